Background: an optimization exercise with open tools, aiming at small area and a short achievable clock period. Do not read the settings as production practice. Where RTL was checked, it was by simulation tests only, not by an equivalence proof against the original. Order is by start time. A run may have started before the one above it ended, and the first run may already hold edits. The series may have gaps, and a smaller design here may also do less where the tests do not look. No functional check of the RTL was part of runs 2 to 5, 7, 15, 18, 21, 22, 24 and 28.

$ cat design/flow/design.v
module FA(inputA, inputB, outputY, Cin, Cout);
 input inputA;
 input inputB;
 input Cin;
 output Cout;
 output outputY;
 wire c1, c2, c3, a1;
 xor g1(a1, inputA, inputB);
 xor g2(outputY, Cin, a1);
 and g3(c1, inputA,inputB);
 and g4(c2, inputA, Cin);
 and g5(c3, inputB, Cin);
 or  g6(Cout, c1, c2, c3);
endmodule  
module FA8(inputA,inputB,outputY,Cin,Co);
 input [7:0]inputA;
 input [7:0]inputB;
 input Cin;
 output Co;
 output [7:0]outputY;
 wire [6:0]Cout;
FA i1(inputA[0], inputB[0], outputY[0], Cin, Cout[0]);
FA i2(inputA[1], inputB[1], outputY[1], Cout[0], Cout[1]);
FA i3(inputA[2], inputB[2], outputY[2], Cout[1], Cout[2]);
FA i4(inputA[3], inputB[3], outputY[3], Cout[2], Cout[3]);
FA i5(inputA[4], inputB[4], outputY[4], Cout[3], Cout[4]);
FA i6(inputA[5], inputB[5], outputY[5], Cout[4], Cout[5]);
FA i7(inputA[6], inputB[6], outputY[6], Cout[5], Cout[6]);
FA i8(inputA[7], inputB[7], outputY[7], Cout[6], Co);
endmodule
module mult8 (out, a, b);
	output [7:0] out;
	input  [7:0] a;
	input  [7:0] b;
        wire  [15:0] out1;
	assign out1 = a * b;
        assign out=out1[11:4];
endmodule
module SigmoidROM(out, add, CS, read);
output[7:0] out;
input[7:0] add;
input CS,read;
reg [7:0] out;
reg [7:0] rom;
always @(*)
begin
case(add)
8'd0: rom = 8'd255;
8'd1: rom = 8'd254;
8'd2: rom = 8'd253;
8'd3: rom = 8'd252;
8'd4: rom = 8'd251;
8'd5: rom = 8'd250;
8'd6: rom = 8'd249;
8'd7: rom = 8'd248;
8'd8: rom = 8'd247;
8'd9: rom = 8'd246;
8'd10: rom = 8'd245;
8'd11: rom = 8'd244;
8'd12: rom = 8'd243;
8'd13: rom = 8'd242;
8'd14: rom = 8'd241;
8'd15: rom = 8'd240;
8'd16: rom = 8'd239;
8'd17: rom = 8'd238;
8'd18: rom = 8'd237;
8'd19: rom = 8'd236;
8'd20: rom = 8'd235;
8'd21: rom = 8'd234;
8'd22: rom = 8'd233;
8'd23: rom = 8'd232;
8'd24: rom = 8'd231;
8'd25: rom = 8'd230;
8'd26: rom = 8'd229;
8'd27: rom = 8'd228;
8'd28: rom = 8'd227;
8'd29: rom = 8'd226;
8'd30: rom = 8'd225;
8'd31: rom = 8'd224;
8'd32: rom = 8'd223;
8'd33: rom = 8'd222;
8'd34: rom = 8'd221;
8'd35: rom = 8'd220;
8'd36: rom = 8'd219;
8'd37: rom = 8'd218;
8'd38: rom = 8'd217;
8'd39: rom = 8'd216;
8'd40: rom = 8'd215;
8'd41: rom = 8'd214;
8'd42: rom = 8'd213;
8'd43: rom = 8'd212;
8'd44: rom = 8'd211;
8'd45: rom = 8'd210;
8'd46: rom = 8'd209;
8'd47: rom = 8'd208;
8'd48: rom = 8'd207;
8'd49: rom = 8'd206;
8'd50: rom = 8'd205;
8'd51: rom = 8'd204;
8'd52: rom = 8'd203;
8'd53: rom = 8'd202;
8'd54: rom = 8'd201;
8'd55: rom = 8'd200;
8'd56: rom = 8'd199;
8'd57: rom = 8'd198;
8'd58: rom = 8'd197;
8'd59: rom = 8'd196;
8'd60: rom = 8'd195;
8'd61: rom = 8'd194;
8'd62: rom = 8'd193;
8'd63: rom = 8'd192;
8'd64: rom = 8'd191;
8'd65: rom = 8'd190;
8'd66: rom = 8'd189;
8'd67: rom = 8'd188;
8'd68: rom = 8'd187;
8'd69: rom = 8'd186;
8'd70: rom = 8'd185;
8'd71: rom = 8'd184;
8'd72: rom = 8'd183;
8'd73: rom = 8'd182;
8'd74: rom = 8'd181;
8'd75: rom = 8'd180;
8'd76: rom = 8'd179;
8'd77: rom = 8'd178;
8'd78: rom = 8'd177;
8'd79: rom = 8'd176;
8'd80: rom = 8'd175;
8'd81: rom = 8'd174;
8'd82: rom = 8'd173;
8'd83: rom = 8'd172;
8'd84: rom = 8'd171;
8'd85: rom = 8'd170;
8'd86: rom = 8'd169;
8'd87: rom = 8'd168;
8'd88: rom = 8'd167;
8'd89: rom = 8'd166;
8'd90: rom = 8'd165;
8'd91: rom = 8'd164;
8'd92: rom = 8'd163;
8'd93: rom = 8'd162;
8'd94: rom = 8'd161;
8'd95: rom = 8'd160;
8'd96: rom = 8'd159;
8'd97: rom = 8'd158;
8'd98: rom = 8'd157;
8'd99: rom = 8'd156;
8'd100: rom = 8'd155;
8'd101: rom = 8'd154;
8'd102: rom = 8'd153;
8'd103: rom = 8'd152;
8'd104: rom = 8'd151;
8'd105: rom = 8'd150;
8'd106: rom = 8'd149;
8'd107: rom = 8'd148;
8'd108: rom = 8'd147;
8'd109: rom = 8'd146;
8'd110: rom = 8'd145;
8'd111: rom = 8'd144;
8'd112: rom = 8'd143;
8'd113: rom = 8'd142;
8'd114: rom = 8'd141;
8'd115: rom = 8'd140;
8'd116: rom = 8'd139;
8'd117: rom = 8'd138;
8'd118: rom = 8'd137;
8'd119: rom = 8'd136;
8'd120: rom = 8'd135;
8'd121: rom = 8'd134;
8'd122: rom = 8'd133;
8'd123: rom = 8'd132;
8'd124: rom = 8'd131;
8'd125: rom = 8'd130;
8'd126: rom = 8'd129;
8'd127: rom = 8'd128;
8'd128: rom = 8'd127;
8'd129: rom = 8'd126;
8'd130: rom = 8'd125;
8'd131: rom = 8'd124;
8'd132: rom = 8'd123;
8'd133: rom = 8'd122;
8'd134: rom = 8'd121;
8'd135: rom = 8'd120;
8'd136: rom = 8'd119;
8'd137: rom = 8'd118;
8'd138: rom = 8'd117;
8'd139: rom = 8'd116;
8'd140: rom = 8'd115;
8'd141: rom = 8'd114;
8'd142: rom = 8'd113;
8'd143: rom = 8'd112;
8'd144: rom = 8'd111;
8'd145: rom = 8'd110;
8'd146: rom = 8'd109;
8'd147: rom = 8'd108;
8'd148: rom = 8'd107;
8'd149: rom = 8'd106;
8'd150: rom = 8'd105;
8'd151: rom = 8'd104;
8'd152: rom = 8'd103;
8'd153: rom = 8'd102;
8'd154: rom = 8'd101;
8'd155: rom = 8'd100;
8'd156: rom = 8'd99;
8'd157: rom = 8'd98;
8'd158: rom = 8'd97;
8'd159: rom = 8'd96;
8'd160: rom = 8'd95;
8'd161: rom = 8'd94;
8'd162: rom = 8'd93;
8'd163: rom = 8'd92;
8'd164: rom = 8'd91;
8'd165: rom = 8'd90;
8'd166: rom = 8'd89;
8'd167: rom = 8'd88;
8'd168: rom = 8'd87;
8'd169: rom = 8'd86;
8'd170: rom = 8'd85;
8'd171: rom = 8'd84;
8'd172: rom = 8'd83;
8'd173: rom = 8'd82;
8'd174: rom = 8'd81;
8'd175: rom = 8'd80;
8'd176: rom = 8'd79;
8'd177: rom = 8'd78;
8'd178: rom = 8'd77;
8'd179: rom = 8'd76;
8'd180: rom = 8'd75;
8'd181: rom = 8'd74;
8'd182: rom = 8'd73;
8'd183: rom = 8'd72;
8'd184: rom = 8'd71;
8'd185: rom = 8'd70;
8'd186: rom = 8'd69;
8'd187: rom = 8'd68;
8'd188: rom = 8'd67;
8'd189: rom = 8'd66;
8'd190: rom = 8'd65;
8'd191: rom = 8'd64;
8'd192: rom = 8'd63;
8'd193: rom = 8'd62;
8'd194: rom = 8'd61;
8'd195: rom = 8'd60;
8'd196: rom = 8'd59;
8'd197: rom = 8'd58;
8'd198: rom = 8'd57;
8'd199: rom = 8'd56;
8'd200: rom = 8'd55;
8'd201: rom = 8'd54;
8'd202: rom = 8'd53;
8'd203: rom = 8'd52;
8'd204: rom = 8'd51;
8'd205: rom = 8'd50;
8'd206: rom = 8'd49;
8'd207: rom = 8'd48;
8'd208: rom = 8'd47;
8'd209: rom = 8'd46;
8'd210: rom = 8'd45;
8'd211: rom = 8'd44;
8'd212: rom = 8'd43;
8'd213: rom = 8'd42;
8'd214: rom = 8'd41;
8'd215: rom = 8'd40;
8'd216: rom = 8'd39;
8'd217: rom = 8'd38;
8'd218: rom = 8'd37;
8'd219: rom = 8'd36;
8'd220: rom = 8'd35;
8'd221: rom = 8'd34;
8'd222: rom = 8'd33;
8'd223: rom = 8'd32;
8'd224: rom = 8'd31;
8'd225: rom = 8'd30;
8'd226: rom = 8'd29;
8'd227: rom = 8'd28;
8'd228: rom = 8'd27;
8'd229: rom = 8'd26;
8'd230: rom = 8'd25;
8'd231: rom = 8'd24;
8'd232: rom = 8'd23;
8'd233: rom = 8'd22;
8'd234: rom = 8'd21;
8'd235: rom = 8'd20;
8'd236: rom = 8'd19;
8'd237: rom = 8'd18;
8'd238: rom = 8'd17;
8'd239: rom = 8'd16;
8'd240: rom = 8'd15;
8'd241: rom = 8'd14;
8'd242: rom = 8'd13;
8'd243: rom = 8'd12;
8'd244: rom = 8'd11;
8'd245: rom = 8'd10;
8'd246: rom = 8'd9;
8'd247: rom = 8'd8;
8'd248: rom = 8'd7;
8'd249: rom = 8'd6;
8'd250: rom = 8'd5;
8'd251: rom = 8'd4;
8'd252: rom = 8'd3;
8'd253: rom = 8'd2;
8'd254: rom = 8'd1;
8'd255: rom = 8'd0;
default: rom = 8'd0;
endcase
end
always @(posedge CS)
begin
if(read==1)
out<=rom;
else
out<=0;
end
endmodule
module LSTM(clk, Of, En, Ci, Cip, In, Ui, Uf, Uk, Uo, Wi, Wk, Wf, Wo, Vo, Bi, Bo, Bf, Bk, PrevH, Cout, Hout);
 input clk, En, Cip; 
 input [7:0] In, Ci, Ui, Uf, Uk;
 input [7:0] Uo, Wi, Wk, Wf, Wo;
 input [7:0] Vo, Bi, Bo, Bf, Bk;
 input [7:0]           PrevH;
 output [7:0] Cout, Hout;
 output Of;
 wire [7:0] m1, m2, m3, m4;
 wire [7:0] m5, m7, m8;
 wire [7:0] m9, m10, m11, m12;
 wire [7:0] m13, m14, m15, m16;
 wire [7:0] i1, f1, k1, o1;
 wire [7:0] It, Ft, Kt, t1;
 wire [10:0] Cin;
 mult8 ins1(m1, In, Wi); 
 mult8 ins2(m2, PrevH, Ui);
 FA8   ins3(m1, m2, m3, Cip, Cin[0]);
 FA8   ins4(m3, Bi, i1,Cin[0], Cin[1]);
 SigmoidROM sg1(It, i1, clk, En);
 mult8 ins5(m4, In, Wf); 
 mult8 ins6(t1, In, Wf);
 FA8   ins7(t1, m4, m5, Cin[1], Cin[2]);
 FA8   ins8(t1, Bi, f1, Cin[2], Cin[3]);
 SigmoidROM sg2(Ft, f1, clk, En);
 mult8 ins9(m7, In, Wk); 
 mult8 ins10(m8, PrevH, Uk);
 FA8   ins11(m7, m8, m9, Cin[3], Cin[4]);
 FA8   ins12(m9, Bk, k1, Cin[4], Cin[5]);
 SigmoidROM sg3(Kt, k1, clk, En);
 FA8   ins13(It, Kt, m10,Cin[5], Cin[6]);
 FA8   ins14(Ft, Ci, m11, Cin[6], Cin[7]);
 FA8   ins15(m10, m11, Cout, Cin[7], Cin[8]);
 mult8 ins16(m12, In, Wo); 
 mult8 ins17(m13, PrevH, Uo);
 mult8 ins18(m14, Ci, Vo);
 FA8   ins19(m12, m13, m15, Cin[8], Cin[9]);
 FA8   ins21(m14, Bo, m16, Cin[9], Cin[10]);
 FA8   ins22(m16, m15, o1, Cin[10], Of);
 SigmoidROM sg4(Hout, o1, clk, En);
 endmodule
$ cat design/flow/run.sh
#!/bin/bash
# synth_recipe.tcl (not shown) runs the flow's synth.tcl, then flattens the netlist and writes it again
# the make line also repeats each setting of config.mk as NAME=value (left out here)
make -C /OpenROAD-flow-scripts/flow DESIGN_CONFIG=/design/flow/config.mk WORK_HOME=/design/flow/orfs CLKGATE_MAP_FILE= SYNTH_SCRIPT=/design/flow/synth_recipe.tcl finish
$ cat design/flow/config.mk
export PLATFORM = sky130hd
export DESIGN_NAME = LSTM
export DESIGN_NICKNAME = LSTM
export VERILOG_FILES = /design/flow/design.v
export SDC_FILE = /design/flow/constraint.sdc
export NUM_CORES = 4
export LEC_CHECK = 0
export CAP_MARGIN = 20
export CORE_MARGIN = 2
export CORE_UTILIZATION = 40
export SLEW_MARGIN = 20
$ cat design/flow/constraint.sdc
create_clock -name core_clock -period 45.0 [get_ports {clk}]
set_input_delay 9.0000 -clock core_clock [delete_from_list [all_inputs] [get_ports {clk}]]
set_output_delay 9.0000 -clock core_clock [all_outputs]
set_load 0.01 [all_outputs]
==> key figures, run 1 <==
Placed design
  • Port Buf Inserts: ~130
  • GP Congestion: approximately 0.84
  • Place WS: -1.949 ns
  • Final HPWL DP: 31,170 µm

Synthesis
  • Mean Syn Cell Area: 8.942 µm²
  • Yosys top cell by area: fa_1
  • Cell count after synthesis: about 1,800
  • Post-synth top area share: 0.4273
  • Top cells by area, synth: fa_1, ha_1, and2_1, inv_1, nand2_1
  • Seq/Total Area, Yosys: 0.04082
  • Post-synth EDFFs: 0
  • Primary FF master, synth: dfxtp_1
  • Seq cells post-synth: 32
  • Ys Warns: 1
  • Netlist Area Pre-Place: about 16,000 µm²
  • Syn_nets: 2,381
  • Synth async-reset ratio: 0
  • Synth cell types: 40

Timing
  • Skew final: 0.004654 ns
  • Fmax: 0.02275 GHz
  • Final period util: 0.9767
  • Slew @ Worst Pin: around 0.84 ns
  • Fin crit period: roughly 44 ns
  • RSZ-0062 raised after global routing: no
  • Final hold vios: 0
  • Final setup margin: 1.048 ns
  • Final hold slack: 1.572 ns
  • Final Max Slew Viols: 0
  • Final setup TNS: 0 ns
  • Slew headroom: 0.4396
  • Final setup vio count: 0

Drt
  • Vias: about 12,000
  • Routed vias/inst: 4.821
  • Routed WL: 36,440 µm
  • Routed len/inst: 15.06 µm
  • Detail Route Antenna Nets: 0
  • DR pass1 iterations: 4
  • 1st-iter DRT viols: 415
  • Number of remaining DRC errors: 0

Clock network
  • Clock insertion delay at the later pin of the skew report: 0.27 ns
  • Root Driver: clkbuf_16
  • Num CTS Buffers: 5
  • CTS tree: yes
  • Clk buf depth: 2
  • Clk pin slew, worst setup/hold paths: about 0.050 ns
  • Clock sink total: 32
  • Depth of the CTS H-tree: 2

Critical path
  • Critical Path End Type: output pin
  • Crit-path max FO: 7
  • Startpoint types: primary input
  • CP arrival: 34.95 ns
  • CP required: 36.00 ns
  • Most used cell along the critical path: fa_2
  • Crit-path slowest cell: fa_1
  • Kind of critical path: in -> out
  • Largest stage delay, worst path: 0.55 ns

Floorplanning
  • Placement row count: 72
  • Initial Util: 0.4061
  • Core ar.: 38,650 µm²
  • Die ar.: roughly 41,000 µm²
  • # IOs: 148
  • Die Wd: 202.1 µm
  • Die Y-Extent: 202.1 µm

Flow run
  • Total of max-cap violations: 0

Global routing
  • Largest net degree at the start of global routing: 33
  • Number of global-route vias before repair: 13,030
  • Total GRT Usage: 0.1909
  • Total gr overflow: 0
  • Initial antenna violation count: 3
  • Global-route wire length before repair: between 60,000 and 70,000 µm

Worst hold path
  • Worst min path class: reg -> reg

Cells and area
  • Layout cells sized above 1: 0.07676
  • N_diodes: 0
  • Filler cells: 3,708
  • Final nets: between 2,000 and 3,000
  • Area growth from synthesis to final layout: 16.10%

Status
  • Status: finished clean
synth_stat cells, types with 4 or more instances:
cell and instances:
inv_1 397, fa_1 335, and2_1 252, nand2_1 207
ha_1 160, xnor2_1 79, clkbuf_1 40, xor2_1 34
dfxtp_1 32, nor2_1 32, nor2b_1 26, a21oi_1 24
o21ai_0 24, a21o_1 17, nand4_1 10, a211oi_1 9
nor3_1 9, buf_4 8, a311oi_1 7, o21ai_1 7
a31oi_1 6, o2111a_1 6, o41ai_1 6, and2_2 5
nand4b_1 5, nand2b_1 4
layout make-up:
cell class / count / area [µm²] / area share
inverter: 397 / 1490 / 0.08179
tap: 518 / 648.1 / 0.03557
multi-input combinational: 1277 / 13550 / 0.7439
clock buffer: 8 / 146.4 / 0.008035
timing repair buffer: 188 / 1742 / 0.09559
sequential: 32 / 640.6 / 0.03516
sequential cells by signal (all words and copies together) (netlist names):
| register | flops |
|---|---|
| sg2.out | 8 |
| sg4.out | 8 |
| sg1.out | 8 |
| sg3.out | 8 |
timing repair:
item | in CTS | in global routing
endpoints found under the setup margin | 1 | 1
hold buffers | 0 | 0
resized for setup | 71 | 18
pin swaps | 9 | 40
hold endpoints to repair | 0 | 0
setup buffers | 1 | 2
layer usage:
metal  up-vias  GRT usage  routed length [µm]
met4         6    0.02705                 466
met2       186     0.3454               18300
met1      5932     0.2488               15990
met3        28    0.02483                1640
li1       5516          -                   -
met5         -          0                  36
cell families (layout without fill, tap and decap cells):
| family | count (synthesis) | in the layout | share of synthesized area |
|---|---|---|---|
| flip-flops | 32 | 32 | 0.04082 |
| XOR/XNOR | 113 | 113 | 0.06306 |
| AO/OA/AOI/OAI | 115 | 115 | 0.04871 |
| buffers and inverters | 446 | 593 | 0.1087 |
| AND/OR/NAND/NOR | 554 | 554 | 0.1838 |
| adder cells (fa/ha/maj) | 495 | 495 | 0.5549 |
layout by cell type (no fill, tap or decap), drive strengths merged, types with 18 or more instances in the layout:
cell	instances
a21oi	24
nor2	32
nor2b	26
nand2	207
xnor2	79
o21ai	32
clkdlybuf4s50	122
buf	57
fa	335
xor2	34
dfxtp	32
and2	257
inv	397
ha	160
a21o	18
worst max-delay path: cells and delay by family:
kind / cells / cell delay (ns)
simple gates: 2 / 0.21
compound gates: 2 / 0.29
xor+xnor: 1 / 0.23
buf+inv: 16 / 1.66
fa+ha+maj: 77 / 23.50
through the flow:
stage	util	instances	instance area (µm²)
floorplan	-	1755	15690
global placement	0.4617	2409	17840
detailed placement	0.4617	2409	17840
CTS	0.4700	2418	18160
global route	0.4714	2420	18220
finish	0.4714	2420	18220
worst paths after layout:
path	start	end	cells after the start	slack [ns]
setup / recovery	In[2]	Of	98	1.05
hold / removal	sg2.out[7]	sg4.out[0]	7	1.57
setup reg to reg	sg1.out[0]	sg4.out[7]	56	28.84
hold reg to reg	sg2.out[7]	sg4.out[0]	7	1.57
Power of run 1 is not shown: the default activity estimate is doubtful for this run.
==> run 2, diff against run 1 <==
==> design/flow/design.v (replaced) <==
module LSTM(clk, Of, En, Ci, Cip, In, Ui, Uf, Uk, Uo, Wi, Wk, Wf, Wo, Vo, Bi, Bo, Bf, Bk, PrevH, Cout, Hout);
  input clk, En, Cip;
  input [7:0] In, Ci, Ui, Uf, Uk;
  input [7:0] Uo, Wi, Wk, Wf, Wo;
  input [7:0] Vo, Bi, Bo, Bf, Bk;
  input [7:0] PrevH;
  output [7:0] Cout, Hout;
  output Of;
  reg [8:0] u_r;    
  reg [7:0] ft_r;   
  reg [7:0] h_r;    
  wire w1 = ~Bi[0];
  wire w2 = ~Bi[1];
  wire w3 = ~Bi[2];
  wire w4 = ~Bi[3];
  wire w5 = ~Bi[4];
  wire w6 = ~Bi[5];
  wire w7 = ~Bi[6];
  wire w8 = ~Bi[7];
  wire w9 = ~Bk[0];
  wire w10 = ~Bk[1];
  wire w11 = ~Bk[2];
  wire w12 = ~Bk[3];
  wire w13 = ~Bk[4];
  wire w14 = ~Bk[5];
  wire w15 = ~Bk[6];
  wire w16 = ~Bk[7];
  wire w17 = ~Bo[0];
  wire w18 = ~Bo[1];
  wire w19 = ~Bo[2];
  wire w20 = ~Bo[3];
  wire w21 = ~Bo[4];
  wire w22 = ~Bo[5];
  wire w23 = ~Bo[6];
  wire w24 = ~Bo[7];
  wire pp25 = ~(In[0] & Wi[0]);
  wire pp26 = ~(In[0] & Wi[1]);
  wire pp27 = ~(In[0] & Wi[2]);
  wire pp28 = ~(In[0] & Wi[3]);
  wire pp29 = ~(In[0] & Wi[4]);
  wire pp30 = ~(In[0] & Wi[5]);
  wire pp31 = ~(In[0] & Wi[6]);
  wire pp32 = ~(In[0] & Wi[7]);
  wire pp33 = ~(In[1] & Wi[0]);
  wire pp34 = ~(In[1] & Wi[1]);
  wire pp35 = ~(In[1] & Wi[2]);
  wire pp36 = ~(In[1] & Wi[3]);
  wire pp37 = ~(In[1] & Wi[4]);
  wire pp38 = ~(In[1] & Wi[5]);
  wire pp39 = ~(In[1] & Wi[6]);
  wire pp40 = ~(In[1] & Wi[7]);
  wire pp41 = ~(In[2] & Wi[0]);
  wire pp42 = ~(In[2] & Wi[1]);
  wire pp43 = ~(In[2] & Wi[2]);
  wire pp44 = ~(In[2] & Wi[3]);
  wire pp45 = ~(In[2] & Wi[4]);
  wire pp46 = ~(In[2] & Wi[5]);
  wire pp47 = ~(In[2] & Wi[6]);
  wire pp48 = ~(In[2] & Wi[7]);
  wire pp49 = ~(In[3] & Wi[0]);
  wire pp50 = ~(In[3] & Wi[1]);
  wire pp51 = ~(In[3] & Wi[2]);
  wire pp52 = ~(In[3] & Wi[3]);
  wire pp53 = ~(In[3] & Wi[4]);
  wire pp54 = ~(In[3] & Wi[5]);
  wire pp55 = ~(In[3] & Wi[6]);
  wire pp56 = ~(In[3] & Wi[7]);
  wire pp57 = ~(In[4] & Wi[0]);
  wire pp58 = ~(In[4] & Wi[1]);
  wire pp59 = ~(In[4] & Wi[2]);
  wire pp60 = ~(In[4] & Wi[3]);
  wire pp61 = ~(In[4] & Wi[4]);
  wire pp62 = ~(In[4] & Wi[5]);
  wire pp63 = ~(In[4] & Wi[6]);
  wire pp64 = ~(In[4] & Wi[7]);
  wire pp65 = ~(In[5] & Wi[0]);
  wire pp66 = ~(In[5] & Wi[1]);
  wire pp67 = ~(In[5] & Wi[2]);
  wire pp68 = ~(In[5] & Wi[3]);
  wire pp69 = ~(In[5] & Wi[4]);
  wire pp70 = ~(In[5] & Wi[5]);
  wire pp71 = ~(In[5] & Wi[6]);
  wire pp72 = ~(In[6] & Wi[0]);
  wire pp73 = ~(In[6] & Wi[1]);
  wire pp74 = ~(In[6] & Wi[2]);
  wire pp75 = ~(In[6] & Wi[3]);
  wire pp76 = ~(In[6] & Wi[4]);
  wire pp77 = ~(In[6] & Wi[5]);
  wire pp78 = ~(In[7] & Wi[0]);
  wire pp79 = ~(In[7] & Wi[1]);
  wire pp80 = ~(In[7] & Wi[2]);
  wire pp81 = ~(In[7] & Wi[3]);
  wire pp82 = ~(In[7] & Wi[4]);
  wire s83 = ~(pp31 ^ pp38);
  wire c84 = pp31 | pp38;
  wire s85 = pp32 ^ pp39 ^ pp46;
  wire c86 = (pp32 & pp39) | (pp32 & pp46) | (pp39 & pp46);
  wire s87 = ~(pp53 ^ pp60);
  wire c88 = pp53 | pp60;
  wire s89 = pp40 ^ pp47 ^ pp54;
  wire c90 = (pp40 & pp47) | (pp40 & pp54) | (pp47 & pp54);
  wire s91 = ~(pp61 ^ pp68);
  wire c92 = pp61 | pp68;
  wire s93 = pp48 ^ pp55 ^ pp62;
  wire c94 = (pp48 & pp55) | (pp48 & pp62) | (pp55 & pp62);
  wire s95 = ~(pp29 ^ pp36);
  wire c96 = pp29 | pp36;
  wire s97 = pp30 ^ pp37 ^ pp44;
  wire c98 = (pp30 & pp37) | (pp30 & pp44) | (pp37 & pp44);
  wire s99 = ~(pp51 ^ pp58);
  wire c100 = pp51 | pp58;
  wire s101 = pp45 ^ pp52 ^ pp59;
  wire c102 = (pp45 & pp52) | (pp45 & pp59) | (pp52 & pp59);
  wire s103 = pp66 ^ pp72 ^ s83;
  wire c104 = (pp66 & pp72) | (pp66 & s83) | (pp72 & s83);
  wire s105 = pp67 ^ pp73 ^ pp78;
  wire c106 = (pp67 & pp73) | (pp67 & pp78) | (pp73 & pp78);
  wire s107 = c84 ^ s87 ^ s85;
  wire c108 = (c84 & s87) | (c84 & s85) | (s87 & s85);
  wire s109 = pp74 ^ pp79 ^ c88;
  wire c110 = (pp74 & pp79) | (pp74 & c88) | (pp79 & c88);
  wire s111 = s91 ^ c86 ^ s89;
  wire c112 = (s91 & c86) | (s91 & s89) | (c86 & s89);
  wire s113 = pp69 ^ pp75 ^ pp80;
  wire c114 = (pp69 & pp75) | (pp69 & pp80) | (pp75 & pp80);
  wire s115 = c92 ^ c90 ^ s93;
  wire c116 = (c92 & c90) | (c92 & s93) | (c90 & s93);
  wire s117 = pp56 ^ pp63 ^ pp70;
  wire c118 = (pp56 & pp63) | (pp56 & pp70) | (pp63 & pp70);
  wire s119 = pp76 ^ pp81 ^ c94;
  wire c120 = (pp76 & pp81) | (pp76 & c94) | (pp81 & c94);
  wire s121 = pp64 ^ pp71 ^ pp77;
  wire s122 = ~(pp28 ^ pp35);
  wire c123 = pp28 | pp35;
  wire s124 = pp43 ^ pp50 ^ pp57;
  wire c125 = (pp43 & pp50) | (pp43 & pp57) | (pp50 & pp57);
  wire s126 = pp65 ^ c96 ^ s99;
  wire c127 = (pp65 & c96) | (pp65 & s99) | (c96 & s99);
  wire s128 = c100 ^ c98 ^ s101;
  wire c129 = (c100 & c98) | (c100 & s101) | (c98 & s101);
  wire s130 = c102 ^ s105 ^ c104;
  wire c131 = (c102 & s105) | (c102 & c104) | (s105 & c104);
  wire s132 = c106 ^ s109 ^ c108;
  wire c133 = (c106 & s109) | (c106 & c108) | (s109 & c108);
  wire s134 = s113 ^ c110 ^ c112;
  wire c135 = (s113 & c110) | (s113 & c112) | (c110 & c112);
  wire s136 = c114 ^ s117 ^ c116;
  wire c137 = (c114 & s117) | (c114 & c116) | (s117 & c116);
  wire s138 = pp82 ^ c118 ^ s121;
  wire s139 = ~(pp27 ^ pp34);
  wire c140 = pp27 | pp34;
  wire s141 = pp42 ^ pp49 ^ s122;
  wire c142 = (pp42 & pp49) | (pp42 & s122) | (pp49 & s122);
  wire s143 = c123 ^ s95 ^ s124;
  wire c144 = (c123 & s95) | (c123 & s124) | (s95 & s124);
  wire s145 = c125 ^ s97 ^ s126;
  wire c146 = (c125 & s97) | (c125 & s126) | (s97 & s126);
  wire s147 = c127 ^ s103 ^ s128;
  wire c148 = (c127 & s103) | (c127 & s128) | (s103 & s128);
  wire s149 = c129 ^ s107 ^ s130;
  wire c150 = (c129 & s107) | (c129 & s130) | (s107 & s130);
  wire s151 = s111 ^ c131 ^ s132;
  wire c152 = (s111 & c131) | (s111 & s132) | (c131 & s132);
  wire s153 = s115 ^ c133 ^ s134;
  wire c154 = (s115 & c133) | (s115 & s134) | (c133 & s134);
  wire s155 = s119 ^ c135 ^ s136;
  wire c156 = (s119 & c135) | (s119 & s136) | (c135 & s136);
  wire s157 = c120 ^ s138 ^ c137;
  wire c158 = pp26 | pp33;
  wire c159 = (s139 & pp41) | (s139 & c158) | (pp41 & c158);
  wire c160 = (c140 & s141) | (c140 & c159) | (s141 & c159);
  wire s161 = c142 ^ s143 ^ c160;
  wire c162 = (c142 & s143) | (c142 & c160) | (s143 & c160);
  wire s163 = c144 ^ s145 ^ c162;
  wire c164 = (c144 & s145) | (c144 & c162) | (s145 & c162);
  wire s165 = c146 ^ s147 ^ c164;
  wire c166 = (c146 & s147) | (c146 & c164) | (s147 & c164);
  wire s167 = c148 ^ s149 ^ c166;
  wire c168 = (c148 & s149) | (c148 & c166) | (s149 & c166);
  wire s169 = c150 ^ s151 ^ c168;
  wire c170 = (c150 & s151) | (c150 & c168) | (s151 & c168);
  wire s171 = c152 ^ s153 ^ c170;
  wire c172 = (c152 & s153) | (c152 & c170) | (s153 & c170);
  wire s173 = c154 ^ s155 ^ c172;
  wire c174 = (c154 & s155) | (c154 & c172) | (s155 & c172);
  wire s175 = c156 ^ s157 ^ c174;
  wire pp176 = ~(PrevH[0] & Ui[0]);
  wire pp177 = ~(PrevH[0] & Ui[1]);
  wire pp178 = ~(PrevH[0] & Ui[2]);
  wire pp179 = ~(PrevH[0] & Ui[3]);
  wire pp180 = ~(PrevH[0] & Ui[4]);
  wire pp181 = ~(PrevH[0] & Ui[5]);
  wire pp182 = ~(PrevH[0] & Ui[6]);
  wire pp183 = ~(PrevH[0] & Ui[7]);
  wire pp184 = ~(PrevH[1] & Ui[0]);
  wire pp185 = ~(PrevH[1] & Ui[1]);
  wire pp186 = ~(PrevH[1] & Ui[2]);
  wire pp187 = ~(PrevH[1] & Ui[3]);
  wire pp188 = ~(PrevH[1] & Ui[4]);
  wire pp189 = ~(PrevH[1] & Ui[5]);
  wire pp190 = ~(PrevH[1] & Ui[6]);
  wire pp191 = ~(PrevH[1] & Ui[7]);
  wire pp192 = ~(PrevH[2] & Ui[0]);
  wire pp193 = ~(PrevH[2] & Ui[1]);
  wire pp194 = ~(PrevH[2] & Ui[2]);
  wire pp195 = ~(PrevH[2] & Ui[3]);
  wire pp196 = ~(PrevH[2] & Ui[4]);
  wire pp197 = ~(PrevH[2] & Ui[5]);
  wire pp198 = ~(PrevH[2] & Ui[6]);
  wire pp199 = ~(PrevH[2] & Ui[7]);
  wire pp200 = ~(PrevH[3] & Ui[0]);
  wire pp201 = ~(PrevH[3] & Ui[1]);
  wire pp202 = ~(PrevH[3] & Ui[2]);
  wire pp203 = ~(PrevH[3] & Ui[3]);
  wire pp204 = ~(PrevH[3] & Ui[4]);
  wire pp205 = ~(PrevH[3] & Ui[5]);
  wire pp206 = ~(PrevH[3] & Ui[6]);
  wire pp207 = ~(PrevH[3] & Ui[7]);
  wire pp208 = ~(PrevH[4] & Ui[0]);
  wire pp209 = ~(PrevH[4] & Ui[1]);
  wire pp210 = ~(PrevH[4] & Ui[2]);
  wire pp211 = ~(PrevH[4] & Ui[3]);
  wire pp212 = ~(PrevH[4] & Ui[4]);
  wire pp213 = ~(PrevH[4] & Ui[5]);
  wire pp214 = ~(PrevH[4] & Ui[6]);
  wire pp215 = ~(PrevH[4] & Ui[7]);
  wire pp216 = ~(PrevH[5] & Ui[0]);
  wire pp217 = ~(PrevH[5] & Ui[1]);
  wire pp218 = ~(PrevH[5] & Ui[2]);
  wire pp219 = ~(PrevH[5] & Ui[3]);
  wire pp220 = ~(PrevH[5] & Ui[4]);
  wire pp221 = ~(PrevH[5] & Ui[5]);
  wire pp222 = ~(PrevH[5] & Ui[6]);
  wire pp223 = ~(PrevH[6] & Ui[0]);
  wire pp224 = ~(PrevH[6] & Ui[1]);
  wire pp225 = ~(PrevH[6] & Ui[2]);
  wire pp226 = ~(PrevH[6] & Ui[3]);
  wire pp227 = ~(PrevH[6] & Ui[4]);
  wire pp228 = ~(PrevH[6] & Ui[5]);
  wire pp229 = ~(PrevH[7] & Ui[0]);
  wire pp230 = ~(PrevH[7] & Ui[1]);
  wire pp231 = ~(PrevH[7] & Ui[2]);
  wire pp232 = ~(PrevH[7] & Ui[3]);
  wire pp233 = ~(PrevH[7] & Ui[4]);
  wire s234 = ~(pp182 ^ pp189);
  wire c235 = pp182 | pp189;
  wire s236 = pp183 ^ pp190 ^ pp197;
  wire c237 = (pp183 & pp190) | (pp183 & pp197) | (pp190 & pp197);
  wire s238 = ~(pp204 ^ pp211);
  wire c239 = pp204 | pp211;
  wire s240 = pp191 ^ pp198 ^ pp205;
  wire c241 = (pp191 & pp198) | (pp191 & pp205) | (pp198 & pp205);
  wire s242 = ~(pp212 ^ pp219);
  wire c243 = pp212 | pp219;
  wire s244 = pp199 ^ pp206 ^ pp213;
  wire c245 = (pp199 & pp206) | (pp199 & pp213) | (pp206 & pp213);
  wire s246 = ~(pp180 ^ pp187);
  wire c247 = pp180 | pp187;
  wire s248 = pp181 ^ pp188 ^ pp195;
  wire c249 = (pp181 & pp188) | (pp181 & pp195) | (pp188 & pp195);
  wire s250 = ~(pp202 ^ pp209);
  wire c251 = pp202 | pp209;
  wire s252 = pp196 ^ pp203 ^ pp210;
  wire c253 = (pp196 & pp203) | (pp196 & pp210) | (pp203 & pp210);
  wire s254 = pp217 ^ pp223 ^ s234;
  wire c255 = (pp217 & pp223) | (pp217 & s234) | (pp223 & s234);
  wire s256 = pp218 ^ pp224 ^ pp229;
  wire c257 = (pp218 & pp224) | (pp218 & pp229) | (pp224 & pp229);
  wire s258 = c235 ^ s238 ^ s236;
  wire c259 = (c235 & s238) | (c235 & s236) | (s238 & s236);
  wire s260 = pp225 ^ pp230 ^ c239;
  wire c261 = (pp225 & pp230) | (pp225 & c239) | (pp230 & c239);
  wire s262 = s242 ^ c237 ^ s240;
  wire c263 = (s242 & c237) | (s242 & s240) | (c237 & s240);
  wire s264 = pp220 ^ pp226 ^ pp231;
  wire c265 = (pp220 & pp226) | (pp220 & pp231) | (pp226 & pp231);
  wire s266 = c243 ^ c241 ^ s244;
  wire c267 = (c243 & c241) | (c243 & s244) | (c241 & s244);
  wire s268 = pp207 ^ pp214 ^ pp221;
  wire c269 = (pp207 & pp214) | (pp207 & pp221) | (pp214 & pp221);
  wire s270 = pp227 ^ pp232 ^ c245;
  wire c271 = (pp227 & pp232) | (pp227 & c245) | (pp232 & c245);
  wire s272 = pp215 ^ pp222 ^ pp228;
  wire s273 = ~(pp179 ^ pp186);
  wire c274 = pp179 | pp186;
  wire s275 = pp194 ^ pp201 ^ pp208;
  wire c276 = (pp194 & pp201) | (pp194 & pp208) | (pp201 & pp208);
  wire s277 = pp216 ^ c247 ^ s250;
  wire c278 = (pp216 & c247) | (pp216 & s250) | (c247 & s250);
  wire s279 = c251 ^ c249 ^ s252;
  wire c280 = (c251 & c249) | (c251 & s252) | (c249 & s252);
  wire s281 = c253 ^ s256 ^ c255;
  wire c282 = (c253 & s256) | (c253 & c255) | (s256 & c255);
  wire s283 = c257 ^ s260 ^ c259;
  wire c284 = (c257 & s260) | (c257 & c259) | (s260 & c259);
  wire s285 = s264 ^ c261 ^ c263;
  wire c286 = (s264 & c261) | (s264 & c263) | (c261 & c263);
  wire s287 = c265 ^ s268 ^ c267;
  wire c288 = (c265 & s268) | (c265 & c267) | (s268 & c267);
  wire s289 = pp233 ^ c269 ^ s272;
  wire s290 = ~(pp178 ^ pp185);
  wire c291 = pp178 | pp185;
  wire s292 = pp193 ^ pp200 ^ s273;
  wire c293 = (pp193 & pp200) | (pp193 & s273) | (pp200 & s273);
  wire s294 = c274 ^ s246 ^ s275;
  wire c295 = (c274 & s246) | (c274 & s275) | (s246 & s275);
  wire s296 = c276 ^ s248 ^ s277;
  wire c297 = (c276 & s248) | (c276 & s277) | (s248 & s277);
  wire s298 = c278 ^ s254 ^ s279;
  wire c299 = (c278 & s254) | (c278 & s279) | (s254 & s279);
  wire s300 = c280 ^ s258 ^ s281;
  wire c301 = (c280 & s258) | (c280 & s281) | (s258 & s281);
  wire s302 = s262 ^ c282 ^ s283;
  wire c303 = (s262 & c282) | (s262 & s283) | (c282 & s283);
  wire s304 = s266 ^ c284 ^ s285;
  wire c305 = (s266 & c284) | (s266 & s285) | (c284 & s285);
  wire s306 = s270 ^ c286 ^ s287;
  wire c307 = (s270 & c286) | (s270 & s287) | (c286 & s287);
  wire s308 = c271 ^ s289 ^ c288;
  wire c309 = pp177 | pp184;
  wire c310 = (s290 & pp192) | (s290 & c309) | (pp192 & c309);
  wire c311 = (c291 & s292) | (c291 & c310) | (s292 & c310);
  wire s312 = c293 ^ s294 ^ c311;
  wire c313 = (c293 & s294) | (c293 & c311) | (s294 & c311);
  wire s314 = c295 ^ s296 ^ c313;
  wire c315 = (c295 & s296) | (c295 & c313) | (s296 & c313);
  wire s316 = c297 ^ s298 ^ c315;
  wire c317 = (c297 & s298) | (c297 & c315) | (s298 & c315);
  wire s318 = c299 ^ s300 ^ c317;
  wire c319 = (c299 & s300) | (c299 & c317) | (s300 & c317);
  wire s320 = c301 ^ s302 ^ c319;
  wire c321 = (c301 & s302) | (c301 & c319) | (s302 & c319);
  wire s322 = c303 ^ s304 ^ c321;
  wire c323 = (c303 & s304) | (c303 & c321) | (s304 & c321);
  wire s324 = c305 ^ s306 ^ c323;
  wire c325 = (c305 & s306) | (c305 & c323) | (s306 & c323);
  wire s326 = c307 ^ s308 ^ c325;
  wire pp327 = ~(In[0] & Wf[0]);
  wire pp328 = ~(In[0] & Wf[1]);
  wire pp329 = ~(In[0] & Wf[2]);
  wire pp330 = ~(In[0] & Wf[3]);
  wire pp331 = ~(In[0] & Wf[4]);
  wire pp332 = ~(In[0] & Wf[5]);
  wire pp333 = ~(In[0] & Wf[6]);
  wire pp334 = ~(In[0] & Wf[7]);
  wire pp335 = ~(In[1] & Wf[0]);
  wire pp336 = ~(In[1] & Wf[1]);
  wire pp337 = ~(In[1] & Wf[2]);
  wire pp338 = ~(In[1] & Wf[3]);
  wire pp339 = ~(In[1] & Wf[4]);
  wire pp340 = ~(In[1] & Wf[5]);
  wire pp341 = ~(In[1] & Wf[6]);
  wire pp342 = ~(In[1] & Wf[7]);
  wire pp343 = ~(In[2] & Wf[0]);
  wire pp344 = ~(In[2] & Wf[1]);
  wire pp345 = ~(In[2] & Wf[2]);
  wire pp346 = ~(In[2] & Wf[3]);
  wire pp347 = ~(In[2] & Wf[4]);
  wire pp348 = ~(In[2] & Wf[5]);
  wire pp349 = ~(In[2] & Wf[6]);
  wire pp350 = ~(In[2] & Wf[7]);
  wire pp351 = ~(In[3] & Wf[0]);
  wire pp352 = ~(In[3] & Wf[1]);
  wire pp353 = ~(In[3] & Wf[2]);
  wire pp354 = ~(In[3] & Wf[3]);
  wire pp355 = ~(In[3] & Wf[4]);
  wire pp356 = ~(In[3] & Wf[5]);
  wire pp357 = ~(In[3] & Wf[6]);
  wire pp358 = ~(In[3] & Wf[7]);
  wire pp359 = ~(In[4] & Wf[0]);
  wire pp360 = ~(In[4] & Wf[1]);
  wire pp361 = ~(In[4] & Wf[2]);
  wire pp362 = ~(In[4] & Wf[3]);
  wire pp363 = ~(In[4] & Wf[4]);
  wire pp364 = ~(In[4] & Wf[5]);
  wire pp365 = ~(In[4] & Wf[6]);
  wire pp366 = ~(In[4] & Wf[7]);
  wire pp367 = ~(In[5] & Wf[0]);
  wire pp368 = ~(In[5] & Wf[1]);
  wire pp369 = ~(In[5] & Wf[2]);
  wire pp370 = ~(In[5] & Wf[3]);
  wire pp371 = ~(In[5] & Wf[4]);
  wire pp372 = ~(In[5] & Wf[5]);
  wire pp373 = ~(In[5] & Wf[6]);
  wire pp374 = ~(In[6] & Wf[0]);
  wire pp375 = ~(In[6] & Wf[1]);
  wire pp376 = ~(In[6] & Wf[2]);
  wire pp377 = ~(In[6] & Wf[3]);
  wire pp378 = ~(In[6] & Wf[4]);
  wire pp379 = ~(In[6] & Wf[5]);
  wire pp380 = ~(In[7] & Wf[0]);
  wire pp381 = ~(In[7] & Wf[1]);
  wire pp382 = ~(In[7] & Wf[2]);
  wire pp383 = ~(In[7] & Wf[3]);
  wire pp384 = ~(In[7] & Wf[4]);
  wire s385 = ~(pp333 ^ pp340);
  wire c386 = pp333 | pp340;
  wire s387 = pp334 ^ pp341 ^ pp348;
  wire c388 = (pp334 & pp341) | (pp334 & pp348) | (pp341 & pp348);
  wire s389 = ~(pp355 ^ pp362);
  wire c390 = pp355 | pp362;
  wire s391 = pp342 ^ pp349 ^ pp356;
  wire c392 = (pp342 & pp349) | (pp342 & pp356) | (pp349 & pp356);
  wire s393 = ~(pp363 ^ pp370);
  wire c394 = pp363 | pp370;
  wire s395 = pp350 ^ pp357 ^ pp364;
  wire c396 = (pp350 & pp357) | (pp350 & pp364) | (pp357 & pp364);
  wire s397 = ~(pp331 ^ pp338);
  wire c398 = pp331 | pp338;
  wire s399 = pp332 ^ pp339 ^ pp346;
  wire c400 = (pp332 & pp339) | (pp332 & pp346) | (pp339 & pp346);
  wire s401 = ~(pp353 ^ pp360);
  wire c402 = pp353 | pp360;
  wire s403 = pp347 ^ pp354 ^ pp361;
  wire c404 = (pp347 & pp354) | (pp347 & pp361) | (pp354 & pp361);
  wire s405 = pp368 ^ pp374 ^ s385;
  wire c406 = (pp368 & pp374) | (pp368 & s385) | (pp374 & s385);
  wire s407 = pp369 ^ pp375 ^ pp380;
  wire c408 = (pp369 & pp375) | (pp369 & pp380) | (pp375 & pp380);
  wire s409 = c386 ^ s389 ^ s387;
  wire c410 = (c386 & s389) | (c386 & s387) | (s389 & s387);
  wire s411 = pp376 ^ pp381 ^ c390;
  wire c412 = (pp376 & pp381) | (pp376 & c390) | (pp381 & c390);
  wire s413 = s393 ^ c388 ^ s391;
  wire c414 = (s393 & c388) | (s393 & s391) | (c388 & s391);
  wire s415 = pp371 ^ pp377 ^ pp382;
  wire c416 = (pp371 & pp377) | (pp371 & pp382) | (pp377 & pp382);
  wire s417 = c394 ^ c392 ^ s395;
  wire c418 = (c394 & c392) | (c394 & s395) | (c392 & s395);
  wire s419 = pp358 ^ pp365 ^ pp372;
  wire c420 = (pp358 & pp365) | (pp358 & pp372) | (pp365 & pp372);
  wire s421 = pp378 ^ pp383 ^ c396;
  wire c422 = (pp378 & pp383) | (pp378 & c396) | (pp383 & c396);
  wire s423 = pp366 ^ pp373 ^ pp379;
  wire s424 = ~(pp330 ^ pp337);
  wire c425 = pp330 | pp337;
  wire s426 = pp345 ^ pp352 ^ pp359;
  wire c427 = (pp345 & pp352) | (pp345 & pp359) | (pp352 & pp359);
  wire s428 = pp367 ^ c398 ^ s401;
  wire c429 = (pp367 & c398) | (pp367 & s401) | (c398 & s401);
  wire s430 = c402 ^ c400 ^ s403;
  wire c431 = (c402 & c400) | (c402 & s403) | (c400 & s403);
  wire s432 = c404 ^ s407 ^ c406;
  wire c433 = (c404 & s407) | (c404 & c406) | (s407 & c406);
  wire s434 = c408 ^ s411 ^ c410;
  wire c435 = (c408 & s411) | (c408 & c410) | (s411 & c410);
  wire s436 = s415 ^ c412 ^ c414;
  wire c437 = (s415 & c412) | (s415 & c414) | (c412 & c414);
  wire s438 = c416 ^ s419 ^ c418;
  wire c439 = (c416 & s419) | (c416 & c418) | (s419 & c418);
  wire s440 = pp384 ^ c420 ^ s423;
  wire s441 = ~(pp329 ^ pp336);
  wire c442 = pp329 | pp336;
  wire s443 = pp344 ^ pp351 ^ s424;
  wire c444 = (pp344 & pp351) | (pp344 & s424) | (pp351 & s424);
  wire s445 = c425 ^ s397 ^ s426;
  wire c446 = (c425 & s397) | (c425 & s426) | (s397 & s426);
  wire s447 = c427 ^ s399 ^ s428;
  wire c448 = (c427 & s399) | (c427 & s428) | (s399 & s428);
  wire s449 = c429 ^ s405 ^ s430;
  wire c450 = (c429 & s405) | (c429 & s430) | (s405 & s430);
  wire s451 = c431 ^ s409 ^ s432;
  wire c452 = (c431 & s409) | (c431 & s432) | (s409 & s432);
  wire s453 = s413 ^ c433 ^ s434;
  wire c454 = (s413 & c433) | (s413 & s434) | (c433 & s434);
  wire s455 = s417 ^ c435 ^ s436;
  wire c456 = (s417 & c435) | (s417 & s436) | (c435 & s436);
  wire s457 = s421 ^ c437 ^ s438;
  wire c458 = (s421 & c437) | (s421 & s438) | (c437 & s438);
  wire s459 = c422 ^ s440 ^ c439;
  wire c460 = pp328 | pp335;
  wire c461 = (s441 & pp343) | (s441 & c460) | (pp343 & c460);
  wire c462 = (c442 & s443) | (c442 & c461) | (s443 & c461);
  wire s463 = c444 ^ s445 ^ c462;
  wire c464 = (c444 & s445) | (c444 & c462) | (s445 & c462);
  wire s465 = c446 ^ s447 ^ c464;
  wire c466 = (c446 & s447) | (c446 & c464) | (s447 & c464);
  wire s467 = c448 ^ s449 ^ c466;
  wire c468 = (c448 & s449) | (c448 & c466) | (s449 & c466);
  wire s469 = c450 ^ s451 ^ c468;
  wire c470 = (c450 & s451) | (c450 & c468) | (s451 & c468);
  wire s471 = c452 ^ s453 ^ c470;
  wire c472 = (c452 & s453) | (c452 & c470) | (s453 & c470);
  wire s473 = c454 ^ s455 ^ c472;
  wire c474 = (c454 & s455) | (c454 & c472) | (s455 & c472);
  wire s475 = c456 ^ s457 ^ c474;
  wire c476 = (c456 & s457) | (c456 & c474) | (s457 & c474);
  wire s477 = c458 ^ s459 ^ c476;
  wire pp478 = ~(In[0] & Wk[0]);
  wire pp479 = ~(In[0] & Wk[1]);
  wire pp480 = ~(In[0] & Wk[2]);
  wire pp481 = ~(In[0] & Wk[3]);
  wire pp482 = ~(In[0] & Wk[4]);
  wire pp483 = ~(In[0] & Wk[5]);
  wire pp484 = ~(In[0] & Wk[6]);
  wire pp485 = ~(In[0] & Wk[7]);
  wire pp486 = ~(In[1] & Wk[0]);
  wire pp487 = ~(In[1] & Wk[1]);
  wire pp488 = ~(In[1] & Wk[2]);
  wire pp489 = ~(In[1] & Wk[3]);
  wire pp490 = ~(In[1] & Wk[4]);
  wire pp491 = ~(In[1] & Wk[5]);
  wire pp492 = ~(In[1] & Wk[6]);
  wire pp493 = ~(In[1] & Wk[7]);
  wire pp494 = ~(In[2] & Wk[0]);
  wire pp495 = ~(In[2] & Wk[1]);
  wire pp496 = ~(In[2] & Wk[2]);
  wire pp497 = ~(In[2] & Wk[3]);
  wire pp498 = ~(In[2] & Wk[4]);
  wire pp499 = ~(In[2] & Wk[5]);
  wire pp500 = ~(In[2] & Wk[6]);
  wire pp501 = ~(In[2] & Wk[7]);
  wire pp502 = ~(In[3] & Wk[0]);
  wire pp503 = ~(In[3] & Wk[1]);
  wire pp504 = ~(In[3] & Wk[2]);
  wire pp505 = ~(In[3] & Wk[3]);
  wire pp506 = ~(In[3] & Wk[4]);
  wire pp507 = ~(In[3] & Wk[5]);
  wire pp508 = ~(In[3] & Wk[6]);
  wire pp509 = ~(In[3] & Wk[7]);
  wire pp510 = ~(In[4] & Wk[0]);
  wire pp511 = ~(In[4] & Wk[1]);
  wire pp512 = ~(In[4] & Wk[2]);
  wire pp513 = ~(In[4] & Wk[3]);
  wire pp514 = ~(In[4] & Wk[4]);
  wire pp515 = ~(In[4] & Wk[5]);
  wire pp516 = ~(In[4] & Wk[6]);
  wire pp517 = ~(In[4] & Wk[7]);
  wire pp518 = ~(In[5] & Wk[0]);
  wire pp519 = ~(In[5] & Wk[1]);
  wire pp520 = ~(In[5] & Wk[2]);
  wire pp521 = ~(In[5] & Wk[3]);
  wire pp522 = ~(In[5] & Wk[4]);
  wire pp523 = ~(In[5] & Wk[5]);
  wire pp524 = ~(In[5] & Wk[6]);
  wire pp525 = ~(In[6] & Wk[0]);
  wire pp526 = ~(In[6] & Wk[1]);
  wire pp527 = ~(In[6] & Wk[2]);
  wire pp528 = ~(In[6] & Wk[3]);
  wire pp529 = ~(In[6] & Wk[4]);
  wire pp530 = ~(In[6] & Wk[5]);
  wire pp531 = ~(In[7] & Wk[0]);
  wire pp532 = ~(In[7] & Wk[1]);
  wire pp533 = ~(In[7] & Wk[2]);
  wire pp534 = ~(In[7] & Wk[3]);
  wire pp535 = ~(In[7] & Wk[4]);
  wire s536 = ~(pp484 ^ pp491);
  wire c537 = pp484 | pp491;
  wire s538 = pp485 ^ pp492 ^ pp499;
  wire c539 = (pp485 & pp492) | (pp485 & pp499) | (pp492 & pp499);
  wire s540 = ~(pp506 ^ pp513);
  wire c541 = pp506 | pp513;
  wire s542 = pp493 ^ pp500 ^ pp507;
  wire c543 = (pp493 & pp500) | (pp493 & pp507) | (pp500 & pp507);
  wire s544 = ~(pp514 ^ pp521);
  wire c545 = pp514 | pp521;
  wire s546 = pp501 ^ pp508 ^ pp515;
  wire c547 = (pp501 & pp508) | (pp501 & pp515) | (pp508 & pp515);
  wire s548 = ~(pp482 ^ pp489);
  wire c549 = pp482 | pp489;
  wire s550 = pp483 ^ pp490 ^ pp497;
  wire c551 = (pp483 & pp490) | (pp483 & pp497) | (pp490 & pp497);
  wire s552 = ~(pp504 ^ pp511);
  wire c553 = pp504 | pp511;
  wire s554 = pp498 ^ pp505 ^ pp512;
  wire c555 = (pp498 & pp505) | (pp498 & pp512) | (pp505 & pp512);
  wire s556 = pp519 ^ pp525 ^ s536;
  wire c557 = (pp519 & pp525) | (pp519 & s536) | (pp525 & s536);
  wire s558 = pp520 ^ pp526 ^ pp531;
  wire c559 = (pp520 & pp526) | (pp520 & pp531) | (pp526 & pp531);
  wire s560 = c537 ^ s540 ^ s538;
  wire c561 = (c537 & s540) | (c537 & s538) | (s540 & s538);
  wire s562 = pp527 ^ pp532 ^ c541;
  wire c563 = (pp527 & pp532) | (pp527 & c541) | (pp532 & c541);
  wire s564 = s544 ^ c539 ^ s542;
  wire c565 = (s544 & c539) | (s544 & s542) | (c539 & s542);
  wire s566 = pp522 ^ pp528 ^ pp533;
  wire c567 = (pp522 & pp528) | (pp522 & pp533) | (pp528 & pp533);
  wire s568 = c545 ^ c543 ^ s546;
  wire c569 = (c545 & c543) | (c545 & s546) | (c543 & s546);
  wire s570 = pp509 ^ pp516 ^ pp523;
  wire c571 = (pp509 & pp516) | (pp509 & pp523) | (pp516 & pp523);
  wire s572 = pp529 ^ pp534 ^ c547;
  wire c573 = (pp529 & pp534) | (pp529 & c547) | (pp534 & c547);
  wire s574 = pp517 ^ pp524 ^ pp530;
  wire s575 = ~(pp481 ^ pp488);
  wire c576 = pp481 | pp488;
  wire s577 = pp496 ^ pp503 ^ pp510;
  wire c578 = (pp496 & pp503) | (pp496 & pp510) | (pp503 & pp510);
  wire s579 = pp518 ^ c549 ^ s552;
  wire c580 = (pp518 & c549) | (pp518 & s552) | (c549 & s552);
  wire s581 = c553 ^ c551 ^ s554;
  wire c582 = (c553 & c551) | (c553 & s554) | (c551 & s554);
  wire s583 = c555 ^ s558 ^ c557;
  wire c584 = (c555 & s558) | (c555 & c557) | (s558 & c557);
  wire s585 = c559 ^ s562 ^ c561;
  wire c586 = (c559 & s562) | (c559 & c561) | (s562 & c561);
  wire s587 = s566 ^ c563 ^ c565;
  wire c588 = (s566 & c563) | (s566 & c565) | (c563 & c565);
  wire s589 = c567 ^ s570 ^ c569;
  wire c590 = (c567 & s570) | (c567 & c569) | (s570 & c569);
  wire s591 = pp535 ^ c571 ^ s574;
  wire s592 = ~(pp480 ^ pp487);
  wire c593 = pp480 | pp487;
  wire s594 = pp495 ^ pp502 ^ s575;
  wire c595 = (pp495 & pp502) | (pp495 & s575) | (pp502 & s575);
  wire s596 = c576 ^ s548 ^ s577;
  wire c597 = (c576 & s548) | (c576 & s577) | (s548 & s577);
  wire s598 = c578 ^ s550 ^ s579;
  wire c599 = (c578 & s550) | (c578 & s579) | (s550 & s579);
  wire s600 = c580 ^ s556 ^ s581;
  wire c601 = (c580 & s556) | (c580 & s581) | (s556 & s581);
  wire s602 = c582 ^ s560 ^ s583;
  wire c603 = (c582 & s560) | (c582 & s583) | (s560 & s583);
  wire s604 = s564 ^ c584 ^ s585;
  wire c605 = (s564 & c584) | (s564 & s585) | (c584 & s585);
  wire s606 = s568 ^ c586 ^ s587;
  wire c607 = (s568 & c586) | (s568 & s587) | (c586 & s587);
  wire s608 = s572 ^ c588 ^ s589;
  wire c609 = (s572 & c588) | (s572 & s589) | (c588 & s589);
  wire s610 = c573 ^ s591 ^ c590;
  wire c611 = pp479 | pp486;
  wire c612 = (s592 & pp494) | (s592 & c611) | (pp494 & c611);
  wire c613 = (c593 & s594) | (c593 & c612) | (s594 & c612);
  wire s614 = c595 ^ s596 ^ c613;
  wire c615 = (c595 & s596) | (c595 & c613) | (s596 & c613);
  wire s616 = c597 ^ s598 ^ c615;
  wire c617 = (c597 & s598) | (c597 & c615) | (s598 & c615);
  wire s618 = c599 ^ s600 ^ c617;
  wire c619 = (c599 & s600) | (c599 & c617) | (s600 & c617);
  wire s620 = c601 ^ s602 ^ c619;
  wire c621 = (c601 & s602) | (c601 & c619) | (s602 & c619);
  wire s622 = c603 ^ s604 ^ c621;
  wire c623 = (c603 & s604) | (c603 & c621) | (s604 & c621);
  wire s624 = c605 ^ s606 ^ c623;
  wire c625 = (c605 & s606) | (c605 & c623) | (s606 & c623);
  wire s626 = c607 ^ s608 ^ c625;
  wire c627 = (c607 & s608) | (c607 & c625) | (s608 & c625);
  wire s628 = c609 ^ s610 ^ c627;
  wire pp629 = ~(PrevH[0] & Uk[0]);
  wire pp630 = ~(PrevH[0] & Uk[1]);
  wire pp631 = ~(PrevH[0] & Uk[2]);
  wire pp632 = ~(PrevH[0] & Uk[3]);
  wire pp633 = ~(PrevH[0] & Uk[4]);
  wire pp634 = ~(PrevH[0] & Uk[5]);
  wire pp635 = ~(PrevH[0] & Uk[6]);
  wire pp636 = ~(PrevH[0] & Uk[7]);
  wire pp637 = ~(PrevH[1] & Uk[0]);
  wire pp638 = ~(PrevH[1] & Uk[1]);
  wire pp639 = ~(PrevH[1] & Uk[2]);
  wire pp640 = ~(PrevH[1] & Uk[3]);
  wire pp641 = ~(PrevH[1] & Uk[4]);
  wire pp642 = ~(PrevH[1] & Uk[5]);
  wire pp643 = ~(PrevH[1] & Uk[6]);
  wire pp644 = ~(PrevH[1] & Uk[7]);
  wire pp645 = ~(PrevH[2] & Uk[0]);
  wire pp646 = ~(PrevH[2] & Uk[1]);
  wire pp647 = ~(PrevH[2] & Uk[2]);
  wire pp648 = ~(PrevH[2] & Uk[3]);
  wire pp649 = ~(PrevH[2] & Uk[4]);
  wire pp650 = ~(PrevH[2] & Uk[5]);
  wire pp651 = ~(PrevH[2] & Uk[6]);
  wire pp652 = ~(PrevH[2] & Uk[7]);
  wire pp653 = ~(PrevH[3] & Uk[0]);
  wire pp654 = ~(PrevH[3] & Uk[1]);
  wire pp655 = ~(PrevH[3] & Uk[2]);
  wire pp656 = ~(PrevH[3] & Uk[3]);
  wire pp657 = ~(PrevH[3] & Uk[4]);
  wire pp658 = ~(PrevH[3] & Uk[5]);
  wire pp659 = ~(PrevH[3] & Uk[6]);
  wire pp660 = ~(PrevH[3] & Uk[7]);
  wire pp661 = ~(PrevH[4] & Uk[0]);
  wire pp662 = ~(PrevH[4] & Uk[1]);
  wire pp663 = ~(PrevH[4] & Uk[2]);
  wire pp664 = ~(PrevH[4] & Uk[3]);
  wire pp665 = ~(PrevH[4] & Uk[4]);
  wire pp666 = ~(PrevH[4] & Uk[5]);
  wire pp667 = ~(PrevH[4] & Uk[6]);
  wire pp668 = ~(PrevH[4] & Uk[7]);
  wire pp669 = ~(PrevH[5] & Uk[0]);
  wire pp670 = ~(PrevH[5] & Uk[1]);
  wire pp671 = ~(PrevH[5] & Uk[2]);
  wire pp672 = ~(PrevH[5] & Uk[3]);
  wire pp673 = ~(PrevH[5] & Uk[4]);
  wire pp674 = ~(PrevH[5] & Uk[5]);
  wire pp675 = ~(PrevH[5] & Uk[6]);
  wire pp676 = ~(PrevH[6] & Uk[0]);
  wire pp677 = ~(PrevH[6] & Uk[1]);
  wire pp678 = ~(PrevH[6] & Uk[2]);
  wire pp679 = ~(PrevH[6] & Uk[3]);
  wire pp680 = ~(PrevH[6] & Uk[4]);
  wire pp681 = ~(PrevH[6] & Uk[5]);
  wire pp682 = ~(PrevH[7] & Uk[0]);
  wire pp683 = ~(PrevH[7] & Uk[1]);
  wire pp684 = ~(PrevH[7] & Uk[2]);
  wire pp685 = ~(PrevH[7] & Uk[3]);
  wire pp686 = ~(PrevH[7] & Uk[4]);
  wire s687 = ~(pp635 ^ pp642);
  wire c688 = pp635 | pp642;
  wire s689 = pp636 ^ pp643 ^ pp650;
  wire c690 = (pp636 & pp643) | (pp636 & pp650) | (pp643 & pp650);
  wire s691 = ~(pp657 ^ pp664);
  wire c692 = pp657 | pp664;
  wire s693 = pp644 ^ pp651 ^ pp658;
  wire c694 = (pp644 & pp651) | (pp644 & pp658) | (pp651 & pp658);
  wire s695 = ~(pp665 ^ pp672);
  wire c696 = pp665 | pp672;
  wire s697 = pp652 ^ pp659 ^ pp666;
  wire c698 = (pp652 & pp659) | (pp652 & pp666) | (pp659 & pp666);
  wire s699 = ~(pp633 ^ pp640);
  wire c700 = pp633 | pp640;
  wire s701 = pp634 ^ pp641 ^ pp648;
  wire c702 = (pp634 & pp641) | (pp634 & pp648) | (pp641 & pp648);
  wire s703 = ~(pp655 ^ pp662);
  wire c704 = pp655 | pp662;
  wire s705 = pp649 ^ pp656 ^ pp663;
  wire c706 = (pp649 & pp656) | (pp649 & pp663) | (pp656 & pp663);
  wire s707 = pp670 ^ pp676 ^ s687;
  wire c708 = (pp670 & pp676) | (pp670 & s687) | (pp676 & s687);
  wire s709 = pp671 ^ pp677 ^ pp682;
  wire c710 = (pp671 & pp677) | (pp671 & pp682) | (pp677 & pp682);
  wire s711 = c688 ^ s691 ^ s689;
  wire c712 = (c688 & s691) | (c688 & s689) | (s691 & s689);
  wire s713 = pp678 ^ pp683 ^ c692;
  wire c714 = (pp678 & pp683) | (pp678 & c692) | (pp683 & c692);
  wire s715 = s695 ^ c690 ^ s693;
  wire c716 = (s695 & c690) | (s695 & s693) | (c690 & s693);
  wire s717 = pp673 ^ pp679 ^ pp684;
  wire c718 = (pp673 & pp679) | (pp673 & pp684) | (pp679 & pp684);
  wire s719 = c696 ^ c694 ^ s697;
  wire c720 = (c696 & c694) | (c696 & s697) | (c694 & s697);
  wire s721 = pp660 ^ pp667 ^ pp674;
  wire c722 = (pp660 & pp667) | (pp660 & pp674) | (pp667 & pp674);
  wire s723 = pp680 ^ pp685 ^ c698;
  wire c724 = (pp680 & pp685) | (pp680 & c698) | (pp685 & c698);
  wire s725 = pp668 ^ pp675 ^ pp681;
  wire s726 = ~(pp632 ^ pp639);
  wire c727 = pp632 | pp639;
  wire s728 = pp647 ^ pp654 ^ pp661;
  wire c729 = (pp647 & pp654) | (pp647 & pp661) | (pp654 & pp661);
  wire s730 = pp669 ^ c700 ^ s703;
  wire c731 = (pp669 & c700) | (pp669 & s703) | (c700 & s703);
  wire s732 = c704 ^ c702 ^ s705;
  wire c733 = (c704 & c702) | (c704 & s705) | (c702 & s705);
  wire s734 = c706 ^ s709 ^ c708;
  wire c735 = (c706 & s709) | (c706 & c708) | (s709 & c708);
  wire s736 = c710 ^ s713 ^ c712;
  wire c737 = (c710 & s713) | (c710 & c712) | (s713 & c712);
  wire s738 = s717 ^ c714 ^ c716;
  wire c739 = (s717 & c714) | (s717 & c716) | (c714 & c716);
  wire s740 = c718 ^ s721 ^ c720;
  wire c741 = (c718 & s721) | (c718 & c720) | (s721 & c720);
  wire s742 = pp686 ^ c722 ^ s725;
  wire s743 = ~(pp631 ^ pp638);
  wire c744 = pp631 | pp638;
  wire s745 = pp646 ^ pp653 ^ s726;
  wire c746 = (pp646 & pp653) | (pp646 & s726) | (pp653 & s726);
  wire s747 = c727 ^ s699 ^ s728;
  wire c748 = (c727 & s699) | (c727 & s728) | (s699 & s728);
  wire s749 = c729 ^ s701 ^ s730;
  wire c750 = (c729 & s701) | (c729 & s730) | (s701 & s730);
  wire s751 = c731 ^ s707 ^ s732;
  wire c752 = (c731 & s707) | (c731 & s732) | (s707 & s732);
  wire s753 = c733 ^ s711 ^ s734;
  wire c754 = (c733 & s711) | (c733 & s734) | (s711 & s734);
  wire s755 = s715 ^ c735 ^ s736;
  wire c756 = (s715 & c735) | (s715 & s736) | (c735 & s736);
  wire s757 = s719 ^ c737 ^ s738;
  wire c758 = (s719 & c737) | (s719 & s738) | (c737 & s738);
  wire s759 = s723 ^ c739 ^ s740;
  wire c760 = (s723 & c739) | (s723 & s740) | (c739 & s740);
  wire s761 = c724 ^ s742 ^ c741;
  wire c762 = pp630 | pp637;
  wire c763 = (s743 & pp645) | (s743 & c762) | (pp645 & c762);
  wire c764 = (c744 & s745) | (c744 & c763) | (s745 & c763);
  wire s765 = c746 ^ s747 ^ c764;
  wire c766 = (c746 & s747) | (c746 & c764) | (s747 & c764);
  wire s767 = c748 ^ s749 ^ c766;
  wire c768 = (c748 & s749) | (c748 & c766) | (s749 & c766);
  wire s769 = c750 ^ s751 ^ c768;
  wire c770 = (c750 & s751) | (c750 & c768) | (s751 & c768);
  wire s771 = c752 ^ s753 ^ c770;
  wire c772 = (c752 & s753) | (c752 & c770) | (s753 & c770);
  wire s773 = c754 ^ s755 ^ c772;
  wire c774 = (c754 & s755) | (c754 & c772) | (s755 & c772);
  wire s775 = c756 ^ s757 ^ c774;
  wire c776 = (c756 & s757) | (c756 & c774) | (s757 & c774);
  wire s777 = c758 ^ s759 ^ c776;
  wire c778 = (c758 & s759) | (c758 & c776) | (s759 & c776);
  wire s779 = c760 ^ s761 ^ c778;
  wire pp780 = ~(In[0] & Wo[0]);
  wire pp781 = ~(In[0] & Wo[1]);
  wire pp782 = ~(In[0] & Wo[2]);
  wire pp783 = ~(In[0] & Wo[3]);
  wire pp784 = ~(In[0] & Wo[4]);
  wire pp785 = ~(In[0] & Wo[5]);
  wire pp786 = ~(In[0] & Wo[6]);
  wire pp787 = ~(In[0] & Wo[7]);
  wire pp788 = ~(In[1] & Wo[0]);
  wire pp789 = ~(In[1] & Wo[1]);
  wire pp790 = ~(In[1] & Wo[2]);
  wire pp791 = ~(In[1] & Wo[3]);
  wire pp792 = ~(In[1] & Wo[4]);
  wire pp793 = ~(In[1] & Wo[5]);
  wire pp794 = ~(In[1] & Wo[6]);
  wire pp795 = ~(In[1] & Wo[7]);
  wire pp796 = ~(In[2] & Wo[0]);
  wire pp797 = ~(In[2] & Wo[1]);
  wire pp798 = ~(In[2] & Wo[2]);
  wire pp799 = ~(In[2] & Wo[3]);
  wire pp800 = ~(In[2] & Wo[4]);
  wire pp801 = ~(In[2] & Wo[5]);
  wire pp802 = ~(In[2] & Wo[6]);
  wire pp803 = ~(In[2] & Wo[7]);
  wire pp804 = ~(In[3] & Wo[0]);
  wire pp805 = ~(In[3] & Wo[1]);
  wire pp806 = ~(In[3] & Wo[2]);
  wire pp807 = ~(In[3] & Wo[3]);
  wire pp808 = ~(In[3] & Wo[4]);
  wire pp809 = ~(In[3] & Wo[5]);
  wire pp810 = ~(In[3] & Wo[6]);
  wire pp811 = ~(In[3] & Wo[7]);
  wire pp812 = ~(In[4] & Wo[0]);
  wire pp813 = ~(In[4] & Wo[1]);
  wire pp814 = ~(In[4] & Wo[2]);
  wire pp815 = ~(In[4] & Wo[3]);
  wire pp816 = ~(In[4] & Wo[4]);
  wire pp817 = ~(In[4] & Wo[5]);
  wire pp818 = ~(In[4] & Wo[6]);
  wire pp819 = ~(In[4] & Wo[7]);
  wire pp820 = ~(In[5] & Wo[0]);
  wire pp821 = ~(In[5] & Wo[1]);
  wire pp822 = ~(In[5] & Wo[2]);
  wire pp823 = ~(In[5] & Wo[3]);
  wire pp824 = ~(In[5] & Wo[4]);
  wire pp825 = ~(In[5] & Wo[5]);
  wire pp826 = ~(In[5] & Wo[6]);
  wire pp827 = ~(In[6] & Wo[0]);
  wire pp828 = ~(In[6] & Wo[1]);
  wire pp829 = ~(In[6] & Wo[2]);
  wire pp830 = ~(In[6] & Wo[3]);
  wire pp831 = ~(In[6] & Wo[4]);
  wire pp832 = ~(In[6] & Wo[5]);
  wire pp833 = ~(In[7] & Wo[0]);
  wire pp834 = ~(In[7] & Wo[1]);
  wire pp835 = ~(In[7] & Wo[2]);
  wire pp836 = ~(In[7] & Wo[3]);
  wire pp837 = ~(In[7] & Wo[4]);
  wire s838 = ~(pp786 ^ pp793);
  wire c839 = pp786 | pp793;
  wire s840 = pp787 ^ pp794 ^ pp801;
  wire c841 = (pp787 & pp794) | (pp787 & pp801) | (pp794 & pp801);
  wire s842 = ~(pp808 ^ pp815);
  wire c843 = pp808 | pp815;
  wire s844 = pp795 ^ pp802 ^ pp809;
  wire c845 = (pp795 & pp802) | (pp795 & pp809) | (pp802 & pp809);
  wire s846 = ~(pp816 ^ pp823);
  wire c847 = pp816 | pp823;
  wire s848 = pp803 ^ pp810 ^ pp817;
  wire c849 = (pp803 & pp810) | (pp803 & pp817) | (pp810 & pp817);
  wire s850 = ~(pp784 ^ pp791);
  wire c851 = pp784 | pp791;
  wire s852 = pp785 ^ pp792 ^ pp799;
  wire c853 = (pp785 & pp792) | (pp785 & pp799) | (pp792 & pp799);
  wire s854 = ~(pp806 ^ pp813);
  wire c855 = pp806 | pp813;
  wire s856 = pp800 ^ pp807 ^ pp814;
  wire c857 = (pp800 & pp807) | (pp800 & pp814) | (pp807 & pp814);
  wire s858 = pp821 ^ pp827 ^ s838;
  wire c859 = (pp821 & pp827) | (pp821 & s838) | (pp827 & s838);
  wire s860 = pp822 ^ pp828 ^ pp833;
  wire c861 = (pp822 & pp828) | (pp822 & pp833) | (pp828 & pp833);
  wire s862 = c839 ^ s842 ^ s840;
  wire c863 = (c839 & s842) | (c839 & s840) | (s842 & s840);
  wire s864 = pp829 ^ pp834 ^ c843;
  wire c865 = (pp829 & pp834) | (pp829 & c843) | (pp834 & c843);
  wire s866 = s846 ^ c841 ^ s844;
  wire c867 = (s846 & c841) | (s846 & s844) | (c841 & s844);
  wire s868 = pp824 ^ pp830 ^ pp835;
  wire c869 = (pp824 & pp830) | (pp824 & pp835) | (pp830 & pp835);
  wire s870 = c847 ^ c845 ^ s848;
  wire c871 = (c847 & c845) | (c847 & s848) | (c845 & s848);
  wire s872 = pp811 ^ pp818 ^ pp825;
  wire c873 = (pp811 & pp818) | (pp811 & pp825) | (pp818 & pp825);
  wire s874 = pp831 ^ pp836 ^ c849;
  wire c875 = (pp831 & pp836) | (pp831 & c849) | (pp836 & c849);
  wire s876 = pp819 ^ pp826 ^ pp832;
  wire s877 = ~(pp783 ^ pp790);
  wire c878 = pp783 | pp790;
  wire s879 = pp798 ^ pp805 ^ pp812;
  wire c880 = (pp798 & pp805) | (pp798 & pp812) | (pp805 & pp812);
  wire s881 = pp820 ^ c851 ^ s854;
  wire c882 = (pp820 & c851) | (pp820 & s854) | (c851 & s854);
  wire s883 = c855 ^ c853 ^ s856;
  wire c884 = (c855 & c853) | (c855 & s856) | (c853 & s856);
  wire s885 = c857 ^ s860 ^ c859;
  wire c886 = (c857 & s860) | (c857 & c859) | (s860 & c859);
  wire s887 = c861 ^ s864 ^ c863;
  wire c888 = (c861 & s864) | (c861 & c863) | (s864 & c863);
  wire s889 = s868 ^ c865 ^ c867;
  wire c890 = (s868 & c865) | (s868 & c867) | (c865 & c867);
  wire s891 = c869 ^ s872 ^ c871;
  wire c892 = (c869 & s872) | (c869 & c871) | (s872 & c871);
  wire s893 = pp837 ^ c873 ^ s876;
  wire s894 = ~(pp782 ^ pp789);
  wire c895 = pp782 | pp789;
  wire s896 = pp797 ^ pp804 ^ s877;
  wire c897 = (pp797 & pp804) | (pp797 & s877) | (pp804 & s877);
  wire s898 = c878 ^ s850 ^ s879;
  wire c899 = (c878 & s850) | (c878 & s879) | (s850 & s879);
  wire s900 = c880 ^ s852 ^ s881;
  wire c901 = (c880 & s852) | (c880 & s881) | (s852 & s881);
  wire s902 = c882 ^ s858 ^ s883;
  wire c903 = (c882 & s858) | (c882 & s883) | (s858 & s883);
  wire s904 = c884 ^ s862 ^ s885;
  wire c905 = (c884 & s862) | (c884 & s885) | (s862 & s885);
  wire s906 = s866 ^ c886 ^ s887;
  wire c907 = (s866 & c886) | (s866 & s887) | (c886 & s887);
  wire s908 = s870 ^ c888 ^ s889;
  wire c909 = (s870 & c888) | (s870 & s889) | (c888 & s889);
  wire s910 = s874 ^ c890 ^ s891;
  wire c911 = (s874 & c890) | (s874 & s891) | (c890 & s891);
  wire s912 = c875 ^ s893 ^ c892;
  wire c913 = pp781 | pp788;
  wire c914 = (s894 & pp796) | (s894 & c913) | (pp796 & c913);
  wire c915 = (c895 & s896) | (c895 & c914) | (s896 & c914);
  wire s916 = c897 ^ s898 ^ c915;
  wire c917 = (c897 & s898) | (c897 & c915) | (s898 & c915);
  wire s918 = c899 ^ s900 ^ c917;
  wire c919 = (c899 & s900) | (c899 & c917) | (s900 & c917);
  wire s920 = c901 ^ s902 ^ c919;
  wire c921 = (c901 & s902) | (c901 & c919) | (s902 & c919);
  wire s922 = c903 ^ s904 ^ c921;
  wire c923 = (c903 & s904) | (c903 & c921) | (s904 & c921);
  wire s924 = c905 ^ s906 ^ c923;
  wire c925 = (c905 & s906) | (c905 & c923) | (s906 & c923);
  wire s926 = c907 ^ s908 ^ c925;
  wire c927 = (c907 & s908) | (c907 & c925) | (s908 & c925);
  wire s928 = c909 ^ s910 ^ c927;
  wire c929 = (c909 & s910) | (c909 & c927) | (s910 & c927);
  wire s930 = c911 ^ s912 ^ c929;
  wire pp931 = ~(PrevH[0] & Uo[0]);
  wire pp932 = ~(PrevH[0] & Uo[1]);
  wire pp933 = ~(PrevH[0] & Uo[2]);
  wire pp934 = ~(PrevH[0] & Uo[3]);
  wire pp935 = ~(PrevH[0] & Uo[4]);
  wire pp936 = ~(PrevH[0] & Uo[5]);
  wire pp937 = ~(PrevH[0] & Uo[6]);
  wire pp938 = ~(PrevH[0] & Uo[7]);
  wire pp939 = ~(PrevH[1] & Uo[0]);
  wire pp940 = ~(PrevH[1] & Uo[1]);
  wire pp941 = ~(PrevH[1] & Uo[2]);
  wire pp942 = ~(PrevH[1] & Uo[3]);
  wire pp943 = ~(PrevH[1] & Uo[4]);
  wire pp944 = ~(PrevH[1] & Uo[5]);
  wire pp945 = ~(PrevH[1] & Uo[6]);
  wire pp946 = ~(PrevH[1] & Uo[7]);
  wire pp947 = ~(PrevH[2] & Uo[0]);
  wire pp948 = ~(PrevH[2] & Uo[1]);
  wire pp949 = ~(PrevH[2] & Uo[2]);
  wire pp950 = ~(PrevH[2] & Uo[3]);
  wire pp951 = ~(PrevH[2] & Uo[4]);
  wire pp952 = ~(PrevH[2] & Uo[5]);
  wire pp953 = ~(PrevH[2] & Uo[6]);
  wire pp954 = ~(PrevH[2] & Uo[7]);
  wire pp955 = ~(PrevH[3] & Uo[0]);
  wire pp956 = ~(PrevH[3] & Uo[1]);
  wire pp957 = ~(PrevH[3] & Uo[2]);
  wire pp958 = ~(PrevH[3] & Uo[3]);
  wire pp959 = ~(PrevH[3] & Uo[4]);
  wire pp960 = ~(PrevH[3] & Uo[5]);
  wire pp961 = ~(PrevH[3] & Uo[6]);
  wire pp962 = ~(PrevH[3] & Uo[7]);
  wire pp963 = ~(PrevH[4] & Uo[0]);
  wire pp964 = ~(PrevH[4] & Uo[1]);
  wire pp965 = ~(PrevH[4] & Uo[2]);
  wire pp966 = ~(PrevH[4] & Uo[3]);
  wire pp967 = ~(PrevH[4] & Uo[4]);
  wire pp968 = ~(PrevH[4] & Uo[5]);
  wire pp969 = ~(PrevH[4] & Uo[6]);
  wire pp970 = ~(PrevH[4] & Uo[7]);
  wire pp971 = ~(PrevH[5] & Uo[0]);
  wire pp972 = ~(PrevH[5] & Uo[1]);
  wire pp973 = ~(PrevH[5] & Uo[2]);
  wire pp974 = ~(PrevH[5] & Uo[3]);
  wire pp975 = ~(PrevH[5] & Uo[4]);
  wire pp976 = ~(PrevH[5] & Uo[5]);
  wire pp977 = ~(PrevH[5] & Uo[6]);
  wire pp978 = ~(PrevH[6] & Uo[0]);
  wire pp979 = ~(PrevH[6] & Uo[1]);
  wire pp980 = ~(PrevH[6] & Uo[2]);
  wire pp981 = ~(PrevH[6] & Uo[3]);
  wire pp982 = ~(PrevH[6] & Uo[4]);
  wire pp983 = ~(PrevH[6] & Uo[5]);
  wire pp984 = ~(PrevH[7] & Uo[0]);
  wire pp985 = ~(PrevH[7] & Uo[1]);
  wire pp986 = ~(PrevH[7] & Uo[2]);
  wire pp987 = ~(PrevH[7] & Uo[3]);
  wire pp988 = ~(PrevH[7] & Uo[4]);
  wire s989 = ~(pp937 ^ pp944);
  wire c990 = pp937 | pp944;
  wire s991 = pp938 ^ pp945 ^ pp952;
  wire c992 = (pp938 & pp945) | (pp938 & pp952) | (pp945 & pp952);
  wire s993 = ~(pp959 ^ pp966);
  wire c994 = pp959 | pp966;
  wire s995 = pp946 ^ pp953 ^ pp960;
  wire c996 = (pp946 & pp953) | (pp946 & pp960) | (pp953 & pp960);
  wire s997 = ~(pp967 ^ pp974);
  wire c998 = pp967 | pp974;
  wire s999 = pp954 ^ pp961 ^ pp968;
  wire c1000 = (pp954 & pp961) | (pp954 & pp968) | (pp961 & pp968);
  wire s1001 = ~(pp935 ^ pp942);
  wire c1002 = pp935 | pp942;
  wire s1003 = pp936 ^ pp943 ^ pp950;
  wire c1004 = (pp936 & pp943) | (pp936 & pp950) | (pp943 & pp950);
  wire s1005 = ~(pp957 ^ pp964);
  wire c1006 = pp957 | pp964;
  wire s1007 = pp951 ^ pp958 ^ pp965;
  wire c1008 = (pp951 & pp958) | (pp951 & pp965) | (pp958 & pp965);
  wire s1009 = pp972 ^ pp978 ^ s989;
  wire c1010 = (pp972 & pp978) | (pp972 & s989) | (pp978 & s989);
  wire s1011 = pp973 ^ pp979 ^ pp984;
  wire c1012 = (pp973 & pp979) | (pp973 & pp984) | (pp979 & pp984);
  wire s1013 = c990 ^ s993 ^ s991;
  wire c1014 = (c990 & s993) | (c990 & s991) | (s993 & s991);
  wire s1015 = pp980 ^ pp985 ^ c994;
  wire c1016 = (pp980 & pp985) | (pp980 & c994) | (pp985 & c994);
  wire s1017 = s997 ^ c992 ^ s995;
  wire c1018 = (s997 & c992) | (s997 & s995) | (c992 & s995);
  wire s1019 = pp975 ^ pp981 ^ pp986;
  wire c1020 = (pp975 & pp981) | (pp975 & pp986) | (pp981 & pp986);
  wire s1021 = c998 ^ c996 ^ s999;
  wire c1022 = (c998 & c996) | (c998 & s999) | (c996 & s999);
  wire s1023 = pp962 ^ pp969 ^ pp976;
  wire c1024 = (pp962 & pp969) | (pp962 & pp976) | (pp969 & pp976);
  wire s1025 = pp982 ^ pp987 ^ c1000;
  wire c1026 = (pp982 & pp987) | (pp982 & c1000) | (pp987 & c1000);
  wire s1027 = pp970 ^ pp977 ^ pp983;
  wire s1028 = ~(pp934 ^ pp941);
  wire c1029 = pp934 | pp941;
  wire s1030 = pp949 ^ pp956 ^ pp963;
  wire c1031 = (pp949 & pp956) | (pp949 & pp963) | (pp956 & pp963);
  wire s1032 = pp971 ^ c1002 ^ s1005;
  wire c1033 = (pp971 & c1002) | (pp971 & s1005) | (c1002 & s1005);
  wire s1034 = c1006 ^ c1004 ^ s1007;
  wire c1035 = (c1006 & c1004) | (c1006 & s1007) | (c1004 & s1007);
  wire s1036 = c1008 ^ s1011 ^ c1010;
  wire c1037 = (c1008 & s1011) | (c1008 & c1010) | (s1011 & c1010);
  wire s1038 = c1012 ^ s1015 ^ c1014;
  wire c1039 = (c1012 & s1015) | (c1012 & c1014) | (s1015 & c1014);
  wire s1040 = s1019 ^ c1016 ^ c1018;
  wire c1041 = (s1019 & c1016) | (s1019 & c1018) | (c1016 & c1018);
  wire s1042 = c1020 ^ s1023 ^ c1022;
  wire c1043 = (c1020 & s1023) | (c1020 & c1022) | (s1023 & c1022);
  wire s1044 = pp988 ^ c1024 ^ s1027;
  wire s1045 = ~(pp933 ^ pp940);
  wire c1046 = pp933 | pp940;
  wire s1047 = pp948 ^ pp955 ^ s1028;
  wire c1048 = (pp948 & pp955) | (pp948 & s1028) | (pp955 & s1028);
  wire s1049 = c1029 ^ s1001 ^ s1030;
  wire c1050 = (c1029 & s1001) | (c1029 & s1030) | (s1001 & s1030);
  wire s1051 = c1031 ^ s1003 ^ s1032;
  wire c1052 = (c1031 & s1003) | (c1031 & s1032) | (s1003 & s1032);
  wire s1053 = c1033 ^ s1009 ^ s1034;
  wire c1054 = (c1033 & s1009) | (c1033 & s1034) | (s1009 & s1034);
  wire s1055 = c1035 ^ s1013 ^ s1036;
  wire c1056 = (c1035 & s1013) | (c1035 & s1036) | (s1013 & s1036);
  wire s1057 = s1017 ^ c1037 ^ s1038;
  wire c1058 = (s1017 & c1037) | (s1017 & s1038) | (c1037 & s1038);
  wire s1059 = s1021 ^ c1039 ^ s1040;
  wire c1060 = (s1021 & c1039) | (s1021 & s1040) | (c1039 & s1040);
  wire s1061 = s1025 ^ c1041 ^ s1042;
  wire c1062 = (s1025 & c1041) | (s1025 & s1042) | (c1041 & s1042);
  wire s1063 = c1026 ^ s1044 ^ c1043;
  wire c1064 = pp932 | pp939;
  wire c1065 = (s1045 & pp947) | (s1045 & c1064) | (pp947 & c1064);
  wire c1066 = (c1046 & s1047) | (c1046 & c1065) | (s1047 & c1065);
  wire s1067 = c1048 ^ s1049 ^ c1066;
  wire c1068 = (c1048 & s1049) | (c1048 & c1066) | (s1049 & c1066);
  wire s1069 = c1050 ^ s1051 ^ c1068;
  wire c1070 = (c1050 & s1051) | (c1050 & c1068) | (s1051 & c1068);
  wire s1071 = c1052 ^ s1053 ^ c1070;
  wire c1072 = (c1052 & s1053) | (c1052 & c1070) | (s1053 & c1070);
  wire s1073 = c1054 ^ s1055 ^ c1072;
  wire c1074 = (c1054 & s1055) | (c1054 & c1072) | (s1055 & c1072);
  wire s1075 = c1056 ^ s1057 ^ c1074;
  wire c1076 = (c1056 & s1057) | (c1056 & c1074) | (s1057 & c1074);
  wire s1077 = c1058 ^ s1059 ^ c1076;
  wire c1078 = (c1058 & s1059) | (c1058 & c1076) | (s1059 & c1076);
  wire s1079 = c1060 ^ s1061 ^ c1078;
  wire c1080 = (c1060 & s1061) | (c1060 & c1078) | (s1061 & c1078);
  wire s1081 = c1062 ^ s1063 ^ c1080;
  wire pp1082 = ~(Ci[0] & Vo[0]);
  wire pp1083 = ~(Ci[0] & Vo[1]);
  wire pp1084 = ~(Ci[0] & Vo[2]);
  wire pp1085 = ~(Ci[0] & Vo[3]);
  wire pp1086 = ~(Ci[0] & Vo[4]);
  wire pp1087 = ~(Ci[0] & Vo[5]);
  wire pp1088 = ~(Ci[0] & Vo[6]);
  wire pp1089 = ~(Ci[0] & Vo[7]);
  wire pp1090 = ~(Ci[1] & Vo[0]);
  wire pp1091 = ~(Ci[1] & Vo[1]);
  wire pp1092 = ~(Ci[1] & Vo[2]);
  wire pp1093 = ~(Ci[1] & Vo[3]);
  wire pp1094 = ~(Ci[1] & Vo[4]);
  wire pp1095 = ~(Ci[1] & Vo[5]);
  wire pp1096 = ~(Ci[1] & Vo[6]);
  wire pp1097 = ~(Ci[1] & Vo[7]);
  wire pp1098 = ~(Ci[2] & Vo[0]);
  wire pp1099 = ~(Ci[2] & Vo[1]);
  wire pp1100 = ~(Ci[2] & Vo[2]);
  wire pp1101 = ~(Ci[2] & Vo[3]);
  wire pp1102 = ~(Ci[2] & Vo[4]);
  wire pp1103 = ~(Ci[2] & Vo[5]);
  wire pp1104 = ~(Ci[2] & Vo[6]);
  wire pp1105 = ~(Ci[2] & Vo[7]);
  wire pp1106 = ~(Ci[3] & Vo[0]);
  wire pp1107 = ~(Ci[3] & Vo[1]);
  wire pp1108 = ~(Ci[3] & Vo[2]);
  wire pp1109 = ~(Ci[3] & Vo[3]);
  wire pp1110 = ~(Ci[3] & Vo[4]);
  wire pp1111 = ~(Ci[3] & Vo[5]);
  wire pp1112 = ~(Ci[3] & Vo[6]);
  wire pp1113 = ~(Ci[3] & Vo[7]);
  wire pp1114 = ~(Ci[4] & Vo[0]);
  wire pp1115 = ~(Ci[4] & Vo[1]);
  wire pp1116 = ~(Ci[4] & Vo[2]);
  wire pp1117 = ~(Ci[4] & Vo[3]);
  wire pp1118 = ~(Ci[4] & Vo[4]);
  wire pp1119 = ~(Ci[4] & Vo[5]);
  wire pp1120 = ~(Ci[4] & Vo[6]);
  wire pp1121 = ~(Ci[4] & Vo[7]);
  wire pp1122 = ~(Ci[5] & Vo[0]);
  wire pp1123 = ~(Ci[5] & Vo[1]);
  wire pp1124 = ~(Ci[5] & Vo[2]);
  wire pp1125 = ~(Ci[5] & Vo[3]);
  wire pp1126 = ~(Ci[5] & Vo[4]);
  wire pp1127 = ~(Ci[5] & Vo[5]);
  wire pp1128 = ~(Ci[5] & Vo[6]);
  wire pp1129 = ~(Ci[6] & Vo[0]);
  wire pp1130 = ~(Ci[6] & Vo[1]);
  wire pp1131 = ~(Ci[6] & Vo[2]);
  wire pp1132 = ~(Ci[6] & Vo[3]);
  wire pp1133 = ~(Ci[6] & Vo[4]);
  wire pp1134 = ~(Ci[6] & Vo[5]);
  wire pp1135 = ~(Ci[7] & Vo[0]);
  wire pp1136 = ~(Ci[7] & Vo[1]);
  wire pp1137 = ~(Ci[7] & Vo[2]);
  wire pp1138 = ~(Ci[7] & Vo[3]);
  wire pp1139 = ~(Ci[7] & Vo[4]);
  wire s1140 = ~(pp1088 ^ pp1095);
  wire c1141 = pp1088 | pp1095;
  wire s1142 = pp1089 ^ pp1096 ^ pp1103;
  wire c1143 = (pp1089 & pp1096) | (pp1089 & pp1103) | (pp1096 & pp1103);
  wire s1144 = ~(pp1110 ^ pp1117);
  wire c1145 = pp1110 | pp1117;
  wire s1146 = pp1097 ^ pp1104 ^ pp1111;
  wire c1147 = (pp1097 & pp1104) | (pp1097 & pp1111) | (pp1104 & pp1111);
  wire s1148 = ~(pp1118 ^ pp1125);
  wire c1149 = pp1118 | pp1125;
  wire s1150 = pp1105 ^ pp1112 ^ pp1119;
  wire c1151 = (pp1105 & pp1112) | (pp1105 & pp1119) | (pp1112 & pp1119);
  wire s1152 = ~(pp1086 ^ pp1093);
  wire c1153 = pp1086 | pp1093;
  wire s1154 = pp1087 ^ pp1094 ^ pp1101;
  wire c1155 = (pp1087 & pp1094) | (pp1087 & pp1101) | (pp1094 & pp1101);
  wire s1156 = ~(pp1108 ^ pp1115);
  wire c1157 = pp1108 | pp1115;
  wire s1158 = pp1102 ^ pp1109 ^ pp1116;
  wire c1159 = (pp1102 & pp1109) | (pp1102 & pp1116) | (pp1109 & pp1116);
  wire s1160 = pp1123 ^ pp1129 ^ s1140;
  wire c1161 = (pp1123 & pp1129) | (pp1123 & s1140) | (pp1129 & s1140);
  wire s1162 = pp1124 ^ pp1130 ^ pp1135;
  wire c1163 = (pp1124 & pp1130) | (pp1124 & pp1135) | (pp1130 & pp1135);
  wire s1164 = c1141 ^ s1144 ^ s1142;
  wire c1165 = (c1141 & s1144) | (c1141 & s1142) | (s1144 & s1142);
  wire s1166 = pp1131 ^ pp1136 ^ c1145;
  wire c1167 = (pp1131 & pp1136) | (pp1131 & c1145) | (pp1136 & c1145);
  wire s1168 = s1148 ^ c1143 ^ s1146;
  wire c1169 = (s1148 & c1143) | (s1148 & s1146) | (c1143 & s1146);
  wire s1170 = pp1126 ^ pp1132 ^ pp1137;
  wire c1171 = (pp1126 & pp1132) | (pp1126 & pp1137) | (pp1132 & pp1137);
  wire s1172 = c1149 ^ c1147 ^ s1150;
  wire c1173 = (c1149 & c1147) | (c1149 & s1150) | (c1147 & s1150);
  wire s1174 = pp1113 ^ pp1120 ^ pp1127;
  wire c1175 = (pp1113 & pp1120) | (pp1113 & pp1127) | (pp1120 & pp1127);
  wire s1176 = pp1133 ^ pp1138 ^ c1151;
  wire c1177 = (pp1133 & pp1138) | (pp1133 & c1151) | (pp1138 & c1151);
  wire s1178 = pp1121 ^ pp1128 ^ pp1134;
  wire s1179 = ~(pp1085 ^ pp1092);
  wire c1180 = pp1085 | pp1092;
  wire s1181 = pp1100 ^ pp1107 ^ pp1114;
  wire c1182 = (pp1100 & pp1107) | (pp1100 & pp1114) | (pp1107 & pp1114);
  wire s1183 = pp1122 ^ c1153 ^ s1156;
  wire c1184 = (pp1122 & c1153) | (pp1122 & s1156) | (c1153 & s1156);
  wire s1185 = c1157 ^ c1155 ^ s1158;
  wire c1186 = (c1157 & c1155) | (c1157 & s1158) | (c1155 & s1158);
  wire s1187 = c1159 ^ s1162 ^ c1161;
  wire c1188 = (c1159 & s1162) | (c1159 & c1161) | (s1162 & c1161);
  wire s1189 = c1163 ^ s1166 ^ c1165;
  wire c1190 = (c1163 & s1166) | (c1163 & c1165) | (s1166 & c1165);
  wire s1191 = s1170 ^ c1167 ^ c1169;
  wire c1192 = (s1170 & c1167) | (s1170 & c1169) | (c1167 & c1169);
  wire s1193 = c1171 ^ s1174 ^ c1173;
  wire c1194 = (c1171 & s1174) | (c1171 & c1173) | (s1174 & c1173);
  wire s1195 = pp1139 ^ c1175 ^ s1178;
  wire s1196 = ~(pp1084 ^ pp1091);
  wire c1197 = pp1084 | pp1091;
  wire s1198 = pp1099 ^ pp1106 ^ s1179;
  wire c1199 = (pp1099 & pp1106) | (pp1099 & s1179) | (pp1106 & s1179);
  wire s1200 = c1180 ^ s1152 ^ s1181;
  wire c1201 = (c1180 & s1152) | (c1180 & s1181) | (s1152 & s1181);
  wire s1202 = c1182 ^ s1154 ^ s1183;
  wire c1203 = (c1182 & s1154) | (c1182 & s1183) | (s1154 & s1183);
  wire s1204 = c1184 ^ s1160 ^ s1185;
  wire c1205 = (c1184 & s1160) | (c1184 & s1185) | (s1160 & s1185);
  wire s1206 = c1186 ^ s1164 ^ s1187;
  wire c1207 = (c1186 & s1164) | (c1186 & s1187) | (s1164 & s1187);
  wire s1208 = s1168 ^ c1188 ^ s1189;
  wire c1209 = (s1168 & c1188) | (s1168 & s1189) | (c1188 & s1189);
  wire s1210 = s1172 ^ c1190 ^ s1191;
  wire c1211 = (s1172 & c1190) | (s1172 & s1191) | (c1190 & s1191);
  wire s1212 = s1176 ^ c1192 ^ s1193;
  wire c1213 = (s1176 & c1192) | (s1176 & s1193) | (c1192 & s1193);
  wire s1214 = c1177 ^ s1195 ^ c1194;
  wire c1215 = pp1083 | pp1090;
  wire c1216 = (s1196 & pp1098) | (s1196 & c1215) | (pp1098 & c1215);
  wire c1217 = (c1197 & s1198) | (c1197 & c1216) | (s1198 & c1216);
  wire s1218 = c1199 ^ s1200 ^ c1217;
  wire c1219 = (c1199 & s1200) | (c1199 & c1217) | (s1200 & c1217);
  wire s1220 = c1201 ^ s1202 ^ c1219;
  wire c1221 = (c1201 & s1202) | (c1201 & c1219) | (s1202 & c1219);
  wire s1222 = c1203 ^ s1204 ^ c1221;
  wire c1223 = (c1203 & s1204) | (c1203 & c1221) | (s1204 & c1221);
  wire s1224 = c1205 ^ s1206 ^ c1223;
  wire c1225 = (c1205 & s1206) | (c1205 & c1223) | (s1206 & c1223);
  wire s1226 = c1207 ^ s1208 ^ c1225;
  wire c1227 = (c1207 & s1208) | (c1207 & c1225) | (s1208 & c1225);
  wire s1228 = c1209 ^ s1210 ^ c1227;
  wire c1229 = (c1209 & s1210) | (c1209 & c1227) | (s1210 & c1227);
  wire s1230 = c1211 ^ s1212 ^ c1229;
  wire c1231 = (c1211 & s1212) | (c1211 & c1229) | (s1212 & c1229);
  wire s1232 = c1213 ^ s1214 ^ c1231;
  wire s1233 = s161 ^ s312 ^ ~Cip;
  wire c1234 = (s161 & s312) | (s161 & ~Cip) | (s312 & ~Cip);
  wire s1235 = s163 ^ s314 ^ c1234;
  wire c1236 = (s163 & s314) | (s163 & c1234) | (s314 & c1234);
  wire s1237 = s165 ^ s316 ^ c1236;
  wire c1238 = (s165 & s316) | (s165 & c1236) | (s316 & c1236);
  wire s1239 = s167 ^ s318 ^ c1238;
  wire c1240 = (s167 & s318) | (s167 & c1238) | (s318 & c1238);
  wire s1241 = s169 ^ s320 ^ c1240;
  wire c1242 = (s169 & s320) | (s169 & c1240) | (s320 & c1240);
  wire s1243 = s171 ^ s322 ^ c1242;
  wire c1244 = (s171 & s322) | (s171 & c1242) | (s322 & c1242);
  wire s1245 = s173 ^ s324 ^ c1244;
  wire c1246 = (s173 & s324) | (s173 & c1244) | (s324 & c1244);
  wire s1247 = s175 ^ s326 ^ c1246;
  wire c1248 = (s175 & s326) | (s175 & c1246) | (s326 & c1246);
  wire s1249 = s1233 ^ w1 ^ c1248;
  wire c1250 = (s1233 & w1) | (s1233 & c1248) | (w1 & c1248);
  wire s1251 = s1235 ^ w2 ^ c1250;
  wire c1252 = (s1235 & w2) | (s1235 & c1250) | (w2 & c1250);
  wire s1253 = s1237 ^ w3 ^ c1252;
  wire c1254 = (s1237 & w3) | (s1237 & c1252) | (w3 & c1252);
  wire s1255 = s1239 ^ w4 ^ c1254;
  wire c1256 = (s1239 & w4) | (s1239 & c1254) | (w4 & c1254);
  wire s1257 = s1241 ^ w5 ^ c1256;
  wire c1258 = (s1241 & w5) | (s1241 & c1256) | (w5 & c1256);
  wire s1259 = s1243 ^ w6 ^ c1258;
  wire c1260 = (s1243 & w6) | (s1243 & c1258) | (w6 & c1258);
  wire s1261 = s1245 ^ w7 ^ c1260;
  wire c1262 = (s1245 & w7) | (s1245 & c1260) | (w7 & c1260);
  wire s1263 = s1247 ^ w8 ^ c1262;
  wire s1264 = ~(s463 ^ w1);
  wire c1265 = s463 | w1;
  wire s1266 = s465 ^ w2 ^ c1265;
  wire c1267 = (s465 & w2) | (s465 & c1265) | (w2 & c1265);
  wire s1268 = s467 ^ w3 ^ c1267;
  wire c1269 = (s467 & w3) | (s467 & c1267) | (w3 & c1267);
  wire s1270 = s469 ^ w4 ^ c1269;
  wire c1271 = (s469 & w4) | (s469 & c1269) | (w4 & c1269);
  wire s1272 = s471 ^ w5 ^ c1271;
  wire c1273 = (s471 & w5) | (s471 & c1271) | (w5 & c1271);
  wire s1274 = s473 ^ w6 ^ c1273;
  wire c1275 = (s473 & w6) | (s473 & c1273) | (w6 & c1273);
  wire s1276 = s475 ^ w7 ^ c1275;
  wire c1277 = (s475 & w7) | (s475 & c1275) | (w7 & c1275);
  wire s1278 = s477 ^ w8 ^ c1277;
  wire c1279 = (s477 & w8) | (s477 & c1277) | (w8 & c1277);
  wire w1280 = &{~s1264, ~s1266, ~s1268, ~s1270, ~s1272, ~s1274, ~s1276, ~s1278};
  wire w1281 = ~c1279 | (~s477 & w1280);
  wire s1282 = ~(s1264 ^ s477);
  wire c1283 = s1264 | s477;
  wire s1284 = ~(s1266 ^ c1283);
  wire c1285 = s1266 | c1283;
  wire s1286 = ~(s1268 ^ c1285);
  wire c1287 = s1268 | c1285;
  wire s1288 = ~(s1270 ^ c1287);
  wire c1289 = s1270 | c1287;
  wire s1290 = ~(s1272 ^ c1289);
  wire c1291 = s1272 | c1289;
  wire s1292 = ~(s1274 ^ c1291);
  wire c1293 = s1274 | c1291;
  wire s1294 = ~(s1276 ^ c1293);
  wire c1295 = s1276 | c1293;
  wire s1296 = ~(s1278 ^ c1295);
  wire s1297 = ~(s614 ^ s765);
  wire c1298 = s614 | s765;
  wire s1299 = s616 ^ s767 ^ c1298;
  wire c1300 = (s616 & s767) | (s616 & c1298) | (s767 & c1298);
  wire s1301 = s618 ^ s769 ^ c1300;
  wire c1302 = (s618 & s769) | (s618 & c1300) | (s769 & c1300);
  wire s1303 = s620 ^ s771 ^ c1302;
  wire c1304 = (s620 & s771) | (s620 & c1302) | (s771 & c1302);
  wire s1305 = s622 ^ s773 ^ c1304;
  wire c1306 = (s622 & s773) | (s622 & c1304) | (s773 & c1304);
  wire s1307 = s624 ^ s775 ^ c1306;
  wire c1308 = (s624 & s775) | (s624 & c1306) | (s775 & c1306);
  wire s1309 = s626 ^ s777 ^ c1308;
  wire c1310 = (s626 & s777) | (s626 & c1308) | (s777 & c1308);
  wire s1311 = s628 ^ s779 ^ c1310;
  wire c1312 = (s628 & s779) | (s628 & c1310) | (s779 & c1310);
  wire s1313 = ~(s1297 ^ w9);
  wire c1314 = s1297 | w9;
  wire s1315 = s1299 ^ w10 ^ c1314;
  wire c1316 = (s1299 & w10) | (s1299 & c1314) | (w10 & c1314);
  wire s1317 = s1301 ^ w11 ^ c1316;
  wire c1318 = (s1301 & w11) | (s1301 & c1316) | (w11 & c1316);
  wire s1319 = s1303 ^ w12 ^ c1318;
  wire c1320 = (s1303 & w12) | (s1303 & c1318) | (w12 & c1318);
  wire s1321 = s1305 ^ w13 ^ c1320;
  wire c1322 = (s1305 & w13) | (s1305 & c1320) | (w13 & c1320);
  wire s1323 = s1307 ^ w14 ^ c1322;
  wire c1324 = (s1307 & w14) | (s1307 & c1322) | (w14 & c1322);
  wire s1325 = s1309 ^ w15 ^ c1324;
  wire c1326 = (s1309 & w15) | (s1309 & c1324) | (w15 & c1324);
  wire s1327 = s1311 ^ w16 ^ c1326;
  wire c1328 = (s1311 & w16) | (s1311 & c1326) | (w16 & c1326);
  wire w1329 = &{~s1297, ~s1299, ~s1301, ~s1303, ~s1305, ~s1307, ~s1309, ~s1311};
  wire w1330 = &{~s1313, ~s1315, ~s1317, ~s1319, ~s1321, ~s1323, ~s1325, ~s1327};
  wire w1331 = (&{~s1315, ~s1317, ~s1319, ~s1321, ~s1323, ~s1325, ~s1327}) & ~(~s1313);
  wire w1332 = &Bk;
  wire w1333 = ~c1312 | (w1281 & w1329);
  wire w1334 = ~c1328 | (~c1312 & w1330);
  wire w1335 = w1329 ? w1332 : (~c1328 | w1330 | (~c1312 & w1331));
  wire w1336 = w1281 ? w1335 : w1334;
  wire w1337 = w1281 ^ w1333;
  wire w1338 = w1281 & w1333;
  wire s1339 = ~(s1313 ^ ~w1337);
  wire c1340 = s1313 | ~w1337;
  wire s1341 = s1315 ^ ~w1338 ^ c1340;
  wire c1342 = (s1315 & ~w1338) | (s1315 & c1340) | (~w1338 & c1340);
  wire s1343 = ~(s1317 ^ c1342);
  wire c1344 = s1317 | c1342;
  wire s1345 = ~(s1319 ^ c1344);
  wire c1346 = s1319 | c1344;
  wire s1347 = ~(s1321 ^ c1346);
  wire c1348 = s1321 | c1346;
  wire s1349 = ~(s1323 ^ c1348);
  wire c1350 = s1323 | c1348;
  wire s1351 = ~(s1325 ^ c1350);
  wire c1352 = s1325 | c1350;
  wire s1353 = ~(s1327 ^ c1352);
  wire s1354 = s1249 ^ s1339;
  wire c1355 = s1249 & s1339;
  wire s1356 = s1251 ^ s1341 ^ c1355;
  wire c1357 = (s1251 & s1341) | (s1251 & c1355) | (s1341 & c1355);
  wire s1358 = s1253 ^ s1343 ^ c1357;
  wire c1359 = (s1253 & s1343) | (s1253 & c1357) | (s1343 & c1357);
  wire s1360 = s1255 ^ s1345 ^ c1359;
  wire c1361 = (s1255 & s1345) | (s1255 & c1359) | (s1345 & c1359);
  wire s1362 = s1257 ^ s1347 ^ c1361;
  wire c1363 = (s1257 & s1347) | (s1257 & c1361) | (s1347 & c1361);
  wire s1364 = s1259 ^ s1349 ^ c1363;
  wire c1365 = (s1259 & s1349) | (s1259 & c1363) | (s1349 & c1363);
  wire s1366 = s1261 ^ s1351 ^ c1365;
  wire c1367 = (s1261 & s1351) | (s1261 & c1365) | (s1351 & c1365);
  wire s1368 = s1263 ^ s1353 ^ c1367;
  wire c1369 = (s1263 & s1353) | (s1263 & c1367) | (s1353 & c1367);
  wire [8:0] u_d = {c1369, s1368, s1366, s1364, s1362, s1360, s1358, s1356, s1354};
  wire [7:0] ft_d = {s1296, s1294, s1292, s1290, s1288, s1286, s1284, s1282};
  wire s1370 = ft_r[0] ^ Ci[0];
  wire c1371 = ft_r[0] & Ci[0];
  wire s1372 = ft_r[1] ^ Ci[1] ^ c1371;
  wire c1373 = (ft_r[1] & Ci[1]) | (ft_r[1] & c1371) | (Ci[1] & c1371);
  wire s1374 = ft_r[2] ^ Ci[2] ^ c1373;
  wire c1375 = (ft_r[2] & Ci[2]) | (ft_r[2] & c1373) | (Ci[2] & c1373);
  wire s1376 = ft_r[3] ^ Ci[3] ^ c1375;
  wire c1377 = (ft_r[3] & Ci[3]) | (ft_r[3] & c1375) | (Ci[3] & c1375);
  wire s1378 = ft_r[4] ^ Ci[4] ^ c1377;
  wire c1379 = (ft_r[4] & Ci[4]) | (ft_r[4] & c1377) | (Ci[4] & c1377);
  wire s1380 = ft_r[5] ^ Ci[5] ^ c1379;
  wire c1381 = (ft_r[5] & Ci[5]) | (ft_r[5] & c1379) | (Ci[5] & c1379);
  wire s1382 = ft_r[6] ^ Ci[6] ^ c1381;
  wire c1383 = (ft_r[6] & Ci[6]) | (ft_r[6] & c1381) | (Ci[6] & c1381);
  wire s1384 = ft_r[7] ^ Ci[7] ^ c1383;
  wire c1385 = (ft_r[7] & Ci[7]) | (ft_r[7] & c1383) | (Ci[7] & c1383);
  wire s1386 = u_r[0] ^ s1370;
  wire c1387 = u_r[0] & s1370;
  wire s1388 = u_r[1] ^ s1372 ^ c1387;
  wire c1389 = (u_r[1] & s1372) | (u_r[1] & c1387) | (s1372 & c1387);
  wire s1390 = u_r[2] ^ s1374 ^ c1389;
  wire c1391 = (u_r[2] & s1374) | (u_r[2] & c1389) | (s1374 & c1389);
  wire s1392 = u_r[3] ^ s1376 ^ c1391;
  wire c1393 = (u_r[3] & s1376) | (u_r[3] & c1391) | (s1376 & c1391);
  wire s1394 = u_r[4] ^ s1378 ^ c1393;
  wire c1395 = (u_r[4] & s1378) | (u_r[4] & c1393) | (s1378 & c1393);
  wire s1396 = u_r[5] ^ s1380 ^ c1395;
  wire c1397 = (u_r[5] & s1380) | (u_r[5] & c1395) | (s1380 & c1395);
  wire s1398 = u_r[6] ^ s1382 ^ c1397;
  wire c1399 = (u_r[6] & s1382) | (u_r[6] & c1397) | (s1382 & c1397);
  wire s1400 = u_r[7] ^ s1384 ^ c1399;
  wire c1401 = (u_r[7] & s1384) | (u_r[7] & c1399) | (s1384 & c1399);
  wire s1402 = u_r[8] ^ c1385 ^ c1401;
  wire c1403 = (u_r[8] & c1385) | (u_r[8] & c1401) | (c1385 & c1401);
  wire [9:0] P1403 = {c1403, s1402, s1400, s1398, s1396, s1394, s1392, s1390, s1388, s1386};
  wire w1404 = &{u_r[0], u_r[1], u_r[2], u_r[3], u_r[4], u_r[5], u_r[6], u_r[7]};
  wire w1405 = &{s1370, s1372, s1374, s1376, s1378, s1380, s1382, s1384};
  wire w1406 = u_r[8] | (0 & w1404);
  wire w1407 = c1385 | (w1406 & w1405);
  wire w1408 = ((w1406 & w1407) ? ({1'b0, P1403} + 11'd0 >= 11'd766) : ((w1406 | w1407) ? ({1'b0, P1403} + 11'd0 >= 11'd511) : ({1'b0, P1403} + 11'd0 >= 11'd256)));
  wire w1409 = 0 ^ w1406 ^ w1407;
  wire w1410 = (0 & w1406) | (0 & w1407) | (w1406 & w1407);
  wire w1411 = u_r[8] | (1 & w1404);
  wire w1412 = c1385 | (w1411 & w1405);
  wire w1413 = ((w1411 & w1412) ? ({1'b0, P1403} + 11'd1 >= 11'd766) : ((w1411 | w1412) ? ({1'b0, P1403} + 11'd1 >= 11'd511) : ({1'b0, P1403} + 11'd1 >= 11'd256)));
  wire w1414 = 1 ^ w1411 ^ w1412;
  wire w1415 = (1 & w1411) | (1 & w1412) | (w1411 & w1412);
  wire w1416 = w1336 ? w1414 : w1409;
  wire w1417 = w1336 ? w1415 : w1410;
  wire w1418 = w1336 ? w1413 : w1408;
  wire w1419 = s1386 & w1416;
  wire w1420 = (s1388 & w1417) | ((s1388 ^ w1417) & w1419);
  wire w1421 = s1386 ^ w1416;
  wire w1422 = s1388 ^ w1417 ^ w1419;
  wire w1423 = s1390 ^ (w1420 & 1'b1);
  wire w1424 = &{s1390};
  wire w1425 = s1392 ^ (w1420 & w1424);
  wire w1426 = &{s1390, s1392};
  wire w1427 = s1394 ^ (w1420 & w1426);
  wire w1428 = &{s1390, s1392, s1394};
  wire w1429 = s1396 ^ (w1420 & w1428);
  wire w1430 = &{s1390, s1392, s1394, s1396};
  wire w1431 = s1398 ^ (w1420 & w1430);
  wire w1432 = &{s1390, s1392, s1394, s1396, s1398};
  wire w1433 = s1400 ^ (w1420 & w1432);
  wire [7:0] cout_w = {w1433, w1431, w1429, w1427, w1425, w1423, w1422, w1421};
  wire s1434 = ~(s916 ^ s1067);
  wire c1435 = s916 | s1067;
  wire s1436 = s918 ^ s1069 ^ c1435;
  wire c1437 = (s918 & s1069) | (s918 & c1435) | (s1069 & c1435);
  wire s1438 = s920 ^ s1071 ^ c1437;
  wire c1439 = (s920 & s1071) | (s920 & c1437) | (s1071 & c1437);
  wire s1440 = s922 ^ s1073 ^ c1439;
  wire c1441 = (s922 & s1073) | (s922 & c1439) | (s1073 & c1439);
  wire s1442 = s924 ^ s1075 ^ c1441;
  wire c1443 = (s924 & s1075) | (s924 & c1441) | (s1075 & c1441);
  wire s1444 = s926 ^ s1077 ^ c1443;
  wire c1445 = (s926 & s1077) | (s926 & c1443) | (s1077 & c1443);
  wire s1446 = s928 ^ s1079 ^ c1445;
  wire c1447 = (s928 & s1079) | (s928 & c1445) | (s1079 & c1445);
  wire s1448 = s930 ^ s1081 ^ c1447;
  wire c1449 = (s930 & s1081) | (s930 & c1447) | (s1081 & c1447);
  wire s1450 = ~(s1218 ^ w17);
  wire c1451 = s1218 | w17;
  wire s1452 = s1220 ^ w18 ^ c1451;
  wire c1453 = (s1220 & w18) | (s1220 & c1451) | (w18 & c1451);
  wire s1454 = s1222 ^ w19 ^ c1453;
  wire c1455 = (s1222 & w19) | (s1222 & c1453) | (w19 & c1453);
  wire s1456 = s1224 ^ w20 ^ c1455;
  wire c1457 = (s1224 & w20) | (s1224 & c1455) | (w20 & c1455);
  wire s1458 = s1226 ^ w21 ^ c1457;
  wire c1459 = (s1226 & w21) | (s1226 & c1457) | (w21 & c1457);
  wire s1460 = s1228 ^ w22 ^ c1459;
  wire c1461 = (s1228 & w22) | (s1228 & c1459) | (w22 & c1459);
  wire s1462 = s1230 ^ w23 ^ c1461;
  wire c1463 = (s1230 & w23) | (s1230 & c1461) | (w23 & c1461);
  wire s1464 = s1232 ^ w24 ^ c1463;
  wire c1465 = (s1232 & w24) | (s1232 & c1463) | (w24 & c1463);
  wire s1466 = ~(s1434 ^ s1450);
  wire c1467 = s1434 | s1450;
  wire s1468 = s1436 ^ s1452 ^ c1467;
  wire c1469 = (s1436 & s1452) | (s1436 & c1467) | (s1452 & c1467);
  wire s1470 = s1438 ^ s1454 ^ c1469;
  wire c1471 = (s1438 & s1454) | (s1438 & c1469) | (s1454 & c1469);
  wire s1472 = s1440 ^ s1456 ^ c1471;
  wire c1473 = (s1440 & s1456) | (s1440 & c1471) | (s1456 & c1471);
  wire s1474 = s1442 ^ s1458 ^ c1473;
  wire c1475 = (s1442 & s1458) | (s1442 & c1473) | (s1458 & c1473);
  wire s1476 = s1444 ^ s1460 ^ c1475;
  wire c1477 = (s1444 & s1460) | (s1444 & c1475) | (s1460 & c1475);
  wire s1478 = s1446 ^ s1462 ^ c1477;
  wire c1479 = (s1446 & s1462) | (s1446 & c1477) | (s1462 & c1477);
  wire s1480 = s1448 ^ s1464 ^ c1479;
  wire c1481 = (s1448 & s1464) | (s1448 & c1479) | (s1464 & c1479);
  wire s1482 = c1449 ^ c1465 ^ c1481;
  wire c1483 = (c1449 & c1465) | (c1449 & c1481) | (c1465 & c1481);
  wire [9:0] P1483 = {~c1483, ~s1482, ~s1480, ~s1478, ~s1476, ~s1474, ~s1472, ~s1470, ~s1468, ~s1466};
  wire w1484 = &{~s1434, ~s1436, ~s1438, ~s1440, ~s1442, ~s1444, ~s1446, ~s1448};
  wire w1485 = &{~s1450, ~s1452, ~s1454, ~s1456, ~s1458, ~s1460, ~s1462, ~s1464};
  wire w1486 = ~c1449 | (0 & w1484);
  wire w1487 = ~c1465 | (w1486 & w1485);
  wire w1488 = ((w1486 & w1487) ? ({1'b0, P1483} + 11'd0 >= 11'd766) : ((w1486 | w1487) ? ({1'b0, P1483} + 11'd0 >= 11'd511) : ({1'b0, P1483} + 11'd0 >= 11'd256)));
  wire w1489 = 0 ^ w1486 ^ w1487;
  wire w1490 = (0 & w1486) | (0 & w1487) | (w1486 & w1487);
  wire w1491 = ~c1449 | (1 & w1484);
  wire w1492 = ~c1465 | (w1491 & w1485);
  wire w1493 = ((w1491 & w1492) ? ({1'b0, P1483} + 11'd1 >= 11'd766) : ((w1491 | w1492) ? ({1'b0, P1483} + 11'd1 >= 11'd511) : ({1'b0, P1483} + 11'd1 >= 11'd256)));
  wire w1494 = 1 ^ w1491 ^ w1492;
  wire w1495 = (1 & w1491) | (1 & w1492) | (w1491 & w1492);
  wire w1496 = w1418 ? w1493 : w1488;
  wire w1497 = w1418 ? w1494 : w1489;
  wire w1498 = w1418 ? w1495 : w1490;
  wire s1499 = ~(s1466 ^ ~w1497);
  wire c1500 = s1466 | ~w1497;
  wire s1501 = s1468 ^ ~w1498 ^ c1500;
  wire c1502 = (s1468 & ~w1498) | (s1468 & c1500) | (~w1498 & c1500);
  wire s1503 = ~(s1470 ^ c1502);
  wire c1504 = s1470 | c1502;
  wire s1505 = ~(s1472 ^ c1504);
  wire c1506 = s1472 | c1504;
  wire s1507 = ~(s1474 ^ c1506);
  wire c1508 = s1474 | c1506;
  wire s1509 = ~(s1476 ^ c1508);
  wire c1510 = s1476 | c1508;
  wire s1511 = ~(s1478 ^ c1510);
  wire c1512 = s1478 | c1510;
  wire s1513 = ~(s1480 ^ c1512);
  wire [7:0] h_d = {s1513, s1511, s1509, s1507, s1505, s1503, s1501, s1499};
  always @(posedge clk) begin
    u_r  <= En ? u_d  : 9'd0;
    ft_r <= En ? ft_d : 8'd0;
    h_r  <= En ? h_d  : 8'd0;
  end
  assign Hout = h_r;
  assign Cout = cout_w;
  assign Of = w1496;
endmodule
==> run 2 against run 1 <==
Compared with the run above:
- still clean on timing, DRC and antenna
- sequential share of layout area down 0.60 points
- routed wire length down 5.5%
- critical path depth down 68
- register-to-register slack better by 8.8 ns
- area after synthesis down 3.0%
- die area down 2.9%
- synthesized cell count down 5.2%
- largest cell class unchanged
==> key figures, run 2 <==
Placed design
  • Place WS: 17.47 ns (+19.42 ns)
  • GP Congestion: 0.8582 (+2.2%)
  • Port Buf Inserts: 131 (unchanged)
  • Final HPWL DP: 29,150 µm (-6.5%)
  • Placed cell area: 17,060 µm² (-4.4%)

Floorplanning
  • Die Y-Extent: 199.1 µm (-1.5%)
  • Die ar.: 39,650 µm² (-2.9%)
  • # IOs: 148 (unchanged)
  • Placement row count: 71 (-1.4%)
  • Core ar.: 37,580 µm² (-2.8%)
  • Die Wd: 199.1 µm (-1.5%)
  • Initial Util: 0.4053 (-0.0007925)

Cells and area
  • Layout cells sized above 1: 0.01246 (-0.06430)
  • Largest register by flop count: u_r
  • Area growth from synthesis to final layout: 12.55%
  • Most frequent cells in the layout: inv_1, fa_1, and2_1, nand2_1, clkdlybuf4s50_1
  • Biggest regs: u_r x9, ft_r x8, h_r x8
  • N_diodes: 0 (unchanged)
  • Final nets: 2,369 (-6.3%)
  • Leading cell type in the layout, fill and taps excluded: inv_1
  • Filler cells: 3,739 (+0.84%)
  • Multi-input gate area: 12,890 µm² (-4.9%)
  • Design area: 17,140 µm² (-5.9%)
  • Register area: 500.5 µm² (-22%)
  • Max reg flops: 9
  • Final core occ: 0.4561 (-0.01531)

Global routing
  • Initial antenna violation count: 1 (-2)
  • Largest net degree at the start of global routing: 34 (+3.0%)
  • Number of global-route vias before repair: 11,780 (-9.6%)
  • Total GRT Usage: 0.1869 (-0.004062)
  • Global-route wire length before repair: 59,060 µm (-7.0%)
  • Total gr overflow: 0 (unchanged)

Drt
  • Number of remaining DRC errors: 0 (unchanged)
  • Routed vias/inst: 4.682 (-2.9%)
  • Detail Route Antenna Nets: 0 (unchanged)
  • DR pass1 iterations: 4 (unchanged)
  • Routed WL: 34,420 µm (-5.5%)
  • Vias: 10,660 (-8.7%)
  • 1st-iter DRT viols: 364 (-12%)
  • Routed len/inst: 15.12 µm (+0.44%)

Worst hold path
  • Worst min path class: reg -> reg
  • Worst Hold Path EP: h_r[0]
  • Hold_sp: u_r[8]
  • Hold path cells: 7 (unchanged)

Timing
  • Slew headroom: 0.4131 (-0.02648)
  • Fin crit period: 27.51 ns (-16.44 ns)
  • Final period util: 0.6114 (-0.3653)
  • Final hold vios: 0 (unchanged)
  • Final Max Slew Viols: 0 (unchanged)
  • RSZ-0062 raised after global routing: no
  • Slew @ Worst Pin: 0.8776 ns (+0.03959 ns)
  • Final setup vio count: 0 (unchanged)
  • Fmax: 0.03635 GHz (+60%)
  • Final setup TNS: 0 ns (unchanged)
  • Skew final: 0.003886 ns (-0.0007685 ns)
  • Final setup margin: 17.49 ns (+16.44 ns)

Critical path
  • CP arrival: 18.51 ns (-16.44 ns)
  • R2R Setup Slk: 37.64 ns (+8.80 ns)
  • Worst Setup SP: PrevH[1]
  • Reg-to-Reg End: h_r[7]
  • R2R cell count: 30 (-46%)
  • Most used cell along the critical path: fa_1
  • Largest stage delay, worst path: 0.88 ns (+0.33 ns)
  • Startpoint types: primary input
  • Crit-path max FO: 24 (+17)
  • Crit-path slowest cell: clkdlybuf4s50_1
  • Kind of critical path: in -> out
  • Critical Path End Type: output pin
  • CP required: 36.00 ns (about the same)
  • Worst r2r src: ft_r[0]

Clock network
  • Clk buf depth: 2 (unchanged)
  • Clk pin slew, worst setup/hold paths: 0.06 ns (about the same)
  • Hold_buf cts: 0 (unchanged)
  • CTS tree: yes
  • PostCTS Resize Cnt: 0 (-100%)
  • Depth of the CTS H-tree: 1 (-1)
  • Num CTS Buffers: 3 (-2)
  • Root Driver: clkbuf_16
  • Setup Buffers After CTS: 0 (-1)
  • Clock sink total: 25 (-22%)
  • Clock insertion delay at the later pin of the skew report: 0.26 ns (about the same)

Synthesis
  • Top post-synthesis cells by count: inv_1, fa_1, and2_1
  • Synth async-reset ratio: 0 (unchanged)
  • Synth cell types: 47 (+18%)
  • Primary FF master, synth: dfxtp_1
  • Most frequent cell after synthesis: inv_1
  • Seq cells post-synth: 25 (-22%)
  • Syn_nets: 2,267 (-4.8%)
  • Post-synth EDFFs: 0 (unchanged)
  • Ys Warns: 1 (unchanged)
  • Seq/Total Area, Yosys: 0.03286 (-0.007957)
  • Yosys top cell by area: fa_1
  • Top cells by area, synth: fa_1, and2_1, inv_1, ha_1, nand2_1
  • Netlist Area Pre-Place: 15,230 µm² (-3.0%)
  • Mean Syn Cell Area: 9.152 µm² (+2.3%)
  • Cell count after synthesis: 1,664 (-5.2%)
  • Post-synth top area share: 0.4877 (+0.06035)

Flow run
  • Total of max-cap violations: 0 (unchanged)

Status
  • Status: finished clean
[run 2: layout make-up]
cell class                      count  area share
Clock buffer                        3    0.004380
Clock inverter                      1   0.0002920
Timing Repair Buffer              143     0.08176
Multi-Input combinational cell   1158      0.7518
Sequential cell                    25     0.02920
Inverter                          435     0.09526
Tap cell                          511     0.03730
[run 2: worst max-delay path, delay by kind of cell]
family	cells	cell delay, ns
adders and majority gates	14	5.77
buffers and inverters	5	1.61
xor gates and xnor gates	1	0.16
muxes	1	0.34
and+or+nand+nor	5	0.87
AOI/OAI and AO/OA	4	0.74
[run 2: how the worst max path moves through the flow]
stage,slack [ns],to,cells after the start
6_report,17.49,Cout[7],30
4_1_cts,17.45,Cout[7],30
3_5_place_dp,17.47,Cout[7],30
3_3_place_gp,17.61,Cout[7],33
2_1_floorplan,19.33,Cout[7],31
5_1_grt,16.99,Cout[7],30
[run 2: kinds of logic (layout without fill, tap and decap cells)]
group | count (synthesis) | in the layout | synth area share
AND/OR/NAND/NOR | 550 | 550 | 0.1998
buffers and inverters | 481 | 582 | 0.1210
adder cells (fa/ha/maj) | 478 | 478 | 0.5746
XOR/XNOR | 77 | 77 | 0.04617
AO/OA/AOI/OAI | 46 | 46 | 0.01972
flip-flops | 25 | 25 | 0.03286
multiplexers | 7 | 7 | 0.005833
[run 2: through the flow]
stage / cells / hold WS [ns]
4_1_cts: 2276 / 1.414
2_1_floorplan: 1664 / 1.174
3_5_place_dp: 2272 / 1.386
6_report: 2276 / 1.406
5_1_grt: 2276 / 1.538
3_3_place_gp: 2272 / 1.414
[run 2: metal layers]
layer / part of all wire / GRT usage / vias up
li1: - / - / 4965
met1: 0.44 / 0.2451 / 5492
met2: 0.50 / 0.3382 / 169
met3: 0.049 / 0.02667 / 28
met4: 0.0097 / 0.01852 / 2
met5: 0.00029 / 0 / -
Power of run 2 is left out: the tool's default activity adds up to more than one toggle a clock period on the data nets, which glitch-free logic cannot reach.
==> run 3: too many edits to list; what changed since run 2 <==
design/flow/design.v: 1539 -> 1734 lines; modules unchanged: 0
  FA: new, 6 lines
  HA: new, 6 lines
  XN2: new, 5 lines
  OR2: new, 5 lines
  LSTM: edited, 1539 -> 1712 lines, not shown
==> module FA as of run 3 <==
module FA(a, b, ci, s, co);
  input a, b, ci;
  output s, co;
  assign s = a ^ b ^ ci;
  assign co = (a & b) | (a & ci) | (b & ci);
endmodule
==> module HA as of run 3 <==
module HA(a, b, s, co);
  input a, b;
  output s, co;
  assign s = a ^ b;
  assign co = a & b;
endmodule
==> module XN2 as of run 3 <==
module XN2(a, b, y);
  input a, b;
  output y;
  assign y = ~(a ^ b);
endmodule
==> module OR2 as of run 3 <==
module OR2(a, b, y);
  input a, b;
  output y;
  assign y = a | b;
endmodule
--- a/design/flow/config.mk
+++ b/design/flow/config.mk
@@ -9,3 +9,4 @@
 export CORE_MARGIN = 2
 export CORE_UTILIZATION = 40
 export SLEW_MARGIN = 20
+export SYNTH_HIERARCHICAL = 1
==> run 3 against run 2 <==
Compared with the run above:
- maximum frequency decreased by 0.86%
- via count fell by 10%
- design area down 12%
- critical endpoint unchanged
- global-route usage up 0.28 points
- largest cell class unchanged
- routed wire length decreased by 9.7%
- first-iteration DRC count increased by 35%
- hold slack better by 0.00099 ns
- register-to-register slack got worse by 0.56 ns
- critical path type unchanged
- final cell count decreased by 16%
==> key figures, run 3 <==
Status
  • Status: finished clean

Placed design
  • Final HPWL DP: 26,260 µm (-9.9%)
  • Port Buf Inserts: 131 (unchanged)
  • GP Congestion: 0.8614 (+0.37%)

Timing
  • Final hold vios: 0 (unchanged)
  • Skew final: 0.003648 ns (-0.0002377 ns)
  • Final period util: 0.6167 (+0.005309)
  • Final setup TNS: 0 ns (unchanged)
  • Slew @ Worst Pin: 0.9742 ns (+0.09659 ns)
  • RSZ-0062 raised after global routing: no
  • Fin crit period: 27.75 ns (+0.2389 ns)
  • Slew headroom: 0.3485 (-0.06460)
  • Final Max Slew Viols: 0 (unchanged)
  • Final setup vio count: 0 (unchanged)
  • Fmax: 0.03603 GHz (-0.86%)

Critical path
  • Kind of critical path: in -> out
  • Worst Setup SP: PrevH[1]
  • Largest stage delay, worst path: 1.11 ns (+0.23 ns)
  • CP arrival: 18.75 ns (+0.24 ns)
  • Most used cell along the critical path: fa_1
  • Critical Path End Type: output pin
  • R2R Setup Slk: 37.08 ns (-0.56 ns)
  • Worst r2r src: ft_r[0]
  • Crit path to: Cout[7]
  • Crit-path slowest cell: clkdlybuf4s50_1
  • Crit-path max FO: 24 (unchanged)
  • Startpoint types: primary input
  • CP required: 36.00 ns (about the same)
  • Reg-to-Reg End: h_r[7]
  • R2R cell count: 26 (-13%)

Cells and area
  • Register area: 500.5 µm² (unchanged)
  • Biggest regs: u_r x9, ft_r x8, h_r x8
  • Multi-input gate area: 12,310 µm² (-4.5%)
  • Most frequent cells in the layout: nand2_1, fa_1, xnor2_1, clkdlybuf4s50_1, or2_1
  • Leading cell type in the layout, fill and taps excluded: nand2_1
  • Largest register by flop count: u_r
  • Max reg flops: 9 (unchanged)
  • Layout cells sized above 1: 0.01647 (+0.004008)
  • Filler cells: 3,138 (-16%)
  • Final nets: 1,977 (-17%)
  • Area growth from synthesis to final layout: 12.71%

Clock network
  • Root Driver: clkbuf_16
  • Clk buf depth: 2 (unchanged)
  • Clk pin slew, worst setup/hold paths: 0.07 ns (about the same)
  • Clock insertion delay at the later pin of the skew report: 0.27 ns (about the same)
  • CTS tree: yes
  • Num CTS Buffers: 3 (unchanged)
  • Setup Buffers After CTS: 0 (unchanged)
  • PostCTS Resize Cnt: 0 (unchanged)
  • Clock sink total: 25 (unchanged)
  • Hold_buf cts: 0 (unchanged)
  • Depth of the CTS H-tree: 1 (unchanged)

Global routing
  • Number of global-route vias before repair: 10,880 (-7.6%)
  • Largest net degree at the start of global routing: 33 (-2.9%)
  • Initial antenna violation count: 3 (+2)
  • Total gr overflow: 0 (unchanged)
  • Total GRT Usage: 0.1897 (+0.002825)
  • Global-route wire length before repair: 53,550 µm (-9.3%)

Synthesis
  • Primary FF master, synth: dfxtp_1
  • Top post-synthesis cells by count: nand2_1, fa_1, xnor2_1
  • Yosys top cell by area: fa_1
  • Synth async-reset ratio: 0 (unchanged)
  • Seq cells post-synth: 25 (unchanged)
  • Synth cell types: 49 (+4.3%)
  • Post-synth top area share: 0.5572 (+0.06954)
  • Seq/Total Area, Yosys: 0.03755 (+0.004686)
  • Mean Syn Cell Area: 9.569 µm² (+4.5%)
  • Cell count after synthesis: 1,393 (-16%)
  • Ys Warns: 7 (+6)
  • Most frequent cell after synthesis: nand2_1
  • Syn_nets: 1,912 (-16%)
  • Post-synth EDFFs: 0 (unchanged)
  • Top cells by area, synth: fa_1, nand2_1, xnor2_1, or2_1, dfxtp_1
  • Netlist Area Pre-Place: 13,330 µm² (-12%)

Drt
  • 1st-iter DRT viols: 493 (+35%)
  • Number of remaining DRC errors: 0 (unchanged)
  • Routed WL: 31,080 µm (-9.7%)
  • DR pass1 iterations: 4 (unchanged)
  • Routed vias/inst: 5.018 (+7.2%)
  • Detail Route Antenna Nets: 0 (unchanged)
  • Vias: 9,540 (-10%)
  • Routed len/inst: 16.35 µm (+8.1%)

Floorplanning
  • Die ar.: 34,800 µm² (-12%)
  • Initial Util: 0.4076 (+0.002311)
  • Die Wd: 186.5 µm (-6.3%)
  • Placement row count: 66 (-7.0%)
  • Core ar.: 32,700 µm² (-13%)
  • # IOs: 148 (unchanged)
  • Die Y-Extent: 186.5 µm (-6.3%)

Worst hold path
  • Worst min path class: reg -> reg

Flow run
  • Total of max-cap violations: 0 (unchanged)
[run 3: cell types whose count changed after synthesis, moves of 27 or more]
cell      delta
or2_1       +88
xnor2_1     +79
inv_1      -388
clkbuf_1    +27
and2_1     -295
nand2_1    +331
ha_1        -84
[run 3: cells by family after synthesis]
group,after synthesis,share of synthesized area
compound gates,36,0.01915
xor+xnor,156,0.1051
mux,8,0.007040
flops,25,0.03755
buf+inv,129,0.03914
simple gates,635,0.2068
fa+ha+maj,404,0.5852
[run 3: critical path, delay by kind of cell]
family / cells / cell delay [ns]
adders and majority gates: 13 / 5.20
buffers and inverters: 3 / 1.72
and+or+nand+nor: 6 / 1.03
xor gates and xnor gates: 5 / 0.99
AOI/OAI and AO/OA: 2 / 0.43
muxes: 1 / 0.37
[run 3: worst min-delay path by stage]
stage | from | to | slack [ns] | depth (start not counted)
finish | u_r[8] | h_r[0] | 1.41 | 6
detailed placement | u_r[8] | h_r[0] | 1.40 | 6
floorplan | u_r[8] | h_r[0] | 1.18 | 6
global placement | u_r[8] | h_r[0] | 1.40 | 6
global route | u_r[8] | h_r[0] | 1.51 | 6
CTS | u_r[8] | h_r[0] | 1.42 | 6
[run 3: cell type report]
type / instances / share of cell area
Antenna cell: 2 / 0.0003331
Clock buffer: 3 / 0.004997
Clock inverter: 1 / 0.0005830
Inverter: 46 / 0.01149
Multi-Input combinational cell: 1239 / 0.8192
Sequential cell: 25 / 0.03331
Tap cell: 442 / 0.03681
Timing Repair Buffer: 143 / 0.09328
[run 3: metrics by stage]
step	instance area, µm²	cells	utilization	setup WS, ns	hold WS (ns)
CTS	15020	1899	0.4593	17.16	1.421
global placement	14930	1895	0.4567	17.29	1.396
detailed placement	14930	1895	0.4567	17.16	1.400
finish	15020	1901	0.4594	17.25	1.407
global route	15020	1901	0.4594	16.62	1.510
floorplan	13330	1393	-	18.99	1.176
[run 3: per-layer routing]
| layer | routed length [µm] | GRT usage | up-vias |
|---|---|---|---|
| met1 | 13440 | 0.2497 | 4943 |
| met5 | 0 | 0 | - |
| li1 | - | - | 4353 |
| met3 | 1258 | 0.01429 | 33 |
| met4 | 591 | 0.05128 | 0 |
| met2 | 15790 | 0.3387 | 211 |
[run 3: per-module statistics from Yosys, one instance, submodules excluded]
module / cells / flops+latches / area (µm²)
OR2: 1 / 0 / 6.256
FA: 1 / 0 / 20.02
LSTM: 847 / 25 / 4592
HA: 1 / 0 / 12.51
XN2: 1 / 0 / 8.758
Power of run 3 is left out for the same reason.
==> run 4, diff against run 3 <==
==> design/flow/flow/run.sh (new file) <==
#!/bin/bash
set -euo pipefail
export BUFFER_PORTS_ARGS="-buffer_cell sky130_fd_sc_hd__buf_2"
bash standard.sh > standard_flow.log 2>&1
==> design/flow/standard.sh (new file) <==
#!/bin/bash
# synth_recipe.tcl (not shown) runs the flow's synth.tcl, then flattens the netlist and writes it again
# the make line also repeats each setting of config.mk as NAME=value (left out here)
make -C /OpenROAD-flow-scripts/flow DESIGN_CONFIG=/design/flow/config.mk WORK_HOME=/design/flow/orfs CLKGATE_MAP_FILE= SYNTH_SCRIPT=/design/flow/synth_recipe.tcl "${@:-finish}"
removed: design/flow/run.sh
==> run 4 against run 3 <==
Compared with the run above:
- final cell count down 0.47%
- area after synthesis stayed put
- critical endpoint unchanged
- flip-flop and latch count stayed put
- critical path type unchanged
- non-clock buffer count is 10 lower
==> key figures, run 4 <==
Cells and area
  • Largest register by flop count: u_r
  • Most frequent cells in the layout: nand2_1, fa_1, xnor2_1, buf_2, or2_1
  • Biggest regs: u_r x9, ft_r x8, h_r x8
  • Max reg flops: 9 (unchanged)
  • Layout cells sized above 1: 0.1002 (+0.08374)
  • Area growth from synthesis to final layout: 7.247%
  • Filler cells: 3,210 (+2.3%)
  • Leading cell type in the layout, fill and taps excluded: nand2_1
  • Final nets: 1,967 (-0.51%)

Clock network
  • Hold_buf cts: 0 (unchanged)
  • CTS tree: yes
  • Depth of the CTS H-tree: 1 (unchanged)
  • Clock insertion delay at the later pin of the skew report: 0.27 ns (about the same)
  • Clock sink total: 25 (unchanged)
  • Root Driver: clkbuf_16
  • Clk buf depth: 2 (unchanged)
  • Num CTS Buffers: 3 (unchanged)
  • Setup Buffers After CTS: 0 (unchanged)
  • Clk pin slew, worst setup/hold paths: 0.07 ns (about the same)
  • PostCTS Resize Cnt: 0 (unchanged)

Drt
  • Met2 wire length: 15,840 µm (+0.28%)
  • Routed vias/inst: 5.100 (+1.6%)
  • Number of remaining DRC errors: 0 (unchanged)
  • WL met1: 13,760 µm (+2.4%)
  • Routed len/inst: 16.49 µm (+0.88%)
  • Top routing layer in use: met5
  • DR pass1 iterations: 6 (+2)
  • Detail Route Antenna Nets: 0 (unchanged)
  • 1st-iter DRT viols: 471 (-4.5%)
  • Routed WL: 31,200 µm (+0.41%)
  • Vias: 9,650 (+1.2%)
  • DR WL met3: 1287 µm (+2.3%)

Critical path
  • CP required: 36.00 ns (about the same)
  • Most used cell along the critical path: fa_1
  • Startpoint types: primary input
  • Crit-path leading delay family: adder cells
  • CP arrival: 17.78 ns (-0.97 ns)
  • Largest stage delay, worst path: 0.60 ns (-0.51 ns)
  • Crit-path max FO: 32 (+33%)
  • Critical Path End Type: output pin
  • R2R Setup Slk: 37.10 ns (+0.02 ns)
  • R2R cell count: 26 (unchanged)
  • Crit-path slowest cell: fa_1
  • Kind of critical path: in -> out
  • Buf/Inv on CP: 3 (unchanged)
  • Crit path depth: 29 (-3.3%)

Timing
  • Final setup vio count: 0 (unchanged)
  • Final setup TNS: 0 ns (unchanged)
  • Fin crit period: 26.78 ns (-0.9691 ns)
  • Final period util: 0.5952 (-0.02154)
  • Slew headroom: 0.5078 (+0.1593)
  • Skew final: 0.003040 ns (-0.0006083 ns)
  • Fmax: 0.03734 GHz (+3.6%)
  • RSZ-0062 raised after global routing: no
  • Slew @ Worst Pin: 0.7383 ns (-0.2358 ns)
  • Final Max Slew Viols: 0 (unchanged)
  • Final hold vios: 0 (unchanged)

Synthesis
  • Yosys top cell by area: fa_1
  • Post-synth top area share: 0.5572 (unchanged)
  • Cell count after synthesis: 1,393 (unchanged)
  • Synth async-reset ratio: 0 (unchanged)
  • Syn_nets: 1,912 (unchanged)
  • Top post-synthesis cells by count: nand2_1, fa_1, xnor2_1
  • Netlist Area Pre-Place: 13,330 µm² (unchanged)
  • Ys Warns: 7 (unchanged)
  • Seq/Total Area, Yosys: 0.03755 (unchanged)
  • Synth cell types: 49 (unchanged)
  • Seq cells post-synth: 25 (unchanged)
  • Post-synth EDFFs: 0 (unchanged)
  • Top cells by area, synth: fa_1, nand2_1, xnor2_1, or2_1, dfxtp_1
  • Most frequent cell after synthesis: nand2_1
  • Mean Syn Cell Area: 9.569 µm² (unchanged)
  • Primary FF master, synth: dfxtp_1

Floorplanning
  • Die ar.: 34,800 µm² (unchanged)
  • Placement row count: 66 (unchanged)
  • Die Wd: 186.5 µm (unchanged)
  • Core ar.: 32,700 µm² (unchanged)
  • Die Y-Extent: 186.5 µm (unchanged)
  • # IOs: 148 (unchanged)
  • Initial Util: 0.4076 (unchanged)

Global routing
  • Largest net degree at the start of global routing: 33 (unchanged)
  • Initial antenna violation count: 6 (+3)
  • Total gr overflow: 0 (unchanged)
  • Global-route wire length before repair: 53,880 µm (+0.62%)
  • Number of global-route vias before repair: 10,790 (-0.81%)
  • Total GRT Usage: 0.1891 (-0.0005497)

Status
  • Status: finished clean

Placed design
  • GP Congestion: 0.8377 (-2.8%)
  • Port Buf Inserts: 131 (unchanged)
  • Final HPWL DP: 26,170 µm (-0.36%)

Worst hold path
  • Hold path cells: 6 (unchanged)
  • Worst min path class: reg -> reg

Flow run
  • Total of max-cap violations: 0 (unchanged)
## run 4: cell counts after synthesis
No cell type changed its count.
## run 4: final cells by class
cell class	count	area (µm²)	share of cell area
Multi-Input combinational cell	1239	12310	0.8609
Timing Repair Buffer	133	670.6	0.04691
Inverter	46	172.7	0.01208
Clock inverter	1	8.758	0.0006127
Sequential cell	25	500.5	0.03501
Tap cell	442	553.0	0.03869
Antenna cell	3	7.507	0.0005252
Clock buffer	3	75.07	0.005252
## run 4: final timing paths
kind / start / to
min reg2reg: u_r[8] / h_r[0]
min: u_r[8] / h_r[0]
max: In[2] / Cout[7]
max reg2reg: ft_r[0] / h_r[7]
## run 4: routing by layer
metal	vias up	GRT usage
li1	4332	-
met1	5067	0.2569
met2	217	0.3360
met3	28	0.01561
met4	6	0.03327
met5	-	0
## run 4: per-module statistics from Yosys (local to each module, per instance)
module  flops+latches  times used
FA                  0         370
HA                  0           3
LSTM               25           1
OR2                 0          89
XN2                 0          84
## run 4: kinds of logic (layout without fill, tap and decap cells)
kind of cell,Yosys count,count (layout),share of synthesized area
xor+xnor,156,156,0.1051
other cells,0,3,0
flops,25,25,0.03755
mux,8,8,0.007040
compound gates,36,36,0.01915
fa+ha+maj,404,404,0.5852
simple gates,635,635,0.2068
buf+inv,129,183,0.03914
## run 4: stage by stage
stage | area (µm²) | cells | hold WS, ns | utilization | setup WS, ns
2_1_floorplan | 13330 | 1393 | 1.176 | - | 18.99
3_3_place_gp | 14200 | 1885 | 1.388 | 0.4343 | 18.25
3_5_place_dp | 14200 | 1885 | 1.394 | 0.4343 | 18.18
4_1_cts | 14290 | 1889 | 1.408 | 0.4369 | 18.17
5_1_grt | 14290 | 1891 | 1.536 | 0.4371 | 17.80
6_report | 14300 | 1892 | 1.407 | 0.4371 | 18.22
## run 4: tightest hold or removal path: stages (launching register included)
cell and delay (ns):
dfxtp_1 0.47, o22ai_1 0.12, a31oi_1 0.16, mux2_4 0.21, mux2i_1 0.13, xnor2_1 0.15
and2_1 0.12
Power of run 4 is left out for the same reason.
==> run 5, diff against run 4 <==
--- a/design/flow/design.v
+++ b/design/flow/design.v
@@ -1603,126 +1603,149 @@
   wire w991 = ((w989 & w990) ? ({1'b0, P981} + 11'd1 >= 11'd766) : ((w989 | w990) ? ({1'b0, P981} + 11'd1 >= 11'd511) : ({1'b0, P981} + 11'd1 >= 11'd256)));
   wire w992 = 1 ^ w989 ^ w990;
   wire w993 = (1 & w989) | (1 & w990) | (w989 & w990);
-  wire w994 = w946 ? w992 : w987;
-  wire w995 = w946 ? w993 : w988;
-  wire w996 = w946 ? w991 : w986;
-  wire w997 = s973 & w994;
-  wire w998 = (s974 & w995) | ((s974 ^ w995) & w997);
-  wire w999 = s973 ^ w994;
-  wire w1000 = s974 ^ w995 ^ w997;
-  wire w1001 = s975 ^ (w998 & 1'b1);
-  wire w1002 = &{s975};
-  wire w1003 = s976 ^ (w998 & w1002);
-  wire w1004 = &{s975, s976};
-  wire w1005 = s977 ^ (w998 & w1004);
-  wire w1006 = &{s975, s976, s977};
-  wire w1007 = s978 ^ (w998 & w1006);
-  wire w1008 = &{s975, s976, s977, s978};
-  wire w1009 = s979 ^ (w998 & w1008);
-  wire w1010 = &{s975, s976, s977, s978, s979};
-  wire w1011 = s980 ^ (w998 & w1010);
-  wire [7:0] cout_w = {w1011, w1009, w1007, w1005, w1003, w1001, w1000, w999};
-  wire s1012;
-  XN2 xn1012(.a(s665), .b(s773), .y(s1012));
-  wire c1012;
-  OR2 or1012(.a(s665), .b(s773), .y(c1012));
-  wire s1013, c1013;
-  FA fa1013(.a(s666), .b(s774), .ci(c1012), .s(s1013), .co(c1013));
-  wire s1014, c1014;
-  FA fa1014(.a(s667), .b(s775), .ci(c1013), .s(s1014), .co(c1014));
-  wire s1015, c1015;
-  FA fa1015(.a(s668), .b(s776), .ci(c1014), .s(s1015), .co(c1015));
-  wire s1016, c1016;
-  FA fa1016(.a(s669), .b(s777), .ci(c1015), .s(s1016), .co(c1016));
-  wire s1017, c1017;
-  FA fa1017(.a(s670), .b(s778), .ci(c1016), .s(s1017), .co(c1017));
-  wire s1018, c1018;
-  FA fa1018(.a(s671), .b(s779), .ci(c1017), .s(s1018), .co(c1018));
-  wire s1019, c1019;
-  FA fa1019(.a(s672), .b(s780), .ci(c1018), .s(s1019), .co(c1019));
-  wire s1020;
-  XN2 xn1020(.a(s881), .b(w17), .y(s1020));
-  wire c1020;
-  OR2 or1020(.a(s881), .b(w17), .y(c1020));
+  wire w994 = w946 ? w991 : w986;
+  wire s995, c995;
+  HA ha995(.a(s973), .b(w987), .s(s995), .co(c995));
+  wire s996, c996;
+  FA fa996(.a(s974), .b(w988), .ci(c995), .s(s996), .co(c996));
+  wire s997, c997;
+  HA ha997(.a(s975), .b(c996), .s(s997), .co(c997));
+  wire s998, c998;
+  HA ha998(.a(s976), .b(c997), .s(s998), .co(c998));
+  wire s999, c999;
+  HA ha999(.a(s977), .b(c998), .s(s999), .co(c999));
+  wire s1000, c1000;
+  HA ha1000(.a(s978), .b(c999), .s(s1000), .co(c1000));
+  wire s1001, c1001;
+  HA ha1001(.a(s979), .b(c1000), .s(s1001), .co(c1001));
+  wire s1002 = s980 ^ c1001;
+  wire s1003, c1003;
+  HA ha1003(.a(s973), .b(w992), .s(s1003), .co(c1003));
+  wire s1004, c1004;
+  FA fa1004(.a(s974), .b(w993), .ci(c1003), .s(s1004), .co(c1004));
+  wire s1005, c1005;
+  HA ha1005(.a(s975), .b(c1004), .s(s1005), .co(c1005));
+  wire s1006, c1006;
+  HA ha1006(.a(s976), .b(c1005), .s(s1006), .co(c1006));
+  wire s1007, c1007;
+  HA ha1007(.a(s977), .b(c1006), .s(s1007), .co(c1007));
+  wire s1008, c1008;
+  HA ha1008(.a(s978), .b(c1007), .s(s1008), .co(c1008));
+  wire s1009, c1009;
+  HA ha1009(.a(s979), .b(c1008), .s(s1009), .co(c1009));
+  wire s1010 = s980 ^ c1009;
+  wire w1011 = w946 ? s1003 : s995;
+  wire w1012 = w946 ? s1004 : s996;
+  wire w1013 = w946 ? s1005 : s997;
+  wire w1014 = w946 ? s1006 : s998;
+  wire w1015 = w946 ? s1007 : s999;
+  wire w1016 = w946 ? s1008 : s1000;
+  wire w1017 = w946 ? s1009 : s1001;
+  wire w1018 = w946 ? s1010 : s1002;
+  wire [7:0] cout_w = {w1018, w1017, w1016, w1015, w1014, w1013, w1012, w1011};
+  wire s1019;
+  XN2 xn1019(.a(s665), .b(s773), .y(s1019));
+  wire c1019;
+  OR2 or1019(.a(s665), .b(s773), .y(c1019));
+  wire s1020, c1020;
+  FA fa1020(.a(s666), .b(s774), .ci(c1019), .s(s1020), .co(c1020));
   wire s1021, c1021;
-  FA fa1021(.a(s882), .b(w18), .ci(c1020), .s(s1021), .co(c1021));
+  FA fa1021(.a(s667), .b(s775), .ci(c1020), .s(s1021), .co(c1021));
   wire s1022, c1022;
-  FA fa1022(.a(s883), .b(w19), .ci(c1021), .s(s1022), .co(c1022));
+  FA fa1022(.a(s668), .b(s776), .ci(c1021), .s(s1022), .co(c1022));
   wire s1023, c1023;
-  FA fa1023(.a(s884), .b(w20), .ci(c1022), .s(s1023), .co(c1023));
+  FA fa1023(.a(s669), .b(s777), .ci(c1022), .s(s1023), .co(c1023));
   wire s1024, c1024;
-  FA fa1024(.a(s885), .b(w21), .ci(c1023), .s(s1024), .co(c1024));
+  FA fa1024(.a(s670), .b(s778), .ci(c1023), .s(s1024), .co(c1024));
   wire s1025, c1025;
-  FA fa1025(.a(s886), .b(w22), .ci(c1024), .s(s1025), .co(c1025));
+  FA fa1025(.a(s671), .b(s779), .ci(c1024), .s(s1025), .co(c1025));
   wire s1026, c1026;
-  FA fa1026(.a(s887), .b(w23), .ci(c1025), .s(s1026), .co(c1026));
-  wire s1027, c1027;
-  FA fa1027(.a(s888), .b(w24), .ci(c1026), .s(s1027), .co(c1027));
-  wire s1028;
-  XN2 xn1028(.a(s1012), .b(s1020), .y(s1028));
-  wire c1028;
-  OR2 or1028(.a(s1012), .b(s1020), .y(c1028));
+  FA fa1026(.a(s672), .b(s780), .ci(c1025), .s(s1026), .co(c1026));
+  wire s1027;
+  XN2 xn1027(.a(s881), .b(w17), .y(s1027));
+  wire c1027;
+  OR2 or1027(.a(s881), .b(w17), .y(c1027));
+  wire s1028, c1028;
+  FA fa1028(.a(s882), .b(w18), .ci(c1027), .s(s1028), .co(c1028));
   wire s1029, c1029;
-  FA fa1029(.a(s1013), .b(s1021), .ci(c1028), .s(s1029), .co(c1029));
+  FA fa1029(.a(s883), .b(w19), .ci(c1028), .s(s1029), .co(c1029));
   wire s1030, c1030;
-  FA fa1030(.a(s1014), .b(s1022), .ci(c1029), .s(s1030), .co(c1030));
+  FA fa1030(.a(s884), .b(w20), .ci(c1029), .s(s1030), .co(c1030));
   wire s1031, c1031;
-  FA fa1031(.a(s1015), .b(s1023), .ci(c1030), .s(s1031), .co(c1031));
+  FA fa1031(.a(s885), .b(w21), .ci(c1030), .s(s1031), .co(c1031));
   wire s1032, c1032;
-  FA fa1032(.a(s1016), .b(s1024), .ci(c1031), .s(s1032), .co(c1032));
+  FA fa1032(.a(s886), .b(w22), .ci(c1031), .s(s1032), .co(c1032));
   wire s1033, c1033;
-  FA fa1033(.a(s1017), .b(s1025), .ci(c1032), .s(s1033), .co(c1033));
+  FA fa1033(.a(s887), .b(w23), .ci(c1032), .s(s1033), .co(c1033));
   wire s1034, c1034;
-  FA fa1034(.a(s1018), .b(s1026), .ci(c1033), .s(s1034), .co(c1034));
-  wire s1035, c1035;
-  FA fa1035(.a(s1019), .b(s1027), .ci(c1034), .s(s1035), .co(c1035));
+  FA fa1034(.a(s888), .b(w24), .ci(c1033), .s(s1034), .co(c1034));
+  wire s1035;
+  XN2 xn1035(.a(s1019), .b(s1027), .y(s1035));
+  wire c1035;
+  OR2 or1035(.a(s1019), .b(s1027), .y(c1035));
   wire s1036, c1036;
-  FA fa1036(.a(c1019), .b(c1027), .ci(c1035), .s(s1036), .co(c1036));
-  wire [9:0] P1036 = {~c1036, ~s1036, ~s1035, ~s1034, ~s1033, ~s1032, ~s1031, ~s1030, ~s1029, ~s1028};
-  wire w1037 = &{~s1012, ~s1013, ~s1014, ~s1015, ~s1016, ~s1017, ~s1018, ~s1019};
-  wire w1038 = &{~s1020, ~s1021, ~s1022, ~s1023, ~s1024, ~s1025, ~s1026, ~s1027};
-  wire w1039 = ~c1019 | (0 & w1037);
-  wire w1040 = ~c1027 | (w1039 & w1038);
-  wire w1041 = ((w1039 & w1040) ? ({1'b0, P1036} + 11'd0 >= 11'd766) : ((w1039 | w1040) ? ({1'b0, P1036} + 11'd0 >= 11'd511) : ({1'b0, P1036} + 11'd0 >= 11'd256)));
-  wire w1042 = 0 ^ w1039 ^ w1040;
-  wire w1043 = (0 & w1039) | (0 & w1040) | (w1039 & w1040);
-  wire w1044 = ~c1019 | (1 & w1037);
-  wire w1045 = ~c1027 | (w1044 & w1038);
-  wire w1046 = ((w1044 & w1045) ? ({1'b0, P1036} + 11'd1 >= 11'd766) : ((w1044 | w1045) ? ({1'b0, P1036} + 11'd1 >= 11'd511) : ({1'b0, P1036} + 11'd1 >= 11'd256)));
-  wire w1047 = 1 ^ w1044 ^ w1045;
-  wire w1048 = (1 & w1044) | (1 & w1045) | (w1044 & w1045);
-  wire w1049 = w996 ? w1046 : w1041;
-  wire w1050 = w996 ? w1047 : w1042;
-  wire w1051 = w996 ? w1048 : w1043;
-  wire s1052;
-  XN2 xn1052(.a(s1028), .b(~w1050), .y(s1052));
-  wire c1052;
-  OR2 or1052(.a(s1028), .b(~w1050), .y(c1052));
-  wire s1053, c1053;
-  FA fa1053(.a(s1029), .b(~w1051), .ci(c1052), .s(s1053), .co(c1053));
-  wire s1054;
-  XN2 xn1054(.a(s1030), .b(c1053), .y(s1054));
-  wire c1054;
-  OR2 or1054(.a(s1030), .b(c1053), .y(c1054));
-  wire s1055;
-  XN2 xn1055(.a(s1031), .b(c1054), .y(s1055));
-  wire c1055;
-  OR2 or1055(.a(s1031), .b(c1054), .y(c1055));
-  wire s1056;
-  XN2 xn1056(.a(s1032), .b(c1055), .y(s1056));
-  wire c1056;
-  OR2 or1056(.a(s1032), .b(c1055), .y(c1056));
-  wire s1057;
-  XN2 xn1057(.a(s1033), .b(c1056), .y(s1057));
-  wire c1057;
-  OR2 or1057(.a(s1033), .b(c1056), .y(c1057));
-  wire s1058;
-  XN2 xn1058(.a(s1034), .b(c1057), .y(s1058));
-  wire c1058;
-  OR2 or1058(.a(s1034), .b(c1057), .y(c1058));
-  wire s1059;
-  XN2 xn1059(.a(s1035), .b(c1058), .y(s1059));
-  wire [7:0] h_d = {s1059, s1058, s1057, s1056, s1055, s1054, s1053, s1052};
+  FA fa1036(.a(s1020), .b(s1028), .ci(c1035), .s(s1036), .co(c1036));
+  wire s1037, c1037;
+  FA fa1037(.a(s1021), .b(s1029), .ci(c1036), .s(s1037), .co(c1037));
+  wire s1038, c1038;
+  FA fa1038(.a(s1022), .b(s1030), .ci(c1037), .s(s1038), .co(c1038));
+  wire s1039, c1039;
+  FA fa1039(.a(s1023), .b(s1031), .ci(c1038), .s(s1039), .co(c1039));
+  wire s1040, c1040;
+  FA fa1040(.a(s1024), .b(s1032), .ci(c1039), .s(s1040), .co(c1040));
+  wire s1041, c1041;
+  FA fa1041(.a(s1025), .b(s1033), .ci(c1040), .s(s1041), .co(c1041));
+  wire s1042, c1042;
+  FA fa1042(.a(s1026), .b(s1034), .ci(c1041), .s(s1042), .co(c1042));
+  wire s1043, c1043;
+  FA fa1043(.a(c1026), .b(c1034), .ci(c1042), .s(s1043), .co(c1043));
+  wire [9:0] P1043 = {~c1043, ~s1043, ~s1042, ~s1041, ~s1040, ~s1039, ~s1038, ~s1037, ~s1036, ~s1035};
+  wire w1044 = &{~s1019, ~s1020, ~s1021, ~s1022, ~s1023, ~s1024, ~s1025, ~s1026};
+  wire w1045 = &{~s1027, ~s1028, ~s1029, ~s1030, ~s1031, ~s1032, ~s1033, ~s1034};
+  wire w1046 = ~c1026 | (0 & w1044);
+  wire w1047 = ~c1034 | (w1046 & w1045);
+  wire w1048 = ((w1046 & w1047) ? ({1'b0, P1043} + 11'd0 >= 11'd766) : ((w1046 | w1047) ? ({1'b0, P1043} + 11'd0 >= 11'd511) : ({1'b0, P1043} + 11'd0 >= 11'd256)));
+  wire w1049 = 0 ^ w1046 ^ w1047;
+  wire w1050 = (0 & w1046) | (0 & w1047) | (w1046 & w1047);
+  wire w1051 = ~c1026 | (1 & w1044);
+  wire w1052 = ~c1034 | (w1051 & w1045);
+  wire w1053 = ((w1051 & w1052) ? ({1'b0, P1043} + 11'd1 >= 11'd766) : ((w1051 | w1052) ? ({1'b0, P1043} + 11'd1 >= 11'd511) : ({1'b0, P1043} + 11'd1 >= 11'd256)));
+  wire w1054 = 1 ^ w1051 ^ w1052;
+  wire w1055 = (1 & w1051) | (1 & w1052) | (w1051 & w1052);
+  wire w1056 = w986 ? w1053 : w1048;
+  wire w1057 = w991 ? w1053 : w1048;
+  wire w1058 = w946 ? w1057 : w1056;
+  wire w1059 = w994 ? w1054 : w1049;
+  wire w1060 = w994 ? w1055 : w1050;
+  wire s1061;
+  XN2 xn1061(.a(s1035), .b(~w1059), .y(s1061));
+  wire c1061;
+  OR2 or1061(.a(s1035), .b(~w1059), .y(c1061));
+  wire s1062, c1062;
+  FA fa1062(.a(s1036), .b(~w1060), .ci(c1061), .s(s1062), .co(c1062));
+  wire s1063;
+  XN2 xn1063(.a(s1037), .b(c1062), .y(s1063));
+  wire c1063;
+  OR2 or1063(.a(s1037), .b(c1062), .y(c1063));
+  wire s1064;
+  XN2 xn1064(.a(s1038), .b(c1063), .y(s1064));
+  wire c1064;
+  OR2 or1064(.a(s1038), .b(c1063), .y(c1064));
+  wire s1065;
+  XN2 xn1065(.a(s1039), .b(c1064), .y(s1065));
+  wire c1065;
+  OR2 or1065(.a(s1039), .b(c1064), .y(c1065));
+  wire s1066;
+  XN2 xn1066(.a(s1040), .b(c1065), .y(s1066));
+  wire c1066;
+  OR2 or1066(.a(s1040), .b(c1065), .y(c1066));
+  wire s1067;
+  XN2 xn1067(.a(s1041), .b(c1066), .y(s1067));
+  wire c1067;
+  OR2 or1067(.a(s1041), .b(c1066), .y(c1067));
+  wire s1068;
+  XN2 xn1068(.a(s1042), .b(c1067), .y(s1068));
+  wire [7:0] h_d = {s1068, s1067, s1066, s1065, s1064, s1063, s1062, s1061};
   always @(posedge clk) begin
     u_r  <= En ? u_d  : 9'd0;
     ft_r <= En ? ft_d : 8'd0;
@@ -1730,5 +1753,5 @@
   end
   assign Hout = h_r;
   assign Cout = cout_w;
-  assign Of = w1049;
+  assign Of = w1058;
 endmodule
==> run 5 against run 4 <==
Compared with the run above:
- first-iteration DRC count grew 11%
- hold slack gained 0.16 ns
- routed wire length up 2.6%
- still clean
- final cell count up 1.8%
- clock skew is 0.00067 ns higher
- core utilization is 0.12 points lower
- largest cell class unchanged
==> key figures, run 5 <==
Status
  • Status: finished clean

Worst hold path
  • Hold path cells: 8 (+2)
  • Worst min path class: reg -> reg

Critical path
  • Startpoint types: primary input
  • CP required: 36.00 ns (about the same)
  • Buf/Inv on CP: 2 (-1)
  • Crit-path slowest cell: fa_1
  • Crit-path max FO: 32 (unchanged)
  • Largest stage delay, worst path: 0.55 ns (-0.05 ns)
  • Cells along the critical path: buf_2, nand2_1, xnor2_1, fa_1, maj3_1, fa_1, fa_1, fa_1, fa_1, fa_1, fa_1, fa_1, fa_1, fa_1, fa_1, or3_1, a211o_1, a31oi_1, nor2_1, a221oi_4, mux2i_1, buf_2
  • CP arrival: 17.17 ns (-0.61 ns)
  • Critical Path End Type: output pin
  • Crit path depth: 22 (-24%)
  • Kind of critical path: in -> out
  • Crit-path leading delay family: adder cells
  • R2R cell count: 25 (-3.8%)
  • Most used cell along the critical path: fa_1

Synthesis
  • Primary FF master, synth: dfxtp_1
  • Seq cells post-synth: 25 (unchanged)
  • Cell count after synthesis: 1,422 (+2.1%)
  • Top cells by area, synth: fa_1, nand2_1, xnor2_1, or2_1, dfxtp_1
  • Post-synth EDFFs: 0 (unchanged)
  • Netlist Area Pre-Place: 13,730 µm² (+3.0%)
  • Seq/Total Area, Yosys: 0.03645 (-0.001098)
  • Mean Syn Cell Area: 9.656 µm² (+0.91%)
  • Syn_nets: 1,953 (+2.1%)
  • Yosys top cell by area: fa_1
  • Synth async-reset ratio: 0 (unchanged)
  • Post-synth top area share: 0.5424 (-0.01484)
  • Most frequent cell after synthesis: nand2_1
  • Ys Warns: 7 (unchanged)
  • Top post-synthesis cells by count: nand2_1, fa_1, xnor2_1
  • Synth cell types: 70 (+43%)

Global routing
  • Total GRT Usage: 0.1893 (+0.0001904)
  • Number of global-route vias before repair: 10,880 (+0.82%)
  • Total gr overflow: 0 (unchanged)
  • Global-route wire length before repair: 54,560 µm (+1.3%)
  • Largest net degree at the start of global routing: 33 (unchanged)
  • Initial antenna violation count: 8 (+2)

Placed design
  • Port Buf Inserts: 131 (unchanged)
  • Place WS: 18.76 ns (+0.5821 ns)
  • GP Congestion: 0.8752 (+4.5%)
  • Final HPWL DP: 27,310 µm (+4.4%)

Timing
  • Final setup margin: 18.83 ns (+0.6168 ns)
  • Final hold vios: 0 (unchanged)
  • Slew headroom: 0.5200 (+0.01221)
  • Fmax: 0.03822 GHz (+2.4%)
  • Skew final: 0.003707 ns (+0.0006674 ns)
  • Fin crit period: 26.17 ns (-0.6168 ns)
  • Slew @ Worst Pin: 0.7200 ns (-0.01832 ns)
  • Final setup vio count: 0 (unchanged)
  • Final period util: 0.5815 (-0.01371)
  • Final setup TNS: 0 ns (unchanged)
  • RSZ-0062 raised after global routing: no
  • Final Max Slew Viols: 0 (unchanged)

Drt
  • WL met1: 13,610 µm (-1.1%)
  • 1st-iter DRT viols: 521 (+11%)
  • Routed WL: 32,000 µm (+2.6%)
  • Routed len/inst: 16.61 µm (+0.74%)
  • Met2 wire length: 16,340 µm (+3.2%)
  • Top routing layer in use: met5
  • Detail Route Antenna Nets: 0 (unchanged)
  • DR WL met3: 1706 µm (+33%)
  • Number of remaining DRC errors: 0 (unchanged)
  • Routed vias/inst: 5.129 (+0.57%)
  • Vias: 9,879 (+2.4%)
  • DR pass1 iterations: 4 (-2)

Flow run
  • Total of max-cap violations: 0 (unchanged)

Floorplanning
  • Die Y-Extent: 189.3 µm (+1.5%)
  • # IOs: 148 (unchanged)
  • Placement row count: 67 (+1.5%)
  • Core ar.: 33,700 µm² (+3.1%)
  • Die Wd: 189.3 µm (+1.5%)
  • Die ar.: 35,830 µm² (+2.9%)
  • Initial Util: 0.4074 (about the same)

Cells and area
  • Biggest regs: u_r x9, ft_r x8, h_r x8
  • Filler cells: 3,290 (+2.5%)
  • Area growth from synthesis to final layout: 6.989%
  • Largest register by flop count: u_r
  • Max reg flops: 9 (unchanged)
  • Final nets: 2,006 (+2.0%)
  • Layout cells sized above 1: 0.1038 (+0.003592)
  • Most frequent cells in the layout: nand2_1, fa_1, xnor2_1, buf_2, or2_1
  • Leading cell type in the layout, fill and taps excluded: nand2_1

Clock network
  • Depth of the CTS H-tree: 1 (unchanged)
  • Clock insertion delay at the later pin of the skew report: 0.26 ns (about the same)
  • Root Driver: clkbuf_16
  • Num CTS Buffers: 3 (unchanged)
  • PostCTS Resize Cnt: 0 (unchanged)
  • Clk buf depth: 2 (unchanged)
  • Clock sink total: 25 (unchanged)
  • CTS tree: yes
  • Clk pin slew, worst setup/hold paths: 0.07 ns (about the same)
  • Hold_buf cts: 0 (unchanged)
  • Setup Buffers After CTS: 0 (unchanged)
run 5: metrics by stage:
stage                     hold slack [ns]  utilization  std cells  area [µm²]
after floorplan                     1.365            -       1422       13730
after global placement              1.533       0.4331       1918       14600
after detailed placement            1.540       0.4331       1918       14600
after CTS                           1.558       0.4356       1922       14680
after global routing                1.761       0.4358       1925       14690
final                               1.567       0.4359       1926       14690
run 5: path summary, 6_finish.rpt:
check / startpoint / end / slack (ns)
setup reg to reg: ft_r[0] / h_r[7] / 36.79
hold / removal: u_r[8] / h_r[0] / 1.57
setup / recovery: In[1] / Of / 18.83
hold reg to reg: u_r[8] / h_r[0] / 1.57
run 5: per-module statistics from Yosys, one instance, submodules excluded:
module,flops+latches,cells inside,copies in the design,cell area (µm²)
LSTM,25,862,1,4803
FA,0,1,372,20.02
HA,0,1,15,12.51
XN2,0,1,84,8.758
OR2,0,1,89,6.256
run 5: logic make-up after synthesis:
kind of cell | synth area share
AND/OR/NAND/NOR | 0.2051
adder cells (fa/ha/maj) | 0.5796
XOR/XNOR | 0.09960
AO/OA/AOI/OAI | 0.02980
multiplexers | 0.01057
buffers and inverters | 0.03891
flip-flops | 0.03645
run 5: final cells by class:
| type | count | area, µm² | area share |
|---|---|---|---|
| diodes | 4 | 10.01 | 0.0006814 |
| inverters | 45 | 168.9 | 0.01150 |
| clock inverters | 1 | 8.758 | 0.0005962 |
| well taps | 448 | 560.5 | 0.03816 |
| multi-input cells | 1267 | 12700 | 0.8642 |
| clock buffers | 3 | 75.07 | 0.005110 |
| repair buffers | 133 | 670.6 | 0.04565 |
| flip-flops and latches | 25 | 500.5 | 0.03407 |
run 5: tightest hold or removal path, delay by kind of cell (launching register included):
kind,cells,cell delay [ns]
DFF,1,0.45
xor gates and xnor gates,1,0.15
muxes,1,0.17
AOI/OAI and AO/OA,3,0.40
and+or+nand+nor,3,0.38
run 5: per-layer routing:
layer,up-vias,global-route usage
li1,4466,-
met1,5148,0.2534
met2,231,0.3425
met3,26,0.01854
met4,8,0.02296
met5,-,0
Power of run 5 is left out for the same reason.
## Run 6: large edit since run 5, in outline
design/flow/design.v: 1757 -> 1741 lines; modules unchanged: 4
  LSTM: edited, 1735 -> 1719 lines, shown in part
==> module LSTM, changes in run 6, first 50 of 1520 lines <==
@@ -91,114 +91,112 @@
   wire pp80 = ~(In[7] & Wi[2]);
   wire pp81 = ~(In[7] & Wi[3]);
   wire pp82 = ~(In[7] & Wi[4]);
-  wire s83;
-  XN2 xn83(.a(pp31), .b(pp38), .y(s83));
-  wire c83;
-  OR2 or83(.a(pp31), .b(pp38), .y(c83));
+  wire s83, c83;
+  FA fa83(.a(pp27), .b(pp34), .ci(pp41), .s(s83), .co(c83));
   wire s84, c84;
-  FA fa84(.a(pp32), .b(pp39), .ci(pp46), .s(s84), .co(c84));
-  wire s85;
-  XN2 xn85(.a(pp53), .b(pp60), .y(s85));
-  wire c85;
-  OR2 or85(.a(pp53), .b(pp60), .y(c85));
+  FA fa84(.a(pp28), .b(pp35), .ci(pp42), .s(s84), .co(c84));
+  wire s85, c85;
+  FA fa85(.a(pp49), .b(c83), .ci(s84), .s(s85), .co(c85));
   wire s86, c86;
-  FA fa86(.a(pp40), .b(pp47), .ci(pp54), .s(s86), .co(c86));
-  wire s87;
-  XN2 xn87(.a(pp61), .b(pp68), .y(s87));
-  wire c87;
-  OR2 or87(.a(pp61), .b(pp68), .y(c87));
+  FA fa86(.a(pp29), .b(pp36), .ci(pp43), .s(s86), .co(c86));
+  wire s87, c87;
+  FA fa87(.a(pp50), .b(pp57), .ci(c84), .s(s87), .co(c87));
   wire s88, c88;
-  FA fa88(.a(pp48), .b(pp55), .ci(pp62), .s(s88), .co(c88));
-  wire s89;
-  XN2 xn89(.a(pp29), .b(pp36), .y(s89));
-  wire c89;
-  OR2 or89(.a(pp29), .b(pp36), .y(c89));
+  FA fa88(.a(s86), .b(c85), .ci(s87), .s(s88), .co(c88));
+  wire s89, c89;
+  FA fa89(.a(pp30), .b(pp37), .ci(pp44), .s(s89), .co(c89));
   wire s90, c90;
-  FA fa90(.a(pp30), .b(pp37), .ci(pp44), .s(s90), .co(c90));
-  wire s91;
-  XN2 xn91(.a(pp51), .b(pp58), .y(s91));
-  wire c91;
-  OR2 or91(.a(pp51), .b(pp58), .y(c91));
+  FA fa90(.a(pp51), .b(pp58), .ci(pp65), .s(s90), .co(c90));
+  wire s91, c91;
+  FA fa91(.a(c86), .b(s89), .ci(s90), .s(s91), .co(c91));
   wire s92, c92;
-  FA fa92(.a(pp45), .b(pp52), .ci(pp59), .s(s92), .co(c92));
+  FA fa92(.a(c87), .b(s91), .ci(c88), .s(s92), .co(c92));
   wire s93, c93;
==> run 6 against run 5 <==
Compared with the run above:
- still clean on timing, DRC and antenna
- via count shrank 3.7%
- count of clock-buffer cells in the layout did not move
- first-iteration DRC count decreased by 11%
- clock skew is 0.00087 ns higher
- non-clock buffer count down 1
- core utilization shrank 0.21 points
- die area fell by 1.6%
- global-route usage decreased by 0.58 points
- sequential share of layout area up 0.051 points
- synthesized cell count shrank 3.0%
- area after synthesis decreased by 1.7%
- routed wire length fell by 4.7%
- highest routed layer unchanged
==> key figures, run 6 <==
Status
  • Status: finished clean

Clock network
  • Clock insertion delay at the later pin of the skew report: 0.27 ns (about the same)
  • PostCTS Resize Cnt: 0 (unchanged)
  • Setup Buffers After CTS: 0 (unchanged)
  • Num CTS Buffers: 3 (unchanged)
  • CTS tree: yes
  • Clk buf depth: 2 (unchanged)
  • Clk pin slew, worst setup/hold paths: 0.07 ns (about the same)
  • Clock sink total: 25 (unchanged)
  • Depth of the CTS H-tree: 1 (unchanged)
  • Root Driver: clkbuf_16
  • Hold_buf cts: 0 (unchanged)

Critical path
  • Startpoint types: primary input
  • Critical Path End Type: output pin
  • Crit-path max FO: 32 (unchanged)
  • CP arrival: 17.38 ns (+0.21 ns)
  • Kind of critical path: in -> out
  • CP required: 36.00 ns (about the same)

Worst hold path
  • Worst min path class: reg -> reg

Floorplanning
  • Die Y-Extent: 187.7 µm (-0.82%)
  • Core ar.: 33,360 µm² (-0.99%)
  • Placement row count: 67 (unchanged)
  • Die Wd: 187.7 µm (-0.82%)
  • Die ar.: 35,240 µm² (-1.6%)
  • # IOs: 148 (unchanged)
  • Initial Util: 0.4047 (-0.002768)

Synthesis
  • Top cells by area, synth: fa_1, nand2_1, xnor2_1, or2_1, dfxtp_1
  • Seq cells post-synth: 25 (unchanged)
  • Post-synth EDFFs: 0 (unchanged)
  • Mean Syn Cell Area: 9.784 µm² (+1.3%)
  • Seq/Total Area, Yosys: 0.03707 (+0.0006181)
  • Post-synth top area share: 0.5753 (+0.03292)
  • Cell count after synthesis: 1,380 (-3.0%)
  • Top post-synthesis cells by count: nand2_1, fa_1, xnor2_1
  • Most frequent cell after synthesis: nand2_1
  • Syn_nets: 1,927 (-1.3%)
  • Synth async-reset ratio: 0 (unchanged)
  • Synth cell types: 50 (-29%)
  • Ys Warns: 7 (unchanged)
  • Yosys top cell by area: fa_1
  • Netlist Area Pre-Place: 13,500 µm² (-1.7%)
  • Primary FF master, synth: dfxtp_1

Cells and area
  • Leading cell type in the layout, fill and taps excluded: nand2_1
  • Design area: 14,470 µm² (-1.5%)
  • Most frequent cells in the layout: nand2_1, fa_1, buf_2, xnor2_1, or2_1
  • Final nets: 1,981 (-1.2%)
  • Filler cells: 3,312 (+0.67%)
  • Max reg flops: 9 (unchanged)
  • Layout cells sized above 1: 0.1068 (+0.002970)
  • Biggest regs: u_r x9, ft_r x8, h_r x8
  • Area growth from synthesis to final layout: 7.191%
  • Largest register by flop count: u_r

Drt
  • DR pass1 iterations: 5 (+1)
  • Routed WL: 30,500 µm (-4.7%)
  • 1st-iter DRT viols: 465 (-11%)
  • Detail Route Antenna Nets: 0 (unchanged)
  • Routed len/inst: 16.18 µm (-2.6%)
  • Routed vias/inst: 5.046 (-1.6%)
  • Number of remaining DRC errors: 0 (unchanged)
  • Vias: 9,511 (-3.7%)

Global routing
  • Global-route wire length before repair: 52,300 µm (-4.1%)
  • Largest net degree at the start of global routing: 33 (unchanged)
  • Initial antenna violation count: 6 (-2)
  • Total gr overflow: 0 (unchanged)
  • Number of global-route vias before repair: 10,480 (-3.6%)
  • Total GRT Usage: 0.1835 (-0.005782)

Timing
  • Final hold slack: 1.504 ns (-0.06279 ns)
  • Slew headroom: 0.4912 (-0.02882)
  • Slew @ Worst Pin: 0.7563 ns (+0.03626 ns)
  • Fin crit period: 26.38 ns (+0.2142 ns)
  • Final setup TNS: 0 ns (unchanged)
  • RSZ-0062 raised after global routing: no
  • Final setup vio count: 0 (unchanged)
  • Fmax: 0.03791 GHz (-0.81%)
  • Final hold vios: 0 (unchanged)
  • Final Max Slew Viols: 0 (unchanged)
  • Final period util: 0.5862 (+0.004760)
  • Skew final: 0.004576 ns (+0.0008691 ns)

Placed design
  • Final HPWL DP: 25,900 µm (-5.1%)
  • GP Congestion: 0.8417 (-3.8%)
  • Placed cell area: 14,380 µm² (-1.5%)
  • Port Buf Inserts: 131 (unchanged)

Flow run
  • Total of max-cap violations: 0 (unchanged)
run 6: final timing paths:
path / start / endpoint / slack [ns] / cells after the start
worst max-delay path: In[1] / Of / 18.62 / 22
worst max register to register: ft_r[0] / h_r[7] / 37.05 / 26
worst min-delay path: u_r[8] / h_r[0] / 1.50 / 7
worst min register to register: u_r[8] / h_r[0] / 1.50 / 7
run 6: modules after synthesis (local to each module, per instance):
module  cell area (µm²)  copies in the design  cells inside
LSTM               4394                     1           820
HA                12.51                    15             1
XN2               8.758                    68             1
FA                20.02                   388             1
OR2               6.256                    89             1
run 6: through the flow:
stage | setup WS (ns) | instances | util
6_report | 18.62 | 1885 | 0.4338
5_1_grt | 18.25 | 1883 | 0.4336
4_1_cts | 18.59 | 1881 | 0.4335
3_5_place_dp | 18.58 | 1877 | 0.4310
3_3_place_gp | 18.63 | 1877 | 0.4310
2_1_floorplan | 19.37 | 1380 | -
run 6: routing by layer:
layer / up-vias / track usage / part of all wire
met5: - / 0 / 0.00079
met4: 4 / 0.03059 / 0.013
met3: 27 / 0.01422 / 0.040
met2: 221 / 0.3282 / 0.51
met1: 4984 / 0.2485 / 0.43
li1: 4275 / - / -
run 6: cells by family (layout without fill, tap and decap cells):
kind of cell    Yosys count  after routing  synth area share
other cells               0              4                 0
fa+ha+maj               416            416            0.6012
simple gates            624            624            0.2017
mux                      14             14           0.01260
compound gates           36             36           0.01798
buf+inv                 129            182           0.03846
flops                    25             25           0.03707
xor+xnor                136            136           0.09091
run 6: final cells by class:
type	instances	area [µm²]	area share
multi-input combinational	1226	12480	0.8625
timing repair buffer	132	663.1	0.04582
clock inverter	1	8.758	0.0006052
inverter	46	172.7	0.01193
antenna	4	10.01	0.0006916
tap	448	560.5	0.03873
sequential	25	500.5	0.03458
clock buffer	3	75.07	0.005187
run 6: worst max-delay path, stage by stage:
cell	delay, ns
buf_2	0.52
nand2_1	0.16
fa_1	0.50
fa_1	0.41
fa_1	0.42
fa_1	0.39
fa_1	0.38
fa_1	0.38
fa_1	0.47
or2_1	0.24
fa_1	0.38
fa_1	0.49
fa_1	0.60
fa_1	0.47
fa_1	0.48
nor3_1	0.26
nand2_1	0.09
o31a_1	0.28
mux2i_4	0.42
mux2i_2	0.53
mux2_4	0.34
buf_2	0.14
Power of run 6 is left out for the same reason.
==> run 7, diff against run 6 <==
--- a/design/flow/design.v
+++ b/design/flow/design.v
@@ -20,6 +20,11 @@
   output y;
   assign y = a | b;
 endmodule
+module MX(s, a, b, y);
+  input s, a, b;
+  output y;
+  assign y = s ? a : b;
+endmodule
 module LSTM(clk, Of, En, Ci, Cip, In, Ui, Uf, Uk, Uo, Wi, Wk, Wf, Wo, Vo, Bi, Bo, Bf, Bk, PrevH, Cout, Hout);
   input clk, En, Cip;
   input [7:0] In, Ci, Ui, Uf, Uk;
@@ -1491,7 +1496,8 @@
   wire w943 = ~c930 | (w914 & w939);
   wire w944 = ~c938 | (~c930 & w940);
   wire w945 = w939 ? w942 : (~c938 | w940 | (~c930 & w941));
-  wire w946 = w914 ? w945 : w944;
+  wire m946;
+  MX mx946(.s(w914), .a(w945), .b(w944), .y(m946));
   wire w947 = w914 ^ w943;
   wire w948 = w914 & w943;
   wire s949;
@@ -1587,7 +1593,7 @@
   wire w991 = ((w989 & w990) ? ({1'b0, P981} + 11'd1 >= 11'd766) : ((w989 | w990) ? ({1'b0, P981} + 11'd1 >= 11'd511) : ({1'b0, P981} + 11'd1 >= 11'd256)));
   wire w992 = 1 ^ w989 ^ w990;
   wire w993 = (1 & w989) | (1 & w990) | (w989 & w990);
-  wire w994 = w946 ? w991 : w986;
+  wire w994 = m946 ? w991 : w986;
   wire s995, c995;
   HA ha995(.a(s973), .b(w987), .s(s995), .co(c995));
   wire s996, c996;
@@ -1618,15 +1624,23 @@
   wire s1009, c1009;
   HA ha1009(.a(s979), .b(c1008), .s(s1009), .co(c1009));
   wire s1010 = s980 ^ c1009;
-  wire w1011 = w946 ? s1003 : s995;
-  wire w1012 = w946 ? s1004 : s996;
-  wire w1013 = w946 ? s1005 : s997;
-  wire w1014 = w946 ? s1006 : s998;
-  wire w1015 = w946 ? s1007 : s999;
-  wire w1016 = w946 ? s1008 : s1000;
-  wire w1017 = w946 ? s1009 : s1001;
-  wire w1018 = w946 ? s1010 : s1002;
-  wire [7:0] cout_w = {w1018, w1017, w1016, w1015, w1014, w1013, w1012, w1011};
+  wire m1011;
+  MX mx1011(.s(m946), .a(s1003), .b(s995), .y(m1011));
+  wire m1012;
+  MX mx1012(.s(m946), .a(s1004), .b(s996), .y(m1012));
+  wire m1013;
+  MX mx1013(.s(m946), .a(s1005), .b(s997), .y(m1013));
+  wire m1014;
+  MX mx1014(.s(m946), .a(s1006), .b(s998), .y(m1014));
+  wire m1015;
+  MX mx1015(.s(m946), .a(s1007), .b(s999), .y(m1015));
+  wire m1016;
+  MX mx1016(.s(m946), .a(s1008), .b(s1000), .y(m1016));
+  wire m1017;
+  MX mx1017(.s(m946), .a(s1009), .b(s1001), .y(m1017));
+  wire m1018;
+  MX mx1018(.s(m946), .a(s1010), .b(s1002), .y(m1018));
+  wire [7:0] cout_w = {m1018, m1017, m1016, m1015, m1014, m1013, m1012, m1011};
   wire s1019;
   XN2 xn1019(.a(s665), .b(s773), .y(s1019));
   wire c1019;
@@ -1696,9 +1710,12 @@
   wire w1053 = ((w1051 & w1052) ? ({1'b0, P1043} + 11'd1 >= 11'd766) : ((w1051 | w1052) ? ({1'b0, P1043} + 11'd1 >= 11'd511) : ({1'b0, P1043} + 11'd1 >= 11'd256)));
   wire w1054 = 1 ^ w1051 ^ w1052;
   wire w1055 = (1 & w1051) | (1 & w1052) | (w1051 & w1052);
-  wire w1056 = w986 ? w1053 : w1048;
-  wire w1057 = w991 ? w1053 : w1048;
-  wire w1058 = w946 ? w1057 : w1056;
+  wire m1056;
+  MX mx1056(.s(w986), .a(w1053), .b(w1048), .y(m1056));
+  wire m1057;
+  MX mx1057(.s(w991), .a(w1053), .b(w1048), .y(m1057));
+  wire m1058;
+  MX mx1058(.s(m946), .a(m1057), .b(m1056), .y(m1058));
   wire w1059 = w994 ? w1054 : w1049;
   wire w1060 = w994 ? w1055 : w1050;
   wire s1061;
@@ -1737,5 +1754,5 @@
   end
   assign Hout = h_r;
   assign Cout = cout_w;
-  assign Of = w1058;
+  assign Of = m1058;
 endmodule
==> run 7 against run 6 <==
Compared with the run above:
- still clean on timing, DRC and antenna
- routed wire length rose by 5.1%
- sequential share of layout area barely moved
- critical path depth rose by 3
- die area rose by 0.53%
- largest cell class unchanged
==> key figures, run 7 <==
Synthesis
  • Mean Syn Cell Area: 9.774 µm² (-0.10%)
  • Synth cell types: 46 (-8.0%)
  • Primary FF master, synth: dfxtp_1
  • Top post-synthesis cells by count: nand2_1, fa_1, xnor2_1
  • Top cells by area, synth: fa_1, nand2_1, xnor2_1, or2_1, dfxtp_1
  • Netlist Area Pre-Place: 13,580 µm² (+0.55%)
  • Yosys top cell by area: fa_1
  • Post-synth top area share: 0.5722 (-0.003128)
  • Ys Warns: 7 (unchanged)
  • Syn_nets: 1,936 (+0.47%)
  • Synth async-reset ratio: 0 (unchanged)
  • Seq cells post-synth: 25 (unchanged)
  • Cell count after synthesis: 1,389 (+0.65%)
  • Seq/Total Area, Yosys: 0.03687 (-0.0002016)
  • Most frequent cell after synthesis: nand2_1
  • Post-synth EDFFs: 0 (unchanged)

Floorplanning
  • Die Wd: 188.2 µm (+0.27%)
  • Initial Util: 0.4059 (+0.001193)
  • Core ar.: 33,450 µm² (+0.25%)
  • Placement row count: 67 (unchanged)
  • # IOs: 148 (unchanged)
  • Die Y-Extent: 188.2 µm (+0.27%)
  • Die ar.: 35,430 µm² (+0.53%)

Global routing
  • Global-route wire length before repair: 54,170 µm (+3.6%)
  • Met3 Usage GRT: 0.01769 (+0.003470)
  • Met2 global-route usage: 0.3385 (+0.01028)
  • Initial antenna violation count: 10 (+4)
  • Gr busiest metal: met2
  • Total gr overflow: 0 (unchanged)
  • Largest net degree at the start of global routing: 33 (unchanged)
  • Met1 usage: 0.2591 (+0.01062)
  • Number of global-route vias before repair: 10,580 (+0.96%)
  • Total GRT Usage: 0.1908 (+0.007234)

Drt
  • Routed vias/inst: 5.109 (+1.3%)
  • Number of remaining DRC errors: 0 (unchanged)
  • 1st-iter DRT viols: 534 (+15%)
  • Routed len/inst: 16.91 µm (+4.5%)
  • Routed WL: 32,050 µm (+5.1%)
  • DR pass1 iterations: 5 (unchanged)
  • Vias: 9,681 (+1.8%)
  • Detail Route Antenna Nets: 0 (unchanged)

Clock network
  • Clock sink total: 25 (unchanged)
  • CTS tree: yes
  • Setup Buffers After CTS: 0 (unchanged)
  • Depth of the CTS H-tree: 1 (unchanged)
  • Clock insertion delay at the later pin of the skew report: 0.27 ns (about the same)
  • Root Driver: clkbuf_16
  • Clk pin slew, worst setup/hold paths: 0.07 ns (about the same)
  • PostCTS Resize Cnt: 0 (unchanged)
  • Num CTS Buffers: 3 (unchanged)
  • Hold_buf cts: 0 (unchanged)
  • Clk buf depth: 2 (unchanged)

Timing
  • Final Max Slew Viols: 0 (unchanged)
  • Fin crit period: 26.86 ns (+0.4817 ns)
  • RSZ-0062 raised after global routing: no
  • Final period util: 0.5969 (+0.01070)
  • Final setup vio count: 0 (unchanged)
  • Slew headroom: 0.5135 (+0.02229)
  • Final setup margin: 18.14 ns (-0.4817 ns)
  • Slew @ Worst Pin: 0.7298 ns (-0.02646 ns)
  • Fmax: 0.03723 GHz (-1.8%)
  • Final hold vios: 0 (unchanged)
  • Skew final: 0.009099 ns (+0.004522 ns)
  • Final setup TNS: 0 ns (unchanged)

Critical path
  • Most used cell along the critical path: fa_1
  • Crit-path slowest cell: or4_4
  • Worst r2r src: ft_r[0]
  • CP required: 36.00 ns (about the same)
  • CP arrival: 17.86 ns (+0.48 ns)
  • Crit-path max FO: 32 (unchanged)
  • Crit-path leading delay family: adder cells
  • Largest stage delay, worst path: 0.58 ns (-0.02 ns)
  • Worst Setup SP: In[1]
  • Critical Path End Type: output pin
  • Kind of critical path: in -> out
  • Startpoint types: primary input
  • Buf/Inv on CP: 2 (unchanged)

Cells and area
  • Area growth from synthesis to final layout: 7.208% (about the same)
  • Multi-input gate area: 12,560 µm² (+0.59%)
  • Biggest regs: u_r x9, ft_r x8, h_r x8
  • Most frequent cells in the layout: nand2_1, fa_1, buf_2, xnor2_1, or2_1
  • Layout cells sized above 1: 0.1083 (+0.001564)
  • Final nets: 1,988 (+0.35%)
  • Register area: 500.5 µm² (unchanged)
  • Filler cells: 3,252 (-1.8%)
  • Max reg flops: 9 (unchanged)
  • Largest register by flop count: u_r
  • Leading cell type in the layout, fill and taps excluded: nand2_1

Status
  • Status: finished clean

Worst hold path
  • Worst min path class: reg -> reg
  • Hold_sp: u_r[8]

Placed design
  • Final HPWL DP: 27,090 µm (+4.6%)
  • Place WS: 18.11 ns (-0.4671 ns)
  • GP Congestion: 0.9128 (+8.4%)
  • Port Buf Inserts: 131 (unchanged)

Flow run
  • Total of max-cap violations: 0 (unchanged)
run 7: cells by family (layout without fill, tap and decap cells):
kind of cell	after synthesis	after routing	synth area share
buffers and inverters	130	181	0.03825
AO/OA/AOI/OAI	40	40	0.01926
XOR/XNOR	138	138	0.08903
adder cells (fa/ha/maj)	416	416	0.5980
multiplexers	15	15	0.01558
flip-flops	25	25	0.03687
other	0	7	0
AND/OR/NAND/NOR	625	625	0.2030
run 7: final timing paths:
path	endpoint	slack (ns)	cells after the start
setup / recovery	Of	18.14	25
hold / removal	h_r[0]	1.50	7
setup reg to reg	h_r[7]	37.12	25
hold reg to reg	h_r[0]	1.50	7
run 7: cell type report:
class	instances	share of cell area
Multi-Input combinational cell	1234	0.8627
Clock buffer	3	0.005158
Tap cell	448	0.03851
Antenna cell	7	0.001204
Timing Repair Buffer	133	0.04608
Inverter	44	0.01135
Clock inverter	1	0.0006018
Sequential cell	25	0.03439
run 7: routing by layer:
layer,share of wire,up-vias,wire length (µm)
met5,0.0013,-,41
met4,0.012,6,400
met3,0.056,32,1804
met2,0.51,292,16360
met1,0.42,5035,13450
li1,-,4316,-
run 7: per-module statistics from Yosys (local to each module, per instance):
module,cell area [µm²],cells inside
XN2,8.758,1
MX,15.01,1
HA,12.51,1
LSTM,4288,817
OR2,6.256,1
FA,20.02,1
run 7: worst min-delay path: stages, from the launching register on:
cell     delay (ns)
dfxtp_1        0.37
nor3_1         0.18
o21ai_0        0.10
nand3_1        0.15
mux2_2         0.22
mux2i_1        0.11
xnor2_1        0.14
and2_1         0.18
run 7: per-stage QoR:
step           area [µm²]  hold WS [ns]  std cells    util
6_report            14550         1.500       1895  0.4351
4_1_cts             14540         1.516       1888  0.4346
5_1_grt             14540         1.656       1891  0.4348
2_1_floorplan       13580         1.234       1389       -
3_5_place_dp        14450         1.513       1884  0.4321
3_3_place_gp        14450         1.502       1884  0.4321
Power of run 7 is left out for the same reason.
## Run 8: large edit since run 7, in outline
design/flow/design.v: 1758 -> 1811 lines; modules unchanged: 5
  X2: new, 5 lines
  LSTM: edited, 1731 -> 1779 lines, shown in part
==> module X2 as of run 8 <==
module X2(a, b, y);
  input a, b;
  output y;
  assign y = a ^ b;
endmodule
==> module LSTM as of run 8, first 64 of 1779 lines <==
module LSTM(clk, Of, En, Ci, Cip, In, Ui, Uf, Uk, Uo, Wi, Wk, Wf, Wo, Vo, Bi, Bo, Bf, Bk, PrevH, Cout, Hout);
  input clk, En, Cip;
  input [7:0] In, Ci, Ui, Uf, Uk;
  input [7:0] Uo, Wi, Wk, Wf, Wo;
  input [7:0] Vo, Bi, Bo, Bf, Bk;
  input [7:0] PrevH;
  output [7:0] Cout, Hout;
  output Of;
  reg [8:0] u_r;    
  reg [7:0] ft_r;   
  reg [7:0] h_r;    
  wire w1 = ~Bi[0];
  wire w2 = ~Bi[1];
  wire w3 = ~Bi[2];
  wire w4 = ~Bi[3];
  wire w5 = ~Bi[4];
  wire w6 = ~Bi[5];
  wire w7 = ~Bi[6];
  wire w8 = ~Bi[7];
  wire w9 = ~Bk[0];
  wire w10 = ~Bk[1];
  wire w11 = ~Bk[2];
  wire w12 = ~Bk[3];
  wire w13 = ~Bk[4];
  wire w14 = ~Bk[5];
  wire w15 = ~Bk[6];
  wire w16 = ~Bk[7];
  wire w17 = ~Bo[0];
  wire w18 = ~Bo[1];
  wire w19 = ~Bo[2];
  wire w20 = ~Bo[3];
  wire w21 = ~Bo[4];
  wire w22 = ~Bo[5];
  wire w23 = ~Bo[6];
  wire w24 = ~Bo[7];
  wire pp25 = ~(In[0] & Wi[0]);
  wire pp26 = ~(In[0] & Wi[1]);
  wire pp27 = ~(In[0] & Wi[2]);
  wire pp28 = ~(In[0] & Wi[3]);
  wire pp29 = ~(In[0] & Wi[4]);
  wire pp30 = ~(In[0] & Wi[5]);
  wire pp31 = ~(In[0] & Wi[6]);
  wire pp32 = ~(In[0] & Wi[7]);
  wire pp33 = ~(In[1] & Wi[0]);
  wire pp34 = ~(In[1] & Wi[1]);
  wire pp35 = ~(In[1] & Wi[2]);
  wire pp36 = ~(In[1] & Wi[3]);
  wire pp37 = ~(In[1] & Wi[4]);
  wire pp38 = ~(In[1] & Wi[5]);
  wire pp39 = ~(In[1] & Wi[6]);
  wire pp40 = ~(In[1] & Wi[7]);
  wire pp41 = ~(In[2] & Wi[0]);
  wire pp42 = ~(In[2] & Wi[1]);
  wire pp43 = ~(In[2] & Wi[2]);
  wire pp44 = ~(In[2] & Wi[3]);
  wire pp45 = ~(In[2] & Wi[4]);
  wire pp46 = ~(In[2] & Wi[5]);
  wire pp47 = ~(In[2] & Wi[6]);
  wire pp48 = ~(In[2] & Wi[7]);
  wire pp49 = ~(In[3] & Wi[0]);
  wire pp50 = ~(In[3] & Wi[1]);
  wire pp51 = ~(In[3] & Wi[2]);
  wire pp52 = ~(In[3] & Wi[3]);
  wire pp53 = ~(In[3] & Wi[4]);
==> run 8 against run 7 <==
Compared with the run above:
- non-clock buffer count is 1 lower
- largest cell class unchanged
- count of clock-buffer cells in the layout stayed put
- flip-flop and latch count stayed put
- design area is 0.33% higher
==> key figures, run 8 <==
Cells and area
  • Max reg flops: 9 (unchanged)
  • Biggest regs: u_r x9, ft_r x8, h_r x8
  • Most frequent cells in the layout: nand2_1, fa_1, buf_2, xnor2_1, or2_1
  • N_diodes: 0 (-7)
  • Leading cell type in the layout, fill and taps excluded: nand2_1
  • Final nets: 2,002 (+0.70%)
  • Area growth from synthesis to final layout: 7.054%
  • Largest register by flop count: u_r
  • Layout cells sized above 1: 0.1091 (+0.0007950)

Timing
  • Slew @ Worst Pin: 0.9844 ns (+0.2546 ns)
  • Final hold vios: 0 (unchanged)
  • Fin crit period: 26.13 ns (-0.7324 ns)
  • Final Max Slew Viols: 0 (unchanged)
  • Final period util: 0.5807 (-0.01628)
  • Skew final: 0.004273 ns (-0.004826 ns)
  • Fmax: 0.03827 GHz (+2.8%)
  • Final setup vio count: 0 (unchanged)
  • Final setup TNS: 0 ns (unchanged)
  • Slew headroom: 0.3352 (-0.1783)
  • RSZ-0062 raised after global routing: no

Critical path
  • Startpoint types: primary input
  • CP required: 36.00 ns (about the same)
  • CP arrival: 17.13 ns (-0.73 ns)
  • Crit-path max FO: 32 (unchanged)
  • Kind of critical path: in -> out
  • Critical Path End Type: output pin

Synthesis
  • Synth async-reset ratio: 0 (unchanged)
  • Seq/Total Area, Yosys: 0.03669 (-0.0001725)
  • Ys Warns: 7 (unchanged)
  • Yosys top cell by area: fa_1
  • Seq cells post-synth: 25 (unchanged)
  • Top post-synthesis cells by count: nand2_1, fa_1, xnor2_1
  • Top cells by area, synth: fa_1, nand2_1, xnor2_1, or2_1, dfxtp_1
  • Mean Syn Cell Area: 9.708 µm² (-0.67%)
  • Post-synth top area share: 0.5695 (-0.002677)
  • Primary FF master, synth: dfxtp_1
  • Syn_nets: 1,949 (+0.67%)
  • Cell count after synthesis: 1,405 (+1.2%)
  • Netlist Area Pre-Place: 13,640 µm² (+0.47%)
  • Post-synth EDFFs: 0 (unchanged)
  • Most frequent cell after synthesis: nand2_1
  • Synth cell types: 46 (unchanged)

Placed design
  • GP Congestion: 0.8303 (-9.0%)
  • Port Buf Inserts: 131 (unchanged)
  • Final HPWL DP: 26,570 µm (-1.9%)

Global routing
  • Met2 global-route usage: 0.3170 (-0.02147)
  • Total gr overflow: 0 (unchanged)
  • Initial antenna violation count: 1 (-9)
  • Met3 Usage GRT: 0.01676 (-0.0009313)
  • Gr busiest metal: met2
  • Met1 usage: 0.2563 (-0.002792)
  • Number of global-route vias before repair: 10,360 (-2.1%)
  • Global-route wire length before repair: 52,710 µm (-2.7%)
  • Total GRT Usage: 0.1835 (-0.007260)
  • Largest net degree at the start of global routing: 33 (unchanged)

Drt
  • Routed len/inst: 16.23 µm (-4.0%)
  • Routed vias/inst: 5.014 (-1.9%)
  • 1st-iter DRT viols: 513 (-3.9%)
  • Vias: 9,552 (-1.3%)
  • Number of remaining DRC errors: 0 (unchanged)
  • DR pass1 iterations: 4 (-1)
  • Detail Route Antenna Nets: 0 (unchanged)
  • Routed WL: 30,920 µm (-3.5%)

Clock network
  • PostCTS Resize Cnt: 0 (unchanged)
  • Setup Buffers After CTS: 0 (unchanged)
  • Root Driver: clkbuf_16
  • CTS tree: yes
  • Clk buf depth: 2 (unchanged)
  • Clk pin slew, worst setup/hold paths: 0.06 ns (about the same)
  • Clock insertion delay at the later pin of the skew report: 0.26 ns (about the same)
  • Depth of the CTS H-tree: 1 (unchanged)
  • Hold_buf cts: 0 (unchanged)
  • Clock sink total: 25 (unchanged)
  • Num CTS Buffers: 3 (unchanged)

Status
  • Status: finished clean

Flow run
  • Total of max-cap violations: 0 (unchanged)

Floorplanning
  • Die Y-Extent: 188.7 µm (+0.23%)
  • Die ar.: 35,590 µm² (+0.46%)
  • Die Wd: 188.7 µm (+0.23%)
  • # IOs: 148 (unchanged)
  • Core ar.: 33,530 µm² (+0.25%)
  • Initial Util: 0.4068 (+0.0008883)
  • Placement row count: 67 (unchanged)

Worst hold path
  • Worst min path class: reg -> reg
==> run 8: Yosys stat by module, one instance, submodules excluded <==
| module | cell area [µm²] | times used |
|---|---|---|
| LSTM | 4209 | 1 |
| XN2 | 8.758 | 68 |
| MX | 15.01 | 16 |
| HA | 12.51 | 15 |
| X2 | 8.758 | 8 |
| FA | 20.02 | 388 |
| OR2 | 6.256 | 91 |
==> run 8: cell families (layout without fill, tap and decap cells) <==
family                   Yosys count  after routing  share of synthesized area
AND/OR/NAND/NOR                  639            639                     0.2059
adder cells (fa/ha/maj)          413            413                     0.5924
buffers and inverters            141            193                    0.04101
XOR/XNOR                         140            140                    0.08990
AO/OA/AOI/OAI                     28             28                    0.01468
flip-flops                        25             25                    0.03669
multiplexers                      18             18                    0.01908
other                              1              1                  0.0002749
==> run 8: per-stage QoR <==
step / util / cells / instance area (µm²) / setup WS, ns / hold WS, ns
6_report: 0.4354 / 1905 / 14600 / 18.87 / 1.390
5_1_grt: 0.4354 / 1905 / 14600 / 18.57 / 1.568
4_1_cts: 0.4354 / 1905 / 14600 / 18.85 / 1.399
3_5_place_dp: 0.4329 / 1901 / 14520 / 18.87 / 1.371
3_3_place_gp: 0.4329 / 1901 / 14520 / 18.92 / 1.360
2_1_floorplan: - / 1405 / 13640 / 19.42 / 1.238
==> run 8: worst paths after layout <==
check / startpoint / endpoint / slack [ns] / cells after the start
hold reg to reg: u_r[8] / h_r[0] / 1.39 / 8
setup reg to reg: ft_r[0] / h_r[7] / 36.95 / 25
hold / removal: u_r[8] / h_r[0] / 1.39 / 8
setup / recovery: In[1] / Of / 18.87 / 25
==> run 8: area by class of cell <==
| class | instances | area [µm²] |
|---|---|---|
| clock buffer | 3 | 75.07 |
| sequential | 25 | 500.5 |
| clock inverter | 1 | 8.758 |
| fill | 3293 | 18930 |
| timing repair buffer | 132 | 663.1 |
| tap | 448 | 560.5 |
| inverter | 57 | 214.0 |
| multi-input combinational | 1239 | 12580 |
==> run 8: worst max-delay path: stages <==
cell and delay (ns):
buf_2 0.52, nand2_1 0.16, fa_1 0.52, fa_1 0.40, fa_1 0.42, fa_1 0.38
fa_1 0.39, fa_1 0.39, fa_1 0.48, or2_1 0.25, fa_1 0.49, fa_1 0.45
fa_1 0.55, fa_1 0.47, fa_1 0.56, nor2_1 0.06, nand2_1 0.07, or2_2 0.14
nor2_1 0.05, and2_1 0.17, mux2_4 0.26, mux2_4 0.27, mux2_4 0.26, mux2_4 0.27
buf_2 0.15
==> run 8: per-layer routing <==
metal  vias to the layer above  routed length [µm]  share of wire
met5                         -                  13        0.00042
met4                         2                 497          0.016
met3                        31                1635          0.053
met2                       271               15200           0.49
met1                      4925               13580           0.44
li1                       4323                   -              -
Power of run 8 is left out for the same reason.
==> run 9, diff against run 8 <==
==> design/flow/flow/run.sh (replaced) <==
#!/bin/bash
set -euo pipefail
export BUFFER_PORTS_ARGS="-buffer_cell sky130_fd_sc_hd__buf_2"
export SETUP_SLACK_MARGIN=20
bash standard.sh > standard_flow.log 2>&1
==> run 9 against run 8 <==
Compared with the run above:
- critical path depth unchanged
- highest routed layer is now met4
- synthesized cell count stayed put
- flip-flop and latch count unchanged
- hold slack better by 0.045 ns
- global-route usage increased by 0.69 points
- clock skew shrank 0.0010 ns
- final cell count increased by 1.6%
- largest cell class unchanged
- design area increased by 6.9%
==> key figures, run 9 <==
Critical path
  • Crit-path slowest cell: fa_2
  • Crit path depth: 25 (unchanged)
  • Crit path to: Of
  • R2R Setup Slk: 36.90 ns (-0.05 ns)
  • Crit-path leading delay family: adder cells
  • CP required: 36.00 ns (about the same)
  • Crit-path max FO: 8 (-75%)
  • Largest stage delay, worst path: 0.56 ns (about the same)
  • Critical Path End Type: output pin
  • Reg-to-Reg End: h_r[7]
  • Worst Setup SP: Vo[3]
  • Startpoint types: primary input
  • Buf/Inv on CP: 2 (unchanged)
  • R2R cell count: 25 (unchanged)
  • Worst r2r src: ft_r[0]
  • Kind of critical path: in -> out
  • CP arrival: 16.29 ns (-0.84 ns)

Placed design
  • Port Buf Inserts: 131 (unchanged)
  • Final HPWL DP: 26,240 µm (-1.2%)
  • GP Congestion: 0.8430 (+1.5%)

Clock network
  • Clock insertion delay at the later pin of the skew report: 0.26 ns (about the same)
  • Clk buf depth: 2 (unchanged)
  • Hold_buf cts: 0 (unchanged)
  • Root Driver: clkbuf_16
  • Depth of the CTS H-tree: 1 (unchanged)
  • Clk pin slew, worst setup/hold paths: 0.06 ns (about the same)
  • Clock sink total: 25 (unchanged)
  • CTS tree: yes
  • Num CTS Buffers: 3 (unchanged)

Drt
  • Number of remaining DRC errors: 0 (unchanged)
  • Detail Route Antenna Nets: 0 (unchanged)
  • Routed len/inst: 16.66 µm (+2.6%)
  • Routed vias/inst: 5.064 (+0.99%)
  • 1st-iter DRT viols: 392 (-24%)
  • DR pass1 iterations: 7 (+3)
  • Vias: 9,804 (+2.6%)
  • Routed WL: 32,250 µm (+4.3%)

Cells and area
  • Final nets: 2,030 (+1.4%)
  • Max reg flops: 9 (unchanged)
  • Biggest regs: u_r x9, ft_r x8, h_r x8
  • Area growth from synthesis to final layout: 14.41%
  • Largest register by flop count: u_r
  • Filler cells: 3,165 (-3.9%)
  • Most frequent cells in the layout: nand2_1, fa_1, xnor2_1, or2_1, buf_2
  • Layout cells sized above 1: 0.1899 (+0.08077)
  • Leading cell type in the layout, fill and taps excluded: nand2_1

Timing
  • Final setup TNS: 0 ns (unchanged)
  • Final Max Slew Viols: 0 (unchanged)
  • Final hold vios: 0 (unchanged)
  • Fin crit period: 25.29 ns (-0.8357 ns)
  • Final setup vio count: 0 (unchanged)
  • Slew headroom: 0.6464 (+0.3112)
  • RSZ-0062 raised after global routing: yes
  • Final period util: 0.5621 (-0.01857)
  • Slew @ Worst Pin: 0.5304 ns (-0.4540 ns)
  • Fmax: 0.03953 GHz (+3.3%)
  • Skew final: 0.003264 ns (-0.001009 ns)

Worst hold path
  • Worst min path class: reg -> reg

Synthesis
  • Cell count after synthesis: 1,405 (unchanged)
  • Top cells by area, synth: fa_1, nand2_1, xnor2_1, or2_1, dfxtp_1
  • Synth cell types: 46 (unchanged)
  • Top post-synthesis cells by count: nand2_1, fa_1, xnor2_1
  • Mean Syn Cell Area: 9.708 µm² (unchanged)
  • Most frequent cell after synthesis: nand2_1
  • Primary FF master, synth: dfxtp_1
  • Syn_nets: 1,949 (unchanged)
  • Seq cells post-synth: 25 (unchanged)
  • Post-synth EDFFs: 0 (unchanged)
  • Synth async-reset ratio: 0 (unchanged)
  • Seq/Total Area, Yosys: 0.03669 (unchanged)
  • Ys Warns: 7 (unchanged)
  • Netlist Area Pre-Place: 13,640 µm² (unchanged)
  • Yosys top cell by area: fa_1
  • Post-synth top area share: 0.5695 (unchanged)

Floorplanning
  • Die Wd: 188.7 µm (unchanged)
  • Initial Util: 0.4068 (unchanged)
  • # IOs: 148 (unchanged)
  • Core ar.: 33,530 µm² (unchanged)
  • Placement row count: 67 (unchanged)
  • Die ar.: 35,590 µm² (unchanged)
  • Die Y-Extent: 188.7 µm (unchanged)

Global routing
  • Total GRT Usage: 0.1904 (+0.006858)
  • Number of global-route vias before repair: 10,490 (+1.3%)
  • Global-route wire length before repair: 53,990 µm (+2.4%)
  • Total gr overflow: 0 (unchanged)
  • Largest net degree at the start of global routing: 33 (unchanged)
  • Initial antenna violation count: 0 (-1)

Flow run
  • Total of max-cap violations: 0 (unchanged)

Status
  • Status: finished clean
==> run 9: cell counts after synthesis <==
No cell type changed its count.
==> run 9: Yosys stat by module (local to each module, per instance) <==
module | cells inside | flip-flops and latches
XN2 | 1 | 0
X2 | 1 | 0
LSTM | 819 | 25
OR2 | 1 | 0
FA | 1 | 0
HA | 1 | 0
MX | 1 | 0
==> run 9: layer usage <==
metal  GRT usage  wire, µm  share of wire  up-vias
met5           0         0              0        -
met4     0.04447       779          0.024        0
met3     0.01416      1714          0.053       45
met2      0.3266     16010           0.50      322
met1      0.2647     13750           0.43     5026
li1            -         -              -     4411
==> run 9: cell families after synthesis <==
| kind of cell | after synthesis | share of synthesized area |
|---|---|---|
| buf+inv | 141 | 0.04101 |
| mux | 18 | 0.01908 |
| compound gates | 28 | 0.01468 |
| fa+ha+maj | 413 | 0.5924 |
| other cells | 1 | 0.0002749 |
| xor+xnor | 140 | 0.08990 |
| flops | 25 | 0.03669 |
| simple gates | 639 | 0.2059 |
==> run 9: stage by stage <==
step | cell area, µm² | util | worst slack [ns] | hold WS [ns] | std cells
6_report | 15610 | 0.4654 | 19.71 | 1.435 | 1936
5_1_grt | 15600 | 0.4651 | 19.50 | 1.523 | 1933
4_1_cts | 15350 | 0.4576 | 19.65 | 1.424 | 1921
2_1_floorplan | 13750 | - | 19.95 | 1.238 | 1405
3_3_place_gp | 14590 | 0.4350 | 19.09 | 1.352 | 1900
3_5_place_dp | 14590 | 0.4350 | 19.04 | 1.396 | 1900
==> run 9: worst min-delay path, delay by kind of cell (launching register included) <==
kind / cells / cell delay [ns]
AO/OA/AOI/OAI: 3 / 0.34
XOR/XNOR: 1 / 0.11
flip-flops: 1 / 0.37
AND/OR/NAND/NOR: 4 / 0.59
==> run 9: area by class of cell <==
type	instances	area, µm²	area share
Antenna cell	3	7.507	0.0004811
Sequential cell	25	500.5	0.03207
Clock buffer	3	75.07	0.004811
Multi-Input combinational cell	1240	12890	0.8262
Timing Repair Buffer	159	1346	0.08627
Clock inverter	1	8.758	0.0005613
Inverter	57	214.0	0.01371
Tap cell	448	560.5	0.03592
==> run 9: what timing repair did <==
action                     CTS  global route
cloned                       7             0
resized for setup          117            40
setup endpoints to repair    9             9
buffers inserted            10            12
pin swaps                   39            38
==> run 9: how the worst min path moves through the flow <==
stage                 from  endpoint  cells past startpoint
global placement    u_r[8]    h_r[0]                      8
CTS                 u_r[8]    h_r[0]                      8
finish              u_r[8]    h_r[0]                      8
detailed placement  u_r[8]    h_r[0]                      8
floorplan           u_r[8]    h_r[0]                      8
global route        u_r[8]    h_r[0]                      8
Power of run 9 is left out for the same reason.
==> run 10, diff against run 9 <==
==> design/flow/flow/run.sh (replaced) <==
#!/bin/bash
set -euo pipefail
export BUFFER_PORTS_ARGS="-buffer_cell sky130_fd_sc_hd__buf_2"
export SETUP_SLACK_MARGIN=22
bash standard.sh > standard_flow.log 2>&1
==> run 10 against run 9 <==
Compared with the run above:
- global-route usage increased by 0.44 points
- core utilization rose by 0.37 points
- non-clock buffer count up 5
- register-to-register slack about the same
- hold slack worse by 0.028 ns
- final cell count increased by 0.26%
- sequential share of layout area hardly changed
- critical path depth increased by 2
- die area did not move
- design area grew 0.80%
- routed wire length increased by 3.2%
==> key figures, run 10 <==
Status
  • Status: finished clean

Timing
  • Final setup vio count: 0 (unchanged)
  • Skew final: 0.002179 ns (-0.001085 ns)
  • Final hold vios: 0 (unchanged)
  • Final period util: 0.5602 (-0.001900)
  • Fin crit period: 25.21 ns (-0.08550 ns)
  • RSZ-0062 raised after global routing: yes
  • Fmax: 0.03967 GHz (+0.34%)
  • Slew headroom: 0.6245 (-0.02190)
  • Slew @ Worst Pin: 0.5632 ns (+0.03284 ns)
  • Final Max Slew Viols: 0 (unchanged)
  • Final setup TNS: 0 ns (unchanged)

Critical path
  • CP arrival: 16.21 ns (-0.08 ns)
  • Worst Setup SP: In[3]
  • Kind of critical path: in -> out
  • CP required: 36.00 ns (about the same)
  • Largest stage delay, worst path: 0.57 ns (about the same)
  • Most used cell along the critical path: fa_2
  • R2R cell count: 25 (unchanged)
  • Buf/Inv on CP: 5 (+3)
  • R2R Setup Slk: 36.90 ns (about the same)
  • Crit-path leading delay family: adder cells
  • Crit path to: Of
  • Crit-path max FO: 16 (+8)
  • Worst r2r src: ft_r[0]
  • Reg-to-Reg End: h_r[7]
  • Critical Path End Type: output pin
  • Crit-path slowest cell: fa_2
  • Startpoint types: primary input
  • Crit path depth: 27 (+8.0%)

Cells and area
  • Largest register by flop count: u_r
  • Area growth from synthesis to final layout: 15.33%
  • Most frequent cells in the layout: nand2_1, fa_1, xnor2_1, buf_2, or2_1
  • Layout cells sized above 1: 0.2020 (+0.01211)
  • Leading cell type in the layout, fill and taps excluded: nand2_1
  • Multi-input gate area: 12,950 µm² (+0.48%)
  • Final nets: 2,035 (+0.25%)
  • Biggest regs: u_r x9, ft_r x8, h_r x8
  • Filler cells: 3,188 (+0.73%)
  • Register area: 500.5 µm² (unchanged)
  • Design area: 15,730 µm² (+0.80%)
  • Max reg flops: 9 (unchanged)
  • Non-filler cells, final: 1,941 (+0.26%)

Synthesis
  • Most frequent cell after synthesis: nand2_1
  • Post-synth top area share: 0.5695 (unchanged)
  • Seq cells post-synth: 25 (unchanged)
  • Primary FF master, synth: dfxtp_1
  • Top cells by area, synth: fa_1, nand2_1, xnor2_1, or2_1, dfxtp_1
  • Syn_nets: 1,949 (unchanged)
  • Synth cell types: 46 (unchanged)
  • Mean Syn Cell Area: 9.708 µm² (unchanged)
  • Seq/Total Area, Yosys: 0.03669 (unchanged)
  • Synth async-reset ratio: 0 (unchanged)
  • Ys Warns: 7 (unchanged)
  • Top post-synthesis cells by count: nand2_1, fa_1, xnor2_1
  • Post-synth EDFFs: 0 (unchanged)
  • Cell count after synthesis: 1,405 (unchanged)
  • Netlist Area Pre-Place: 13,640 µm² (unchanged)
  • Yosys top cell by area: fa_1

Floorplanning
  • Die Wd: 188.7 µm (unchanged)
  • Die Y-Extent: 188.7 µm (unchanged)
  • Initial Util: 0.4068 (unchanged)
  • Placement row count: 67 (unchanged)
  • # IOs: 148 (unchanged)
  • Die ar.: 35,590 µm² (unchanged)
  • Core ar.: 33,530 µm² (unchanged)

Drt
  • Vias: 9,939 (+1.4%)
  • Number of remaining DRC errors: 0 (unchanged)
  • Routed len/inst: 17.15 µm (+2.9%)
  • Routed vias/inst: 5.121 (+1.1%)
  • 1st-iter DRT viols: 511 (+30%)
  • Detail Route Antenna Nets: 0 (unchanged)
  • Routed WL: 33,280 µm (+3.2%)
  • DR pass1 iterations: 5 (-2)

Global routing
  • Largest net degree at the start of global routing: 33 (unchanged)
  • Global-route wire length before repair: 55,170 µm (+2.2%)
  • Total GRT Usage: 0.1948 (+0.004431)
  • Total gr overflow: 0 (unchanged)
  • Number of global-route vias before repair: 10,850 (+3.4%)
  • Initial antenna violation count: 5 (+5)

Worst hold path
  • Worst min path class: reg -> reg
  • Hold path cells: 8 (unchanged)

Clock network
  • Depth of the CTS H-tree: 1 (unchanged)
  • Hold_buf cts: 0 (unchanged)
  • Clk buf depth: 2 (unchanged)
  • CTS tree: yes
  • Clock sink total: 25 (unchanged)
  • Root Driver: clkbuf_16
  • Clock insertion delay at the later pin of the skew report: 0.26 ns (about the same)
  • Clk pin slew, worst setup/hold paths: 0.06 ns (about the same)
  • Num CTS Buffers: 3 (unchanged)

Placed design
  • GP Congestion: 0.8153 (-3.3%)
  • Cell total after placement: 1,902 (+0.11%)
  • Port Buf Inserts: 131 (unchanged)
  • Final HPWL DP: 26,500 µm (+0.99%)
  • Placed cell area: 14,680 µm² (+0.63%)

Flow run
  • Total of max-cap violations: 0 (unchanged)
## run 10: cell counts after synthesis
No cell type changed its count.
## run 10: layout make-up
cell class,instances,share of cell area
multi-input cells,1240,0.8236
repair buffers,164,0.08956
well taps,448,0.03563
flip-flops and latches,25,0.03182
inverters,57,0.01360
clock buffers,3,0.004773
clock inverters,1,0.0005568
diodes,3,0.0004773
## run 10: routing by layer
metal  global-route usage  vias to the layer above  routed length [µm]
met5                    0                        -                   7
met1               0.2620                     5155               13560
met3              0.02030                       37                2151
li1                     -                     4409                   -
met2               0.3421                      336               17090
met4              0.04087                        2                 479
## run 10: per-module statistics from Yosys, one instance, submodules excluded
module / cell area, µm² / times used / cells / flops+latches
X2: 8.758 / 8 / 1 / 0
LSTM: 4209 / 1 / 819 / 25
OR2: 6.256 / 91 / 1 / 0
HA: 12.51 / 15 / 1 / 0
XN2: 8.758 / 68 / 1 / 0
MX: 15.01 / 16 / 1 / 0
FA: 20.02 / 388 / 1 / 0
## run 10: how the worst min path moves through the flow
stage,from,to
5_1_grt,u_r[8],h_r[0]
6_report,u_r[8],h_r[0]
3_3_place_gp,u_r[8],h_r[0]
3_5_place_dp,u_r[8],h_r[0]
4_1_cts,u_r[8],h_r[0]
2_1_floorplan,u_r[8],h_r[0]
## run 10: repair_timing
action,CTS,global route
resized for setup,111,37
setup endpoints to repair,9,9
endpoints found under the hold margin,0,0
setup buffers,22,2
gates cloned,6,2
pin swaps,27,20
## run 10: cell families (layout without fill, tap and decap cells)
group | count (synthesis) | after routing | share of synthesized area
simple gates | 639 | 639 | 0.2059
fa+ha+maj | 413 | 413 | 0.5924
buf+inv | 141 | 225 | 0.04101
xor+xnor | 140 | 140 | 0.08990
compound gates | 28 | 28 | 0.01468
flops | 25 | 25 | 0.03669
mux | 18 | 19 | 0.01908
other cells | 1 | 4 | 0.0002749
## run 10: stage by stage
| stage | worst slack [ns] | hold slack [ns] | utilization |
|---|---|---|---|
| global placement | 19.16 | 1.353 | 0.4378 |
| finish | 19.79 | 1.406 | 0.4691 |
| detailed placement | 19.09 | 1.362 | 0.4378 |
| CTS | 19.67 | 1.378 | 0.4628 |
| floorplan | 19.97 | 1.238 | - |
| global route | 19.56 | 1.487 | 0.4691 |
## run 10: worst reg2reg max path, cell delays in order, from the launching register on
cell and delay [ns]:
dfxtp_1 0.31, ha_1 0.20, fa_1 0.38, fa_1 0.39, fa_1 0.50, fa_1 0.43, fa_1 0.40, fa_1 0.39
fa_1 0.39, fa_1 0.39, fa_1 0.63, inv_1 0.10, nor4_1 0.34, xnor2_1 0.12, o311a_1 0.15, or3_4 0.39
a211o_1 0.29, or2_1 0.25, fa_1 0.39, or2_1 0.27, or2_1 0.25, or2_1 0.25, or2_1 0.25, or2_1 0.24
xnor2_1 0.14, and2_1 0.16
Power of run 10 is left out for the same reason.
==> run 11, diff against run 10 <==
==> design/flow/flow/run.sh (replaced) <==
#!/bin/bash
set -euo pipefail
export BUFFER_PORTS_ARGS="-buffer_cell sky130_fd_sc_hd__buf_1"
bash standard.sh > standard_flow.log 2>&1
==> run 11 against run 10 <==
Compared with the run above:
- first-iteration DRC count down 17%
- routed wire length down 7.3%
- synthesized cell count did not move
- area after synthesis stayed put
- critical path type unchanged
==> key figures, run 11 <==
Synthesis
  • Netlist Area Pre-Place: 13,640 µm² (unchanged)
  • Most frequent cell after synthesis: nand2_1
  • Compound-cell area share of the yosys netlist: 0.01468 (unchanged)
  • Ys Warns: 7 (unchanged)
  • Largest family of logic cells by synthesized area: adder cells
  • Mux contribution to synthesized area: 0.01908 (unchanged)
  • Post-synth EDFFs: 0 (unchanged)
  • Simple-gate share of the synthesized area: 0.2059 (unchanged)
  • Post-synth top area share: 0.5695 (unchanged)
  • Seq cells post-synth: 25 (unchanged)
  • Top cells by area, synth: fa_1, nand2_1, xnor2_1, or2_1, dfxtp_1
  • Synth cell types: 46 (unchanged)
  • Yosys top cell by area: fa_1
  • Seq/Total Area, Yosys: 0.03669 (unchanged)
  • Primary FF master, synth: dfxtp_1
  • Syn_nets: 1,949 (unchanged)
  • Cell count after synthesis: 1,405 (unchanged)
  • Synth Area in Adders: 0.5924 (unchanged)
  • Xor/xnor share of the synthesized area: 0.08990 (unchanged)
  • Top post-synthesis cells by count: nand2_1, fa_1, xnor2_1
  • Synth async-reset ratio: 0 (unchanged)
  • Mean Syn Cell Area: 9.708 µm² (unchanged)

Floorplanning
  • Core ar.: 33,530 µm² (unchanged)
  • # IOs: 148 (unchanged)
  • Die ar.: 35,590 µm² (unchanged)
  • Die Y-Extent: 188.7 µm (unchanged)
  • Initial Util: 0.4068 (unchanged)
  • Die Wd: 188.7 µm (unchanged)
  • Placement row count: 67 (unchanged)

Critical path
  • Critical Path End Type: output pin
  • CP required: 36.00 ns (about the same)
  • Kind of critical path: in -> out
  • Crit-path max FO: 9 (-7)
  • Crit-path slowest cell: fa_1
  • Largest stage delay, worst path: 0.59 ns (+0.02 ns)
  • Buf/Inv on CP: 2 (-3)
  • Startpoint types: primary input
  • Most used cell along the critical path: fa_1
  • CP arrival: 16.93 ns (+0.72 ns)
  • Crit-path leading delay family: adder cells

Cells and area
  • Register area: 500.5 µm² (unchanged)
  • Filler cells: 3,294 (+3.3%)
  • Area growth from synthesis to final layout: 6.697%
  • Max reg flops: 9 (unchanged)
  • Biggest regs: u_r x9, ft_r x8, h_r x8
  • Leading cell type in the layout, fill and taps excluded: nand2_1
  • Layout cells sized above 1: 0.02921 (-0.1728)
  • Largest register by flop count: u_r
  • Most frequent cells in the layout: nand2_1, fa_1, buf_1, xnor2_1, or2_1
  • Final nets: 2,017 (-0.88%)
  • Multi-input gate area: 12,580 µm² (-2.9%)
  • Design area: 14,550 µm² (-7.5%)

Drt
  • 1st-iter DRT viols: 426 (-17%)
  • Routed len/inst: 16.06 µm (-6.3%)
  • Routed WL: 30,850 µm (-7.3%)
  • Number of remaining DRC errors: 0 (unchanged)
  • DR pass1 iterations: 5 (unchanged)
  • Detail Route Antenna Nets: 0 (unchanged)
  • Vias: 9,542 (-4.0%)
  • Routed vias/inst: 4.967 (-3.0%)

Timing
  • RSZ-0062 raised after global routing: no
  • Final Max Slew Viols: 0 (unchanged)
  • Final setup TNS: 0 ns (unchanged)
  • Fmax: 0.03857 GHz (-2.8%)
  • Final setup margin: 19.07 ns (-0.7166 ns)
  • Final setup vio count: 0 (unchanged)
  • Final hold vios: 0 (unchanged)
  • Slew headroom: 0.4056 (-0.2189)
  • Slew @ Worst Pin: 0.8800 ns (+0.3168 ns)
  • Skew final: 0.002905 ns (+0.0007267 ns)
  • Final period util: 0.5761 (+0.01592)
  • Fin crit period: 25.93 ns (+0.7166 ns)
  • Final hold slack: 1.378 ns (-0.02856 ns)

Flow run
  • Total of max-cap violations: 0 (unchanged)

Global routing
  • Total gr overflow: 0 (unchanged)
  • Total GRT Usage: 0.1833 (-0.01151)
  • Global-route wire length before repair: 52,760 µm (-4.4%)
  • Initial antenna violation count: 2 (-3)
  • Largest net degree at the start of global routing: 33 (unchanged)
  • Number of global-route vias before repair: 10,360 (-4.5%)

Placed design
  • Final HPWL DP: 26,370 µm (-0.47%)
  • Placed cell area: 14,470 µm² (-1.4%)
  • Port Buf Inserts: 131 (unchanged)
  • GP Congestion: 0.8184 (+0.38%)
  • Place WS: 19.00 ns (-0.08940 ns)

Clock network
  • Clock sink total: 25 (unchanged)
  • Clock insertion delay at the later pin of the skew report: 0.26 ns (about the same)
  • Clk pin slew, worst setup/hold paths: 0.07 ns (about the same)
  • CTS tree: yes
  • Hold_buf cts: 0 (unchanged)
  • Setup Buffers After CTS: 0 (-100%)
  • Num CTS Buffers: 3 (unchanged)
  • Depth of the CTS H-tree: 1 (unchanged)
  • Root Driver: clkbuf_16
  • PostCTS Resize Cnt: 0 (-100%)
  • Clk buf depth: 2 (unchanged)

Worst hold path
  • Worst min path class: reg -> reg

Status
  • Status: finished clean
[run 11: cell counts after synthesis]
Identical to the previous run, type by type.
[run 11: layout make-up]
| cell class | count | area share |
|---|---|---|
| Clock inverter | 1 | 0.0006018 |
| Clock buffer | 3 | 0.005159 |
| Sequential cell | 25 | 0.03439 |
| Tap cell | 448 | 0.03852 |
| Antenna cell | 1 | 0.0001720 |
| Inverter | 57 | 0.01470 |
| Multi-Input combinational cell | 1239 | 0.8644 |
| Timing Repair Buffer | 147 | 0.04204 |
[run 11: metrics by stage]
stage                       util  instances
final                     0.4340       1921
after global routing      0.4339       1920
after CTS                 0.4339       1920
after detailed placement  0.4314       1916
after global placement    0.4314       1916
after floorplan                -       1405
[run 11: worst paths after layout]
| kind | startpoint | end | slack [ns] | depth (start not counted) |
|---|---|---|---|---|
| worst max-delay path | Ci[1] | Of | 19.07 | 25 |
| worst min-delay path | u_r[8] | h_r[0] | 1.38 | 8 |
| worst max register to register | ft_r[0] | h_r[7] | 36.96 | 25 |
| worst min register to register | u_r[8] | h_r[0] | 1.38 | 8 |
[run 11: metal layers]
metal | global-route usage | routed length, µm | up-vias
met3 | 0.01602 | 1359 | 32
li1 | - | - | 4358
met5 | 0 | 13 | -
met1 | 0.2606 | 13840 | 4935
met2 | 0.3119 | 15080 | 215
met4 | 0.03005 | 562 | 2
[run 11: Yosys stat by module (local to each module, per instance), excerpt]
module	area (µm²)	cells	copies in the design	flip-flops and latches
HA	12.51	1	15	0
OR2	6.256	1	91	0
FA	20.02	1	388	0
XN2	8.758	1	68	0
LSTM	4209	819	1	25
X2	8.758	1	8	0
[run 11: kinds of logic (layout without fill, tap and decap cells)]
group | Yosys count | in the layout
AO/OA/AOI/OAI | 28 | 28
flip-flops | 25 | 25
other | 1 | 2
adder cells (fa/ha/maj) | 413 | 413
buffers and inverters | 141 | 208
multiplexers | 18 | 18
AND/OR/NAND/NOR | 639 | 639
XOR/XNOR | 140 | 140
[run 11: worst reg2reg max path, cell delays in order (launching register included)]
cell and delay [ns]:
dfxtp_1 0.31, ha_1 0.20, fa_1 0.38, fa_1 0.50, fa_1 0.42, fa_1 0.39
fa_1 0.40, fa_1 0.39, fa_1 0.39, fa_1 0.39, fa_1 0.63, inv_1 0.09
nor4_1 0.35, xnor2_1 0.11, o311a_1 0.14, or3_4 0.39, a211o_1 0.29, or2_1 0.24
fa_1 0.39, or2_1 0.26, or2_1 0.25, or2_1 0.25, or2_1 0.25, or2_1 0.24
xnor2_1 0.13, and2_1 0.15
Power of run 11 is left out for the same reason.
==> run 12, diff against run 11 <==
==> design/flow/flow/run.sh (replaced) <==
#!/bin/bash
set -euo pipefail
export BUFFER_PORTS_ARGS="-buffer_cell sky130_fd_sc_hd__buf_1"
export SETUP_SLACK_MARGIN=20
export TNS_END_PERCENT=0
bash standard.sh > standard_flow.log 2>&1
--- a/design/flow/config.mk
+++ b/design/flow/config.mk
@@ -8,5 +8,6 @@
 export CAP_MARGIN = 20
 export CORE_MARGIN = 2
 export CORE_UTILIZATION = 40
+export CTS_BUF_LIST = sky130_fd_sc_hd__clkbuf_8
 export SLEW_MARGIN = 20
 export SYNTH_HIERARCHICAL = 1
==> run 12 against run 11 <==
Compared with the run above:
- global-route usage up 1.4 points
- synthesized cell count did not move
- first-iteration DRC count increased by 19%
- largest cell class unchanged
- count of clock-buffer cells in the layout did not move
- sequential share of layout area is 0.18 points lower
==> key figures, run 12 <==
Floorplanning
  • Die Wd: 188.7 µm (unchanged)
  • Placement row count: 67 (unchanged)
  • Die ar.: 35,590 µm² (unchanged)
  • Core ar.: 33,530 µm² (unchanged)
  • Die Y-Extent: 188.7 µm (unchanged)
  • Initial Util: 0.4068 (unchanged)
  • # IOs: 148 (unchanged)

Critical path
  • Critical Path End Type: output pin
  • Buf/Inv on CP: 5 (+3)
  • Worst r2r src: ft_r[0]
  • Startpoint types: primary input
  • Most used cell along the critical path: fa_2
  • Worst Setup SP: In[2]
  • Kind of critical path: in -> out
  • Crit-path max FO: 9 (unchanged)
  • R2R cell count: 25 (unchanged)
  • Largest stage delay, worst path: 0.56 ns (-0.03 ns)
  • CP required: 36.00 ns (about the same)
  • Crit-path slowest cell: fa_2
  • Reg-to-Reg End: h_r[7]
  • Crit-path leading delay family: adder cells
  • R2R Setup Slk: 36.91 ns (-0.05 ns)
  • CP arrival: 16.35 ns (-0.58 ns)

Timing
  • Final period util: 0.5633 (-0.01277)
  • Final setup margin: 19.65 ns (+0.5747 ns)
  • Final hold vios: 0 (unchanged)
  • Fmax: 0.03945 GHz (+2.3%)
  • Final setup TNS: 0 ns (unchanged)
  • Final setup vio count: 0 (unchanged)
  • Slew headroom: 0.4616 (+0.05592)
  • Skew final: 0.003895 ns (+0.0009899 ns)
  • Final Max Slew Viols: 0 (unchanged)
  • Final hold slack: 1.394 ns (+0.01584 ns)
  • RSZ-0062 raised after global routing: yes
  • Slew @ Worst Pin: 0.8077 ns (-0.07236 ns)
  • Fin crit period: 25.35 ns (-0.5747 ns)

Cells and area
  • Largest register by flop count: u_r
  • Leading cell type in the layout, fill and taps excluded: nand2_1
  • Most frequent cells in the layout: nand2_1, fa_1, xnor2_1, buf_1, or2_1
  • Area growth from synthesis to final layout: 12.46%
  • Final core occ: 0.4574 (+0.02343)
  • Max reg flops: 9 (unchanged)
  • Biggest regs: u_r x9, ft_r x8, h_r x8
  • Layout cells sized above 1: 0.1238 (+0.09463)
  • Final nets: 2,055 (+1.9%)

Synthesis
  • Primary FF master, synth: dfxtp_1
  • Seq cells post-synth: 25 (unchanged)
  • Top post-synthesis cells by count: nand2_1, fa_1, xnor2_1
  • Post-synth EDFFs: 0 (unchanged)
  • Most frequent cell after synthesis: nand2_1
  • Synth cell types: 46 (unchanged)
  • Post-synth top area share: 0.5695 (unchanged)
  • Netlist Area Pre-Place: 13,640 µm² (unchanged)
  • Seq/Total Area, Yosys: 0.03669 (unchanged)
  • Top cells by area, synth: fa_1, nand2_1, xnor2_1, or2_1, dfxtp_1
  • Cell count after synthesis: 1,405 (unchanged)
  • Yosys top cell by area: fa_1
  • Synth async-reset ratio: 0 (unchanged)
  • Mean Syn Cell Area: 9.708 µm² (unchanged)
  • Ys Warns: 7 (unchanged)
  • Syn_nets: 1,949 (unchanged)

Placed design
  • Final HPWL DP: 26,400 µm (about the same)
  • Port Buf Inserts: 131 (unchanged)
  • GP Congestion: 0.8647 (+5.7%)
  • Place WS: 19.08 ns (+0.07600 ns)

Global routing
  • Initial antenna violation count: 2 (unchanged)
  • Total GRT Usage: 0.1969 (+0.01361)
  • Global-route wire length before repair: 56,010 µm (+6.2%)
  • Total gr overflow: 0 (unchanged)
  • Number of global-route vias before repair: 11,090 (+7.0%)
  • Largest net degree at the start of global routing: 33 (unchanged)

Worst hold path
  • Hold_sp: u_r[8]
  • Hold path cells: 8 (unchanged)
  • Worst Hold Path EP: h_r[0]
  • Worst min path class: reg -> reg

Clock network
  • CTS tree: yes
  • Num CTS Buffers: 3 (unchanged)
  • Root Driver: clkbuf_8
  • Depth of the CTS H-tree: 1 (unchanged)
  • Clock sink total: 25 (unchanged)
  • Clk buf depth: 2 (unchanged)
  • Clk pin slew, worst setup/hold paths: 0.09 ns (+0.02 ns)
  • Clock insertion delay at the later pin of the skew report: 0.27 ns (about the same)

Flow run
  • Total of max-cap violations: 0 (unchanged)

Drt
  • DR pass1 iterations: 5 (unchanged)
  • Vias: 9,906 (+3.8%)
  • Detail Route Antenna Nets: 0 (unchanged)
  • Routed len/inst: 16.91 µm (+5.3%)
  • 1st-iter DRT viols: 507 (+19%)
  • Number of remaining DRC errors: 0 (unchanged)
  • Routed WL: 33,130 µm (+7.4%)
  • Routed vias/inst: 5.057 (+1.8%)

Status
  • Status: finished clean
==> run 12: cell types whose count changed in the layout (fill, tap and decap cells not counted), sizes merged <==
cell / previous run / this run
clkbuf: 3 / 12
mux2: 16 / 17
buf: 147 / 171
bufbuf: 0 / 4
==> run 12: Yosys stat by module, one instance, submodules excluded, a selection <==
module / copies in the design / flops+latches / cells / cell area (µm²)
LSTM: 1 / 25 / 819 / 4209
FA: 388 / 0 / 1 / 20.02
MX: 16 / 0 / 1 / 15.01
XN2: 68 / 0 / 1 / 8.758
X2: 8 / 0 / 1 / 8.758
OR2: 91 / 0 / 1 / 6.256
==> run 12: kinds of logic after synthesis <==
logic type	count (synthesis)	share of synthesized area
AND/OR/NAND/NOR	639	0.2059
buffers and inverters	141	0.04101
adder cells (fa/ha/maj)	413	0.5924
AO/OA/AOI/OAI	28	0.01468
flip-flops	25	0.03669
other	1	0.0002749
multiplexers	18	0.01908
XOR/XNOR	140	0.08990
==> run 12: worst min-delay path, cell delays in order, from the launching register on <==
cell and delay (ns):
dfxtp_1 0.37, nor3_1 0.19, o21ai_0 0.12, nand4b_1 0.17, nand3_1 0.08, o21ai_0 0.08, a211o_1 0.14, xnor2_1 0.11
and2_1 0.11
==> run 12: area by class of cell <==
class                           count  area, µm²
Fill cell                        3231      18190
Multi-Input combinational cell   1240      12830
Timing Repair Buffer              184       1180
Tap cell                          448      560.5
Sequential cell                    25      500.5
Inverter                           57      214.0
Clock buffer                        3      41.29
Clock inverter                      1      8.758
Antenna cell                        1      2.502
==> run 12: stage by stage <==
step	instance area [µm²]	cells
6_report	15340	1959
5_1_grt	15340	1958
4_1_cts	15210	1954
3_5_place_dp	14540	1916
3_3_place_gp	14540	1916
2_1_floorplan	13750	1405
==> run 12: worst max-delay path by stage <==
stage / to / slack (ns) / depth (start not counted)
floorplan: Of / 19.95 / 24
global placement: Of / 19.19 / 25
detailed placement: Of / 19.08 / 25
CTS: Of / 19.64 / 26
global route: Cout[1] / 19.47 / 26
finish: Of / 19.65 / 28
==> run 12: layer usage <==
| layer | track usage | wire (µm) |
|---|---|---|
| met5 | 0 | 12 |
| met4 | 0.03966 | 701 |
| met3 | 0.01658 | 1690 |
| met2 | 0.3470 | 16870 |
| met1 | 0.2670 | 13850 |
==> run 12: what timing repair did <==
| item | 4_1_cts | 5_1_grt |
|---|---|---|
| buffers inserted | 27 | 4 |
| setup endpoints to repair | 9 | 9 |
| resized for setup | 91 | 37 |
| pin swaps | 26 | 21 |
| hold buffers | 0 | 0 |
| gates cloned | 7 | 0 |
Power of run 12 is left out for the same reason.
==> run 13, diff against run 12 <==
==> design/flow/flow/run.sh (replaced) <==
#!/bin/bash
set -euo pipefail
export BUFFER_PORTS_ARGS="-buffer_cell sky130_fd_sc_hd__buf_1"
bash standard.sh > standard_flow.log 2>&1
==> run 13 against run 12 <==
Compared with the run above:
- setup slack got worse by 0.58 ns
- clock skew rose by 0.0019 ns
- count of clock-buffer cells in the layout did not move
- critical path depth fell by 2
- core utilization fell by 2.4 points
- final cell count fell by 1.9%
- synthesized cell count did not move
- via count fell by 3.2%
- critical path type unchanged
- largest cell class unchanged
==> key figures, run 13 <==
Synthesis
  • Netlist Area Pre-Place: 13,640 µm² (unchanged)
  • Top post-synthesis cells by count: nand2_1, fa_1, xnor2_1
  • Synth async-reset ratio: 0 (unchanged)
  • Syn_nets: 1,949 (unchanged)
  • Mean Syn Cell Area: 9.708 µm² (unchanged)
  • Xor/xnor share of the synthesized area: 0.08990 (unchanged)
  • Primary FF master, synth: dfxtp_1
  • Most frequent cell after synthesis: nand2_1
  • Post-synth top area share: 0.5695 (unchanged)
  • Seq/Total Area, Yosys: 0.03669 (unchanged)
  • Compound-cell area share of the yosys netlist: 0.01468 (unchanged)
  • Yosys top cell by area: fa_1
  • Synth Area in Adders: 0.5924 (unchanged)
  • Mux contribution to synthesized area: 0.01908 (unchanged)
  • Seq cells post-synth: 25 (unchanged)
  • Largest family of logic cells by synthesized area: adder cells
  • Synth cell types: 46 (unchanged)
  • Ys Warns: 7 (unchanged)
  • Top cells by area, synth: fa_1, nand2_1, xnor2_1, or2_1, dfxtp_1
  • Cell count after synthesis: 1,405 (unchanged)
  • Simple-gate share of the synthesized area: 0.2059 (unchanged)
  • Post-synth EDFFs: 0 (unchanged)

Global routing
  • Total GRT Usage: 0.1827 (-0.01422)
  • Total gr overflow: 0 (unchanged)
  • Largest net degree at the start of global routing: 33 (unchanged)
  • Initial antenna violation count: 2 (unchanged)
  • Gr busiest metal: met2
  • Number of global-route vias before repair: 10,360 (-6.6%)
  • Met3 Usage GRT: 0.01602 (-0.0005588)
  • Met1 usage: 0.2594 (-0.007635)
  • Global-route wire length before repair: 52,570 µm (-6.1%)
  • Met2 global-route usage: 0.3108 (-0.03620)

Timing
  • Final Max Slew Viols: 0 (unchanged)
  • Final hold vios: 0 (unchanged)
  • Fmax: 0.03857 GHz (-2.2%)
  • RSZ-0062 raised after global routing: no
  • Fin crit period: 25.93 ns (+0.5790 ns)
  • Final setup TNS: 0 ns (unchanged)
  • Final period util: 0.5762 (+0.01287)
  • Skew final: 0.005775 ns (+0.001879 ns)
  • Slew headroom: 0.4056 (-0.05592)
  • Slew @ Worst Pin: 0.8800 ns (+0.07236 ns)
  • Final setup vio count: 0 (unchanged)

Critical path
  • R2R cell count: 25 (unchanged)
  • Critical Path End Type: output pin
  • Startpoint types: primary input
  • Crit-path max FO: 32 (+23)
  • Kind of critical path: in -> out
  • Reg-to-Reg End: h_r[7]
  • Crit-path slowest cell: fa_1
  • R2R Setup Slk: 36.97 ns (+0.06 ns)
  • CP arrival: 16.93 ns (+0.58 ns)
  • CP required: 36.00 ns (about the same)
  • Largest stage delay, worst path: 0.61 ns (+0.05 ns)
  • Worst r2r src: ft_r[0]
  • Most used cell along the critical path: fa_1

Drt
  • 1st-iter DRT viols: 441 (-13%)
  • Detail Route Antenna Nets: 0 (unchanged)
  • Number of remaining DRC errors: 0 (unchanged)
  • Vias: 9,585 (-3.2%)
  • DR pass1 iterations: 5 (unchanged)
  • Routed WL: 30,770 µm (-7.1%)
  • Routed vias/inst: 4.987 (-1.4%)
  • Routed len/inst: 16.01 µm (-5.3%)

Clock network
  • Setup Buffers After CTS: 0 (-100%)
  • Clock insertion delay at the later pin of the skew report: 0.27 ns (about the same)
  • Root Driver: clkbuf_8
  • Hold_buf cts: 0 (unchanged)
  • PostCTS Resize Cnt: 0 (-100%)
  • Clk buf depth: 2 (unchanged)
  • CTS tree: yes
  • Clock sink total: 25 (unchanged)
  • Clk pin slew, worst setup/hold paths: 0.09 ns (about the same)
  • Depth of the CTS H-tree: 1 (unchanged)
  • Num CTS Buffers: 3 (unchanged)

Worst hold path
  • Hold_sp: u_r[8]
  • Worst min path class: reg -> reg
  • Hold path cells: 8 (unchanged)
  • Worst Hold Path EP: h_r[0]

Floorplanning
  • Initial Util: 0.4068 (unchanged)
  • Core ar.: 33,530 µm² (unchanged)
  • # IOs: 148 (unchanged)
  • Die Y-Extent: 188.7 µm (unchanged)
  • Die Wd: 188.7 µm (unchanged)
  • Die ar.: 35,590 µm² (unchanged)
  • Placement row count: 67 (unchanged)

Cells and area
  • Leading cell type in the layout, fill and taps excluded: nand2_1
  • Non-filler cells, final: 1,922 (-1.9%)
  • Max reg flops: 9 (unchanged)
  • Register area: 500.5 µm² (unchanged)
  • Biggest regs: u_r x9, ft_r x8, h_r x8
  • Multi-input gate area: 12,580 µm² (-2.0%)
  • Layout cells sized above 1: 0.02921 (-0.09463)
  • Largest register by flop count: u_r
  • Final nets: 2,017 (-1.8%)
  • Filler cells: 3,302 (+2.2%)
  • Final core occ: 0.4331 (-0.02437)
  • Most frequent cells in the layout: nand2_1, fa_1, buf_1, xnor2_1, or2_1
  • Area growth from synthesis to final layout: 6.467%

Placed design
  • GP Congestion: 0.8184 (-5.4%)
  • Cell total after placement: 1,916 (unchanged)
  • Final HPWL DP: 26,370 µm (about the same)
  • Port Buf Inserts: 131 (unchanged)

Flow run
  • Total of max-cap violations: 0 (unchanged)

Status
  • Status: finished clean
[run 13: cell types whose count changed in the layout (fill, tap and decap cells not counted), sizes merged]
cell / change
clkbuf: -9
bufbuf: -4
mux2: -1
diode: +1
buf: -24
[run 13: final cells by class]
cell class | count | area share
clock inverter | 1 | 0.0006031
timing repair buffer | 147 | 0.04213
tap | 448 | 0.03860
inverter | 57 | 0.01473
antenna | 2 | 0.0003446
multi-input combinational | 1239 | 0.8663
sequential | 25 | 0.03446
clock buffer | 3 | 0.002843
[run 13: worst max-delay path by stage]
stage	startpoint	end	slack, ns	cells past startpoint
after floorplan	In[0]	Of	19.42	25
after CTS	Ci[1]	Of	19.02	25
after global placement	In[1]	Of	19.09	26
final	In[1]	Of	19.07	26
after global routing	Ci[1]	Of	18.73	25
after detailed placement	Ci[1]	Of	19.00	25
[run 13: metrics by stage]
| stage | cell area (µm²) | setup WS, ns | hold WS (ns) |
|---|---|---|---|
| after floorplan | 13640 | 19.42 | 1.238 |
| after global placement | 14470 | 19.09 | 1.366 |
| after CTS | 14520 | 19.02 | 1.394 |
| after detailed placement | 14470 | 19.00 | 1.362 |
| final | 14520 | 19.07 | 1.379 |
| after global routing | 14520 | 18.73 | 1.566 |
[run 13: worst max-delay path: cells and delay by family]
kind	cells	cell delay (ns)
adder cells (fa/ha/maj)	12	5.41
buffers and inverters	3	0.56
multiplexers	4	1.07
AND/OR/NAND/NOR	7	0.86
[run 13: cell families after synthesis]
family | Yosys count
flops | 25
other cells | 1
compound gates | 28
simple gates | 639
xor+xnor | 140
mux | 18
buf+inv | 141
fa+ha+maj | 413
[run 13: layer usage]
metal | wire length (µm) | part of all wire | up-vias
li1 | - | - | 4362
met5 | 13 | 0.00042 | -
met3 | 1519 | 0.049 | 32
met1 | 13610 | 0.44 | 4955
met4 | 568 | 0.018 | 2
met2 | 15060 | 0.49 | 234
[run 13: Yosys stat by module (local to each module, per instance), excerpt]
module | cells inside | area (µm²) | flops+latches
OR2 | 1 | 6.256 | 0
HA | 1 | 12.51 | 0
MX | 1 | 15.01 | 0
XN2 | 1 | 8.758 | 0
FA | 1 | 20.02 | 0
X2 | 1 | 8.758 | 0
Power of run 13 is left out for the same reason.
==> run 14, diff against run 13 <==
==> design/flow/flow/run.sh (replaced) <==
#!/bin/bash
set -euo pipefail
export BUFFER_PORTS_ARGS="-buffer_cell sky130_fd_sc_hd__buf_1"
export RECOVER_POWER=100
bash standard.sh > standard_flow.log 2>&1
==> run 14 against run 13 <==
Compared with the run above:
- the layout now fails its checks (max-capacitance violations, max-slew violations)
- flip-flop and latch count stayed put
- maximum frequency shrank 4.0%
- hold slack gained 0.0080 ns
- core utilization shrank 0.13 points
- via count decreased by 0.17%
- design area shrank 0.30%
- first-iteration DRC count rose by 1.4%
- global-route usage unchanged
- critical endpoint unchanged
==> key figures, run 14 <==
Critical path
  • Crit-path slowest cell: clkbuf_1
  • Critical Path End Type: output pin
  • Crit-path leading delay family: adder cells
  • Cells along the critical path: buf_1, clkbuf_1, nand2_1, fa_1, fa_1, fa_1, fa_1, fa_1, fa_1, fa_1, or2_0, fa_1, fa_1, fa_1, fa_1, or4_1, o41ai_1, mux2_1, mux2_1, buf_1
  • Reg-to-Reg End: h_r[7]
  • Startpoint types: primary input
  • Kind of critical path: in -> out
  • R2R cell count: 25 (unchanged)
  • CP required: 36.00 ns (about the same)
  • Most used cell along the critical path: fa_1
  • R2R Setup Slk: 36.94 ns (-0.03 ns)
  • Crit-path max FO: 32 (unchanged)
  • Largest stage delay, worst path: 1.19 ns (+0.58 ns)
  • Worst r2r src: ft_r[0]
  • Buf/Inv on CP: 3 (unchanged)
  • CP arrival: 18.01 ns (+1.08 ns)

Clock network
  • Num CTS Buffers: 3 (unchanged)
  • Root Driver: clkbuf_8
  • CTS tree: yes
  • Setup Buffers After CTS: 0 (unchanged)
  • Clk buf depth: 2 (unchanged)
  • Clock sink total: 25 (unchanged)
  • PostCTS Resize Cnt: 0 (unchanged)
  • Clock insertion delay at the later pin of the skew report: 0.27 ns (about the same)
  • Hold_buf cts: 0 (unchanged)
  • Depth of the CTS H-tree: 1 (unchanged)
  • Clk pin slew, worst setup/hold paths: 0.09 ns (about the same)

Drt
  • Detail Route Antenna Nets: 0 (unchanged)
  • Vias: 9,569 (-0.17%)
  • Number of remaining DRC errors: 0 (unchanged)
  • Routed vias/inst: 4.981 (-0.11%)
  • Routed WL: 30,800 µm (+0.10%)
  • Routed len/inst: 16.03 µm (+0.15%)
  • DR pass1 iterations: 5 (unchanged)
  • 1st-iter DRT viols: 447 (+1.4%)

Floorplanning
  • Core ar.: 33,530 µm² (unchanged)
  • Die ar.: 35,590 µm² (unchanged)
  • Die Y-Extent: 188.7 µm (unchanged)
  • Die Wd: 188.7 µm (unchanged)
  • Placement row count: 67 (unchanged)
  • Initial Util: 0.4068 (unchanged)
  • # IOs: 148 (unchanged)

Cells and area
  • Filler cells: 3,310 (+0.24%)
  • Biggest regs: u_r x9, ft_r x8, h_r x8
  • Layout cells sized above 1: 0.02174 (-0.007473)
  • Multi-input gate area: 12,540 µm² (-0.30%)
  • Final nets: 2,017 (unchanged)
  • Largest register by flop count: u_r
  • Max reg flops: 9 (unchanged)
  • Leading cell type in the layout, fill and taps excluded: nand2_1
  • Area growth from synthesis to final layout: 6.146%
  • Register area: 500.5 µm² (unchanged)
  • Most frequent cells in the layout: nand2_1, fa_1, buf_1, xnor2_1, or2_1

Synthesis
  • Seq/Total Area, Yosys: 0.03669 (unchanged)
  • Synth async-reset ratio: 0 (unchanged)
  • Top post-synthesis cells by count: nand2_1, fa_1, xnor2_1
  • Most frequent cell after synthesis: nand2_1
  • Yosys top cell by area: fa_1
  • Mean Syn Cell Area: 9.708 µm² (unchanged)
  • Ys Warns: 7 (unchanged)
  • Synth cell types: 46 (unchanged)
  • Top cells by area, synth: fa_1, nand2_1, xnor2_1, or2_1, dfxtp_1
  • Post-synth top area share: 0.5695 (unchanged)
  • Post-synth EDFFs: 0 (unchanged)
  • Netlist Area Pre-Place: 13,640 µm² (unchanged)
  • Syn_nets: 1,949 (unchanged)
  • Cell count after synthesis: 1,405 (unchanged)
  • Primary FF master, synth: dfxtp_1
  • Seq cells post-synth: 25 (unchanged)

Timing
  • Slew @ Worst Pin: 1.653 ns (+0.7726 ns)
  • Fin crit period: 27.01 ns (+1.081 ns)
  • Fmax: 0.03702 GHz (-4.0%)
  • RSZ-0062 raised after global routing: no
  • Final setup vio count: 0 (unchanged)
  • Slew headroom: -0.1017 (-0.5074)
  • Skew final: 0.005096 ns (-0.0006786 ns)
  • Final hold vios: 0 (unchanged)
  • Final setup TNS: 0 ns (unchanged)
  • Final Max Slew Viols: 33 (+33)
  • Final period util: 0.6002 (+0.02403)

Worst hold path
  • Hold path cells: 8 (unchanged)
  • Hold_sp: u_r[8]
  • Worst Hold Path EP: h_r[0]
  • Worst min path class: reg -> reg

Placed design
  • Port Buf Inserts: 131 (unchanged)
  • GP Congestion: 0.8184 (unchanged)
  • Final HPWL DP: 26,370 µm (unchanged)

Flow run
  • Total of max-cap violations: 1 (+1)

Global routing
  • Largest net degree at the start of global routing: 33 (unchanged)
  • Global-route wire length before repair: 52,570 µm (unchanged)
  • Initial antenna violation count: 2 (unchanged)
  • Number of global-route vias before repair: 10,360 (unchanged)
  • Total gr overflow: 0 (unchanged)
  • Total GRT Usage: 0.1827 (unchanged)

Status
  • Fail Reasons: max-capacitance violations, max-slew violations
  • Status: failed layout checks
## run 14: cell types whose count changed in the layout (fill, tap and decap cells not counted), sizes merged
cell	before	now
diode	2	1
clkbuf	3	4
buf	147	146
## run 14: how the worst max path moves through the flow
stage                from  cells after the start  to  slack [ns]
floorplan           In[0]                     25  Of       19.42
global placement    In[1]                     26  Of       19.09
detailed placement  Ci[1]                     25  Of       19.00
CTS                 Ci[1]                     25  Of       19.02
global route        In[1]                     20  Of       17.56
finish              In[1]                     20  Of       17.99
## run 14: stage by stage
| step | std cells | utilization | instance area (µm²) | setup slack [ns] | hold WS [ns] |
|---|---|---|---|---|---|
| floorplan | 1405 | - | 13640 | 19.42 | 1.238 |
| global placement | 1916 | 0.4314 | 14470 | 19.09 | 1.366 |
| detailed placement | 1916 | 0.4314 | 14470 | 19.00 | 1.362 |
| CTS | 1920 | 0.4329 | 14520 | 19.02 | 1.394 |
| global route | 1920 | 0.4317 | 14480 | 17.56 | 1.566 |
| finish | 1921 | 0.4318 | 14480 | 17.99 | 1.387 |
## run 14: per-module statistics from Yosys (local to each module, per instance)
module	area, µm²	times used
LSTM	4209	1
HA	12.51	15
MX	15.01	16
XN2	8.758	68
FA	20.02	388
X2	8.758	8
OR2	6.256	91
## run 14: logic make-up (layout without fill, tap and decap cells)
kind of cell,after synthesis,after routing,synth area share
buf+inv,141,208,0.04101
other cells,1,2,0.0002749
flops,25,25,0.03669
xor+xnor,140,140,0.08990
simple gates,639,639,0.2059
fa+ha+maj,413,413,0.5924
mux,18,18,0.01908
compound gates,28,28,0.01468
## run 14: worst register-to-register path, delay by kind of cell, from the launching register on
kind | cells | cell delay [ns]
AO/OA/AOI/OAI | 2 | 0.43
XOR/XNOR | 2 | 0.24
adder cells (fa/ha/maj) | 11 | 4.48
buffers and inverters | 1 | 0.09
flip-flops | 1 | 0.32
AND/OR/NAND/NOR | 9 | 2.42
## run 14: area by class of cell
cell class | count | area share
Clock inverter | 1 | 0.0006050
Tap cell | 448 | 0.03872
Multi-Input combinational cell | 1239 | 0.8663
Antenna cell | 1 | 0.0001728
Sequential cell | 25 | 0.03457
Clock buffer | 3 | 0.002852
Inverter | 57 | 0.01478
Timing Repair Buffer | 147 | 0.04200
## run 14: layer usage
| metal | wire [µm] | vias up | GRT usage |
|---|---|---|---|
| met5 | 13 | - | 0 |
| met4 | 568 | 2 | 0.03095 |
| met3 | 1574 | 32 | 0.01602 |
| met2 | 15000 | 250 | 0.3108 |
| met1 | 13640 | 4921 | 0.2594 |
| li1 | - | 4364 | - |
Power of run 14 is left out for the same reason.
--- run 15: outline of the changes from run 14 ---
design/flow/design.v: 1811 -> 1817 lines; modules unchanged: 6
  LSTM: edited, 1779 -> 1785 lines, shown in part
==> module LSTM, changes in run 15, first 45 of 584 lines <==
@@ -1410,7 +1410,7 @@
   FA fa919(.a(s349), .b(w7), .ci(c918), .s(s919), .co(c919));
   wire s920, c920;
   FA fa920(.a(~x351), .b(w8), .ci(c919), .s(s920), .co(c920));
-  wire w921 = &{~s913, ~s914, ~s915, ~s916, ~s917, ~s918, ~s919, ~s920};
+  wire w921 = &{~s343 ^ Bi[0], ~s344 ^ Bi[1], ~s345 ^ Bi[2], ~s346 ^ Bi[3], ~s347 ^ Bi[4], ~s348 ^ Bi[5], ~s349 ^ Bi[6], x351 ^ Bi[7]};
   wire w922 = ~c920 | (x351 & w921);
   wire s923;
   XN2 xn923(.a(s913), .b(~x351), .y(s923));
@@ -1478,296 +1478,302 @@
   FA fa945(.a(s937), .b(w15), .ci(c944), .s(s945), .co(c945));
   wire s946, c946;
   FA fa946(.a(~s938), .b(w16), .ci(c945), .s(s946), .co(c946));
-  wire w947 = &{~s931, ~s932, ~s933, ~s934, ~s935, ~s936, ~s937, s938};
-  wire w948 = &{~s939, ~s940, ~s941, ~s942, ~s943, ~s944, ~s945, ~s946};
-  wire w949 = (&{~s940, ~s941, ~s942, ~s943, ~s944, ~s945, ~s946}) & ~(~s939);
-  wire w950 = &Bk;
-  wire w951 = c938 | (w922 & w947);
-  wire w952 = ~c946 | (c938 & w948);
-  wire w953 = w947 ? w950 : (~c946 | w948 | (c938 & w949));
-  wire m954;
-  MX mx954(.s(w922), .a(w953), .b(w952), .y(m954));
-  wire w955 = w922 ^ w951;
-  wire w956 = w922 & w951;
-  wire s957;
-  XN2 xn957(.a(s939), .b(~w955), .y(s957));
-  wire c957;
-  OR2 or957(.a(s939), .b(~w955), .y(c957));
-  wire s958, c958;
-  FA fa958(.a(s940), .b(~w956), .ci(c957), .s(s958), .co(c958));
-  wire s959;
-  XN2 xn959(.a(s941), .b(c958), .y(s959));
-  wire c959;
-  OR2 or959(.a(s941), .b(c958), .y(c959));
-  wire s960;
-  XN2 xn960(.a(s942), .b(c959), .y(s960));
-  wire c960;
-  OR2 or960(.a(s942), .b(c959), .y(c960));
-  wire s961;
-  XN2 xn961(.a(s943), .b(c960), .y(s961));
-  wire c961;
-  OR2 or961(.a(s943), .b(c960), .y(c961));
-  wire s962;
-  XN2 xn962(.a(s944), .b(c961), .y(s962));
-  wire c962;
==> design/flow/flow/run.sh (replaced) <==
#!/bin/bash
set -euo pipefail
export BUFFER_PORTS_ARGS="-buffer_cell sky130_fd_sc_hd__buf_1"
bash standard.sh > standard_flow.log 2>&1
==> run 15 against run 14 <==
Compared with the run above:
- the run now finishes clean
- maximum frequency grew 4.2%
- hold slack gained 0.034 ns
- synthesized cell count grew 4.1%
- die area grew 3.8%
- first-iteration DRC count shrank 10%
- area after synthesis grew 3.9%
- flip-flop and latch count is the same
- critical path type unchanged
- core utilization grew 0.26 points
==> key figures, run 15 <==
Global routing
  • Total GRT Usage: 0.1849 (+0.002206)
  • Global-route wire length before repair: 54,320 µm (+3.3%)
  • Met1 usage: 0.2474 (-0.01195)
  • Met3 Usage GRT: 0.01590 (-0.0001217)
  • Gr busiest metal: met2
  • Largest net degree at the start of global routing: 33 (unchanged)
  • Met2 global-route usage: 0.3362 (+0.02539)
  • Total gr overflow: 0 (unchanged)
  • Initial antenna violation count: 4 (+2)
  • Number of global-route vias before repair: 10,890 (+5.1%)

Drt
  • DR pass1 iterations: 5 (unchanged)
  • Vias: 10,140 (+6.0%)
  • Detail Route Antenna Nets: 0 (unchanged)
  • Routed WL: 32,680 µm (+6.1%)
  • Routed len/inst: 16.44 µm (+2.5%)
  • Routed vias/inst: 5.103 (+2.4%)
  • 1st-iter DRT viols: 402 (-10%)
  • Number of remaining DRC errors: 0 (unchanged)

Cells and area
  • Leading cell type in the layout, fill and taps excluded: nand2_1
  • Layout cells sized above 1: 0.03070 (+0.008960)
  • Biggest regs: u_r x9, ft_r x8, h_r x8
  • Largest register by flop count: u_r
  • Area growth from synthesis to final layout: 6.364%
  • Most frequent cells in the layout: nand2_1, fa_1, xnor2_1, buf_1, or2_1
  • Final core occ: 0.4343 (+0.002574)
  • Max reg flops: 9 (unchanged)
  • Final nets: 2,084 (+3.3%)

Clock network
  • Num CTS Buffers: 3 (unchanged)
  • Hold_buf cts: 0 (unchanged)
  • Depth of the CTS H-tree: 1 (unchanged)
  • Clk pin slew, worst setup/hold paths: 0.10 ns (about the same)
  • Clock insertion delay at the later pin of the skew report: 0.27 ns (about the same)
  • Clk buf depth: 2 (unchanged)
  • Clock sink total: 25 (unchanged)
  • CTS tree: yes
  • Setup Buffers After CTS: 0 (unchanged)
  • Root Driver: clkbuf_8
  • PostCTS Resize Cnt: 0 (unchanged)

Synthesis
  • Largest family of logic cells by synthesized area: adder cells
  • Mux contribution to synthesized area: 0.02013 (+0.001045)
  • Compound-cell area share of the yosys netlist: 0.02189 (+0.007213)
  • Yosys top cell by area: fa_1
  • Post-synth top area share: 0.5466 (-0.02293)
  • Synth Area in Adders: 0.5773 (-0.01514)
  • Xor/xnor share of the synthesized area: 0.1087 (+0.01885)
  • Post-synth EDFFs: 0 (unchanged)
  • Most frequent cell after synthesis: nand2_1
  • Netlist Area Pre-Place: 14,170 µm² (+3.9%)
  • Top post-synthesis cells by count: nand2_1, fa_1, xnor2_1
  • Cell count after synthesis: 1,462 (+4.1%)
  • Mean Syn Cell Area: 9.696 µm² (-0.13%)
  • Seq/Total Area, Yosys: 0.03531 (-0.001386)
  • Top cells by area, synth: fa_1, nand2_1, xnor2_1, or2_1, dfxtp_1
  • Synth cell types: 49 (+6.5%)
  • Seq cells post-synth: 25 (unchanged)
  • Ys Warns: 7 (unchanged)
  • Syn_nets: 2,014 (+3.3%)
  • Simple-gate share of the synthesized area: 0.1951 (-0.01087)
  • Primary FF master, synth: dfxtp_1
  • Synth async-reset ratio: 0 (unchanged)

Floorplanning
  • # IOs: 148 (unchanged)
  • Die Wd: 192.2 µm (+1.9%)
  • Die Y-Extent: 192.2 µm (+1.9%)
  • Initial Util: 0.4083 (+0.001587)
  • Die ar.: 36,960 µm² (+3.8%)
  • Placement row count: 68 (+1.5%)
  • Core ar.: 34,710 µm² (+3.5%)

Timing
  • Final period util: 0.5759 (-0.02437)
  • RSZ-0062 raised after global routing: no
  • Fmax: 0.03859 GHz (+4.2%)
  • Final setup vio count: 0 (unchanged)
  • Skew final: 0.008401 ns (+0.003305 ns)
  • Final Max Slew Viols: 0 (-100%)
  • Final setup TNS: 0 ns (unchanged)
  • Fin crit period: 25.91 ns (-1.097 ns)
  • Slew @ Worst Pin: 0.7565 ns (-0.8961 ns)
  • Final hold vios: 0 (unchanged)
  • Final hold slack: 1.421 ns (+0.03379 ns)
  • Slew headroom: 0.4957 (+0.5974)

Critical path
  • Crit-path slowest cell: fa_1
  • Kind of critical path: in -> out
  • CP arrival: 16.91 ns (-1.10 ns)
  • Buf/Inv on CP: 2 (-1)
  • Crit-path leading delay family: adder cells
  • CP required: 36.00 ns (about the same)
  • Crit-path max FO: 9 (-72%)
  • Most used cell along the critical path: fa_1
  • Largest stage delay, worst path: 0.52 ns (-0.67 ns)
  • Critical Path End Type: output pin
  • Startpoint types: primary input

Placed design
  • Port Buf Inserts: 131 (unchanged)
  • Final HPWL DP: 27,790 µm (+5.4%)
  • GP Congestion: 0.8642 (+5.6%)

Flow run
  • Total of max-cap violations: 0 (-1)

Status
  • Status: finished clean

Worst hold path
  • Worst min path class: reg -> reg
-- run 15: worst register-to-register path: stages (launching register included) --
cell       delay [ns]
dfxtp_1          0.31
ha_1             0.20
fa_1             0.49
fa_1             0.44
fa_1             0.41
fa_1             0.41
fa_1             0.40
fa_1             0.39
fa_1             0.39
fa_1             0.40
fa_1             0.64
inv_1            0.15
or4_4            0.56
o2111ai_2        0.11
o31ai_2          0.13
o31ai_4          0.28
mux2i_1          0.15
or2_1            0.25
fa_1             0.40
or2_1            0.26
or2_1            0.25
or2_1            0.26
or2_1            0.25
or2_1            0.24
xnor2_1          0.31
and2_1           0.17
-- run 15: cell families (layout without fill, tap and decap cells) --
| kind of cell | Yosys count | after routing |
|---|---|---|
| compound gates | 42 | 42 |
| xor+xnor | 176 | 176 |
| fa+ha+maj | 422 | 422 |
| buf+inv | 149 | 218 |
| flops | 25 | 25 |
| mux | 20 | 20 |
| other cells | 0 | 2 |
| simple gates | 628 | 628 |
-- run 15: area by class of cell --
cell class	count	area, µm²
inverters	66	247.7
flip-flops and latches	25	500.5
fillers	3404	19640
well taps	455	569.3
clock inverters	1	8.758
repair buffers	148	619.3
clock buffers	3	41.29
multi-input cells	1288	13090
diodes	2	5.005
-- run 15: routing by layer --
| layer | vias to the layer above | part of all wire |
|---|---|---|
| met5 | - | 0.00064 |
| met1 | 5273 | 0.42 |
| met4 | 4 | 0.012 |
| met2 | 271 | 0.52 |
| li1 | 4568 | - |
| met3 | 28 | 0.049 |
-- run 15: stage by stage --
stage	cells	worst slack [ns]	cell area (µm²)
2_1_floorplan	1462	19.54	14170
3_3_place_gp	1982	19.19	15020
3_5_place_dp	1982	19.10	15020
4_1_cts	1986	19.10	15070
5_1_grt	1987	18.69	15070
6_report	1988	19.09	15080
-- run 15: path summary, 6_finish.rpt --
| kind | cells after the start | end | start | slack [ns] |
|---|---|---|---|---|
| setup reg to reg | 25 | h_r[7] | ft_r[0] | 36.71 |
| hold / removal | 8 | h_r[0] | u_r[8] | 1.42 |
| hold reg to reg | 8 | h_r[0] | u_r[8] | 1.42 |
| setup / recovery | 25 | Of | Ci[1] | 19.09 |
-- run 15: modules after synthesis, one instance, submodules excluded --
module,times used,flip-flops and latches,cells inside
FA,387,0,1
HA,15,0,1
LSTM,1,25,878
MX,17,0,1
OR2,89,0,1
X2,8,0,1
XN2,68,0,1
Power of run 15 is left out for the same reason.
==> run 16, diff against run 15 <==
==> design/flow/design.v: back to that of run 8 <==
--- a/design/flow/config.mk
+++ b/design/flow/config.mk
@@ -7,7 +7,7 @@
 export LEC_CHECK = 0
 export CAP_MARGIN = 20
 export CORE_MARGIN = 2
-export CORE_UTILIZATION = 40
+export CORE_UTILIZATION = 55
 export CTS_BUF_LIST = sky130_fd_sc_hd__clkbuf_8
 export SLEW_MARGIN = 20
 export SYNTH_HIERARCHICAL = 1
==> run 16 against run 15 <==
Compared with the run above:
- global-route usage rose by 5.9 points
- core utilization grew 16 points
- area after synthesis fell by 3.8%
- largest cell class unchanged
==> key figures, run 16 <==
Status
  • Status: finished clean

Synthesis
  • Seq/Total Area, Yosys: 0.03669 (+0.001386)
  • Post-synth EDFFs: 0 (unchanged)
  • Ys Warns: 7 (unchanged)
  • Cell count after synthesis: 1,405 (-3.9%)
  • Top post-synthesis cells by count: nand2_1, fa_1, xnor2_1
  • Syn_nets: 1,949 (-3.2%)
  • Post-synth top area share: 0.5695 (+0.02293)
  • Top cells by area, synth: fa_1, nand2_1, xnor2_1, or2_1, dfxtp_1
  • Mean Syn Cell Area: 9.708 µm² (+0.13%)
  • Synth cell types: 46 (-6.1%)
  • Yosys top cell by area: fa_1
  • Most frequent cell after synthesis: nand2_1
  • Seq cells post-synth: 25 (unchanged)
  • Primary FF master, synth: dfxtp_1
  • Netlist Area Pre-Place: 13,640 µm² (-3.8%)
  • Synth async-reset ratio: 0 (unchanged)

Critical path
  • Most used cell along the critical path: fa_1
  • Startpoint types: primary input
  • Crit-path slowest cell: buf_1
  • CP required: 36.00 ns (about the same)
  • Crit-path leading delay family: adder cells
  • Critical Path End Type: output pin
  • Worst r2r src: ft_r[0]
  • Buf/Inv on CP: 2 (unchanged)
  • Worst Setup SP: PrevH[0]
  • Crit-path max FO: 21 (+12)
  • Largest stage delay, worst path: 0.72 ns (+0.20 ns)
  • CP arrival: 17.35 ns (+0.44 ns)
  • Kind of critical path: in -> out

Floorplanning
  • Placement row count: 57 (-16%)
  • Die Y-Extent: 161.5 µm (-16%)
  • Die ar.: 26,070 µm² (-29%)
  • Die Wd: 161.5 µm (-16%)
  • # IOs: 148 (unchanged)
  • Core ar.: 24,320 µm² (-30%)
  • Initial Util: 0.5608 (+0.1525)

Worst hold path
  • Worst min path class: reg -> reg
  • Hold_sp: u_r[8]

Cells and area
  • Leading cell type in the layout, fill and taps excluded: nand2_1
  • Layout cells sized above 1: 0.02921 (-0.001487)
  • Largest register by flop count: u_r
  • Biggest regs: u_r x9, ft_r x8, h_r x8
  • Non-filler cells, final: 1,796 (-9.7%)
  • Max reg flops: 9 (unchanged)
  • N_diodes: 0 (-2)
  • Area growth from synthesis to final layout: 5.293%
  • Final nets: 2,017 (-3.2%)
  • Most frequent cells in the layout: nand2_1, fa_1, buf_1, xnor2_1, or2_1

Timing
  • Skew final: 0.004903 ns (-0.003498 ns)
  • Fmax: 0.03796 GHz (-1.6%)
  • Final setup vio count: 0 (unchanged)
  • Slew @ Worst Pin: 1.000 ns (+0.2440 ns)
  • Final setup TNS: 0 ns (unchanged)
  • Fin crit period: 26.35 ns (+0.4311 ns)
  • RSZ-0062 raised after global routing: no
  • Slew headroom: 0.3330 (-0.1626)
  • Final Max Slew Viols: 0 (unchanged)
  • Final period util: 0.5855 (+0.009580)
  • Final hold vios: 0 (unchanged)

Drt
  • 1st-iter DRT viols: 430 (+7.0%)
  • Detail Route Antenna Nets: 0 (unchanged)
  • DR pass1 iterations: 4 (-1)
  • Number of remaining DRC errors: 0 (unchanged)
  • Vias: 9,602 (-5.3%)
  • Routed vias/inst: 5.346 (+4.8%)
  • Routed len/inst: 16.43 µm (about the same)
  • Routed WL: 29,500 µm (-9.7%)

Global routing
  • Global-route wire length before repair: 50,640 µm (-6.8%)
  • Initial antenna violation count: 1 (-3)
  • Total GRT Usage: 0.2435 (+0.05859)
  • Number of global-route vias before repair: 10,310 (-5.3%)
  • Total gr overflow: 0 (unchanged)
  • Largest net degree at the start of global routing: 33 (unchanged)

Clock network
  • Depth of the CTS H-tree: 1 (unchanged)
  • PostCTS Resize Cnt: 0 (unchanged)
  • Root Driver: clkbuf_8
  • Clock sink total: 25 (unchanged)
  • Clock insertion delay at the later pin of the skew report: 0.27 ns (about the same)
  • CTS tree: yes
  • Num CTS Buffers: 3 (unchanged)
  • Setup Buffers After CTS: 0 (unchanged)
  • Clk pin slew, worst setup/hold paths: 0.09 ns (about the same)
  • Hold_buf cts: 0 (unchanged)
  • Clk buf depth: 2 (unchanged)

Placed design
  • Final HPWL DP: 25,410 µm (-8.6%)
  • Cell total after placement: 1,792 (-9.6%)
  • GP Congestion: 0.8558 (-0.97%)
  • Port Buf Inserts: 131 (unchanged)

Flow run
  • Total of max-cap violations: 0 (unchanged)
-- run 16: worst min-delay path: cells and delay by family, from the launching register on --
| family | cells | cell delay (ns) |
|---|---|---|
| XOR/XNOR | 1 | 0.11 |
| flip-flops | 1 | 0.39 |
| AND/OR/NAND/NOR | 4 | 0.58 |
| AO/OA/AOI/OAI | 3 | 0.33 |
-- run 16: worst paths after layout --
check,end,slack [ns],cells past startpoint
worst max-delay path,Of,18.65,25
worst min-delay path,h_r[0],1.45,8
worst max register to register,h_r[7],36.90,25
worst min register to register,h_r[0],1.45,8
-- run 16: kinds of logic (layout without fill, tap and decap cells) --
group / after synthesis / after routing / share of synthesized area
other: 1 / 1 / 0.0002749
buffers and inverters: 141 / 208 / 0.04101
flip-flops: 25 / 25 / 0.03669
multiplexers: 18 / 18 / 0.01908
AND/OR/NAND/NOR: 639 / 639 / 0.2059
adder cells (fa/ha/maj): 413 / 413 / 0.5924
XOR/XNOR: 140 / 140 / 0.08990
AO/OA/AOI/OAI: 28 / 28 / 0.01468
-- run 16: routing by layer --
| metal | wire, µm | GRT usage | up-vias |
|---|---|---|---|
| met4 | 184 | 0.02070 | 0 |
| met5 | 0 | 0 | - |
| met3 | 1357 | 0.02645 | 14 |
| met2 | 15850 | 0.4485 | 211 |
| li1 | - | - | 4370 |
| met1 | 12110 | 0.3248 | 5007 |
-- run 16: metrics by stage --
| stage | setup slack [ns] | cell area [µm²] | utilization | hold slack [ns] |
|---|---|---|---|---|
| floorplan | 19.42 | 13640 | - | 1.238 |
| finish | 18.65 | 14360 | 0.5905 | 1.451 |
| detailed placement | 18.64 | 14310 | 0.5885 | 1.401 |
| global placement | 18.76 | 14310 | 0.5885 | 1.392 |
| CTS | 18.63 | 14360 | 0.5905 | 1.456 |
| global route | 18.27 | 14360 | 0.5905 | 1.599 |
-- run 16: layout make-up --
cell class              count  area [µm²]
multi-input cells        1239       12580
fillers                  2232        9958
repair buffers            147       611.8
flip-flops and latches     25       500.5
well taps                 324       405.4
inverters                  57       214.0
clock buffers               3       41.29
clock inverters             1       8.758
-- run 16: Yosys stat by module, one instance, submodules excluded --
module  flops+latches  cells inside
LSTM               25           819
FA                  0             1
MX                  0             1
HA                  0             1
X2                  0             1
XN2                 0             1
OR2                 0             1
Power of run 16 is left out for the same reason.
==> run 17, diff against run 16 <==
--- a/design/flow/config.mk
+++ b/design/flow/config.mk
@@ -7,7 +7,7 @@
 export LEC_CHECK = 0
 export CAP_MARGIN = 20
 export CORE_MARGIN = 2
-export CORE_UTILIZATION = 55
+export CORE_UTILIZATION = 70
 export CTS_BUF_LIST = sky130_fd_sc_hd__clkbuf_8
 export SLEW_MARGIN = 20
 export SYNTH_HIERARCHICAL = 1
==> run 17 against run 16 <==
Compared with the run above:
- final cell count shrank 3.3%
- die area shrank 21%
- area after synthesis is the same
- flip-flop and latch count is the same
- highest routed layer unchanged
- hold slack gained 0.024 ns
- setup slack gained 0.14 ns
- first-iteration DRC count shrank 3.7%
- synthesized cell count is the same
- clock skew grew 0.0045 ns
- sequential share of layout area is essentially flat
- still clean
- global-route usage grew 5.9 points
- critical path type unchanged
==> key figures, run 17 <==
Synthesis
  • Netlist Area Pre-Place: 13,640 µm² (unchanged)
  • Post-synth EDFFs: 0 (unchanged)
  • Seq/Total Area, Yosys: 0.03669 (unchanged)
  • Synth async-reset ratio: 0 (unchanged)
  • Seq cells post-synth: 25 (unchanged)
  • Mean Syn Cell Area: 9.708 µm² (unchanged)
  • Syn_nets: 1,949 (unchanged)
  • Ys Warns: 7 (unchanged)
  • Yosys top cell by area: fa_1
  • Post-synth top area share: 0.5695 (unchanged)
  • Cell count after synthesis: 1,405 (unchanged)
  • Most frequent cell after synthesis: nand2_1
  • Synth cell types: 46 (unchanged)
  • Top post-synthesis cells by count: nand2_1, fa_1, xnor2_1
  • Primary FF master, synth: dfxtp_1
  • Top cells by area, synth: fa_1, nand2_1, xnor2_1, or2_1, dfxtp_1

Global routing
  • Number of global-route vias before repair: 10,650 (+3.3%)
  • Total GRT Usage: 0.3028 (+0.05928)
  • Total gr overflow: 0 (unchanged)
  • Initial antenna violation count: 0 (-1)
  • Largest net degree at the start of global routing: 33 (unchanged)
  • Global-route wire length before repair: 49,290 µm (-2.7%)

Cells and area
  • Final nets: 2,016 (-0.050%)
  • Most frequent cells in the layout: nand2_1, fa_1, buf_1, xnor2_1, or2_1
  • Biggest regs: u_r x9, ft_r x8, h_r x8
  • Layout cells sized above 1: 0.02855 (-0.0006600)
  • Leading cell type in the layout, fill and taps excluded: nand2_1
  • Max reg flops: 9 (unchanged)
  • N_diodes: 0 (unchanged)
  • Area growth from synthesis to final layout: 4.696%
  • Design area: 14,280 µm² (-0.57%)
  • Largest register by flop count: u_r

Critical path
  • CP required: 36.00 ns (about the same)
  • Critical Path End Type: output pin
  • Startpoint types: primary input
  • Kind of critical path: in -> out
  • R2R cell count: 25 (unchanged)
  • Worst r2r src: ft_r[0]
  • CP arrival: 17.20 ns (-0.15 ns)
  • Worst Setup SP: PrevH[0]
  • Crit-path max FO: 21 (unchanged)

Placed design
  • GP Congestion: 0.8728 (+2.0%)
  • Port Buf Inserts: 131 (unchanged)
  • Final HPWL DP: 24,660 µm (-2.9%)
  • Placed cell area: 14,230 µm² (-0.57%)

Drt
  • DR pass1 iterations: 7 (+3)
  • Routed len/inst: 16.53 µm (+0.64%)
  • Detail Route Antenna Nets: 0 (unchanged)
  • Routed WL: 28,700 µm (-2.7%)
  • Routed vias/inst: 5.660 (+5.9%)
  • 1st-iter DRT viols: 414 (-3.7%)
  • Vias: 9,826 (+2.3%)
  • Number of remaining DRC errors: 0 (unchanged)

Timing
  • Slew headroom: 0.3402 (+0.007174)
  • Skew final: 0.009387 ns (+0.004484 ns)
  • Slew @ Worst Pin: 0.9897 ns (-0.01076 ns)
  • Fin crit period: 26.20 ns (-0.1412 ns)
  • Fmax: 0.03816 GHz (+0.54%)
  • Final hold vios: 0 (unchanged)
  • Final setup TNS: 0 ns (unchanged)
  • RSZ-0062 raised after global routing: no
  • Final setup vio count: 0 (unchanged)
  • Final period util: 0.5823 (-0.003138)
  • Final Max Slew Viols: 0 (unchanged)

Clock network
  • Hold_buf cts: 0 (unchanged)
  • Root Driver: clkbuf_8
  • Clk pin slew, worst setup/hold paths: 0.09 ns (about the same)
  • Setup Buffers After CTS: 0 (unchanged)
  • PostCTS Resize Cnt: 0 (unchanged)
  • Depth of the CTS H-tree: 1 (unchanged)
  • Clock insertion delay at the later pin of the skew report: 0.27 ns (about the same)
  • CTS tree: yes
  • Clock sink total: 25 (unchanged)
  • Num CTS Buffers: 3 (unchanged)
  • Clk buf depth: 2 (unchanged)

Floorplanning
  • Die Wd: 143.6 µm (-11%)
  • Initial Util: 0.7078 (+0.1469)
  • Core ar.: 19,270 µm² (-21%)
  • Placement row count: 51 (-11%)
  • Die ar.: 20,620 µm² (-21%)
  • # IOs: 148 (unchanged)
  • Die Y-Extent: 143.6 µm (-11%)

Flow run
  • Total of max-cap violations: 0 (unchanged)

Worst hold path
  • Worst min path class: reg -> reg
  • Hold_sp: u_r[8]
  • Hold path cells: 8 (unchanged)

Status
  • Status: finished clean
run 17: cell counts after synthesis:
Identical to the previous run, type by type.
run 17: path summary, 6_finish.rpt:
check	to	slack (ns)
worst max-delay path	Of	18.80
worst min-delay path	h_r[0]	1.48
worst max register to register	h_r[7]	36.87
worst min register to register	h_r[0]	1.48
run 17: cell type report:
| class | instances | area, µm² |
|---|---|---|
| Inverter | 57 | 214.0 |
| Fill cell | 1491 | 4991 |
| Multi-Input combinational cell | 1239 | 12580 |
| Tap cell | 265 | 331.6 |
| Clock buffer | 3 | 41.29 |
| Sequential cell | 25 | 500.5 |
| Timing Repair Buffer | 146 | 604.3 |
| Clock inverter | 1 | 8.758 |
run 17: cell families after synthesis:
kind of cell	Yosys count	share of synthesized area
AO/OA/AOI/OAI	28	0.01468
AND/OR/NAND/NOR	639	0.2059
buffers and inverters	141	0.04101
XOR/XNOR	140	0.08990
adder cells (fa/ha/maj)	413	0.5924
other	1	0.0002749
flip-flops	25	0.03669
multiplexers	18	0.01908
run 17: critical path, cell delays in order:
cell     delay (ns)
buf_1          0.71
nand2_1        0.18
fa_1           0.54
fa_1           0.41
fa_1           0.43
fa_1           0.39
fa_1           0.39
fa_1           0.38
fa_1           0.48
or2_1          0.25
fa_1           0.46
fa_1           0.42
fa_1           0.51
fa_1           0.45
fa_1           0.53
nor2_1         0.06
nand2_1        0.06
or2_2          0.13
nor2_1         0.05
and2_1         0.18
mux2_4         0.26
mux2_4         0.28
mux2_4         0.25
mux2_4         0.26
buf_1          0.12
run 17: modules after synthesis (local to each module, per instance):
module / times used / flops+latches / cells / cell area (µm²)
LSTM: 1 / 25 / 819 / 4209
MX: 16 / 0 / 1 / 15.01
HA: 15 / 0 / 1 / 12.51
X2: 8 / 0 / 1 / 8.758
OR2: 91 / 0 / 1 / 6.256
XN2: 68 / 0 / 1 / 8.758
FA: 388 / 0 / 1 / 20.02
run 17: per-layer routing:
metal / vias up / GRT usage / share of wire
met3: 60 / 0.02732 / 0.054
met2: 348 / 0.5481 / 0.53
met1: 5060 / 0.3976 / 0.38
met4: 0 / 0.07740 / 0.029
met5: - / 0 / 0
li1: 4358 / - / -
run 17: through the flow:
stage	std cells	util	setup slack, ns	hold WS (ns)
2_1_floorplan	1405	-	19.42	1.238
3_3_place_gp	1732	0.7384	18.85	1.367
3_5_place_dp	1732	0.7384	18.75	1.407
4_1_cts	1736	0.7410	18.75	1.443
5_1_grt	1736	0.7410	18.45	1.631
6_report	1736	0.7410	18.80	1.475
Power of run 17 is left out for the same reason.
==> run 18, diff against run 17 <==
--- a/design/flow/design.v
+++ b/design/flow/design.v
@@ -1517,195 +1517,194 @@
   wire w951 = c938 | (w922 & w947);
   wire w952 = ~c946 | (c938 & w948);
   wire w953 = w947 ? w950 : (~c946 | w948 | (c938 & w949));
-  wire m954;
-  MX mx954(.s(w922), .a(w953), .b(w952), .y(m954));
-  wire w955 = w922 ^ w951;
-  wire w956 = w922 & w951;
-  wire s957;
-  XN2 xn957(.a(s939), .b(~w955), .y(s957));
-  wire c957;
-  OR2 or957(.a(s939), .b(~w955), .y(c957));
-  wire s958, c958;
-  FA fa958(.a(s940), .b(~w956), .ci(c957), .s(s958), .co(c958));
+  wire w954 = x351 & w921;
+  wire o955;
+  OR2 ok955(.a(~c920), .b(w954), .y(o955));
+  wire m956;
+  MX mx956(.s(o955), .a(w953), .b(w952), .y(m956));
+  wire w957 = w922 ^ w951;
+  wire w958 = w922 & w951;
   wire s959;
-  XN2 xn959(.a(s941), .b(c958), .y(s959));
+  XN2 xn959(.a(s939), .b(~w957), .y(s959));
   wire c959;
-  OR2 or959(.a(s941), .b(c958), .y(c959));
-  wire s960;
-  XN2 xn960(.a(s942), .b(c959), .y(s960));
-  wire c960;
-  OR2 or960(.a(s942), .b(c959), .y(c960));
+  OR2 or959(.a(s939), .b(~w957), .y(c959));
+  wire s960, c960;
+  FA fa960(.a(s940), .b(~w958), .ci(c959), .s(s960), .co(c960));
   wire s961;
-  XN2 xn961(.a(s943), .b(c960), .y(s961));
+  XN2 xn961(.a(s941), .b(c960), .y(s961));
   wire c961;
-  OR2 or961(.a(s943), .b(c960), .y(c961));
+  OR2 or961(.a(s941), .b(c960), .y(c961));
   wire s962;
-  XN2 xn962(.a(s944), .b(c961), .y(s962));
+  XN2 xn962(.a(s942), .b(c961), .y(s962));
   wire c962;
-  OR2 or962(.a(s944), .b(c961), .y(c962));
+  OR2 or962(.a(s942), .b(c961), .y(c962));
   wire s963;
-  XN2 xn963(.a(s945), .b(c962), .y(s963));
+  XN2 xn963(.a(s943), .b(c962), .y(s963));
   wire c963;
-  OR2 or963(.a(s945), .b(c962), .y(c963));
+  OR2 or963(.a(s943), .b(c962), .y(c963));
   wire s964;
-  XN2 xn964(.a(s946), .b(c963), .y(s964));
-  wire s965, c965;
-  HA ha965(.a(s905), .b(s957), .s(s965), .co(c965));
-  wire s966, c966;
-  FA fa966(.a(s906), .b(s958), .ci(c965), .s(s966), .co(c966));
+  XN2 xn964(.a(s944), .b(c963), .y(s964));
+  wire c964;
+  OR2 or964(.a(s944), .b(c963), .y(c964));
+  wire s965;
+  XN2 xn965(.a(s945), .b(c964), .y(s965));
+  wire c965;
+  OR2 or965(.a(s945), .b(c964), .y(c965));
+  wire s966;
+  XN2 xn966(.a(s946), .b(c965), .y(s966));
   wire s967, c967;
-  FA fa967(.a(s907), .b(s959), .ci(c966), .s(s967), .co(c967));
+  HA ha967(.a(s905), .b(s959), .s(s967), .co(c967));
   wire s968, c968;
-  FA fa968(.a(s908), .b(s960), .ci(c967), .s(s968), .co(c968));
+  FA fa968(.a(s906), .b(s960), .ci(c967), .s(s968), .co(c968));
   wire s969, c969;
-  FA fa969(.a(s909), .b(s961), .ci(c968), .s(s969), .co(c969));
+  FA fa969(.a(s907), .b(s961), .ci(c968), .s(s969), .co(c969));
   wire s970, c970;
-  FA fa970(.a(s910), .b(s962), .ci(c969), .s(s970), .co(c970));
+  FA fa970(.a(s908), .b(s962), .ci(c969), .s(s970), .co(c970));
   wire s971, c971;
-  FA fa971(.a(s911), .b(s963), .ci(c970), .s(s971), .co(c971));
+  FA fa971(.a(s909), .b(s963), .ci(c970), .s(s971), .co(c971));
   wire s972, c972;
-  FA fa972(.a(s912), .b(s964), .ci(c971), .s(s972), .co(c972));
-  wire [8:0] u_d = {c972, s972, s971, s970, s969, s968, s967, s966, s965};
-  wire [7:0] ft_d = {s930, s929, s928, s927, s926, s925, s924, s923};
+  FA fa972(.a(s910), .b(s964), .ci(c971), .s(s972), .co(c972));
   wire s973, c973;
-  HA ha973(.a(ft_r[0]), .b(Ci[0]), .s(s973), .co(c973));
+  FA fa973(.a(s911), .b(s965), .ci(c972), .s(s973), .co(c973));
   wire s974, c974;
-  FA fa974(.a(ft_r[1]), .b(Ci[1]), .ci(c973), .s(s974), .co(c974));
+  FA fa974(.a(s912), .b(s966), .ci(c973), .s(s974), .co(c974));
+  wire [8:0] u_d = {c974, s974, s973, s972, s971, s970, s969, s968, s967};
+  wire [7:0] ft_d = {s930, s929, s928, s927, s926, s925, s924, s923};
   wire s975, c975;
-  FA fa975(.a(ft_r[2]), .b(Ci[2]), .ci(c974), .s(s975), .co(c975));
+  HA ha975(.a(ft_r[0]), .b(Ci[0]), .s(s975), .co(c975));
   wire s976, c976;
-  FA fa976(.a(ft_r[3]), .b(Ci[3]), .ci(c975), .s(s976), .co(c976));
+  FA fa976(.a(ft_r[1]), .b(Ci[1]), .ci(c975), .s(s976), .co(c976));
   wire s977, c977;
-  FA fa977(.a(ft_r[4]), .b(Ci[4]), .ci(c976), .s(s977), .co(c977));
+  FA fa977(.a(ft_r[2]), .b(Ci[2]), .ci(c976), .s(s977), .co(c977));
   wire s978, c978;
-  FA fa978(.a(ft_r[5]), .b(Ci[5]), .ci(c977), .s(s978), .co(c978));
+  FA fa978(.a(ft_r[3]), .b(Ci[3]), .ci(c977), .s(s978), .co(c978));
   wire s979, c979;
-  FA fa979(.a(ft_r[6]), .b(Ci[6]), .ci(c978), .s(s979), .co(c979));
+  FA fa979(.a(ft_r[4]), .b(Ci[4]), .ci(c978), .s(s979), .co(c979));
   wire s980, c980;
-  FA fa980(.a(ft_r[7]), .b(Ci[7]), .ci(c979), .s(s980), .co(c980));
+  FA fa980(.a(ft_r[5]), .b(Ci[5]), .ci(c979), .s(s980), .co(c980));
   wire s981, c981;
-  HA ha981(.a(u_r[0]), .b(s973), .s(s981), .co(c981));
+  FA fa981(.a(ft_r[6]), .b(Ci[6]), .ci(c980), .s(s981), .co(c981));
   wire s982, c982;
-  FA fa982(.a(u_r[1]), .b(s974), .ci(c981), .s(s982), .co(c982));
+  FA fa982(.a(ft_r[7]), .b(Ci[7]), .ci(c981), .s(s982), .co(c982));
   wire s983, c983;
-  FA fa983(.a(u_r[2]), .b(s975), .ci(c982), .s(s983), .co(c983));
+  HA ha983(.a(u_r[0]), .b(s975), .s(s983), .co(c983));
   wire s984, c984;
-  FA fa984(.a(u_r[3]), .b(s976), .ci(c983), .s(s984), .co(c984));
+  FA fa984(.a(u_r[1]), .b(s976), .ci(c983), .s(s984), .co(c984));
   wire s985, c985;
-  FA fa985(.a(u_r[4]), .b(s977), .ci(c984), .s(s985), .co(c985));
+  FA fa985(.a(u_r[2]), .b(s977), .ci(c984), .s(s985), .co(c985));
   wire s986, c986;
-  FA fa986(.a(u_r[5]), .b(s978), .ci(c985), .s(s986), .co(c986));
+  FA fa986(.a(u_r[3]), .b(s978), .ci(c985), .s(s986), .co(c986));
   wire s987, c987;
-  FA fa987(.a(u_r[6]), .b(s979), .ci(c986), .s(s987), .co(c987));
+  FA fa987(.a(u_r[4]), .b(s979), .ci(c986), .s(s987), .co(c987));
   wire s988, c988;
-  FA fa988(.a(u_r[7]), .b(s980), .ci(c987), .s(s988), .co(c988));
+  FA fa988(.a(u_r[5]), .b(s980), .ci(c987), .s(s988), .co(c988));
   wire s989, c989;
-  FA fa989(.a(u_r[8]), .b(c980), .ci(c988), .s(s989), .co(c989));
-  wire [9:0] P989 = {c989, s989, s988, s987, s986, s985, s984, s983, s982, s981};
-  wire w990 = &{u_r[0], u_r[1], u_r[2], u_r[3], u_r[4], u_r[5], u_r[6], u_r[7]};
-  wire w991 = &{s973, s974, s975, s976, s977, s978, s979, s980};
-  wire w992 = u_r[8] | (0 & w990);
-  wire w993 = c980 | (w992 & w991);
-  wire w994 = ((w992 & w993) ? ({1'b0, P989} + 11'd0 >= 11'd766) : ((w992 | w993) ? ({1'b0, P989} + 11'd0 >= 11'd511) : ({1'b0, P989} + 11'd0 >= 11'd256)));
-  wire w995 = 0 ^ w992 ^ w993;
-  wire w996 = (0 & w992) | (0 & w993) | (w992 & w993);
-  wire w997 = u_r[8] | (1 & w990);
-  wire w998 = c980 | (w997 & w991);
-  wire w999 = ((w997 & w998) ? ({1'b0, P989} + 11'd1 >= 11'd766) : ((w997 | w998) ? ({1'b0, P989} + 11'd1 >= 11'd511) : ({1'b0, P989} + 11'd1 >= 11'd256)));
-  wire w1000 = 1 ^ w997 ^ w998;
-  wire w1001 = (1 & w997) | (1 & w998) | (w997 & w998);
-  wire w1002 = m954 ? w999 : w994;
-  wire s1003, c1003;
-  HA ha1003(.a(s981), .b(w995), .s(s1003), .co(c1003));
-  wire s1004, c1004;
-  FA fa1004(.a(s982), .b(w996), .ci(c1003), .s(s1004), .co(c1004));
+  FA fa989(.a(u_r[6]), .b(s981), .ci(c988), .s(s989), .co(c989));
+  wire s990, c990;
+  FA fa990(.a(u_r[7]), .b(s982), .ci(c989), .s(s990), .co(c990));
+  wire s991, c991;
+  FA fa991(.a(u_r[8]), .b(c982), .ci(c990), .s(s991), .co(c991));
+  wire [9:0] P991 = {c991, s991, s990, s989, s988, s987, s986, s985, s984, s983};
+  wire w992 = &{u_r[0], u_r[1], u_r[2], u_r[3], u_r[4], u_r[5], u_r[6], u_r[7]};
+  wire w993 = &{s975, s976, s977, s978, s979, s980, s981, s982};
+  wire w994 = u_r[8] | (0 & w992);
+  wire w995 = c982 | (w994 & w993);
+  wire w996 = ((w994 & w995) ? ({1'b0, P991} + 11'd0 >= 11'd766) : ((w994 | w995) ? ({1'b0, P991} + 11'd0 >= 11'd511) : ({1'b0, P991} + 11'd0 >= 11'd256)));
+  wire w997 = 0 ^ w994 ^ w995;
+  wire w998 = (0 & w994) | (0 & w995) | (w994 & w995);
+  wire w999 = u_r[8] | (1 & w992);
+  wire w1000 = c982 | (w999 & w993);
+  wire w1001 = ((w999 & w1000) ? ({1'b0, P991} + 11'd1 >= 11'd766) : ((w999 | w1000) ? ({1'b0, P991} + 11'd1 >= 11'd511) : ({1'b0, P991} + 11'd1 >= 11'd256)));
+  wire w1002 = 1 ^ w999 ^ w1000;
+  wire w1003 = (1 & w999) | (1 & w1000) | (w999 & w1000);
+  wire w1004 = m956 ? w1001 : w996;
   wire s1005, c1005;
-  HA ha1005(.a(s983), .b(c1004), .s(s1005), .co(c1005));
+  HA ha1005(.a(s983), .b(w997), .s(s1005), .co(c1005));
   wire s1006, c1006;
-  HA ha1006(.a(s984), .b(c1005), .s(s1006), .co(c1006));
+  FA fa1006(.a(s984), .b(w998), .ci(c1005), .s(s1006), .co(c1006));
   wire s1007, c1007;
   HA ha1007(.a(s985), .b(c1006), .s(s1007), .co(c1007));
   wire s1008, c1008;
   HA ha1008(.a(s986), .b(c1007), .s(s1008), .co(c1008));
   wire s1009, c1009;
   HA ha1009(.a(s987), .b(c1008), .s(s1009), .co(c1009));
-  wire s1010 = s988 ^ c1009;
+  wire s1010, c1010;
+  HA ha1010(.a(s988), .b(c1009), .s(s1010), .co(c1010));
   wire s1011, c1011;
-  HA ha1011(.a(s981), .b(w1000), .s(s1011), .co(c1011));
-  wire s1012, c1012;
-  FA fa1012(.a(s982), .b(w1001), .ci(c1011), .s(s1012), .co(c1012));
+  HA ha1011(.a(s989), .b(c1010), .s(s1011), .co(c1011));
+  wire s1012 = s990 ^ c1011;
   wire s1013, c1013;
-  HA ha1013(.a(s983), .b(c1012), .s(s1013), .co(c1013));
+  HA ha1013(.a(s983), .b(w1002), .s(s1013), .co(c1013));
   wire s1014, c1014;
-  HA ha1014(.a(s984), .b(c1013), .s(s1014), .co(c1014));
+  FA fa1014(.a(s984), .b(w1003), .ci(c1013), .s(s1014), .co(c1014));
   wire s1015, c1015;
   HA ha1015(.a(s985), .b(c1014), .s(s1015), .co(c1015));
   wire s1016, c1016;
   HA ha1016(.a(s986), .b(c1015), .s(s1016), .co(c1016));
   wire s1017, c1017;
   HA ha1017(.a(s987), .b(c1016), .s(s1017), .co(c1017));
-  wire s1018 = s988 ^ c1017;
-  wire m1019;
-  MX mx1019(.s(m954), .a(s1011), .b(s1003), .y(m1019));
-  wire m1020;
-  MX mx1020(.s(m954), .a(s1012), .b(s1004), .y(m1020));
+  wire s1018, c1018;
+  HA ha1018(.a(s988), .b(c1017), .s(s1018), .co(c1018));
+  wire s1019, c1019;
+  HA ha1019(.a(s989), .b(c1018), .s(s1019), .co(c1019));
+  wire s1020 = s990 ^ c1019;
   wire m1021;
-  MX mx1021(.s(m954), .a(s1013), .b(s1005), .y(m1021));
+  MX mx1021(.s(m956), .a(s1013), .b(s1005), .y(m1021));
   wire m1022;
-  MX mx1022(.s(m954), .a(s1014), .b(s1006), .y(m1022));
+  MX mx1022(.s(m956), .a(s1014), .b(s1006), .y(m1022));
   wire m1023;
-  MX mx1023(.s(m954), .a(s1015), .b(s1007), .y(m1023));
+  MX mx1023(.s(m956), .a(s1015), .b(s1007), .y(m1023));
   wire m1024;
-  MX mx1024(.s(m954), .a(s1016), .b(s1008), .y(m1024));
+  MX mx1024(.s(m956), .a(s1016), .b(s1008), .y(m1024));
   wire m1025;
-  MX mx1025(.s(m954), .a(s1017), .b(s1009), .y(m1025));
+  MX mx1025(.s(m956), .a(s1017), .b(s1009), .y(m1025));
   wire m1026;
-  MX mx1026(.s(m954), .a(s1018), .b(s1010), .y(m1026));
-  wire [7:0] cout_w = {m1026, m1025, m1024, m1023, m1022, m1021, m1020, m1019};
-  wire s1027;
-  XN2 xn1027(.a(s670), .b(s779), .y(s1027));
-  wire c1027;
-  OR2 or1027(.a(s670), .b(s779), .y(c1027));
-  wire s1028, c1028;
-  FA fa1028(.a(s671), .b(s780), .ci(c1027), .s(s1028), .co(c1028));
-  wire s1029, c1029;
-  FA fa1029(.a(s672), .b(s781), .ci(c1028), .s(s1029), .co(c1029));
+  MX mx1026(.s(m956), .a(s1018), .b(s1010), .y(m1026));
+  wire m1027;
+  MX mx1027(.s(m956), .a(s1019), .b(s1011), .y(m1027));
+  wire m1028;
+  MX mx1028(.s(m956), .a(s1020), .b(s1012), .y(m1028));
+  wire [7:0] cout_w = {m1028, m1027, m1026, m1025, m1024, m1023, m1022, m1021};
+  wire s1029;
+  XN2 xn1029(.a(s670), .b(s779), .y(s1029));
+  wire c1029;
+  OR2 or1029(.a(s670), .b(s779), .y(c1029));
   wire s1030, c1030;
-  FA fa1030(.a(s673), .b(s782), .ci(c1029), .s(s1030), .co(c1030));
+  FA fa1030(.a(s671), .b(s780), .ci(c1029), .s(s1030), .co(c1030));
   wire s1031, c1031;
-  FA fa1031(.a(s674), .b(s783), .ci(c1030), .s(s1031), .co(c1031));
+  FA fa1031(.a(s672), .b(s781), .ci(c1030), .s(s1031), .co(c1031));
   wire s1032, c1032;
-  FA fa1032(.a(s675), .b(s784), .ci(c1031), .s(s1032), .co(c1032));
+  FA fa1032(.a(s673), .b(s782), .ci(c1031), .s(s1032), .co(c1032));
   wire s1033, c1033;
-  FA fa1033(.a(s676), .b(s785), .ci(c1032), .s(s1033), .co(c1033));
+  FA fa1033(.a(s674), .b(s783), .ci(c1032), .s(s1033), .co(c1033));
   wire s1034, c1034;
-  FA fa1034(.a(x678), .b(x787), .ci(~c1033), .s(s1034), .co(c1034));
-  wire s1035;
-  XN2 xn1035(.a(s888), .b(w17), .y(s1035));
-  wire c1035;
-  OR2 or1035(.a(s888), .b(w17), .y(c1035));
+  FA fa1034(.a(s675), .b(s784), .ci(c1033), .s(s1034), .co(c1034));
+  wire s1035, c1035;
+  FA fa1035(.a(s676), .b(s785), .ci(c1034), .s(s1035), .co(c1035));
   wire s1036, c1036;
-  FA fa1036(.a(s889), .b(w18), .ci(c1035), .s(s1036), .co(c1036));
-  wire s1037, c1037;
-  FA fa1037(.a(s890), .b(w19), .ci(c1036), .s(s1037), .co(c1037));
+  FA fa1036(.a(x678), .b(x787), .ci(~c1035), .s(s1036), .co(c1036));
+  wire s1037;
+  XN2 xn1037(.a(s888), .b(w17), .y(s1037));
+  wire c1037;
+  OR2 or1037(.a(s888), .b(w17), .y(c1037));
   wire s1038, c1038;
-  FA fa1038(.a(s891), .b(w20), .ci(c1037), .s(s1038), .co(c1038));
+  FA fa1038(.a(s889), .b(w18), .ci(c1037), .s(s1038), .co(c1038));
   wire s1039, c1039;
-  FA fa1039(.a(s892), .b(w21), .ci(c1038), .s(s1039), .co(c1039));
+  FA fa1039(.a(s890), .b(w19), .ci(c1038), .s(s1039), .co(c1039));
   wire s1040, c1040;
-  FA fa1040(.a(s893), .b(w22), .ci(c1039), .s(s1040), .co(c1040));
+  FA fa1040(.a(s891), .b(w20), .ci(c1039), .s(s1040), .co(c1040));
   wire s1041, c1041;
-  FA fa1041(.a(s894), .b(w23), .ci(c1040), .s(s1041), .co(c1041));
+  FA fa1041(.a(s892), .b(w21), .ci(c1040), .s(s1041), .co(c1041));
   wire s1042, c1042;
-  FA fa1042(.a(~x896), .b(w24), .ci(c1041), .s(s1042), .co(c1042));
-  wire s1043;
-  XN2 xn1043(.a(s1027), .b(s1035), .y(s1043));
-  wire c1043;
-  OR2 or1043(.a(s1027), .b(s1035), .y(c1043));
+  FA fa1042(.a(s893), .b(w22), .ci(c1041), .s(s1042), .co(c1042));
+  wire s1043, c1043;
+  FA fa1043(.a(s894), .b(w23), .ci(c1042), .s(s1043), .co(c1043));
   wire s1044, c1044;
-  FA fa1044(.a(s1028), .b(s1036), .ci(c1043), .s(s1044), .co(c1044));
-  wire s1045, c1045;
-  FA fa1045(.a(s1029), .b(s1037), .ci(c1044), .s(s1045), .co(c1045));
+  FA fa1044(.a(~x896), .b(w24), .ci(c1043), .s(s1044), .co(c1044));
+  wire s1045;
+  XN2 xn1045(.a(s1029), .b(s1037), .y(s1045));
+  wire c1045;
+  OR2 or1045(.a(s1029), .b(s1037), .y(c1045));
   wire s1046, c1046;
   FA fa1046(.a(s1030), .b(s1038), .ci(c1045), .s(s1046), .co(c1046));
   wire s1047, c1047;
@@ -1715,91 +1714,99 @@
   wire s1049, c1049;
   FA fa1049(.a(s1033), .b(s1041), .ci(c1048), .s(s1049), .co(c1049));
   wire s1050, c1050;
-  FA fa1050(.a(~s1034), .b(s1042), .ci(c1049), .s(s1050), .co(c1050));
+  FA fa1050(.a(s1034), .b(s1042), .ci(c1049), .s(s1050), .co(c1050));
   wire s1051, c1051;
-  FA fa1051(.a(~c1034), .b(c1042), .ci(c1050), .s(s1051), .co(c1051));
-  wire [9:0] P1051 = {~c1051, ~s1051, ~s1050, ~s1049, ~s1048, ~s1047, ~s1046, ~s1045, ~s1044, ~s1043};
-  wire w1052 = &{~s1027, ~s1028, ~s1029, ~s1030, ~s1031, ~s1032, ~s1033, s1034};
-  wire w1053 = &{~s1035, ~s1036, ~s1037, ~s1038, ~s1039, ~s1040, ~s1041, ~s1042};
-  wire w1054 = c1034 | (0 & w1052);
-  wire w1055 = ~c1042 | (w1054 & w1053);
-  wire w1056 = ((w1054 & w1055) ? ({1'b0, P1051} + 11'd0 >= 11'd766) : ((w1054 | w1055) ? ({1'b0, P1051} + 11'd0 >= 11'd511) : ({1'b0, P1051} + 11'd0 >= 11'd256)));
-  wire w1057 = 0 ^ w1054 ^ w1055;
-  wire w1058 = (0 & w1054) | (0 & w1055) | (w1054 & w1055);
-  wire w1059 = c1034 | (1 & w1052);
-  wire w1060 = ~c1042 | (w1059 & w1053);
-  wire w1061 = ((w1059 & w1060) ? ({1'b0, P1051} + 11'd1 >= 11'd766) : ((w1059 | w1060) ? ({1'b0, P1051} + 11'd1 >= 11'd511) : ({1'b0, P1051} + 11'd1 >= 11'd256)));
-  wire w1062 = 1 ^ w1059 ^ w1060;
-  wire w1063 = (1 & w1059) | (1 & w1060) | (w1059 & w1060);
-  wire w1064 = &{~s1043, ~s1044, ~s1045, ~s1046, ~s1047, ~s1048, ~s1049};
-  wire w1065 = &{~s1044, ~s1045, ~s1046, ~s1047, ~s1048, ~s1049};
-  wire w1066 = (&{~s1045, ~s1046, ~s1047, ~s1048, ~s1049}) & (~s1044 | ~s1043);
-  wire w1067 = &{~s1027, ~s1028, ~s1029, ~s1030, ~s1031, ~s1032, ~s1033, s1034};
-  wire w1068 = &{~s1035, ~s1036, ~s1037, ~s1038, ~s1039, ~s1040, ~s1041, ~s1042};
-  wire w1069 = c1034 | (0 & w1067);
-  wire w1070 = ~c1042 | (w1069 & w1068);
-  wire w1071 = ~w1069 & ~w1070;
-  wire w1072 = w1069 ^ w1070;
-  wire w1073 = ~(w1069 & w1070);
-  wire w1074 = w1073 | (~s1050 & w1065);
-  wire w1075 = w1071 | (w1072 & ~s1050 & w1064);
-  wire o1076;
-  OR2 ok1076(.a(~c1051), .b(w1075), .y(o1076));
+  FA fa1051(.a(s1035), .b(s1043), .ci(c1050), .s(s1051), .co(c1051));
+  wire w1052 = s1036 ^ ~s1044 ^ ~c1051;
+  wire w1053 = &{~s1029, ~s1030, ~s1031, ~s1032, ~s1033, ~s1034, ~s1035, s1036};
+  wire w1054 = &{~s1037, ~s1038, ~s1039, ~s1040, ~s1041, ~s1042, ~s1043, ~s1044};
+  wire w1055 = &{~s1045, ~s1046, ~s1047, ~s1048, ~s1049, ~s1050, ~s1051};
+  wire w1056 = &{~s1046, ~s1047, ~s1048, ~s1049, ~s1050, ~s1051};
+  wire w1057 = (&{~s1047, ~s1048, ~s1049, ~s1050, ~s1051}) & (~s1046 | ~s1045);
+  wire w1058 = c1036 | (0 & w1053);
+  wire w1059 = ~c1044 | (w1058 & w1054);
+  wire w1060 = ~w1058 & ~w1059;
+  wire w1061 = w1058 ^ w1059;
+  wire w1062 = ~(w1058 & w1059);
+  wire w1063 = s1036 ^ ~s1044 ^ 1'b0;
+  wire w1064 = (s1036 & ~s1044) | (s1036 & 1'b0) | (~s1044 & 1'b0);
+  wire w1065 = c1036 ^ ~c1044 ^ w1064;
+  wire w1066 = (c1036 & ~c1044) | (c1036 & w1064) | (~c1044 & w1064);
+  wire w1067 = w1062 | (w1063 & w1056);
+  wire w1068 = w1060 | (w1061 & w1063 & w1055);
+  wire w1069 = w1065 ? (w1066 | w1068) : (w1066 ? w1067 : 1'b0);
+  wire w1070 = s1036 ^ ~s1044 ^ 1'b1;
+  wire w1071 = (s1036 & ~s1044) | (s1036 & 1'b1) | (~s1044 & 1'b1);
+  wire w1072 = c1036 ^ ~c1044 ^ w1071;
+  wire w1073 = (c1036 & ~c1044) | (c1036 & w1071) | (~c1044 & w1071);
+  wire w1074 = w1062 | (w1070 & w1056);
+  wire w1075 = w1060 | (w1061 & w1070 & w1055);
+  wire w1076 = w1072 ? (w1073 | w1075) : (w1073 ? w1074 : 1'b0);
   wire m1077;
-  MX mx1077(.s(~c1051), .a(w1074), .b(1'b0), .y(m1077));
-  wire m1078;
-  MX mx1078(.s(~s1051), .a(o1076), .b(m1077), .y(m1078));
-  wire w1079 = c1034 | (1 & w1067);
-  wire w1080 = ~c1042 | (w1079 & w1068);
-  wire w1081 = ~w1079 & ~w1080;
-  wire w1082 = w1079 ^ w1080;
-  wire w1083 = ~(w1079 & w1080);
-  wire w1084 = w1083 | (~s1050 & w1066);
-  wire w1085 = w1081 | (w1082 & ~s1050 & w1065);
-  wire w1086 = w1081 & ~s1050 & w1064;
-  wire o1087;
-  OR2 ok1087(.a(~c1051), .b(w1085), .y(o1087));
-  wire m1088;
-  MX mx1088(.s(~c1051), .a(w1084), .b(w1086), .y(m1088));
-  wire m1089;
-  MX mx1089(.s(~s1051), .a(o1087), .b(m1088), .y(m1089));
-  wire m1090;
-  MX mx1090(.s(w994), .a(m1089), .b(m1078), .y(m1090));
-  wire m1091;
-  MX mx1091(.s(w999), .a(m1089), .b(m1078), .y(m1091));
-  wire m1092;
-  MX mx1092(.s(m954), .a(m1091), .b(m1090), .y(m1092));
-  wire w1093 = w1002 ? w1062 : w1057;
-  wire w1094 = w1002 ? w1063 : w1058;
-  wire s1095;
-  XN2 xn1095(.a(s1043), .b(~w1093), .y(s1095));
-  wire c1095;
-  OR2 or1095(.a(s1043), .b(~w1093), .y(c1095));
-  wire s1096, c1096;
-  FA fa1096(.a(s1044), .b(~w1094), .ci(c1095), .s(s1096), .co(c1096));
-  wire s1097;
-  XN2 xn1097(.a(s1045), .b(c1096), .y(s1097));
-  wire c1097;
-  OR2 or1097(.a(s1045), .b(c1096), .y(c1097));
-  wire s1098;
-  XN2 xn1098(.a(s1046), .b(c1097), .y(s1098));
-  wire c1098;
-  OR2 or1098(.a(s1046), .b(c1097), .y(c1098));
-  wire s1099;
-  XN2 xn1099(.a(s1047), .b(c1098), .y(s1099));
-  wire c1099;
-  OR2 or1099(.a(s1047), .b(c1098), .y(c1099));
-  wire s1100;
-  XN2 xn1100(.a(s1048), .b(c1099), .y(s1100));
-  wire c1100;
-  OR2 or1100(.a(s1048), .b(c1099), .y(c1100));
-  wire s1101;
-  XN2 xn1101(.a(s1049), .b(c1100), .y(s1101));
-  wire c1101;
-  OR2 or1101(.a(s1049), .b(c1100), .y(c1101));
-  wire s1102;
-  XN2 xn1102(.a(s1050), .b(c1101), .y(s1102));
-  wire [7:0] h_d = {s1102, s1101, s1100, s1099, s1098, s1097, s1096, s1095};
+  MX mx1077(.s(~c1051), .a(w1076), .b(w1069), .y(m1077));
+  wire w1078 = 0 ^ w1058 ^ w1059;
+  wire w1079 = (0 & w1058) | (0 & w1059) | (w1058 & w1059);
+  wire w1080 = c1036 | (1 & w1053);
+  wire w1081 = ~c1044 | (w1080 & w1054);
+  wire w1082 = ~w1080 & ~w1081;
+  wire w1083 = w1080 ^ w1081;
+  wire w1084 = ~(w1080 & w1081);
+  wire w1085 = s1036 ^ ~s1044 ^ 1'b0;
+  wire w1086 = (s1036 & ~s1044) | (s1036 & 1'b0) | (~s1044 & 1'b0);
+  wire w1087 = c1036 ^ ~c1044 ^ w1086;
+  wire w1088 = (c1036 & ~c1044) | (c1036 & w1086) | (~c1044 & w1086);
+  wire w1089 = w1084 | (w1085 & w1057);
+  wire w1090 = w1082 | (w1083 & w1085 & w1056);
+  wire w1091 = w1082 & w1085 & w1055;
+  wire w1092 = w1087 ? (w1088 | w1090) : (w1088 ? w1089 : w1091);
+  wire w1093 = s1036 ^ ~s1044 ^ 1'b1;
+  wire w1094 = (s1036 & ~s1044) | (s1036 & 1'b1) | (~s1044 & 1'b1);
+  wire w1095 = c1036 ^ ~c1044 ^ w1094;
+  wire w1096 = (c1036 & ~c1044) | (c1036 & w1094) | (~c1044 & w1094);
+  wire w1097 = w1084 | (w1093 & w1057);
+  wire w1098 = w1082 | (w1083 & w1093 & w1056);
+  wire w1099 = w1082 & w1093 & w1055;
+  wire w1100 = w1095 ? (w1096 | w1098) : (w1096 ? w1097 : w1099);
+  wire m1101;
+  MX mx1101(.s(~c1051), .a(w1100), .b(w1092), .y(m1101));
+  wire w1102 = 1 ^ w1080 ^ w1081;
+  wire w1103 = (1 & w1080) | (1 & w1081) | (w1080 & w1081);
+  wire m1104;
+  MX mx1104(.s(w996), .a(m1101), .b(m1077), .y(m1104));
+  wire m1105;
+  MX mx1105(.s(w1001), .a(m1101), .b(m1077), .y(m1105));
+  wire m1106;
+  MX mx1106(.s(m956), .a(m1105), .b(m1104), .y(m1106));
+  wire w1107 = w1004 ? w1102 : w1078;
+  wire w1108 = w1004 ? w1103 : w1079;
+  wire s1109;
+  XN2 xn1109(.a(s1045), .b(~w1107), .y(s1109));
+  wire c1109;
+  OR2 or1109(.a(s1045), .b(~w1107), .y(c1109));
+  wire s1110, c1110;
+  FA fa1110(.a(s1046), .b(~w1108), .ci(c1109), .s(s1110), .co(c1110));
+  wire s1111;
+  XN2 xn1111(.a(s1047), .b(c1110), .y(s1111));
+  wire c1111;
+  OR2 or1111(.a(s1047), .b(c1110), .y(c1111));
+  wire s1112;
+  XN2 xn1112(.a(s1048), .b(c1111), .y(s1112));
+  wire c1112;
+  OR2 or1112(.a(s1048), .b(c1111), .y(c1112));
+  wire s1113;
+  XN2 xn1113(.a(s1049), .b(c1112), .y(s1113));
+  wire c1113;
+  OR2 or1113(.a(s1049), .b(c1112), .y(c1113));
+  wire s1114;
+  XN2 xn1114(.a(s1050), .b(c1113), .y(s1114));
+  wire c1114;
+  OR2 or1114(.a(s1050), .b(c1113), .y(c1114));
+  wire s1115;
+  XN2 xn1115(.a(s1051), .b(c1114), .y(s1115));
+  wire c1115;
+  OR2 or1115(.a(s1051), .b(c1114), .y(c1115));
+  wire s1116 = w1052 ^ ~c1115;
+  wire [7:0] h_d = {~s1116, s1115, s1114, s1113, s1112, s1111, s1110, s1109};
   always @(posedge clk) begin
     u_r  <= En ? u_d  : 9'd0;
     ft_r <= En ? ft_d : 8'd0;
@@ -1807,5 +1814,5 @@
   end
   assign Hout = h_r;
   assign Cout = cout_w;
-  assign Of = m1092;
+  assign Of = m1106;
 endmodule
--- a/design/flow/config.mk
+++ b/design/flow/config.mk
@@ -7,7 +7,7 @@
 export LEC_CHECK = 0
 export CAP_MARGIN = 20
 export CORE_MARGIN = 2
-export CORE_UTILIZATION = 70
+export CORE_UTILIZATION = 40
 export CTS_BUF_LIST = sky130_fd_sc_hd__clkbuf_8
 export SLEW_MARGIN = 20
 export SYNTH_HIERARCHICAL = 1
==> run 18 against run 17 <==
Compared with the run above:
- area after synthesis up 0.72%
- critical path depth up 1
- maximum frequency is 1.1% higher
- highest routed layer unchanged
- sequential share of layout area down 0.081 points
- register-to-register slack got worse by 0.18 ns
- setup slack better by 0.28 ns
- flip-flop and latch count unchanged
- critical endpoint unchanged
- core utilization shrank 31 points
- final cell count up 11%
- critical path type unchanged
==> key figures, run 18 <==
Critical path
  • R2R Setup Slk: 36.69 ns (-0.18 ns)
  • Worst r2r src: ft_r[0]
  • R2R cell count: 26 (+4.0%)
  • Worst Setup SP: Ci[1]
  • CP arrival: 16.93 ns (-0.27 ns)
  • Reg-to-Reg End: h_r[7]
  • Critical Path End Type: output pin
  • Crit path to: Of
  • CP required: 36.00 ns (about the same)
  • Kind of critical path: in -> out
  • Startpoint types: primary input
  • Crit-path max FO: 9 (-57%)

Synthesis
  • Top post-synthesis cells by count: nand2_1, fa_1, xnor2_1
  • Simple-gate share of the synthesized area: 0.2040 (-0.001919)
  • Cell count after synthesis: 1,416 (+0.78%)
  • Xor/xnor share of the synthesized area: 0.08735 (-0.002551)
  • Ys Warns: 7 (unchanged)
  • Largest family of logic cells by synthesized area: adder cells
  • Mean Syn Cell Area: 9.701 µm² (about the same)
  • Seq/Total Area, Yosys: 0.03643 (-0.0002607)
  • Netlist Area Pre-Place: 13,740 µm² (+0.72%)
  • Synth cell types: 48 (+4.3%)
  • Synth Area in Adders: 0.5928 (about the same)
  • Syn_nets: 1,965 (+0.82%)
  • Post-synth EDFFs: 0 (unchanged)
  • Mux contribution to synthesized area: 0.01749 (-0.001593)
  • Yosys top cell by area: fa_1
  • Top cells by area, synth: fa_1, nand2_1, xnor2_1, or2_1, dfxtp_1
  • Primary FF master, synth: dfxtp_1
  • Synth async-reset ratio: 0 (unchanged)
  • Most frequent cell after synthesis: nand2_1
  • Compound-cell area share of the yosys netlist: 0.01931 (+0.004632)
  • Seq cells post-synth: 25 (unchanged)
  • Post-synth top area share: 0.5654 (-0.004046)

Timing
  • Final setup TNS: 0 ns (unchanged)
  • Final setup vio count: 0 (unchanged)
  • Final Max Slew Viols: 0 (unchanged)
  • Slew @ Worst Pin: 0.9642 ns (-0.02550 ns)
  • Final period util: 0.5762 (-0.006118)
  • Fmax: 0.03857 GHz (+1.1%)
  • Final hold vios: 0 (unchanged)
  • RSZ-0062 raised after global routing: no
  • Fin crit period: 25.93 ns (-0.2753 ns)
  • Skew final: 0.01842 ns (+0.009030 ns)
  • Slew headroom: 0.3572 (+0.01700)

Worst hold path
  • Worst min path class: reg -> reg
  • Hold_sp: u_r[8]

Drt
  • DR pass1 iterations: 5 (-2)
  • Routed vias/inst: 5.106 (-9.8%)
  • Number of remaining DRC errors: 0 (unchanged)
  • Vias: 9,869 (+0.44%)
  • Detail Route Antenna Nets: 0 (unchanged)
  • Routed len/inst: 16.52 µm (about the same)
  • 1st-iter DRT viols: 486 (+17%)
  • Routed WL: 31,940 µm (+11%)

Clock network
  • Clock sink total: 25 (unchanged)
  • Clock insertion delay at the later pin of the skew report: 0.29 ns (+0.02 ns)
  • Setup Buffers After CTS: 0 (unchanged)
  • Clk pin slew, worst setup/hold paths: 0.11 ns (+0.02 ns)
  • Num CTS Buffers: 3 (unchanged)
  • Depth of the CTS H-tree: 1 (unchanged)
  • Hold_buf cts: 0 (unchanged)
  • CTS tree: yes
  • PostCTS Resize Cnt: 0 (unchanged)
  • Clk buf depth: 2 (unchanged)
  • Root Driver: clkbuf_8

Cells and area
  • Biggest regs: u_r x9, ft_r x8, h_r x8
  • Max reg flops: 9 (unchanged)
  • Largest register by flop count: u_r
  • Layout cells sized above 1: 0.02765 (-0.0009053)
  • Area growth from synthesis to final layout: 6.421%
  • Leading cell type in the layout, fill and taps excluded: nand2_1
  • Multi-input gate area: 12,650 µm² (+0.57%)
  • Filler cells: 3,315 (+120%)
  • Most frequent cells in the layout: nand2_1, fa_1, buf_1, xnor2_1, or2_1
  • Final nets: 2,033 (+0.84%)
  • Register area: 500.5 µm² (unchanged)

Floorplanning
  • Placement row count: 67 (+31%)
  • Die Y-Extent: 189.3 µm (+32%)
  • Die ar.: 35,840 µm² (+74%)
  • Initial Util: 0.4076 (-0.3001)
  • Core ar.: 33,700 µm² (+75%)
  • Die Wd: 189.3 µm (+32%)
  • # IOs: 148 (unchanged)

Placed design
  • GP Congestion: 0.9144 (+4.8%)
  • Port Buf Inserts: 131 (unchanged)
  • Final HPWL DP: 26,920 µm (+9.2%)

Global routing
  • Initial antenna violation count: 2 (+2)
  • Total GRT Usage: 0.1887 (-0.1141)
  • Number of global-route vias before repair: 11,020 (+3.5%)
  • Global-route wire length before repair: 54,350 µm (+10%)
  • Largest net degree at the start of global routing: 33 (unchanged)
  • Total gr overflow: 0 (unchanged)

Flow run
  • Total of max-cap violations: 0 (unchanged)

Status
  • Status: finished clean
==> run 18: how the worst min path moves through the flow <==
stage	endpoint	slack [ns]	cells after the start
2_1_floorplan	h_r[0]	1.27	7
3_3_place_gp	h_r[0]	1.41	7
3_5_place_dp	h_r[0]	1.42	7
4_1_cts	h_r[0]	1.42	7
5_1_grt	h_r[0]	1.57	7
6_report	h_r[0]	1.40	7
==> run 18: area by class of cell <==
type	instances	share of cell area
Antenna cell	2	0.0003423
Clock buffer	3	0.002824
Clock inverter	1	0.0005991
Inverter	64	0.01643
Multi-Input combinational cell	1243	0.8654
Sequential cell	25	0.03423
Tap cell	448	0.03834
Timing Repair Buffer	147	0.04185
==> run 18: cell families (layout without fill, tap and decap cells) <==
family,count (synthesis),count (layout)
AOI/OAI and AO/OA,38,38
xor gates and xnor gates,137,137
adders and majority gates,418,418
buffers and inverters,148,215
DFF,25,25
muxes,17,17
other,0,2
and+or+nand+nor,633,633
==> run 18: routing by layer <==
metal | GRT usage | wire, µm | vias up
met3 | 0.02484 | 1994 | 28
met2 | 0.3322 | 15850 | 283
li1 | - | - | 4407
met5 | 0 | 0 | -
met4 | 0.03101 | 424 | 0
met1 | 0.2531 | 13660 | 5151
==> run 18: per-stage QoR <==
step | instance area, µm² | hold slack [ns] | util | cells | setup WS, ns
5_1_grt | 14620 | 1.569 | 0.4337 | 1932 | 18.60
3_3_place_gp | 14560 | 1.407 | 0.4322 | 1927 | 19.15
4_1_cts | 14610 | 1.420 | 0.4337 | 1931 | 19.02
2_1_floorplan | 13740 | 1.268 | - | 1416 | 19.62
3_5_place_dp | 14560 | 1.417 | 0.4322 | 1927 | 19.00
6_report | 14620 | 1.405 | 0.4338 | 1933 | 19.07
==> run 18: per-module statistics from Yosys (local to each module, per instance) <==
| module | times used | cell area, µm² | cells |
|---|---|---|---|
| MX | 14 | 15.01 | 1 |
| LSTM | 1 | 4392 | 836 |
| FA | 386 | 20.02 | 1 |
| X2 | 8 | 8.758 | 1 |
| HA | 15 | 12.51 | 1 |
| OR2 | 90 | 6.256 | 1 |
| XN2 | 67 | 8.758 | 1 |
==> run 18: worst max-delay path, stage by stage <==
cell     delay (ns)
buf_1          0.36
nand2_1        0.15
fa_1           0.50
fa_1           0.43
fa_1           0.42
fa_1           0.40
fa_1           0.40
fa_1           0.39
fa_1           0.46
or2_1          0.24
fa_1           0.47
fa_1           0.45
fa_1           0.39
fa_1           0.52
nor4_1         0.25
nand2_1        0.12
o21ai_0        0.18
ha_1           0.28
nor2b_1        0.16
a21o_1         0.20
a21oi_1        0.14
nor2_1         0.07
mux2_4         0.29
mux2_4         0.27
mux2_4         0.27
buf_1          0.13
Power of run 18 is left out for the same reason.
==> run 19, diff against run 18 <==
==> design/flow/design.v: back to that of run 8 <==
==> design/flow/config.mk (replaced) <==
export PLATFORM = sky130hd
export DESIGN_NAME = LSTM
export DESIGN_NICKNAME = LSTM
export VERILOG_FILES = /design/flow/design.v
export SDC_FILE = /design/flow/constraint.sdc
export NUM_CORES = 4
export LEC_CHECK = 0
export CAP_MARGIN = 0
export CORE_MARGIN = 2
export CORE_UTILIZATION = 40
export CTS_BUF_LIST = sky130_fd_sc_hd__clkbuf_8
export SLEW_MARGIN = 0
export SYNTH_HIERARCHICAL = 1
==> run 19 against run 18 <==
Compared with the run above:
- synthesized cell count is 0.78% lower
- highest routed layer is now met5
- final cell count shrank 0.57%
- critical path type unchanged
- maximum frequency about the same
==> key figures, run 19 <==
Status
  • Status: finished clean

Floorplanning
  • Initial Util: 0.4068 (-0.0008723)
  • Placement row count: 67 (unchanged)
  • Die ar.: 35,590 µm² (-0.70%)
  • Die Y-Extent: 188.7 µm (-0.35%)
  • # IOs: 148 (unchanged)
  • Core ar.: 33,530 µm² (-0.50%)
  • Die Wd: 188.7 µm (-0.35%)

Synthesis
  • Post-synth top area share: 0.5695 (+0.004046)
  • Seq cells post-synth: 25 (unchanged)
  • Yosys top cell by area: fa_1
  • Ys Warns: 7 (unchanged)
  • Seq/Total Area, Yosys: 0.03669 (+0.0002607)
  • Cell count after synthesis: 1,405 (-0.78%)
  • Most frequent cell after synthesis: nand2_1
  • Post-synth EDFFs: 0 (unchanged)
  • Synth cell types: 46 (-4.2%)
  • Synth async-reset ratio: 0 (unchanged)
  • Top post-synthesis cells by count: nand2_1, fa_1, xnor2_1
  • Syn_nets: 1,949 (-0.81%)
  • Top cells by area, synth: fa_1, nand2_1, xnor2_1, or2_1, dfxtp_1
  • Primary FF master, synth: dfxtp_1
  • Netlist Area Pre-Place: 13,640 µm² (-0.71%)
  • Mean Syn Cell Area: 9.708 µm² (about the same)

Cells and area
  • Leading cell type in the layout, fill and taps excluded: nand2_1
  • Most frequent cells in the layout: nand2_1, fa_1, buf_1, xnor2_1, or2_1
  • Area growth from synthesis to final layout: 6.467% (about the same)
  • Max reg flops: 9 (unchanged)
  • Final nets: 2,017 (-0.79%)
  • Biggest regs: u_r x9, ft_r x8, h_r x8
  • Design area: 14,520 µm² (-0.67%)
  • Largest register by flop count: u_r
  • Layout cells sized above 1: 0.02921 (+0.001565)
  • Non-filler cells, final: 1,922 (-0.57%)

Clock network
  • CTS tree: yes
  • Hold_buf cts: 0 (unchanged)
  • Depth of the CTS H-tree: 1 (unchanged)
  • Setup Buffers After CTS: 0 (unchanged)
  • Clk buf depth: 2 (unchanged)
  • Clock insertion delay at the later pin of the skew report: 0.27 ns (-0.02 ns)
  • Clock sink total: 25 (unchanged)
  • Root Driver: clkbuf_8
  • Num CTS Buffers: 3 (unchanged)
  • PostCTS Resize Cnt: 0 (unchanged)
  • Clk pin slew, worst setup/hold paths: 0.09 ns (-0.02 ns)

Critical path
  • Crit path depth: 26 (unchanged)
  • Most used cell along the critical path: fa_1
  • Largest stage delay, worst path: 0.61 ns (+0.09 ns)
  • Crit-path max FO: 32 (+23)
  • Worst r2r src: ft_r[0]
  • Crit path to: Of
  • Startpoint types: primary input
  • Critical Path End Type: output pin
  • CP arrival: 16.93 ns (about the same)
  • R2R cell count: 25 (-3.8%)
  • Reg-to-Reg End: h_r[7]
  • R2R Setup Slk: 36.97 ns (+0.28 ns)
  • Crit-path leading delay family: adder cells
  • CP required: 36.00 ns (about the same)
  • Crit-path slowest cell: fa_1
  • Worst Setup SP: In[1]
  • Kind of critical path: in -> out
  • Buf/Inv on CP: 3 (+1)

Timing
  • Final hold vios: 0 (unchanged)
  • Final Max Slew Viols: 0 (unchanged)
  • Fmax: 0.03857 GHz (about the same)
  • Final period util: 0.5762 (about the same)
  • Final setup vio count: 0 (unchanged)
  • Slew @ Worst Pin: 0.8800 ns (-0.08416 ns)
  • RSZ-0062 raised after global routing: no
  • Skew final: 0.005775 ns (-0.01264 ns)
  • Slew headroom: 0.4056 (+0.04844)
  • Fin crit period: 25.93 ns (+0.0006000 ns)
  • Final setup TNS: 0 ns (unchanged)

Drt
  • Routed len/inst: 16.01 µm (-3.1%)
  • Routed WL: 30,770 µm (-3.7%)
  • Routed vias/inst: 4.987 (-2.3%)
  • DR pass1 iterations: 5 (unchanged)
  • Number of remaining DRC errors: 0 (unchanged)
  • 1st-iter DRT viols: 441 (-9.3%)
  • Vias: 9,585 (-2.9%)
  • Detail Route Antenna Nets: 0 (unchanged)

Global routing
  • Number of global-route vias before repair: 10,360 (-6.1%)
  • Initial antenna violation count: 2 (unchanged)
  • Total GRT Usage: 0.1827 (-0.006017)
  • Total gr overflow: 0 (unchanged)
  • Global-route wire length before repair: 52,570 µm (-3.3%)
  • Largest net degree at the start of global routing: 33 (unchanged)

Placed design
  • GP Congestion: 0.8184 (-10%)
  • Port Buf Inserts: 131 (unchanged)
  • Final HPWL DP: 26,370 µm (-2.0%)
  • Cell total after placement: 1,916 (-0.57%)
  • Placed cell area: 14,470 µm² (-0.67%)

Flow run
  • Total of max-cap violations: 0 (unchanged)

Worst hold path
  • Hold path cells: 8 (+1)
  • Worst min path class: reg -> reg
## run 19: kinds of logic (layout without fill, tap and decap cells)
group,after synthesis,after routing,share of synthesized area
compound gates,28,28,0.01468
xor+xnor,140,140,0.08990
fa+ha+maj,413,413,0.5924
buf+inv,141,208,0.04101
flops,25,25,0.03669
mux,18,18,0.01908
other cells,1,3,0.0002749
simple gates,639,639,0.2059
## run 19: how the worst min path moves through the flow
| stage | from | slack (ns) | endpoint |
|---|---|---|---|
| finish | u_r[8] | 1.38 | h_r[0] |
| CTS | u_r[8] | 1.39 | h_r[0] |
| global route | u_r[8] | 1.57 | h_r[0] |
| floorplan | u_r[8] | 1.24 | h_r[0] |
| global placement | u_r[8] | 1.37 | h_r[0] |
| detailed placement | u_r[8] | 1.36 | h_r[0] |
## run 19: area by class of cell
cell class                      instances  area, µm²
Fill cell                            3302      19010
Multi-Input combinational cell       1239      12580
Timing Repair Buffer                  147      611.8
Tap cell                              448      560.5
Sequential cell                        25      500.5
Inverter                               57      214.0
Clock buffer                            3      41.29
Clock inverter                          1      8.758
Antenna cell                            2      5.005
## run 19: modules after synthesis (local to each module, per instance)
module	cell area [µm²]	flops+latches	times used
X2	8.758	0	8
HA	12.51	0	15
OR2	6.256	0	91
FA	20.02	0	388
LSTM	4209	25	1
MX	15.01	0	16
XN2	8.758	0	68
## run 19: per-layer routing
metal | wire, µm | track usage | vias up
li1 | - | - | 4362
met1 | 13610 | 0.2594 | 4955
met2 | 15060 | 0.3108 | 234
met3 | 1519 | 0.01602 | 32
met4 | 568 | 0.03095 | 2
met5 | 13 | 0 | -
## run 19: tightest hold or removal path: cells and delay by family, from the launching register on
kind | cells | cell delay [ns]
and+or+nand+nor | 4 | 0.54
DFF | 1 | 0.38
AOI/OAI and AO/OA | 3 | 0.32
xor gates and xnor gates | 1 | 0.11
## run 19: stage by stage
| step | utilization | hold slack (ns) | setup WS [ns] |
|---|---|---|---|
| after floorplan | - | 1.238 | 19.42 |
| after global routing | 0.4329 | 1.566 | 18.73 |
| after global placement | 0.4314 | 1.366 | 19.09 |
| final | 0.4331 | 1.379 | 19.07 |
| after detailed placement | 0.4314 | 1.362 | 19.00 |
| after CTS | 0.4329 | 1.394 | 19.02 |
Power of run 19 is left out for the same reason.
==> run 20, diff against run 19 <==
==> design/flow/config.mk (replaced) <==
export PLATFORM = sky130hd
export DESIGN_NAME = LSTM
export DESIGN_NICKNAME = LSTM
export VERILOG_FILES = /design/flow/design.v
export SDC_FILE = /design/flow/constraint.sdc
export NUM_CORES = 4
export LEC_CHECK = 0
export CAP_MARGIN = 20
export CORE_MARGIN = 2
export CORE_UTILIZATION = 40
export CTS_BUF_LIST = sky130_fd_sc_hd__clkbuf_8
export CTS_CLUSTER_DIAMETER = 200
export CTS_CLUSTER_SIZE = 30
export SLEW_MARGIN = 20
export SYNTH_HIERARCHICAL = 1
==> run 20 against run 19 <==
Compared with the run above:
- still clean
- flip-flop and latch count stayed put
- register-to-register slack is essentially flat
- critical endpoint unchanged
- area after synthesis did not move
==> key figures, run 20 <==
Timing
  • Final setup TNS: 0 ns (unchanged)
  • Slew @ Worst Pin: 0.8800 ns (unchanged)
  • Skew final: 0.005775 ns (unchanged)
  • Final Max Slew Viols: 0 (unchanged)
  • Fmax: 0.03857 GHz (unchanged)
  • Final setup vio count: 0 (unchanged)
  • Slew headroom: 0.4056 (unchanged)
  • Final hold vios: 0 (unchanged)
  • Final period util: 0.5762 (unchanged)
  • Fin crit period: 25.93 ns (unchanged)
  • RSZ-0062 raised after global routing: no

Floorplanning
  • Die Wd: 188.7 µm (unchanged)
  • # IOs: 148 (unchanged)
  • Die Y-Extent: 188.7 µm (unchanged)
  • Core ar.: 33,530 µm² (unchanged)
  • Initial Util: 0.4068 (unchanged)
  • Placement row count: 67 (unchanged)
  • Die ar.: 35,590 µm² (unchanged)

Synthesis
  • Synth async-reset ratio: 0 (unchanged)
  • Post-synth top area share: 0.5695 (unchanged)
  • Primary FF master, synth: dfxtp_1
  • Seq/Total Area, Yosys: 0.03669 (unchanged)
  • Post-synth EDFFs: 0 (unchanged)
  • Top cells by area, synth: fa_1, nand2_1, xnor2_1, or2_1, dfxtp_1
  • Cell count after synthesis: 1,405 (unchanged)
  • Ys Warns: 7 (unchanged)
  • Top post-synthesis cells by count: nand2_1, fa_1, xnor2_1
  • Synth cell types: 46 (unchanged)
  • Netlist Area Pre-Place: 13,640 µm² (unchanged)
  • Most frequent cell after synthesis: nand2_1
  • Seq cells post-synth: 25 (unchanged)
  • Syn_nets: 1,949 (unchanged)
  • Mean Syn Cell Area: 9.708 µm² (unchanged)
  • Yosys top cell by area: fa_1

Clock network
  • Clk buf depth: 2 (unchanged)
  • CTS tree: yes
  • Clk pin slew, worst setup/hold paths: 0.09 ns (about the same)
  • Clock sink total: 25 (unchanged)
  • Setup Buffers After CTS: 0 (unchanged)
  • Depth of the CTS H-tree: 1 (unchanged)
  • Num CTS Buffers: 3 (unchanged)
  • Root Driver: clkbuf_8
  • Hold_buf cts: 0 (unchanged)
  • PostCTS Resize Cnt: 0 (unchanged)
  • Clock insertion delay at the later pin of the skew report: 0.27 ns (about the same)

Placed design
  • Port Buf Inserts: 131 (unchanged)
  • Placed cell area: 14,470 µm² (unchanged)
  • Final HPWL DP: 26,370 µm (unchanged)
  • Cell total after placement: 1,916 (unchanged)
  • GP Congestion: 0.8184 (unchanged)

Critical path
  • CP arrival: 16.93 ns (about the same)
  • Startpoint types: primary input
  • Crit-path max FO: 32 (unchanged)
  • CP required: 36.00 ns (about the same)
  • Kind of critical path: in -> out
  • Critical Path End Type: output pin

Drt
  • DR WL met3: 1519 µm (unchanged)
  • Met2 wire length: 15,060 µm (unchanged)
  • Detail Route Antenna Nets: 0 (unchanged)
  • Routed len/inst: 16.01 µm (unchanged)
  • WL met1: 13,610 µm (unchanged)
  • 1st-iter DRT viols: 441 (unchanged)
  • Number of remaining DRC errors: 0 (unchanged)
  • Vias: 9,585 (unchanged)
  • Routed vias/inst: 4.987 (unchanged)
  • DR pass1 iterations: 5 (unchanged)
  • Top routing layer in use: met5
  • Routed WL: 30,770 µm (unchanged)

Cells and area
  • Max reg flops: 9 (unchanged)
  • Non-filler cells, final: 1,922 (unchanged)
  • Multi-input gate area: 12,580 µm² (unchanged)
  • Area growth from synthesis to final layout: 6.467% (unchanged)
  • Largest register by flop count: u_r
  • Design area: 14,520 µm² (unchanged)
  • Biggest regs: u_r x9, ft_r x8, h_r x8
  • Layout cells sized above 1: 0.02921 (unchanged)
  • Final nets: 2,017 (unchanged)
  • Filler cells: 3,302 (unchanged)
  • Register area: 500.5 µm² (unchanged)
  • Leading cell type in the layout, fill and taps excluded: nand2_1
  • Most frequent cells in the layout: nand2_1, fa_1, buf_1, xnor2_1, or2_1

Flow run
  • Total of max-cap violations: 0 (unchanged)

Global routing
  • Global-route wire length before repair: 52,570 µm (unchanged)
  • Number of global-route vias before repair: 10,360 (unchanged)
  • Total GRT Usage: 0.1827 (unchanged)
  • Initial antenna violation count: 2 (unchanged)
  • Total gr overflow: 0 (unchanged)
  • Largest net degree at the start of global routing: 33 (unchanged)

Worst hold path
  • Worst min path class: reg -> reg

Status
  • Status: finished clean
==> run 20: cell counts in the layout (fill, tap and decap cells not counted) <==
No cell type changed its count.
==> run 20: cells by family (layout without fill, tap and decap cells) <==
kind of cell / Yosys count / count (layout) / share of synthesized area
buffers and inverters: 141 / 208 / 0.04101
xor gates and xnor gates: 140 / 140 / 0.08990
adders and majority gates: 413 / 413 / 0.5924
AOI/OAI and AO/OA: 28 / 28 / 0.01468
other: 1 / 3 / 0.0002749
DFF: 25 / 25 / 0.03669
and+or+nand+nor: 639 / 639 / 0.2059
muxes: 18 / 18 / 0.01908
==> run 20: per-module statistics from Yosys (local to each module, per instance) <==
module	area, µm²	times used	cells inside
LSTM	4209	1	819
FA	20.02	388	1
MX	15.01	16	1
HA	12.51	15	1
X2	8.758	8	1
XN2	8.758	68	1
OR2	6.256	91	1
==> run 20: per-stage QoR <==
stage | util | setup WS (ns) | hold WS (ns)
final | 0.4331 | 19.07 | 1.379
after floorplan | - | 19.42 | 1.238
after CTS | 0.4329 | 19.02 | 1.394
after global placement | 0.4314 | 19.09 | 1.366
after detailed placement | 0.4314 | 19.00 | 1.362
after global routing | 0.4329 | 18.73 | 1.566
==> run 20: area by class of cell <==
cell class,count,area share
clock buffer,3,0.002843
sequential,25,0.03446
multi-input combinational,1239,0.8663
inverter,57,0.01473
tap,448,0.03860
clock inverter,1,0.0006031
timing repair buffer,147,0.04213
antenna,2,0.0003446
==> run 20: worst paths after layout <==
path	endpoint	start	slack (ns)	depth (start not counted)
setup / recovery	Of	In[1]	19.07	26
hold / removal	h_r[0]	u_r[8]	1.38	8
setup reg to reg	h_r[7]	ft_r[0]	36.97	25
hold reg to reg	h_r[0]	u_r[8]	1.38	8
==> run 20: routing by layer <==
| layer | vias up | GRT usage |
|---|---|---|
| met2 | 234 | 0.3108 |
| li1 | 4362 | - |
| met3 | 32 | 0.01602 |
| met4 | 2 | 0.03095 |
| met5 | - | 0 |
| met1 | 4955 | 0.2594 |
==> run 20: worst max-delay path: stages <==
cell     delay (ns)
buf_1          0.07
buf_4          0.35
nand2_1        0.13
fa_1           0.48
fa_1           0.40
fa_1           0.42
fa_1           0.38
fa_1           0.38
fa_1           0.38
fa_1           0.47
or2_1          0.24
fa_1           0.49
fa_1           0.61
fa_1           0.47
fa_1           0.38
fa_1           0.55
nor2_1         0.06
nand2_1        0.07
or2_2          0.13
nor2_1         0.05
and2_1         0.18
mux2_4         0.26
mux2_4         0.27
mux2_4         0.26
mux2_4         0.28
buf_1          0.14
Power of run 20 is left out for the same reason.
--- run 21: outline of the changes from run 20 ---
design/flow/design.v: 1811 -> 1843 lines; modules unchanged: 6
  LSTM: edited, 1779 -> 1811 lines, shown in part
==> module LSTM, changes in run 21, first 50 of 605 lines <==
@@ -1476,298 +1476,330 @@
   FA fa944(.a(s936), .b(w14), .ci(c943), .s(s944), .co(c944));
   wire s945, c945;
   FA fa945(.a(s937), .b(w15), .ci(c944), .s(s945), .co(c945));
-  wire s946, c946;
-  FA fa946(.a(~s938), .b(w16), .ci(c945), .s(s946), .co(c946));
-  wire w947 = &{~s931, ~s932, ~s933, ~s934, ~s935, ~s936, ~s937, s938};
-  wire w948 = &{~s939, ~s940, ~s941, ~s942, ~s943, ~s944, ~s945, ~s946};
-  wire w949 = (&{~s940, ~s941, ~s942, ~s943, ~s944, ~s945, ~s946}) & ~(~s939);
-  wire w950 = &Bk;
-  wire w951 = c938 | (w922 & w947);
-  wire w952 = ~c946 | (c938 & w948);
-  wire w953 = w947 ? w950 : (~c946 | w948 | (c938 & w949));
-  wire m954;
-  MX mx954(.s(w922), .a(w953), .b(w952), .y(m954));
-  wire w955 = w922 ^ w951;
-  wire w956 = w922 & w951;
-  wire s957;
-  XN2 xn957(.a(s939), .b(~w955), .y(s957));
-  wire c957;
-  OR2 or957(.a(s939), .b(~w955), .y(c957));
-  wire s958, c958;
-  FA fa958(.a(s940), .b(~w956), .ci(c957), .s(s958), .co(c958));
-  wire s959;
-  XN2 xn959(.a(s941), .b(c958), .y(s959));
-  wire c959;
-  OR2 or959(.a(s941), .b(c958), .y(c959));
-  wire s960;
-  XN2 xn960(.a(s942), .b(c959), .y(s960));
-  wire c960;
-  OR2 or960(.a(s942), .b(c959), .y(c960));
-  wire s961;
-  XN2 xn961(.a(s943), .b(c960), .y(s961));
-  wire c961;
-  OR2 or961(.a(s943), .b(c960), .y(c961));
-  wire s962;
-  XN2 xn962(.a(s944), .b(c961), .y(s962));
-  wire c962;
-  OR2 or962(.a(s944), .b(c961), .y(c962));
-  wire s963;
-  XN2 xn963(.a(s945), .b(c962), .y(s963));
-  wire c963;
-  OR2 or963(.a(s945), .b(c962), .y(c963));
-  wire s964;
-  XN2 xn964(.a(s946), .b(c963), .y(s964));
-  wire s965, c965;
-  HA ha965(.a(s905), .b(s957), .s(s965), .co(c965));
-  wire s966, c966;
-  FA fa966(.a(s906), .b(s958), .ci(c965), .s(s966), .co(c966));
-  wire s967, c967;
--- a/design/flow/config.mk
+++ b/design/flow/config.mk
@@ -9,7 +9,5 @@
 export CORE_MARGIN = 2
 export CORE_UTILIZATION = 40
 export CTS_BUF_LIST = sky130_fd_sc_hd__clkbuf_8
-export CTS_CLUSTER_DIAMETER = 200
-export CTS_CLUSTER_SIZE = 30
 export SLEW_MARGIN = 20
 export SYNTH_HIERARCHICAL = 1
==> run 21 against run 20 <==
Compared with the run above:
- still clean on timing, DRC and antenna
- area after synthesis rose by 2.5%
- critical path depth fell by 2
- first-iteration DRC count rose by 8.8%
- final cell count rose by 2.9%
- via count rose by 5.0%
- core utilization fell by 0.13 points
- non-clock buffer count did not move
- critical endpoint unchanged
- largest cell class unchanged
- highest routed layer is now met4
==> key figures, run 21 <==
Critical path
  • CP required: 36.00 ns (about the same)
  • Critical Path End Type: output pin
  • Reg-to-Reg End: h_r[7]
  • Most used cell along the critical path: fa_1
  • R2R Setup Slk: 36.66 ns (-0.31 ns)
  • Kind of critical path: in -> out
  • Cells along the critical path: buf_1, buf_4, nand2_1, fa_1, fa_1, fa_1, fa_1, fa_1, fa_1, fa_1, or2_1, fa_1, fa_1, fa_1, fa_1, or4_4, or4_4, o21ai_1, nand3_1, a32oi_1, mux2_4, mux2_4, mux2_4, buf_1
  • CP arrival: 17.06 ns (+0.13 ns)
  • Startpoint types: primary input
  • Worst r2r src: ft_r[0]
  • Crit-path max FO: 32 (unchanged)
  • Crit-path slowest cell: or4_4
  • Largest stage delay, worst path: 0.58 ns (-0.03 ns)
  • R2R cell count: 26 (+4.0%)

Timing
  • Fmax: 0.03837 GHz (-0.52%)
  • Final Max Slew Viols: 0 (unchanged)
  • Final setup TNS: 0 ns (unchanged)
  • Final hold vios: 0 (unchanged)
  • Slew headroom: 0.4335 (+0.02783)
  • Final setup vio count: 0 (unchanged)
  • Slew @ Worst Pin: 0.8498 ns (-0.03023 ns)
  • Fin crit period: 26.06 ns (+0.1354 ns)
  • RSZ-0062 raised after global routing: no
  • Final period util: 0.5792 (+0.003009)
  • Skew final: 0.006948 ns (+0.001173 ns)

Synthesis
  • Post-synth EDFFs: 0 (unchanged)
  • Most frequent cell after synthesis: nand2_1
  • Syn_nets: 1,996 (+2.4%)
  • Synth async-reset ratio: 0 (unchanged)
  • Post-synth top area share: 0.5543 (-0.01515)
  • Ys Warns: 7 (unchanged)
  • Seq cells post-synth: 25 (unchanged)
  • Top post-synthesis cells by count: nand2_1, fa_1, xnor2_1
  • Cell count after synthesis: 1,449 (+3.1%)
  • Primary FF master, synth: dfxtp_1
  • Mean Syn Cell Area: 9.645 µm² (-0.64%)
  • Top cells by area, synth: fa_1, nand2_1, xnor2_1, or2_1, dfxtp_1
  • Netlist Area Pre-Place: 13,980 µm² (+2.5%)
  • Synth cell types: 54 (+17%)
  • Seq/Total Area, Yosys: 0.03581 (-0.0008837)
  • Yosys top cell by area: fa_1

Clock network
  • Clk buf depth: 2 (unchanged)
  • PostCTS Resize Cnt: 0 (unchanged)
  • Setup Buffers After CTS: 0 (unchanged)
  • Clock insertion delay at the later pin of the skew report: 0.27 ns (about the same)
  • Clock sink total: 25 (unchanged)
  • Depth of the CTS H-tree: 1 (unchanged)
  • CTS tree: yes
  • Hold_buf cts: 0 (unchanged)
  • Num CTS Buffers: 3 (unchanged)
  • Clk pin slew, worst setup/hold paths: 0.09 ns (about the same)
  • Root Driver: clkbuf_8

Cells and area
  • Biggest regs: u_r x9, ft_r x8, h_r x8
  • Layout cells sized above 1: 0.03428 (+0.005066)
  • Final nets: 2,065 (+2.4%)
  • Leading cell type in the layout, fill and taps excluded: nand2_1
  • Most frequent cells in the layout: nand2_1, fa_1, buf_1, xnor2_1, or2_1
  • Largest register by flop count: u_r
  • Max reg flops: 9 (unchanged)
  • Filler cells: 3,397 (+2.9%)
  • Area growth from synthesis to final layout: 6.455% (about the same)

Placed design
  • Final HPWL DP: 27,450 µm (+4.1%)
  • Port Buf Inserts: 131 (unchanged)
  • GP Congestion: 0.8383 (+2.4%)

Status
  • Status: finished clean

Floorplanning
  • Die ar.: 36,450 µm² (+2.4%)
  • Initial Util: 0.4056 (-0.001162)
  • Die Y-Extent: 190.9 µm (+1.2%)
  • Core ar.: 34,460 µm² (+2.8%)
  • # IOs: 148 (unchanged)
  • Die Wd: 190.9 µm (+1.2%)
  • Placement row count: 68 (+1.5%)

Drt
  • Met2 wire length: 16,050 µm (+6.6%)
  • DR pass1 iterations: 7 (+2)
  • Routed vias/inst: 5.091 (+2.1%)
  • Number of remaining DRC errors: 0 (unchanged)
  • Routed WL: 32,060 µm (+4.2%)
  • Routed len/inst: 16.22 µm (+1.3%)
  • WL met1: 13,350 µm (-1.9%)
  • DR WL met3: 2162 µm (+42%)
  • 1st-iter DRT viols: 480 (+8.8%)
  • Top routing layer in use: met4
  • Detail Route Antenna Nets: 0 (unchanged)
  • Vias: 10,070 (+5.0%)

Global routing
  • Total GRT Usage: 0.1883 (+0.005640)
  • Number of global-route vias before repair: 11,210 (+8.2%)
  • Largest net degree at the start of global routing: 33 (unchanged)
  • Initial antenna violation count: 4 (+2)
  • Total gr overflow: 0 (unchanged)
  • Global-route wire length before repair: 55,020 µm (+4.7%)

Flow run
  • Total of max-cap violations: 0 (unchanged)

Worst hold path
  • Worst min path class: reg -> reg
  • Hold path cells: 6 (-2)
  • Hold_sp: u_r[8]
  • Worst Hold Path EP: h_r[0]
## run 21: layout make-up
class,count,area [µm²],share of cell area
Tap cell,455,569.3,0.03826
Antenna cell,5,12.51,0.0008410
Multi-Input combinational cell,1272,12870,0.8654
Inverter,69,259.0,0.01741
Clock buffer,3,41.29,0.002775
Timing Repair Buffer,147,611.8,0.04112
Sequential cell,25,500.5,0.03364
Clock inverter,1,8.758,0.0005887
## run 21: kinds of logic after synthesis
logic type                 count (synthesis)  synth area share
DFF                                       25           0.03581
and+or+nand+nor                          639            0.2001
muxes                                     19           0.01952
xor gates and xnor gates                 139           0.08711
buffers and inverters                    152           0.04297
adders and majority gates                416            0.5803
AOI/OAI and AO/OA                         59           0.03420
## run 21: worst max path at each step
stage	start	end	slack [ns]	depth (start not counted)
4_1_cts	In[1]	Of	18.89	24
3_5_place_dp	In[1]	Of	18.91	24
6_report	In[1]	Of	18.94	24
5_1_grt	In[1]	Of	18.57	24
3_3_place_gp	In[1]	Of	19.01	24
2_1_floorplan	In[0]	Of	19.43	23
## run 21: modules after synthesis (local to each module, per instance)
module	cells inside	times used	flops+latches	cell area (µm²)
FA	1	385	0	20.02
X2	1	8	0	8.758
LSTM	869	1	25	4629
HA	1	15	0	12.51
OR2	1	90	0	6.256
MX	1	16	0	15.01
XN2	1	66	0	8.758
## run 21: worst max-delay path: cells and delay by family
| kind | cells | cell delay, ns |
|---|---|---|
| AO/OA/AOI/OAI | 2 | 0.39 |
| AND/OR/NAND/NOR | 5 | 1.54 |
| multiplexers | 3 | 0.47 |
| buffers and inverters | 3 | 0.61 |
| adder cells (fa/ha/maj) | 11 | 5.03 |
## run 21: stage by stage
| step | instances | setup WS, ns | util | hold slack, ns | instance area (µm²) |
|---|---|---|---|---|---|
| after floorplan | 1449 | 19.43 | - | 1.277 | 13980 |
| after global placement | 1968 | 19.01 | 0.4300 | 1.470 | 14820 |
| after detailed placement | 1968 | 18.91 | 0.4300 | 1.522 | 14820 |
| after CTS | 1972 | 18.89 | 0.4314 | 1.527 | 14870 |
| after global routing | 1973 | 18.57 | 0.4315 | 1.635 | 14870 |
| final | 1977 | 18.94 | 0.4318 | 1.513 | 14880 |
## run 21: layer usage
| metal | vias up | global-route usage |
|---|---|---|
| li1 | 4541 | - |
| met1 | 5168 | 0.2486 |
| met2 | 315 | 0.3342 |
| met3 | 41 | 0.02607 |
| met4 | 0 | 0.03131 |
| met5 | - | 0 |
Power of run 21 is left out for the same reason.
--- run 22: outline of the changes from run 21 ---
design/flow/design.v: 1843 -> 1784 lines; modules unchanged: 6
  LSTM: edited, 1811 -> 1752 lines, shown in part
==> module LSTM, changes in run 22, first 62 of 741 lines <==
@@ -166,12 +166,9 @@
   wire s119 = pp64 ^ pp71 ^ pp77;
   wire s120 = pp82 ^ c115 ^ s119;
   wire s121 = c116 ^ s120 ^ c117;
-  wire c122;
-  OR2 or122(.a(pp26), .b(pp33), .y(c122));
-  wire c123;
-  OR2 or123(.a(s83), .b(c122), .y(c123));
-  wire c124;
-  OR2 or124(.a(s85), .b(c123), .y(c124));
+  wire c122 = pp26 | pp33;
+  wire c123 = s83 | c122;
+  wire c124 = s85 | c123;
   wire s125;
   XN2 xn125(.a(s88), .b(c124), .y(s125));
   wire c125;
@@ -332,12 +329,9 @@
   wire s228 = pp173 ^ pp180 ^ pp186;
   wire s229 = pp191 ^ c224 ^ s228;
   wire s230 = c225 ^ s229 ^ c226;
-  wire c231;
-  OR2 or231(.a(pp135), .b(pp142), .y(c231));
-  wire c232;
-  OR2 or232(.a(s192), .b(c231), .y(c232));
-  wire c233;
-  OR2 or233(.a(s194), .b(c232), .y(c233));
+  wire c231 = pp135 | pp142;
+  wire c232 = s192 | c231;
+  wire c233 = s194 | c232;
   wire s234;
   XN2 xn234(.a(s197), .b(c233), .y(s234));
   wire c234;
@@ -498,12 +492,9 @@
   wire s337 = pp282 ^ pp289 ^ pp295;
   wire s338 = pp300 ^ c333 ^ s337;
   wire s339 = c334 ^ s338 ^ c335;
-  wire c340;
-  OR2 or340(.a(pp244), .b(pp251), .y(c340));
-  wire c341;
-  OR2 or341(.a(s301), .b(c340), .y(c341));
-  wire c342;
-  OR2 or342(.a(s303), .b(c341), .y(c342));
+  wire c340 = pp244 | pp251;
+  wire c341 = s301 | c340;
+  wire c342 = s303 | c341;
   wire s343;
   XN2 xn343(.a(s306), .b(c342), .y(s343));
   wire c343;
@@ -664,12 +655,9 @@
   wire s446 = pp391 ^ pp398 ^ pp404;
   wire s447 = pp409 ^ c442 ^ s446;
   wire s448 = c443 ^ s447 ^ c444;
-  wire c449;
-  OR2 or449(.a(pp353), .b(pp360), .y(c449));
-  wire c450;
-  OR2 or450(.a(s410), .b(c449), .y(c450));
-  wire c451;
-  OR2 or451(.a(s412), .b(c450), .y(c451));
+  wire c449 = pp353 | pp360;
+  wire c450 = s410 | c449;
+  wire c451 = s412 | c450;
   wire s452;
==> run 22 against run 21 <==
Compared with the run above:
- largest cell class unchanged
- global-route usage is 0.13 points higher
- maximum frequency increased by 0.49%
- non-clock buffer count decreased by 1
- via count decreased by 4.0%
- flip-flop and latch count did not move
- critical path depth increased by 1
==> key figures, run 22 <==
Placed design
  • Port Buf Inserts: 131 (unchanged)
  • Final HPWL DP: 27,280 µm (-0.63%)
  • GP Congestion: 0.8621 (+2.8%)

Synthesis
  • Seq/Total Area, Yosys: 0.03688 (+0.001070)
  • Top cells by area, synth: fa_1, nand2_1, xnor2_1, dfxtp_1, or2_1
  • Post-synth top area share: 0.5724 (+0.01803)
  • Mean Syn Cell Area: 9.763 µm² (+1.2%)
  • Syn_nets: 1,934 (-3.1%)
  • Netlist Area Pre-Place: 13,570 µm² (-2.9%)
  • Most frequent cell after synthesis: nand2_1
  • Cell count after synthesis: 1,390 (-4.1%)
  • Synth async-reset ratio: 0 (unchanged)
  • Yosys top cell by area: fa_1
  • Synth cell types: 54 (unchanged)
  • Primary FF master, synth: dfxtp_1
  • Seq cells post-synth: 25 (unchanged)
  • Post-synth EDFFs: 0 (unchanged)
  • Top post-synthesis cells by count: nand2_1, fa_1, xnor2_1
  • Ys Warns: 7 (unchanged)

Drt
  • DR WL met3: 1289 µm (-40%)
  • Vias: 9,665 (-4.0%)
  • DR pass1 iterations: 6 (-1)
  • Routed len/inst: 16.75 µm (+3.3%)
  • Met2 wire length: 16,270 µm (+1.4%)
  • Number of remaining DRC errors: 0 (unchanged)
  • WL met1: 13,960 µm (+4.6%)
  • Routed vias/inst: 5.068 (-0.45%)
  • Detail Route Antenna Nets: 0 (unchanged)
  • Routed WL: 31,940 µm (-0.39%)
  • Top routing layer in use: met4
  • 1st-iter DRT viols: 590 (+23%)

Timing
  • Final hold vios: 0 (unchanged)
  • Final Max Slew Viols: 0 (unchanged)
  • Final setup vio count: 0 (unchanged)
  • Final period util: 0.5764 (-0.002813)
  • Fmax: 0.03855 GHz (+0.49%)
  • RSZ-0062 raised after global routing: no
  • Slew @ Worst Pin: 0.9880 ns (+0.1382 ns)
  • Skew final: 0.002236 ns (-0.004712 ns)
  • Final setup TNS: 0 ns (unchanged)
  • Fin crit period: 25.94 ns (-0.1266 ns)
  • Slew headroom: 0.3413 (-0.09214)

Clock network
  • Clock insertion delay at the later pin of the skew report: 0.27 ns (about the same)
  • Clk pin slew, worst setup/hold paths: 0.09 ns (about the same)
  • CTS tree: yes
  • PostCTS Resize Cnt: 0 (unchanged)
  • Clk buf depth: 2 (unchanged)
  • Setup Buffers After CTS: 0 (unchanged)
  • Depth of the CTS H-tree: 1 (unchanged)
  • Num CTS Buffers: 3 (unchanged)
  • Root Driver: clkbuf_8
  • Clock sink total: 25 (unchanged)
  • Hold_buf cts: 0 (unchanged)

Critical path
  • Buf/Inv on CP: 2 (-1)
  • Kind of critical path: in -> out
  • CP required: 36.00 ns (about the same)
  • R2R cell count: 25 (-3.8%)
  • R2R Setup Slk: 37.02 ns (+0.36 ns)
  • Crit path to: Of
  • Crit-path max FO: 8 (-75%)
  • Worst Setup SP: Wo[2]
  • Largest stage delay, worst path: 0.58 ns (about the same)
  • Worst r2r src: ft_r[0]
  • Startpoint types: primary input
  • Most used cell along the critical path: fa_1
  • Critical Path End Type: output pin
  • Crit path depth: 25 (+4.2%)
  • Reg-to-Reg End: h_r[7]
  • Crit-path slowest cell: fa_1
  • CP arrival: 16.94 ns (-0.12 ns)
  • Crit-path leading delay family: adder cells

Status
  • Status: finished clean

Floorplanning
  • Core ar.: 33,450 µm² (-2.9%)
  • Die Wd: 188.2 µm (-1.4%)
  • Die Y-Extent: 188.2 µm (-1.4%)
  • # IOs: 148 (unchanged)
  • Die ar.: 35,420 µm² (-2.8%)
  • Initial Util: 0.4057 (about the same)
  • Placement row count: 67 (-1.5%)

Cells and area
  • Most frequent cells in the layout: nand2_1, fa_1, buf_1, xnor2_1, or2_1
  • Layout cells sized above 1: 0.03224 (-0.002042)
  • Max reg flops: 9 (unchanged)
  • Biggest regs: u_r x9, ft_r x8, h_r x8
  • Area growth from synthesis to final layout: 6.417% (about the same)
  • Final nets: 2,003 (-3.0%)
  • Leading cell type in the layout, fill and taps excluded: nand2_1
  • Largest register by flop count: u_r

Global routing
  • Largest net degree at the start of global routing: 33 (unchanged)
  • Initial antenna violation count: 1 (-3)
  • Total gr overflow: 0 (unchanged)
  • Number of global-route vias before repair: 10,670 (-4.8%)
  • Global-route wire length before repair: 53,790 µm (-2.2%)
  • Total GRT Usage: 0.1896 (+0.001300)

Worst hold path
  • Worst min path class: reg -> reg

Flow run
  • Total of max-cap violations: 0 (unchanged)
run 22: routing by layer:
metal | up-vias | global-route usage
met4 | 0 | 0.02907
met2 | 233 | 0.3359
met3 | 24 | 0.01192
met1 | 5060 | 0.2624
li1 | 4348 | -
met5 | - | 0
run 22: final cells by class:
type,instances,area (µm²)
fillers,3260,19010
multi-input cells,1226,12510
repair buffers,146,604.3
well taps,448,560.5
flip-flops and latches,25,500.5
inverters,57,214.0
clock buffers,3,41.29
clock inverters,1,7.507
diodes,1,2.502
run 22: worst register-to-register path, stage by stage (launching register included):
cell      delay (ns)
dfxtp_1         0.31
ha_1            0.20
fa_1            0.38
fa_1            0.49
fa_1            0.42
fa_1            0.38
fa_1            0.39
fa_1            0.40
fa_1            0.40
fa_1            0.41
fa_1            0.55
inv_1           0.18
o311ai_0        0.24
a221oi_1        0.43
inv_1           0.13
a32oi_1         0.21
o221ai_1        0.17
or2_1           0.27
fa_1            0.39
or2_1           0.26
or2_1           0.25
or2_1           0.25
or2_1           0.25
or2_1           0.24
xnor2_1         0.12
and2_1          0.15
run 22: kinds of logic after synthesis:
group	after synthesis	share of synthesized area
multiplexers	16	0.01770
XOR/XNOR	136	0.08777
other	1	0.0002763
adder cells (fa/ha/maj)	413	0.5954
AO/OA/AOI/OAI	38	0.01982
AND/OR/NAND/NOR	622	0.2009
buffers and inverters	139	0.04121
flip-flops	25	0.03688
run 22: how the worst min path moves through the flow:
stage / from / endpoint / slack, ns / cells past startpoint
5_1_grt: u_r[8] / h_r[1] / 1.55 / 7
3_3_place_gp: u_r[8] / h_r[0] / 1.31 / 7
2_1_floorplan: u_r[8] / h_r[0] / 1.15 / 7
3_5_place_dp: u_r[8] / h_r[0] / 1.32 / 7
4_1_cts: u_r[8] / h_r[0] / 1.35 / 7
6_report: u_r[8] / h_r[0] / 1.36 / 7
run 22: Yosys stat by module, one instance, submodules excluded:
module,flops+latches,cell area (µm²),times used
MX,0,15.01,16
OR2,0,6.256,67
FA,0,20.02,388
HA,0,12.51,15
LSTM,25,4317,1
XN2,0,8.758,65
X2,0,8.758,8
run 22: through the flow:
step                std cells  area, µm²  setup WS (ns)  hold slack (ns)  utilization
detailed placement       1902      14390          19.06            1.324       0.4302
global placement         1902      14390          19.09            1.308       0.4302
floorplan                1390      13570          19.47            1.154            -
CTS                      1906      14440          19.05            1.351       0.4317
finish                   1907      14440          19.06            1.364       0.4318
global route             1907      14440          18.77            1.550       0.4318
Power of run 22 is left out for the same reason.
==> run 23, diff against run 22 <==
--- a/design/flow/design.v
+++ b/design/flow/design.v
@@ -227,7 +227,7 @@
   FA fa131(.a(s118), .b(c114), .ci(c130), .s(s131), .co(c131));
   wire w132 = ~c118 ^ ~s121;
   wire x133;
-  X2 xo133(.a(w132), .b(~c131), .y(x133));
+  X2 xo133(.a(w132), .b(c131), .y(x133));
   wire pp134 = ~(PrevH[0] & Ui[0]);
   wire pp135 = ~(PrevH[0] & Ui[1]);
   wire pp136 = ~(PrevH[0] & Ui[2]);
@@ -390,7 +390,7 @@
   FA fa240(.a(s227), .b(c223), .ci(c239), .s(s240), .co(c240));
   wire w241 = ~c227 ^ ~s230;
   wire x242;
-  X2 xo242(.a(w241), .b(~c240), .y(x242));
+  X2 xo242(.a(w241), .b(c240), .y(x242));
   wire pp243 = ~(In[0] & Wf[0]);
   wire pp244 = ~(In[0] & Wf[1]);
   wire pp245 = ~(In[0] & Wf[2]);
@@ -553,7 +553,7 @@
   FA fa349(.a(s336), .b(c332), .ci(c348), .s(s349), .co(c349));
   wire w350 = ~c336 ^ ~s339;
   wire x351;
-  X2 xo351(.a(w350), .b(~c349), .y(x351));
+  X2 xo351(.a(w350), .b(c349), .y(x351));
   wire pp352 = ~(In[0] & Wk[0]);
   wire pp353 = ~(In[0] & Wk[1]);
   wire pp354 = ~(In[0] & Wk[2]);
@@ -716,7 +716,7 @@
   FA fa458(.a(s445), .b(c441), .ci(c457), .s(s458), .co(c458));
   wire w459 = ~c445 ^ ~s448;
   wire x460;
-  X2 xo460(.a(w459), .b(~c458), .y(x460));
+  X2 xo460(.a(w459), .b(c458), .y(x460));
   wire pp461 = ~(PrevH[0] & Uk[0]);
   wire pp462 = ~(PrevH[0] & Uk[1]);
   wire pp463 = ~(PrevH[0] & Uk[2]);
@@ -879,7 +879,7 @@
   FA fa567(.a(s554), .b(c550), .ci(c566), .s(s567), .co(c567));
   wire w568 = ~c554 ^ ~s557;
   wire x569;
-  X2 xo569(.a(w568), .b(~c567), .y(x569));
+  X2 xo569(.a(w568), .b(c567), .y(x569));
   wire pp570 = ~(In[0] & Wo[0]);
   wire pp571 = ~(In[0] & Wo[1]);
   wire pp572 = ~(In[0] & Wo[2]);
@@ -1042,7 +1042,7 @@
   FA fa676(.a(s663), .b(c659), .ci(c675), .s(s676), .co(c676));
   wire w677 = ~c663 ^ ~s666;
   wire x678;
-  X2 xo678(.a(w677), .b(~c676), .y(x678));
+  X2 xo678(.a(w677), .b(c676), .y(x678));
   wire pp679 = ~(PrevH[0] & Uo[0]);
   wire pp680 = ~(PrevH[0] & Uo[1]);
   wire pp681 = ~(PrevH[0] & Uo[2]);
@@ -1205,7 +1205,7 @@
   FA fa785(.a(s772), .b(c768), .ci(c784), .s(s785), .co(c785));
   wire w786 = ~c772 ^ ~s775;
   wire x787;
-  X2 xo787(.a(w786), .b(~c785), .y(x787));
+  X2 xo787(.a(w786), .b(c785), .y(x787));
   wire pp788 = ~(Ci[0] & Vo[0]);
   wire pp789 = ~(Ci[0] & Vo[1]);
   wire pp790 = ~(Ci[0] & Vo[2]);
@@ -1368,7 +1368,7 @@
   FA fa894(.a(s881), .b(c877), .ci(c893), .s(s894), .co(c894));
   wire w895 = ~c881 ^ ~s884;
   wire x896;
-  X2 xo896(.a(w895), .b(~c894), .y(x896));
+  X2 xo896(.a(w895), .b(c894), .y(x896));
   wire s897, c897;
   FA fa897(.a(s125), .b(s234), .ci(~Cip), .s(s897), .co(c897));
   wire s898, c898;
@@ -1384,9 +1384,9 @@
   wire s903, c903;
   FA fa903(.a(s131), .b(s240), .ci(c902), .s(s903), .co(c903));
   wire s904, c904;
-  FA fa904(.a(x133), .b(x242), .ci(~c903), .s(s904), .co(c904));
+  FA fa904(.a(x133), .b(x242), .ci(c903), .s(s904), .co(c904));
   wire s905, c905;
-  FA fa905(.a(s897), .b(w1), .ci(~c904), .s(s905), .co(c905));
+  FA fa905(.a(s897), .b(w1), .ci(c904), .s(s905), .co(c905));
   wire s906, c906;
   FA fa906(.a(s898), .b(w2), .ci(c905), .s(s906), .co(c906));
   wire s907, c907;
@@ -1399,7 +1399,7 @@
   FA fa910(.a(s902), .b(w6), .ci(c909), .s(s910), .co(c910));
   wire s911, c911;
   FA fa911(.a(s903), .b(w7), .ci(c910), .s(s911), .co(c911));
-  wire s912 = ~s904 ^ w8 ^ c911;
+  wire s912 = s904 ^ w8 ^ c911;
   wire s913;
   XN2 xn913(.a(s343), .b(w1), .y(s913));
   wire c913;
@@ -1417,13 +1417,13 @@
   wire s919, c919;
   FA fa919(.a(s349), .b(w7), .ci(c918), .s(s919), .co(c919));
   wire s920, c920;
-  FA fa920(.a(~x351), .b(w8), .ci(c919), .s(s920), .co(c920));
+  FA fa920(.a(x351), .b(w8), .ci(c919), .s(s920), .co(c920));
   wire w921 = &{~s913, ~s914, ~s915, ~s916, ~s917, ~s918, ~s919, ~s920};
-  wire w922 = ~c920 | (x351 & w921);
+  wire w922 = ~c920 | (~x351 & w921);
   wire s923;
-  XN2 xn923(.a(s913), .b(~x351), .y(s923));
+  XN2 xn923(.a(s913), .b(x351), .y(s923));
   wire c923;
-  OR2 or923(.a(s913), .b(~x351), .y(c923));
+  OR2 or923(.a(s913), .b(x351), .y(c923));
   wire s924;
   XN2 xn924(.a(s914), .b(c923), .y(s924));
   wire c924;
@@ -1466,7 +1466,7 @@
   wire s937, c937;
   FA fa937(.a(s458), .b(s567), .ci(c936), .s(s937), .co(c937));
   wire s938, c938;
-  FA fa938(.a(x460), .b(x569), .ci(~c937), .s(s938), .co(c938));
+  FA fa938(.a(x460), .b(x569), .ci(c937), .s(s938), .co(c938));
   wire s939;
   XN2 xn939(.a(s931), .b(w9), .y(s939));
   wire c939;
@@ -1484,14 +1484,14 @@
   wire s945, c945;
   FA fa945(.a(s937), .b(w15), .ci(c944), .s(s945), .co(c945));
   wire s946, c946;
-  FA fa946(.a(~s938), .b(w16), .ci(c945), .s(s946), .co(c946));
-  wire w947 = &{~s931, ~s932, ~s933, ~s934, ~s935, ~s936, ~s937, s938};
+  FA fa946(.a(s938), .b(w16), .ci(c945), .s(s946), .co(c946));
+  wire w947 = &{~s931, ~s932, ~s933, ~s934, ~s935, ~s936, ~s937, ~s938};
   wire w948 = &{~s939, ~s940, ~s941, ~s942, ~s943, ~s944, ~s945, ~s946};
   wire w949 = (&{~s940, ~s941, ~s942, ~s943, ~s944, ~s945, ~s946}) & ~(~s939);
   wire w950 = &Bk;
-  wire w951 = c938 | (w922 & w947);
-  wire w952 = ~c946 | (c938 & w948);
-  wire w953 = w947 ? w950 : (~c946 | w948 | (c938 & w949));
+  wire w951 = ~c938 | (w922 & w947);
+  wire w952 = ~c946 | (~c938 & w948);
+  wire w953 = w947 ? w950 : (~c946 | w948 | (~c938 & w949));
   wire m954;
   MX mx954(.s(w922), .a(w953), .b(w952), .y(m954));
   wire w955 = w922 ^ w951;
@@ -1653,7 +1653,7 @@
   wire s1033, c1033;
   FA fa1033(.a(s676), .b(s785), .ci(c1032), .s(s1033), .co(c1033));
   wire s1034, c1034;
-  FA fa1034(.a(x678), .b(x787), .ci(~c1033), .s(s1034), .co(c1034));
+  FA fa1034(.a(x678), .b(x787), .ci(c1033), .s(s1034), .co(c1034));
   wire s1035;
   XN2 xn1035(.a(s888), .b(w17), .y(s1035));
   wire c1035;
@@ -1671,7 +1671,7 @@
   wire s1041, c1041;
   FA fa1041(.a(s894), .b(w23), .ci(c1040), .s(s1041), .co(c1041));
   wire s1042, c1042;
-  FA fa1042(.a(~x896), .b(w24), .ci(c1041), .s(s1042), .co(c1042));
+  FA fa1042(.a(x896), .b(w24), .ci(c1041), .s(s1042), .co(c1042));
   wire s1043;
   XN2 xn1043(.a(s1027), .b(s1035), .y(s1043));
   wire c1043;
@@ -1689,18 +1689,18 @@
   wire s1049, c1049;
   FA fa1049(.a(s1033), .b(s1041), .ci(c1048), .s(s1049), .co(c1049));
   wire s1050, c1050;
-  FA fa1050(.a(~s1034), .b(s1042), .ci(c1049), .s(s1050), .co(c1050));
+  FA fa1050(.a(s1034), .b(s1042), .ci(c1049), .s(s1050), .co(c1050));
   wire s1051, c1051;
-  FA fa1051(.a(~c1034), .b(c1042), .ci(c1050), .s(s1051), .co(c1051));
+  FA fa1051(.a(c1034), .b(c1042), .ci(c1050), .s(s1051), .co(c1051));
   wire [9:0] P1051 = {~c1051, ~s1051, ~s1050, ~s1049, ~s1048, ~s1047, ~s1046, ~s1045, ~s1044, ~s1043};
-  wire w1052 = &{~s1027, ~s1028, ~s1029, ~s1030, ~s1031, ~s1032, ~s1033, s1034};
+  wire w1052 = &{~s1027, ~s1028, ~s1029, ~s1030, ~s1031, ~s1032, ~s1033, ~s1034};
   wire w1053 = &{~s1035, ~s1036, ~s1037, ~s1038, ~s1039, ~s1040, ~s1041, ~s1042};
-  wire w1054 = c1034 | (0 & w1052);
+  wire w1054 = ~c1034 | (0 & w1052);
   wire w1055 = ~c1042 | (w1054 & w1053);
   wire w1056 = ((w1054 & w1055) ? ({1'b0, P1051} + 11'd0 >= 11'd766) : ((w1054 | w1055) ? ({1'b0, P1051} + 11'd0 >= 11'd511) : ({1'b0, P1051} + 11'd0 >= 11'd256)));
   wire w1057 = 0 ^ w1054 ^ w1055;
   wire w1058 = (0 & w1054) | (0 & w1055) | (w1054 & w1055);
-  wire w1059 = c1034 | (1 & w1052);
+  wire w1059 = ~c1034 | (1 & w1052);
   wire w1060 = ~c1042 | (w1059 & w1053);
   wire w1061 = ((w1059 & w1060) ? ({1'b0, P1051} + 11'd1 >= 11'd766) : ((w1059 | w1060) ? ({1'b0, P1051} + 11'd1 >= 11'd511) : ({1'b0, P1051} + 11'd1 >= 11'd256)));
   wire w1062 = 1 ^ w1059 ^ w1060;
@@ -1708,9 +1708,9 @@
   wire w1064 = &{~s1043, ~s1044, ~s1045, ~s1046, ~s1047, ~s1048, ~s1049};
   wire w1065 = &{~s1044, ~s1045, ~s1046, ~s1047, ~s1048, ~s1049};
   wire w1066 = (&{~s1045, ~s1046, ~s1047, ~s1048, ~s1049}) & (~s1044 | ~s1043);
-  wire w1067 = &{~s1027, ~s1028, ~s1029, ~s1030, ~s1031, ~s1032, ~s1033, s1034};
+  wire w1067 = &{~s1027, ~s1028, ~s1029, ~s1030, ~s1031, ~s1032, ~s1033, ~s1034};
   wire w1068 = &{~s1035, ~s1036, ~s1037, ~s1038, ~s1039, ~s1040, ~s1041, ~s1042};
-  wire w1069 = c1034 | (0 & w1067);
+  wire w1069 = ~c1034 | (0 & w1067);
   wire w1070 = ~c1042 | (w1069 & w1068);
   wire w1071 = ~w1069 & ~w1070;
   wire w1072 = w1069 ^ w1070;
@@ -1723,7 +1723,7 @@
   MX mx1077(.s(~c1051), .a(w1074), .b(1'b0), .y(m1077));
   wire m1078;
   MX mx1078(.s(~s1051), .a(o1076), .b(m1077), .y(m1078));
-  wire w1079 = c1034 | (1 & w1067);
+  wire w1079 = ~c1034 | (1 & w1067);
   wire w1080 = ~c1042 | (w1079 & w1068);
   wire w1081 = ~w1079 & ~w1080;
   wire w1082 = w1079 ^ w1080;
==> run 23 against run 22 <==
Compared with the run above:
- highest routed layer is now met5
- die area is 0.24% lower
- area after synthesis is 0.25% lower
- sequential share of layout area hardly changed
- clock skew is 0.0032 ns higher
- maximum frequency hardly changed
- critical endpoint unchanged
- via count hardly changed
- critical path depth is 1 higher
- still clean on timing, DRC and antenna
- register-to-register slack better by 0.07 ns
- first-iteration DRC count is 4.6% lower
- routed wire length is 0.98% lower
- design area is 0.29% lower
- synthesized cell count is 1.0% lower
==> key figures, run 23 <==
Status
  • Status: finished clean

Flow run
  • Total of max-cap violations: 0 (unchanged)

Global routing
  • Total gr overflow: 0 (unchanged)
  • Total GRT Usage: 0.1885 (-0.001156)
  • Gr busiest metal: met2
  • Largest net degree at the start of global routing: 33 (unchanged)
  • Initial antenna violation count: 5 (+4)
  • Number of global-route vias before repair: 10,590 (-0.76%)
  • Global-route wire length before repair: 53,230 µm (-1.0%)
  • Met3 Usage GRT: 0.02283 (+0.01091)
  • Met2 global-route usage: 0.3296 (-0.006306)
  • Met1 usage: 0.2545 (-0.007913)

Synthesis
  • Post-synth top area share: 0.5738 (+0.001428)
  • Mean Syn Cell Area: 9.838 µm² (+0.77%)
  • Most frequent cell after synthesis: nand2_1
  • Synth cell types: 56 (+3.7%)
  • Synth async-reset ratio: 0 (unchanged)
  • Top post-synthesis cells by count: nand2_1, fa_1, xnor2_1
  • Netlist Area Pre-Place: 13,540 µm² (-0.25%)
  • Ys Warns: 7 (unchanged)
  • Seq cells post-synth: 25 (unchanged)
  • Primary FF master, synth: dfxtp_1
  • Yosys top cell by area: fa_1
  • Syn_nets: 1,920 (-0.72%)
  • Cell count after synthesis: 1,376 (-1.0%)
  • Top cells by area, synth: fa_1, nand2_1, xnor2_1, dfxtp_1, or2_1
  • Post-synth EDFFs: 0 (unchanged)
  • Seq/Total Area, Yosys: 0.03697 (+0.00009204)

Timing
  • Fin crit period: 25.92 ns (-0.01820 ns)
  • Final Max Slew Viols: 0 (unchanged)
  • Final hold vios: 0 (unchanged)
  • Final period util: 0.5760 (about the same)
  • Final setup vio count: 0 (unchanged)
  • Final setup TNS: 0 ns (unchanged)
  • Fmax: 0.03858 GHz (about the same)
  • Slew @ Worst Pin: 0.9240 ns (-0.06397 ns)
  • Skew final: 0.005397 ns (+0.003161 ns)
  • Slew headroom: 0.3840 (+0.04265)
  • Final setup margin: 19.08 ns (+0.01820 ns)
  • RSZ-0062 raised after global routing: no

Critical path
  • Largest stage delay, worst path: 0.60 ns (+0.02 ns)
  • Crit-path max FO: 29 (+21)
  • Kind of critical path: in -> out
  • CP required: 36.00 ns (about the same)
  • Crit-path leading delay family: adder cells
  • Most used cell along the critical path: fa_1
  • Buf/Inv on CP: 3 (+1)
  • Worst r2r src: ft_r[0]
  • Startpoint types: primary input
  • Worst Setup SP: In[1]
  • CP arrival: 16.92 ns (-0.02 ns)
  • Crit-path slowest cell: fa_1
  • Critical Path End Type: output pin
  • R2R Setup Slk: 37.09 ns (+0.07 ns)
  • Reg-to-Reg End: h_r[7]
  • R2R cell count: 25 (unchanged)

Cells and area
  • Layout cells sized above 1: 0.03194 (-0.0002915)
  • Leading cell type in the layout, fill and taps excluded: nand2_1
  • Largest register by flop count: u_r
  • Area growth from synthesis to final layout: 6.378% (about the same)
  • Final nets: 1,985 (-0.90%)
  • Most frequent cells in the layout: nand2_1, fa_1, buf_1, xnor2_1, or2_1
  • Max reg flops: 9 (unchanged)
  • Biggest regs: u_r x9, ft_r x8, h_r x8
  • Non-filler cells, final: 1,890 (-0.89%)

Clock network
  • Clock insertion delay at the later pin of the skew report: 0.28 ns (about the same)
  • CTS tree: yes
  • Depth of the CTS H-tree: 1 (unchanged)
  • Num CTS Buffers: 3 (unchanged)
  • Hold_buf cts: 0 (unchanged)
  • Clk buf depth: 2 (unchanged)
  • Clock sink total: 25 (unchanged)
  • PostCTS Resize Cnt: 0 (unchanged)
  • Root Driver: clkbuf_8
  • Clk pin slew, worst setup/hold paths: 0.10 ns (about the same)
  • Setup Buffers After CTS: 0 (unchanged)

Placed design
  • Cell total after placement: 1,884 (-0.95%)
  • Place WS: 19.06 ns (-0.0009000 ns)
  • GP Congestion: 0.8229 (-4.5%)
  • Port Buf Inserts: 131 (unchanged)
  • Final HPWL DP: 26,890 µm (-1.4%)

Worst hold path
  • Worst Hold Path EP: h_r[0]
  • Hold path cells: 7 (unchanged)
  • Hold_sp: u_r[8]
  • Worst min path class: reg -> reg

Floorplanning
  • Die Wd: 188.0 µm (-0.12%)
  • # IOs: 148 (unchanged)
  • Initial Util: 0.4047 (-0.001010)
  • Die Y-Extent: 188.0 µm (-0.12%)
  • Placement row count: 67 (unchanged)
  • Die ar.: 35,330 µm² (-0.24%)
  • Core ar.: 33,450 µm² (unchanged)

Drt
  • DR pass1 iterations: 5 (-1)
  • Routed WL: 31,630 µm (-0.98%)
  • Number of remaining DRC errors: 0 (unchanged)
  • 1st-iter DRT viols: 563 (-4.6%)
  • Routed len/inst: 16.73 µm (about the same)
  • Detail Route Antenna Nets: 0 (unchanged)
  • Vias: 9,667 (+0.021%)
  • Routed vias/inst: 5.115 (+0.92%)
[run 23: worst reg2reg max path, cell delays in order (launching register included)]
cell	delay, ns
dfxtp_1	0.31
ha_1	0.20
fa_1	0.38
fa_1	0.39
fa_1	0.39
fa_1	0.39
fa_1	0.39
fa_1	0.40
fa_1	0.49
fa_1	0.43
fa_1	0.67
inv_1	0.11
nor4_2	0.34
xnor2_1	0.13
o32ai_2	0.24
a211o_1	0.19
nand4_1	0.14
or2_1	0.28
fa_1	0.39
or2_1	0.27
or2_1	0.26
or2_1	0.25
or2_1	0.25
or2_1	0.24
xnor2_1	0.14
and2_1	0.16
[run 23: metal layers]
layer / part of all wire / vias to the layer above
li1: - / 4313
met1: 0.43 / 5060
met2: 0.50 / 252
met3: 0.053 / 36
met4: 0.014 / 6
met5: 0.0011 / -
[run 23: worst max path at each step]
| stage | endpoint | cells after the start | slack (ns) |
|---|---|---|---|
| 4_1_cts | Of | 26 | 19.06 |
| 3_3_place_gp | Of | 25 | 19.14 |
| 6_report | Of | 26 | 19.08 |
| 3_5_place_dp | Of | 26 | 19.06 |
| 2_1_floorplan | Of | 27 | 19.41 |
| 5_1_grt | Of | 27 | 18.78 |
[run 23: cell families after synthesis]
logic type | count (synthesis) | share of synthesized area
AO/OA/AOI/OAI | 34 | 0.01987
adder cells (fa/ha/maj) | 413 | 0.5969
multiplexers | 16 | 0.01775
flip-flops | 25 | 0.03697
AND/OR/NAND/NOR | 620 | 0.2003
buffers and inverters | 128 | 0.03799
other | 1 | 0.0002770
XOR/XNOR | 139 | 0.08993
[run 23: per-module statistics from Yosys (local to each module, per instance)]
| module | cells inside | times used |
|---|---|---|
| OR2 | 1 | 67 |
| X2 | 1 | 8 |
| XN2 | 1 | 65 |
| HA | 1 | 15 |
| LSTM | 817 | 1 |
| FA | 1 | 388 |
| MX | 1 | 16 |
[run 23: layout make-up]
cell class	instances	area, µm²
clock inverters	1	8.758
repair buffers	146	604.3
well taps	448	560.5
inverters	42	157.7
multi-input cells	1223	12520
fillers	3316	19050
clock buffers	3	41.29
diodes	2	5.005
flip-flops and latches	25	500.5
[run 23: stage by stage]
step                        util  hold WS, ns  area, µm²
after global placement    0.4289        1.384      14350
after CTS                 0.4304        1.456      14400
after detailed placement  0.4289        1.438      14350
after floorplan                -        1.196      13540
after global routing      0.4305        1.603      14400
final                     0.4305        1.456      14400
Power of run 23 is left out for the same reason.
==> run 24, diff against run 23 <==
--- a/design/flow/design.v
+++ b/design/flow/design.v
@@ -1492,194 +1492,193 @@
   wire w951 = ~c938 | (w922 & w947);
   wire w952 = ~c946 | (~c938 & w948);
   wire w953 = w947 ? w950 : (~c946 | w948 | (~c938 & w949));
-  wire m954;
-  MX mx954(.s(w922), .a(w953), .b(w952), .y(m954));
-  wire w955 = w922 ^ w951;
-  wire w956 = w922 & w951;
-  wire s957;
-  XN2 xn957(.a(s939), .b(~w955), .y(s957));
-  wire c957;
-  OR2 or957(.a(s939), .b(~w955), .y(c957));
-  wire s958, c958;
-  FA fa958(.a(s940), .b(~w956), .ci(c957), .s(s958), .co(c958));
+  wire w954 = ~x351 & w921;
+  wire o955;
+  OR2 ok955(.a(~c920), .b(w954), .y(o955));
+  wire m956;
+  MX mx956(.s(o955), .a(w953), .b(w952), .y(m956));
+  wire w957 = w922 ^ w951;
+  wire w958 = w922 & w951;
   wire s959;
-  XN2 xn959(.a(s941), .b(c958), .y(s959));
+  XN2 xn959(.a(s939), .b(~w957), .y(s959));
   wire c959;
-  OR2 or959(.a(s941), .b(c958), .y(c959));
-  wire s960;
-  XN2 xn960(.a(s942), .b(c959), .y(s960));
-  wire c960;
-  OR2 or960(.a(s942), .b(c959), .y(c960));
+  OR2 or959(.a(s939), .b(~w957), .y(c959));
+  wire s960, c960;
+  FA fa960(.a(s940), .b(~w958), .ci(c959), .s(s960), .co(c960));
   wire s961;
-  XN2 xn961(.a(s943), .b(c960), .y(s961));
+  XN2 xn961(.a(s941), .b(c960), .y(s961));
   wire c961;
-  OR2 or961(.a(s943), .b(c960), .y(c961));
+  OR2 or961(.a(s941), .b(c960), .y(c961));
   wire s962;
-  XN2 xn962(.a(s944), .b(c961), .y(s962));
+  XN2 xn962(.a(s942), .b(c961), .y(s962));
   wire c962;
-  OR2 or962(.a(s944), .b(c961), .y(c962));
+  OR2 or962(.a(s942), .b(c961), .y(c962));
   wire s963;
-  XN2 xn963(.a(s945), .b(c962), .y(s963));
+  XN2 xn963(.a(s943), .b(c962), .y(s963));
   wire c963;
-  OR2 or963(.a(s945), .b(c962), .y(c963));
-  wire s964 = ~(s946 ^ c963);
-  wire s965, c965;
-  HA ha965(.a(s905), .b(s957), .s(s965), .co(c965));
-  wire s966, c966;
-  FA fa966(.a(s906), .b(s958), .ci(c965), .s(s966), .co(c966));
+  OR2 or963(.a(s943), .b(c962), .y(c963));
+  wire s964;
+  XN2 xn964(.a(s944), .b(c963), .y(s964));
+  wire c964;
+  OR2 or964(.a(s944), .b(c963), .y(c964));
+  wire s965;
+  XN2 xn965(.a(s945), .b(c964), .y(s965));
+  wire c965;
+  OR2 or965(.a(s945), .b(c964), .y(c965));
+  wire s966 = ~(s946 ^ c965);
   wire s967, c967;
-  FA fa967(.a(s907), .b(s959), .ci(c966), .s(s967), .co(c967));
+  HA ha967(.a(s905), .b(s959), .s(s967), .co(c967));
   wire s968, c968;
-  FA fa968(.a(s908), .b(s960), .ci(c967), .s(s968), .co(c968));
+  FA fa968(.a(s906), .b(s960), .ci(c967), .s(s968), .co(c968));
   wire s969, c969;
-  FA fa969(.a(s909), .b(s961), .ci(c968), .s(s969), .co(c969));
+  FA fa969(.a(s907), .b(s961), .ci(c968), .s(s969), .co(c969));
   wire s970, c970;
-  FA fa970(.a(s910), .b(s962), .ci(c969), .s(s970), .co(c970));
+  FA fa970(.a(s908), .b(s962), .ci(c969), .s(s970), .co(c970));
   wire s971, c971;
-  FA fa971(.a(s911), .b(s963), .ci(c970), .s(s971), .co(c971));
+  FA fa971(.a(s909), .b(s963), .ci(c970), .s(s971), .co(c971));
   wire s972, c972;
-  FA fa972(.a(s912), .b(s964), .ci(c971), .s(s972), .co(c972));
-  wire [8:0] u_d = {c972, s972, s971, s970, s969, s968, s967, s966, s965};
-  wire [7:0] ft_d = {s930, s929, s928, s927, s926, s925, s924, s923};
+  FA fa972(.a(s910), .b(s964), .ci(c971), .s(s972), .co(c972));
   wire s973, c973;
-  HA ha973(.a(ft_r[0]), .b(Ci[0]), .s(s973), .co(c973));
+  FA fa973(.a(s911), .b(s965), .ci(c972), .s(s973), .co(c973));
   wire s974, c974;
-  FA fa974(.a(ft_r[1]), .b(Ci[1]), .ci(c973), .s(s974), .co(c974));
+  FA fa974(.a(s912), .b(s966), .ci(c973), .s(s974), .co(c974));
+  wire [8:0] u_d = {c974, s974, s973, s972, s971, s970, s969, s968, s967};
+  wire [7:0] ft_d = {s930, s929, s928, s927, s926, s925, s924, s923};
   wire s975, c975;
-  FA fa975(.a(ft_r[2]), .b(Ci[2]), .ci(c974), .s(s975), .co(c975));
+  HA ha975(.a(ft_r[0]), .b(Ci[0]), .s(s975), .co(c975));
   wire s976, c976;
-  FA fa976(.a(ft_r[3]), .b(Ci[3]), .ci(c975), .s(s976), .co(c976));
+  FA fa976(.a(ft_r[1]), .b(Ci[1]), .ci(c975), .s(s976), .co(c976));
   wire s977, c977;
-  FA fa977(.a(ft_r[4]), .b(Ci[4]), .ci(c976), .s(s977), .co(c977));
+  FA fa977(.a(ft_r[2]), .b(Ci[2]), .ci(c976), .s(s977), .co(c977));
   wire s978, c978;
-  FA fa978(.a(ft_r[5]), .b(Ci[5]), .ci(c977), .s(s978), .co(c978));
+  FA fa978(.a(ft_r[3]), .b(Ci[3]), .ci(c977), .s(s978), .co(c978));
   wire s979, c979;
-  FA fa979(.a(ft_r[6]), .b(Ci[6]), .ci(c978), .s(s979), .co(c979));
+  FA fa979(.a(ft_r[4]), .b(Ci[4]), .ci(c978), .s(s979), .co(c979));
   wire s980, c980;
-  FA fa980(.a(ft_r[7]), .b(Ci[7]), .ci(c979), .s(s980), .co(c980));
+  FA fa980(.a(ft_r[5]), .b(Ci[5]), .ci(c979), .s(s980), .co(c980));
   wire s981, c981;
-  HA ha981(.a(u_r[0]), .b(s973), .s(s981), .co(c981));
+  FA fa981(.a(ft_r[6]), .b(Ci[6]), .ci(c980), .s(s981), .co(c981));
   wire s982, c982;
-  FA fa982(.a(u_r[1]), .b(s974), .ci(c981), .s(s982), .co(c982));
+  FA fa982(.a(ft_r[7]), .b(Ci[7]), .ci(c981), .s(s982), .co(c982));
   wire s983, c983;
-  FA fa983(.a(u_r[2]), .b(s975), .ci(c982), .s(s983), .co(c983));
+  HA ha983(.a(u_r[0]), .b(s975), .s(s983), .co(c983));
   wire s984, c984;
-  FA fa984(.a(u_r[3]), .b(s976), .ci(c983), .s(s984), .co(c984));
+  FA fa984(.a(u_r[1]), .b(s976), .ci(c983), .s(s984), .co(c984));
   wire s985, c985;
-  FA fa985(.a(u_r[4]), .b(s977), .ci(c984), .s(s985), .co(c985));
+  FA fa985(.a(u_r[2]), .b(s977), .ci(c984), .s(s985), .co(c985));
   wire s986, c986;
-  FA fa986(.a(u_r[5]), .b(s978), .ci(c985), .s(s986), .co(c986));
+  FA fa986(.a(u_r[3]), .b(s978), .ci(c985), .s(s986), .co(c986));
   wire s987, c987;
-  FA fa987(.a(u_r[6]), .b(s979), .ci(c986), .s(s987), .co(c987));
+  FA fa987(.a(u_r[4]), .b(s979), .ci(c986), .s(s987), .co(c987));
   wire s988, c988;
-  FA fa988(.a(u_r[7]), .b(s980), .ci(c987), .s(s988), .co(c988));
+  FA fa988(.a(u_r[5]), .b(s980), .ci(c987), .s(s988), .co(c988));
   wire s989, c989;
-  FA fa989(.a(u_r[8]), .b(c980), .ci(c988), .s(s989), .co(c989));
-  wire [9:0] P989 = {c989, s989, s988, s987, s986, s985, s984, s983, s982, s981};
-  wire w990 = &{u_r[0], u_r[1], u_r[2], u_r[3], u_r[4], u_r[5], u_r[6], u_r[7]};
-  wire w991 = &{s973, s974, s975, s976, s977, s978, s979, s980};
-  wire w992 = u_r[8] | (0 & w990);
-  wire w993 = c980 | (w992 & w991);
-  wire w994 = ((w992 & w993) ? ({1'b0, P989} + 11'd0 >= 11'd766) : ((w992 | w993) ? ({1'b0, P989} + 11'd0 >= 11'd511) : ({1'b0, P989} + 11'd0 >= 11'd256)));
-  wire w995 = 0 ^ w992 ^ w993;
-  wire w996 = (0 & w992) | (0 & w993) | (w992 & w993);
-  wire w997 = u_r[8] | (1 & w990);
-  wire w998 = c980 | (w997 & w991);
-  wire w999 = ((w997 & w998) ? ({1'b0, P989} + 11'd1 >= 11'd766) : ((w997 | w998) ? ({1'b0, P989} + 11'd1 >= 11'd511) : ({1'b0, P989} + 11'd1 >= 11'd256)));
-  wire w1000 = 1 ^ w997 ^ w998;
-  wire w1001 = (1 & w997) | (1 & w998) | (w997 & w998);
-  wire w1002 = m954 ? w999 : w994;
-  wire s1003, c1003;
-  HA ha1003(.a(s981), .b(w995), .s(s1003), .co(c1003));
-  wire s1004, c1004;
-  FA fa1004(.a(s982), .b(w996), .ci(c1003), .s(s1004), .co(c1004));
+  FA fa989(.a(u_r[6]), .b(s981), .ci(c988), .s(s989), .co(c989));
+  wire s990, c990;
+  FA fa990(.a(u_r[7]), .b(s982), .ci(c989), .s(s990), .co(c990));
+  wire s991, c991;
+  FA fa991(.a(u_r[8]), .b(c982), .ci(c990), .s(s991), .co(c991));
+  wire [9:0] P991 = {c991, s991, s990, s989, s988, s987, s986, s985, s984, s983};
+  wire w992 = &{u_r[0], u_r[1], u_r[2], u_r[3], u_r[4], u_r[5], u_r[6], u_r[7]};
+  wire w993 = &{s975, s976, s977, s978, s979, s980, s981, s982};
+  wire w994 = u_r[8] | (0 & w992);
+  wire w995 = c982 | (w994 & w993);
+  wire w996 = ((w994 & w995) ? ({1'b0, P991} + 11'd0 >= 11'd766) : ((w994 | w995) ? ({1'b0, P991} + 11'd0 >= 11'd511) : ({1'b0, P991} + 11'd0 >= 11'd256)));
+  wire w997 = 0 ^ w994 ^ w995;
+  wire w998 = (0 & w994) | (0 & w995) | (w994 & w995);
+  wire w999 = u_r[8] | (1 & w992);
+  wire w1000 = c982 | (w999 & w993);
+  wire w1001 = ((w999 & w1000) ? ({1'b0, P991} + 11'd1 >= 11'd766) : ((w999 | w1000) ? ({1'b0, P991} + 11'd1 >= 11'd511) : ({1'b0, P991} + 11'd1 >= 11'd256)));
+  wire w1002 = 1 ^ w999 ^ w1000;
+  wire w1003 = (1 & w999) | (1 & w1000) | (w999 & w1000);
+  wire w1004 = m956 ? w1001 : w996;
   wire s1005, c1005;
-  HA ha1005(.a(s983), .b(c1004), .s(s1005), .co(c1005));
+  HA ha1005(.a(s983), .b(w997), .s(s1005), .co(c1005));
   wire s1006, c1006;
-  HA ha1006(.a(s984), .b(c1005), .s(s1006), .co(c1006));
+  FA fa1006(.a(s984), .b(w998), .ci(c1005), .s(s1006), .co(c1006));
   wire s1007, c1007;
   HA ha1007(.a(s985), .b(c1006), .s(s1007), .co(c1007));
   wire s1008, c1008;
   HA ha1008(.a(s986), .b(c1007), .s(s1008), .co(c1008));
   wire s1009, c1009;
   HA ha1009(.a(s987), .b(c1008), .s(s1009), .co(c1009));
-  wire s1010 = s988 ^ c1009;
+  wire s1010, c1010;
+  HA ha1010(.a(s988), .b(c1009), .s(s1010), .co(c1010));
   wire s1011, c1011;
-  HA ha1011(.a(s981), .b(w1000), .s(s1011), .co(c1011));
-  wire s1012, c1012;
-  FA fa1012(.a(s982), .b(w1001), .ci(c1011), .s(s1012), .co(c1012));
+  HA ha1011(.a(s989), .b(c1010), .s(s1011), .co(c1011));
+  wire s1012 = s990 ^ c1011;
   wire s1013, c1013;
-  HA ha1013(.a(s983), .b(c1012), .s(s1013), .co(c1013));
+  HA ha1013(.a(s983), .b(w1002), .s(s1013), .co(c1013));
   wire s1014, c1014;
-  HA ha1014(.a(s984), .b(c1013), .s(s1014), .co(c1014));
+  FA fa1014(.a(s984), .b(w1003), .ci(c1013), .s(s1014), .co(c1014));
   wire s1015, c1015;
   HA ha1015(.a(s985), .b(c1014), .s(s1015), .co(c1015));
   wire s1016, c1016;
   HA ha1016(.a(s986), .b(c1015), .s(s1016), .co(c1016));
   wire s1017, c1017;
   HA ha1017(.a(s987), .b(c1016), .s(s1017), .co(c1017));
-  wire s1018 = s988 ^ c1017;
-  wire m1019;
-  MX mx1019(.s(m954), .a(s1011), .b(s1003), .y(m1019));
-  wire m1020;
-  MX mx1020(.s(m954), .a(s1012), .b(s1004), .y(m1020));
+  wire s1018, c1018;
+  HA ha1018(.a(s988), .b(c1017), .s(s1018), .co(c1018));
+  wire s1019, c1019;
+  HA ha1019(.a(s989), .b(c1018), .s(s1019), .co(c1019));
+  wire s1020 = s990 ^ c1019;
   wire m1021;
-  MX mx1021(.s(m954), .a(s1013), .b(s1005), .y(m1021));
+  MX mx1021(.s(m956), .a(s1013), .b(s1005), .y(m1021));
   wire m1022;
-  MX mx1022(.s(m954), .a(s1014), .b(s1006), .y(m1022));
+  MX mx1022(.s(m956), .a(s1014), .b(s1006), .y(m1022));
   wire m1023;
-  MX mx1023(.s(m954), .a(s1015), .b(s1007), .y(m1023));
+  MX mx1023(.s(m956), .a(s1015), .b(s1007), .y(m1023));
   wire m1024;
-  MX mx1024(.s(m954), .a(s1016), .b(s1008), .y(m1024));
+  MX mx1024(.s(m956), .a(s1016), .b(s1008), .y(m1024));
   wire m1025;
-  MX mx1025(.s(m954), .a(s1017), .b(s1009), .y(m1025));
+  MX mx1025(.s(m956), .a(s1017), .b(s1009), .y(m1025));
   wire m1026;
-  MX mx1026(.s(m954), .a(s1018), .b(s1010), .y(m1026));
-  wire [7:0] cout_w = {m1026, m1025, m1024, m1023, m1022, m1021, m1020, m1019};
-  wire s1027;
-  XN2 xn1027(.a(s670), .b(s779), .y(s1027));
-  wire c1027;
-  OR2 or1027(.a(s670), .b(s779), .y(c1027));
-  wire s1028, c1028;
-  FA fa1028(.a(s671), .b(s780), .ci(c1027), .s(s1028), .co(c1028));
-  wire s1029, c1029;
-  FA fa1029(.a(s672), .b(s781), .ci(c1028), .s(s1029), .co(c1029));
+  MX mx1026(.s(m956), .a(s1018), .b(s1010), .y(m1026));
+  wire m1027;
+  MX mx1027(.s(m956), .a(s1019), .b(s1011), .y(m1027));
+  wire m1028;
+  MX mx1028(.s(m956), .a(s1020), .b(s1012), .y(m1028));
+  wire [7:0] cout_w = {m1028, m1027, m1026, m1025, m1024, m1023, m1022, m1021};
+  wire s1029;
+  XN2 xn1029(.a(s670), .b(s779), .y(s1029));
+  wire c1029;
+  OR2 or1029(.a(s670), .b(s779), .y(c1029));
   wire s1030, c1030;
-  FA fa1030(.a(s673), .b(s782), .ci(c1029), .s(s1030), .co(c1030));
+  FA fa1030(.a(s671), .b(s780), .ci(c1029), .s(s1030), .co(c1030));
   wire s1031, c1031;
-  FA fa1031(.a(s674), .b(s783), .ci(c1030), .s(s1031), .co(c1031));
+  FA fa1031(.a(s672), .b(s781), .ci(c1030), .s(s1031), .co(c1031));
   wire s1032, c1032;
-  FA fa1032(.a(s675), .b(s784), .ci(c1031), .s(s1032), .co(c1032));
+  FA fa1032(.a(s673), .b(s782), .ci(c1031), .s(s1032), .co(c1032));
   wire s1033, c1033;
-  FA fa1033(.a(s676), .b(s785), .ci(c1032), .s(s1033), .co(c1033));
+  FA fa1033(.a(s674), .b(s783), .ci(c1032), .s(s1033), .co(c1033));
   wire s1034, c1034;
-  FA fa1034(.a(x678), .b(x787), .ci(c1033), .s(s1034), .co(c1034));
-  wire s1035;
-  XN2 xn1035(.a(s888), .b(w17), .y(s1035));
-  wire c1035;
-  OR2 or1035(.a(s888), .b(w17), .y(c1035));
+  FA fa1034(.a(s675), .b(s784), .ci(c1033), .s(s1034), .co(c1034));
+  wire s1035, c1035;
+  FA fa1035(.a(s676), .b(s785), .ci(c1034), .s(s1035), .co(c1035));
   wire s1036, c1036;
-  FA fa1036(.a(s889), .b(w18), .ci(c1035), .s(s1036), .co(c1036));
-  wire s1037, c1037;
-  FA fa1037(.a(s890), .b(w19), .ci(c1036), .s(s1037), .co(c1037));
+  FA fa1036(.a(x678), .b(x787), .ci(c1035), .s(s1036), .co(c1036));
+  wire s1037;
+  XN2 xn1037(.a(s888), .b(w17), .y(s1037));
+  wire c1037;
+  OR2 or1037(.a(s888), .b(w17), .y(c1037));
   wire s1038, c1038;
-  FA fa1038(.a(s891), .b(w20), .ci(c1037), .s(s1038), .co(c1038));
+  FA fa1038(.a(s889), .b(w18), .ci(c1037), .s(s1038), .co(c1038));
   wire s1039, c1039;
-  FA fa1039(.a(s892), .b(w21), .ci(c1038), .s(s1039), .co(c1039));
+  FA fa1039(.a(s890), .b(w19), .ci(c1038), .s(s1039), .co(c1039));
   wire s1040, c1040;
-  FA fa1040(.a(s893), .b(w22), .ci(c1039), .s(s1040), .co(c1040));
+  FA fa1040(.a(s891), .b(w20), .ci(c1039), .s(s1040), .co(c1040));
   wire s1041, c1041;
-  FA fa1041(.a(s894), .b(w23), .ci(c1040), .s(s1041), .co(c1041));
+  FA fa1041(.a(s892), .b(w21), .ci(c1040), .s(s1041), .co(c1041));
   wire s1042, c1042;
-  FA fa1042(.a(x896), .b(w24), .ci(c1041), .s(s1042), .co(c1042));
-  wire s1043;
-  XN2 xn1043(.a(s1027), .b(s1035), .y(s1043));
-  wire c1043;
-  OR2 or1043(.a(s1027), .b(s1035), .y(c1043));
+  FA fa1042(.a(s893), .b(w22), .ci(c1041), .s(s1042), .co(c1042));
+  wire s1043, c1043;
+  FA fa1043(.a(s894), .b(w23), .ci(c1042), .s(s1043), .co(c1043));
   wire s1044, c1044;
-  FA fa1044(.a(s1028), .b(s1036), .ci(c1043), .s(s1044), .co(c1044));
-  wire s1045, c1045;
-  FA fa1045(.a(s1029), .b(s1037), .ci(c1044), .s(s1045), .co(c1045));
+  FA fa1044(.a(x896), .b(w24), .ci(c1043), .s(s1044), .co(c1044));
+  wire s1045;
+  XN2 xn1045(.a(s1029), .b(s1037), .y(s1045));
+  wire c1045;
+  OR2 or1045(.a(s1029), .b(s1037), .y(c1045));
   wire s1046, c1046;
   FA fa1046(.a(s1030), .b(s1038), .ci(c1045), .s(s1046), .co(c1046));
   wire s1047, c1047;
@@ -1691,88 +1690,94 @@
   wire s1050, c1050;
   FA fa1050(.a(s1034), .b(s1042), .ci(c1049), .s(s1050), .co(c1050));
   wire s1051, c1051;
-  FA fa1051(.a(c1034), .b(c1042), .ci(c1050), .s(s1051), .co(c1051));
-  wire [9:0] P1051 = {~c1051, ~s1051, ~s1050, ~s1049, ~s1048, ~s1047, ~s1046, ~s1045, ~s1044, ~s1043};
-  wire w1052 = &{~s1027, ~s1028, ~s1029, ~s1030, ~s1031, ~s1032, ~s1033, ~s1034};
-  wire w1053 = &{~s1035, ~s1036, ~s1037, ~s1038, ~s1039, ~s1040, ~s1041, ~s1042};
-  wire w1054 = ~c1034 | (0 & w1052);
-  wire w1055 = ~c1042 | (w1054 & w1053);
-  wire w1056 = ((w1054 & w1055) ? ({1'b0, P1051} + 11'd0 >= 11'd766) : ((w1054 | w1055) ? ({1'b0, P1051} + 11'd0 >= 11'd511) : ({1'b0, P1051} + 11'd0 >= 11'd256)));
-  wire w1057 = 0 ^ w1054 ^ w1055;
-  wire w1058 = (0 & w1054) | (0 & w1055) | (w1054 & w1055);
-  wire w1059 = ~c1034 | (1 & w1052);
-  wire w1060 = ~c1042 | (w1059 & w1053);
-  wire w1061 = ((w1059 & w1060) ? ({1'b0, P1051} + 11'd1 >= 11'd766) : ((w1059 | w1060) ? ({1'b0, P1051} + 11'd1 >= 11'd511) : ({1'b0, P1051} + 11'd1 >= 11'd256)));
-  wire w1062 = 1 ^ w1059 ^ w1060;
-  wire w1063 = (1 & w1059) | (1 & w1060) | (w1059 & w1060);
-  wire w1064 = &{~s1043, ~s1044, ~s1045, ~s1046, ~s1047, ~s1048, ~s1049};
-  wire w1065 = &{~s1044, ~s1045, ~s1046, ~s1047, ~s1048, ~s1049};
-  wire w1066 = (&{~s1045, ~s1046, ~s1047, ~s1048, ~s1049}) & (~s1044 | ~s1043);
-  wire w1067 = &{~s1027, ~s1028, ~s1029, ~s1030, ~s1031, ~s1032, ~s1033, ~s1034};
-  wire w1068 = &{~s1035, ~s1036, ~s1037, ~s1038, ~s1039, ~s1040, ~s1041, ~s1042};
-  wire w1069 = ~c1034 | (0 & w1067);
-  wire w1070 = ~c1042 | (w1069 & w1068);
-  wire w1071 = ~w1069 & ~w1070;
-  wire w1072 = w1069 ^ w1070;
-  wire w1073 = ~(w1069 & w1070);
-  wire w1074 = w1073 | (~s1050 & w1065);
-  wire w1075 = w1071 | (w1072 & ~s1050 & w1064);
-  wire o1076;
-  OR2 ok1076(.a(~c1051), .b(w1075), .y(o1076));
-  wire m1077;
-  MX mx1077(.s(~c1051), .a(w1074), .b(1'b0), .y(m1077));
-  wire m1078;
-  MX mx1078(.s(~s1051), .a(o1076), .b(m1077), .y(m1078));
-  wire w1079 = ~c1034 | (1 & w1067);
-  wire w1080 = ~c1042 | (w1079 & w1068);
-  wire w1081 = ~w1079 & ~w1080;
-  wire w1082 = w1079 ^ w1080;
-  wire w1083 = ~(w1079 & w1080);
-  wire w1084 = w1083 | (~s1050 & w1066);
-  wire w1085 = w1081 | (w1082 & ~s1050 & w1065);
-  wire w1086 = w1081 & ~s1050 & w1064;
-  wire o1087;
-  OR2 ok1087(.a(~c1051), .b(w1085), .y(o1087));
-  wire m1088;
-  MX mx1088(.s(~c1051), .a(w1084), .b(w1086), .y(m1088));
-  wire m1089;
-  MX mx1089(.s(~s1051), .a(o1087), .b(m1088), .y(m1089));
+  FA fa1051(.a(s1035), .b(s1043), .ci(c1050), .s(s1051), .co(c1051));
+  wire s1052, c1052;
+  FA fa1052(.a(s1036), .b(s1044), .ci(c1051), .s(s1052), .co(c1052));
+  wire s1053, c1053;
+  FA fa1053(.a(c1036), .b(c1044), .ci(c1052), .s(s1053), .co(c1053));
+  wire [9:0] P1053 = {~c1053, ~s1053, ~s1052, ~s1051, ~s1050, ~s1049, ~s1048, ~s1047, ~s1046, ~s1045};
+  wire w1054 = &{~s1029, ~s1030, ~s1031, ~s1032, ~s1033, ~s1034, ~s1035, ~s1036};
+  wire w1055 = &{~s1037, ~s1038, ~s1039, ~s1040, ~s1041, ~s1042, ~s1043, ~s1044};
+  wire w1056 = ~c1036 | (0 & w1054);
+  wire w1057 = ~c1044 | (w1056 & w1055);
+  wire w1058 = ((w1056 & w1057) ? ({1'b0, P1053} + 11'd0 >= 11'd766) : ((w1056 | w1057) ? ({1'b0, P1053} + 11'd0 >= 11'd511) : ({1'b0, P1053} + 11'd0 >= 11'd256)));
+  wire w1059 = 0 ^ w1056 ^ w1057;
+  wire w1060 = (0 & w1056) | (0 & w1057) | (w1056 & w1057);
+  wire w1061 = ~c1036 | (1 & w1054);
+  wire w1062 = ~c1044 | (w1061 & w1055);
+  wire w1063 = ((w1061 & w1062) ? ({1'b0, P1053} + 11'd1 >= 11'd766) : ((w1061 | w1062) ? ({1'b0, P1053} + 11'd1 >= 11'd511) : ({1'b0, P1053} + 11'd1 >= 11'd256)));
+  wire w1064 = 1 ^ w1061 ^ w1062;
+  wire w1065 = (1 & w1061) | (1 & w1062) | (w1061 & w1062);
+  wire w1066 = &{~s1045, ~s1046, ~s1047, ~s1048, ~s1049, ~s1050, ~s1051};
+  wire w1067 = &{~s1046, ~s1047, ~s1048, ~s1049, ~s1050, ~s1051};
+  wire w1068 = (&{~s1047, ~s1048, ~s1049, ~s1050, ~s1051}) & (~s1046 | ~s1045);
+  wire w1069 = &{~s1029, ~s1030, ~s1031, ~s1032, ~s1033, ~s1034, ~s1035, ~s1036};
+  wire w1070 = &{~s1037, ~s1038, ~s1039, ~s1040, ~s1041, ~s1042, ~s1043, ~s1044};
+  wire w1071 = ~c1036 | (0 & w1069);
+  wire w1072 = ~c1044 | (w1071 & w1070);
+  wire w1073 = ~w1071 & ~w1072;
+  wire w1074 = w1071 ^ w1072;
+  wire w1075 = ~(w1071 & w1072);
+  wire w1076 = w1075 | (~s1052 & w1067);
+  wire w1077 = w1073 | (w1074 & ~s1052 & w1066);
+  wire w1078 = ~c1036 | (1 & w1069);
+  wire w1079 = ~c1044 | (w1078 & w1070);
+  wire w1080 = ~w1078 & ~w1079;
+  wire w1081 = w1078 ^ w1079;
+  wire w1082 = ~(w1078 & w1079);
+  wire w1083 = w1082 | (~s1052 & w1068);
+  wire w1084 = w1080 | (w1081 & ~s1052 & w1067);
+  wire w1085 = w1080 & ~s1052 & w1066;
+  wire w1086 = w996 ? w1083 : w1076;
+  wire w1087 = w996 ? w1084 : w1077;
+  wire w1088 = w996 ? w1085 : 1'b0;
+  wire o1089;
+  OR2 ok1089(.a(~c1053), .b(w1087), .y(o1089));
   wire m1090;
-  MX mx1090(.s(w994), .a(m1089), .b(m1078), .y(m1090));
+  MX mx1090(.s(~c1053), .a(w1086), .b(w1088), .y(m1090));
   wire m1091;
-  MX mx1091(.s(w999), .a(m1089), .b(m1078), .y(m1091));
-  wire m1092;
-  MX mx1092(.s(m954), .a(m1091), .b(m1090), .y(m1092));
-  wire w1093 = w1002 ? w1062 : w1057;
-  wire w1094 = w1002 ? w1063 : w1058;
-  wire s1095;
-  XN2 xn1095(.a(s1043), .b(~w1093), .y(s1095));
-  wire c1095;
-  OR2 or1095(.a(s1043), .b(~w1093), .y(c1095));
-  wire s1096, c1096;
-  FA fa1096(.a(s1044), .b(~w1094), .ci(c1095), .s(s1096), .co(c1096));
-  wire s1097;
-  XN2 xn1097(.a(s1045), .b(c1096), .y(s1097));
-  wire c1097;
-  OR2 or1097(.a(s1045), .b(c1096), .y(c1097));
-  wire s1098;
-  XN2 xn1098(.a(s1046), .b(c1097), .y(s1098));
-  wire c1098;
-  OR2 or1098(.a(s1046), .b(c1097), .y(c1098));
-  wire s1099;
-  XN2 xn1099(.a(s1047), .b(c1098), .y(s1099));
-  wire c1099;
-  OR2 or1099(.a(s1047), .b(c1098), .y(c1099));
-  wire s1100;
-  XN2 xn1100(.a(s1048), .b(c1099), .y(s1100));
-  wire c1100;
-  OR2 or1100(.a(s1048), .b(c1099), .y(c1100));
+  MX mx1091(.s(~s1053), .a(o1089), .b(m1090), .y(m1091));
+  wire w1092 = w1001 ? w1083 : w1076;
+  wire w1093 = w1001 ? w1084 : w1077;
+  wire w1094 = w1001 ? w1085 : 1'b0;
+  wire o1095;
+  OR2 ok1095(.a(~c1053), .b(w1093), .y(o1095));
+  wire m1096;
+  MX mx1096(.s(~c1053), .a(w1092), .b(w1094), .y(m1096));
+  wire m1097;
+  MX mx1097(.s(~s1053), .a(o1095), .b(m1096), .y(m1097));
+  wire m1098;
+  MX mx1098(.s(m956), .a(m1097), .b(m1091), .y(m1098));
+  wire w1099 = w1004 ? w1064 : w1059;
+  wire w1100 = w1004 ? w1065 : w1060;
   wire s1101;
-  XN2 xn1101(.a(s1049), .b(c1100), .y(s1101));
+  XN2 xn1101(.a(s1045), .b(~w1099), .y(s1101));
   wire c1101;
-  OR2 or1101(.a(s1049), .b(c1100), .y(c1101));
-  wire s1102 = ~(s1050 ^ c1101);
-  wire [7:0] h_d = {s1102, s1101, s1100, s1099, s1098, s1097, s1096, s1095};
+  OR2 or1101(.a(s1045), .b(~w1099), .y(c1101));
+  wire s1102, c1102;
+  FA fa1102(.a(s1046), .b(~w1100), .ci(c1101), .s(s1102), .co(c1102));
+  wire s1103;
+  XN2 xn1103(.a(s1047), .b(c1102), .y(s1103));
+  wire c1103;
+  OR2 or1103(.a(s1047), .b(c1102), .y(c1103));
+  wire s1104;
+  XN2 xn1104(.a(s1048), .b(c1103), .y(s1104));
+  wire c1104;
+  OR2 or1104(.a(s1048), .b(c1103), .y(c1104));
+  wire s1105;
+  XN2 xn1105(.a(s1049), .b(c1104), .y(s1105));
+  wire c1105;
+  OR2 or1105(.a(s1049), .b(c1104), .y(c1105));
+  wire s1106;
+  XN2 xn1106(.a(s1050), .b(c1105), .y(s1106));
+  wire c1106;
+  OR2 or1106(.a(s1050), .b(c1105), .y(c1106));
+  wire s1107;
+  XN2 xn1107(.a(s1051), .b(c1106), .y(s1107));
+  wire c1107;
+  OR2 or1107(.a(s1051), .b(c1106), .y(c1107));
+  wire s1108 = ~(s1052 ^ c1107);
+  wire [7:0] h_d = {s1108, s1107, s1106, s1105, s1104, s1103, s1102, s1101};
   always @(posedge clk) begin
     u_r  <= En ? u_d  : 9'd0;
     ft_r <= En ? ft_d : 8'd0;
@@ -1780,5 +1785,5 @@
   end
   assign Hout = h_r;
   assign Cout = cout_w;
-  assign Of = m1092;
+  assign Of = m1098;
 endmodule
==> run 24 against run 23 <==
Compared with the run above:
- critical path depth is 1 lower
- sequential share of layout area is essentially flat
- still clean
- critical endpoint unchanged
- die area grew 0.26%
- hold slack better by 0.18 ns
- core utilization grew 0.13 points
==> key figures, run 24 <==
Cells and area
  • Design area: 14,440 µm² (+0.30%)
  • Leading cell type in the layout, fill and taps excluded: nand2_1
  • Layout cells sized above 1: 0.03183 (-0.0001105)
  • Max reg flops: 9 (unchanged)
  • Most frequent cells in the layout: nand2_1, fa_1, buf_1, xnor2_1, or2_1
  • Largest register by flop count: u_r
  • Final nets: 1,991 (+0.30%)
  • Biggest regs: u_r x9, ft_r x8, h_r x8
  • Area growth from synthesis to final layout: 6.407% (about the same)

Critical path
  • Worst r2r src: ft_r[0]
  • Crit-path leading delay family: adder cells
  • CP arrival: 16.82 ns (-0.10 ns)
  • Buf/Inv on CP: 3 (unchanged)
  • Startpoint types: primary input
  • CP required: 36.00 ns (about the same)
  • Crit-path max FO: 9 (-69%)
  • R2R Setup Slk: 36.80 ns (-0.29 ns)
  • Most used cell along the critical path: fa_1
  • Worst Setup SP: Ci[2]
  • R2R cell count: 26 (+4.0%)
  • Critical Path End Type: output pin
  • Crit-path slowest cell: fa_1
  • Kind of critical path: in -> out
  • Largest stage delay, worst path: 0.49 ns (-0.11 ns)
  • Reg-to-Reg End: h_r[7]

Worst hold path
  • Hold path cells: 9 (+2)
  • Worst Hold Path EP: h_r[0]
  • Worst min path class: reg -> reg
  • Hold_sp: u_r[8]

Clock network
  • Clock insertion delay at the later pin of the skew report: 0.28 ns (about the same)
  • Clk pin slew, worst setup/hold paths: 0.11 ns (about the same)
  • Depth of the CTS H-tree: 1 (unchanged)
  • PostCTS Resize Cnt: 0 (unchanged)
  • Setup Buffers After CTS: 0 (unchanged)
  • Clk buf depth: 2 (unchanged)
  • Clock sink total: 25 (unchanged)
  • Num CTS Buffers: 3 (unchanged)
  • CTS tree: yes
  • Hold_buf cts: 0 (unchanged)
  • Root Driver: clkbuf_8

Global routing
  • Global-route wire length before repair: 54,040 µm (+1.5%)
  • Largest net degree at the start of global routing: 33 (unchanged)
  • Total GRT Usage: 0.1887 (+0.0002345)
  • Number of global-route vias before repair: 10,530 (-0.53%)
  • Total gr overflow: 0 (unchanged)
  • Initial antenna violation count: 4 (-1)

Synthesis
  • Top post-synthesis cells by count: nand2_1, fa_1, xnor2_1
  • Syn_nets: 1,924 (+0.21%)
  • Cell count after synthesis: 1,379 (+0.22%)
  • Yosys top cell by area: fa_1
  • Seq cells post-synth: 25 (unchanged)
  • Ys Warns: 7 (unchanged)
  • Synth cell types: 53 (-5.4%)
  • Synth async-reset ratio: 0 (unchanged)
  • Primary FF master, synth: dfxtp_1
  • Netlist Area Pre-Place: 13,570 µm² (+0.27%)
  • Seq/Total Area, Yosys: 0.03687 (-0.00009884)
  • Post-synth EDFFs: 0 (unchanged)
  • Most frequent cell after synthesis: nand2_1
  • Top cells by area, synth: fa_1, nand2_1, xnor2_1, dfxtp_1, or2_1
  • Mean Syn Cell Area: 9.843 µm² (about the same)
  • Post-synth top area share: 0.5723 (-0.001534)

Timing
  • RSZ-0062 raised after global routing: no
  • Final Max Slew Viols: 0 (unchanged)
  • Final setup TNS: 0 ns (unchanged)
  • Skew final: 0.01409 ns (+0.008691 ns)
  • Slew headroom: 0.4902 (+0.1062)
  • Final period util: 0.5738 (-0.002176)
  • Fin crit period: 25.82 ns (-0.09790 ns)
  • Fmax: 0.03873 GHz (+0.38%)
  • Final hold vios: 0 (unchanged)
  • Slew @ Worst Pin: 0.7647 ns (-0.1593 ns)
  • Final setup vio count: 0 (unchanged)

Floorplanning
  • Die Y-Extent: 188.2 µm (+0.13%)
  • Die Wd: 188.2 µm (+0.13%)
  • Placement row count: 67 (unchanged)
  • Core ar.: 33,450 µm² (unchanged)
  • Initial Util: 0.4058 (+0.001085)
  • Die ar.: 35,420 µm² (+0.26%)
  • # IOs: 148 (unchanged)

Drt
  • Routed WL: 31,600 µm (about the same)
  • Number of remaining DRC errors: 0 (unchanged)
  • Detail Route Antenna Nets: 0 (unchanged)
  • Routed vias/inst: 5.080 (-0.68%)
  • 1st-iter DRT viols: 427 (-24%)
  • Routed len/inst: 16.67 µm (-0.39%)
  • Vias: 9,632 (-0.36%)
  • DR pass1 iterations: 5 (unchanged)

Placed design
  • Final HPWL DP: 26,840 µm (-0.18%)
  • Port Buf Inserts: 131 (unchanged)
  • Placed cell area: 14,390 µm² (+0.28%)
  • GP Congestion: 0.8414 (+2.2%)

Flow run
  • Total of max-cap violations: 0 (unchanged)

Status
  • Status: finished clean
==> run 24: cell types whose count changed after synthesis, sizes merged, moves of 2 or more <==
cell / delta
a211o: -2
nand2: -2
nand4: -5
a32oi: -2
inv: +2
and3: +2
mux2i: +4
and3b: -2
and2: -2
nor3: +6
a21oi: +4
==> run 24: final cells by class <==
type	count	area (µm²)
diodes	3	7.507
flip-flops and latches	25	500.5
clock inverters	1	8.758
clock buffers	3	41.29
inverters	44	165.2
fillers	3246	19010
repair buffers	147	611.8
multi-input cells	1225	12550
well taps	448	560.5
==> run 24: worst max-delay path by stage <==
stage | to | slack (ns) | cells after the start
6_report | Of | 19.18 | 25
3_3_place_gp | Of | 19.26 | 25
3_5_place_dp | Of | 19.19 | 25
5_1_grt | Of | 18.79 | 25
2_1_floorplan | Of | 19.61 | 26
4_1_cts | Of | 19.17 | 25
==> run 24: per-layer routing <==
metal,part of all wire,up-vias,global-route usage
met3,0.058,30,0.02105
li1,-,4326,-
met4,0.012,2,0.03119
met2,0.51,257,0.3281
met1,0.42,5017,0.2594
met5,0.00041,-,0
==> run 24: cell families after synthesis <==
kind of cell | synth area share
AND/OR/NAND/NOR | 0.1965
adder cells (fa/ha/maj) | 0.5962
AO/OA/AOI/OAI | 0.02074
flip-flops | 0.03687
multiplexers | 0.02120
buffers and inverters | 0.03872
XOR/XNOR | 0.08969
==> run 24: Yosys stat by module (local to each module, per instance) <==
module / copies in the design / flops+latches
FA: 388 / 0
HA: 15 / 0
LSTM: 1 / 25
MX: 14 / 0
OR2: 68 / 0
X2: 8 / 0
XN2: 65 / 0
==> run 24: stage by stage <==
step / instances / utilization / worst slack [ns] / hold WS (ns)
2_1_floorplan: 1379 / - / 19.61 / 1.353
6_report: 1896 / 0.4318 / 19.18 / 1.636
5_1_grt: 1894 / 0.4316 / 18.79 / 1.799
3_3_place_gp: 1889 / 0.4301 / 19.26 / 1.583
4_1_cts: 1893 / 0.4316 / 19.17 / 1.615
3_5_place_dp: 1889 / 0.4301 / 19.19 / 1.611
==> run 24: worst reg2reg max path, cell delays in order, from the launching register on <==
cell and delay (ns):
dfxtp_1 0.31, ha_1 0.20, fa_1 0.49, fa_1 0.43, fa_1 0.40, fa_1 0.42, fa_1 0.40, fa_1 0.39
fa_1 0.40, fa_1 0.40, fa_1 0.59, nand3_1 0.16, nor3_1 0.33, xnor2_1 0.21, nor4_1 0.10, o31ai_2 0.27
o211ai_2 0.17, mux2i_1 0.17, or2_1 0.25, fa_1 0.40, or2_1 0.26, or2_1 0.27, or2_1 0.26, or2_1 0.26
or2_1 0.24, xnor2_1 0.19, and2_1 0.18
Power of run 24 is left out for the same reason.
==> run 25, diff against run 24 <==
--- a/design/flow/design.v
+++ b/design/flow/design.v
@@ -1713,71 +1713,69 @@
   wire w1068 = (&{~s1047, ~s1048, ~s1049, ~s1050, ~s1051}) & (~s1046 | ~s1045);
   wire w1069 = &{~s1029, ~s1030, ~s1031, ~s1032, ~s1033, ~s1034, ~s1035, ~s1036};
   wire w1070 = &{~s1037, ~s1038, ~s1039, ~s1040, ~s1041, ~s1042, ~s1043, ~s1044};
-  wire w1071 = ~c1036 | (0 & w1069);
-  wire w1072 = ~c1044 | (w1071 & w1070);
-  wire w1073 = ~w1071 & ~w1072;
-  wire w1074 = w1071 ^ w1072;
-  wire w1075 = ~(w1071 & w1072);
-  wire w1076 = w1075 | (~s1052 & w1067);
-  wire w1077 = w1073 | (w1074 & ~s1052 & w1066);
-  wire w1078 = ~c1036 | (1 & w1069);
-  wire w1079 = ~c1044 | (w1078 & w1070);
-  wire w1080 = ~w1078 & ~w1079;
-  wire w1081 = w1078 ^ w1079;
-  wire w1082 = ~(w1078 & w1079);
-  wire w1083 = w1082 | (~s1052 & w1068);
-  wire w1084 = w1080 | (w1081 & ~s1052 & w1067);
-  wire w1085 = w1080 & ~s1052 & w1066;
-  wire w1086 = w996 ? w1083 : w1076;
-  wire w1087 = w996 ? w1084 : w1077;
-  wire w1088 = w996 ? w1085 : 1'b0;
-  wire o1089;
-  OR2 ok1089(.a(~c1053), .b(w1087), .y(o1089));
-  wire m1090;
-  MX mx1090(.s(~c1053), .a(w1086), .b(w1088), .y(m1090));
-  wire m1091;
-  MX mx1091(.s(~s1053), .a(o1089), .b(m1090), .y(m1091));
-  wire w1092 = w1001 ? w1083 : w1076;
-  wire w1093 = w1001 ? w1084 : w1077;
-  wire w1094 = w1001 ? w1085 : 1'b0;
-  wire o1095;
-  OR2 ok1095(.a(~c1053), .b(w1093), .y(o1095));
+  wire w1071 = ~c1044 | w1070;
+  wire w1072 = ~(~c1036) & ~(~c1044);
+  wire w1073 = ~c1036 ? ~(w1071) : ~c1044;
+  wire w1074 = ~(~c1036) | ~(w1071);
+  wire w1075 = w1074 | (~s1052 & w1067);
+  wire w1076 = w1072 | (w1073 & ~s1052 & w1066);
+  wire w1077 = ~c1036 | w1069;
+  wire w1078 = ~(w1077) & ~(~c1044);
+  wire w1079 = w1077 ? ~(w1071) : ~c1044;
+  wire w1080 = ~(w1077) | ~(w1071);
+  wire w1081 = w1080 | (~s1052 & w1068);
+  wire w1082 = w1078 | (w1079 & ~s1052 & w1067);
+  wire w1083 = w1078 & ~s1052 & w1066;
+  wire w1084 = w996 ? w1081 : w1075;
+  wire w1085 = w996 ? w1082 : w1076;
+  wire w1086 = w996 ? w1083 : 1'b0;
+  wire o1087;
+  OR2 ok1087(.a(~c1053), .b(w1085), .y(o1087));
+  wire m1088;
+  MX mx1088(.s(~c1053), .a(w1084), .b(w1086), .y(m1088));
+  wire m1089;
+  MX mx1089(.s(~s1053), .a(o1087), .b(m1088), .y(m1089));
+  wire w1090 = w1001 ? w1081 : w1075;
+  wire w1091 = w1001 ? w1082 : w1076;
+  wire w1092 = w1001 ? w1083 : 1'b0;
+  wire o1093;
+  OR2 ok1093(.a(~c1053), .b(w1091), .y(o1093));
+  wire m1094;
+  MX mx1094(.s(~c1053), .a(w1090), .b(w1092), .y(m1094));
+  wire m1095;
+  MX mx1095(.s(~s1053), .a(o1093), .b(m1094), .y(m1095));
   wire m1096;
-  MX mx1096(.s(~c1053), .a(w1092), .b(w1094), .y(m1096));
-  wire m1097;
-  MX mx1097(.s(~s1053), .a(o1095), .b(m1096), .y(m1097));
-  wire m1098;
-  MX mx1098(.s(m956), .a(m1097), .b(m1091), .y(m1098));
-  wire w1099 = w1004 ? w1064 : w1059;
-  wire w1100 = w1004 ? w1065 : w1060;
+  MX mx1096(.s(m956), .a(m1095), .b(m1089), .y(m1096));
+  wire w1097 = w1004 ? w1064 : w1059;
+  wire w1098 = w1004 ? w1065 : w1060;
+  wire s1099;
+  XN2 xn1099(.a(s1045), .b(~w1097), .y(s1099));
+  wire c1099;
+  OR2 or1099(.a(s1045), .b(~w1097), .y(c1099));
+  wire s1100, c1100;
+  FA fa1100(.a(s1046), .b(~w1098), .ci(c1099), .s(s1100), .co(c1100));
   wire s1101;
-  XN2 xn1101(.a(s1045), .b(~w1099), .y(s1101));
+  XN2 xn1101(.a(s1047), .b(c1100), .y(s1101));
   wire c1101;
-  OR2 or1101(.a(s1045), .b(~w1099), .y(c1101));
-  wire s1102, c1102;
-  FA fa1102(.a(s1046), .b(~w1100), .ci(c1101), .s(s1102), .co(c1102));
+  OR2 or1101(.a(s1047), .b(c1100), .y(c1101));
+  wire s1102;
+  XN2 xn1102(.a(s1048), .b(c1101), .y(s1102));
+  wire c1102;
+  OR2 or1102(.a(s1048), .b(c1101), .y(c1102));
   wire s1103;
-  XN2 xn1103(.a(s1047), .b(c1102), .y(s1103));
+  XN2 xn1103(.a(s1049), .b(c1102), .y(s1103));
   wire c1103;
-  OR2 or1103(.a(s1047), .b(c1102), .y(c1103));
+  OR2 or1103(.a(s1049), .b(c1102), .y(c1103));
   wire s1104;
-  XN2 xn1104(.a(s1048), .b(c1103), .y(s1104));
+  XN2 xn1104(.a(s1050), .b(c1103), .y(s1104));
   wire c1104;
-  OR2 or1104(.a(s1048), .b(c1103), .y(c1104));
+  OR2 or1104(.a(s1050), .b(c1103), .y(c1104));
   wire s1105;
-  XN2 xn1105(.a(s1049), .b(c1104), .y(s1105));
+  XN2 xn1105(.a(s1051), .b(c1104), .y(s1105));
   wire c1105;
-  OR2 or1105(.a(s1049), .b(c1104), .y(c1105));
-  wire s1106;
-  XN2 xn1106(.a(s1050), .b(c1105), .y(s1106));
-  wire c1106;
-  OR2 or1106(.a(s1050), .b(c1105), .y(c1106));
-  wire s1107;
-  XN2 xn1107(.a(s1051), .b(c1106), .y(s1107));
-  wire c1107;
-  OR2 or1107(.a(s1051), .b(c1106), .y(c1107));
-  wire s1108 = ~(s1052 ^ c1107);
-  wire [7:0] h_d = {s1108, s1107, s1106, s1105, s1104, s1103, s1102, s1101};
+  OR2 or1105(.a(s1051), .b(c1104), .y(c1105));
+  wire s1106 = ~(s1052 ^ c1105);
+  wire [7:0] h_d = {s1106, s1105, s1104, s1103, s1102, s1101, s1100, s1099};
   always @(posedge clk) begin
     u_r  <= En ? u_d  : 9'd0;
     ft_r <= En ? ft_d : 8'd0;
@@ -1785,5 +1783,5 @@
   end
   assign Hout = h_r;
   assign Cout = cout_w;
-  assign Of = m1098;
+  assign Of = m1096;
 endmodule
==> run 25 against run 24 <==
Compared with the run above:
- still clean on timing, DRC and antenna
- die area down 0.72%
- register-to-register slack worse by 0.06 ns
- non-clock buffer count stayed put
- first-iteration DRC count fell by 5.2%
- count of clock-buffer cells in the layout stayed put
- clock skew fell by 0.012 ns
- core utilization decreased by 0.11 points
- critical path depth down 1
- setup slack worse by 0.097 ns
- highest routed layer unchanged
==> key figures, run 25 <==
Status
  • Status: finished clean

Critical path
  • Crit-path max FO: 9 (unchanged)
  • Crit-path leading delay family: adder cells
  • Startpoint types: primary input
  • CP required: 36.00 ns (about the same)
  • Critical Path End Type: output pin
  • Most used cell along the critical path: fa_1
  • Kind of critical path: in -> out
  • Crit-path slowest cell: fa_1
  • Buf/Inv on CP: 2 (-1)
  • CP arrival: 16.92 ns (+0.10 ns)
  • Largest stage delay, worst path: 0.60 ns (+0.11 ns)
  • Cells along the critical path: buf_1, nand2_1, fa_1, fa_1, fa_1, fa_1, fa_1, fa_1, fa_1, or2_1, fa_1, fa_1, fa_1, fa_1, fa_1, nor2_1, nand2_1, or2_1, nand3_1, mux2_1, mux2_4, mux2_4, mux2_4, buf_1

Flow run
  • Total of max-cap violations: 0 (unchanged)

Global routing
  • Total gr overflow: 0 (unchanged)
  • Total GRT Usage: 0.1890 (+0.0002697)
  • Gr busiest metal: met2
  • Global-route wire length before repair: 53,680 µm (-0.68%)
  • Met3 Usage GRT: 0.02077 (-0.0002719)
  • Initial antenna violation count: 3 (-1)
  • Number of global-route vias before repair: 10,540 (+0.12%)
  • Met2 global-route usage: 0.3353 (+0.007198)
  • Largest net degree at the start of global routing: 33 (unchanged)
  • Met1 usage: 0.2583 (-0.001069)

Cells and area
  • Register area: 500.5 µm² (unchanged)
  • Filler cells: 3,343 (+3.0%)
  • Largest register by flop count: u_r
  • Biggest regs: u_r x9, ft_r x8, h_r x8
  • Area growth from synthesis to final layout: 6.649%
  • Max reg flops: 9 (unchanged)
  • Layout cells sized above 1: 0.03206 (+0.0002218)
  • Multi-input gate area: 12,470 µm² (-0.62%)
  • Final nets: 1,980 (-0.55%)
  • Most frequent cells in the layout: nand2_1, fa_1, buf_1, xnor2_1, or2_1
  • Leading cell type in the layout, fill and taps excluded: nand2_1

Synthesis
  • Cell count after synthesis: 1,365 (-1.0%)
  • Netlist Area Pre-Place: 13,470 µm² (-0.74%)
  • Mean Syn Cell Area: 9.870 µm² (+0.28%)
  • Top post-synthesis cells by count: nand2_1, fa_1, xnor2_1
  • Top cells by area, synth: fa_1, nand2_1, xnor2_1, dfxtp_1, or2_1
  • Seq cells post-synth: 25 (unchanged)
  • Post-synth EDFFs: 0 (unchanged)
  • Post-synth top area share: 0.5765 (+0.004252)
  • Most frequent cell after synthesis: nand2_1
  • Yosys top cell by area: fa_1
  • Synth async-reset ratio: 0 (unchanged)
  • Primary FF master, synth: dfxtp_1
  • Syn_nets: 1,909 (-0.78%)
  • Synth cell types: 45 (-15%)
  • Ys Warns: 7 (unchanged)
  • Seq/Total Area, Yosys: 0.03715 (+0.0002739)

Clock network
  • CTS tree: yes
  • Clock sink total: 25 (unchanged)
  • Num CTS Buffers: 3 (unchanged)
  • Depth of the CTS H-tree: 1 (unchanged)
  • Clk pin slew, worst setup/hold paths: 0.09 ns (-0.02 ns)
  • PostCTS Resize Cnt: 0 (unchanged)
  • Setup Buffers After CTS: 0 (unchanged)
  • Clk buf depth: 2 (unchanged)
  • Root Driver: clkbuf_8
  • Clock insertion delay at the later pin of the skew report: 0.27 ns (about the same)
  • Hold_buf cts: 0 (unchanged)

Drt
  • DR pass1 iterations: 5 (unchanged)
  • Number of remaining DRC errors: 0 (unchanged)
  • Routed len/inst: 16.63 µm (-0.22%)
  • 1st-iter DRT viols: 405 (-5.2%)
  • Detail Route Antenna Nets: 0 (unchanged)
  • Routed vias/inst: 5.063 (-0.34%)
  • Vias: 9,549 (-0.86%)
  • Routed WL: 31,370 µm (-0.75%)

Floorplanning
  • Die Wd: 187.5 µm (-0.36%)
  • # IOs: 148 (unchanged)
  • Placement row count: 67 (unchanged)
  • Die ar.: 35,170 µm² (-0.72%)
  • Die Y-Extent: 187.5 µm (-0.36%)
  • Initial Util: 0.4038 (-0.001980)
  • Core ar.: 33,360 µm² (-0.25%)

Timing
  • Slew headroom: 0.4746 (-0.01561)
  • Fin crit period: 25.92 ns (+0.09670 ns)
  • Final setup TNS: 0 ns (unchanged)
  • Final Max Slew Viols: 0 (unchanged)
  • Skew final: 0.002303 ns (-0.01179 ns)
  • RSZ-0062 raised after global routing: no
  • Final setup vio count: 0 (unchanged)
  • Fmax: 0.03858 GHz (-0.37%)
  • Slew @ Worst Pin: 0.7881 ns (+0.02341 ns)
  • Final period util: 0.5760 (+0.002149)
  • Final hold vios: 0 (unchanged)

Placed design
  • Port Buf Inserts: 131 (unchanged)
  • GP Congestion: 0.8524 (+1.3%)
  • Final HPWL DP: 26,880 µm (+0.13%)

Worst hold path
  • Worst min path class: reg -> reg
-- run 25: cell types whose count changed after synthesis, sizes merged, moves of 2 or more --
cell	previous run	this run
a21oi	7	4
a22oi	2	0
and3	3	0
clkbuf	62	58
nand2	452	455
nand3b	0	2
nor2	21	17
nor4	10	12
xnor2	121	119
-- run 25: cell type report --
class,count,area share
multi-input cells,1214,0.8678
repair buffers,147,0.04258
well taps,448,0.03901
flip-flops and latches,25,0.03483
inverters,45,0.01176
clock buffers,3,0.002874
clock inverters,1,0.0006095
diodes,3,0.0005225
-- run 25: modules after synthesis, one instance, submodules excluded --
module  flops+latches  cell area (µm²)
FA                  0            20.02
LSTM               25             4243
HA                  0            12.51
X2                  0            8.758
OR2                 0            6.256
MX                  0            15.01
XN2                 0            8.758
-- run 25: cell families (layout without fill, tap and decap cells) --
kind of cell	after synthesis	after routing	synth area share
other	0	3	0
multiplexers	21	21	0.02136
AND/OR/NAND/NOR	617	617	0.2013
adder cells (fa/ha/maj)	413	413	0.5997
XOR/XNOR	137	137	0.08906
AO/OA/AOI/OAI	26	26	0.01402
flip-flops	25	25	0.03715
buffers and inverters	126	196	0.03733
-- run 25: worst paths after layout --
path | start | to | slack (ns) | depth (start not counted)
worst min register to register | u_r[8] | h_r[0] | 1.58 | 7
worst min-delay path | u_r[8] | h_r[0] | 1.58 | 7
worst max-delay path | Ci[2] | Of | 19.08 | 24
worst max register to register | ft_r[0] | h_r[7] | 36.74 | 25
-- run 25: routing by layer --
layer | vias to the layer above | wire length (µm)
met5 | - | 16
met4 | 2 | 287
met3 | 18 | 1833
met2 | 264 | 15920
met1 | 4985 | 13310
li1 | 4280 | -
-- run 25: stage by stage --
| step | utilization | instance area (µm²) | worst slack (ns) | instances | hold slack [ns] |
|---|---|---|---|---|---|
| after floorplan | - | 13470 | 19.48 | 1365 | 1.261 |
| after CTS | 0.4304 | 14360 | 19.03 | 1883 | 1.567 |
| final | 0.4307 | 14370 | 19.08 | 1886 | 1.580 |
| after global routing | 0.4304 | 14360 | 18.70 | 1883 | 1.703 |
| after detailed placement | 0.4289 | 14310 | 19.02 | 1879 | 1.484 |
| after global placement | 0.4289 | 14310 | 19.12 | 1879 | 1.482 |
-- run 25: worst min-delay path, delay by kind of cell (launching register included) --
family | cells | cell delay, ns
AOI/OAI and AO/OA | 3 | 0.46
muxes | 1 | 0.16
xor gates and xnor gates | 1 | 0.17
and+or+nand+nor | 2 | 0.36
DFF | 1 | 0.39
Power of run 25 is left out for the same reason.
==> run 26, diff against run 25 <==
--- a/design/flow/design.v
+++ b/design/flow/design.v
@@ -1574,58 +1574,54 @@
   FA fa988(.a(u_r[5]), .b(s980), .ci(c987), .s(s988), .co(c988));
   wire s989, c989;
   FA fa989(.a(u_r[6]), .b(s981), .ci(c988), .s(s989), .co(c989));
-  wire s990, c990;
-  FA fa990(.a(u_r[7]), .b(s982), .ci(c989), .s(s990), .co(c990));
-  wire s991, c991;
-  FA fa991(.a(u_r[8]), .b(c982), .ci(c990), .s(s991), .co(c991));
-  wire [9:0] P991 = {c991, s991, s990, s989, s988, s987, s986, s985, s984, s983};
-  wire w992 = &{u_r[0], u_r[1], u_r[2], u_r[3], u_r[4], u_r[5], u_r[6], u_r[7]};
-  wire w993 = &{s975, s976, s977, s978, s979, s980, s981, s982};
-  wire w994 = u_r[8] | (0 & w992);
-  wire w995 = c982 | (w994 & w993);
-  wire w996 = ((w994 & w995) ? ({1'b0, P991} + 11'd0 >= 11'd766) : ((w994 | w995) ? ({1'b0, P991} + 11'd0 >= 11'd511) : ({1'b0, P991} + 11'd0 >= 11'd256)));
-  wire w997 = 0 ^ w994 ^ w995;
-  wire w998 = (0 & w994) | (0 & w995) | (w994 & w995);
-  wire w999 = u_r[8] | (1 & w992);
-  wire w1000 = c982 | (w999 & w993);
-  wire w1001 = ((w999 & w1000) ? ({1'b0, P991} + 11'd1 >= 11'd766) : ((w999 | w1000) ? ({1'b0, P991} + 11'd1 >= 11'd511) : ({1'b0, P991} + 11'd1 >= 11'd256)));
-  wire w1002 = 1 ^ w999 ^ w1000;
-  wire w1003 = (1 & w999) | (1 & w1000) | (w999 & w1000);
-  wire w1004 = m956 ? w1001 : w996;
-  wire s1005, c1005;
-  HA ha1005(.a(s983), .b(w997), .s(s1005), .co(c1005));
-  wire s1006, c1006;
-  FA fa1006(.a(s984), .b(w998), .ci(c1005), .s(s1006), .co(c1006));
+  wire s990 = u_r[7] ^ s982 ^ c989;
+  wire c991 = (u_r[7] & s982) | (u_r[7] & c989) | (s982 & c989);
+  wire s992 = u_r[8] ^ c982 ^ c991;
+  wire c993 = (u_r[8] & c982) | (u_r[8] & c991) | (c982 & c991);
+  wire [9:0] P993 = {c993, s992, s990, s989, s988, s987, s986, s985, s984, s983};
+  wire w994 = &{u_r[0], u_r[1], u_r[2], u_r[3], u_r[4], u_r[5], u_r[6], u_r[7]};
+  wire w995 = &{s975, s976, s977, s978, s979, s980, s981, s982};
+  wire w996 = u_r[8] | (0 & w994);
+  wire w997 = c982 | (w996 & w995);
+  wire w998 = ((w996 & w997) ? ({1'b0, P993} + 11'd0 >= 11'd766) : ((w996 | w997) ? ({1'b0, P993} + 11'd0 >= 11'd511) : ({1'b0, P993} + 11'd0 >= 11'd256)));
+  wire w999 = 0 ^ w996 ^ w997;
+  wire w1000 = (0 & w996) | (0 & w997) | (w996 & w997);
+  wire w1001 = u_r[8] | (1 & w994);
+  wire w1002 = c982 | (w1001 & w995);
+  wire w1003 = ((w1001 & w1002) ? ({1'b0, P993} + 11'd1 >= 11'd766) : ((w1001 | w1002) ? ({1'b0, P993} + 11'd1 >= 11'd511) : ({1'b0, P993} + 11'd1 >= 11'd256)));
+  wire w1004 = 1 ^ w1001 ^ w1002;
+  wire w1005 = (1 & w1001) | (1 & w1002) | (w1001 & w1002);
+  wire w1006 = m956 ? w1003 : w998;
   wire s1007, c1007;
-  HA ha1007(.a(s985), .b(c1006), .s(s1007), .co(c1007));
+  HA ha1007(.a(s983), .b(w999), .s(s1007), .co(c1007));
   wire s1008, c1008;
-  HA ha1008(.a(s986), .b(c1007), .s(s1008), .co(c1008));
+  FA fa1008(.a(s984), .b(w1000), .ci(c1007), .s(s1008), .co(c1008));
   wire s1009, c1009;
-  HA ha1009(.a(s987), .b(c1008), .s(s1009), .co(c1009));
+  HA ha1009(.a(s985), .b(c1008), .s(s1009), .co(c1009));
   wire s1010, c1010;
-  HA ha1010(.a(s988), .b(c1009), .s(s1010), .co(c1010));
+  HA ha1010(.a(s986), .b(c1009), .s(s1010), .co(c1010));
   wire s1011, c1011;
-  HA ha1011(.a(s989), .b(c1010), .s(s1011), .co(c1011));
-  wire s1012 = s990 ^ c1011;
+  HA ha1011(.a(s987), .b(c1010), .s(s1011), .co(c1011));
+  wire s1012, c1012;
+  HA ha1012(.a(s988), .b(c1011), .s(s1012), .co(c1012));
   wire s1013, c1013;
-  HA ha1013(.a(s983), .b(w1002), .s(s1013), .co(c1013));
-  wire s1014, c1014;
-  FA fa1014(.a(s984), .b(w1003), .ci(c1013), .s(s1014), .co(c1014));
+  HA ha1013(.a(s989), .b(c1012), .s(s1013), .co(c1013));
+  wire s1014 = s990 ^ c1013;
   wire s1015, c1015;
-  HA ha1015(.a(s985), .b(c1014), .s(s1015), .co(c1015));
+  HA ha1015(.a(s983), .b(w1004), .s(s1015), .co(c1015));
   wire s1016, c1016;
-  HA ha1016(.a(s986), .b(c1015), .s(s1016), .co(c1016));
+  FA fa1016(.a(s984), .b(w1005), .ci(c1015), .s(s1016), .co(c1016));
   wire s1017, c1017;
-  HA ha1017(.a(s987), .b(c1016), .s(s1017), .co(c1017));
+  HA ha1017(.a(s985), .b(c1016), .s(s1017), .co(c1017));
   wire s1018, c1018;
-  HA ha1018(.a(s988), .b(c1017), .s(s1018), .co(c1018));
+  HA ha1018(.a(s986), .b(c1017), .s(s1018), .co(c1018));
   wire s1019, c1019;
-  HA ha1019(.a(s989), .b(c1018), .s(s1019), .co(c1019));
-  wire s1020 = s990 ^ c1019;
-  wire m1021;
-  MX mx1021(.s(m956), .a(s1013), .b(s1005), .y(m1021));
-  wire m1022;
-  MX mx1022(.s(m956), .a(s1014), .b(s1006), .y(m1022));
+  HA ha1019(.a(s987), .b(c1018), .s(s1019), .co(c1019));
+  wire s1020, c1020;
+  HA ha1020(.a(s988), .b(c1019), .s(s1020), .co(c1020));
+  wire s1021, c1021;
+  HA ha1021(.a(s989), .b(c1020), .s(s1021), .co(c1021));
+  wire s1022 = s990 ^ c1021;
   wire m1023;
   MX mx1023(.s(m956), .a(s1015), .b(s1007), .y(m1023));
   wire m1024;
@@ -1638,51 +1634,51 @@
   MX mx1027(.s(m956), .a(s1019), .b(s1011), .y(m1027));
   wire m1028;
   MX mx1028(.s(m956), .a(s1020), .b(s1012), .y(m1028));
-  wire [7:0] cout_w = {m1028, m1027, m1026, m1025, m1024, m1023, m1022, m1021};
-  wire s1029;
-  XN2 xn1029(.a(s670), .b(s779), .y(s1029));
-  wire c1029;
-  OR2 or1029(.a(s670), .b(s779), .y(c1029));
-  wire s1030, c1030;
-  FA fa1030(.a(s671), .b(s780), .ci(c1029), .s(s1030), .co(c1030));
-  wire s1031, c1031;
-  FA fa1031(.a(s672), .b(s781), .ci(c1030), .s(s1031), .co(c1031));
+  wire m1029;
+  MX mx1029(.s(m956), .a(s1021), .b(s1013), .y(m1029));
+  wire m1030;
+  MX mx1030(.s(m956), .a(s1022), .b(s1014), .y(m1030));
+  wire [7:0] cout_w = {m1030, m1029, m1028, m1027, m1026, m1025, m1024, m1023};
+  wire s1031;
+  XN2 xn1031(.a(s670), .b(s779), .y(s1031));
+  wire c1031;
+  OR2 or1031(.a(s670), .b(s779), .y(c1031));
   wire s1032, c1032;
-  FA fa1032(.a(s673), .b(s782), .ci(c1031), .s(s1032), .co(c1032));
+  FA fa1032(.a(s671), .b(s780), .ci(c1031), .s(s1032), .co(c1032));
   wire s1033, c1033;
-  FA fa1033(.a(s674), .b(s783), .ci(c1032), .s(s1033), .co(c1033));
+  FA fa1033(.a(s672), .b(s781), .ci(c1032), .s(s1033), .co(c1033));
   wire s1034, c1034;
-  FA fa1034(.a(s675), .b(s784), .ci(c1033), .s(s1034), .co(c1034));
+  FA fa1034(.a(s673), .b(s782), .ci(c1033), .s(s1034), .co(c1034));
   wire s1035, c1035;
-  FA fa1035(.a(s676), .b(s785), .ci(c1034), .s(s1035), .co(c1035));
+  FA fa1035(.a(s674), .b(s783), .ci(c1034), .s(s1035), .co(c1035));
   wire s1036, c1036;
-  FA fa1036(.a(x678), .b(x787), .ci(c1035), .s(s1036), .co(c1036));
-  wire s1037;
-  XN2 xn1037(.a(s888), .b(w17), .y(s1037));
-  wire c1037;
-  OR2 or1037(.a(s888), .b(w17), .y(c1037));
+  FA fa1036(.a(s675), .b(s784), .ci(c1035), .s(s1036), .co(c1036));
+  wire s1037, c1037;
+  FA fa1037(.a(s676), .b(s785), .ci(c1036), .s(s1037), .co(c1037));
   wire s1038, c1038;
-  FA fa1038(.a(s889), .b(w18), .ci(c1037), .s(s1038), .co(c1038));
-  wire s1039, c1039;
-  FA fa1039(.a(s890), .b(w19), .ci(c1038), .s(s1039), .co(c1039));
+  FA fa1038(.a(x678), .b(x787), .ci(c1037), .s(s1038), .co(c1038));
+  wire s1039;
+  XN2 xn1039(.a(s888), .b(w17), .y(s1039));
+  wire c1039;
+  OR2 or1039(.a(s888), .b(w17), .y(c1039));
   wire s1040, c1040;
-  FA fa1040(.a(s891), .b(w20), .ci(c1039), .s(s1040), .co(c1040));
+  FA fa1040(.a(s889), .b(w18), .ci(c1039), .s(s1040), .co(c1040));
   wire s1041, c1041;
-  FA fa1041(.a(s892), .b(w21), .ci(c1040), .s(s1041), .co(c1041));
+  FA fa1041(.a(s890), .b(w19), .ci(c1040), .s(s1041), .co(c1041));
   wire s1042, c1042;
-  FA fa1042(.a(s893), .b(w22), .ci(c1041), .s(s1042), .co(c1042));
+  FA fa1042(.a(s891), .b(w20), .ci(c1041), .s(s1042), .co(c1042));
   wire s1043, c1043;
-  FA fa1043(.a(s894), .b(w23), .ci(c1042), .s(s1043), .co(c1043));
+  FA fa1043(.a(s892), .b(w21), .ci(c1042), .s(s1043), .co(c1043));
   wire s1044, c1044;
-  FA fa1044(.a(x896), .b(w24), .ci(c1043), .s(s1044), .co(c1044));
-  wire s1045;
-  XN2 xn1045(.a(s1029), .b(s1037), .y(s1045));
-  wire c1045;
-  OR2 or1045(.a(s1029), .b(s1037), .y(c1045));
+  FA fa1044(.a(s893), .b(w22), .ci(c1043), .s(s1044), .co(c1044));
+  wire s1045, c1045;
+  FA fa1045(.a(s894), .b(w23), .ci(c1044), .s(s1045), .co(c1045));
   wire s1046, c1046;
-  FA fa1046(.a(s1030), .b(s1038), .ci(c1045), .s(s1046), .co(c1046));
-  wire s1047, c1047;
-  FA fa1047(.a(s1031), .b(s1039), .ci(c1046), .s(s1047), .co(c1047));
+  FA fa1046(.a(x896), .b(w24), .ci(c1045), .s(s1046), .co(c1046));
+  wire s1047;
+  XN2 xn1047(.a(s1031), .b(s1039), .y(s1047));
+  wire c1047;
+  OR2 or1047(.a(s1031), .b(s1039), .y(c1047));
   wire s1048, c1048;
   FA fa1048(.a(s1032), .b(s1040), .ci(c1047), .s(s1048), .co(c1048));
   wire s1049, c1049;
@@ -1694,88 +1690,92 @@
   wire s1052, c1052;
   FA fa1052(.a(s1036), .b(s1044), .ci(c1051), .s(s1052), .co(c1052));
   wire s1053, c1053;
-  FA fa1053(.a(c1036), .b(c1044), .ci(c1052), .s(s1053), .co(c1053));
-  wire [9:0] P1053 = {~c1053, ~s1053, ~s1052, ~s1051, ~s1050, ~s1049, ~s1048, ~s1047, ~s1046, ~s1045};
-  wire w1054 = &{~s1029, ~s1030, ~s1031, ~s1032, ~s1033, ~s1034, ~s1035, ~s1036};
-  wire w1055 = &{~s1037, ~s1038, ~s1039, ~s1040, ~s1041, ~s1042, ~s1043, ~s1044};
-  wire w1056 = ~c1036 | (0 & w1054);
-  wire w1057 = ~c1044 | (w1056 & w1055);
-  wire w1058 = ((w1056 & w1057) ? ({1'b0, P1053} + 11'd0 >= 11'd766) : ((w1056 | w1057) ? ({1'b0, P1053} + 11'd0 >= 11'd511) : ({1'b0, P1053} + 11'd0 >= 11'd256)));
-  wire w1059 = 0 ^ w1056 ^ w1057;
-  wire w1060 = (0 & w1056) | (0 & w1057) | (w1056 & w1057);
-  wire w1061 = ~c1036 | (1 & w1054);
-  wire w1062 = ~c1044 | (w1061 & w1055);
-  wire w1063 = ((w1061 & w1062) ? ({1'b0, P1053} + 11'd1 >= 11'd766) : ((w1061 | w1062) ? ({1'b0, P1053} + 11'd1 >= 11'd511) : ({1'b0, P1053} + 11'd1 >= 11'd256)));
-  wire w1064 = 1 ^ w1061 ^ w1062;
-  wire w1065 = (1 & w1061) | (1 & w1062) | (w1061 & w1062);
-  wire w1066 = &{~s1045, ~s1046, ~s1047, ~s1048, ~s1049, ~s1050, ~s1051};
-  wire w1067 = &{~s1046, ~s1047, ~s1048, ~s1049, ~s1050, ~s1051};
-  wire w1068 = (&{~s1047, ~s1048, ~s1049, ~s1050, ~s1051}) & (~s1046 | ~s1045);
-  wire w1069 = &{~s1029, ~s1030, ~s1031, ~s1032, ~s1033, ~s1034, ~s1035, ~s1036};
-  wire w1070 = &{~s1037, ~s1038, ~s1039, ~s1040, ~s1041, ~s1042, ~s1043, ~s1044};
-  wire w1071 = ~c1044 | w1070;
-  wire w1072 = ~(~c1036) & ~(~c1044);
-  wire w1073 = ~c1036 ? ~(w1071) : ~c1044;
-  wire w1074 = ~(~c1036) | ~(w1071);
-  wire w1075 = w1074 | (~s1052 & w1067);
-  wire w1076 = w1072 | (w1073 & ~s1052 & w1066);
-  wire w1077 = ~c1036 | w1069;
-  wire w1078 = ~(w1077) & ~(~c1044);
-  wire w1079 = w1077 ? ~(w1071) : ~c1044;
-  wire w1080 = ~(w1077) | ~(w1071);
-  wire w1081 = w1080 | (~s1052 & w1068);
-  wire w1082 = w1078 | (w1079 & ~s1052 & w1067);
-  wire w1083 = w1078 & ~s1052 & w1066;
-  wire w1084 = w996 ? w1081 : w1075;
-  wire w1085 = w996 ? w1082 : w1076;
-  wire w1086 = w996 ? w1083 : 1'b0;
-  wire o1087;
-  OR2 ok1087(.a(~c1053), .b(w1085), .y(o1087));
-  wire m1088;
-  MX mx1088(.s(~c1053), .a(w1084), .b(w1086), .y(m1088));
-  wire m1089;
-  MX mx1089(.s(~s1053), .a(o1087), .b(m1088), .y(m1089));
-  wire w1090 = w1001 ? w1081 : w1075;
-  wire w1091 = w1001 ? w1082 : w1076;
-  wire w1092 = w1001 ? w1083 : 1'b0;
-  wire o1093;
-  OR2 ok1093(.a(~c1053), .b(w1091), .y(o1093));
-  wire m1094;
-  MX mx1094(.s(~c1053), .a(w1090), .b(w1092), .y(m1094));
-  wire m1095;
-  MX mx1095(.s(~s1053), .a(o1093), .b(m1094), .y(m1095));
-  wire m1096;
-  MX mx1096(.s(m956), .a(m1095), .b(m1089), .y(m1096));
-  wire w1097 = w1004 ? w1064 : w1059;
-  wire w1098 = w1004 ? w1065 : w1060;
-  wire s1099;
-  XN2 xn1099(.a(s1045), .b(~w1097), .y(s1099));
-  wire c1099;
-  OR2 or1099(.a(s1045), .b(~w1097), .y(c1099));
-  wire s1100, c1100;
-  FA fa1100(.a(s1046), .b(~w1098), .ci(c1099), .s(s1100), .co(c1100));
-  wire s1101;
-  XN2 xn1101(.a(s1047), .b(c1100), .y(s1101));
-  wire c1101;
-  OR2 or1101(.a(s1047), .b(c1100), .y(c1101));
-  wire s1102;
-  XN2 xn1102(.a(s1048), .b(c1101), .y(s1102));
-  wire c1102;
-  OR2 or1102(.a(s1048), .b(c1101), .y(c1102));
+  FA fa1053(.a(s1037), .b(s1045), .ci(c1052), .s(s1053), .co(c1053));
+  wire s1054 = s1038 ^ s1046 ^ c1053;
+  wire c1055 = (s1038 & s1046) | (s1038 & c1053) | (s1046 & c1053);
+  wire s1056 = c1038 ^ c1046 ^ c1055;
+  wire c1057 = (c1038 & c1046) | (c1038 & c1055) | (c1046 & c1055);
+  wire [9:0] P1057 = {~c1057, ~s1056, ~s1054, ~s1053, ~s1052, ~s1051, ~s1050, ~s1049, ~s1048, ~s1047};
+  wire w1058 = &{~s1031, ~s1032, ~s1033, ~s1034, ~s1035, ~s1036, ~s1037, ~s1038};
+  wire w1059 = &{~s1039, ~s1040, ~s1041, ~s1042, ~s1043, ~s1044, ~s1045, ~s1046};
+  wire w1060 = ~c1038 | (0 & w1058);
+  wire w1061 = ~c1046 | (w1060 & w1059);
+  wire w1062 = ((w1060 & w1061) ? ({1'b0, P1057} + 11'd0 >= 11'd766) : ((w1060 | w1061) ? ({1'b0, P1057} + 11'd0 >= 11'd511) : ({1'b0, P1057} + 11'd0 >= 11'd256)));
+  wire w1063 = 0 ^ w1060 ^ w1061;
+  wire w1064 = (0 & w1060) | (0 & w1061) | (w1060 & w1061);
+  wire w1065 = ~c1038 | (1 & w1058);
+  wire w1066 = ~c1046 | (w1065 & w1059);
+  wire w1067 = ((w1065 & w1066) ? ({1'b0, P1057} + 11'd1 >= 11'd766) : ((w1065 | w1066) ? ({1'b0, P1057} + 11'd1 >= 11'd511) : ({1'b0, P1057} + 11'd1 >= 11'd256)));
+  wire w1068 = 1 ^ w1065 ^ w1066;
+  wire w1069 = (1 & w1065) | (1 & w1066) | (w1065 & w1066);
+  wire w1070 = &{~s1047, ~s1048, ~s1049, ~s1050, ~s1051, ~s1052, ~s1053};
+  wire w1071 = &{~s1048, ~s1049, ~s1050, ~s1051, ~s1052, ~s1053};
+  wire w1072 = (&{~s1049, ~s1050, ~s1051, ~s1052, ~s1053}) & (~s1048 | ~s1047);
+  wire w1073 = &{~s1031, ~s1032, ~s1033, ~s1034, ~s1035, ~s1036, ~s1037, ~s1038};
+  wire w1074 = &{~s1039, ~s1040, ~s1041, ~s1042, ~s1043, ~s1044, ~s1045, ~s1046};
+  wire w1075 = ~c1046 | w1074;
+  wire w1076 = ~c1038 | (w998 & w1073);
+  wire w1077 = ~(w1076) & ~(~c1046);
+  wire w1078 = w1076 ? ~(w1075) : ~c1046;
+  wire w1079 = ~(w1076) | ~(w1075);
+  wire w1080 = w998 ? w1072 : w1071;
+  wire w1081 = w998 ? w1071 : w1070;
+  wire w1082 = w1079 | (~s1054 & w1080);
+  wire w1083 = w1077 | (w1078 & ~s1054 & w1081);
+  wire w1084 = w998 & w1077 & ~s1054 & w1070;
+  wire o1085;
+  OR2 ok1085(.a(~c1057), .b(w1083), .y(o1085));
+  wire m1086;
+  MX mx1086(.s(~c1057), .a(w1082), .b(w1084), .y(m1086));
+  wire m1087;
+  MX mx1087(.s(~s1056), .a(o1085), .b(m1086), .y(m1087));
+  wire w1088 = ~c1038 | (w1003 & w1073);
+  wire w1089 = ~(w1088) & ~(~c1046);
+  wire w1090 = w1088 ? ~(w1075) : ~c1046;
+  wire w1091 = ~(w1088) | ~(w1075);
+  wire w1092 = w1003 ? w1072 : w1071;
+  wire w1093 = w1003 ? w1071 : w1070;
+  wire w1094 = w1091 | (~s1054 & w1092);
+  wire w1095 = w1089 | (w1090 & ~s1054 & w1093);
+  wire w1096 = w1003 & w1089 & ~s1054 & w1070;
+  wire o1097;
+  OR2 ok1097(.a(~c1057), .b(w1095), .y(o1097));
+  wire m1098;
+  MX mx1098(.s(~c1057), .a(w1094), .b(w1096), .y(m1098));
+  wire m1099;
+  MX mx1099(.s(~s1056), .a(o1097), .b(m1098), .y(m1099));
+  wire m1100;
+  MX mx1100(.s(m956), .a(m1099), .b(m1087), .y(m1100));
+  wire w1101 = w1006 ? w1068 : w1063;
+  wire w1102 = w1006 ? w1069 : w1064;
   wire s1103;
-  XN2 xn1103(.a(s1049), .b(c1102), .y(s1103));
+  XN2 xn1103(.a(s1047), .b(~w1101), .y(s1103));
   wire c1103;
-  OR2 or1103(.a(s1049), .b(c1102), .y(c1103));
-  wire s1104;
-  XN2 xn1104(.a(s1050), .b(c1103), .y(s1104));
-  wire c1104;
-  OR2 or1104(.a(s1050), .b(c1103), .y(c1104));
+  OR2 or1103(.a(s1047), .b(~w1101), .y(c1103));
+  wire s1104, c1104;
+  FA fa1104(.a(s1048), .b(~w1102), .ci(c1103), .s(s1104), .co(c1104));
   wire s1105;
-  XN2 xn1105(.a(s1051), .b(c1104), .y(s1105));
+  XN2 xn1105(.a(s1049), .b(c1104), .y(s1105));
   wire c1105;
-  OR2 or1105(.a(s1051), .b(c1104), .y(c1105));
-  wire s1106 = ~(s1052 ^ c1105);
-  wire [7:0] h_d = {s1106, s1105, s1104, s1103, s1102, s1101, s1100, s1099};
+  OR2 or1105(.a(s1049), .b(c1104), .y(c1105));
+  wire s1106;
+  XN2 xn1106(.a(s1050), .b(c1105), .y(s1106));
+  wire c1106;
+  OR2 or1106(.a(s1050), .b(c1105), .y(c1106));
+  wire s1107;
+  XN2 xn1107(.a(s1051), .b(c1106), .y(s1107));
+  wire c1107;
+  OR2 or1107(.a(s1051), .b(c1106), .y(c1107));
+  wire s1108;
+  XN2 xn1108(.a(s1052), .b(c1107), .y(s1108));
+  wire c1108;
+  OR2 or1108(.a(s1052), .b(c1107), .y(c1108));
+  wire s1109;
+  XN2 xn1109(.a(s1053), .b(c1108), .y(s1109));
+  wire c1109;
+  OR2 or1109(.a(s1053), .b(c1108), .y(c1109));
+  wire s1110 = ~(s1054 ^ c1109);
+  wire [7:0] h_d = {s1110, s1109, s1108, s1107, s1106, s1105, s1104, s1103};
   always @(posedge clk) begin
     u_r  <= En ? u_d  : 9'd0;
     ft_r <= En ? ft_d : 8'd0;
@@ -1783,5 +1783,5 @@
   end
   assign Hout = h_r;
   assign Cout = cout_w;
-  assign Of = m1096;
+  assign Of = m1100;
 endmodule
==> run 26 against run 25 <==
Compared with the run above:
- clock skew increased by 0.0092 ns
- via count increased by 1.3%
- routed wire length decreased by 2.6%
- still clean
- critical path depth unchanged
- global-route usage decreased by 0.34 points
- hold slack improved by 0.13 ns
==> key figures, run 26 <==
Status
  • Status: finished clean

Synthesis
  • Ys Warns: 7 (unchanged)
  • Mux contribution to synthesized area: 0.01786 (-0.003501)
  • Mean Syn Cell Area: 9.791 µm² (-0.80%)
  • Post-synth top area share: 0.5744 (-0.002081)
  • Syn_nets: 1,927 (+0.94%)
  • Most frequent cell after synthesis: nand2_1
  • Compound-cell area share of the yosys netlist: 0.01814 (+0.004113)
  • Yosys top cell by area: fa_1
  • Synth cell types: 50 (+11%)
  • Netlist Area Pre-Place: 13,520 µm² (+0.36%)
  • Top post-synthesis cells by count: nand2_1, fa_1, xnor2_1
  • Cell count after synthesis: 1,381 (+1.2%)
  • Primary FF master, synth: dfxtp_1
  • Xor/xnor share of the synthesized area: 0.08939 (+0.0003263)
  • Seq/Total Area, Yosys: 0.03701 (-0.0001341)
  • Largest family of logic cells by synthesized area: adder cells
  • Simple-gate share of the synthesized area: 0.1993 (-0.002022)
  • Synth Area in Adders: 0.5994 (about the same)
  • Seq cells post-synth: 25 (unchanged)
  • Post-synth EDFFs: 0 (unchanged)
  • Top cells by area, synth: fa_1, nand2_1, xnor2_1, dfxtp_1, or2_1
  • Synth async-reset ratio: 0 (unchanged)

Timing
  • Final hold vios: 0 (unchanged)
  • RSZ-0062 raised after global routing: no
  • Fmax: 0.03879 GHz (+0.54%)
  • Final setup TNS: 0 ns (unchanged)
  • Fin crit period: 25.78 ns (-0.1383 ns)
  • Slew @ Worst Pin: 0.8838 ns (+0.09568 ns)
  • Slew headroom: 0.4108 (-0.06379)
  • Skew final: 0.01151 ns (+0.009211 ns)
  • Final setup vio count: 0 (unchanged)
  • Final period util: 0.5729 (-0.003073)
  • Final Max Slew Viols: 0 (unchanged)

Clock network
  • PostCTS Resize Cnt: 0 (unchanged)
  • Clk buf depth: 2 (unchanged)
  • Depth of the CTS H-tree: 1 (unchanged)
  • Hold_buf cts: 0 (unchanged)
  • Clock insertion delay at the later pin of the skew report: 0.28 ns (about the same)
  • Clock sink total: 25 (unchanged)
  • Clk pin slew, worst setup/hold paths: 0.10 ns (about the same)
  • CTS tree: yes
  • Root Driver: clkbuf_8
  • Num CTS Buffers: 3 (unchanged)
  • Setup Buffers After CTS: 0 (unchanged)

Cells and area
  • Area growth from synthesis to final layout: 6.496%
  • Max reg flops: 9 (unchanged)
  • Layout cells sized above 1: 0.02901 (-0.003050)
  • Biggest regs: u_r x9, ft_r x8, h_r x8
  • Final core occ: 0.4305 (about the same)
  • Most frequent cells in the layout: nand2_1, fa_1, buf_1, xnor2_1, or2_1
  • Multi-input gate area: 12,500 µm² (+0.21%)
  • Leading cell type in the layout, fill and taps excluded: nand2_1
  • Design area: 14,400 µm² (+0.22%)
  • Register area: 500.5 µm² (unchanged)
  • Filler cells: 3,268 (-2.2%)
  • Largest register by flop count: u_r
  • Final nets: 1,995 (+0.76%)

Floorplanning
  • Initial Util: 0.4043 (+0.0004468)
  • Placement row count: 67 (unchanged)
  • Core ar.: 33,450 µm² (+0.25%)
  • # IOs: 148 (unchanged)
  • Die Wd: 187.9 µm (+0.18%)
  • Die ar.: 35,290 µm² (+0.36%)
  • Die Y-Extent: 187.9 µm (+0.18%)

Placed design
  • Final HPWL DP: 26,300 µm (-2.1%)
  • GP Congestion: 0.8958 (+5.1%)
  • Placed cell area: 14,350 µm² (+0.24%)
  • Port Buf Inserts: 131 (unchanged)

Global routing
  • Met2 global-route usage: 0.3303 (-0.004986)
  • Met3 Usage GRT: 0.02265 (+0.001872)
  • Largest net degree at the start of global routing: 33 (unchanged)
  • Number of global-route vias before repair: 10,870 (+3.1%)
  • Initial antenna violation count: 4 (+1)
  • Gr busiest metal: met2
  • Global-route wire length before repair: 53,330 µm (-0.64%)
  • Met1 usage: 0.2512 (-0.007128)
  • Total GRT Usage: 0.1856 (-0.003418)
  • Total gr overflow: 0 (unchanged)

Drt
  • 1st-iter DRT viols: 414 (+2.2%)
  • Routed len/inst: 16.10 µm (-3.2%)
  • Routed vias/inst: 5.097 (+0.67%)
  • Vias: 9,674 (+1.3%)
  • DR pass1 iterations: 5 (unchanged)
  • Number of remaining DRC errors: 0 (unchanged)
  • Detail Route Antenna Nets: 0 (unchanged)
  • Routed WL: 30,550 µm (-2.6%)

Critical path
  • R2R cell count: 25 (unchanged)
  • Startpoint types: primary input
  • Crit-path max FO: 8 (-1)
  • Kind of critical path: in -> out
  • Critical Path End Type: output pin
  • CP arrival: 16.78 ns (-0.14 ns)
  • CP required: 36.00 ns (about the same)

Worst hold path
  • Hold path cells: 8 (+1)
  • Worst min path class: reg -> reg

Flow run
  • Total of max-cap violations: 0 (unchanged)
run 26: cell types whose count changed after synthesis, moves of 3 or more:
cell / before / now
o31ai_1: 5 / 2
clkbuf_1: 58 / 64
nand2_1: 454 / 460
o21ai_0: 2 / 5
buf_1: 15 / 9
inv_1: 44 / 47
run 26: worst paths after layout:
| kind | start | end | slack (ns) |
|---|---|---|---|
| hold / removal | u_r[8] | h_r[0] | 1.71 |
| setup reg to reg | ft_r[0] | h_r[7] | 36.84 |
| hold reg to reg | u_r[8] | h_r[0] | 1.71 |
| setup / recovery | Uo[3] | Of | 19.22 |
run 26: cells by family (layout without fill, tap and decap cells):
family          count (synthesis)  in the layout
simple gates                  621            621
mux                            17             17
fa+ha+maj                     415            415
compound gates                 34             34
buf+inv                       131            198
flops                          25             25
other cells                     0              2
xor+xnor                      138            138
run 26: cell type report:
class                   count  share of cell area
inverters                  47             0.01225
clock buffers               3            0.002867
clock inverters             1           0.0006082
multi-input cells        1225              0.8678
diodes                      2           0.0003476
flip-flops and latches     25             0.03476
repair buffers            147             0.04249
well taps                 448             0.03893
run 26: metal layers:
layer | up-vias | share of wire
met2 | 259 | 0.51
met1 | 5055 | 0.43
li1 | 4338 | -
met4 | 2 | 0.0074
met5 | - | 0.00029
met3 | 20 | 0.054
run 26: worst max-delay path: stages:
cell and delay, ns:
buf_1 0.34, nand2_1 0.15, fa_1 0.47, fa_1 0.47, fa_1 0.39, fa_1 0.39, fa_1 0.39, fa_1 0.39
fa_1 0.47, or2_1 0.24, fa_1 0.38, fa_1 0.50, fa_1 0.60, fa_1 0.47, fa_1 0.49, nor2_1 0.12
nand2_1 0.08, or2_2 0.31, or3_1 0.37, nor2_1 0.12, mux2_4 0.14, mux2_4 0.13, mux2_4 0.14, buf_1 0.19
run 26: stage by stage:
step / hold WS [ns] / cells / setup slack [ns]
4_1_cts: 1.708 / 1896 / 19.19
3_3_place_gp: 1.697 / 1892 / 19.25
2_1_floorplan: 1.348 / 1381 / 19.64
3_5_place_dp: 1.709 / 1892 / 19.19
5_1_grt: 1.812 / 1897 / 18.83
6_report: 1.711 / 1898 / 19.22
run 26: Yosys stat by module (local to each module, per instance):
| module | cells inside | times used |
|---|---|---|
| X2 | 1 | 8 |
| FA | 1 | 384 |
| OR2 | 1 | 68 |
| HA | 1 | 15 |
| XN2 | 1 | 65 |
| MX | 1 | 14 |
| LSTM | 827 | 1 |
Power of run 26 is left out for the same reason.
==> run 27, diff against run 26 <==
--- a/design/flow/config.mk
+++ b/design/flow/config.mk
@@ -9,5 +9,6 @@
 export CORE_MARGIN = 2
 export CORE_UTILIZATION = 40
 export CTS_BUF_LIST = sky130_fd_sc_hd__clkbuf_8
+export PLACE_DENSITY = 0.85
 export SLEW_MARGIN = 20
 export SYNTH_HIERARCHICAL = 1
==> run 27 against run 26 <==
Compared with the run above:
- global-route usage up 0.55 points
- still clean on timing, DRC and antenna
- register-to-register slack worse by 0.17 ns
- setup slack worse by 0.093 ns
- die area is the same
- maximum frequency fell by 0.36%
- via count increased by 5.5%
- non-clock buffer count stayed put
- highest routed layer unchanged
- area after synthesis stayed put
==> key figures, run 27 <==
Status
  • Status: finished clean

Synthesis
  • Syn_nets: 1,927 (unchanged)
  • Primary FF master, synth: dfxtp_1
  • Synth cell types: 50 (unchanged)
  • Seq cells post-synth: 25 (unchanged)
  • Post-synth EDFFs: 0 (unchanged)
  • Top cells by area, synth: fa_1, nand2_1, xnor2_1, dfxtp_1, or2_1
  • Seq/Total Area, Yosys: 0.03701 (unchanged)
  • Netlist Area Pre-Place: 13,520 µm² (unchanged)
  • Yosys top cell by area: fa_1
  • Post-synth top area share: 0.5744 (unchanged)
  • Synth async-reset ratio: 0 (unchanged)
  • Most frequent cell after synthesis: nand2_1
  • Top post-synthesis cells by count: nand2_1, fa_1, xnor2_1
  • Mean Syn Cell Area: 9.791 µm² (unchanged)
  • Ys Warns: 7 (unchanged)
  • Cell count after synthesis: 1,381 (unchanged)

Floorplanning
  • Die ar.: 35,290 µm² (unchanged)
  • Placement row count: 67 (unchanged)
  • Core ar.: 33,450 µm² (unchanged)
  • Die Wd: 187.9 µm (unchanged)
  • Die Y-Extent: 187.9 µm (unchanged)
  • # IOs: 148 (unchanged)
  • Initial Util: 0.4043 (unchanged)

Critical path
  • Crit-path max FO: 29 (+21)
  • Kind of critical path: in -> out
  • Worst r2r src: ft_r[0]
  • Crit path depth: 25 (+4.2%)
  • CP arrival: 16.87 ns (+0.09 ns)
  • R2R cell count: 25 (unchanged)
  • Worst Setup SP: In[1]
  • Crit-path leading delay family: adder cells
  • Largest stage delay, worst path: 0.58 ns (-0.02 ns)
  • Startpoint types: primary input
  • CP required: 36.00 ns (about the same)
  • Critical Path End Type: output pin
  • Crit-path slowest cell: fa_1
  • Most used cell along the critical path: fa_1
  • Buf/Inv on CP: 3 (+1)

Timing
  • Fmax: 0.03865 GHz (-0.36%)
  • Final setup vio count: 0 (unchanged)
  • Final period util: 0.5750 (+0.002069)
  • Slew headroom: 0.3938 (-0.01696)
  • Final hold slack: 1.694 ns (-0.01696 ns)
  • Final setup TNS: 0 ns (unchanged)
  • RSZ-0062 raised after global routing: no
  • Slew @ Worst Pin: 0.9031 ns (+0.01933 ns)
  • Skew final: 0.004292 ns (-0.007222 ns)
  • Fin crit period: 25.87 ns (+0.09310 ns)
  • Final hold vios: 0 (unchanged)
  • Final Max Slew Viols: 0 (unchanged)

Clock network
  • Root Driver: clkbuf_8
  • Clock insertion delay at the later pin of the skew report: 0.27 ns (about the same)
  • PostCTS Resize Cnt: 0 (unchanged)
  • Setup Buffers After CTS: 0 (unchanged)
  • Clock sink total: 25 (unchanged)
  • Clk buf depth: 2 (unchanged)
  • CTS tree: yes
  • Depth of the CTS H-tree: 1 (unchanged)
  • Hold_buf cts: 0 (unchanged)
  • Clk pin slew, worst setup/hold paths: 0.10 ns (about the same)
  • Num CTS Buffers: 3 (unchanged)

Cells and area
  • Multi-input gate area: 12,500 µm² (unchanged)
  • Leading cell type in the layout, fill and taps excluded: nand2_1
  • Biggest regs: u_r x9, ft_r x8, h_r x8
  • Max reg flops: 9 (unchanged)
  • Non-filler cells, final: 1,902 (+0.21%)
  • Most frequent cells in the layout: nand2_1, fa_1, buf_1, xnor2_1, or2_1
  • Final nets: 1,995 (unchanged)
  • Largest register by flop count: u_r
  • Register area: 500.5 µm² (unchanged)
  • Layout cells sized above 1: 0.02901 (unchanged)
  • Area growth from synthesis to final layout: 6.570% (about the same)
  • Filler cells: 3,140 (-3.9%)

Drt
  • Routed vias/inst: 5.365 (+5.3%)
  • Routed WL: 32,470 µm (+6.3%)
  • Number of remaining DRC errors: 0 (unchanged)
  • Routed len/inst: 17.07 µm (+6.1%)
  • Vias: 10,200 (+5.5%)
  • DR pass1 iterations: 6 (+1)
  • 1st-iter DRT viols: 851 (+110%)
  • Detail Route Antenna Nets: 0 (unchanged)

Worst hold path
  • Worst min path class: reg -> reg
  • Hold path cells: 8 (unchanged)
  • Hold_sp: u_r[8]

Global routing
  • Initial antenna violation count: 12 (+8)
  • Number of global-route vias before repair: 11,330 (+4.2%)
  • Total gr overflow: 0 (unchanged)
  • Total GRT Usage: 0.1910 (+0.005465)
  • Global-route wire length before repair: 54,330 µm (+1.9%)
  • Largest net degree at the start of global routing: 33 (unchanged)

Placed design
  • Cell total after placement: 1,892 (unchanged)
  • GP Congestion: 0.9025 (+0.75%)
  • Final HPWL DP: 27,470 µm (+4.4%)
  • Port Buf Inserts: 131 (unchanged)

Flow run
  • Total of max-cap violations: 0 (unchanged)
[run 27: cell counts after synthesis]
Identical to the previous run, type by type.
[run 27: worst paths after layout]
path	end	slack, ns
setup reg to reg	h_r[7]	36.67
hold reg to reg	h_r[0]	1.69
setup / recovery	Of	19.13
hold / removal	h_r[0]	1.69
[run 27: cell type report]
class,instances,share of cell area
Multi-Input combinational cell,1225,0.8671
Timing Repair Buffer,147,0.04246
Tap cell,448,0.03890
Sequential cell,25,0.03473
Inverter,47,0.01224
Clock buffer,3,0.002865
Antenna cell,6,0.001042
Clock inverter,1,0.0006078
[run 27: tightest hold or removal path, stage by stage (launching register included)]
cell	delay, ns
dfxtp_1	0.36
inv_1	0.08
ha_1	0.14
a311oi_1	0.23
nor2b_1	0.17
a31oi_2	0.22
mux2i_1	0.14
xnor2_1	0.18
and2_1	0.13
[run 27: cells by family after synthesis]
family,Yosys count,share of synthesized area
compound gates,34,0.01814
mux,17,0.01786
fa+ha+maj,415,0.5994
xor+xnor,138,0.08939
flops,25,0.03701
simple gates,621,0.1993
buf+inv,131,0.03886
[run 27: through the flow]
step	util	area [µm²]	setup WS (ns)
floorplan	-	13520	19.64
global placement	0.4289	14350	19.30
detailed placement	0.4289	14350	19.19
CTS	0.4304	14400	19.14
global route	0.4308	14410	18.78
finish	0.4308	14410	19.13
[run 27: routing by layer]
metal	vias to the layer above	share of wire	track usage
met5	-	0.0022	0
met4	10	0.033	0.06420
met3	96	0.096	0.03668
met2	540	0.50	0.3350
met1	5219	0.36	0.2368
li1	4339	-	-
[run 27: Yosys stat by module, one instance, submodules excluded, excerpt]
module | cells inside | area [µm²]
FA | 1 | 20.02
HA | 1 | 12.51
LSTM | 827 | 4372
MX | 1 | 15.01
OR2 | 1 | 6.256
XN2 | 1 | 8.758
Power of run 27 is left out for the same reason.
==> run 28, diff against run 27 <==
--- a/design/flow/design.v
+++ b/design/flow/design.v
@@ -1592,93 +1592,82 @@
   wire w1004 = 1 ^ w1001 ^ w1002;
   wire w1005 = (1 & w1001) | (1 & w1002) | (w1001 & w1002);
   wire w1006 = m956 ? w1003 : w998;
-  wire s1007, c1007;
-  HA ha1007(.a(s983), .b(w999), .s(s1007), .co(c1007));
-  wire s1008, c1008;
-  FA fa1008(.a(s984), .b(w1000), .ci(c1007), .s(s1008), .co(c1008));
-  wire s1009, c1009;
-  HA ha1009(.a(s985), .b(c1008), .s(s1009), .co(c1009));
-  wire s1010, c1010;
-  HA ha1010(.a(s986), .b(c1009), .s(s1010), .co(c1010));
-  wire s1011, c1011;
-  HA ha1011(.a(s987), .b(c1010), .s(s1011), .co(c1011));
-  wire s1012, c1012;
-  HA ha1012(.a(s988), .b(c1011), .s(s1012), .co(c1012));
-  wire s1013, c1013;
-  HA ha1013(.a(s989), .b(c1012), .s(s1013), .co(c1013));
-  wire s1014 = s990 ^ c1013;
-  wire s1015, c1015;
-  HA ha1015(.a(s983), .b(w1004), .s(s1015), .co(c1015));
-  wire s1016, c1016;
-  FA fa1016(.a(s984), .b(w1005), .ci(c1015), .s(s1016), .co(c1016));
-  wire s1017, c1017;
-  HA ha1017(.a(s985), .b(c1016), .s(s1017), .co(c1017));
-  wire s1018, c1018;
-  HA ha1018(.a(s986), .b(c1017), .s(s1018), .co(c1018));
-  wire s1019, c1019;
-  HA ha1019(.a(s987), .b(c1018), .s(s1019), .co(c1019));
-  wire s1020, c1020;
-  HA ha1020(.a(s988), .b(c1019), .s(s1020), .co(c1020));
-  wire s1021, c1021;
-  HA ha1021(.a(s989), .b(c1020), .s(s1021), .co(c1021));
-  wire s1022 = s990 ^ c1021;
-  wire m1023;
-  MX mx1023(.s(m956), .a(s1015), .b(s1007), .y(m1023));
-  wire m1024;
-  MX mx1024(.s(m956), .a(s1016), .b(s1008), .y(m1024));
-  wire m1025;
-  MX mx1025(.s(m956), .a(s1017), .b(s1009), .y(m1025));
-  wire m1026;
-  MX mx1026(.s(m956), .a(s1018), .b(s1010), .y(m1026));
-  wire m1027;
-  MX mx1027(.s(m956), .a(s1019), .b(s1011), .y(m1027));
-  wire m1028;
-  MX mx1028(.s(m956), .a(s1020), .b(s1012), .y(m1028));
-  wire m1029;
-  MX mx1029(.s(m956), .a(s1021), .b(s1013), .y(m1029));
-  wire m1030;
-  MX mx1030(.s(m956), .a(s1022), .b(s1014), .y(m1030));
-  wire [7:0] cout_w = {m1030, m1029, m1028, m1027, m1026, m1025, m1024, m1023};
-  wire s1031;
-  XN2 xn1031(.a(s670), .b(s779), .y(s1031));
-  wire c1031;
-  OR2 or1031(.a(s670), .b(s779), .y(c1031));
+  wire m1007;
+  MX mx1007(.s(m956), .a(w1004), .b(w999), .y(m1007));
+  wire m1008;
+  MX mx1008(.s(m956), .a(w1005), .b(w1000), .y(m1008));
+  wire w1009 = s983 & m1007;
+  wire w1010 = (s984 & m1008) | ((s984 | m1008) & s983 & m1007);
+  wire x1011;
+  X2 xo1011(.a(s983), .b(m1007), .y(x1011));
+  wire w1012 = s984 ^ m1008;
+  wire x1013;
+  X2 xo1013(.a(w1012), .b(w1009), .y(x1013));
+  wire x1014;
+  X2 xo1014(.a(s985), .b(w1010), .y(x1014));
+  wire w1015 = &{s985};
+  wire w1016 = w1010 & w1015;
+  wire x1017;
+  X2 xo1017(.a(s986), .b(w1016), .y(x1017));
+  wire w1018 = &{s985, s986};
+  wire w1019 = w1010 & w1018;
+  wire x1020;
+  X2 xo1020(.a(s987), .b(w1019), .y(x1020));
+  wire w1021 = &{s985, s986, s987};
+  wire w1022 = w1010 & w1021;
+  wire x1023;
+  X2 xo1023(.a(s988), .b(w1022), .y(x1023));
+  wire w1024 = &{s985, s986, s987, s988};
+  wire w1025 = w1010 & w1024;
+  wire x1026;
+  X2 xo1026(.a(s989), .b(w1025), .y(x1026));
+  wire w1027 = &{s985, s986, s987, s988, s989};
+  wire w1028 = w1010 & w1027;
+  wire x1029;
+  X2 xo1029(.a(s990), .b(w1028), .y(x1029));
+  wire [7:0] cout_w = {x1029, x1026, x1023, x1020, x1017, x1014, x1013, x1011};
+  wire s1030;
+  XN2 xn1030(.a(s670), .b(s779), .y(s1030));
+  wire c1030;
+  OR2 or1030(.a(s670), .b(s779), .y(c1030));
+  wire s1031, c1031;
+  FA fa1031(.a(s671), .b(s780), .ci(c1030), .s(s1031), .co(c1031));
   wire s1032, c1032;
-  FA fa1032(.a(s671), .b(s780), .ci(c1031), .s(s1032), .co(c1032));
+  FA fa1032(.a(s672), .b(s781), .ci(c1031), .s(s1032), .co(c1032));
   wire s1033, c1033;
-  FA fa1033(.a(s672), .b(s781), .ci(c1032), .s(s1033), .co(c1033));
+  FA fa1033(.a(s673), .b(s782), .ci(c1032), .s(s1033), .co(c1033));
   wire s1034, c1034;
-  FA fa1034(.a(s673), .b(s782), .ci(c1033), .s(s1034), .co(c1034));
+  FA fa1034(.a(s674), .b(s783), .ci(c1033), .s(s1034), .co(c1034));
   wire s1035, c1035;
-  FA fa1035(.a(s674), .b(s783), .ci(c1034), .s(s1035), .co(c1035));
+  FA fa1035(.a(s675), .b(s784), .ci(c1034), .s(s1035), .co(c1035));
   wire s1036, c1036;
-  FA fa1036(.a(s675), .b(s784), .ci(c1035), .s(s1036), .co(c1036));
+  FA fa1036(.a(s676), .b(s785), .ci(c1035), .s(s1036), .co(c1036));
   wire s1037, c1037;
-  FA fa1037(.a(s676), .b(s785), .ci(c1036), .s(s1037), .co(c1037));
-  wire s1038, c1038;
-  FA fa1038(.a(x678), .b(x787), .ci(c1037), .s(s1038), .co(c1038));
-  wire s1039;
-  XN2 xn1039(.a(s888), .b(w17), .y(s1039));
-  wire c1039;
-  OR2 or1039(.a(s888), .b(w17), .y(c1039));
+  FA fa1037(.a(x678), .b(x787), .ci(c1036), .s(s1037), .co(c1037));
+  wire s1038;
+  XN2 xn1038(.a(s888), .b(w17), .y(s1038));
+  wire c1038;
+  OR2 or1038(.a(s888), .b(w17), .y(c1038));
+  wire s1039, c1039;
+  FA fa1039(.a(s889), .b(w18), .ci(c1038), .s(s1039), .co(c1039));
   wire s1040, c1040;
-  FA fa1040(.a(s889), .b(w18), .ci(c1039), .s(s1040), .co(c1040));
+  FA fa1040(.a(s890), .b(w19), .ci(c1039), .s(s1040), .co(c1040));
   wire s1041, c1041;
-  FA fa1041(.a(s890), .b(w19), .ci(c1040), .s(s1041), .co(c1041));
+  FA fa1041(.a(s891), .b(w20), .ci(c1040), .s(s1041), .co(c1041));
   wire s1042, c1042;
-  FA fa1042(.a(s891), .b(w20), .ci(c1041), .s(s1042), .co(c1042));
+  FA fa1042(.a(s892), .b(w21), .ci(c1041), .s(s1042), .co(c1042));
   wire s1043, c1043;
-  FA fa1043(.a(s892), .b(w21), .ci(c1042), .s(s1043), .co(c1043));
+  FA fa1043(.a(s893), .b(w22), .ci(c1042), .s(s1043), .co(c1043));
   wire s1044, c1044;
-  FA fa1044(.a(s893), .b(w22), .ci(c1043), .s(s1044), .co(c1044));
+  FA fa1044(.a(s894), .b(w23), .ci(c1043), .s(s1044), .co(c1044));
   wire s1045, c1045;
-  FA fa1045(.a(s894), .b(w23), .ci(c1044), .s(s1045), .co(c1045));
-  wire s1046, c1046;
-  FA fa1046(.a(x896), .b(w24), .ci(c1045), .s(s1046), .co(c1046));
-  wire s1047;
-  XN2 xn1047(.a(s1031), .b(s1039), .y(s1047));
-  wire c1047;
-  OR2 or1047(.a(s1031), .b(s1039), .y(c1047));
+  FA fa1045(.a(x896), .b(w24), .ci(c1044), .s(s1045), .co(c1045));
+  wire s1046;
+  XN2 xn1046(.a(s1030), .b(s1038), .y(s1046));
+  wire c1046;
+  OR2 or1046(.a(s1030), .b(s1038), .y(c1046));
+  wire s1047, c1047;
+  FA fa1047(.a(s1031), .b(s1039), .ci(c1046), .s(s1047), .co(c1047));
   wire s1048, c1048;
   FA fa1048(.a(s1032), .b(s1040), .ci(c1047), .s(s1048), .co(c1048));
   wire s1049, c1049;
@@ -1689,71 +1678,73 @@
   FA fa1051(.a(s1035), .b(s1043), .ci(c1050), .s(s1051), .co(c1051));
   wire s1052, c1052;
   FA fa1052(.a(s1036), .b(s1044), .ci(c1051), .s(s1052), .co(c1052));
-  wire s1053, c1053;
-  FA fa1053(.a(s1037), .b(s1045), .ci(c1052), .s(s1053), .co(c1053));
-  wire s1054 = s1038 ^ s1046 ^ c1053;
-  wire c1055 = (s1038 & s1046) | (s1038 & c1053) | (s1046 & c1053);
-  wire s1056 = c1038 ^ c1046 ^ c1055;
-  wire c1057 = (c1038 & c1046) | (c1038 & c1055) | (c1046 & c1055);
-  wire [9:0] P1057 = {~c1057, ~s1056, ~s1054, ~s1053, ~s1052, ~s1051, ~s1050, ~s1049, ~s1048, ~s1047};
-  wire w1058 = &{~s1031, ~s1032, ~s1033, ~s1034, ~s1035, ~s1036, ~s1037, ~s1038};
-  wire w1059 = &{~s1039, ~s1040, ~s1041, ~s1042, ~s1043, ~s1044, ~s1045, ~s1046};
-  wire w1060 = ~c1038 | (0 & w1058);
-  wire w1061 = ~c1046 | (w1060 & w1059);
-  wire w1062 = ((w1060 & w1061) ? ({1'b0, P1057} + 11'd0 >= 11'd766) : ((w1060 | w1061) ? ({1'b0, P1057} + 11'd0 >= 11'd511) : ({1'b0, P1057} + 11'd0 >= 11'd256)));
-  wire w1063 = 0 ^ w1060 ^ w1061;
-  wire w1064 = (0 & w1060) | (0 & w1061) | (w1060 & w1061);
-  wire w1065 = ~c1038 | (1 & w1058);
-  wire w1066 = ~c1046 | (w1065 & w1059);
-  wire w1067 = ((w1065 & w1066) ? ({1'b0, P1057} + 11'd1 >= 11'd766) : ((w1065 | w1066) ? ({1'b0, P1057} + 11'd1 >= 11'd511) : ({1'b0, P1057} + 11'd1 >= 11'd256)));
-  wire w1068 = 1 ^ w1065 ^ w1066;
-  wire w1069 = (1 & w1065) | (1 & w1066) | (w1065 & w1066);
-  wire w1070 = &{~s1047, ~s1048, ~s1049, ~s1050, ~s1051, ~s1052, ~s1053};
-  wire w1071 = &{~s1048, ~s1049, ~s1050, ~s1051, ~s1052, ~s1053};
-  wire w1072 = (&{~s1049, ~s1050, ~s1051, ~s1052, ~s1053}) & (~s1048 | ~s1047);
-  wire w1073 = &{~s1031, ~s1032, ~s1033, ~s1034, ~s1035, ~s1036, ~s1037, ~s1038};
-  wire w1074 = &{~s1039, ~s1040, ~s1041, ~s1042, ~s1043, ~s1044, ~s1045, ~s1046};
-  wire w1075 = ~c1046 | w1074;
-  wire w1076 = ~c1038 | (w998 & w1073);
-  wire w1077 = ~(w1076) & ~(~c1046);
-  wire w1078 = w1076 ? ~(w1075) : ~c1046;
-  wire w1079 = ~(w1076) | ~(w1075);
-  wire w1080 = w998 ? w1072 : w1071;
-  wire w1081 = w998 ? w1071 : w1070;
-  wire w1082 = w1079 | (~s1054 & w1080);
-  wire w1083 = w1077 | (w1078 & ~s1054 & w1081);
-  wire w1084 = w998 & w1077 & ~s1054 & w1070;
-  wire o1085;
-  OR2 ok1085(.a(~c1057), .b(w1083), .y(o1085));
+  wire s1053 = s1037 ^ s1045 ^ c1052;
+  wire c1054 = (s1037 & s1045) | (s1037 & c1052) | (s1045 & c1052);
+  wire s1055 = c1037 ^ c1045 ^ c1054;
+  wire c1056 = (c1037 & c1045) | (c1037 & c1054) | (c1045 & c1054);
+  wire [9:0] P1056 = {~c1056, ~s1055, ~s1053, ~s1052, ~s1051, ~s1050, ~s1049, ~s1048, ~s1047, ~s1046};
+  wire w1057 = &{~s1030, ~s1031, ~s1032, ~s1033, ~s1034, ~s1035, ~s1036, ~s1037};
+  wire w1058 = &{~s1038, ~s1039, ~s1040, ~s1041, ~s1042, ~s1043, ~s1044, ~s1045};
+  wire w1059 = ~c1037 | (0 & w1057);
+  wire w1060 = ~c1045 | (w1059 & w1058);
+  wire w1061 = ((w1059 & w1060) ? ({1'b0, P1056} + 11'd0 >= 11'd766) : ((w1059 | w1060) ? ({1'b0, P1056} + 11'd0 >= 11'd511) : ({1'b0, P1056} + 11'd0 >= 11'd256)));
+  wire w1062 = 0 ^ w1059 ^ w1060;
+  wire w1063 = (0 & w1059) | (0 & w1060) | (w1059 & w1060);
+  wire w1064 = ~c1037 | (1 & w1057);
+  wire w1065 = ~c1045 | (w1064 & w1058);
+  wire w1066 = ((w1064 & w1065) ? ({1'b0, P1056} + 11'd1 >= 11'd766) : ((w1064 | w1065) ? ({1'b0, P1056} + 11'd1 >= 11'd511) : ({1'b0, P1056} + 11'd1 >= 11'd256)));
+  wire w1067 = 1 ^ w1064 ^ w1065;
+  wire w1068 = (1 & w1064) | (1 & w1065) | (w1064 & w1065);
+  wire w1069 = &{~s1046, ~s1047, ~s1048, ~s1049, ~s1050, ~s1051, ~s1052};
+  wire w1070 = &{~s1047, ~s1048, ~s1049, ~s1050, ~s1051, ~s1052};
+  wire w1071 = (&{~s1048, ~s1049, ~s1050, ~s1051, ~s1052}) & (~s1047 | ~s1046);
+  wire w1072 = &{~s1030, ~s1031, ~s1032, ~s1033, ~s1034, ~s1035, ~s1036, ~s1037};
+  wire w1073 = &{~s1038, ~s1039, ~s1040, ~s1041, ~s1042, ~s1043, ~s1044, ~s1045};
+  wire w1074 = ~c1045 | w1073;
+  wire w1075 = ~c1037 | (w998 & w1072);
+  wire w1076 = ~(w1075) & ~(~c1045);
+  wire w1077 = w1075 ? ~(w1074) : ~c1045;
+  wire w1078 = ~(w1075) | ~(w1074);
+  wire w1079 = w998 ? w1071 : w1070;
+  wire w1080 = w998 ? w1070 : w1069;
+  wire w1081 = w1078 | (~s1053 & w1079);
+  wire w1082 = w1076 | (w1077 & ~s1053 & w1080);
+  wire w1083 = w998 & w1076 & ~s1053 & w1069;
+  wire o1084;
+  OR2 ok1084(.a(~c1056), .b(w1082), .y(o1084));
+  wire m1085;
+  MX mx1085(.s(~c1056), .a(w1081), .b(w1083), .y(m1085));
   wire m1086;
-  MX mx1086(.s(~c1057), .a(w1082), .b(w1084), .y(m1086));
-  wire m1087;
-  MX mx1087(.s(~s1056), .a(o1085), .b(m1086), .y(m1087));
-  wire w1088 = ~c1038 | (w1003 & w1073);
-  wire w1089 = ~(w1088) & ~(~c1046);
-  wire w1090 = w1088 ? ~(w1075) : ~c1046;
-  wire w1091 = ~(w1088) | ~(w1075);
-  wire w1092 = w1003 ? w1072 : w1071;
-  wire w1093 = w1003 ? w1071 : w1070;
-  wire w1094 = w1091 | (~s1054 & w1092);
-  wire w1095 = w1089 | (w1090 & ~s1054 & w1093);
-  wire w1096 = w1003 & w1089 & ~s1054 & w1070;
-  wire o1097;
-  OR2 ok1097(.a(~c1057), .b(w1095), .y(o1097));
+  MX mx1086(.s(~s1055), .a(o1084), .b(m1085), .y(m1086));
+  wire w1087 = ~c1037 | (w1003 & w1072);
+  wire w1088 = ~(w1087) & ~(~c1045);
+  wire w1089 = w1087 ? ~(w1074) : ~c1045;
+  wire w1090 = ~(w1087) | ~(w1074);
+  wire w1091 = w1003 ? w1071 : w1070;
+  wire w1092 = w1003 ? w1070 : w1069;
+  wire w1093 = w1090 | (~s1053 & w1091);
+  wire w1094 = w1088 | (w1089 & ~s1053 & w1092);
+  wire w1095 = w1003 & w1088 & ~s1053 & w1069;
+  wire o1096;
+  OR2 ok1096(.a(~c1056), .b(w1094), .y(o1096));
+  wire m1097;
+  MX mx1097(.s(~c1056), .a(w1093), .b(w1095), .y(m1097));
   wire m1098;
-  MX mx1098(.s(~c1057), .a(w1094), .b(w1096), .y(m1098));
+  MX mx1098(.s(~s1055), .a(o1096), .b(m1097), .y(m1098));
   wire m1099;
-  MX mx1099(.s(~s1056), .a(o1097), .b(m1098), .y(m1099));
-  wire m1100;
-  MX mx1100(.s(m956), .a(m1099), .b(m1087), .y(m1100));
+  MX mx1099(.s(m956), .a(m1098), .b(m1086), .y(m1099));
+  wire w1100 = w1006 ? w1067 : w1062;
   wire w1101 = w1006 ? w1068 : w1063;
-  wire w1102 = w1006 ? w1069 : w1064;
-  wire s1103;
-  XN2 xn1103(.a(s1047), .b(~w1101), .y(s1103));
-  wire c1103;
-  OR2 or1103(.a(s1047), .b(~w1101), .y(c1103));
-  wire s1104, c1104;
-  FA fa1104(.a(s1048), .b(~w1102), .ci(c1103), .s(s1104), .co(c1104));
+  wire s1102;
+  XN2 xn1102(.a(s1046), .b(~w1100), .y(s1102));
+  wire c1102;
+  OR2 or1102(.a(s1046), .b(~w1100), .y(c1102));
+  wire s1103, c1103;
+  FA fa1103(.a(s1047), .b(~w1101), .ci(c1102), .s(s1103), .co(c1103));
+  wire s1104;
+  XN2 xn1104(.a(s1048), .b(c1103), .y(s1104));
+  wire c1104;
+  OR2 or1104(.a(s1048), .b(c1103), .y(c1104));
   wire s1105;
   XN2 xn1105(.a(s1049), .b(c1104), .y(s1105));
   wire c1105;
@@ -1770,12 +1761,8 @@
   XN2 xn1108(.a(s1052), .b(c1107), .y(s1108));
   wire c1108;
   OR2 or1108(.a(s1052), .b(c1107), .y(c1108));
-  wire s1109;
-  XN2 xn1109(.a(s1053), .b(c1108), .y(s1109));
-  wire c1109;
-  OR2 or1109(.a(s1053), .b(c1108), .y(c1109));
-  wire s1110 = ~(s1054 ^ c1109);
-  wire [7:0] h_d = {s1110, s1109, s1108, s1107, s1106, s1105, s1104, s1103};
+  wire s1109 = ~(s1053 ^ c1108);
+  wire [7:0] h_d = {s1109, s1108, s1107, s1106, s1105, s1104, s1103, s1102};
   always @(posedge clk) begin
     u_r  <= En ? u_d  : 9'd0;
     ft_r <= En ? ft_d : 8'd0;
@@ -1783,5 +1770,5 @@
   end
   assign Hout = h_r;
   assign Cout = cout_w;
-  assign Of = m1100;
+  assign Of = m1099;
 endmodule
--- a/design/flow/config.mk
+++ b/design/flow/config.mk
@@ -9,6 +9,5 @@
 export CORE_MARGIN = 2
 export CORE_UTILIZATION = 40
 export CTS_BUF_LIST = sky130_fd_sc_hd__clkbuf_8
-export PLACE_DENSITY = 0.85
 export SLEW_MARGIN = 20
 export SYNTH_HIERARCHICAL = 1
==> run 28 against run 27 <==
Compared with the run above:
- routed wire length shrank 3.8%
- via count shrank 5.6%
- global-route usage shrank 0.23 points
- critical path depth grew 7
- sequential share of layout area grew 0.057 points
- design area shrank 1.6%
- area after synthesis shrank 1.6%
- synthesized cell count shrank 1.0%
- first-iteration DRC count shrank 50%
- critical path type unchanged
- highest routed layer unchanged
==> key figures, run 28 <==
Timing
  • Skew final: 0.005642 ns (+0.001350 ns)
  • Final period util: 0.5899 (+0.01497)
  • Final setup TNS: 0 ns (unchanged)
  • Fmax: 0.03767 GHz (-2.5%)
  • Fin crit period: 26.55 ns (+0.6735 ns)
  • Slew @ Worst Pin: 0.8147 ns (-0.08845 ns)
  • Final hold vios: 0 (unchanged)
  • Final hold slack: 1.398 ns (-0.2965 ns)
  • Final setup vio count: 0 (unchanged)
  • Final Max Slew Viols: 0 (unchanged)
  • Slew headroom: 0.4569 (+0.06305)
  • RSZ-0062 raised after global routing: no

Global routing
  • Largest net degree at the start of global routing: 33 (unchanged)
  • Total gr overflow: 0 (unchanged)
  • Global-route wire length before repair: 53,240 µm (-2.0%)
  • Total GRT Usage: 0.1887 (-0.002320)
  • Number of global-route vias before repair: 10,590 (-6.5%)
  • Initial antenna violation count: 3 (-9)

Cells and area
  • Most frequent cells in the layout: nand2_1, fa_1, buf_1, xnor2_1, or2_1
  • Leading cell type in the layout, fill and taps excluded: nand2_1
  • Largest register by flop count: u_r
  • Final core occ: 0.4346 (+0.003822)
  • Area growth from synthesis to final layout: 6.544% (about the same)
  • Biggest regs: u_r x9, ft_r x8, h_r x8
  • Layout cells sized above 1: 0.02369 (-0.005312)
  • Final nets: 1,970 (-1.3%)
  • Max reg flops: 9 (unchanged)
  • Non-filler cells, final: 1,879 (-1.2%)

Clock network
  • CTS tree: yes
  • Clk buf depth: 2 (unchanged)
  • Num CTS Buffers: 3 (unchanged)
  • PostCTS Resize Cnt: 0 (unchanged)
  • Depth of the CTS H-tree: 1 (unchanged)
  • Clock insertion delay at the later pin of the skew report: 0.27 ns (about the same)
  • Clk pin slew, worst setup/hold paths: 0.09 ns (about the same)
  • Clock sink total: 25 (unchanged)
  • Hold_buf cts: 0 (unchanged)
  • Setup Buffers After CTS: 0 (unchanged)
  • Root Driver: clkbuf_8

Floorplanning
  • Placement row count: 66 (-1.5%)
  • Die Wd: 186.4 µm (-0.78%)
  • # IOs: 148 (unchanged)
  • Initial Util: 0.4079 (+0.003683)
  • Die Y-Extent: 186.4 µm (-0.78%)
  • Die ar.: 34,740 µm² (-1.6%)
  • Core ar.: 32,620 µm² (-2.5%)

Synthesis
  • Seq/Total Area, Yosys: 0.03761 (+0.0005986)
  • Mean Syn Cell Area: 9.734 µm² (-0.58%)
  • Most frequent cell after synthesis: nand2_1
  • Yosys top cell by area: fa_1
  • Netlist Area Pre-Place: 13,310 µm² (-1.6%)
  • Seq cells post-synth: 25 (unchanged)
  • Post-synth top area share: 0.5807 (+0.006282)
  • Primary FF master, synth: dfxtp_1
  • Cell count after synthesis: 1,367 (-1.0%)
  • Post-synth EDFFs: 0 (unchanged)
  • Top post-synthesis cells by count: nand2_1, fa_1, xnor2_1
  • Top cells by area, synth: fa_1, nand2_1, xnor2_1, dfxtp_1, or2_1
  • Synth async-reset ratio: 0 (unchanged)
  • Synth cell types: 45 (-10%)
  • Syn_nets: 1,901 (-1.3%)
  • Ys Warns: 7 (unchanged)

Drt
  • 1st-iter DRT viols: 425 (-50%)
  • Routed WL: 31,240 µm (-3.8%)
  • Number of remaining DRC errors: 0 (unchanged)
  • Routed vias/inst: 5.126 (-4.5%)
  • DR pass1 iterations: 5 (-1)
  • Vias: 9,632 (-5.6%)
  • Routed len/inst: 16.63 µm (-2.6%)
  • Detail Route Antenna Nets: 0 (unchanged)

Worst hold path
  • Worst min path class: reg -> reg

Critical path
  • Startpoint types: primary input
  • CP arrival: 17.55 ns (+0.68 ns)
  • Largest stage delay, worst path: 0.57 ns (about the same)
  • Kind of critical path: in -> out
  • Critical Path End Type: output pin
  • Crit-path max FO: 32 (+10%)
  • CP required: 36.00 ns (about the same)
  • Most used cell along the critical path: fa_1
  • Crit-path slowest cell: fa_1

Placed design
  • Port Buf Inserts: 131 (unchanged)
  • Final HPWL DP: 26,400 µm (-3.9%)
  • Cell total after placement: 1,873 (-1.0%)
  • GP Congestion: 0.8476 (-6.1%)

Status
  • Status: finished clean

Flow run
  • Total of max-cap violations: 0 (unchanged)
run 28: cell count changes in the layout (fill, tap and decap cells not counted), sizes merged, moves of 4 or more:
cell / delta
diode: -4
ha: -10
mux2: -7
nand2: -4
nor4: -4
xor2: +6
run 28: area by class of cell:
type	count	area, µm²
sequential	25	500.5
timing repair buffer	147	611.8
inverter	49	183.9
antenna	2	5.005
fill	3193	18440
clock buffer	3	41.29
clock inverter	1	8.758
multi-input combinational	1210	12270
tap	442	553.0
run 28: worst paths after layout:
check	startpoint	to	slack (ns)	cells after the start
setup / recovery	In[2]	Cout[7]	18.45	32
hold / removal	u_r[8]	h_r[0]	1.40	7
setup reg to reg	ft_r[0]	h_r[7]	37.02	25
hold reg to reg	u_r[8]	h_r[0]	1.40	7
run 28: modules after synthesis (local to each module, per instance):
| module | copies in the design | area [µm²] | flops+latches | cells inside |
|---|---|---|---|---|
| OR2 | 68 | 6.256 | 0 | 1 |
| MX | 8 | 15.01 | 0 | 1 |
| FA | 382 | 20.02 | 0 | 1 |
| X2 | 16 | 8.758 | 0 | 1 |
| XN2 | 65 | 8.758 | 0 | 1 |
| HA | 3 | 12.51 | 0 | 1 |
| LSTM | 1 | 4367 | 25 | 825 |
run 28: per-layer routing:
metal / vias to the layer above / track usage / routed length, µm
li1: 4277 / - / -
met1: 5022 / 0.2575 / 13380
met2: 297 / 0.3294 / 15670
met3: 34 / 0.02163 / 1710
met4: 2 / 0.03231 / 476
met5: - / 0 / 13
run 28: through the flow:
step,instance area (µm²),setup WS (ns)
floorplan,13310,18.80
global placement,14120,18.55
detailed placement,14120,18.43
CTS,14170,18.42
global route,14170,18.01
finish,14180,18.45
run 28: logic make-up (layout without fill, tap and decap cells):
kind of cell | count (synthesis) | count (layout) | share of synthesized area
adder cells (fa/ha/maj) | 403 | 403 | 0.5967
AND/OR/NAND/NOR | 618 | 618 | 0.2019
AO/OA/AOI/OAI | 36 | 36 | 0.01909
XOR/XNOR | 143 | 143 | 0.09412
multiplexers | 10 | 10 | 0.01053
flip-flops | 25 | 25 | 0.03761
buffers and inverters | 132 | 200 | 0.04006
other | 0 | 2 | 0
run 28: critical path, delay by kind of cell:
kind,cells,cell delay (ns)
mux,2,0.52
simple gates,7,1.14
buf+inv,6,0.77
compound gates,3,0.48
fa+ha+maj,13,5.46
xor+xnor,1,0.15
Power of run 28 is left out for the same reason.

re-timing with driven ports:
The results above use ideal ports. As a check the final layouts listed here were re-extracted and re-timed, cells and wires unchanged.
Step 1 (the two cells are an assumption about what drives the block):
set clk [get_ports {clk}]
set_driving_cell -lib_cell sky130_fd_sc_hd__clkbuf_16 $clk
set_driving_cell -lib_cell sky130_fd_sc_hd__buf_2 [delete_from_list [all_inputs] $clk]
Step 2, shift: input delay + t, output delay - t, t = (earliest + latest rising clock arrival at the registers) / 2. This alone moves slack from input paths to output paths.
Three values: ideal, step 1, step 2; two values: the first two.
run | t, ns | setup slack, ns | clock arrival spread, ns | pins driven straight from the clock port
run 1 | 0.305 | 1.048 / 1.024 / 1.024 | 0.005 / 0.005 | 1
run 2 | 0.284 | 17.487 / 17.463 / 17.463 | 0.005 / 0.004 | 1
run 3 | 0.309 | 17.248 / 17.223 / 17.223 | 0.005 / 0.005 | 1
run 4 | 0.302 | 18.217 / 18.195 / 18.195 | 0.003 / 0.003 | 1
run 5 | 0.296 | 18.834 / 18.813 / 18.813 | 0.003 / 0.004 | 1
run 6 | 0.302 | 18.619 / 18.596 / 18.596 | 0.005 / 0.006 | 1
run 7 | 0.304 | 18.138 / 18.116 / 18.116 | 0.009 / 0.009 | 1
run 8 | 0.292 | 18.870 / 18.849 / 18.849 | 0.004 / 0.005 | 1
run 9 | 0.287 | 19.706 / 19.648 / 19.648 | 0.003 / 0.003 | 1
run 10 | 0.296 | 19.791 / 19.674 / 19.674 | 0.002 / 0.003 | 1
run 11 | 0.288 | 19.075 / 19.047 / 19.047 | 0.003 / 0.003 | 1
run 12 | 0.298 | 19.649 / 19.625 / 19.625 | 0.004 / 0.004 | 1
run 13 | 0.298 | 19.071 / 19.044 / 19.044 | 0.006 / 0.006 | 1
run 14 | 0.298 | 17.989 / 17.967 / 17.967 | 0.005 / 0.005 | 1
run 15 | 0.290 | 19.086 / 19.060 / 19.060 | 0.009 / 0.009 | 1
run 16 | 0.296 | 18.655 / 18.623 / 18.623 | 0.005 / 0.005 | 1
run 17 | 0.289 | 18.796 / 18.770 / 18.770 | 0.009 / 0.009 | 1
run 18 | 0.311 | 19.071 / 19.048 / 19.048 | 0.018 / 0.018 | 1
run 19 | 0.298 | 19.071 / 19.044 / 19.044 | 0.006 / 0.006 | 1
run 20 | 0.298 | 19.071 / 19.044 / 19.044 | 0.006 / 0.006 | 1
run 21 | 0.293 | 18.935 / 18.912 / 18.912 | 0.007 / 0.007 | 1
run 22 | 0.297 | 19.062 / 19.035 / 19.035 | 0.003 / 0.002 | 1
run 23 | 0.311 | 19.080 / 19.055 / 19.055 | 0.005 / 0.005 | 1
run 24 | 0.309 | 19.178 / 19.153 / 19.153 | 0.014 / 0.014 | 1
run 25 | 0.293 | 19.081 / 19.054 / 19.054 | 0.002 / 0.002 | 1
run 26 | 0.302 | 19.219 / 19.195 / 19.195 | 0.011 / 0.011 | 1
run 27 | 0.303 | 19.126 / 19.104 / 19.104 | 0.005 / 0.004 | 1
run 28 | 0.295 | 18.453 / 18.430 / 18.430 | 0.006 / 0.005 | 1
For run 10, which loses most, drivers alone change the setup slack by -0.117 ns; drivers and shift together by -0.117 ns.
